Source: an optimization exercise on an open RTL-to-GDS flow (aim: small area and a short achievable clock period). Production flows keep margins and buffers that such runs may drop. At most, simulation tests tie the RTL to the original design; equivalence was not proved. Order is by start time. A run may have started before the one above it ended, and the first run may already hold edits. Not every run is shown, and edits may drop behaviour that the tests do not exercise. Only the layout flow was run in runs 4, 11 and 12; the RTL was not checked for function there. No driver is modelled on the clock port, so clocking that relies on it looks cheaper here than on a real chip. Power figures rest on the tool's default switching activity, not on a simulated workload.

[flow/design.v]
module Adder(divisor,dividend,carry,difference); 
parameter divisorBITS=8; 
parameter dividendBITS=16;
parameter addBITS=divisorBITS+dividendBITS-1;
input [addBITS-1:0] divisor;
input [addBITS-1:0] dividend;
wire [addBITS-1:0] divisorinv;
output carry;
output [addBITS-1:0] difference;
assign divisorinv=~divisor; 
assign {carry,difference} = dividend+divisorinv+1'b1; 
endmodule 
module Shifter(divisor,shiftby,shiftedvalue);
parameter divisorBITS=8;
parameter dividendBITS=16;
parameter shiftBITS=divisorBITS+dividendBITS-1;
input [shiftBITS-1:0]divisor;
input [31:0]shiftby;
output [shiftBITS-1:0]shiftedvalue;
assign shiftedvalue=divisor<<shiftby; 
endmodule 
module Register(register_divisor_in,register_dividend_in,register_quotient_in,register_divisor_out,register_dividend_out,register_quotient_out,clock);
parameter divisorBITS=8;
parameter dividendBITS=16;
parameter addBITS=divisorBITS+dividendBITS-1;
input [addBITS-1:0]register_dividend_in;
input [addBITS-1:0]register_divisor_in;
input [dividendBITS-1:0]register_quotient_in;
input clock;
output reg [22:0]register_dividend_out;
output reg [22:0]register_divisor_out;
output reg[15:0] register_quotient_out;
always@(posedge clock)     
begin
register_dividend_out<=register_dividend_in; 
register_divisor_out<=register_divisor_in;
register_quotient_out<=register_quotient_in;
end
endmodule
module Stage(divisor,dividend,shiftby,stage_quotient_in,quotient,difference,stage_divisor_out);
parameter divisorBITS=8;
parameter dividendBITS=16;
parameter addBITS=divisorBITS+dividendBITS-1;
input [addBITS-1:0]divisor;
input [addBITS-1:0]dividend;
input [addBITS+divisorBITS:0] shiftby;
input [dividendBITS-1:0]stage_quotient_in;
output [dividendBITS-1:0]quotient;
output [addBITS-1:0]stage_divisor_out;
output signed [addBITS-1:0] difference;
wire [addBITS-1:0] difference1;
wire [addBITS-1:0] shiftedvalue;
wire carry;
Shifter S1 (divisor, shiftby,shiftedvalue); 
Adder A1(shiftedvalue,dividend,carry,difference1);
assign quotient=(carry==1'b1)? ((stage_quotient_in<<1)+1'b1):((stage_quotient_in<<1)+1'b0);
assign difference=(carry==1'b1)?difference1:dividend;	
assign stage_divisor_out=divisor; 
endmodule
module Divider(divisor,dividend,quotient_final,remainder,clock);
parameter divisorBITS=8;
parameter dividendBITS=16;
parameter addBITS=divisorBITS+dividendBITS-1;
input clock;
input [divisorBITS-1:0] divisor;
input [dividendBITS-1:0] dividend;
output [dividendBITS-1:0]quotient_final;
wire [dividendBITS-1:0]quotient[dividendBITS-1:0];
wire [dividendBITS-1:0]quotient_temp[dividendBITS-1:0];
output [addBITS-1:0]remainder;
wire [addBITS-1:0] difference[dividendBITS-1:0];
genvar i;
wire [addBITS-1:0] divisor_int [dividendBITS-1:0];
wire [addBITS-1:0] dividend_int [dividendBITS-1:0];	
wire [addBITS-1:0] stage_divisor_int_out [dividendBITS-1:0];
wire [addBITS-1:0]register_dividend_int_out[dividendBITS-1:0];
wire [addBITS-1:0]register_divisor_int_out[dividendBITS-1:0];
wire [dividendBITS-1:0]register_quotient_int_out[dividendBITS-1:0];
wire [dividendBITS-1:0]stage_quotient_int_in[dividendBITS-1:0];
wire [dividendBITS-1:0]register_quotient_int_in[dividendBITS-1:0];
assign divisor_int[dividendBITS-1]=divisor;
assign dividend_int[dividendBITS-1]=dividend;
assign stage_quotient_int_in[dividendBITS-1] = 'b0;
Stage S1 (divisor_int[dividendBITS-1],dividend_int[dividendBITS-1],dividendBITS-1,stage_quotient_int_in[dividendBITS-1],quotient[dividendBITS-1],difference[dividendBITS-1],stage_divisor_int_out[dividendBITS-1]);  
Register R (stage_divisor_int_out[dividendBITS-1],difference[dividendBITS-1],quotient[dividendBITS-1],register_divisor_int_out[dividendBITS-1],register_dividend_int_out[dividendBITS-1],register_quotient_int_out[dividendBITS-1],clock); 
generate
for (i=dividendBITS-2;i>=0; i=i-1)
begin
Stage S (register_divisor_int_out[i+1],register_dividend_int_out[i+1],i,register_quotient_int_out[i+1],quotient[i],difference[i],stage_divisor_int_out[i]);  
Register R (stage_divisor_int_out[i],difference[i],quotient[i],register_divisor_int_out[i],register_dividend_int_out[i],register_quotient_int_out[i],clock);  
end
endgenerate 
assign quotient_final=register_quotient_int_out[0];  
assign remainder=register_dividend_int_out[0];  
endmodule
[flow/run.sh]
#!/bin/bash
# synth_recipe.tcl (not shown) runs the flow's synth.tcl, then flattens the netlist and writes it again
# the make line also repeats each setting of config.mk as NAME=value (left out here)
make -C /OpenROAD-flow-scripts/flow DESIGN_CONFIG=/design/flow/config.mk WORK_HOME=/design/flow/orfs CLKGATE_MAP_FILE= SYNTH_SCRIPT=/design/flow/synth_recipe.tcl finish
[flow/config.mk]
export PLATFORM = sky130hd
export DESIGN_NAME = Divider
export DESIGN_NICKNAME = Divider
export VERILOG_FILES = /design/flow/design.v
export SDC_FILE = /design/flow/constraint.sdc
export NUM_CORES = 4
export LEC_CHECK = 0
export CAP_MARGIN = 20
export CORE_MARGIN = 2
export CORE_UTILIZATION = 40
export SLEW_MARGIN = 20
[flow/constraint.sdc]
create_clock -name core_clock -period 3.0 [get_ports {clock}]
set_input_delay 0.6000 -clock core_clock [delete_from_list [all_inputs] [get_ports {clock}]]
set_output_delay 0.6000 -clock core_clock [all_outputs]
set_load 0.01 [all_outputs]
==> results of run 1 <==
-- worst max-delay path: cells and delay by family (launching register included) --
family,cells,cell delay (ns)
xor gates and xnor gates,1,0.12
adders and majority gates,2,0.58
AOI/OAI and AO/OA,3,1.02
and+or+nand+nor,2,0.44
buffers and inverters,2,0.11
DFF,1,0.30
-- sequential cells by signal, summed over array words and instances (netlist names) --
signal	cells
R.register_dividend_out	23
genblk1.R.register_quotient_out	135
genblk1.R.register_dividend_out	345
R.register_quotient_out	1
R.register_divisor_out	8
genblk1.R.register_divisor_out	112
-- metrics by stage --
step           area, µm²  cells
2_1_floorplan      22000   2032
4_1_cts            25700   2902
6_report           25700   2902
5_1_grt            25700   2902
3_5_place_dp       23500   2783
3_3_place_gp       23500   2783
-- cell usage in the layout (no fill, tap or decap), types with 24 or more instances in the layout --
cell	n
clkdlybuf4s50_1	63
o21ai_0	102
nor2_1	135
nor3_1	63
nor2b_1	37
a21oi_1	89
ha_1	122
xnor2_1	80
nand2b_1	34
o21a_1	37
clkbuf_16	69
inv_1	163
nand2_1	103
nand3_1	24
mux2_2	46
dfxtp_1	624
a21o_1	24
xor2_1	75
-- cell usage after synthesis, drive strengths merged, types with 10 or more instances --
library cell    n
xnor2          80
a21o           24
nand3b         11
o31ai          14
inv           164
nor3           66
nand2         103
nor2b          37
o21a           37
a21oi          89
nor2          135
buf            10
fa             15
ha            122
nand2b         34
clkbuf         11
mux2           46
dfxtp         624
o21ai         103
nor4           25
xor2           75
a211oi         16
nand3          24
or3            24
or4            12
o31a           12
-- kinds of logic after synthesis --
kind of cell / synth area share, %
other cells: 0.0171
xor+xnor: 6.19
mux: 2.77
compound gates: 10.5
buf+inv: 3.26
simple gates: 12.1
fa+ha+maj: 8.32
flops: 56.9
-- final cells by class --
cell class / instances / area (µm²) / share of cell area [%]
clock buffers: 96 / 1940 / 7.55
clock inverters: 23 / 297 / 1.15
inverters: 164 / 616 / 2.40
multi-input cells: 1223 / 8750 / 34.0
flip-flops and latches: 624 / 12500 / 48.6
well taps: 696 / 871 / 3.39
repair buffers: 76 / 728 / 2.83
-- how the worst max path moves through the flow --
stage | from | end | slack [ns] | depth (start not counted)
CTS | genblk1[9].R.register_dividend_out[8] | genblk1[8].R.register_dividend_out[22] | 0.28 | 10
global placement | genblk1[12].R.register_dividend_out[11] | genblk1[11].R.register_dividend_out[13] | 0.43 | 10
detailed placement | genblk1[9].R.register_dividend_out[8] | genblk1[8].R.register_dividend_out[22] | 0.37 | 10
finish | genblk1[9].R.register_dividend_out[8] | genblk1[8].R.register_dividend_out[22] | 0.29 | 10
global route | genblk1[12].R.register_dividend_out[11] | genblk1[11].R.register_dividend_out[13] | 0.1 | 10
floorplan | genblk1[9].R.register_dividend_out[8] | genblk1[8].R.register_dividend_out[22] | 0.61 | 10
-- layer usage --
layer | vias to the layer above | wire, µm | part of all wire, %
met5 | - | 0 | 0
met4 | 0 | 1390 | 3.8
met3 | 103 | 1310 | 3.6
met2 | 222 | 18600 | 50
met1 | 6457 | 15500 | 42
li1 | 7183 | - | -
-- report_power, final --
part | internal [mW] | switching (mW) | leakage [nW] | total [mW]
sequential | 10.4 | 1.30 | 5.23 | 11.7
combinational | 3.84 | 3.87 | 4.69 | 7.71
clock | 5.03 | 3.21 | 1.10 | 8.24
==> results.toml, run 1 <==
[yosys]
syn_area_per_cell_um2 = 10.8
synth.area.top_cells = "dfxtp_1, ha_1, xnor2_1"
ys.warnings.count = 2
yosysTopAreaCell = "dfxtp_1"
synth_area_um2 = 21900
yosys_register_bits = 624
synth_top_area_share_pct = 56.9
synthArstFlopShare_pct = 0
yosysSeqAreaShare_pct = 56.9
synth_ff_type = "dfxtp_1"
synth_cell_type_count = 75
syn_inst = 2030
synth_edf_count = 0

[critical_path]
worst_path_most_repeated_cell = "inv_1"
crit-reg2reg-launch = "genblk1[9].R.register_dividend_out[8]"
worstSetupStartpointType = "flip-flop"
r2r_slack_ns = 0.29
critPathMaxStageDelay_ns = 0.42
critPathRequiredTime_ns = 3.46
endpoint_kind = "flip-flop"
reg2reg_depth = 10
r2r_end = "genblk1[8].R.register_dividend_out[22]"
critPathMaxFanout = 4
worst-setup-path-type = "reg2reg"
cp.arrival_ns = 3.17
path_cells = "inv_1 > ha_1 > inv_1 > fa_1 > a211oi_1 > nor2_1 > o41a_1 > a221o_1 > nor4_1 > xor2_1"
crit_slowest_cell = "a221o_1"

[clock_network]
cts_hold_buf = 0
numCtsBuffers = 68
root_buffer = "clkbuf_16"
cts_resized = 0
cts_buffer_depth = 3
clk_latency_ns = 0.59
h-tree-depth = 3
cts_sinks = 624
post-cts-setup-buffers = 0
clk_pin_slew_ns = 0.06
cts_tree = "yes"

[pwr]
peakVddDrop_uv = 627
powerDensity_nw_per_um2 = 1080
p_total_mw = 27.6
p_leak_nw = 11.0

[finish]
antenna_cells = 0
area_growth_pct = 17.1
final_util_pct = 47.5
nNetsFinal = 2319
fill_cells = 4896
drive_gt1_share_pct = 8.70

[sta]
setup_slack_ns = 0.292
max_freq_mhz = 369
setup_tns_ns = 0
finalHoldWorstSlack_ns = 0.318
setup_viol = 0
min_period_over_period_pct = 90.3
period_needed_ns = 2.71
worst_pin_slew_ns = 0.633
finalHoldViolCount = 0
fin_skew_ns = 0.0120
rsz0062_at_grt = "false"
slew_viol_final = 0
slew_headroom_pct = 57.4

[route]
firstDrtPassIters = 5
antenna_left = 0
drt_iter0_drc = 625
vias_per_cell = 4.81
vias = 13965
routed_wirelength_mm = 36.8
wire_per_inst_um = 12.7
drc = 0

[die]
die_w_um = 238
ios = 64
num_rows = 85
chipHeight_um = 238
initial_core_util_pct = 40.6
core-area_um2 = 54000
dieArea_um2 = 56800

[placed_design]
pre_cts_ws_ns = 0.370
gp_congestion = 0.850
io_buffers = 63
post-dp-hpwl_mm = 26.8

[global_routing]
grt_first_pass_wirelength_mm = 62.8
grt_util_met1_pct = 14.3
met3_usage_pct = 3.16
grt_pass1_vias = 14039
grt_use_met2_pct = 24.0
grt-busiest-layer = "met2"
track_usage_pct = 13.2
grt_max_degree = 18
gr-total-overflow = 0
antenna_found_initial = 0

[worst_hold_path]
worstHoldStart = "genblk1[1].R.register_quotient_out[11]"
hold_path.class = "reg2reg"
min_to = "genblk1[0].R.register_quotient_out[12]"
min_path_cells = 0

[outcome]
status = "finished clean"

[flow_run]
cap_violations = 0
==> run 2: changes to the inputs <==
==> flow/design.v (replaced) <==
module Register(s_in, r_in, d_in, s_out, r_out, d_out, clock);
parameter W = 8;
input  [15:0] s_in;
input  [7:0]  r_in;
input  [7:0]  d_in;
input         clock;
output reg [15:0] s_out;
output     [7:0]  r_out;
output reg [7:0]  d_out;
reg [W-1:0] r_q;
always @(posedge clock) begin
  s_out <= s_in;
  r_q   <= r_in[W-1:0];
  d_out <= d_in;
end
generate
  if (W < 8) begin : pad
    assign r_out = {{(8 - W){1'b0}}, r_q};
  end else begin : full
    assign r_out = r_q;
  end
endgenerate
endmodule
module Stage(s_in, r_in, d, s_out, r_out);
parameter J = 9;
input  [15:0] s_in;
input  [7:0]  r_in;
input  [7:0]  d;
output [15:0] s_out;
output [7:0]  r_out;
localparam WI = (J - 1 < 8) ? J - 1 : 8;
localparam WO = (J < 8) ? J : 8;
wire [8:0] rin_w = (WI == 0) ? 9'd0 : {1'b0, r_in} & ((9'd1 << WI) - 9'd1);
wire [8:0] t     = {rin_w[7:0], s_in[15]};
wire [9:0] diff  = {1'b0, t} - {2'b0, d};
wire       q     = ~diff[9];
wire [8:0] rn    = q ? diff[8:0] : t;
wire       z     = (d == 8'd0);
wire       qrec  = (J <= 8 && z) ? s_in[15] : q;
assign s_out = {s_in[14:0], qrec};
assign r_out = rn[7:0] & ((9'd1 << WO) - 9'd1);
endmodule
module Divider(divisor,dividend,quotient_final,remainder,clock);
input clock;
input [7:0] divisor;
input [15:0] dividend;
output [15:0] quotient_final;
output [22:0] remainder;
wire [15:0] s  [1:15];
wire [7:0]  r  [1:15];
wire [7:0]  d  [1:15];
wire [15:0] sn [1:15];
wire [7:0]  rn [1:15];
reg [15:0] s1;
reg [7:0]  d1;
always @(posedge clock) begin
  s1 <= dividend;
  d1 <= divisor;
end
assign s[1] = s1;
assign r[1] = 8'd0;
assign d[1] = d1;
wire [15:0] sa;
wire [7:0]  ra;
Stage #(.J(1)) S1 (s[1], r[1], d[1], sa, ra);
Stage #(.J(2)) S2 (sa, ra, d[1], sn[1], rn[1]);
Register #(.W(2)) R2 (sn[1], rn[1], d[1], s[2], r[2], d[2], clock);
genvar k;
generate
  for (k = 2; k <= 14; k = k + 1) begin : st
    Stage #(.J(k + 1)) S (s[k], r[k], d[k], sn[k], rn[k]);
    Register #(.W((k + 1 < 8) ? k + 1 : 8)) R (sn[k], rn[k], d[k], s[k+1], r[k+1], d[k+1], clock);
  end
endgenerate
Stage #(.J(16)) S16 (s[15], r[15], d[15], sn[15], rn[15]);
wire z15 = (d[15] == 8'd0);
reg [15:0] qf;
reg [15:0] rf;
always @(posedge clock) begin
  qf <= sn[15] | {16{z15}};
  rf <= {sn[15][15:8] & {8{z15}}, rn[15]};
end
assign quotient_final = qf;
assign remainder = {7'd0, rf};
endmodule
==> run 2 against run 1 <==
  * Highest routed layer unchanged
  * Final cell count shrank 33%
  * Worst hold slack gained 0.0031 ns
  * Die area shrank 29%
  * Routed wire length shrank 36%
  * Maximum frequency grew 13%
  * Sequential share of layout area grew 3.9 points
  * Sequential power shrank 32%
  * Critical path type unchanged
  * Critical path depth shrank 2
  * Still clean
  * Power shrank 31%
  * Flip-flop and latch count shrank 141
  * First-iteration DRC count shrank 50%
  * Largest power group unchanged
  * Setup slack gained 0.31 ns
==> results.toml, run 2 <==
[placed_design]
io_buffers = 56
post-dp-hpwl_mm = 16.8
gp_congestion = 0.803
pre_cts_ws_ns = 0.600

[clock_network]
numCtsBuffers = 48
clk_pin_slew_ns = 0.06
post-cts-setup-buffers = 0
clk_latency_ns = 0.59
h-tree-depth = 2
cts_hold_buf = 0
cts_sinks = 483
cts_resized = 0
cts_tree = "yes"
cts_buffer_depth = 3
root_buffer = "clkbuf_16"

[route]
drc = 0
drt_iter0_drc = 315
vias_per_cell = 4.62
routed_wirelength_mm = 23.4
vias = 9042
antenna_left = 0
wire_per_inst_um = 12.0
firstDrtPassIters = 4

[finish]
fill_cells = 3550
final_common_cell = "dfxtp_1"
area_growth_pct = 18.1
drive_gt1_share_pct = 10.6
antenna_cells = 0
reg.largest.list = "st.R.s_out: 208 flops, st.R.d_out: 104 flops, st.R.r_q: 89 flops"
final_cell_mix = "dfxtp_1, inv_1, ha_1"
nNetsFinal = 1542
largest-register = "st.R.s_out"
largest_register_ffs = 208
final_util_pct = 47.7

[yosys]
yosys.cell_count.top_type = "dfxtp_1"
synth.area.top_cells = "dfxtp_1, ha_1, mux2_2"
synthMuxAreaShare_pct = 5.37
yosys-top-cells-count = "dfxtp_1, inv_1, ha_1, nor2_1, o21ai_0"
synth-compound-area-share_pct = 10.5
synthAdderAreaFrac_pct = 9.80
syn_inst = 1305
synth_simple_gate_area_share_pct = 7.12
synth_top_area_share_pct = 62.1
syn_area_per_cell_um2 = 11.9
synth_top_family_by_area = "compound AO/OA/AOI/OAI gates"
synthArstFlopShare_pct = 0
yosysSeqAreaShare_pct = 62.1
synth_edf_count = 0
synth_ff_type = "dfxtp_1"
yosysTopAreaCell = "dfxtp_1"
synth_cell_type_count = 48
synth_area_um2 = 15600
yosys_register_bits = 483
ys.warnings.count = 8
synth_xor_area_share_pct = 1.18

[global_routing]
gr-total-overflow = 0
grt_max_degree = 25
grt_pass1_vias = 9133
antenna_found_initial = 0
grt_first_pass_wirelength_mm = 40.7
track_usage_pct = 12.0

[pwr]
p_leak_nw = 8.05
powerDensity_nw_per_um2 = 1030
peakVddDrop_uv = 538

[sta]
period_needed_ns = 2.39
slew_viol_final = 0
setup_tns_ns = 0
setup_viol = 0
setup_slack_ns = 0.607
rsz0062_at_grt = "false"
worst_pin_slew_ns = 0.802
slew_headroom_pct = 46.4
max_freq_mhz = 418
finalHoldViolCount = 0
min_period_over_period_pct = 79.8
fin_skew_ns = 0.0183

[die]
chipHeight_um = 201
die_w_um = 201
num_rows = 72
dieArea_um2 = 40500
core-area_um2 = 38600
initial_core_util_pct = 40.4
ios = 64

[critical_path]
critPathMaxStageDelay_ns = 0.42
endpoint_kind = "flip-flop"
critPathMaxFanout = 7
crit_family = "compound AO/OA/AOI/OAI gates"
path_cells = "ha_1 > inv_1 > fa_1 > a211oi_1 > o21ai_0 > a31oi_1 > or2_2 > mux2_2"
crit_slowest_cell = "fa_1"
worst-setup-path-type = "reg2reg"
worstSetupStartpointType = "flip-flop"
crit_buf_inv = 1
r2r_slack_ns = 0.61
cp.arrival_ns = 2.86
critPathRequiredTime_ns = 3.47

[worst_hold_path]
hold_path.class = "reg2reg"

[flow_run]
cap_violations = 0

[outcome]
status = "finished clean"
==> run 2: cell count changes after synthesis, sizes merged, moves of 21 or more <==
cell / change
or3: -22
a21oi: -51
nor2: -72
nor3: -27
nand2: -60
o21ai: -34
dfxtp: -141
ha: -24
nand2b: -21
xnor2: -64
xor2: -70
inv: -24
==> run 2: worst reg2reg max path: stages, from the launching register on <==
cell and delay (ns):
dfxtp_1 0.39, ha_1 0.20, inv_1 0.06, fa_1 0.42, a211oi_1 0.26, o21ai_0 0.16
a31oi_1 0.21, or2_2 0.23, mux2_2 0.35
==> run 2: report_power, final <==
part | switching (mW) | internal, mW
combinational | 2.44 | 2.54
sequential | 0.445 | 7.49
clock | 2.44 | 3.69
==> run 2: worst paths after layout <==
kind,startpoint,end,depth (start not counted)
worst max register to register,st[5].R.d_out[0],st[6].R.r_q[3],8
worst min register to register,st[2].R.s_out[13],st[3].R.s_out[14],0
worst min-delay path,st[2].R.s_out[13],st[3].R.s_out[14],0
worst max-delay path,st[5].R.d_out[0],st[6].R.r_q[3],8
==> run 2: stage by stage <==
step	cells	area [µm²]	power [mW]	hold slack (ns)
after detailed placement	1872	16700	13.1	0.312
after global placement	1872	16700	12.9	0.310
final	1958	18400	19.0	0.321
after global routing	1958	18400	20.3	0.328
after floorplan	1311	15600	11.9	0.310
after CTS	1958	18400	19.3	0.321
==> run 2: final cells by class <==
type                    count  area (µm²)  area share, %
repair buffers             56         561           3.05
multi-input cells         675        5330           29.0
flip-flops and latches    483        9670           52.6
clock buffers              64        1380           7.52
clock inverters            22         284           1.54
well taps                 518         648           3.52
inverters                 140         526           2.86
==> run 2: metal layers <==
layer	track usage, %	wire (µm)
met1	12.5	9320
met2	22.3	12300
met3	2.92	910
met4	6.25	895
met5	0	0
==> run 3: changes to the inputs <==
--- a/flow/config.mk
+++ b/flow/config.mk
@@ -8,4 +8,6 @@
 export CAP_MARGIN = 20
 export CORE_MARGIN = 2
 export CORE_UTILIZATION = 40
+export CTS_BUF_LIST = sky130_fd_sc_hd__clkbuf_4 sky130_fd_sc_hd__clkbuf_8
+export SETUP_SLACK_MARGIN = 1.2
 export SLEW_MARGIN = 20
==> run 3 against run 2 <==
  * Still clean
  * Worst hold slack got worse by 0.0064 ns
  * Final cell count increased by 7.2%
  * Flip-flop and latch count is the same
  * Synthesized area unchanged
  * Largest power group unchanged
==> results.toml, run 3 <==
[pwr]
clockPowerShare_pct = 26.3
pg_seq_mw = 8.08
peakVddDrop_uv = 538
p_sw_mw = 6.00
p_comb_mw = 7.01
powerDensity_nw_per_um2 = 1010
intPower_mw = 14.5
p_leak_nw = 8.98
seqPwrFrac_pct = 39.4
combPwrFrac_pct = 34.2
power-top-group = "registers"
swShare_pct = 29.3
pg_clk_mw = 5.40

[clock_network]
numCtsBuffers = 79
cts_sinks = 483
clk_latency_ns = 0.61
cts_tree = "yes"
cts_hold_buf = 0
clk_pin_slew_ns = 0.06
cts_buffer_depth = 3
h-tree-depth = 3
root_buffer = "clkbuf_8"

[yosys]
syn_inst = 1305
ys.warnings.count = 8
yosysSeqAreaShare_pct = 62.1
synth_ff_type = "dfxtp_1"
yosys_register_bits = 483
synth_area_um2 = 15600
synth_top_area_share_pct = 62.1
synth_cell_type_count = 48
synth_edf_count = 0
synth.area.top_cells = "dfxtp_1, ha_1, mux2_2"
yosysTopAreaCell = "dfxtp_1"
yosys-top-cells-count = "dfxtp_1, inv_1, ha_1, nor2_1, o21ai_0"
synthArstFlopShare_pct = 0
yosys.cell_count.top_type = "dfxtp_1"
syn_area_per_cell_um2 = 11.9

[global_routing]
grt_use_met2_pct = 24.2
met3_usage_pct = 3.69
gr-total-overflow = 0
grt_util_met1_pct = 14.3
grt_first_pass_wirelength_mm = 45.1
grt_max_degree = 25
grt_pass1_vias = 9845
grt-busiest-layer = "met2"
track_usage_pct = 13.4
antenna_found_initial = 0

[sta]
max_freq_mhz = 485
slew_viol_final = 0
min_period_over_period_pct = 68.7
period_needed_ns = 2.06
worst_pin_slew_ns = 0.608
fin_skew_ns = 0.0231
finalHoldWorstSlack_ns = 0.315
slew_headroom_pct = 59.1
setup_viol = 0
rsz0062_at_grt = "true"
finalHoldViolCount = 0
setup_tns_ns = 0

[die]
initial_core_util_pct = 40.4
ios = 64
num_rows = 72
die_w_um = 201
dieArea_um2 = 40500
core-area_um2 = 38600
chipHeight_um = 201

[route]
drc = 0
routed_wirelength_mm = 27.0
wl_met3_mm = 1.05
wl_met2_mm = 13.9
m1WireLength_mm = 11.2
firstDrtPassIters = 4
antenna_left = 0
vias = 9644
wire_per_inst_um = 12.9
drt_iter0_drc = 294
highest-signal-layer = "met4"
vias_per_cell = 4.59

[placed_design]
post-dp-hpwl_mm = 17.1
placed_cell_area_um2 = 17100
io_buffers = 56
gp_congestion = 0.777

[critical_path]
worst-setup-path-type = "reg2reg"
worstSetupStartpointType = "flip-flop"
crit_buf_inv = 2
critPathMaxStageDelay_ns = 0.34
endpoint_kind = "flip-flop"
critPathMaxFanout = 8
critPathRequiredTime_ns = 3.50
crit_family = "adder cells"
path_cells = "inv_2 > ha_4 > fa_2 > nand2b_4 > a21o_1 > a211oi_4 > buf_12 > mux2_4"
crit_slowest_cell = "fa_2"
cp.arrival_ns = 2.56

[outcome]
status = "finished clean"

[finish]
largest_register_ffs = 208
nNetsFinal = 1671
reg.largest.list = "st.R.s_out: 208 flops, st.R.d_out: 104 flops, st.R.r_q: 89 flops"
final_cell_mix = "dfxtp_1, inv_1, clkbuf_8"
drive_gt1_share_pct = 33.5
fill_cells = 3343
antenna_cells = 0
area_growth_pct = 30.1
largest-register = "st.R.s_out"
final_area_um2 = 20300
final_common_cell = "dfxtp_1"

[worst_hold_path]
hold_path.class = "reg2reg"

[flow_run]
cap_violations = 0
## run 3: cell counts after synthesis
Identical to the previous run, type by type.
## run 3: kinds of logic (layout without fill, tap and decap cells)
logic type	count (synthesis)	after routing	share of synthesized area [%]
other cells	1	7	0.0241
mux	77	77	5.37
flops	483	483	62.1
fa+ha+maj	113	113	9.80
simple gates	229	229	7.12
compound gates	228	230	10.5
xor+xnor	21	21	1.18
buf+inv	153	421	3.90
## run 3: per-stage QoR
step                      total power [mW]  setup WS (ns)  std cells  util (%)
after global routing                  21.8          0.865       2099      52.6
final                                 20.5          0.939       2099      52.6
after global placement                13.3          0.739       1872      44.3
after floorplan                       12.3          0.880       1311         -
after detailed placement              13.5          0.659       1872      44.3
after CTS                             20.4          0.950       2073      51.8
## run 3: final timing paths
path | depth (start not counted) | slack (ns) | start | to
max | 8 | 0.94 | st[6].R.s_out[15] | st[7].R.r_q[2]
min | 0 | 0.31 | st[3].R.s_out[7] | st[4].R.s_out[8]
min reg2reg | 0 | 0.31 | st[3].R.s_out[7] | st[4].R.s_out[8]
max reg2reg | 8 | 0.94 | st[6].R.s_out[15] | st[7].R.r_q[2]
## run 3: final cells by class
class                      count  area [µm²]  area share [%]
timing repair buffer         152        1300            6.43
multi-input combinational    677        6540            32.3
clock buffer                 115        1400            6.92
tap                          518         648            3.20
clock inverter                14         114           0.562
sequential                   483        9740            48.0
inverter                     140         526            2.59
## run 3: worst register-to-register path, delay by kind of cell (launching register included)
kind | cells | cell delay [ns]
flip-flops | 1 | 0.33
AO/OA/AOI/OAI | 2 | 0.46
buffers and inverters | 2 | 0.22
AND/OR/NAND/NOR | 1 | 0.15
adder cells (fa/ha/maj) | 2 | 0.49
multiplexers | 1 | 0.29
## run 3: repair_timing
item | in CTS | in global routing
buffers inserted | 71 | 25
gates resized for setup | 269 | 83
cloned | 1 | 1
pin swaps | 83 | 46
hold endpoints to repair | 0 | 0
endpoints found under the setup margin | 134 | 143
==> run 4: changes to the inputs <==
--- a/flow/design.v
+++ b/flow/design.v
@@ -21,24 +21,33 @@
   end
 endgenerate
 endmodule
-module Stage(s_in, r_in, d, s_out, r_out);
+module Stage(s_in, r_in, nd, s_out, r_out);
 parameter J = 9;
 input  [15:0] s_in;
 input  [7:0]  r_in;
-input  [7:0]  d;
+input  [7:0]  nd;
 output [15:0] s_out;
 output [7:0]  r_out;
 localparam WI = (J - 1 < 8) ? J - 1 : 8;
 localparam WO = (J < 8) ? J : 8;
-wire [8:0] rin_w = (WI == 0) ? 9'd0 : {1'b0, r_in} & ((9'd1 << WI) - 9'd1);
-wire [8:0] t     = {rin_w[7:0], s_in[15]};
-wire [9:0] diff  = {1'b0, t} - {2'b0, d};
-wire       q     = ~diff[9];
-wire [8:0] rn    = q ? diff[8:0] : t;
-wire       z     = (d == 8'd0);
-wire       qrec  = (J <= 8 && z) ? s_in[15] : q;
+wire [7:0] rin_w = r_in & ((9'd1 << WI) - 9'd1);
+wire [8:0] t     = {rin_w, s_in[15]};
+wire [8:0] c;
+wire [7:0] diff;
+assign c[0] = 1'b1;
+genvar i;
+generate
+  for (i = 0; i < 8; i = i + 1) begin : b
+    assign c[i+1] = (t[i] & nd[i]) | ((t[i] | nd[i]) & c[i]);
+    assign diff[i] = t[i] ^ nd[i] ^ c[i];
+  end
+endgenerate
+wire       q    = t[8] | c[8];
+wire [7:0] rn   = q ? diff : t[7:0];
+wire       z    = (nd == 8'hFF);
+wire       qrec = (J <= 8 && z) ? s_in[15] : q;
 assign s_out = {s_in[14:0], qrec};
-assign r_out = rn[7:0] & ((9'd1 << WO) - 9'd1);
+assign r_out = rn & ((9'd1 << WO) - 9'd1);
 endmodule
 module Divider(divisor,dividend,quotient_final,remainder,clock);
 input clock;
@@ -55,7 +64,7 @@
 reg [7:0]  d1;
 always @(posedge clock) begin
   s1 <= dividend;
-  d1 <= divisor;
+  d1 <= ~divisor;
 end
 assign s[1] = s1;
 assign r[1] = 8'd0;
@@ -73,7 +82,7 @@
   end
 endgenerate
 Stage #(.J(16)) S16 (s[15], r[15], d[15], sn[15], rn[15]);
-wire z15 = (d[15] == 8'd0);
+wire z15 = (d[15] == 8'hFF);
 reg [15:0] qf;
 reg [15:0] rf;
 always @(posedge clock) begin
==> run 4 against run 3 <==
  * Now fails the layout checks on setup timing
  * Critical path depth up 6
  * Clock-buffer cell count down 4
  * Final area down 12%
  * Critical path type unchanged
  * Die area down 12%
  * Largest power group unchanged
==> results.toml, run 4 <==
[critical_path]
endpoint_kind = "flip-flop"
crit_buf_inv = 4
r2r_slack_ns = -0.58
worstSetupStartpointType = "flip-flop"
worst-setup-path-type = "reg2reg"
critPathMaxFanout = 9
critPathMaxStageDelay_ns = 0.37
path_cells = "inv_2 > ha_4 > inv_2 > fa_2 > fa_2 > fa_2 > fa_2 > fa_2 > fa_2 > inv_2 > fa_2 > nor2b_4 > buf_12 > mux2_2"
crit_slowest_cell = "fa_2"
cp.arrival_ns = 4.04
crit_family = "adder cells"
critPathRequiredTime_ns = 3.46
worst_path_most_repeated_cell = "fa_2"

[placed_design]
dp_cells = 1492
io_buffers = 56
gp_congestion = 0.757
post-dp-hpwl_mm = 12.2
pre_cts_ws_ns = -0.664
placed_cell_area_um2 = 15400

[pwr]
swShare_pct = 25.7
powerDensity_nw_per_um2 = 983
peakVddDrop_uv = 473
p_comb_mw = 3.65
clockPowerShare_pct = 33.1
pg_seq_mw = 8.09
intPower_mw = 13.0
combPwrFrac_pct = 20.8
p_sw_mw = 4.51
power-top-group = "registers"
p_total_mw = 17.5
p_leak_nw = 7.61
seqPwrFrac_pct = 46.1
pg_clk_mw = 5.80

[route]
vias_per_cell = 4.06
routed_wirelength_mm = 19.0
drt_iter0_drc = 205
wire_per_inst_um = 11.4
drc = 0
vias = 6759
antenna_left = 0
firstDrtPassIters = 4

[yosys]
synth_ff_type = "dfxtp_1"
yosys_register_bits = 483
yosys-top-cells-count = "dfxtp_1, inv_1, nand2_1, fa_1, mux2_2"
synthArstFlopShare_pct = 0
ys.warnings.count = 8
synth.area.top_cells = "dfxtp_1, fa_1, mux2_2"
synth_cell_type_count = 42
synth_area_um2 = 13700
yosysTopAreaCell = "dfxtp_1"
yosys.cell_count.top_type = "dfxtp_1"
yosysSeqAreaShare_pct = 70.7
syn_inst = 974
syn_area_per_cell_um2 = 14.0
synth_edf_count = 0
synth_top_area_share_pct = 70.7

[die]
dieArea_um2 = 35700
die_w_um = 189
initial_core_util_pct = 40.7
ios = 64
num_rows = 67
chipHeight_um = 189
core-area_um2 = 33600

[finish]
area_growth_pct = 30.4
final_area_um2 = 17800
final_cell_mix = "dfxtp_1, clkbuf_8, fa_2"
drive_gt1_share_pct = 42.4
fill_cells = 2799
layout.cells.non_filler = 1666
largest-register = "st.R.s_out"
nNetsFinal = 1290
reg.largest.list = "st.R.s_out: 208 flops, st.R.d_out: 104 flops, st.R.r_q: 89 flops"
final_util_pct = 53.1
largest_register_ffs = 208
antenna_cells = 0
final_common_cell = "dfxtp_1"

[sta]
period_needed_ns = 3.58
fin_skew_ns = 0.0184
min_period_over_period_pct = 119
slew_viol_final = 0
rsz0062_at_grt = "true"
finalHoldViolCount = 0
setup_tns_ns = -32.02
setup_slack_ns = -0.576
setup_viol = 82
finalHoldWorstSlack_ns = 0.317
max_freq_mhz = 280

[clock_network]
cts_buffer_depth = 3
clk_latency_ns = 0.58
root_buffer = "clkbuf_8"
clk_pin_slew_ns = 0.06
cts_sinks = 483
cts_tree = "yes"
h-tree-depth = 3
numCtsBuffers = 75

[outcome]
failed_checks = "setup timing"
status = "finished with violations"

[global_routing]
antenna_found_initial = 0
grt_pass1_vias = 7036
grt_first_pass_wirelength_mm = 31.9
gr-total-overflow = 0
track_usage_pct = 11.2
grt_max_degree = 24

[flow_run]
cap_violations = 0

[worst_hold_path]
hold_path.class = "reg2reg"
[run 4: cell types whose count changed in the layout (fill, tap and decap cells not counted), moves of 36 or more]
cell / before / now
inv_1: 109 / 47
ha_1: 53 / 2
o21ai_0: 44 / 3
fa_2: 13 / 81
buf_4: 76 / 40
nor2_1: 62 / 8
[run 4: timing repair]
action / in CTS / in global routing
endpoints found under the setup margin: 143 / 125
pin swaps: 20 / 22
gates resized for setup: 175 / 68
hold buffers: 0 / 0
cloned: 1 / 0
setup buffers: 26 / 17
[run 4: worst paths after layout]
kind / endpoint / depth (start not counted) / start
setup / recovery: st[12].R.r_q[1] / 14 / st[11].R.s_out[15]
hold / removal: st[6].R.s_out[11] / 0 / st[5].R.s_out[10]
setup reg to reg: st[12].R.r_q[1] / 14 / st[11].R.s_out[15]
hold reg to reg: st[6].R.s_out[11] / 0 / st[5].R.s_out[10]
[run 4: layout make-up]
class | count | area [µm²] | share of cell area [%]
timing repair buffer | 125 | 1170 | 6.58
multi-input combinational | 368 | 4300 | 24.1
clock buffer | 111 | 1410 | 7.90
clock inverter | 19 | 235 | 1.32
tap | 448 | 561 | 3.14
inverter | 111 | 444 | 2.49
sequential | 483 | 9710 | 54.4
timing repair inverter | 1 | 6.26 | 0.0351
[run 4: kinds of logic after synthesis]
group	Yosys count	synth area share (%)
AOI/OAI and AO/OA	41	1.66
and+or+nand+nor	170	5.96
other	1	0.0274
muxes	49	4.05
adders and majority gates	100	13.7
DFF	483	70.7
buffers and inverters	129	3.87
xor gates and xnor gates	1	0.0640
[run 4: layer usage]
metal / vias up / routed length (µm) / share of wire [%] / track usage (%)
met3: 47 / 921 / 4.9 / 3.63
met5: - / 0 / 0 / 0
met4: 0 / 538 / 2.8 / 6.31
met1: 3206 / 7470 / 39 / 11.5
met2: 116 / 10000 / 53 / 19.9
li1: 3390 / - / - / -
==> run 5: changes to the inputs <==
--- a/flow/design.v
+++ b/flow/design.v
@@ -32,16 +32,23 @@
 localparam WO = (J < 8) ? J : 8;
 wire [7:0] rin_w = r_in & ((9'd1 << WI) - 9'd1);
 wire [8:0] t     = {rin_w, s_in[15]};
-wire [8:0] c;
-wire [7:0] diff;
-assign c[0] = 1'b1;
-genvar i;
-generate
-  for (i = 0; i < 8; i = i + 1) begin : b
-    assign c[i+1] = (t[i] & nd[i]) | ((t[i] | nd[i]) & c[i]);
-    assign diff[i] = t[i] ^ nd[i] ^ c[i];
-  end
-endgenerate
+wire [7:0] g0, p0;
+assign g0[0] = t[0] | nd[0];
+assign p0[0] = 1'b0;
+assign g0[7:1] = t[7:1] & nd[7:1];
+assign p0[7:1] = t[7:1] | nd[7:1];
+wire [7:0] g1 = {g0[7] | p0[7] & g0[6], g0[6], g0[5] | p0[5] & g0[4], g0[4],
+                 g0[3] | p0[3] & g0[2], g0[2], g0[1] | p0[1] & g0[0], g0[0]};
+wire [7:0] p1 = {p0[7] & p0[6], p0[6], p0[5] & p0[4], p0[4],
+                 p0[3] & p0[2], p0[2], p0[1] & p0[0], p0[0]};
+wire [7:0] g2 = {g1[7] | p1[7] & g1[5], g1[6] | p1[6] & g1[5], g1[5], g1[4],
+                 g1[3] | p1[3] & g1[1], g1[2] | p1[2] & g1[1], g1[1], g1[0]};
+wire [7:0] p2 = {p1[7] & p1[5], p1[6] & p1[5], p1[5], p1[4],
+                 p1[3] & p1[1], p1[2] & p1[1], p1[1], p1[0]};
+wire [7:0] g3 = {g2[7:4] | p2[7:4] & {4{g2[3]}}, g2[3:0]};
+wire [8:0] c  = {g3, 1'b1};
+wire [7:0] x    = nd ^ c[7:0];
+wire [7:0] diff = t[7:0] ^ x;
 wire       q    = t[8] | c[8];
 wire [7:0] rn   = q ? diff : t[7:0];
 wire       z    = (nd == 8'hFF);
--- a/flow/config.mk
+++ b/flow/config.mk
@@ -8,6 +8,8 @@
 export CAP_MARGIN = 20
 export CORE_MARGIN = 2
 export CORE_UTILIZATION = 40
-export CTS_BUF_LIST = sky130_fd_sc_hd__clkbuf_4 sky130_fd_sc_hd__clkbuf_8
-export SETUP_SLACK_MARGIN = 1.2
+export CTS_BUF_LIST = sky130_fd_sc_hd__clkbuf_8 sky130_fd_sc_hd__clkbuf_16
+export CTS_CLUSTER_DIAMETER = 80
+export CTS_CLUSTER_SIZE = 20
+export SETUP_SLACK_MARGIN = 1.4
 export SLEW_MARGIN = 20
==> run 5 against run 4 <==
  * Now clean on timing, DRC and antenna
  * Global-route usage is 0.11 points lower
  * Synthesized area is 5.1% higher
  * Clock power is 37% lower
  * Final area is 0.53% higher
  * Combinational power is 28% higher
  * Clock-buffer cell count is 81 lower
  * Synthesized cell count is 15% higher
  * Flip-flop and latch count stayed put
  * Critical path depth is 5 lower
  * First-iteration DRC count is 21% higher
  * Critical endpoint is now st[13].R.r_q[2]
  * Largest power group unchanged
==> results.toml, run 5 <==
[finish]
reg.largest.list = "st.R.s_out: 208 flops, st.R.d_out: 104 flops, st.R.r_q: 89 flops"
final_area_um2 = 17900
drive_gt1_share_pct = 35.0
final_cell_mix = "dfxtp_1, buf_6, buf_4"
largest-register = "st.R.s_out"
final_util_pct = 50.5
nNetsFinal = 1355
largest_register_ffs = 208
area_growth_pct = 24.7
final_common_cell = "dfxtp_1"
antenna_cells = 0
layout.cells.non_filler = 1740
fill_cells = 3001

[critical_path]
worst-setup-path-type = "reg2reg"
crit_slowest_cell = "a211o_4"
crit_path_start = "st[12].R.d_out[0]"
critPathMaxFanout = 6
crit-reg2reg-launch = "st[12].R.d_out[0]"
cp.arrival_ns = 2.96
endpoint_kind = "flip-flop"
path_cells = "inv_2 > ha_4 > inv_2 > fa_2 > maj3_2 > maj3_2 > a2bb2oi_4 > a211o_4 > mux2_4"
worstSetupStartpointType = "flip-flop"
critPathMaxStageDelay_ns = 0.39
critPathRequiredTime_ns = 3.43

[yosys]
yosysSeqAreaShare_pct = 67.3
yosys_register_bits = 483
yosysTopAreaCell = "dfxtp_1"
synth_cell_type_count = 59
synth_edf_count = 0
synth_ff_type = "dfxtp_1"
syn_inst = 1118
synth_top_area_share_pct = 67.3
yosys.cell_count.top_type = "dfxtp_1"
synthArstFlopShare_pct = 0
ys.warnings.count = 8
yosys-top-cells-count = "dfxtp_1, inv_1, nor2_1, nand2_1, fa_1"
syn_area_per_cell_um2 = 12.9
synth_area_um2 = 14400
synth.area.top_cells = "dfxtp_1, fa_1, mux2_2"

[pwr]
powerDensity_nw_per_um2 = 927
p_total_mw = 16.6
p_leak_nw = 7.40
peakVddDrop_uv = 686

[clock_network]
cts_buffer_depth = 3
cts_tree = "yes"
cts_hold_buf = 0
clk_latency_ns = 0.55
cts_sinks = 483
h-tree-depth = 1
clk_pin_slew_ns = 0.08
root_buffer = "clkbuf_16"
numCtsBuffers = 28

[die]
die_w_um = 194
dieArea_um2 = 37500
num_rows = 69
chipHeight_um = 194
core-area_um2 = 35500
initial_core_util_pct = 40.5
ios = 64

[placed_design]
dp_cells = 1623
gp_congestion = 0.749
io_buffers = 56
placed_cell_area_um2 = 15900
post-dp-hpwl_mm = 13.7
pre_cts_ws_ns = 0.377

[route]
drc = 0
firstDrtPassIters = 4
vias_per_cell = 4.46
vias = 7756
m1WireLength_mm = 8.81
wl_met2_mm = 10.7
wire_per_inst_um = 12.0
wl_met3_um = 706
routed_wirelength_mm = 20.8
drt_iter0_drc = 248
antenna_left = 0
highest-signal-layer = "met4"

[sta]
setup_tns_ns = 0
finalHoldViolCount = 0
slew_viol_final = 0
setup_slack_ns = 0.473
setup_viol = 0
rsz0062_at_grt = "true"
fin_skew_ns = 0.0163
finalHoldWorstSlack_ns = 0.322
period_needed_ns = 2.53
max_freq_mhz = 396
min_period_over_period_pct = 84.2

[flow_run]
cap_violations = 0

[global_routing]
gr-total-overflow = 0
track_usage_pct = 11.0
antenna_found_initial = 0
grt_pass1_vias = 7730
grt_first_pass_wirelength_mm = 35.3
grt_max_degree = 24

[worst_hold_path]
hold_path.class = "reg2reg"
worstHoldStart = "s1[6]"

[outcome]
status = "finished clean"
[run 5: cell types whose count changed after synthesis, sizes merged, moves of 20 or more]
cell   change
inv       -27
nand2     -43
nor2      +38
a21oi     +27
xor2      +31
o21ai     +20
fa        -45
maj3      +34
xnor2     +24
[run 5: cells by family after synthesis]
family | synth area share [%]
DFF | 67.3
and+or+nand+nor | 6.28
AOI/OAI and AO/OA | 6.64
buffers and inverters | 2.94
adders and majority gates | 9.17
xor gates and xnor gates | 3.41
muxes | 4.27
other | 0.0261
[run 5: worst paths after layout]
check / depth (start not counted) / end / slack, ns
worst max register to register: 9 / st[13].R.r_q[2] / 0.47
worst min register to register: 0 / R2.s_out[8] / 0.32
worst min-delay path: 0 / R2.s_out[8] / 0.32
worst max-delay path: 9 / st[13].R.r_q[2] / 0.47
[run 5: repair_timing]
action / in CTS / in global routing
buffers inserted: 59 / 25
resized for setup: 235 / 93
pin swaps: 55 / 68
endpoints found under the setup margin: 143 / 143
[run 5: report_power, final]
part	internal, mW	total [mW]	switching, mW
Sequential	7.51	8.32	0.809
Combinational	2.75	4.66	1.90
Clock	1.75	3.65	1.90
Total	12.0	16.6	4.62
[run 5: critical path, delay by kind of cell (launching register included)]
family / cells / cell delay, ns
flops: 1 / 0.35
fa+ha+maj: 4 / 1.13
compound gates: 2 / 0.55
mux: 1 / 0.31
buf+inv: 2 / 0.09
[run 5: per-layer routing]
metal	GRT usage (%)	up-vias
met4	3.62	0
met2	20.1	92
met1	13.0	3658
li1	-	3966
met3	2.13	40
met5	0	-
[run 5: cell type report]
cell class | count | area (µm²) | share of cell area (%)
tap | 461 | 577 | 3.22
sequential | 483 | 9720 | 54.2
clock inverter | 3 | 21.3 | 0.119
inverter | 84 | 323 | 1.80
multi-input combinational | 538 | 5280 | 29.5
timing repair buffer | 141 | 1270 | 7.10
clock buffer | 30 | 739 | 4.12
==> run 6: changes to the inputs <==
--- a/flow/config.mk
+++ b/flow/config.mk
@@ -8,8 +8,8 @@
 export CAP_MARGIN = 20
 export CORE_MARGIN = 2
 export CORE_UTILIZATION = 40
-export CTS_BUF_LIST = sky130_fd_sc_hd__clkbuf_8 sky130_fd_sc_hd__clkbuf_16
-export CTS_CLUSTER_DIAMETER = 80
-export CTS_CLUSTER_SIZE = 20
+export CTS_BUF_LIST = sky130_fd_sc_hd__clkbuf_16
+export CTS_CLUSTER_DIAMETER = 100
+export CTS_CLUSTER_SIZE = 30
 export SETUP_SLACK_MARGIN = 1.4
 export SLEW_MARGIN = 20
==> run 6 against run 5 <==
  * Non-clock buffer count is 3 lower
  * Clock-buffer cell count is 10 lower
  * Flip-flop and latch count stayed put
  * Combinational power is 2% lower
  * Critical path type unchanged
  * Largest power group unchanged
==> results.toml, run 6 <==
[global_routing]
grt_util_met1_pct = 12.9
grt_first_pass_wirelength_mm = 35.2
grt_use_met2_pct = 20.2
grt-busiest-layer = "met2"
track_usage_pct = 11.0
grt_pass1_vias = 7697
gr-total-overflow = 0
met3_usage_pct = 1.99
antenna_found_initial = 0
grt_max_degree = 31

[finish]
largest-register = "st.R.s_out"
antenna_cells = 0
largest_register_ffs = 208
area_growth_pct = 22.9
reg.largest.list = "st.R.s_out: 208 flops, st.R.d_out: 104 flops, st.R.r_q: 89 flops"
final_common_cell = "dfxtp_1"
drive_gt1_share_pct = 34.3
final_cell_mix = "dfxtp_1, buf_4, nand2_1, nor2_1, buf_6"
nNetsFinal = 1344

[die]
dieArea_um2 = 37500
chipHeight_um = 194
initial_core_util_pct = 40.5
num_rows = 69
ios = 64
core-area_um2 = 35500
die_w_um = 194

[critical_path]
crit_slowest_cell = "a211o_4"
worst-setup-path-type = "reg2reg"
critPathRequiredTime_ns = 3.43
endpoint_kind = "flip-flop"
path_cells = "inv_2 > ha_4 > inv_2 > fa_2 > maj3_2 > maj3_2 > a2bb2oi_4 > a211o_4 > mux2_4"
cp.arrival_ns = 2.93
worstSetupStartpointType = "flip-flop"
crit_buf_inv = 2
critPathMaxStageDelay_ns = 0.38
critPathMaxFanout = 7
crit_family = "adder cells"

[pwr]
swShare_pct = 28.2
combPwrFrac_pct = 28.6
p_leak_nw = 7.27
powerDensity_nw_per_um2 = 901
power-top-group = "registers"
clockPowerShare_pct = 19.2
seqPwrFrac_pct = 52.2
pg_clk_mw = 3.06
intPower_mw = 11.4
peakVddDrop_uv = 630
p_total_mw = 15.9
p_comb_mw = 4.56
pg_seq_mw = 8.32
p_sw_mw = 4.50

[yosys]
yosysTopAreaCell = "dfxtp_1"
synth_area_um2 = 14400
synth.area.top_cells = "dfxtp_1, fa_1, mux2_2"
synthArstFlopShare_pct = 0
yosys.cell_count.top_type = "dfxtp_1"
yosys-top-cells-count = "dfxtp_1, inv_1, nor2_1, nand2_1, fa_1"
syn_area_per_cell_um2 = 12.9
synth_top_area_share_pct = 67.3
synth_ff_type = "dfxtp_1"
yosys_register_bits = 483
synth_cell_type_count = 59
ys.warnings.count = 8
synth_edf_count = 0
syn_inst = 1118
yosysSeqAreaShare_pct = 67.3

[route]
wire_per_inst_um = 11.9
routed_wirelength_mm = 20.5
m1WireLength_mm = 8.73
antenna_left = 0
vias_per_cell = 4.43
wl_met2_mm = 10.6
drt_iter0_drc = 248
drc = 0
wl_met3_um = 716
highest-signal-layer = "met4"
firstDrtPassIters = 4
vias = 7650

[sta]
fin_skew_ns = 0.0199
slew_viol_final = 0
setup_tns_ns = 0
rsz0062_at_grt = "true"
finalHoldViolCount = 0
setup_viol = 0
min_period_over_period_pct = 83.2
period_needed_ns = 2.50
max_freq_mhz = 401

[clock_network]
clk_latency_ns = 0.54
clk_pin_slew_ns = 0.11
cts_tree = "yes"
cts_sinks = 483
h-tree-depth = 1
numCtsBuffers = 20
root_buffer = "clkbuf_16"
cts_buffer_depth = 3

[outcome]
status = "finished clean"

[worst_hold_path]
hold_path.class = "reg2reg"

[flow_run]
cap_violations = 0

[placed_design]
gp_congestion = 0.749
io_buffers = 56
post-dp-hpwl_mm = 13.7
-- run 6: cell counts after synthesis --
Identical to the previous run, type by type.
-- run 6: timing repair --
action | in CTS | in global routing
setup endpoints to repair | 144 | 142
pin swaps | 44 | 51
setup buffers | 60 | 21
resized for setup | 235 | 88
hold buffers | 0 | 0
cloned | 0 | 0
-- run 6: worst paths after layout --
path / cells after the start / slack, ns / startpoint / endpoint
worst max-delay path: 9 / 0.50 / st[12].R.s_out[15] / st[13].R.r_q[2]
worst min-delay path: 0 / 0.32 / st[3].R.s_out[7] / st[4].R.s_out[8]
worst max register to register: 9 / 0.50 / st[12].R.s_out[15] / st[13].R.r_q[2]
worst min register to register: 0 / 0.32 / st[3].R.s_out[7] / st[4].R.s_out[8]
-- run 6: per-stage QoR --
stage | cells | utilization (%) | instance area (µm²) | hold WS [ns] | setup slack [ns]
finish | 1728 | 49.8 | 17700 | 0.321 | 0.504
global placement | 1623 | 44.7 | 15900 | 0.310 | 0.436
detailed placement | 1623 | 44.7 | 15900 | 0.312 | 0.377
CTS | 1707 | 48.4 | 17200 | 0.327 | 0.484
global route | 1728 | 49.8 | 17700 | 0.328 | 0.429
floorplan | 1124 | - | 14800 | 0.310 | 0.570
-- run 6: final cells by class --
type | instances | area [µm²]
Fill cell | 3024 | 17800
Sequential cell | 483 | 9720
Multi-Input combinational cell | 538 | 5260
Timing Repair Buffer | 138 | 1240
Tap cell | 461 | 577
Clock buffer | 20 | 500
Inverter | 84 | 323
Clock inverter | 4 | 50.0
-- run 6: logic make-up (layout without fill, tap and decap cells) --
kind of cell	after synthesis	after routing	share of synthesized area (%)
AOI/OAI and AO/OA	143	143	6.64
and+or+nand+nor	188	188	6.28
DFF	483	483	67.3
xor gates and xnor gates	56	56	3.41
muxes	56	56	4.27
buffers and inverters	103	246	2.94
adders and majority gates	88	88	9.17
other	1	7	0.0261
==> run 7: changes to the inputs <==
==> flow/design.v (replaced) <==
module Register(s_in, r_in, d_in, s_out, r_out, d_out, clock);
parameter W = 8;
input  [15:0] s_in;
input  [7:0]  r_in;
input  [7:0]  d_in;
input         clock;
output reg [15:0] s_out;
output     [7:0]  r_out;
output reg [7:0]  d_out;
reg [W-1:0] r_q;
always @(posedge clock) begin
  s_out <= s_in;
  r_q   <= r_in[W-1:0];
  d_out <= d_in;
end
generate
  if (W < 8) begin : pad
    assign r_out = {{(8 - W){1'b0}}, r_q};
  end else begin : full
    assign r_out = r_q;
  end
endgenerate
endmodule
module Stage(s_in, r_in, d, s_out, r_out);
parameter J = 9;
input  [15:0] s_in;
input  [7:0]  r_in;
input  [7:0]  d;
output [15:0] s_out;
output [7:0]  r_out;
localparam WI = (J - 1 < 8) ? J - 1 : 8;
localparam WO = (J < 8) ? J : 8;
wire [8:0] rin_w = (WI == 0) ? 9'd0 : {1'b0, r_in} & ((9'd1 << WI) - 9'd1);
wire [8:0] t     = {rin_w[7:0], s_in[15]};
wire [9:0] diff  = {1'b0, t} - {2'b0, d};
wire       q     = ~diff[9];
wire [8:0] rn    = q ? diff[8:0] : t;
wire       z     = (d == 8'd0);
wire       qrec  = (J <= 8 && z) ? s_in[15] : q;
assign s_out = {s_in[14:0], qrec};
assign r_out = rn[7:0] & ((9'd1 << WO) - 9'd1);
endmodule
module Divider(divisor,dividend,quotient_final,remainder,clock);
input clock;
input [7:0] divisor;
input [15:0] dividend;
output [15:0] quotient_final;
output [22:0] remainder;
wire [15:0] s  [1:15];
wire [7:0]  r  [1:15];
wire [7:0]  d  [1:15];
wire [15:0] sn [1:15];
wire [7:0]  rn [1:15];
reg [15:0] s1;
reg [7:0]  d1;
always @(posedge clock) begin
  s1 <= dividend;
  d1 <= divisor;
end
assign s[1] = s1;
assign r[1] = 8'd0;
assign d[1] = d1;
wire [15:0] sa;
wire [7:0]  ra;
Stage #(.J(1)) S1 (s[1], r[1], d[1], sa, ra);
Stage #(.J(2)) S2 (sa, ra, d[1], sn[1], rn[1]);
Register #(.W(2)) R2 (sn[1], rn[1], d[1], s[2], r[2], d[2], clock);
genvar k;
generate
  for (k = 2; k <= 14; k = k + 1) begin : st
    Stage #(.J(k + 1)) S (s[k], r[k], d[k], sn[k], rn[k]);
    Register #(.W((k + 1 < 8) ? k + 1 : 8)) R (sn[k], rn[k], d[k], s[k+1], r[k+1], d[k+1], clock);
  end
endgenerate
Stage #(.J(16)) S16 (s[15], r[15], d[15], sn[15], rn[15]);
wire z15 = (d[15] == 8'd0);
reg [15:0] qf;
reg [15:0] rf;
always @(posedge clock) begin
  qf <= sn[15] | {16{z15}};
  rf <= {sn[15][15:8] & {8{z15}}, rn[15]};
end
assign quotient_final = qf;
assign remainder = {7'd0, rf};
endmodule
==> flow/flow/run.sh (new file) <==
#!/bin/bash
# The standard ORFS layout, with Yosys's full-adder extraction turned off
# (ADDER_MAP_FILE empty) so that ABC maps the divider steps' carry logic
# itself instead of chaining sky130 fa/ha cells.
set -euo pipefail
bash standard.sh ADDER_MAP_FILE= finish > flow_make.log 2>&1
==> flow/standard.sh (new file) <==
#!/bin/bash
# synth_recipe.tcl (not shown) runs the flow's synth.tcl, then flattens the netlist and writes it again
# the make line also repeats each setting of config.mk as NAME=value (left out here)
make -C /OpenROAD-flow-scripts/flow DESIGN_CONFIG=/design/flow/config.mk WORK_HOME=/design/flow/orfs CLKGATE_MAP_FILE= SYNTH_SCRIPT=/design/flow/synth_recipe.tcl "${@:-finish}"
removed: flow/run.sh
==> run 7 against run 6 <==
  * Final cell count up 6.5%
  * Clock skew grew 0.014 ns
  * Worst hold slack about the same
  * Sequential share of layout area fell by 1.6 points
  * Non-clock buffer count grew 6
  * Largest cell class unchanged
  * Highest routed layer unchanged
==> results.toml, run 7 <==
[outcome]
status = "finished clean"

[finish]
ff_latch_area_um2 = 9780
nNetsFinal = 1405
area_growth_pct = 25.7
fill_cells = 3113
nNonClkBuffers = 144
largest_register_ffs = 208
nMultiInputCombCells = 663
antenna_cells = 0
multi_input_area_um2 = 5910
largestClassByArea = "flip-flops and latches"
clock_buffers = 20
seq_cells = 483
largest-register = "st.R.s_out"
final_common_cell = "dfxtp_1"
non_clock_buffer_area_share_pct = 6.68
seq_share_pct = 53.5
drive_gt1_share_pct = 32.9
final_cell_mix = "dfxtp_1, xnor2_1, buf_4"
n_all_inverters = 68
final_area_um2 = 18300
reg.largest.list = "st.R.s_out: 208 flops, st.R.d_out: 104 flops, st.R.r_q: 89 flops"
multi_input_area_share_pct = 32.3
clk_share_pct = 2.99

[sta]
min_period_over_period_pct = 65.0
rsz0062_at_grt = "true"
finalHoldViolCount = 0
slew_viol_final = 0
slew_headroom_pct = 49.0
period_needed_ns = 1.95
setup_tns_ns = 0
max_freq_mhz = 513
worst_pin_slew_ns = 0.758
fin_skew_ns = 0.0339
finalHoldWorstSlack_ns = 0.320
setup_viol = 0

[placed_design]
placed_cell_area_um2 = 16000
gp_congestion = 0.764
io_buffers = 56
post-dp-hpwl_mm = 13.8

[global_routing]
grt_util_met1_pct = 12.1
gr-total-overflow = 0
grt_first_pass_wirelength_mm = 35.2
grt-busiest-layer = "met2"
antenna_found_initial = 0
met3_usage_pct = 1.72
grt_use_met2_pct = 21.4
grt_pass1_vias = 7936
track_usage_pct = 10.9
grt_max_degree = 31

[die]
dieArea_um2 = 37900
chipHeight_um = 195
well_tap_count = 461
ios = 64
die_w_um = 195
num_rows = 69
core-area_um2 = 35700
initial_core_util_pct = 40.8

[clock_network]
clk_latency_ns = 0.54
root_buffer = "clkbuf_16"
numCtsBuffers = 20
h-tree-depth = 1
cts_tree = "yes"
cts_sinks = 483
clk_pin_slew_ns = 0.11
cts_hold_buf = 0
cts_buffer_depth = 3

[yosys]
syn_area_per_cell_um2 = 11.9
synth_top_area_share_pct = 66.5
yosys-top-cells-count = "dfxtp_1, xnor2_1, nand2b_1, inv_1, nor2_1"
yosysSeqAreaShare_pct = 66.5
synth_ff_type = "dfxtp_1"
synth.area.top_cells = "dfxtp_1, xnor2_1, xor2_1"
ys.warnings.count = 8
yosysTopAreaCell = "dfxtp_1"
synth_area_um2 = 14500
synthArstFlopShare_pct = 0
synth_cell_type_count = 57
yosys.cell_count.top_type = "dfxtp_1"
yosys_register_bits = 483
synth_edf_count = 0
syn_inst = 1221

[pwr]
peakVddDrop_uv = 442
p_total_mw = 16.4
powerDensity_nw_per_um2 = 898
p_leak_nw = 7.53

[route]
routed_wirelength_mm = 21.4
vias_per_cell = 4.36
drt_iter0_drc = 213
wire_per_inst_um = 11.6
antenna_left = 0
drc = 0
vias = 8030
firstDrtPassIters = 4

[critical_path]
critPathRequiredTime_ns = 3.44
cp.arrival_ns = 2.39
worstSetupStartpointType = "flip-flop"
endpoint_kind = "flip-flop"
critPathMaxFanout = 3
worst-setup-path-type = "reg2reg"

[flow_run]
cap_violations = 0

[worst_hold_path]
hold_path.class = "reg2reg"
-- run 7: through the flow --
stage,setup WS (ns),util [%],std cells
after floorplan,1.12,-,1227
after global routing,0.986,51.3,1841
after detailed placement,0.890,44.8,1733
final,1.05,51.3,1841
after global placement,0.933,44.8,1733
after CTS,0.994,48.7,1807
-- run 7: final timing paths --
kind | slack [ns] | depth (start not counted) | to | startpoint
setup / recovery | 1.05 | 8 | st[12].R.r_q[7] | st[11].R.d_out[1]
hold / removal | 0.32 | 0 | st[7].R.s_out[1] | st[6].R.s_out[0]
setup reg to reg | 1.05 | 8 | st[12].R.r_q[7] | st[11].R.d_out[1]
hold reg to reg | 0.32 | 0 | st[7].R.s_out[1] | st[6].R.s_out[0]
-- run 7: logic make-up after synthesis --
kind of cell    Yosys count  synth area share (%)
fa+ha+maj                51                  3.62
flops                   483                  66.5
simple gates            299                  11.0
buf+inv                  81                  2.27
compound gates          129                  5.94
xor+xnor                176                  10.6
other cells               1                0.0258
mux                       1                0.0774
-- run 7: report_power, final --
part           internal [mW]  total [mW]  switching [mW]
logic                   2.79        5.17            2.37
registers               7.52        8.18           0.652
clock network           1.24        3.09            1.85
total                   11.6        16.4            4.87
-- run 7: worst max-delay path, cell delays in order, from the launching register on --
cell and delay (ns):
dfxtp_2 0.34, or2b_1 0.27, o21ai_4 0.20, nor4_4 0.07
o2111a_2 0.29, buf_6 0.13, nor2_4 0.07, xor2_1 0.18
mux2_4 0.31
-- run 7: routing by layer --
layer  part of all wire [%]  wire, µm
met5                      0         0
met4                    1.6       338
met3                    3.1       665
met2                     55     11700
met1                     41      8700
-- run 7: repair_timing --
action / CTS / global route
pin swaps: 74 / 106
gates resized for setup: 287 / 151
endpoints found under the setup margin: 146 / 139
buffers inserted: 52 / 34
==> run 8: changes to the inputs <==
--- a/flow/design.v
+++ b/flow/design.v
@@ -21,24 +21,40 @@
   end
 endgenerate
 endmodule
-module Stage(s_in, r_in, d, s_out, r_out);
+module Stage(s_in, r_in, nd, s_out, r_out);
 parameter J = 9;
 input  [15:0] s_in;
 input  [7:0]  r_in;
-input  [7:0]  d;
+input  [7:0]  nd;
 output [15:0] s_out;
 output [7:0]  r_out;
 localparam WI = (J - 1 < 8) ? J - 1 : 8;
 localparam WO = (J < 8) ? J : 8;
-wire [8:0] rin_w = (WI == 0) ? 9'd0 : {1'b0, r_in} & ((9'd1 << WI) - 9'd1);
-wire [8:0] t     = {rin_w[7:0], s_in[15]};
-wire [9:0] diff  = {1'b0, t} - {2'b0, d};
-wire       q     = ~diff[9];
-wire [8:0] rn    = q ? diff[8:0] : t;
-wire       z     = (d == 8'd0);
-wire       qrec  = (J <= 8 && z) ? s_in[15] : q;
+wire [7:0] rin_w = r_in & ((9'd1 << WI) - 9'd1);
+wire [8:0] t     = {rin_w, s_in[15]};
+wire [7:0] g0, p0;
+assign g0[0] = t[0] | nd[0];
+assign p0[0] = 1'b0;
+assign g0[7:1] = t[7:1] & nd[7:1];
+assign p0[7:1] = t[7:1] | nd[7:1];
+wire [7:0] g1 = {g0[7] | p0[7] & g0[6], g0[6], g0[5] | p0[5] & g0[4], g0[4],
+                 g0[3] | p0[3] & g0[2], g0[2], g0[1] | p0[1] & g0[0], g0[0]};
+wire [7:0] p1 = {p0[7] & p0[6], p0[6], p0[5] & p0[4], p0[4],
+                 p0[3] & p0[2], p0[2], p0[1] & p0[0], p0[0]};
+wire [7:0] g2 = {g1[7] | p1[7] & g1[5], g1[6] | p1[6] & g1[5], g1[5], g1[4],
+                 g1[3] | p1[3] & g1[1], g1[2] | p1[2] & g1[1], g1[1], g1[0]};
+wire [7:0] p2 = {p1[7] & p1[5], p1[6] & p1[5], p1[5], p1[4],
+                 p1[3] & p1[1], p1[2] & p1[1], p1[1], p1[0]};
+wire [7:0] g3 = {g2[7:4] | p2[7:4] & {4{g2[3]}}, g2[3:0]};
+wire [8:0] c  = {g3, 1'b1};
+wire [7:0] x    = nd ^ c[7:0];
+wire [7:0] diff = t[7:0] ^ x;
+wire       q    = t[8] | c[8];
+wire [7:0] rn   = q ? diff : t[7:0];
+wire       z    = (nd == 8'hFF);
+wire       qrec = (J <= 8 && z) ? s_in[15] : q;
 assign s_out = {s_in[14:0], qrec};
-assign r_out = rn[7:0] & ((9'd1 << WO) - 9'd1);
+assign r_out = rn & ((9'd1 << WO) - 9'd1);
 endmodule
 module Divider(divisor,dividend,quotient_final,remainder,clock);
 input clock;
@@ -55,7 +71,7 @@
 reg [7:0]  d1;
 always @(posedge clock) begin
   s1 <= dividend;
-  d1 <= divisor;
+  d1 <= ~divisor;
 end
 assign s[1] = s1;
 assign r[1] = 8'd0;
@@ -73,7 +89,7 @@
   end
 endgenerate
 Stage #(.J(16)) S16 (s[15], r[15], d[15], sn[15], rn[15]);
-wire z15 = (d[15] == 8'd0);
+wire z15 = (d[15] == 8'hFF);
 reg [15:0] qf;
 reg [15:0] rf;
 always @(posedge clock) begin
==> run 8 against run 7 <==
  * Combinational power is 16% lower
  * Non-clock buffer count rose by 12
  * First-iteration DRC count fell by 13%
  * Clock power about the same
  * Synthesized area fell by 3.7%
  * Flip-flop and latch count stayed put
  * Critical path depth is the same
  * Power decreased by 3.6%
  * Clock skew decreased by 0.0058 ns
  * Sequential power increased by 2.6%
  * Largest cell class unchanged
  * Largest power group unchanged
==> results.toml, run 8 <==
[outcome]
status = "finished clean"

[yosys]
syn_area_per_cell_um2 = 12.5
syn_inst = 1119
synth_edf_count = 0
synth_cell_type_count = 57
synth_top_area_share_pct = 69.0
synth_ff_type = "dfxtp_1"
yosys_register_bits = 483
synth.area.top_cells = "dfxtp_1, xnor2_1, xor2_1"
synth_area_um2 = 14000
yosysTopAreaCell = "dfxtp_1"
yosys-top-cells-count = "dfxtp_1, nand2_1, xnor2_1, xor2_1, nor2_1"
synthArstFlopShare_pct = 0
yosysSeqAreaShare_pct = 69.0
yosys.cell_count.top_type = "dfxtp_1"
ys.warnings.count = 8

[sta]
max_freq_mhz = 500
fin_skew_ns = 0.0281
setup_tns_ns = 0
worst_pin_slew_ns = 0.807
setup_viol = 0
rsz0062_at_grt = "true"
slew_viol_final = 0
min_period_over_period_pct = 66.6
period_needed_ns = 2.00
slew_headroom_pct = 44.8
finalHoldViolCount = 0

[worst_hold_path]
min_path_cells = 0
min_to = "st[4].R.s_out[12]"
worstHoldStart = "st[3].R.s_out[11]"
hold_path.class = "reg2reg"

[global_routing]
antenna_found_initial = 1
grt_max_degree = 32
grt_first_pass_wirelength_mm = 33.9
grt_pass1_vias = 7539
gr-total-overflow = 0
track_usage_pct = 11.1

[pwr]
peakVddDrop_uv = 493
p_total_mw = 15.8
p_leak_nw = 6.92
powerDensity_nw_per_um2 = 906

[route]
drc = 0
wire_per_inst_um = 11.6
routed_wirelength_mm = 20.3
antenna_left = 0
vias_per_cell = 4.46
firstDrtPassIters = 4
drt_iter0_drc = 185
vias = 7805

[finish]
nNetsFinal = 1318
drive_gt1_share_pct = 32.9
largest-register = "st.R.s_out"
largest_register_ffs = 208
final_common_cell = "dfxtp_1"
fill_cells = 3078
antenna_cells = 0
final_cell_mix = "dfxtp_1, buf_4, xnor2_1"
area_growth_pct = 24.7
reg.largest.list = "st.R.s_out: 208 flops, st.R.d_out: 104 flops, st.R.r_q: 89 flops"

[placed_design]
post-dp-hpwl_mm = 13.3
gp_congestion = 0.720
io_buffers = 56

[critical_path]
r2r_slack_ns = 1.00
critPathMaxStageDelay_ns = 0.41
critPathMaxFanout = 6
critPathRequiredTime_ns = 3.46
path_cells = "o21ai_4 > a211o_4 > a21oi_4 > a31oi_4 > o211ai_4 > buf_4 > nand3_2 > xnor2_1"
endpoint_kind = "flip-flop"
cp.arrival_ns = 2.46
cp_num_cells = 8
crit_buf_inv = 1
endpoint = "st[7].R.r_q[4]"
crit_slowest_cell = "dfxtp_4"
crit-reg2reg-launch = "st[6].R.d_out[1]"
crit_family = "compound AO/OA/AOI/OAI gates"
reg2reg_depth = 8
worstSetupStartpointType = "flip-flop"
r2r_end = "st[7].R.r_q[4]"
worst-setup-path-type = "reg2reg"
crit_path_start = "st[6].R.d_out[1]"

[clock_network]
cts_sinks = 483
root_buffer = "clkbuf_16"
cts_buffer_depth = 3
numCtsBuffers = 20
clk_latency_ns = 0.54
clk_pin_slew_ns = 0.11
cts_tree = "yes"
h-tree-depth = 1

[die]
initial_core_util_pct = 40.5
die_w_um = 191
dieArea_um2 = 36500
chipHeight_um = 191
num_rows = 68
core-area_um2 = 34500
ios = 64

[flow_run]
cap_violations = 0
## run 8: cell count changes after synthesis, moves of 11 or more
cell and delta:
nand2_1 +47, inv_1 -53, maj3_1 -22, and3_1 -13, xor2_1 +18, a21oi_1 -11
nor2b_1 -38, nand2b_1 -57, or2_2 +23, xnor2_1 -37
## run 8: cell type report
type / count / area (µm²) / area share, %
repair buffers: 156 / 1340 / 7.67
multi-input cells: 617 / 5060 / 29.0
inverters: 15 / 56.3 / 0.322
clock inverters: 5 / 57.6 / 0.329
well taps: 455 / 569 / 3.26
flip-flops and latches: 483 / 9890 / 56.6
clock buffers: 20 / 500 / 2.87
## run 8: cells by family after synthesis
logic type	synth area share, %
DFF	69.0
and+or+nand+nor	9.29
xor gates and xnor gates	9.82
AOI/OAI and AO/OA	8.41
adders and majority gates	2.27
buffers and inverters	0.866
muxes	0.286
other	0.0268
## run 8: timing repair
item | CTS | global route
setup endpoints to repair | 134 | 136
hold buffers | 0 | 0
pin swaps | 94 | 85
buffers inserted | 58 | 41
gates resized for setup | 285 | 109
## run 8: metal layers
metal  global-route usage, %  part of all wire (%)  vias up  wire length, µm
li1                        -                     -     4049                -
met1                    11.1                    38     3646             7650
met2                    23.1                    57       80            11700
met3                    1.67                   2.6       30              527
met4                    3.08                   2.3        0              460
met5                       0                     0        -                0
## run 8: power by group
part / internal, mW / total [mW] / switching, mW
registers: 7.55 / 8.39 / 0.842
logic: 2.51 / 4.36 / 1.86
clock network: 1.24 / 3.08 / 1.84
## run 8: through the flow
step | worst slack, ns | hold slack, ns | cell area, µm² | cells | utilization [%]
global placement | 0.990 | 0.310 | 15300 | 1627 | 44.4
detailed placement | 0.968 | 0.312 | 15300 | 1627 | 44.4
floorplan | 1.23 | 0.310 | 14300 | 1125 | -
CTS | 1.05 | 0.293 | 16800 | 1710 | 48.5
global route | 0.909 | 0.291 | 17500 | 1751 | 50.6
finish | 1.00 | 0.296 | 17500 | 1751 | 50.6
==> run 9: changes to the inputs <==
==> flow/flow/run.sh (replaced) <==
#!/bin/bash
# The standard ORFS layout with two changes to synthesis: Yosys's full-adder
# extraction is off (ADDER_MAP_FILE empty), and ABC maps for delay with the
# script in flow/abc_speed.script (map -D) instead of ORFS's default. ORFS's
# scripts are copied here so that only that one ABC script differs.
set -euo pipefail
rm -rf scripts_local
cp -r "$FLOW_HOME/scripts" scripts_local
cp flow/abc_speed.script scripts_local/abc_speed.script
bash standard.sh ADDER_MAP_FILE= SCRIPTS_DIR="$PWD/scripts_local" finish > flow_make.log 2>&1
==> flow/flow/abc_speed.script (new file) <==
strash
dch
map -D 700
topo
stime -c
buffer -c
upsize -c
dnsize -c
==> run 9 against run 8 <==
  * Still clean on timing, DRC and antenna
  * Clock skew decreased by 0.0076 ns
  * First-iteration DRC count grew to 3.0 times the previous value
  * Worst hold slack better by 0.012 ns
  * Sequential power shrank 3.3%
  * Critical endpoint is now quotient_final[10]
==> results.toml, run 9 <==
[route]
antenna_left = 0
vias_per_cell = 4.62
drt_iter0_drc = 558
vias = 10504
firstDrtPassIters = 5
routed_wirelength_mm = 26.2
wire_per_inst_um = 11.5
drc = 0

[finish]
layout.cells.non_filler = 2276
antenna_cells = 0
area_growth_pct = 11.9
final_common_cell = "dfxtp_1"
largest-register = "st.R.s_out"
fill_cells = 3640
drive_gt1_share_pct = 14.1
nNetsFinal = 1782
reg.largest.list = "st.R.s_out: 208 flops, st.R.d_out: 104 flops, st.R.r_q: 89 flops"
final_cell_mix = "dfxtp_1, nand2_1, inv_1"
largest_register_ffs = 208
multi_input_area_um2 = 5470
final_util_pct = 45.5
final_area_um2 = 17600
ff_latch_area_um2 = 9700

[yosys]
yosys-top-cells-count = "dfxtp_1, nand2_1, inv_1, nor2_1, nand3_1"
synth_cell_type_count = 55
synth_ff_type = "dfxtp_1"
synth_area_um2 = 15800
synth.area.top_cells = "dfxtp_1, nand2_1, inv_1"
syn_area_per_cell_um2 = 9.40
yosysTopAreaCell = "dfxtp_1"
yosysSeqAreaShare_pct = 61.3
synthArstFlopShare_pct = 0
synth_edf_count = 0
yosys.cell_count.top_type = "dfxtp_1"
syn_inst = 1677
synth_top_area_share_pct = 61.3
yosys_register_bits = 483
ys.warnings.count = 8

[die]
dieArea_um2 = 41000
num_rows = 72
core-area_um2 = 38700
chipHeight_um = 203
die_w_um = 203
ios = 64
initial_core_util_pct = 40.7

[critical_path]
cp.arrival_ns = 0.99
crit_family = "flip-flops"
critPathRequiredTime_ns = 2.40
worstSetupStartpointType = "flip-flop"
critPathMaxFanout = 1
endpoint_kind = "primary output"
path_cells = "buf_6"
worst-setup-path-type = "reg2out"
critPathMaxStageDelay_ns = 0.34
crit_buf_inv = 1
crit_slowest_cell = "dfxtp_2"

[sta]
setup_slack_ns = 1.41
setup_viol = 0
min_period_over_period_pct = 53.1
setup_tns_ns = 0
rsz0062_at_grt = "true"
max_freq_mhz = 628
finalHoldViolCount = 0
finalHoldWorstSlack_ns = 0.308
slew_viol_final = 0
period_needed_ns = 1.59
fin_skew_ns = 0.0205

[global_routing]
grt_pass1_vias = 9469
grt_max_degree = 31
track_usage_pct = 12.1
antenna_found_initial = 1
gr-total-overflow = 0
grt_first_pass_wirelength_mm = 42.6

[clock_network]
cts_sinks = 483
h-tree-depth = 1
clk_pin_slew_ns = 0.11
cts_hold_buf = 0
numCtsBuffers = 20
root_buffer = "clkbuf_16"
clk_latency_ns = 0.54
cts_buffer_depth = 3
cts_tree = "yes"

[pwr]
seqPwrFrac_pct = 50.3
clockPowerShare_pct = 19.2
combPwrFrac_pct = 30.5
intPower_mw = 10.6
powerDensity_nw_per_um2 = 913
pg_seq_mw = 8.11
pg_clk_mw = 3.09
p_comb_mw = 4.91
swShare_pct = 34.0
p_sw_mw = 5.47
p_total_mw = 16.1
power-top-group = "registers"
p_leak_nw = 7.99
peakVddDrop_uv = 528

[worst_hold_path]
hold_path.class = "reg2reg"

[outcome]
status = "finished clean"

[placed_design]
pre_cts_ws_ns = 1.26
dp_cells = 2233
gp_congestion = 0.884
post-dp-hpwl_mm = 18.1
placed_cell_area_um2 = 16800
io_buffers = 56

[flow_run]
cap_violations = 0
==> run 9: final cells by class <==
| type | instances | share of cell area, % |
|---|---|---|
| clock buffer | 20 | 2.84 |
| multi-input combinational | 987 | 31.0 |
| tap | 518 | 3.67 |
| sequential | 483 | 55.0 |
| clock inverter | 3 | 0.255 |
| timing repair buffer | 71 | 3.16 |
| inverter | 194 | 4.13 |
==> run 9: cell families (layout without fill, tap and decap cells) <==
group	after synthesis	in the layout	share of synthesized area, %
AND/OR/NAND/NOR	674	678	19.9
flip-flops	483	483	61.3
AO/OA/AOI/OAI	276	277	11.4
buffers and inverters	218	288	5.97
XOR/XNOR	25	25	1.39
other	1	7	0.0238
==> run 9: path summary, 6_finish.rpt <==
check                    start                 end  slack (ns)  depth (start not counted)
min reg2reg  st[5].R.s_out[14]   st[6].R.s_out[15]        0.31                          0
max reg2reg   st[9].R.d_out[6]   st[10].R.s_out[0]        1.42                          6
max                     qf[10]  quotient_final[10]        1.41                          1
min          st[5].R.s_out[14]   st[6].R.s_out[15]        0.31                          0
==> run 9: timing repair <==
| item | in CTS | in global routing |
|---|---|---|
| resized for setup | 133 | 83 |
| setup endpoints to repair | 45 | 126 |
| cloned | 0 | 5 |
| buffers inserted | 0 | 15 |
| pin swaps | 0 | 12 |
==> run 9: per-layer routing <==
layer | global-route usage, % | part of all wire (%) | routed length (µm) | up-vias
li1 | - | - | - | 5602
met4 | 3.55 | 3.2 | 834 | 2
met5 | 0 | 0.050 | 13 | -
met3 | 1.88 | 3.8 | 997 | 63
met2 | 21.8 | 49 | 12700 | 181
met1 | 14.9 | 44 | 11600 | 4656
==> run 10: changes to the inputs <==
==> flow/flow/abc_speed.script (replaced) <==
strash
dch
map -D 900
topo
stime -c
buffer -c
upsize -c
dnsize -c
==> run 10 against run 9 <==
  * Combinational power decreased by 1%
  * Die area shrank 5.7%
  * Maximum frequency up 0.40%
  * Clock skew grew 0.0058 ns
  * Final cell count fell by 8.7%
  * First-iteration DRC count down 17%
  * Flip-flop and latch count stayed put
  * Via count fell by 11%
  * Non-clock buffer count up 32
  * Clock-buffer cell count unchanged
  * Global-route usage decreased by 0.31 points
  * Synthesized cell count decreased by 11%
  * Largest cell class unchanged
  * Largest power group unchanged
==> results.toml, run 10 <==
[finish]
n_all_inverters = 161
nMultiInputCombCells = 839
multi_input_area_share_pct = 29.4
area_growth_pct = 17.8
final_common_cell = "dfxtp_1"
ff_latch_area_um2 = 9760
multi_input_area_um2 = 5150
largest_register_ffs = 208
seq_share_pct = 55.8
non_clock_buffer_area_share_pct = 4.84
clk_share_pct = 3.13
fill_cells = 3287
reg.largest.list = "st.R.s_out: 208 flops, st.R.d_out: 104 flops, st.R.r_q: 89 flops"
nNetsFinal = 1633
clock_buffers = 20
largestClassByArea = "flip-flops and latches"
seq_cells = 483
final_cell_mix = "dfxtp_1, nand2_1, inv_1"
antenna_cells = 0
largest-register = "st.R.s_out"
drive_gt1_share_pct = 22.5

[route]
routed_wirelength_mm = 23.8
drc = 0
antenna_left = 0
firstDrtPassIters = 5
vias_per_cell = 4.50
wire_per_inst_um = 11.4
drt_iter0_drc = 462

[die]
core-area_um2 = 36600
dieArea_um2 = 38700
ios = 64
well_tap_count = 468
initial_core_util_pct = 40.6

[outcome]
status = "finished clean"

[worst_hold_path]
hold_path.class = "reg2reg"
min_to = "st[11].R.s_out[13]"
worstHoldStart = "st[10].R.s_out[12]"
min_path_cells = 0

[yosys]
synth_xor_area_share_pct = 3.54
synth_ff_type = "dfxtp_1"
ys.warnings.count = 8
yosysSeqAreaShare_pct = 65.1
yosysTopAreaCell = "dfxtp_1"
synthAdderAreaFrac_pct = 0
syn_inst = 1485
synth_area_um2 = 14900
synth_top_area_share_pct = 65.1
synth_cell_type_count = 61
synth_simple_gate_area_share_pct = 15.4
yosys.cell_count.top_type = "dfxtp_1"
synth_edf_count = 0
synth-compound-area-share_pct = 10.8
yosys-top-cells-count = "dfxtp_1, nand2_1, nor2_1, inv_1, o21ai_0"
synth.area.top_cells = "dfxtp_1, nand2_1, nor2_1"

[global_routing]
grt-busiest-layer = "met2"
grt_first_pass_wirelength_mm = 38.6
grt_util_met1_pct = 14.3
grt_pass1_vias = 8658
grt_use_met2_pct = 21.4
gr-total-overflow = 0
antenna_found_initial = 0
track_usage_pct = 11.8
grt_max_degree = 31

[sta]
period_needed_ns = 1.59
fin_skew_ns = 0.0264
setup_tns_ns = 0
max_freq_mhz = 630
setup_slack_ns = 1.41
slew_viol_final = 0
rsz0062_at_grt = "true"
setup_viol = 0

[pwr]
clockPowerShare_pct = 19.3
powerDensity_nw_per_um2 = 918
p_sw_mw = 5.21
p_leak_nw = 7.72
seqPwrFrac_pct = 50.5
combPwrFrac_pct = 30.2
swShare_pct = 32.5

[critical_path]
endpoint_kind = "primary output"
crit-reg2reg-launch = "st[5].R.d_out[1]"
crit_family = "flip-flops"
worstSetupStartpointType = "flip-flop"
critPathMaxFanout = 1
crit_buf_inv = 1
critPathRequiredTime_ns = 2.40
r2r_slack_ns = 1.45
crit_slowest_cell = "dfxtp_2"
reg2reg_depth = 9
critPathMaxStageDelay_ns = 0.33
cp.arrival_ns = 0.99
r2r_end = "st[6].R.r_q[0]"
path_cells = "buf_6"
worst-setup-path-type = "reg2out"

[placed_design]
gp_congestion = 0.796
post-dp-hpwl_mm = 15.4
pre_cts_ws_ns = 1.11
io_buffers = 56

[clock_network]
cts_tree = "yes"
cts_buffer_depth = 3
clk_latency_ns = 0.55
cts_sinks = 483
numCtsBuffers = 20
-- run 10: changes by cell type in the layout (fill, tap and decap cells not counted), moves of 26 or more --
cell     previous run  this run
nand2_1           297       239
dfxtp_1           460       425
nand4_1            52        11
xor2_1              3        37
dfxtp_2            23        49
inv_1             190       151
nand3_1            67        19
-- run 10: cells by family after synthesis --
group,count (synthesis)
AND/OR/NAND/NOR,531
flip-flops,483
buffers and inverters,178
XOR/XNOR,60
AO/OA/AOI/OAI,231
other,1
multiplexers,1
-- run 10: worst max path at each step --
stage | to | slack [ns] | cells after the start
after floorplan | st[10].R.r_q[3] | 1.53 | 9
after global placement | st[6].R.r_q[0] | 1.15 | 8
after detailed placement | st[8].R.r_q[7] | 1.11 | 8
after CTS | quotient_final[14] | 1.36 | 1
after global routing | st[11].R.r_q[5] | 1.34 | 7
final | quotient_final[4] | 1.41 | 1
-- run 10: metal layers --
metal / share of wire [%] / vias up / wire length (µm)
li1: - / 4946 / -
met1: 44 / 4226 / 10400
met2: 49 / 140 / 11700
met3: 4.1 / 48 / 963
met4: 2.8 / 0 / 655
met5: 0 / - / 0
-- run 10: metrics by stage --
step	power (mW)	std cells	hold WS, ns	util (%)	area, µm²
global route	17.2	2078	0.332	47.8	17500
finish	16.1	2078	0.322	47.8	17500
global placement	12.0	1998	0.310	43.4	15900
floorplan	11.2	1491	0.310	-	14900
detailed placement	12.1	1998	0.312	43.4	15900
CTS	15.5	2039	0.330	45.4	16600
-- run 10: power groups by stage --
stage               registers [mW]  logic, mW  clock network, mW
floorplan                     8.06       3.18                  0
global placement              8.15       3.81                  0
detailed placement            8.16       3.93                  0
CTS                           8.03       4.24               3.26
global route                  8.24       5.42               3.50
finish                        8.11       4.86               3.10
-- run 10: what timing repair did --
item                                    in CTS  in global routing
buffers inserted                            13                 34
hold buffers                                 0                  0
pin swaps                                   11                 60
resized for setup                          189                200
endpoints found under the setup margin     114                130
cloned                                       4                  5
==> run 11: changes to the inputs <==
--- a/flow/design.v
+++ b/flow/design.v
@@ -32,28 +32,19 @@
 localparam WO = (J < 8) ? J : 8;
 wire [7:0] rin_w = r_in & ((9'd1 << WI) - 9'd1);
 wire [8:0] t     = {rin_w, s_in[15]};
-wire [7:0] g0, p0;
-assign g0[0] = t[0] | nd[0];
-assign p0[0] = 1'b0;
-assign g0[7:1] = t[7:1] & nd[7:1];
-assign p0[7:1] = t[7:1] | nd[7:1];
-wire [7:0] g1 = {g0[7] | p0[7] & g0[6], g0[6], g0[5] | p0[5] & g0[4], g0[4],
-                 g0[3] | p0[3] & g0[2], g0[2], g0[1] | p0[1] & g0[0], g0[0]};
-wire [7:0] p1 = {p0[7] & p0[6], p0[6], p0[5] & p0[4], p0[4],
-                 p0[3] & p0[2], p0[2], p0[1] & p0[0], p0[0]};
-wire [7:0] g2 = {g1[7] | p1[7] & g1[5], g1[6] | p1[6] & g1[5], g1[5], g1[4],
-                 g1[3] | p1[3] & g1[1], g1[2] | p1[2] & g1[1], g1[1], g1[0]};
-wire [7:0] p2 = {p1[7] & p1[5], p1[6] & p1[5], p1[5], p1[4],
-                 p1[3] & p1[1], p1[2] & p1[1], p1[1], p1[0]};
-wire [7:0] g3 = {g2[7:4] | p2[7:4] & {4{g2[3]}}, g2[3:0]};
-wire [8:0] c  = {g3, 1'b1};
-wire [7:0] x    = nd ^ c[7:0];
-wire [7:0] diff = t[7:0] ^ x;
-wire       q    = t[8] | c[8];
-wire [7:0] rn   = q ? diff : t[7:0];
-wire       z    = (nd == 8'hFF);
-wire       qrec = (J <= 8 && z) ? s_in[15] : q;
-assign s_out = {s_in[14:0], qrec};
+wire [8:0] c;
+wire [7:0] sum;
+assign c[0] = 1'b0;
+genvar i;
+generate
+  for (i = 0; i < 8; i = i + 1) begin : b
+    assign c[i+1] = (t[i] & nd[i]) | ((t[i] | nd[i]) & c[i]);
+    assign sum[i] = t[i] ^ nd[i] ^ c[i];
+  end
+endgenerate
+wire       q     = t[8] | c[8];
+wire [7:0] rn    = q ? sum : t[7:0];
+assign s_out = {s_in[14:0], q};
 assign r_out = rn & ((9'd1 << WO) - 9'd1);
 endmodule
 module Divider(divisor,dividend,quotient_final,remainder,clock);
@@ -71,7 +62,7 @@
 reg [7:0]  d1;
 always @(posedge clock) begin
   s1 <= dividend;
-  d1 <= ~divisor;
+  d1 <= 8'd0 - divisor;
 end
 assign s[1] = s1;
 assign r[1] = 8'd0;
@@ -89,12 +80,12 @@
   end
 endgenerate
 Stage #(.J(16)) S16 (s[15], r[15], d[15], sn[15], rn[15]);
-wire z15 = (d[15] == 8'hFF);
+wire z15 = (d[15] == 8'd0);
 reg [15:0] qf;
 reg [15:0] rf;
 always @(posedge clock) begin
   qf <= sn[15] | {16{z15}};
-  rf <= {sn[15][15:8] & {8{z15}}, rn[15]};
+  rf <= {sn[15][7:0] & {8{z15}}, rn[15]};
 end
 assign quotient_final = qf;
 assign remainder = {7'd0, rf};
--- a/flow/config.mk
+++ b/flow/config.mk
@@ -7,7 +7,7 @@
 export LEC_CHECK = 0
 export CAP_MARGIN = 20
 export CORE_MARGIN = 2
-export CORE_UTILIZATION = 40
+export CORE_UTILIZATION = 60
 export CTS_BUF_LIST = sky130_fd_sc_hd__clkbuf_16
 export CTS_CLUSTER_DIAMETER = 100
 export CTS_CLUSTER_SIZE = 30
==> run 11 against run 10 <==
  * Synthesized cell count shrank 3.7%
  * Largest cell class unchanged
  * Sequential power grew 1%
  * Largest power group unchanged
  * Die area decreased by 33%
  * Register-to-register slack got worse by 0.17 ns
  * Setup slack lost 0.13 ns
  * Power increased by 6.8%
  * Final cell count is 8.0% lower
==> results.toml, run 11 <==
[worst_hold_path]
worstHoldStart = "s1[9]"
min_to = "R2.s_out[11]"
min_path_cells = 0
hold_path.class = "reg2reg"

[die]
num_rows = 57
die_w_um = 161
initial_core_util_pct = 61.0
dieArea_um2 = 25900
core-area_um2 = 24200
chipHeight_um = 161

[finish]
area_growth_pct = 19.8
final_common_cell = "dfxtp_1"
reg.largest.list = "st.R.s_out: 208 flops, st.R.d_out: 104 flops, st.R.r_q: 89 flops"
nNetsFinal = 1612
final_cell_mix = "dfxtp_1, nand2_1, inv_1"
final_util_pct = 73.1
layout.cells.non_filler = 1912
largest_register_ffs = 208
antenna_cells = 0
largest-register = "st.R.s_out"

[critical_path]
crit-reg2reg-launch = "st[10].R.d_out[1]"
r2r_slack_ns = 1.28
critPathRequiredTime_ns = 3.42
path_cells = "o211ai_1 > nand3_2 > nand3_2 > nand3_2 > nand3_2 > nand3_2 > a31oi_4 > clkbuf_16 > o21ai_1"
crit_slowest_cell = "dfxtp_2"
worst-setup-path-type = "reg2reg"
endpoint_kind = "flip-flop"
cp.arrival_ns = 2.13
critPathMaxStageDelay_ns = 0.34
reg2reg_depth = 9
r2r_end = "st[11].R.r_q[1]"
worstSetupStartpointType = "flip-flop"
critPathMaxFanout = 7

[yosys]
yosys_register_bits = 483
synthMuxAreaShare_pct = 0
synth_ff_type = "dfxtp_1"
synth-compound-area-share_pct = 7.70
synth_top_area_share_pct = 65.4
synth_top_family_by_area = "simple AND/OR/NAND/NOR gates"
synth_edf_count = 0
yosys.cell_count.top_type = "dfxtp_1"
syn_inst = 1430
yosys-top-cells-count = "dfxtp_1, nand2_1, inv_1, nor2_1, nand3_1"
synth.area.top_cells = "dfxtp_1, nand2_1, inv_1"
synth_cell_type_count = 43
synth_simple_gate_area_share_pct = 18.6
synth_xor_area_share_pct = 4.50
ys.warnings.count = 8
synthArstFlopShare_pct = 0
yosysSeqAreaShare_pct = 65.4
synth_area_um2 = 14800
yosysTopAreaCell = "dfxtp_1"

[sta]
fin_skew_ns = 0.0230
min_period_over_period_pct = 57.2
slew_headroom_pct = 61.3
period_needed_ns = 1.72
worst_pin_slew_ns = 0.579
setup_tns_ns = 0
finalHoldViolCount = 0
setup_slack_ns = 1.28
setup_viol = 0
slew_viol_final = 0
max_freq_mhz = 583

[outcome]
status = "finished clean"

[route]
firstDrtPassIters = 4
vias = 9222
antenna_left = 0
drt_iter0_drc = 429
routed_wirelength_mm = 22.4
wire_per_inst_um = 11.7
vias_per_cell = 4.82

[clock_network]
numCtsBuffers = 20
cts_tree = "yes"
h-tree-depth = 1
clk_latency_ns = 0.54
cts_hold_buf = 0
clk_pin_slew_ns = 0.11
root_buffer = "clkbuf_16"
cts_buffer_depth = 3

[placed_design]
gp_congestion = 0.803
dp_cells = 1795
io_buffers = 56
pre_cts_ws_ns = 0.716
post-dp-hpwl_mm = 14.3

[global_routing]
gr-total-overflow = 0
grt_first_pass_wirelength_mm = 36.3
track_usage_pct = 16.3
grt_pass1_vias = 8582
grt_max_degree = 31
antenna_found_initial = 0

[pwr]
swShare_pct = 31.8
p_comb_mw = 5.91
pg_seq_mw = 8.21
peakVddDrop_uv = 569
pg_clk_mw = 3.03
intPower_mw = 11.7
p_leak_nw = 8.05
seqPwrFrac_pct = 47.9
clockPowerShare_pct = 17.7
powerDensity_nw_per_um2 = 968
combPwrFrac_pct = 34.5

[flow_run]
cap_violations = 0
run 11: changes by cell type in the layout (fill, tap and decap cells not counted), sizes merged, moves of 26 or more:
cell	previous run	this run
nand3	29	110
nand2	265	317
inv	163	106
or2	14	50
a21oi	47	21
nor2	187	79
o21ai	128	83
buf	79	121
run 11: how the worst max path moves through the flow:
stage,from,end,slack [ns],cells past startpoint
3_3_place_gp,divisor[0],d1[7],0.79,8
6_report,st[10].R.d_out[1],st[11].R.r_q[1],1.28,9
3_5_place_dp,divisor[0],d1[7],0.72,8
4_1_cts,qf[8],quotient_final[8],1.29,1
5_1_grt,st[7].R.d_out[1],st[8].R.r_q[5],1.18,11
2_1_floorplan,divisor[0],d1[7],1.30,7
run 11: metal layers:
metal	up-vias	part of all wire, %	GRT usage [%]
met5	-	0	0
met4	0	2.4	4.87
met3	40	2.7	2.11
met2	103	51	30.2
met1	4174	44	19.9
li1	4905	-	-
run 11: area by class of cell:
class	count	area (µm²)	share of cell area, %
Inverter	105	399	2.25
Timing Repair Buffer	149	1400	7.88
Multi-Input combinational cell	828	5230	29.5
Clock buffer	20	500	2.83
Sequential cell	483	9730	54.9
Clock inverter	3	48.8	0.275
Tap cell	324	405	2.29
run 11: timing repair:
item,CTS,global route
cloned,4,4
setup endpoints to repair,137,150
gates resized for setup,199,190
pin swaps,51,67
hold endpoints to repair,0,0
setup buffers,59,27
run 11: worst max-delay path: cells and delay by family (launching register included):
| family | cells | cell delay [ns] |
|---|---|---|
| flip-flops | 1 | 0.34 |
| AO/OA/AOI/OAI | 3 | 0.56 |
| buffers and inverters | 1 | 0.21 |
| AND/OR/NAND/NOR | 5 | 0.50 |
run 11: stage by stage:
step	power, mW	instance area (µm²)	hold WS, ns
floorplan	11.5	14800	0.310
global placement	12.2	15600	0.310
detailed placement	12.3	15600	0.312
CTS	16.3	16800	0.316
global route	18.2	17700	0.312
finish	17.2	17700	0.313
==> run 12: changes to the inputs <==
--- a/flow/config.mk
+++ b/flow/config.mk
@@ -7,7 +7,7 @@
 export LEC_CHECK = 0
 export CAP_MARGIN = 20
 export CORE_MARGIN = 2
-export CORE_UTILIZATION = 60
+export CORE_UTILIZATION = 40
 export CTS_BUF_LIST = sky130_fd_sc_hd__clkbuf_16
 export CTS_CLUSTER_DIAMETER = 100
 export CTS_CLUSTER_SIZE = 30
==> run 12 against run 11 <==
  * Clock-buffer cell count grew 1
  * Via count is essentially flat
  * Register-to-register slack lost 0.03 ns
  * Sequential share of layout area shrank 0.58 points
  * Combinational power is essentially flat
  * Largest power group unchanged
  * Synthesized cell count is the same
  * Maximum frequency shrank 1.7%
  * Global-route usage shrank 5.8 points
  * Final cell count grew 7.4%
  * Still clean on timing, DRC and antenna
  * Die area grew 49%
  * Sequential power shrank 0.6%
==> results.toml, run 12 <==
[critical_path]
crit_family = "compound AO/OA/AOI/OAI gates"
cp_num_cells = 9
critPathMaxFanout = 6
critPathRequiredTime_ns = 3.44
r2r_end = "st[13].R.r_q[4]"
worst-setup-path-type = "reg2reg"
r2r_slack_ns = 1.26
crit_slowest_cell = "dfxtp_2"
worst_path_most_repeated_cell = "nand3_4"
endpoint = "st[13].R.r_q[4]"
cp.arrival_ns = 2.19
crit_path_start = "st[12].R.d_out[1]"
critPathMaxStageDelay_ns = 0.33
reg2reg_depth = 9
path_cells = "o211ai_1 > nand3_2 > nand3_2 > nand3_4 > nand3_4 > nand3_4 > a31oi_4 > clkbuf_16 > o21ai_1"

[placed_design]
post-dp-hpwl_mm = 13.9
gp_congestion = 0.778
io_buffers = 56

[pwr]
power-top-group = "registers"
p_comb_mw = 5.89
powerDensity_nw_per_um2 = 959
pg_clk_mw = 3.14
seqPwrFrac_pct = 47.5
peakVddDrop_uv = 487
p_sw_mw = 5.49

[die]
num_rows = 70
chipHeight_um = 196
die_w_um = 196

[sta]
finalHoldViolCount = 0
slew_headroom_pct = 64.8
finalHoldWorstSlack_ns = 0.310
max_freq_mhz = 573
setup_tns_ns = 0
min_period_over_period_pct = 58.2
worst_pin_slew_ns = 0.527
slew_viol_final = 0
setup_slack_ns = 1.26

[yosys]
synthArstFlopShare_pct = 0
synth_area_um2 = 14800
synth_cell_type_count = 43
synth.area.top_cells = "dfxtp_1, nand2_1, inv_1"
yosys-top-cells-count = "dfxtp_1, nand2_1, inv_1, nor2_1, nand3_1"
syn_inst = 1430
synth_top_area_share_pct = 65.4
synth_ff_type = "dfxtp_1"
yosys_register_bits = 483

[global_routing]
grt_pass1_vias = 8529
gr-total-overflow = 0
grt_first_pass_wirelength_mm = 35.1
antenna_found_initial = 0
grt_max_degree = 31

[clock_network]
cts_sinks = 483
h-tree-depth = 1
numCtsBuffers = 20
clk_latency_ns = 0.54
cts_tree = "yes"
cts_buffer_depth = 3

[finish]
drive_gt1_share_pct = 25.3
largest_register_ffs = 208
final_cell_mix = "dfxtp_1, nand2_1, inv_1"
antenna_cells = 0
final_common_cell = "dfxtp_1"
nNetsFinal = 1608
layout.cells.non_filler = 2053

[worst_hold_path]
hold_path.class = "reg2reg"

[route]
vias_per_cell = 4.49
drt_iter0_drc = 281
firstDrtPassIters = 6
drc = 0
routed_wirelength_mm = 22.2

[outcome]
status = "finished clean"
==> run 12: worst min path at each step <==
stage          depth (start not counted)  slack (ns)                  to                from
2_1_floorplan                          0        0.31        R2.s_out[10]               s1[8]
3_3_place_gp                           0        0.31  st[11].R.s_out[12]  st[10].R.s_out[11]
3_5_place_dp                           0        0.31        R2.s_out[10]               s1[8]
4_1_cts                                0        0.31   st[4].R.s_out[12]   st[3].R.s_out[11]
5_1_grt                                0        0.31   st[4].R.s_out[12]   st[3].R.s_out[11]
6_report                               0        0.31   st[4].R.s_out[12]   st[3].R.s_out[11]
==> run 12: metal layers <==
layer | routed length (µm) | GRT usage, %
met1 | 9040 | 11.0
met2 | 11800 | 20.9
met3 | 849 | 2.08
met4 | 533 | 3.45
met5 | 0 | 0
==> run 12: through the flow <==
| stage | area (µm²) | utilization (%) |
|---|---|---|
| 2_1_floorplan | 14800 | - |
| 3_3_place_gp | 15800 | 43.2 |
| 3_5_place_dp | 15800 | 43.2 |
| 4_1_cts | 16900 | 46.1 |
| 5_1_grt | 17900 | 49.0 |
| 6_report | 17900 | 49.0 |
==> run 12: layout make-up <==
type | instances | area [µm²]
fill | 3260 | 18600
sequential | 483 | 9740
multi-input combinational | 828 | 5220
timing repair buffer | 145 | 1410
tap | 468 | 586
clock buffer | 21 | 526
inverter | 105 | 397
clock inverter | 3 | 41.3
==> run 12: logic make-up (layout without fill, tap and decap cells) <==
group | count (synthesis) | after routing | synth area share, %
AND/OR/NAND/NOR | 586 | 587 | 18.6
flip-flops | 483 | 483 | 65.4
AO/OA/AOI/OAI | 158 | 158 | 7.70
buffers and inverters | 126 | 274 | 3.82
XOR/XNOR | 76 | 76 | 4.50
other | 1 | 7 | 0.0254
==> run 12: what timing repair did <==
item,4_1_cts,5_1_grt
endpoints found under the hold margin,0,0
endpoints found under the setup margin,155,142
buffers inserted,41,39
hold buffers,0,0
pin swaps,40,73
gates resized for setup,199,182
cloned,1,9
==> run 13: changes to the inputs <==
--- a/flow/design.v
+++ b/flow/design.v
@@ -32,19 +32,28 @@
 localparam WO = (J < 8) ? J : 8;
 wire [7:0] rin_w = r_in & ((9'd1 << WI) - 9'd1);
 wire [8:0] t     = {rin_w, s_in[15]};
-wire [8:0] c;
-wire [7:0] sum;
-assign c[0] = 1'b0;
-genvar i;
-generate
-  for (i = 0; i < 8; i = i + 1) begin : b
-    assign c[i+1] = (t[i] & nd[i]) | ((t[i] | nd[i]) & c[i]);
-    assign sum[i] = t[i] ^ nd[i] ^ c[i];
-  end
-endgenerate
-wire       q     = t[8] | c[8];
-wire [7:0] rn    = q ? sum : t[7:0];
-assign s_out = {s_in[14:0], q};
+wire [7:0] g0, p0;
+assign g0[0] = t[0] | nd[0];
+assign p0[0] = 1'b0;
+assign g0[7:1] = t[7:1] & nd[7:1];
+assign p0[7:1] = t[7:1] | nd[7:1];
+wire [7:0] g1 = {g0[7] | p0[7] & g0[6], g0[6], g0[5] | p0[5] & g0[4], g0[4],
+                 g0[3] | p0[3] & g0[2], g0[2], g0[1] | p0[1] & g0[0], g0[0]};
+wire [7:0] p1 = {p0[7] & p0[6], p0[6], p0[5] & p0[4], p0[4],
+                 p0[3] & p0[2], p0[2], p0[1] & p0[0], p0[0]};
+wire [7:0] g2 = {g1[7] | p1[7] & g1[5], g1[6] | p1[6] & g1[5], g1[5], g1[4],
+                 g1[3] | p1[3] & g1[1], g1[2] | p1[2] & g1[1], g1[1], g1[0]};
+wire [7:0] p2 = {p1[7] & p1[5], p1[6] & p1[5], p1[5], p1[4],
+                 p1[3] & p1[1], p1[2] & p1[1], p1[1], p1[0]};
+wire [7:0] g3 = {g2[7:4] | p2[7:4] & {4{g2[3]}}, g2[3:0]};
+wire [8:0] c  = {g3, 1'b1};
+wire [7:0] x    = nd ^ c[7:0];
+wire [7:0] diff = t[7:0] ^ x;
+wire       q    = t[8] | c[8];
+wire [7:0] rn   = q ? diff : t[7:0];
+wire       z    = (nd == 8'hFF);
+wire       qrec = (J <= 8 && z) ? s_in[15] : q;
+assign s_out = {s_in[14:0], qrec};
 assign r_out = rn & ((9'd1 << WO) - 9'd1);
 endmodule
 module Divider(divisor,dividend,quotient_final,remainder,clock);
@@ -62,7 +71,7 @@
 reg [7:0]  d1;
 always @(posedge clock) begin
   s1 <= dividend;
-  d1 <= 8'd0 - divisor;
+  d1 <= ~divisor;
 end
 assign s[1] = s1;
 assign r[1] = 8'd0;
@@ -80,12 +89,12 @@
   end
 endgenerate
 Stage #(.J(16)) S16 (s[15], r[15], d[15], sn[15], rn[15]);
-wire z15 = (d[15] == 8'd0);
+wire z15 = (d[15] == 8'hFF);
 reg [15:0] qf;
 reg [15:0] rf;
 always @(posedge clock) begin
   qf <= sn[15] | {16{z15}};
-  rf <= {sn[15][7:0] & {8{z15}}, rn[15]};
+  rf <= {sn[15][15:8] & {8{z15}}, rn[15]};
 end
 assign quotient_final = qf;
 assign remainder = {7'd0, rf};
==> flow/flow/run.sh (replaced) <==
#!/bin/bash
# The standard ORFS layout with these changes:
# - synthesis: Yosys's full-adder extraction is off (ADDER_MAP_FILE empty),
#   and ABC maps for delay with flow/abc_speed.script (map -D) instead of
#   ORFS's default script;
# - clock tree: right after TritonCTS builds the tree, its root buffer (which
#   only drives the two first-level buffers) is removed, so the clock port
#   drives those two buffers itself (flow/rmroot.tcl).
# ORFS's scripts are copied here and only those two points differ.
set -euo pipefail
rm -rf scripts_local
cp -r "$FLOW_HOME/scripts" scripts_local
cp flow/abc_speed.script scripts_local/abc_speed.script
cp flow/rmroot.tcl scripts_local/rmroot.tcl
python3 - <<'PY'
p = "scripts_local/cts.tcl"
s = open(p).read()
anchor = "log_cmd clock_tree_synthesis {*}$cts_args\n"
assert anchor in s
s = s.replace(anchor, anchor + "source $::env(SCRIPTS_DIR)/rmroot.tcl\nremove_clock_root\n")
open(p, "w").write(s)
PY
bash standard.sh ADDER_MAP_FILE= SCRIPTS_DIR="$PWD/scripts_local" finish > flow_make.log 2>&1
==> flow/flow/abc_speed.script (replaced) <==
strash
dch
map -D 850
topo
stime -c
buffer -c
upsize -c
dnsize -c
==> flow/flow/rmroot.tcl (new file) <==
# remove the CTS root buffer: connect the clock port net straight to its loads
proc remove_clock_root {} {
  set block [ord::get_db_block]
  set cnet [$block findNet clock]
  set roots {}
  foreach it [$cnet getITerms] {
    set inst [$it getInst]
    if {[[$it getMTerm] getIoType] eq "INPUT"} { lappend roots $inst }
  }
  puts "clock port loads: [llength $roots]"
  foreach inst $roots {
    set onet ""
    foreach it [$inst getITerms] {
      if {[[$it getMTerm] getIoType] eq "OUTPUT"} { set onet [$it getNet] }
    }
    set sinks {}
    foreach it [$onet getITerms] {
      if {[[$it getMTerm] getIoType] eq "INPUT"} { lappend sinks $it }
    }
    puts "root [$inst getName] drives [llength $sinks]"
    foreach it $sinks { $it disconnect; $it connect $cnet }
    odb::dbInst_destroy $inst
    odb::dbNet_destroy $onet
  }
}
--- a/flow/config.mk
+++ b/flow/config.mk
@@ -11,5 +11,5 @@
 export CTS_BUF_LIST = sky130_fd_sc_hd__clkbuf_16
 export CTS_CLUSTER_DIAMETER = 100
 export CTS_CLUSTER_SIZE = 30
-export SETUP_SLACK_MARGIN = 1.4
+export SETUP_SLACK_MARGIN = 1.5
 export SLEW_MARGIN = 20
==> run 13 against run 12 <==
  * Via count rose by 7.5%
  * Synthesized cell count rose by 6.4%
  * Final cell count rose by 3.9%
  * Sequential power rose by 0.7%
  * Non-clock buffer count fell by 30
  * Utilization rose by 0.83 points
  * Synthesized area fell by 0.31%
  * Power fell by 2.6%
  * Critical path depth did not move
  * Setup slack improved by 0.19 ns
  * Worst hold slack got worse by 0.0075 ns
  * Routed wire length rose by 15%
  * Largest cell class unchanged
  * Largest power group unchanged
==> results.toml, run 13 <==
[finish]
nNetsFinal = 1688
area_growth_pct = 23.3
fill_cells = 3238
reg.largest.list = "st.R.s_out: 208 flops, st.R.d_out: 104 flops, st.R.r_q: 89 flops"
antenna_cells = 0
drive_gt1_share_pct = 25.7
final_cell_mix = "dfxtp_1, nand2_1, inv_1"
multi_input_area_um2 = 5630

[route]
routed_wirelength_mm = 25.5
vias_per_cell = 4.65
highest-signal-layer = "met5"
drt_iter0_drc = 349
antenna_left = 0
wire_per_inst_um = 11.9
vias = 9910
m1WireLength_mm = 10.2

[sta]
setup_viol = 0
finalHoldViolCount = 0
rsz0062_at_grt = "true"
slew_viol_final = 0
setup_tns_ns = 0

[yosys]
synth_cell_type_count = 54
synthArstFlopShare_pct = 0
syn_inst = 1522
synth_edf_count = 0
syn_area_per_cell_um2 = 9.68
synth_area_um2 = 14700
yosys_register_bits = 483
synth.area.top_cells = "dfxtp_1, nand2_1, nor2_1"
yosysTopAreaCell = "dfxtp_1"
ys.warnings.count = 8

[die]
die_w_um = 196
dieArea_um2 = 38400
core-area_um2 = 36400
num_rows = 70
chipHeight_um = 196

[critical_path]
r2r_end = "rf[3]"
reg2reg_depth = 9
crit_family = "simple AND/OR/NAND/NOR gates"
crit_buf_inv = 1
endpoint = "rf[3]"
critPathRequiredTime_ns = 3.34
path_cells = "nand2_2 > a21oi_2 > nand2_2 > a21oi_4 > nand3_2 > nand3b_4 > buf_6 > nand2_1 > o21ai_1"
worst-setup-path-type = "reg2reg"
crit_slowest_cell = "dfxtp_4"
r2r_slack_ns = 1.45
worst_path_most_repeated_cell = "nand2_2"
worstSetupStartpointType = "flip-flop"
critPathMaxFanout = 7

[global_routing]
gr-total-overflow = 0
met3_usage_pct = 2.41
grt_util_met1_pct = 13.3
antenna_found_initial = 2
grt_first_pass_wirelength_mm = 40.8
track_usage_pct = 12.6
grt-busiest-layer = "met2"
grt_use_met2_pct = 24.3

[placed_design]
gp_congestion = 0.779
post-dp-hpwl_mm = 15.7
io_buffers = 56

[worst_hold_path]
min_to = "st[4].R.s_out[12]"
worstHoldStart = "st[3].R.s_out[11]"
min_path_cells = 0

[pwr]
p_leak_nw = 7.95

[clock_network]
cts_tree = "yes"
numCtsBuffers = 20
clk_pin_slew_ns = 0.11
cts_hold_buf = 0
cts_sinks = 483

[flow_run]
cap_violations = 0

[outcome]
status = "finished clean"
run 13: cell types whose count changed after synthesis, sizes merged, moves of 7 or more:
cell     delta
buf         -7
o21ai      +31
o2bb2ai     -9
inv        +63
o211ai     -15
a21oi      +38
nor2       +93
nand3      -56
o21bai     +10
or2        -39
nand3b     +15
xnor2       +8
xor2       -26
nand2      -31
run 13: layout make-up:
class / instances / share of cell area (%)
well taps: 468 / 3.22
flip-flops and latches: 483 / 54.1
clock inverters: 4 / 0.393
multi-input cells: 875 / 31.0
clock buffers: 19 / 2.62
repair buffers: 115 / 5.16
inverters: 168 / 3.51
repair inverters: 1 / 0.0344
run 13: timing repair:
item,CTS,global route
gates resized for setup,286,267
pin swaps,39,84
setup buffers,28,31
cloned,11,2
setup endpoints to repair,157,147
endpoints found under the hold margin,0,0
run 13: stage by stage:
step | area, µm² | std cells | util, % | power [mW] | setup WS (ns)
2_1_floorplan | 14800 | 1528 | - | 11.0 | 1.55
3_3_place_gp | 15800 | 2038 | 43.4 | 11.8 | 1.17
3_5_place_dp | 15800 | 2038 | 43.4 | 12.0 | 1.08
4_1_cts | 17100 | 2100 | 47.0 | 16.0 | 1.34
5_1_grt | 18200 | 2133 | 49.9 | 17.9 | 1.37
6_report | 18200 | 2133 | 49.9 | 16.7 | 1.45
run 13: worst register-to-register path, stage by stage (launching register included):
cell and delay [ns]:
dfxtp_4 0.38, nand2_2 0.05, a21oi_2 0.17, nand2_2 0.10, a21oi_4 0.23, nand3_2 0.13
nand3b_4 0.19, buf_6 0.13, nand2_1 0.04, o21ai_1 0.07
run 13: cell families after synthesis:
group	share of synthesized area [%]
AND/OR/NAND/NOR	16.9
flip-flops	65.6
AO/OA/AOI/OAI	9.02
buffers and inverters	4.97
XOR/XNOR	3.45
other	0.0254
run 13: power breakdown:
part           switching (mW)  internal [mW]
clock network            1.86           1.27
registers               0.685           7.54
logic                    3.04           2.35
total                    5.59           11.2
==> run 14: changes to the inputs <==
==> flow/flow/abc_speed.script (replaced) <==
strash
dch
map -D 900
topo
stime -c
buffer -c
upsize -c
dnsize -c
==> run 14 against run 13 <==
  * Utilization is 0.61 points higher
  * Worst hold slack better by 0.021 ns
  * Synthesized area is 0.79% higher
  * Final area is 1.7% higher
  * Sequential power hardly changed
  * Non-clock buffer count is 34 higher
  * Maximum frequency is 0.67% higher
  * Clock power is 3% lower
  * Critical endpoint is now st[8].R.r_q[0]
==> results.toml, run 14 <==
[sta]
finalHoldViolCount = 0
max_freq_mhz = 648
slew_viol_final = 0
period_needed_ns = 1.54
fin_skew_ns = 0.0285
setup_tns_ns = 0
setup_viol = 0
min_period_over_period_pct = 51.4
rsz0062_at_grt = "true"

[clock_network]
clk_pin_slew_ns = 0.11
cts_tree = "yes"
numCtsBuffers = 20
cts_hold_buf = 0
cts_sinks = 483
clk_latency_ns = 0.43

[placed_design]
placed_cell_area_um2 = 15900
gp_congestion = 0.796
io_buffers = 56
post-dp-hpwl_mm = 15.4

[yosys]
ys.warnings.count = 8
synth_area_um2 = 14900
yosys_register_bits = 483
yosys.cell_count.top_type = "dfxtp_1"
synth.area.top_cells = "dfxtp_1, nand2_1, nor2_1"
yosys-top-cells-count = "dfxtp_1, nand2_1, nor2_1, inv_1, o21ai_0"
syn_area_per_cell_um2 = 10.0
yosysSeqAreaShare_pct = 65.1
yosysTopAreaCell = "dfxtp_1"
synthArstFlopShare_pct = 0
synth_ff_type = "dfxtp_1"
syn_inst = 1485
synth_cell_type_count = 61
synth_top_area_share_pct = 65.1
synth_edf_count = 0

[critical_path]
cp.arrival_ns = 1.85
critPathMaxFanout = 6
crit-reg2reg-launch = "st[7].R.d_out[6]"
r2r_end = "st[8].R.r_q[0]"
cp_num_cells = 8
crit_slowest_cell = "dfxtp_2"
path_cells = "nor2_4 > a21oi_2 > a221oi_4 > o21ai_4 > nor2_4 > inv_4 > nand2_2 > nand2_2"
worst-setup-path-type = "reg2reg"
endpoint = "st[8].R.r_q[0]"
crit_path_start = "st[7].R.d_out[6]"
worstSetupStartpointType = "flip-flop"
crit_family = "compound AO/OA/AOI/OAI gates"
endpoint_kind = "flip-flop"
r2r_slack_ns = 1.46
crit_buf_inv = 1
critPathMaxStageDelay_ns = 0.36
critPathRequiredTime_ns = 3.30
reg2reg_depth = 8

[outcome]
status = "finished clean"

[flow_run]
cap_violations = 0

[finish]
final_area_um2 = 18500
multi_input_area_um2 = 5710
final_cell_mix = "dfxtp_1, nand2_1, inv_1"
ff_latch_area_um2 = 9830
area_growth_pct = 24.4
largest-register = "st.R.s_out"
fill_cells = 3176
drive_gt1_share_pct = 32.8
antenna_cells = 0
nNetsFinal = 1679
largest_register_ffs = 208
reg.largest.list = "st.R.s_out: 208 flops, st.R.d_out: 104 flops, st.R.r_q: 89 flops"
final_common_cell = "dfxtp_1"

[die]
chipHeight_um = 197
ios = 64
initial_core_util_pct = 40.6
num_rows = 70
dieArea_um2 = 38700
die_w_um = 197
core-area_um2 = 36600

[route]
drt_iter0_drc = 403
vias_per_cell = 4.54
drc = 0
wire_per_inst_um = 11.8
firstDrtPassIters = 6
routed_wirelength_mm = 25.1
vias = 9641
antenna_left = 0

[pwr]
p_leak_nw = 8.09
peakVddDrop_uv = 443
p_sw_mw = 5.64
swShare_pct = 33.4
seqPwrFrac_pct = 48.6
p_total_mw = 16.9
powerDensity_nw_per_um2 = 915
combPwrFrac_pct = 33.5
clockPowerShare_pct = 17.9
intPower_mw = 11.3

[global_routing]
grt_first_pass_wirelength_mm = 39.9
antenna_found_initial = 0
track_usage_pct = 12.2
grt_pass1_vias = 8974
gr-total-overflow = 0
grt_max_degree = 31

[worst_hold_path]
min_path_cells = 0
worstHoldStart = "st[10].R.s_out[12]"
min_to = "st[11].R.s_out[13]"
hold_path.class = "reg2reg"
## run 14: power groups by stage
stage	Clock, mW	Combinational [mW]	Sequential [mW]
floorplan	0	3.18	8.06
global placement	0	3.81	8.15
detailed placement	0	3.93	8.16
CTS	3.18	4.66	8.06
global route	3.41	6.23	8.36
finish	3.03	5.66	8.23
## run 14: what timing repair did
action                     CTS  global route
setup endpoints to repair  153           136
pin swaps                   51           118
buffers inserted            48            44
gates cloned                 7             4
resized for setup          300           312
## run 14: kinds of logic (layout without fill, tap and decap cells)
| family | count (synthesis) | count (layout) | share of synthesized area, % |
|---|---|---|---|
| buffers and inverters | 178 | 333 | 5.08 |
| and+or+nand+nor | 531 | 541 | 15.4 |
| AOI/OAI and AO/OA | 231 | 231 | 10.8 |
| xor gates and xnor gates | 60 | 60 | 3.54 |
| muxes | 1 | 1 | 0.0758 |
| DFF | 483 | 483 | 65.1 |
| other | 1 | 7 | 0.0252 |
## run 14: through the flow
stage | util (%) | hold WS (ns) | std cells | worst slack (ns)
6_report | 50.5 | 0.324 | 2124 | 1.46
5_1_grt | 50.5 | 0.332 | 2124 | 1.36
4_1_cts | 47.0 | 0.330 | 2076 | 1.45
3_5_place_dp | 43.4 | 0.312 | 1998 | 1.11
3_3_place_gp | 43.4 | 0.310 | 1998 | 1.15
2_1_floorplan | - | 0.310 | 1491 | 1.53
## run 14: cell type report
cell class	count	share of cell area (%)
timing repair buffer	149	6.58
clock inverter	4	0.257
tap	468	3.17
multi-input combinational	840	30.9
clock buffer	19	2.57
sequential	483	53.2
inverter	161	3.32
## run 14: routing by layer
layer | vias up | global-route usage [%] | share of wire [%] | routed length (µm)
met4 | 0 | 4.20 | 3.3 | 821
met3 | 56 | 1.87 | 3.8 | 961
met2 | 140 | 22.5 | 50 | 12500
met5 | - | 0 | 0 | 0
li1 | 5043 | - | - | -
met1 | 4402 | 14.5 | 43 | 10800
==> run 15: changes to the inputs <==
--- a/flow/design.v
+++ b/flow/design.v
@@ -32,11 +32,8 @@
 localparam WO = (J < 8) ? J : 8;
 wire [7:0] rin_w = r_in & ((9'd1 << WI) - 9'd1);
 wire [8:0] t     = {rin_w, s_in[15]};
-wire [7:0] g0, p0;
-assign g0[0] = t[0] | nd[0];
-assign p0[0] = 1'b0;
-assign g0[7:1] = t[7:1] & nd[7:1];
-assign p0[7:1] = t[7:1] | nd[7:1];
+wire [7:0] g0 = t[7:0] & nd;
+wire [7:0] p0 = t[7:0] | nd;
 wire [7:0] g1 = {g0[7] | p0[7] & g0[6], g0[6], g0[5] | p0[5] & g0[4], g0[4],
                  g0[3] | p0[3] & g0[2], g0[2], g0[1] | p0[1] & g0[0], g0[0]};
 wire [7:0] p1 = {p0[7] & p0[6], p0[6], p0[5] & p0[4], p0[4],
@@ -46,14 +43,12 @@
 wire [7:0] p2 = {p1[7] & p1[5], p1[6] & p1[5], p1[5], p1[4],
                  p1[3] & p1[1], p1[2] & p1[1], p1[1], p1[0]};
 wire [7:0] g3 = {g2[7:4] | p2[7:4] & {4{g2[3]}}, g2[3:0]};
-wire [8:0] c  = {g3, 1'b1};
+wire [8:0] c  = {g3, 1'b0};
 wire [7:0] x    = nd ^ c[7:0];
-wire [7:0] diff = t[7:0] ^ x;
+wire [7:0] sum  = t[7:0] ^ x;
 wire       q    = t[8] | c[8];
-wire [7:0] rn   = q ? diff : t[7:0];
-wire       z    = (nd == 8'hFF);
-wire       qrec = (J <= 8 && z) ? s_in[15] : q;
-assign s_out = {s_in[14:0], qrec};
+wire [7:0] rn   = q ? sum : t[7:0];
+assign s_out = {s_in[14:0], q};
 assign r_out = rn & ((9'd1 << WO) - 9'd1);
 endmodule
 module Divider(divisor,dividend,quotient_final,remainder,clock);
@@ -71,7 +66,7 @@
 reg [7:0]  d1;
 always @(posedge clock) begin
   s1 <= dividend;
-  d1 <= ~divisor;
+  d1 <= 8'd0 - divisor;
 end
 assign s[1] = s1;
 assign r[1] = 8'd0;
@@ -89,12 +84,12 @@
   end
 endgenerate
 Stage #(.J(16)) S16 (s[15], r[15], d[15], sn[15], rn[15]);
-wire z15 = (d[15] == 8'hFF);
+wire z15 = (d[15] == 8'd0);
 reg [15:0] qf;
 reg [15:0] rf;
 always @(posedge clock) begin
   qf <= sn[15] | {16{z15}};
-  rf <= {sn[15][15:8] & {8{z15}}, rn[15]};
+  rf <= {sn[15][7:0] & {8{z15}}, rn[15]};
 end
 assign quotient_final = qf;
 assign remainder = {7'd0, rf};
==> flow/flow/run.sh (replaced) <==
#!/bin/bash
# The standard ORFS layout with these changes:
# - the divider steps 3..16 go to synthesis as sky130 gate netlists, which
#   flow/gen_stage.py writes from design.v (it replaces the Stage module; the
#   registers and everything else stay as in the RTL);
# - synthesis: Yosys's full-adder extraction is off (ADDER_MAP_FILE empty),
#   and ABC maps the remaining logic for delay with flow/abc_speed.script;
# - clock tree: right after TritonCTS, its root buffer (which only drives the
#   two first-level buffers) is removed and each first-level buffer is split
#   in two, so the clock port drives four buffers (flow/rmroot.tcl).
# ORFS's scripts are copied here and only those points differ.
set -euo pipefail
rm -rf scripts_local
cp -r "$FLOW_HOME/scripts" scripts_local
cp flow/abc_speed.script scripts_local/abc_speed.script
cp flow/rmroot.tcl scripts_local/rmroot.tcl
python3 - <<'PY'
p = "scripts_local/cts.tcl"
s = open(p).read()
anchor = "log_cmd clock_tree_synthesis {*}$cts_args\n"
assert anchor in s
s = s.replace(anchor, anchor + "source $::env(SCRIPTS_DIR)/rmroot.tcl\nremove_clock_root\nsplit_clock_level1 4\n")
open(p, "w").write(s)
PY
python3 flow/gen_stage.py design.v > mapped.v 2> gen_stage.log
bash standard.sh ADDER_MAP_FILE= SCRIPTS_DIR="$PWD/scripts_local" VERILOG_FILES="$PWD/mapped.v" finish > flow_make.log 2>&1
==> flow/flow/gen_stage.py (new file) <==
#!/usr/bin/env python3
"""Write a gate-level version of the Stage module (sky130hd cells) for the
layout flow. Reads the design (design.v, all modules of the RTL), replaces its
Stage module with one whose steps J >= 3 are sky130 cell netlists, and prints
the result. Steps 1 and 2 keep the RTL's own description.

Each netlist computes what rtl/Stage.v computes: t = {r_in, s_in[15]} (the
r_in bits above J-1 are zero for J <= 8), q = t[8] | carry(t[7:0] + nd),
r_out = q ? t[7:0] + nd : t[7:0], s_out = {s_in[14:0], q}, where the carries
come from a Sklansky prefix tree, q from one AOI gate, and each remainder bit
as t ^ (q & (nd ^ c)).
"""
import re
import sys


class Net:
    def __init__(self, b):
        self.b = b
        self.cells = []
        self.wires = []
        self.n = 0
        self.memo = {}

    def wire(self):
        self.n += 1
        w = f"n{self.n}"
        self.wires.append(w)
        return w

    def cell(self, typ, out, **pins):
        self.n += 1
        name = f"g{self.n}"
        conns = ", ".join(f".{p}({v})" for p, v in list(pins.items()) + [out])
        self.cells.append(f"sky130_fd_sc_hd__{typ} {name} ({conns});")

    def gate(self, typ, outpin, **pins):
        w = self.wire()
        self.cell(typ, (outpin, w), **pins)
        return w


class Step:
    """Signals are keyed by name; avail[name] maps polarity (True = true
    value) to a net."""

    def __init__(self, J):
        self.J = J
        self.m = min(J, 8)
        self.N = Net(J)
        self.avail = {}

    def t(self, i):
        return "s_in[15]" if i == 0 else f"r_in[{i - 1}]"

    def nd(self, i):
        return f"nd[{i}]"

    def get(self, key, pol):
        a = self.avail.setdefault(key, {})
        if pol in a:
            return a[pol]
        if key[0] in "gp" and len(key) == 2:
            # bit generate / propagate straight from the flops
            kind, i = key
            if kind == "g":
                a[pol] = self.N.gate("and2_1" if pol else "nand2_1", "X" if pol else "Y",
                                     A=self.t(i), B=self.nd(i))
            else:
                a[pol] = self.N.gate("or2_1" if pol else "nor2_1", "X" if pol else "Y",
                                     A=self.t(i), B=self.nd(i))
            return a[pol]
        self.build(key)
        if pol in a:
            return a[pol]
        a[pol] = self.N.gate("inv_1", "Y", A=a[not pol])
        return a[pol]

    def has(self, key):
        return key in self.avail and self.avail[key]

    @staticmethod
    def split(i, j):
        h = (i ^ j).bit_length() - 1
        return (i >> h) << h

    def G(self, i, j):
        return ("G", i, j) if i != j else ("g", i)

    def P(self, i, j):
        return ("P", i, j) if i != j else ("p", i)

    def pref_pol(self, key):
        """The polarity a signal is (or will be) built in."""
        if len(key) == 2:
            return None
        if not self.has(key):
            self.build(key)
        a = self.avail[key]
        return next(iter(a))

    def build(self, key):
        kind, i, j = key
        mid = self.split(i, j)
        hi_g, hi_p, lo_g = self.G(i, mid), self.P(i, mid), self.G(mid - 1, j)
        if kind == "G":
            lp = self.pref_pol(lo_g)
            if lp is None:
                lp = False
            if lp is False:
                # inverted inputs: G = !((Ph' | Gl') & Gh')
                out = self.N.gate("o21ai_1", "Y", A1=self.get(hi_p, False),
                                  A2=self.get(lo_g, False), B1=self.get(hi_g, False))
                self.avail.setdefault(key, {})[True] = out
            else:
                out = self.N.gate("a21oi_1", "Y", A1=self.get(hi_p, True),
                                  A2=self.get(lo_g, True), B1=self.get(hi_g, True))
                self.avail.setdefault(key, {})[False] = out
        else:
            lo_p = self.P(mid - 1, j)
            lp = self.pref_pol(lo_p)
            hp = self.pref_pol(hi_p)
            pol = lp if lp is not None else (hp if hp is not None else False)
            if pol is False:
                out = self.N.gate("nor2_1", "Y", A=self.get(hi_p, False), B=self.get(lo_p, False))
                self.avail.setdefault(key, {})[True] = out
            else:
                out = self.N.gate("nand2_1", "Y", A=self.get(hi_p, True), B=self.get(lo_p, True))
                self.avail.setdefault(key, {})[False] = out

    def carry(self, i):
        """Carry into bit i of t[7:0] + nd (carry in 0), as a key."""
        return self.G(i - 1, 0)

    def emit(self):
        J, m, N = self.J, self.m, self.N
        # q
        if J >= 9:
            mid = self.split(7, 0)
            t8n = N.gate("inv_1", "Y", A="r_in[7]")
            q = N.gate("o211ai_2", "Y", A1=self.get(self.P(7, mid), False),
                       A2=self.get(self.G(mid - 1, 0), False),
                       B1=self.get(self.G(7, mid), False), C1=t8n)
        elif m == 8:
            q = self.get(self.G(7, 0), True)
        else:
            ups = [self.nd(i) for i in range(m, 8)]
            if len(ups) == 1:
                upn = N.gate("inv_1", "Y", A=ups[0])
            elif len(ups) <= 4:
                typ = {2: "nand2_1", 3: "nand3_1", 4: "nand4_1"}[len(ups)]
                upn = N.gate(typ, "Y", **dict(zip("ABCD", ups)))
            else:
                a = N.gate("and3_1", "X", A=ups[0], B=ups[1], C=ups[2])
                rest = [a] + ups[3:]
                typ = {2: "nand2_1", 3: "nand3_1", 4: "nand4_1"}[len(rest)]
                upn = N.gate(typ, "Y", **dict(zip("ABCD", rest)))
            q = N.gate("nor2_2", "Y", A=upn, B=self.get(self.G(m - 1, 0), False))
        lines = []
        # remainder bits: t ^ (q & (nd ^ c))
        for i in range(m):
            if i == 0:
                y = self.nd(0)
            else:
                c = self.carry(i)
                cp = self.pref_pol(c)
                if cp is None:
                    cp = False
                cn = self.get(c, cp)
                y = N.gate("xor2_1" if cp else "xnor2_1", "X" if cp else "Y", A=self.nd(i), B=cn)
            nn = N.gate("nand2_1", "Y", A=q, B=y)
            N.cell("xnor2_1", ("Y", f"r_out[{i}]"), A=self.t(i), B=nn)
        for i in range(m, 8):
            lines.append(f"assign r_out[{i}] = 1'b0;")
        lines.append(f"assign s_out = {{s_in[14:0], {q}}};")
        body = [f"wire {w};" for w in N.wires] + N.cells + lines
        return body


def stage_module(rtl_stage):
    out = ["module Stage(s_in, r_in, nd, s_out, r_out);",
           "parameter J = 9;",
           "input  [15:0] s_in;", "input  [7:0]  r_in;", "input  [7:0]  nd;",
           "output [15:0] s_out;", "output [7:0]  r_out;",
           "generate"]
    first = True
    for J in range(3, 17):
        out.append(f"{'if' if first else 'end else if'} (J == {J}) begin : j{J}")
        first = False
        out += ["  " + l for l in Step(J).emit()]
    out.append("end else begin : rtl")
    out.append(f"  Stage_rtl #(.J(J)) u (s_in, r_in, nd, s_out, r_out);")
    out.append("end")
    out.append("endgenerate")
    out.append("endmodule")
    rtl = re.sub(r"\bmodule\s+Stage\b", "module Stage_rtl", rtl_stage, count=1)
    return rtl + "\n" + "\n".join(out) + "\n"


def main():
    src = open(sys.argv[1]).read()
    m = re.search(r"\bmodule\s+Stage\b.*?\bendmodule\b", src, re.S)
    assert m, "no Stage module"
    rest = src[:m.start()] + src[m.end():]
    sys.stdout.write(rest + "\n" + stage_module(m.group(0)))


if __name__ == "__main__":
    main()
--- a/flow/flow/rmroot.tcl
+++ b/flow/flow/rmroot.tcl
@@ -23,3 +23,55 @@
     odb::dbNet_destroy $onet
   }
 }
+
+# split each buffer the clock port drives into two, each driving the half of
+# its loads on one side, while the port drives at most max_loads pins
+proc split_clock_level1 {max_loads} {
+  set block [ord::get_db_block]
+  set cnet [$block findNet clock]
+  set bufs {}
+  foreach it [$cnet getITerms] { lappend bufs [$it getInst] }
+  set n [llength $bufs]
+  foreach inst $bufs {
+    if {$n >= $max_loads} { break }
+    set master [$inst getMaster]
+    set onet ""; set ain ""; set xout ""
+    foreach it [$inst getITerms] {
+      set io [[$it getMTerm] getIoType]
+      if {$io eq "OUTPUT"} { set onet [$it getNet]; set xout [$it getMTerm] }
+      if {$io eq "INPUT"} { set ain [$it getMTerm] }
+    }
+    set sinks {}
+    foreach it [$onet getITerms] {
+      if {[[$it getMTerm] getIoType] eq "INPUT"} {
+        set bb [[$it getInst] getBBox]
+        lappend sinks [list $it [expr {([$bb xMin]+[$bb xMax])/2}] [expr {([$bb yMin]+[$bb yMax])/2}]]
+      }
+    }
+    if {[llength $sinks] < 2} { continue }
+    set xs [lmap s $sinks {lindex $s 1}]; set ys [lmap s $sinks {lindex $s 2}]
+    set dx [expr {[tcl::mathfunc::max {*}$xs] - [tcl::mathfunc::min {*}$xs]}]
+    set dy [expr {[tcl::mathfunc::max {*}$ys] - [tcl::mathfunc::min {*}$ys]}]
+    set k [expr {$dx >= $dy ? 1 : 2}]
+    set sorted [lsort -integer -index $k $sinks]
+    set h [expr {[llength $sorted] / 2}]
+    set g1 [lrange $sorted 0 [expr {$h-1}]]
+    set g2 [lrange $sorted $h end]
+    set name "[$inst getName]_split"
+    set ni [odb::dbInst_create $block $master $name]
+    set nn [odb::dbNet_create $block "${name}_net"]
+    $nn setSigType CLOCK
+    [$ni findITerm [$ain getName]] connect $cnet
+    [$ni findITerm [$xout getName]] connect $nn
+    foreach s $g2 { set it [lindex $s 0]; $it disconnect; $it connect $nn }
+    foreach {grp ii} [list $g1 $inst $g2 $ni] {
+      set cx 0; set cy 0
+      foreach s $grp { set cx [expr {$cx + [lindex $s 1]}]; set cy [expr {$cy + [lindex $s 2]}] }
+      set cx [expr {$cx / [llength $grp]}]; set cy [expr {$cy / [llength $grp]}]
+      $ii setLocation $cx $cy
+      $ii setPlacementStatus PLACED
+    }
+    incr n
+    puts "split [$inst getName]: [llength $g1] + [llength $g2]"
+  }
+}
--- a/flow/config.mk
+++ b/flow/config.mk
@@ -11,5 +11,5 @@
 export CTS_BUF_LIST = sky130_fd_sc_hd__clkbuf_16
 export CTS_CLUSTER_DIAMETER = 100
 export CTS_CLUSTER_SIZE = 30
-export SETUP_SLACK_MARGIN = 1.5
+export SETUP_SLACK_MARGIN = 1.65
 export SLEW_MARGIN = 20
==> run 15 against run 14 <==
  * Still clean on timing, DRC and antenna
  * Synthesized area fell by 4.3%
  * Sequential power up 3.2%
  * Via count down 11%
  * First-iteration DRC count shrank 46%
  * Utilization rose by 1.9 points
==> results.toml, run 15 <==
[finish]
final_common_cell = "dfxtp_1"
largest-register = "st.R.s_out"
nNetsFinal = 1539
drive_gt1_share_pct = 39.9
area_growth_pct = 30.1
final_area_um2 = 18500
final_util_pct = 52.4
reg.largest.list = "st.R.s_out: 208 flops, st.R.d_out: 104 flops, st.R.r_q: 89 flops"
layout.cells.non_filler = 1976
fill_cells = 2976
largest_register_ffs = 208
antenna_cells = 0
final_cell_mix = "dfxtp_1, nand2_1, dfxtp_2"

[critical_path]
r2r_slack_ns = 1.50
crit_path_start = "st[7].R.d_out[1]"
worstSetupStartpointType = "flip-flop"
crit-reg2reg-launch = "st[7].R.d_out[1]"
cp.arrival_ns = 1.73
critPathRequiredTime_ns = 3.22
critPathMaxFanout = 6
endpoint = "st[8].R.r_q[0]"
r2r_end = "st[8].R.r_q[0]"
endpoint_kind = "flip-flop"
reg2reg_depth = 7
worst-setup-path-type = "reg2reg"

[yosys]
synthArstFlopShare_pct = 0
synth_top_area_share_pct = 68.0
yosys.cell_count.top_type = "dfxtp_1"
ys.warnings.count = 8
syn_inst = 1318
synth_ff_type = "dfxtp_1"
synth_edf_count = 0
yosys_register_bits = 483
syn_area_per_cell_um2 = 10.8
synth_cell_type_count = 27
yosys-top-cells-count = "dfxtp_1, nand2_1, nor2_1, xnor2_1, o21ai_1"
synth.area.top_cells = "dfxtp_1, xnor2_1, nand2_1"
yosysTopAreaCell = "dfxtp_1"
synth_area_um2 = 14200
yosysSeqAreaShare_pct = 68.0

[die]
ios = 64
chipHeight_um = 193
dieArea_um2 = 37100
initial_core_util_pct = 40.3
num_rows = 69
core-area_um2 = 35300
die_w_um = 193

[worst_hold_path]
worstHoldStart = "st[6].R.s_out[1]"
min_path_cells = 0
hold_path.class = "reg2reg"
min_to = "st[7].R.s_out[2]"

[pwr]
seqPwrFrac_pct = 49.2
combPwrFrac_pct = 32.5
clockPowerShare_pct = 18.4
p_comb_mw = 5.61
pg_clk_mw = 3.17
p_leak_nw = 7.59
pg_seq_mw = 8.49
intPower_mw = 11.8
p_total_mw = 17.3
p_sw_mw = 5.47
powerDensity_nw_per_um2 = 934
power-top-group = "registers"
peakVddDrop_uv = 544
swShare_pct = 31.7

[route]
firstDrtPassIters = 6
drt_iter0_drc = 216
antenna_left = 0
vias = 8591
drc = 0
routed_wirelength_mm = 21.7
wire_per_inst_um = 11.0
vias_per_cell = 4.35

[clock_network]
cts_hold_buf = 0
clk_latency_ns = 0.35
cts_sinks = 483
cts_tree = "yes"
numCtsBuffers = 20
clk_pin_slew_ns = 0.11

[sta]
period_needed_ns = 1.50
finalHoldWorstSlack_ns = 0.311
fin_skew_ns = 0.0246
finalHoldViolCount = 0
setup_slack_ns = 1.50
setup_tns_ns = 0
max_freq_mhz = 665
min_period_over_period_pct = 50.2
setup_viol = 0
rsz0062_at_grt = "true"
slew_viol_final = 0

[placed_design]
placed_cell_area_um2 = 15500
gp_congestion = 0.751
pre_cts_ws_ns = 0.812
dp_cells = 1832
post-dp-hpwl_mm = 11.9
io_buffers = 56

[global_routing]
grt_pass1_vias = 8198
antenna_found_initial = 0
grt_max_degree = 31
gr-total-overflow = 0
grt_first_pass_wirelength_mm = 34.2
track_usage_pct = 11.2

[flow_run]
cap_violations = 0

[outcome]
status = "finished clean"
[run 15: cell count changes in the layout (fill, tap and decap cells not counted), moves of 30 or more]
| cell | before | now |
|---|---|---|
| dfxtp_1 | 389 | 301 |
| o21ai_0 | 30 | 0 |
| dfxtp_2 | 76 | 143 |
| inv_1 | 142 | 51 |
| xnor2_1 | 22 | 128 |
| nor2_1 | 128 | 76 |
| nand2_1 | 206 | 168 |
[run 15: worst max-delay path, stage by stage (launching register included)]
cell and delay [ns]:
dfxtp_2 0.38, nor2_4 0.05, o21ai_4 0.18, a21oi_4 0.11
buf_6 0.13, o211ai_4 0.29, nand2_1 0.11, xnor2_1 0.14
[run 15: cell type report, without the clock buffers]
class / instances / area (µm²) / area share [%]
sequential: 483 / 9990 / 54.0
multi-input combinational: 789 / 5740 / 31.0
timing repair buffer: 166 / 1410 / 7.61
tap: 461 / 577 / 3.12
inverter: 53 / 199 / 1.08
buffer: 2 / 50.0 / 0.271
clock inverter: 2 / 32.5 / 0.176
[run 15: metal layers]
metal | track usage, % | share of wire, %
met1 | 10.1 | 36
met2 | 24.1 | 57
met3 | 2.42 | 3.2
met5 | 0 | 0
met4 | 3.67 | 2.8
[run 15: kinds of logic (layout without fill, tap and decap cells)]
| logic type | Yosys count | after routing | share of synthesized area (%) |
|---|---|---|---|
| AOI/OAI and AO/OA | 147 | 156 | 5.65 |
| xor gates and xnor gates | 187 | 187 | 11.5 |
| buffers and inverters | 62 | 243 | 1.82 |
| DFF | 483 | 483 | 68.0 |
| muxes | 1 | 1 | 0.106 |
| other | 1 | 7 | 0.0264 |
| and+or+nand+nor | 437 | 438 | 12.8 |
[run 15: timing repair]
action / 4_1_cts / 5_1_grt
resized for setup: 453 / 213
setup buffers: 69 / 41
pin swaps: 97 / 132
cloned: 10 / 0
endpoints found under the hold margin: 0 / 0
endpoints found under the setup margin: 167 / 153
==> run 16: changes to the inputs <==
--- a/flow/config.mk
+++ b/flow/config.mk
@@ -11,5 +11,5 @@
 export CTS_BUF_LIST = sky130_fd_sc_hd__clkbuf_16
 export CTS_CLUSTER_DIAMETER = 100
 export CTS_CLUSTER_SIZE = 30
-export SETUP_SLACK_MARGIN = 1.65
+export SETUP_SLACK_MARGIN = 1.5
 export SLEW_MARGIN = 20
==> run 16 against run 15 <==
  * Still clean
  * Final cell count is 3.2% lower
  * Clock skew is 0.0041 ns higher
  * Routed wire length is 9.3% lower
  * Clock power is 2% higher
  * Sequential share of layout area is 3.2 points higher
  * Synthesized cell count stayed put
  * Sequential power is 2% lower
  * Register-to-register slack better by 0.02 ns
  * Final area is 7.2% lower
  * Global-route usage is 0.84 points lower
  * Largest cell class unchanged
==> results.toml, run 16 <==
[outcome]
status = "finished clean"

[worst_hold_path]
min_path_cells = 0
worstHoldStart = "st[3].R.s_out[3]"
hold_path.class = "reg2reg"
min_to = "st[4].R.s_out[4]"

[route]
wire_per_inst_um = 10.3
drc = 0
vias = 8278
drt_iter0_drc = 225
antenna_left = 0
routed_wirelength_mm = 19.6
firstDrtPassIters = 4
vias_per_cell = 4.33

[clock_network]
clk_pin_slew_ns = 0.11
clk_latency_ns = 0.35
cts_hold_buf = 0
cts_sinks = 483
numCtsBuffers = 20
cts_tree = "yes"

[placed_design]
gp_congestion = 0.743
post-dp-hpwl_mm = 12.0
io_buffers = 56
dp_cells = 1832
pre_cts_ws_ns = 0.798

[sta]
period_needed_ns = 1.48
setup_slack_ns = 1.52
rsz0062_at_grt = "true"
finalHoldViolCount = 0
setup_viol = 0
max_freq_mhz = 675
min_period_over_period_pct = 49.4
slew_viol_final = 0
setup_tns_ns = 0
fin_skew_ns = 0.0287

[yosys]
yosysTopAreaCell = "dfxtp_1"
synth_top_area_share_pct = 68.0
yosys_register_bits = 483
yosys.cell_count.top_type = "dfxtp_1"
synth_cell_type_count = 27
synth_edf_count = 0
syn_area_per_cell_um2 = 10.8
synthArstFlopShare_pct = 0
synth_ff_type = "dfxtp_1"
synth_area_um2 = 14200
synth.area.top_cells = "dfxtp_1, xnor2_1, nand2_1"
ys.warnings.count = 8
yosys-top-cells-count = "dfxtp_1, nand2_1, nor2_1, xnor2_1, o21ai_1"
syn_inst = 1318
yosysSeqAreaShare_pct = 68.0

[global_routing]
gr-total-overflow = 0
antenna_found_initial = 0
grt_first_pass_wirelength_mm = 31.6
grt_pass1_vias = 7538
track_usage_pct = 10.4
grt_max_degree = 31

[critical_path]
cp.arrival_ns = 1.72
crit_path_start = "st[14].R.d_out[1]"
critPathRequiredTime_ns = 3.24
worstSetupStartpointType = "flip-flop"
worst-setup-path-type = "reg2reg"
r2r_slack_ns = 1.52
crit-reg2reg-launch = "st[14].R.d_out[1]"
critPathMaxFanout = 6
reg2reg_depth = 7
r2r_end = "rf[4]"
endpoint_kind = "flip-flop"
endpoint = "rf[4]"

[pwr]
p_total_mw = 16.3
peakVddDrop_uv = 582
powerDensity_nw_per_um2 = 951
p_leak_nw = 7.05

[die]
dieArea_um2 = 37100
chipHeight_um = 193
ios = 64
die_w_um = 193
initial_core_util_pct = 40.3
num_rows = 69
core-area_um2 = 35300

[finish]
drive_gt1_share_pct = 26.7
nNetsFinal = 1474
largest-register = "st.R.s_out"
largest_register_ffs = 208
layout.cells.non_filler = 1912
final_common_cell = "dfxtp_1"
area_growth_pct = 20.8
reg.largest.list = "st.R.s_out: 208 flops, st.R.d_out: 104 flops, st.R.r_q: 89 flops"
antenna_cells = 0
final_cell_mix = "dfxtp_1, nand2_1, xnor2_1"

[flow_run]
cap_violations = 0
## run 16: per-stage QoR
step                instance area, µm²  util, %  hold WS, ns
floorplan                        14300        -        0.310
global placement                 15300     43.4        0.310
detailed placement               15300     43.4        0.312
CTS                              16600     47.1        0.309
global route                     17200     48.6        0.318
finish                           17200     48.6        0.314
## run 16: kinds of logic (layout without fill, tap and decap cells)
kind of cell | after synthesis | after routing | synth area share, %
other cells | 1 | 7 | 0.0264
flops | 483 | 483 | 68.0
xor+xnor | 187 | 187 | 11.5
simple gates | 437 | 438 | 12.8
compound gates | 147 | 154 | 5.65
mux | 1 | 1 | 0.106
buf+inv | 62 | 181 | 1.82
## run 16: what timing repair did
| item | in CTS | in global routing |
|---|---|---|
| cloned | 7 | 1 |
| gates resized for setup | 187 | 263 |
| pin swaps | 30 | 65 |
| endpoints found under the setup margin | 160 | 134 |
| buffers inserted | 28 | 19 |
## run 16: area by class of cell, without the clock buffers
cell class | count | area [µm²]
clock inverters | 3 | 57.6
inverters | 53 | 199
fillers | 3154 | 18100
well taps | 461 | 577
multi-input cells | 787 | 5180
plain buffers | 2 | 50.0
repair buffers | 103 | 777
flip-flops and latches | 483 | 9830
## run 16: power breakdown
part / leakage (nW) / switching [mW] / internal (mW) / total, mW
Clock: 0.299 / 1.80 / 1.44 / 3.24
Sequential: 4.04 / 0.723 / 7.61 / 8.33
Combinational: 2.71 / 2.47 / 2.29 / 4.76
Total: 7.05 / 4.99 / 11.3 / 16.3
## run 16: worst max-delay path: stages, from the launching register on
cell and delay [ns]:
dfxtp_4 0.39, nor2_4 0.13, o21ai_4 0.08, a21oi_4 0.32
buf_6 0.15, xnor2_2 0.10, nand2_1 0.08, xnor2_1 0.13
## run 16: per-layer routing
layer	track usage (%)	part of all wire [%]	vias up
met2	21.5	57	84
met4	3.58	2.4	0
met3	2.45	3.7	31
met5	0	0	-
li1	-	-	4373
met1	9.73	37	3790
==> run 17: changes to the inputs <==
--- a/flow/flow/gen_stage.py
+++ b/flow/flow/gen_stage.py
@@ -11,7 +11,11 @@
 as t ^ (q & (nd ^ c)).
 """
 import re
+import os
 import sys
+
+MUXFROM = int(os.environ.get('GEN_MUXFROM', '4'))
+QDUP = int(os.environ.get('GEN_QDUP', '6'))
 
 
 class Net:
@@ -134,16 +138,24 @@
 
     def emit(self):
         J, m, N = self.J, self.m, self.N
-        # q
+        # q, in two copies for the wide steps: one for the low remainder bits
+        # and the shift register, one for the high remainder bits
+        def make_q():
+            if J >= 9:
+                mid = self.split(7, 0)
+                return N.gate("o211ai_2", "Y", A1=self.get(self.P(7, mid), False),
+                              A2=self.get(self.G(mid - 1, 0), False),
+                              B1=self.get(self.G(7, mid), False), C1=t8n)
+            if m == 8:
+                mid = self.split(7, 0)
+                return N.gate("o21ai_2", "Y", A1=self.get(self.P(7, mid), False),
+                              A2=self.get(self.G(mid - 1, 0), False),
+                              B1=self.get(self.G(7, mid), False))
+            return N.gate("nor2_2", "Y", A=upn, B=self.get(self.G(m - 1, 0), False))
+        t8n = upn = None
         if J >= 9:
-            mid = self.split(7, 0)
             t8n = N.gate("inv_1", "Y", A="r_in[7]")
-            q = N.gate("o211ai_2", "Y", A1=self.get(self.P(7, mid), False),
-                       A2=self.get(self.G(mid - 1, 0), False),
-                       B1=self.get(self.G(7, mid), False), C1=t8n)
-        elif m == 8:
-            q = self.get(self.G(7, 0), True)
-        else:
+        elif m < 8:
             ups = [self.nd(i) for i in range(m, 8)]
             if len(ups) == 1:
                 upn = N.gate("inv_1", "Y", A=ups[0])
@@ -155,21 +167,30 @@
                 rest = [a] + ups[3:]
                 typ = {2: "nand2_1", 3: "nand3_1", 4: "nand4_1"}[len(rest)]
                 upn = N.gate(typ, "Y", **dict(zip("ABCD", rest)))
-            q = N.gate("nor2_2", "Y", A=upn, B=self.get(self.G(m - 1, 0), False))
+        q = make_q()
+        qhi = make_q() if m >= QDUP else q
         lines = []
-        # remainder bits: t ^ (q & (nd ^ c))
+        # remainder bits: t ^ (q & (nd ^ c)) where the carry comes early,
+        # q ? t ^ nd ^ c : t where it comes late
         for i in range(m):
+            qq = q if i < 4 else qhi
             if i == 0:
-                y = self.nd(0)
-            else:
-                c = self.carry(i)
-                cp = self.pref_pol(c)
-                if cp is None:
-                    cp = False
-                cn = self.get(c, cp)
+                nn = N.gate("nand2_1", "Y", A=qq, B=self.nd(0))
+                N.cell("xnor2_1", ("Y", f"r_out[{i}]"), A=self.t(i), B=nn)
+                continue
+            c = self.carry(i)
+            cp = self.pref_pol(c)
+            if cp is None:
+                cp = False
+            cn = self.get(c, cp)
+            if i >= MUXFROM:
+                x = N.gate("xor2_1", "X", A=self.t(i), B=self.nd(i))
+                sm = N.gate("xor2_1" if cp else "xnor2_1", "X" if cp else "Y", A=x, B=cn)
+                N.cell("mux2_1", ("X", f"r_out[{i}]"), A0=self.t(i), A1=sm, S=qq)
+            else:
                 y = N.gate("xor2_1" if cp else "xnor2_1", "X" if cp else "Y", A=self.nd(i), B=cn)
-            nn = N.gate("nand2_1", "Y", A=q, B=y)
-            N.cell("xnor2_1", ("Y", f"r_out[{i}]"), A=self.t(i), B=nn)
+                nn = N.gate("nand2_1", "Y", A=qq, B=y)
+                N.cell("xnor2_1", ("Y", f"r_out[{i}]"), A=self.t(i), B=nn)
         for i in range(m, 8):
             lines.append(f"assign r_out[{i}] = 1'b0;")
         lines.append(f"assign s_out = {{s_in[14:0], {q}}};")
==> run 17 against run 16 <==
  * Worst hold slack improved by 0.0041 ns
  * Setup slack lost 0.10 ns
  * Combinational power increased by 25%
  * Flip-flop and latch count unchanged
  * Critical endpoint is now st[9].R.r_q[7]
  * Highest routed layer unchanged
==> results.toml, run 17 <==
[yosys]
synth_simple_gate_area_share_pct = 11.5
syn_area_per_cell_um2 = 11.0
yosys.cell_count.top_type = "dfxtp_1"
synth_top_family_by_area = "simple AND/OR/NAND/NOR gates"
synthAdderAreaFrac_pct = 0
yosysSeqAreaShare_pct = 66.0
synth_cell_type_count = 29
yosysTopAreaCell = "dfxtp_1"
synthMuxAreaShare_pct = 3.33
synth_top_area_share_pct = 66.0
synth_edf_count = 0
syn_inst = 1329
synth-compound-area-share_pct = 6.25
yosys_register_bits = 483
synthArstFlopShare_pct = 0
synth_xor_area_share_pct = 11.2
synth_ff_type = "dfxtp_1"
yosys-top-cells-count = "dfxtp_1, nand2_1, nor2_1, xnor2_1, xor2_1"
ys.warnings.count = 8
synth_area_um2 = 14700
synth.area.top_cells = "dfxtp_1, xnor2_1, xor2_1"

[clock_network]
cts_resized = 359
clk_latency_ns = 0.35
clk_pin_slew_ns = 0.11
post-cts-setup-buffers = 41
cts_sinks = 483
cts_hold_buf = 0
numCtsBuffers = 20
cts_tree = "yes"

[global_routing]
grt_first_pass_wirelength_mm = 33.7
track_usage_pct = 10.5
gr-total-overflow = 0
antenna_found_initial = 0
grt_max_degree = 31
grt_pass1_vias = 8049

[die]
num_rows = 70
dieArea_um2 = 38200
ios = 64
core-area_um2 = 36300
initial_core_util_pct = 40.3
chipHeight_um = 195
die_w_um = 195

[finish]
final_cell_mix = "dfxtp_1, nand2_1, dfxtp_2"
final_common_cell = "dfxtp_1"
reg.largest.list = "st.R.s_out: 208 flops, st.R.d_out: 104 flops, st.R.r_q: 89 flops"
area_growth_pct = 25.3
largest_register_ffs = 208
antenna_cells = 0
final_util_pct = 50.5
drive_gt1_share_pct = 38.4
nNetsFinal = 1501
final_area_um2 = 18400
largest-register = "st.R.s_out"

[critical_path]
critPathMaxFanout = 6
worstSetupStartpointType = "flip-flop"
critPathMaxStageDelay_ns = 0.38
path_cells = "nor2_4 > o21ai_4 > a21oi_4 > o21ai_2 > xor2_1 > mux2_4"
r2r_slack_ns = 1.42
crit_family = "compound AO/OA/AOI/OAI gates"
crit_buf_inv = 0
worst-setup-path-type = "reg2reg"
endpoint_kind = "flip-flop"
critPathRequiredTime_ns = 3.24
crit_slowest_cell = "dfxtp_4"
cp.arrival_ns = 1.82

[placed_design]
io_buffers = 56
pre_cts_ws_ns = 0.814
post-dp-hpwl_mm = 13.1
gp_congestion = 0.752
placed_cell_area_um2 = 15800

[sta]
setup_slack_ns = 1.42
finalHoldWorstSlack_ns = 0.318
slew_viol_final = 0
period_needed_ns = 1.58
min_period_over_period_pct = 52.7
fin_skew_ns = 0.0183
finalHoldViolCount = 0
setup_viol = 0
rsz0062_at_grt = "true"
max_freq_mhz = 632
setup_tns_ns = 0

[route]
vias_per_cell = 4.40
drc = 0
antenna_left = 0
drt_iter0_drc = 194
firstDrtPassIters = 4
vias = 8572
routed_wirelength_mm = 21.0
wire_per_inst_um = 10.8

[pwr]
peakVddDrop_uv = 337
powerDensity_nw_per_um2 = 960
p_leak_nw = 7.57

[worst_hold_path]
hold_path.class = "reg2reg"

[flow_run]
cap_violations = 0

[outcome]
status = "finished clean"
## run 17: cell count changes after synthesis
cell	delta
mux2_1	+42
nand2_1	-42
xnor2_1	-42
xor2_1	+42
o211ai_2	+8
nor2_2	+2
o21ai_2	+2
o21ai_1	-1
## run 17: cell type report, without the clock buffers
| cell class | count | area, µm² |
|---|---|---|
| Clock inverter | 4 | 51.3 |
| Sequential cell | 483 | 9980 |
| Fill cell | 3173 | 18000 |
| Inverter | 53 | 199 |
| Multi-Input combinational cell | 791 | 6050 |
| Timing Repair Buffer | 126 | 961 |
| Tap cell | 468 | 586 |
| Buffer | 2 | 50.0 |
## run 17: worst reg2reg max path, cell delays in order (launching register included)
cell and delay, ns:
dfxtp_4 0.38, nor2_4 0.13, o21ai_4 0.09, a21oi_4 0.34, o21ai_2 0.13, xor2_1 0.15, mux2_4 0.25
## run 17: routing by layer
layer  part of all wire (%)  up-vias  GRT usage, %
li1                       -     4489             -
met1                     35     3959          9.59
met2                     58       81          21.9
met3                    3.4       43          2.40
met4                    3.7        0          4.18
met5                      0        -             0
## run 17: final timing paths
kind                                         from           endpoint  cells past startpoint
worst max-delay path               st[8].R.r_q[0]     st[9].R.r_q[7]                      6
worst min-delay path            st[4].R.s_out[14]  st[5].R.s_out[15]                      0
worst max register to register     st[8].R.r_q[0]     st[9].R.r_q[7]                      6
worst min register to register  st[4].R.s_out[14]  st[5].R.s_out[15]                      0
## run 17: per-stage QoR
| step | instances | power, mW |
|---|---|---|
| floorplan | 1335 | 11.6 |
| global placement | 1850 | 12.4 |
| detailed placement | 1850 | 12.5 |
| CTS | 1916 | 16.9 |
| global route | 1946 | 18.7 |
| finish | 1946 | 17.6 |
## run 17: power breakdown
part | switching, mW | leakage, nW | internal (mW) | total [mW]
registers | 0.851 | 4.06 | 7.69 | 8.54
clock network | 1.85 | 0.279 | 1.31 | 3.16
logic | 2.77 | 3.23 | 3.16 | 5.93
==> run 18: changes to the inputs <==
--- a/flow/flow/gen_stage.py
+++ b/flow/flow/gen_stage.py
@@ -14,7 +14,7 @@
 import os
 import sys
 
-MUXFROM = int(os.environ.get('GEN_MUXFROM', '4'))
+MUXFROM = int(os.environ.get('GEN_MUXFROM', '8'))
 QDUP = int(os.environ.get('GEN_QDUP', '6'))
 
 
==> run 18 against run 17 <==
  * Final area decreased by 6.2%
  * Die area shrank 2.1%
  * Register-to-register slack better by 0.11 ns
  * Flip-flop and latch count unchanged
  * Sequential share of layout area up 2.8 points
  * Routed wire length decreased by 7.0%
  * Maximum frequency grew 7.1%
  * Clock power about the same
  * Sequential power down 2%
  * Critical path type unchanged
  * Largest cell class unchanged
  * Highest routed layer unchanged
==> results.toml, run 18 <==
[yosys]
synth_cell_type_count = 28
syn_area_per_cell_um2 = 10.8
synth_area_um2 = 14300
ys.warnings.count = 8
synth_edf_count = 0
yosys-top-cells-count = "dfxtp_1, nand2_1, nor2_1, xnor2_1, o21ai_1"
synthArstFlopShare_pct = 0
synth_ff_type = "dfxtp_1"
yosysTopAreaCell = "dfxtp_1"
syn_inst = 1329
yosys.cell_count.top_type = "dfxtp_1"
yosysSeqAreaShare_pct = 67.4
synth.area.top_cells = "dfxtp_1, xnor2_1, nand2_1"
synth_top_area_share_pct = 67.4
yosys_register_bits = 483

[critical_path]
r2r_slack_ns = 1.52
worstSetupStartpointType = "flip-flop"
r2r_end = "rf[0]"
crit_slowest_cell = "dfxtp_4"
crit-reg2reg-launch = "st[14].R.d_out[0]"
critPathMaxFanout = 6
path_cells = "nand2_4 > o21ai_4 > a21oi_4 > o211ai_4 > nand2_2 > xnor2_2"
endpoint_kind = "flip-flop"
crit_family = "compound AO/OA/AOI/OAI gates"
reg2reg_depth = 6
worst-setup-path-type = "reg2reg"
crit_buf_inv = 0
critPathRequiredTime_ns = 3.24
critPathMaxStageDelay_ns = 0.40
cp.arrival_ns = 1.72

[die]
die_w_um = 193
chipHeight_um = 193
num_rows = 69
core-area_um2 = 35400
dieArea_um2 = 37400
ios = 64
initial_core_util_pct = 40.5

[route]
antenna_left = 0
routed_wirelength_mm = 19.5
m1WireLength_mm = 7.06
wl_met3_um = 740
highest-signal-layer = "met4"
wire_per_inst_um = 10.2
firstDrtPassIters = 4
vias = 8249
vias_per_cell = 4.32
wl_met2_mm = 11.2
drt_iter0_drc = 186
drc = 0

[pwr]
peakVddDrop_uv = 658
p_leak_nw = 7.04
powerDensity_nw_per_um2 = 943
p_total_mw = 16.2

[flow_run]
cap_violations = 0

[worst_hold_path]
worstHoldStart = "st[4].R.s_out[7]"
min_path_cells = 0
min_to = "st[5].R.s_out[8]"
hold_path.class = "reg2reg"

[placed_design]
post-dp-hpwl_mm = 12.4
io_buffers = 56
gp_congestion = 0.758

[finish]
ff_latch_area_um2 = 9840
antenna_cells = 0
largest-register = "st.R.s_out"
reg.largest.list = "st.R.s_out: 208 flops, st.R.d_out: 104 flops, st.R.r_q: 89 flops"
nNetsFinal = 1473
drive_gt1_share_pct = 27.2
largest_register_ffs = 208
multi_input_area_um2 = 5300
fill_cells = 3174
final_cell_mix = "dfxtp_1, nand2_1, xnor2_1"
area_growth_pct = 20.1
final_common_cell = "dfxtp_1"

[sta]
setup_viol = 0
setup_tns_ns = 0
finalHoldViolCount = 0
fin_skew_ns = 0.0249
max_freq_mhz = 677
worst_pin_slew_ns = 0.530
rsz0062_at_grt = "true"
period_needed_ns = 1.48
slew_viol_final = 0
min_period_over_period_pct = 49.2
slew_headroom_pct = 64.4

[clock_network]
cts_sinks = 483
cts_tree = "yes"
clk_latency_ns = 0.34
post-cts-setup-buffers = 6
cts_hold_buf = 0
numCtsBuffers = 20
clk_pin_slew_ns = 0.11
cts_resized = 196

[outcome]
status = "finished clean"

[global_routing]
antenna_found_initial = 0
grt_max_degree = 31
grt_pass1_vias = 7478
grt_first_pass_wirelength_mm = 31.4
gr-total-overflow = 0
track_usage_pct = 9.93
-- run 18: cell types whose count changed in the layout (fill, tap and decap cells not counted), sizes merged, moves of 12 or more --
cell and change:
clkbuf -12, mux2 -42, xor2 -42, buf -15, nand2 +42, xnor2 +42
-- run 18: routing by layer --
metal  up-vias  GRT usage (%)
met3        44           2.60
met2        81           20.6
met5         -              0
met1      3749           9.07
li1       4375              -
met4         0           3.45
-- run 18: power breakdown --
part,total (mW),internal [mW],leakage (nW),switching [mW]
Sequential,8.35,7.60,4.05,0.744
Combinational,4.74,2.25,2.70,2.49
Clock,3.16,1.36,0.291,1.80
-- run 18: how the worst max path moves through the flow --
stage                           start           endpoint  slack [ns]  cells past startpoint
CTS                             qf[7]  quotient_final[7]        1.46                      1
global placement           divisor[0]              d1[7]        0.82                      8
finish              st[14].R.d_out[0]              rf[0]        1.52                      6
global route        st[14].R.d_out[0]              rf[0]        1.42                      6
detailed placement         divisor[0]              d1[7]        0.80                      8
floorplan                  divisor[0]              d1[7]        1.34                      7
-- run 18: cell type report, without the clock buffers --
class,instances,area share (%)
multi-input combinational,791,30.8
buffer,2,0.291
inverter,53,1.16
clock inverter,3,0.211
tap,461,3.35
timing repair buffer,98,4.13
sequential,483,57.2
-- run 18: logic make-up after synthesis --
family / count (synthesis) / synth area share [%]
DFF: 483 / 67.4
and+or+nand+nor: 439 / 12.8
xor gates and xnor gates: 187 / 11.4
AOI/OAI and AO/OA: 156 / 6.39
buffers and inverters: 62 / 1.81
muxes: 1 / 0.105
other: 1 / 0.0262
-- run 18: metrics by stage --
stage                     cell area, µm²  instances  util, %  setup slack, ns  hold WS, ns
final                              17200       1911     48.6             1.52        0.317
after floorplan                    14400       1335        -             1.34        0.310
after global placement             15500       1843     43.7            0.816        0.310
after CTS                          16400       1875     46.3             1.46        0.320
after detailed placement           15500       1843     43.7            0.802        0.312
after global routing               17200       1911     48.6             1.42        0.322
==> run 19: changes to the inputs <==
--- a/flow/flow/gen_stage.py
+++ b/flow/flow/gen_stage.py
@@ -11,11 +11,7 @@
 as t ^ (q & (nd ^ c)).
 """
 import re
-import os
 import sys
-
-MUXFROM = int(os.environ.get('GEN_MUXFROM', '8'))
-QDUP = int(os.environ.get('GEN_QDUP', '6'))
 
 
 class Net:
@@ -53,6 +49,7 @@
         self.m = min(J, 8)
         self.N = Net(J)
         self.avail = {}
+        self.level = {}
 
     def t(self, i):
         return "s_in[15]" if i == 0 else f"r_in[{i - 1}]"
@@ -85,8 +82,20 @@
 
     @staticmethod
     def split(i, j):
-        h = (i ^ j).bit_length() - 1
-        return (i >> h) << h
+        """Kogge-Stone: a prefix G(i,0) splits at i-s+1 (s the largest power
+        of two <= i); a group of 2^k bits splits in halves."""
+        if j == 0:
+            s = 1 << (i.bit_length() - 1)
+            return i - s + 1
+        w = i - j + 1
+        return i - w // 2 + 1
+
+    def lvl(self, key):
+        if len(key) == 2:
+            return 0
+        if key not in self.level:
+            self.build(key)
+        return self.level[key]
 
     def G(self, i, j):
         return ("G", i, j) if i != j else ("g", i)
@@ -108,7 +117,10 @@
         mid = self.split(i, j)
         hi_g, hi_p, lo_g = self.G(i, mid), self.P(i, mid), self.G(mid - 1, j)
         if kind == "G":
-            lp = self.pref_pol(lo_g)
+            lh, ll = self.lvl(hi_g), self.lvl(lo_g)
+            self.level[key] = 1 + max(lh, ll, self.lvl(hi_p))
+            deep = hi_g if lh > ll else lo_g
+            lp = self.pref_pol(deep)
             if lp is None:
                 lp = False
             if lp is False:
@@ -122,6 +134,7 @@
                 self.avail.setdefault(key, {})[False] = out
         else:
             lo_p = self.P(mid - 1, j)
+            self.level[key] = 1 + max(self.lvl(hi_p), self.lvl(lo_p))
             lp = self.pref_pol(lo_p)
             hp = self.pref_pol(hi_p)
             pol = lp if lp is not None else (hp if hp is not None else False)
@@ -138,24 +151,16 @@
 
     def emit(self):
         J, m, N = self.J, self.m, self.N
-        # q, in two copies for the wide steps: one for the low remainder bits
-        # and the shift register, one for the high remainder bits
-        def make_q():
-            if J >= 9:
-                mid = self.split(7, 0)
-                return N.gate("o211ai_2", "Y", A1=self.get(self.P(7, mid), False),
-                              A2=self.get(self.G(mid - 1, 0), False),
-                              B1=self.get(self.G(7, mid), False), C1=t8n)
-            if m == 8:
-                mid = self.split(7, 0)
-                return N.gate("o21ai_2", "Y", A1=self.get(self.P(7, mid), False),
-                              A2=self.get(self.G(mid - 1, 0), False),
-                              B1=self.get(self.G(7, mid), False))
-            return N.gate("nor2_2", "Y", A=upn, B=self.get(self.G(m - 1, 0), False))
-        t8n = upn = None
+        # q
         if J >= 9:
+            mid = self.split(7, 0)
             t8n = N.gate("inv_1", "Y", A="r_in[7]")
-        elif m < 8:
+            q = N.gate("o211ai_2", "Y", A1=self.get(self.P(7, mid), False),
+                       A2=self.get(self.G(mid - 1, 0), False),
+                       B1=self.get(self.G(7, mid), False), C1=t8n)
+        elif m == 8:
+            q = self.get(self.G(7, 0), True)
+        else:
             ups = [self.nd(i) for i in range(m, 8)]
             if len(ups) == 1:
                 upn = N.gate("inv_1", "Y", A=ups[0])
@@ -167,30 +172,21 @@
                 rest = [a] + ups[3:]
                 typ = {2: "nand2_1", 3: "nand3_1", 4: "nand4_1"}[len(rest)]
                 upn = N.gate(typ, "Y", **dict(zip("ABCD", rest)))
-        q = make_q()
-        qhi = make_q() if m >= QDUP else q
+            q = N.gate("nor2_2", "Y", A=upn, B=self.get(self.G(m - 1, 0), False))
         lines = []
-        # remainder bits: t ^ (q & (nd ^ c)) where the carry comes early,
-        # q ? t ^ nd ^ c : t where it comes late
+        # remainder bits: t ^ (q & (nd ^ c))
         for i in range(m):
-            qq = q if i < 4 else qhi
             if i == 0:
-                nn = N.gate("nand2_1", "Y", A=qq, B=self.nd(0))
-                N.cell("xnor2_1", ("Y", f"r_out[{i}]"), A=self.t(i), B=nn)
-                continue
-            c = self.carry(i)
-            cp = self.pref_pol(c)
-            if cp is None:
-                cp = False
-            cn = self.get(c, cp)
-            if i >= MUXFROM:
-                x = N.gate("xor2_1", "X", A=self.t(i), B=self.nd(i))
-                sm = N.gate("xor2_1" if cp else "xnor2_1", "X" if cp else "Y", A=x, B=cn)
-                N.cell("mux2_1", ("X", f"r_out[{i}]"), A0=self.t(i), A1=sm, S=qq)
-            else:
+                y = self.nd(0)
+            else:
+                c = self.carry(i)
+                cp = self.pref_pol(c)
+                if cp is None:
+                    cp = False
+                cn = self.get(c, cp)
                 y = N.gate("xor2_1" if cp else "xnor2_1", "X" if cp else "Y", A=self.nd(i), B=cn)
-                nn = N.gate("nand2_1", "Y", A=qq, B=y)
-                N.cell("xnor2_1", ("Y", f"r_out[{i}]"), A=self.t(i), B=nn)
+            nn = N.gate("nand2_1", "Y", A=q, B=y)
+            N.cell("xnor2_1", ("Y", f"r_out[{i}]"), A=self.t(i), B=nn)
         for i in range(m, 8):
             lines.append(f"assign r_out[{i}] = 1'b0;")
         lines.append(f"assign s_out = {{s_in[14:0], {q}}};")
==> run 19 against run 18 <==
  * Die area is 0.79% higher
  * Critical path type unchanged
  * Final cell count is 3.5% higher
  * Still clean on timing, DRC and antenna
  * Synthesized cell count is 4.2% higher
==> results.toml, run 19 <==
[die]
num_rows = 69
core-area_um2 = 35600
die_w_um = 194
chipHeight_um = 194
ios = 64
dieArea_um2 = 37700
initial_core_util_pct = 40.6

[critical_path]
crit_buf_inv = 1
r2r_slack_ns = 1.51
endpoint = "st[6].R.r_q[1]"
crit_family = "simple AND/OR/NAND/NOR gates"
critPathMaxStageDelay_ns = 0.38
worst-setup-path-type = "reg2reg"
crit_slowest_cell = "dfxtp_4"
reg2reg_depth = 8
critPathRequiredTime_ns = 3.21
worstSetupStartpointType = "flip-flop"
r2r_end = "st[6].R.r_q[1]"
path_cells = "nand2_4 > o21ai_4 > a21oi_2 > o21ai_2 > inv_2 > nor2_4 > nand2_1 > xnor2_1"
endpoint_kind = "flip-flop"
cp.arrival_ns = 1.71
cp_num_cells = 8
critPathMaxFanout = 8
crit_path_start = "st[5].R.r_q[0]"
crit-reg2reg-launch = "st[5].R.r_q[0]"

[finish]
final_common_cell = "dfxtp_1"
final_area_um2 = 17400
nNetsFinal = 1541
layout.cells.non_filler = 1978
largest-register = "st.R.s_out"
reg.largest.list = "st.R.s_out: 208 flops, st.R.d_out: 104 flops, st.R.r_q: 89 flops"
final_util_pct = 48.9
drive_gt1_share_pct = 28.9
area_growth_pct = 20.2
antenna_cells = 0
multi_input_area_um2 = 5350
fill_cells = 3217
ff_latch_area_um2 = 9870
final_cell_mix = "dfxtp_1, nand2_1, xnor2_1"
largest_register_ffs = 208

[route]
wl_met2_mm = 11.8
highest-signal-layer = "met4"
vias = 8887
routed_wirelength_mm = 23.2
antenna_left = 0
drc = 0
m1WireLength_mm = 9.72
drt_iter0_drc = 344
wl_met3_um = 967
firstDrtPassIters = 5
wire_per_inst_um = 11.7
vias_per_cell = 4.49

[global_routing]
gr-total-overflow = 0
grt_pass1_vias = 8255
grt_first_pass_wirelength_mm = 37.0
antenna_found_initial = 0
grt_use_met2_pct = 21.4
grt-busiest-layer = "met2"
track_usage_pct = 11.7
grt_util_met1_pct = 13.4
met3_usage_pct = 2.59
grt_max_degree = 31

[yosys]
synth_top_area_share_pct = 66.9
yosysTopAreaCell = "dfxtp_1"
synthArstFlopShare_pct = 0
ys.warnings.count = 8
yosys.cell_count.top_type = "dfxtp_1"
syn_inst = 1385
synth_ff_type = "dfxtp_1"
synth_area_um2 = 14500
yosys-top-cells-count = "dfxtp_1, nand2_1, nor2_1, xnor2_1, o21ai_1"
synth.area.top_cells = "dfxtp_1, xnor2_1, nand2_1"
synth_cell_type_count = 27
syn_area_per_cell_um2 = 10.4
yosys_register_bits = 483
yosysSeqAreaShare_pct = 66.9
synth_edf_count = 0

[outcome]
status = "finished clean"

[flow_run]
cap_violations = 0

[clock_network]
numCtsBuffers = 20
clk_latency_ns = 0.37
cts_tree = "yes"
clk_pin_slew_ns = 0.10
cts_sinks = 483

[sta]
min_period_over_period_pct = 49.7
setup_tns_ns = 0
max_freq_mhz = 670
rsz0062_at_grt = "true"
slew_viol_final = 0
fin_skew_ns = 0.0601
setup_viol = 0
period_needed_ns = 1.49
finalHoldViolCount = 0
setup_slack_ns = 1.51
finalHoldWorstSlack_ns = 0.282

[placed_design]
placed_cell_area_um2 = 15600
post-dp-hpwl_mm = 15.0
io_buffers = 56
pre_cts_ws_ns = 0.787
gp_congestion = 0.894
dp_cells = 1899

[pwr]
p_leak_nw = 7.12
powerDensity_nw_per_um2 = 940
peakVddDrop_uv = 536
p_total_mw = 16.3

[worst_hold_path]
hold_path.class = "reg2reg"
==> run 19: power by group <==
part	leakage (nW)	switching, mW	internal, mW
sequential	4.05	0.743	7.60
clock	0.283	1.84	1.32
combinational	2.78	2.58	2.25
total	7.12	5.16	11.2
==> run 19: kinds of logic (layout without fill, tap and decap cells) <==
| logic type | count (synthesis) | count (layout) | synth area share [%] |
|---|---|---|---|
| XOR/XNOR | 187 | 187 | 11.3 |
| AO/OA/AOI/OAI | 206 | 208 | 7.60 |
| AND/OR/NAND/NOR | 456 | 457 | 12.5 |
| buffers and inverters | 51 | 174 | 1.51 |
| other | 1 | 7 | 0.0259 |
| multiplexers | 1 | 1 | 0.104 |
| flip-flops | 483 | 483 | 66.9 |
==> run 19: worst min-delay path by stage <==
| stage | start | endpoint | slack (ns) | cells past startpoint |
|---|---|---|---|---|
| 4_1_cts | R2.s_out[3] | st[2].R.s_out[4] | 0.29 | 0 |
| 2_1_floorplan | s1[8] | R2.s_out[10] | 0.31 | 0 |
| 3_3_place_gp | st[3].R.s_out[0] | st[4].R.s_out[1] | 0.31 | 0 |
| 5_1_grt | st[9].R.s_out[14] | st[10].R.s_out[15] | 0.29 | 0 |
| 3_5_place_dp | s1[11] | R2.s_out[13] | 0.31 | 0 |
| 6_report | R2.s_out[3] | st[2].R.s_out[4] | 0.28 | 0 |
==> run 19: repair_timing <==
| action | in CTS | in global routing |
|---|---|---|
| hold buffers | 0 | 0 |
| resized for setup | 200 | 299 |
| buffers inserted | 24 | 27 |
| cloned | 3 | 1 |
| pin swaps | 19 | 58 |
| setup endpoints to repair | 151 | 109 |
==> run 19: layout make-up, without the clock buffers <==
cell class,count,share of cell area (%)
plain buffers,2,0.288
multi-input cells,860,30.8
clock inverters,3,0.367
inverters,42,0.907
flip-flops and latches,483,56.8
repair buffers,108,4.75
well taps,461,3.32
==> run 20: changes to the inputs <==
--- a/flow/flow/gen_stage.py
+++ b/flow/flow/gen_stage.py
@@ -49,7 +49,6 @@
         self.m = min(J, 8)
         self.N = Net(J)
         self.avail = {}
-        self.level = {}
 
     def t(self, i):
         return "s_in[15]" if i == 0 else f"r_in[{i - 1}]"
@@ -82,20 +81,8 @@
 
     @staticmethod
     def split(i, j):
-        """Kogge-Stone: a prefix G(i,0) splits at i-s+1 (s the largest power
-        of two <= i); a group of 2^k bits splits in halves."""
-        if j == 0:
-            s = 1 << (i.bit_length() - 1)
-            return i - s + 1
-        w = i - j + 1
-        return i - w // 2 + 1
-
-    def lvl(self, key):
-        if len(key) == 2:
-            return 0
-        if key not in self.level:
-            self.build(key)
-        return self.level[key]
+        h = (i ^ j).bit_length() - 1
+        return (i >> h) << h
 
     def G(self, i, j):
         return ("G", i, j) if i != j else ("g", i)
@@ -117,10 +104,7 @@
         mid = self.split(i, j)
         hi_g, hi_p, lo_g = self.G(i, mid), self.P(i, mid), self.G(mid - 1, j)
         if kind == "G":
-            lh, ll = self.lvl(hi_g), self.lvl(lo_g)
-            self.level[key] = 1 + max(lh, ll, self.lvl(hi_p))
-            deep = hi_g if lh > ll else lo_g
-            lp = self.pref_pol(deep)
+            lp = self.pref_pol(lo_g)
             if lp is None:
                 lp = False
             if lp is False:
@@ -134,7 +118,6 @@
                 self.avail.setdefault(key, {})[False] = out
         else:
             lo_p = self.P(mid - 1, j)
-            self.level[key] = 1 + max(self.lvl(hi_p), self.lvl(lo_p))
             lp = self.pref_pol(lo_p)
             hp = self.pref_pol(hi_p)
             pol = lp if lp is not None else (hp if hp is not None else False)
--- a/flow/config.mk
+++ b/flow/config.mk
@@ -11,5 +11,5 @@
 export CTS_BUF_LIST = sky130_fd_sc_hd__clkbuf_16
 export CTS_CLUSTER_DIAMETER = 100
 export CTS_CLUSTER_SIZE = 30
-export SETUP_SLACK_MARGIN = 1.5
+export SETUP_SLACK_MARGIN = 1.58
 export SLEW_MARGIN = 20
==> run 20 against run 19 <==
  * Worst hold slack improved by 0.035 ns
  * Critical path depth down 1
  * Routed wire length down 8.6%
  * First-iteration DRC count down 33%
  * Largest cell class unchanged
  * Setup slack got worse by 0.038 ns
  * Power rose by 5.1%
  * Flip-flop and latch count is the same
  * Final area grew 4.7%
  * Global-route usage shrank 0.74 points
==> results.toml, run 20 <==
[finish]
antenna_cells = 0
nNetsFinal = 1516
largest-register = "st.R.s_out"
final_common_cell = "dfxtp_1"
drive_gt1_share_pct = 38.3
reg.largest.list = "st.R.s_out: 208 flops, st.R.d_out: 104 flops, st.R.r_q: 89 flops"
final_util_pct = 51.5
ff_latch_area_um2 = 9980
fill_cells = 2998
largest_register_ffs = 208
final_cell_mix = "dfxtp_1, nand2_1, dfxtp_2"
multi_input_area_um2 = 5630
area_growth_pct = 27.9

[critical_path]
worst-setup-path-type = "reg2reg"
critPathMaxStageDelay_ns = 0.35
endpoint_kind = "flip-flop"
r2r_slack_ns = 1.47
path_cells = "nor2_2 > o21ai_2 > a21oi_4 > o21ai_2 > xor2_1 > nand2_2 > xnor2_2"
cp.arrival_ns = 1.75
crit-reg2reg-launch = "st[7].R.d_out[1]"
critPathRequiredTime_ns = 3.22
worst_path_most_repeated_cell = "o21ai_2"
reg2reg_depth = 7
critPathMaxFanout = 5
r2r_end = "st[8].R.r_q[6]"

[yosys]
yosys-top-cells-count = "dfxtp_1, nand2_1, nor2_1, xnor2_1, o21ai_1"
ys.warnings.count = 8
syn_inst = 1318
yosys.cell_count.top_type = "dfxtp_1"
synth_ff_type = "dfxtp_1"
synth-compound-area-share_pct = 5.65
synth_edf_count = 0
synth_top_area_share_pct = 68.0
synthMuxAreaShare_pct = 0.106
synth_area_um2 = 14200
synthAdderAreaFrac_pct = 0
syn_area_per_cell_um2 = 10.8
synthArstFlopShare_pct = 0
synth_cell_type_count = 27
synth.area.top_cells = "dfxtp_1, xnor2_1, nand2_1"
synth_simple_gate_area_share_pct = 12.8
synth_xor_area_share_pct = 11.5
yosysSeqAreaShare_pct = 68.0
synth_top_family_by_area = "simple AND/OR/NAND/NOR gates"
yosys_register_bits = 483

[worst_hold_path]
min_to = "st[3].R.s_out[10]"
worstHoldStart = "st[2].R.s_out[9]"
min_path_cells = 0
hold_path.class = "reg2reg"

[sta]
finalHoldViolCount = 0
setup_viol = 0
slew_headroom_pct = 63.3
setup_tns_ns = 0
fin_skew_ns = 0.0333
setup_slack_ns = 1.47
rsz0062_at_grt = "true"
period_needed_ns = 1.53
worst_pin_slew_ns = 0.547
min_period_over_period_pct = 51.0

[pwr]
p_total_mw = 17.2
seqPwrFrac_pct = 49.3
p_sw_mw = 5.37
peakVddDrop_uv = 806
combPwrFrac_pct = 31.8
intPower_mw = 11.8
powerDensity_nw_per_um2 = 944
swShare_pct = 31.3
clockPowerShare_pct = 18.9
p_leak_nw = 7.44

[flow_run]
cap_violations = 0

[route]
drc = 0
routed_wirelength_mm = 21.2
vias_per_cell = 4.35
antenna_left = 0
vias = 8499
firstDrtPassIters = 4
drt_iter0_drc = 230
wire_per_inst_um = 10.8

[global_routing]
grt_first_pass_wirelength_mm = 33.1
grt_pass1_vias = 7695
antenna_found_initial = 0
grt_max_degree = 31
gr-total-overflow = 0

[clock_network]
cts_tree = "yes"
cts_sinks = 483
clk_latency_ns = 0.35
clk_pin_slew_ns = 0.11
numCtsBuffers = 20
post-cts-setup-buffers = 57
cts_resized = 368
cts_hold_buf = 0

[outcome]
status = "finished clean"

[placed_design]
pre_cts_ws_ns = 0.811
post-dp-hpwl_mm = 11.8
io_buffers = 56
gp_congestion = 0.743

[die]
initial_core_util_pct = 40.3
dieArea_um2 = 37100
die_w_um = 193
ios = 64
num_rows = 69
core-area_um2 = 35300
==> run 20: cell types whose count changed after synthesis, sizes merged <==
| cell | change |
|---|---|
| o21ai | -36 |
| nor2 | -28 |
| nand2 | -25 |
| or2 | +24 |
| a21oi | -23 |
| inv | +11 |
| and2 | +10 |
==> run 20: power by group through the flow <==
stage                     clock network [mW]  logic [mW]  registers, mW
after floorplan                            0        2.98           8.29
after global placement                     0        3.62           8.34
after detailed placement                   0        3.72           8.37
after CTS                               3.40        4.67           8.29
after global routing                    3.62        5.99           8.62
final                                   3.25        5.46           8.47
==> run 20: stage by stage <==
step	hold WS (ns)	cell area, µm²	instances
floorplan	0.310	14300	1324
CTS	0.323	17100	1920
finish	0.317	18200	1955
detailed placement	0.312	15400	1832
global route	0.324	18200	1955
global placement	0.310	15400	1832
==> run 20: worst max path at each step <==
stage | from | end
3_5_place_dp | divisor[0] | d1[7]
2_1_floorplan | divisor[0] | d1[7]
5_1_grt | st[7].R.d_out[1] | st[8].R.r_q[6]
3_3_place_gp | divisor[0] | d1[7]
6_report | st[7].R.d_out[1] | st[8].R.r_q[6]
4_1_cts | qf[10] | quotient_final[10]
==> run 20: layer usage <==
| layer | share of wire [%] | GRT usage [%] | vias up |
|---|---|---|---|
| li1 | - | - | 4467 |
| met1 | 35 | 9.87 | 3894 |
| met2 | 58 | 22.7 | 92 |
| met3 | 3.8 | 2.82 | 46 |
| met4 | 3.4 | 4.11 | 0 |
| met5 | 0 | 0 | - |
==> run 20: layout make-up, without the clock buffers <==
cell class | instances | share of cell area (%)
well taps | 461 | 3.17
clock inverters | 4 | 0.316
repair buffers | 147 | 6.55
inverters | 53 | 1.09
multi-input cells | 785 | 31.0
plain buffers | 2 | 0.275
flip-flops and latches | 483 | 54.9
==> run 20: critical path: cells and delay by family (launching register included) <==
family	cells	cell delay, ns
and+or+nand+nor	2	0.23
AOI/OAI and AO/OA	3	0.49
xor gates and xnor gates	2	0.34
DFF	1	0.35
==> run 21: changes to the inputs <==
--- a/flow/config.mk
+++ b/flow/config.mk
@@ -11,5 +11,5 @@
 export CTS_BUF_LIST = sky130_fd_sc_hd__clkbuf_16
 export CTS_CLUSTER_DIAMETER = 100
 export CTS_CLUSTER_SIZE = 30
-export SETUP_SLACK_MARGIN = 1.58
+export SETUP_SLACK_MARGIN = 1.55
 export SLEW_MARGIN = 20
==> run 21 against run 20 <==
  * Utilization fell by 1.5 points
  * Clock skew is 0.0042 ns lower
  * Power down 3.3%
  * Die area unchanged
  * Synthesized area is the same
  * Setup slack improved by 0.051 ns
  * Sequential share of layout area up 1.3 points
==> results.toml, run 21 <==
[yosys]
synth.area.top_cells = "dfxtp_1, xnor2_1, nand2_1"
synth_area_um2 = 14200
synth_edf_count = 0
yosys_register_bits = 483
synthArstFlopShare_pct = 0
yosysSeqAreaShare_pct = 68.0
syn_area_per_cell_um2 = 10.8
ys.warnings.count = 8
yosysTopAreaCell = "dfxtp_1"
yosys-top-cells-count = "dfxtp_1, nand2_1, nor2_1, xnor2_1, o21ai_1"
synth_cell_type_count = 27
synth_ff_type = "dfxtp_1"
syn_inst = 1318
yosys.cell_count.top_type = "dfxtp_1"
synth_top_area_share_pct = 68.0

[sta]
finalHoldViolCount = 0
finalHoldWorstSlack_ns = 0.310
setup_slack_ns = 1.52
rsz0062_at_grt = "true"
period_needed_ns = 1.48
setup_viol = 0
min_period_over_period_pct = 49.3
setup_tns_ns = 0
max_freq_mhz = 676
slew_viol_final = 0
fin_skew_ns = 0.0291

[route]
wl_met3_um = 732
vias = 8375
wire_per_inst_um = 10.3
firstDrtPassIters = 6
drt_iter0_drc = 226
antenna_left = 0
m1WireLength_mm = 7.24
vias_per_cell = 4.33
routed_wirelength_mm = 19.9
highest-signal-layer = "met4"
wl_met2_mm = 11.4
drc = 0

[finish]
largest-register = "st.R.s_out"
ff_latch_area_um2 = 9910
final_util_pct = 50.0
antenna_cells = 0
final_cell_mix = "dfxtp_1, nand2_1, dfxtp_2"
area_growth_pct = 24.1
reg.largest.list = "st.R.s_out: 208 flops, st.R.d_out: 104 flops, st.R.r_q: 89 flops"
layout.cells.non_filler = 1936
largest_register_ffs = 208
nNetsFinal = 1498
final_area_um2 = 17600
fill_cells = 3093
multi_input_area_um2 = 5350
drive_gt1_share_pct = 33.4
final_common_cell = "dfxtp_1"

[critical_path]
worst-setup-path-type = "reg2reg"
endpoint_kind = "flip-flop"
critPathRequiredTime_ns = 3.25
crit_path_start = "st[12].R.d_out[1]"
crit-reg2reg-launch = "st[12].R.d_out[1]"
critPathMaxFanout = 6
worstSetupStartpointType = "flip-flop"
cp.arrival_ns = 1.73

[placed_design]
pre_cts_ws_ns = 0.798
dp_cells = 1832
io_buffers = 56
placed_cell_area_um2 = 15300
gp_congestion = 0.743
post-dp-hpwl_mm = 12.0

[clock_network]
cts_sinks = 483
cts_hold_buf = 0
cts_tree = "yes"
clk_latency_ns = 0.35
clk_pin_slew_ns = 0.11
numCtsBuffers = 20

[die]
initial_core_util_pct = 40.3
dieArea_um2 = 37100
ios = 64
chipHeight_um = 193
core-area_um2 = 35300
die_w_um = 193
num_rows = 69

[flow_run]
cap_violations = 0

[global_routing]
grt_max_degree = 31
grt_pass1_vias = 7614
antenna_found_initial = 0
grt_first_pass_wirelength_mm = 32.0
gr-total-overflow = 0
track_usage_pct = 10.5

[worst_hold_path]
hold_path.class = "reg2reg"
worstHoldStart = "st[7].R.s_out[14]"

[pwr]
p_leak_nw = 7.24
peakVddDrop_uv = 546
powerDensity_nw_per_um2 = 942
p_total_mw = 16.6

[outcome]
status = "finished clean"
run 21: cell counts after synthesis:
Identical to the previous run, type by type.
run 21: timing repair:
action,4_1_cts,5_1_grt
pin swaps,51,95
cloned,5,0
buffers inserted,47,27
gates resized for setup,281,289
setup endpoints to repair,160,112
run 21: cell families after synthesis:
family,count (synthesis),share of synthesized area (%)
flops,483,68.0
simple gates,437,12.8
xor+xnor,187,11.5
compound gates,147,5.65
buf+inv,62,1.82
mux,1,0.106
other cells,1,0.0264
run 21: path summary, 6_finish.rpt:
| check | end | slack (ns) | cells past startpoint |
|---|---|---|---|
| max | st[13].R.r_q[4] | 1.52 | 7 |
| min | st[8].R.s_out[15] | 0.31 | 0 |
| max reg2reg | st[13].R.r_q[4] | 1.52 | 7 |
| min reg2reg | st[8].R.s_out[15] | 0.31 | 0 |
run 21: final cells by class, without the clock buffers:
type	count	share of cell area [%]
Buffer	2	0.284
Clock inverter	3	0.326
Inverter	53	1.13
Multi-Input combinational cell	784	30.3
Sequential cell	483	56.1
Tap cell	461	3.27
Timing Repair Buffer	130	5.70
run 21: worst max-delay path, stage by stage (launching register included):
cell and delay, ns:
dfxtp_2 0.36, nor2_4 0.13, o21ai_4 0.08, a21oi_4 0.31, buf_4 0.18, xnor2_1 0.11
nand2_1 0.08, xnor2_1 0.14
run 21: power by group:
part	total [mW]	switching, mW	internal [mW]
Sequential	8.41	0.769	7.64
Clock	3.24	1.80	1.44
Combinational	4.97	2.49	2.48
Total	16.6	5.06	11.6
run 21: layer usage:
metal  global-route usage (%)  vias up
li1                         -     4423
met1                     9.78     3841
met2                     21.8       78
met3                     2.53       33
met4                     3.70        0
met5                        0        -
==> run 22: changes to the inputs <==
--- a/flow/flow/gen_stage.py
+++ b/flow/flow/gen_stage.py
@@ -11,7 +11,10 @@
 as t ^ (q & (nd ^ c)).
 """
 import re
+import os
 import sys
+
+MAXFAN = int(os.environ.get('GEN_MAXFAN', '3'))
 
 
 class Net:
@@ -31,8 +34,37 @@
     def cell(self, typ, out, **pins):
         self.n += 1
         name = f"g{self.n}"
-        conns = ", ".join(f".{p}({v})" for p, v in list(pins.items()) + [out])
-        self.cells.append(f"sky130_fd_sc_hd__{typ} {name} ({conns});")
+        self.cells.append([typ, name, dict(pins), out])
+
+    def clone_loaded(self, maxfan):
+        """Give each gate output with more than maxfan loads a copy of its
+        gate, and move half of the loads to the copy."""
+        done = False
+        while not done:
+            done = True
+            loads = {}
+            for c in self.cells:
+                for pin, net in c[2].items():
+                    loads.setdefault(net, []).append((c, pin))
+            for c in list(self.cells):
+                typ, name, pins, (opin, onet) = c
+                ld = loads.get(onet, [])
+                if len(ld) <= maxfan or typ.startswith("inv"):
+                    continue
+                w = self.wire()
+                self.n += 1
+                self.cells.append([typ, f"g{self.n}", dict(pins), (opin, w)])
+                for cc, pin in ld[len(ld) // 2:]:
+                    cc[2][pin] = w
+                done = False
+                break
+
+    def text(self):
+        out = []
+        for typ, name, pins, o in self.cells:
+            conns = ", ".join(f".{p}({v})" for p, v in list(pins.items()) + [o])
+            out.append(f"sky130_fd_sc_hd__{typ} {name} ({conns});")
+        return out
 
     def gate(self, typ, outpin, **pins):
         w = self.wire()
@@ -173,7 +205,8 @@
         for i in range(m, 8):
             lines.append(f"assign r_out[{i}] = 1'b0;")
         lines.append(f"assign s_out = {{s_in[14:0], {q}}};")
-        body = [f"wire {w};" for w in N.wires] + N.cells + lines
+        N.clone_loaded(MAXFAN)
+        body = [f"wire {w};" for w in N.wires] + N.text() + lines
         return body
 
 
==> run 22 against run 21 <==
  * Register-to-register slack improved by 0.02 ns
  * Combinational power increased by 11%
  * Global-route usage increased by 0.68 points
  * Sequential power increased by 0.7%
  * Critical path type unchanged
==> results.toml, run 22 <==
[critical_path]
endpoint_kind = "flip-flop"
reg2reg_depth = 8
endpoint = "st[5].R.r_q[1]"
r2r_end = "st[5].R.r_q[1]"
crit_path_start = "st[4].R.d_out[1]"
crit-reg2reg-launch = "st[4].R.d_out[1]"
worstSetupStartpointType = "flip-flop"
worst-setup-path-type = "reg2reg"
r2r_slack_ns = 1.54
critPathMaxFanout = 4
critPathRequiredTime_ns = 3.24
cp.arrival_ns = 1.70

[placed_design]
io_buffers = 56
post-dp-hpwl_mm = 15.1
gp_congestion = 0.809
placed_cell_area_um2 = 16000

[clock_network]
cts_hold_buf = 0
cts_sinks = 483
numCtsBuffers = 20
clk_pin_slew_ns = 0.11
clk_latency_ns = 0.34
cts_tree = "yes"

[die]
dieArea_um2 = 38700
num_rows = 70
ios = 64
core-area_um2 = 36600
chipHeight_um = 197
initial_core_util_pct = 40.6
die_w_um = 197

[sta]
fin_skew_ns = 0.0179
slew_viol_final = 0
finalHoldViolCount = 0
min_period_over_period_pct = 48.8
max_freq_mhz = 683
rsz0062_at_grt = "true"
period_needed_ns = 1.46
setup_viol = 0
setup_tns_ns = 0

[finish]
multi_input_area_um2 = 6050
largest-register = "st.R.s_out"
drive_gt1_share_pct = 33.8
nNetsFinal = 1579
area_growth_pct = 22.8
final_common_cell = "dfxtp_1"
reg.largest.list = "st.R.s_out: 208 flops, st.R.d_out: 104 flops, st.R.r_q: 89 flops"
antenna_cells = 0
fill_cells = 3201
largest_register_ffs = 208
final_area_um2 = 18200
final_cell_mix = "dfxtp_1, nand2_1, xnor2_1"
ff_latch_area_um2 = 9960

[worst_hold_path]
worstHoldStart = "st[5].R.s_out[14]"
hold_path.class = "reg2reg"
min_to = "st[6].R.s_out[15]"
min_path_cells = 0

[yosys]
yosys-top-cells-count = "dfxtp_1, nand2_1, nor2_1, xnor2_1, o21ai_1"
yosysSeqAreaShare_pct = 65.1
yosys.cell_count.top_type = "dfxtp_1"
syn_inst = 1416
synth_cell_type_count = 27
ys.warnings.count = 8
synth-compound-area-share_pct = 8.81
yosys_register_bits = 483
synth_edf_count = 0
synth.area.top_cells = "dfxtp_1, xnor2_1, nand2_1"
syn_area_per_cell_um2 = 10.5
synthArstFlopShare_pct = 0
yosysTopAreaCell = "dfxtp_1"
synth_top_area_share_pct = 65.1
synth_ff_type = "dfxtp_1"
synth_top_family_by_area = "simple AND/OR/NAND/NOR gates"
synth_simple_gate_area_share_pct = 13.2
synthMuxAreaShare_pct = 0.101
synth_xor_area_share_pct = 11.0
synthAdderAreaFrac_pct = 0
synth_area_um2 = 14900

[route]
drc = 0
vias = 8943
antenna_left = 0
drt_iter0_drc = 302
vias_per_cell = 4.42
firstDrtPassIters = 6
routed_wirelength_mm = 23.2
wire_per_inst_um = 11.5

[pwr]
peakVddDrop_uv = 400
p_leak_nw = 7.39
powerDensity_nw_per_um2 = 938

[global_routing]
grt_max_degree = 31
grt_pass1_vias = 8087
antenna_found_initial = 0
gr-total-overflow = 0
track_usage_pct = 11.2
grt_first_pass_wirelength_mm = 36.0

[flow_run]
cap_violations = 0

[outcome]
status = "finished clean"
-- run 22: logic make-up after synthesis --
group | count (synthesis)
flip-flops | 483
AND/OR/NAND/NOR | 470
AO/OA/AOI/OAI | 212
XOR/XNOR | 187
buffers and inverters | 62
multiplexers | 1
other | 1
-- run 22: repair_timing --
item / 4_1_cts / 5_1_grt
setup buffers: 22 / 39
setup endpoints to repair: 144 / 126
gates resized for setup: 249 / 352
gates cloned: 0 / 1
pin swaps: 28 / 101
-- run 22: cell type report, without the clock buffers --
type	count	share of cell area, %
flip-flops and latches	483	54.6
multi-input cells	878	33.2
plain buffers	2	0.274
clock inverters	3	0.261
well taps	468	3.21
repair buffers	117	4.75
inverters	53	1.09
-- run 22: layer usage --
metal | vias up | global-route usage, % | routed length (µm)
met4 | 0 | 3.90 | 539
met2 | 103 | 19.9 | 11700
met3 | 42 | 2.53 | 803
met1 | 4044 | 13.3 | 10100
li1 | 4754 | - | -
met5 | - | 0 | 0
-- run 22: critical path, cell delays in order (launching register included) --
cell and delay (ns):
dfxtp_4 0.38, nor2_2 0.05, o21ai_2 0.19, a21oi_2 0.11, o21ai_2 0.15, inv_2 0.07, nor2_4 0.19, nand2_2 0.09
xnor2_2 0.13
-- run 22: metrics by stage --
step / instances / util [%] / hold WS, ns / setup WS, ns / power, mW
floorplan: 1422 / - / 0.310 / 1.34 / 11.9
global placement: 1937 / 43.6 / 0.310 / 0.811 / 12.8
detailed placement: 1937 / 43.6 / 0.312 / 0.805 / 12.9
CTS: 1983 / 46.1 / 0.329 / 1.48 / 16.3
global route: 2023 / 49.8 / 0.323 / 1.44 / 18.3
finish: 2023 / 49.8 / 0.323 / 1.54 / 17.1
-- run 22: power by group --
part | leakage (nW) | switching (mW) | internal [mW] | total, mW
logic | 3.05 | 2.97 | 2.54 | 5.50
registers | 4.06 | 0.824 | 7.65 | 8.47
clock network | 0.282 | 1.83 | 1.31 | 3.14
total | 7.39 | 5.62 | 11.5 | 17.1
==> run 23: changes to the inputs <==
--- a/flow/flow/gen_stage.py
+++ b/flow/flow/gen_stage.py
@@ -14,7 +14,7 @@
 import os
 import sys
 
-MAXFAN = int(os.environ.get('GEN_MAXFAN', '3'))
+MAXFAN = int(os.environ.get('GEN_MAXFAN', '4'))
 
 
 class Net:
==> run 23 against run 22 <==
  * Sequential power is 0.6% lower
  * Largest power group unchanged
  * Sequential share of layout area is 1.1 points higher
  * Clock power is 2% higher
  * Maximum frequency is 0.75% higher
  * Still clean
  * Combinational power is 5.1% lower
==> results.toml, run 23 <==
[outcome]
status = "finished clean"

[sta]
finalHoldWorstSlack_ns = 0.305
max_freq_mhz = 688
min_period_over_period_pct = 48.4
rsz0062_at_grt = "true"
fin_skew_ns = 0.0475
setup_slack_ns = 1.55
setup_viol = 0
slew_viol_final = 0
period_needed_ns = 1.45
setup_tns_ns = 0
finalHoldViolCount = 0

[yosys]
synth_edf_count = 0
yosys-top-cells-count = "dfxtp_1, nand2_1, nor2_1, xnor2_1, o21ai_1"
synth.area.top_cells = "dfxtp_1, xnor2_1, nand2_1"
yosys.cell_count.top_type = "dfxtp_1"
yosysSeqAreaShare_pct = 67.2
synth_cell_type_count = 27
yosys_register_bits = 483
synth_top_area_share_pct = 67.2
synthArstFlopShare_pct = 0
ys.warnings.count = 8
synth_area_um2 = 14400
synth_ff_type = "dfxtp_1"
yosysTopAreaCell = "dfxtp_1"
syn_area_per_cell_um2 = 10.7
syn_inst = 1339

[critical_path]
crit_buf_inv = 0
critPathMaxStageDelay_ns = 0.36
critPathRequiredTime_ns = 3.21
crit_family = "compound AO/OA/AOI/OAI gates"
worstSetupStartpointType = "flip-flop"
endpoint_kind = "flip-flop"
cp.arrival_ns = 1.66
path_cells = "nand4_4 > o31ai_4 > nand2_1 > a21oi_2 > nor3_4 > mux2_4"
crit_slowest_cell = "dfxtp_2"
worst-setup-path-type = "reg2reg"
critPathMaxFanout = 3

[placed_design]
pre_cts_ws_ns = 0.804
post-dp-hpwl_mm = 12.9
placed_cell_area_um2 = 15500
io_buffers = 56
dp_cells = 1853
gp_congestion = 0.819

[route]
firstDrtPassIters = 4
drt_iter0_drc = 177
m1WireLength_mm = 7.56
wl_met2_mm = 11.8
highest-signal-layer = "met4"
drc = 0
antenna_left = 0
vias = 8434
routed_wirelength_mm = 21.0
wl_met3_um = 703
vias_per_cell = 4.35
wire_per_inst_um = 10.8

[die]
core-area_um2 = 35500
dieArea_um2 = 37500
chipHeight_um = 194
initial_core_util_pct = 40.5
num_rows = 69
ios = 64
die_w_um = 194

[global_routing]
grt_pass1_vias = 7711
track_usage_pct = 10.4
grt_first_pass_wirelength_mm = 32.8
gr-total-overflow = 0
grt_max_degree = 31
antenna_found_initial = 0

[clock_network]
cts_tree = "yes"
clk_latency_ns = 0.36
cts_hold_buf = 0
clk_pin_slew_ns = 0.11
post-cts-setup-buffers = 37
numCtsBuffers = 20
cts_sinks = 483
cts_resized = 299

[pwr]
p_total_mw = 16.9
powerDensity_nw_per_um2 = 943
p_leak_nw = 7.25
peakVddDrop_uv = 674

[finish]
final_common_cell = "dfxtp_1"
antenna_cells = 0
area_growth_pct = 24.3
layout.cells.non_filler = 1940
reg.largest.list = "st.R.s_out: 208 flops, st.R.d_out: 104 flops, st.R.r_q: 89 flops"
drive_gt1_share_pct = 33.5
final_cell_mix = "dfxtp_1, nand2_1, xnor2_1"
nNetsFinal = 1503
final_util_pct = 50.4
final_area_um2 = 17900
largest-register = "st.R.s_out"
largest_register_ffs = 208

[flow_run]
cap_violations = 0

[worst_hold_path]
hold_path.class = "reg2reg"
[run 23: cell types whose count changed after synthesis]
| cell | delta |
|---|---|
| o21ai_1 | -12 |
| o211ai_2 | -16 |
| a21oi_1 | -19 |
| nand2_1 | -9 |
| nor2_1 | -19 |
| nor2_2 | -2 |
[run 23: final timing paths]
check / end / cells after the start / slack, ns / start
max: R2.r_q[0] / 6 / 1.55 / d1[7]
min: st[2].R.s_out[15] / 0 / 0.30 / R2.s_out[14]
max reg2reg: R2.r_q[0] / 6 / 1.55 / d1[7]
min reg2reg: st[2].R.s_out[15] / 0 / 0.30 / R2.s_out[14]
[run 23: final cells by class, without the clock buffers]
| class | instances | area [µm²] |
|---|---|---|
| Timing Repair Buffer | 118 | 883 |
| Sequential cell | 483 | 9950 |
| Buffer | 2 | 50.0 |
| Multi-Input combinational cell | 801 | 5680 |
| Clock inverter | 2 | 31.3 |
| Inverter | 53 | 199 |
| Fill cell | 3025 | 17600 |
| Tap cell | 461 | 577 |
[run 23: cells by family after synthesis]
logic type,count (synthesis),share of synthesized area (%)
AOI/OAI and AO/OA,165,6.63
xor gates and xnor gates,187,11.4
buffers and inverters,62,1.80
DFF,483,67.2
muxes,1,0.104
other,1,0.0261
and+or+nand+nor,440,12.8
[run 23: power by group]
group / switching (mW) / total [mW] / leakage (nW) / internal, mW
Sequential: 0.769 / 8.42 / 4.05 / 7.66
Clock: 1.85 / 3.21 / 0.287 / 1.36
Combinational: 2.75 / 5.22 / 2.91 / 2.47
Total: 5.37 / 16.9 / 7.25 / 11.5
[run 23: metal layers]
| layer | GRT usage [%] | vias to the layer above |
|---|---|---|
| met5 | 0 | - |
| met4 | 6.16 | 0 |
| met3 | 2.16 | 55 |
| met2 | 20.7 | 97 |
| met1 | 9.68 | 3815 |
| li1 | - | 4467 |
==> run 24: changes to the inputs <==
--- a/flow/flow/run.sh
+++ b/flow/flow/run.sh
@@ -23,4 +23,4 @@
 open(p, "w").write(s)
 PY
 python3 flow/gen_stage.py design.v > mapped.v 2> gen_stage.log
-bash standard.sh ADDER_MAP_FILE= SCRIPTS_DIR="$PWD/scripts_local" VERILOG_FILES="$PWD/mapped.v" finish > flow_make.log 2>&1
+bash standard.sh ADDER_MAP_FILE= RECOVER_POWER=100 BUFFER_PORTS_ARGS="-buffer_cell sky130_fd_sc_hd__buf_1" SCRIPTS_DIR="$PWD/scripts_local" VERILOG_FILES="$PWD/mapped.v" finish > flow_make.log 2>&1
--- a/flow/flow/gen_stage.py
+++ b/flow/flow/gen_stage.py
@@ -11,10 +11,7 @@
 as t ^ (q & (nd ^ c)).
 """
 import re
-import os
 import sys
-
-MAXFAN = int(os.environ.get('GEN_MAXFAN', '4'))
 
 
 class Net:
@@ -34,37 +31,8 @@
     def cell(self, typ, out, **pins):
         self.n += 1
         name = f"g{self.n}"
-        self.cells.append([typ, name, dict(pins), out])
-
-    def clone_loaded(self, maxfan):
-        """Give each gate output with more than maxfan loads a copy of its
-        gate, and move half of the loads to the copy."""
-        done = False
-        while not done:
-            done = True
-            loads = {}
-            for c in self.cells:
-                for pin, net in c[2].items():
-                    loads.setdefault(net, []).append((c, pin))
-            for c in list(self.cells):
-                typ, name, pins, (opin, onet) = c
-                ld = loads.get(onet, [])
-                if len(ld) <= maxfan or typ.startswith("inv"):
-                    continue
-                w = self.wire()
-                self.n += 1
-                self.cells.append([typ, f"g{self.n}", dict(pins), (opin, w)])
-                for cc, pin in ld[len(ld) // 2:]:
-                    cc[2][pin] = w
-                done = False
-                break
-
-    def text(self):
-        out = []
-        for typ, name, pins, o in self.cells:
-            conns = ", ".join(f".{p}({v})" for p, v in list(pins.items()) + [o])
-            out.append(f"sky130_fd_sc_hd__{typ} {name} ({conns});")
-        return out
+        conns = ", ".join(f".{p}({v})" for p, v in list(pins.items()) + [out])
+        self.cells.append(f"sky130_fd_sc_hd__{typ} {name} ({conns});")
 
     def gate(self, typ, outpin, **pins):
         w = self.wire()
@@ -205,8 +173,7 @@
         for i in range(m, 8):
             lines.append(f"assign r_out[{i}] = 1'b0;")
         lines.append(f"assign s_out = {{s_in[14:0], {q}}};")
-        N.clone_loaded(MAXFAN)
-        body = [f"wire {w};" for w in N.wires] + N.text() + lines
+        body = [f"wire {w};" for w in N.wires] + N.cells + lines
         return body
 
 
--- a/flow/config.mk
+++ b/flow/config.mk
@@ -11,5 +11,5 @@
 export CTS_BUF_LIST = sky130_fd_sc_hd__clkbuf_16
 export CTS_CLUSTER_DIAMETER = 100
 export CTS_CLUSTER_SIZE = 30
-export SETUP_SLACK_MARGIN = 1.55
+export SETUP_SLACK_MARGIN = 1.5
 export SLEW_MARGIN = 20
==> run 24 against run 23 <==
  * Combinational power shrank about 20%
  * Sequential share of layout area is 3.6 points higher
  * Final cell count down 1.1%
  * Clock power decreased by 2%
  * Final area down 8.2%
  * Clock skew down 0.0087 ns
  * Still clean on timing, DRC and antenna
  * Setup slack got worse by 0.64 ns
  * First-iteration DRC count rose by 34%
  * Synthesized cell count decreased by 1.6%
  * Power decreased by 7.1%
  * Maximum frequency fell by 31%
==> results.toml, run 24 <==
[yosys]
synth_top_area_share_pct = 68.0
synth_area_um2 = 14200
yosysSeqAreaShare_pct = 68.0
yosys-top-cells-count = "dfxtp_1, nand2_1, nor2_1, xnor2_1, o21ai_1"
syn_inst = 1318
synth.area.top_cells = "dfxtp_1, xnor2_1, nand2_1"
synth_edf_count = 0
synth_ff_type = "dfxtp_1"
ys.warnings.count = 8
yosys.cell_count.top_type = "dfxtp_1"
synth_cell_type_count = 27
yosysTopAreaCell = "dfxtp_1"
syn_area_per_cell_um2 = 10.8
synthArstFlopShare_pct = 0
yosys_register_bits = 483

[finish]
fill_cells = 3268
reg.largest.list = "st.R.s_out: 208 flops, st.R.d_out: 104 flops, st.R.r_q: 89 flops"
final_util_pct = 46.5
nNetsFinal = 1480
final_area_um2 = 16400
antenna_cells = 0
final_common_cell = "dfxtp_1"
drive_gt1_share_pct = 15.2
area_growth_pct = 15.5
largest-register = "st.R.s_out"
layout.cells.non_filler = 1918
largest_register_ffs = 208
final_cell_mix = "dfxtp_1, nand2_1, xnor2_1"

[pwr]
p_sw_mw = 4.68
pg_clk_mw = 3.15
swShare_pct = 29.9
p_total_mw = 15.7
p_leak_nw = 6.75
intPower_mw = 11.0
pg_seq_mw = 8.31
powerDensity_nw_per_um2 = 954
seqPwrFrac_pct = 53.1
power-top-group = "registers"
combPwrFrac_pct = 26.8
p_comb_mw = 4.20
clockPowerShare_pct = 20.1
peakVddDrop_uv = 601

[worst_hold_path]
min_to = "st[13].R.s_out[8]"
hold_path.class = "reg2reg"
min_path_cells = 0
worstHoldStart = "st[12].R.s_out[7]"

[route]
routed_wirelength_mm = 19.5
firstDrtPassIters = 4
drc = 0
drt_iter0_drc = 237
antenna_left = 0
vias_per_cell = 4.28
vias = 8203
wire_per_inst_um = 10.2

[sta]
slew_viol_final = 0
slew_headroom_pct = 21.3
setup_slack_ns = 0.909
finalHoldViolCount = 0
period_needed_ns = 2.09
setup_tns_ns = 0
max_freq_mhz = 478
worst_pin_slew_ns = 1.17
setup_viol = 0
rsz0062_at_grt = "true"
fin_skew_ns = 0.0388
finalHoldWorstSlack_ns = 0.319
min_period_over_period_pct = 69.7

[critical_path]
r2r_slack_ns = 0.91
crit-reg2reg-launch = "st[10].R.d_out[0]"
crit_path_start = "st[10].R.d_out[0]"
cp.arrival_ns = 2.34
critPathRequiredTime_ns = 3.24
reg2reg_depth = 6
critPathMaxFanout = 6
worst-setup-path-type = "reg2reg"
endpoint_kind = "flip-flop"
worstSetupStartpointType = "flip-flop"
r2r_end = "st[11].R.r_q[0]"

[flow_run]
cap_violations = 0

[placed_design]
pre_cts_ws_ns = 1.17
gp_congestion = 0.744
io_buffers = 56
placed_cell_area_um2 = 15000
dp_cells = 1832
post-dp-hpwl_mm = 11.6

[die]
dieArea_um2 = 37100
ios = 64
die_w_um = 193
num_rows = 69
core-area_um2 = 35300
initial_core_util_pct = 40.3
chipHeight_um = 193

[clock_network]
cts_hold_buf = 0
clk_pin_slew_ns = 0.10
numCtsBuffers = 20
clk_latency_ns = 0.35
cts_sinks = 483
cts_tree = "yes"

[global_routing]
grt_max_degree = 31
track_usage_pct = 10.4
antenna_found_initial = 0
grt_pass1_vias = 7514
grt_first_pass_wirelength_mm = 31.7
gr-total-overflow = 0

[outcome]
status = "finished clean"
## run 24: cell count changes after synthesis, sizes merged
| cell | change |
|---|---|
| a21oi | -9 |
| nor2 | -3 |
| o211ai | -8 |
| o21ai | -1 |
## run 24: routing by layer
layer / wire length (µm) / global-route usage (%)
met5: 0 / 0
met3: 576 / 1.82
met1: 7240 / 9.73
met2: 11200 / 21.7
met4: 568 / 4.26
## run 24: how the worst max path moves through the flow
| stage | end | slack (ns) |
|---|---|---|
| after global routing | st[11].R.r_q[0] | 0.75 |
| final | st[11].R.r_q[0] | 0.91 |
| after global placement | d1[7] | 1.18 |
| after CTS | rf[6] | 1.44 |
| after detailed placement | d1[7] | 1.17 |
| after floorplan | d1[7] | 1.34 |
## run 24: worst max-delay path: stages, from the launching register on
cell and delay, ns:
dfxtp_1 0.37, nand2_2 0.07, o21ai_0 0.36, a21oi_1 0.31
o211ai_1 0.58, nand2_1 0.15, xnor2_1 0.15
## run 24: final cells by class, without the clock buffers
class	instances	area, µm²	share of cell area [%]
flip-flops and latches	483	9730	59.3
multi-input cells	785	4710	28.7
repair buffers	111	604	3.68
well taps	461	577	3.51
inverters	53	199	1.21
plain buffers	2	50.0	0.305
clock inverters	3	35.0	0.213
## run 24: logic make-up after synthesis
family | share of synthesized area (%)
AO/OA/AOI/OAI | 5.65
flip-flops | 68.0
AND/OR/NAND/NOR | 12.8
buffers and inverters | 1.82
XOR/XNOR | 11.5
other | 0.0264
multiplexers | 0.106
## run 24: what timing repair did
| item | 4_1_cts | 5_1_grt |
|---|---|---|
| gates resized for setup | 90 | 207 |
| setup buffers | 25 | 29 |
| pin swaps | 29 | 57 |
| cloned | 5 | 2 |
| setup endpoints to repair | 125 | 110 |
==> run 25: changes to the inputs <==
--- a/flow/flow/run.sh
+++ b/flow/flow/run.sh
@@ -23,4 +23,4 @@
 open(p, "w").write(s)
 PY
 python3 flow/gen_stage.py design.v > mapped.v 2> gen_stage.log
-bash standard.sh ADDER_MAP_FILE= RECOVER_POWER=100 BUFFER_PORTS_ARGS="-buffer_cell sky130_fd_sc_hd__buf_1" SCRIPTS_DIR="$PWD/scripts_local" VERILOG_FILES="$PWD/mapped.v" finish > flow_make.log 2>&1
+bash standard.sh ADDER_MAP_FILE= SCRIPTS_DIR="$PWD/scripts_local" VERILOG_FILES="$PWD/mapped.v" finish > flow_make.log 2>&1
--- a/flow/config.mk
+++ b/flow/config.mk
@@ -11,5 +11,5 @@
 export CTS_BUF_LIST = sky130_fd_sc_hd__clkbuf_16
 export CTS_CLUSTER_DIAMETER = 100
 export CTS_CLUSTER_SIZE = 30
-export SETUP_SLACK_MARGIN = 1.5
+export SETUP_SLACK_MARGIN = 1.45
 export SLEW_MARGIN = 20
==> run 25 against run 24 <==
  * Still clean
  * Register-to-register slack improved by 0.60 ns
  * Largest power group unchanged
  * Critical path depth fell by 5
  * Highest routed layer unchanged
  * Largest cell class unchanged
  * Routed wire length up 0.76%
  * Critical path type is now reg2out
  * Maximum frequency grew 39%
  * Clock power is essentially flat
  * Via count fell by 0.32%
  * Setup slack improved by 0.59 ns
  * Synthesized cell count unchanged
  * Worst hold slack worse by 0.0023 ns
==> results.toml, run 25 <==
[critical_path]
crit_slowest_cell = "dfxtp_1"
critPathMaxStageDelay_ns = 0.31
worst-setup-path-type = "reg2out"
critPathRequiredTime_ns = 2.40
r2r_slack_ns = 1.51
cp_num_cells = 1
crit_family = "flip-flops"
endpoint_kind = "primary output"
path_cells = "dlygate4sd2_1"
critPathMaxFanout = 1
r2r_end = "st[10].R.r_q[5]"
reg2reg_depth = 7
cp.arrival_ns = 0.90
crit-reg2reg-launch = "st[9].R.r_q[2]"
crit_buf_inv = 1
worstSetupStartpointType = "flip-flop"

[yosys]
synth_area_um2 = 14200
synth_ff_type = "dfxtp_1"
synth_cell_type_count = 27
synth_top_area_share_pct = 68.0
yosysTopAreaCell = "dfxtp_1"
yosysSeqAreaShare_pct = 68.0
synthArstFlopShare_pct = 0
synth_edf_count = 0
yosys.cell_count.top_type = "dfxtp_1"
yosys-top-cells-count = "dfxtp_1, nand2_1, nor2_1, xnor2_1, o21ai_1"
syn_area_per_cell_um2 = 10.8
syn_inst = 1318
yosys_register_bits = 483
ys.warnings.count = 8
synth.area.top_cells = "dfxtp_1, xnor2_1, nand2_1"

[finish]
fill_cells = 3160
antenna_cells = 0
largest-register = "st.R.s_out"
largest_register_ffs = 208
final_area_um2 = 17100
final_common_cell = "dfxtp_1"
reg.largest.list = "st.R.s_out: 208 flops, st.R.d_out: 104 flops, st.R.r_q: 89 flops"
drive_gt1_share_pct = 19.6
nNetsFinal = 1467
final_cell_mix = "dfxtp_1, nand2_1, xnor2_1"
final_util_pct = 48.4
area_growth_pct = 20.1

[route]
vias = 8177
vias_per_cell = 4.29
antenna_left = 0
wire_per_inst_um = 10.3
routed_wirelength_mm = 19.7
firstDrtPassIters = 4
drt_iter0_drc = 188
drc = 0

[global_routing]
gr-total-overflow = 0
antenna_found_initial = 0
track_usage_pct = 10.6
grt_use_met2_pct = 22.2
grt_max_degree = 31
grt_pass1_vias = 7547
met3_usage_pct = 2.05
grt_util_met1_pct = 9.58
grt_first_pass_wirelength_mm = 32.2
grt-busiest-layer = "met2"

[die]
num_rows = 69
die_w_um = 193
ios = 64
core-area_um2 = 35300
dieArea_um2 = 37100
initial_core_util_pct = 40.3
chipHeight_um = 193

[placed_design]
post-dp-hpwl_mm = 12.1
placed_cell_area_um2 = 15300
gp_congestion = 0.752
io_buffers = 56

[sta]
period_needed_ns = 1.50
setup_viol = 0
finalHoldViolCount = 0
slew_viol_final = 0
max_freq_mhz = 665
finalHoldWorstSlack_ns = 0.317
worst_pin_slew_ns = 0.546
min_period_over_period_pct = 50.1
rsz0062_at_grt = "true"
slew_headroom_pct = 63.3
fin_skew_ns = 0.0351
setup_tns_ns = 0

[clock_network]
numCtsBuffers = 20
clk_latency_ns = 0.34
clk_pin_slew_ns = 0.11
cts_hold_buf = 0
cts_sinks = 483
cts_tree = "yes"

[pwr]
power-top-group = "registers"
p_sw_mw = 4.96
swShare_pct = 30.7
combPwrFrac_pct = 29.3
powerDensity_nw_per_um2 = 947
p_leak_nw = 7.01
seqPwrFrac_pct = 51.3
pg_clk_mw = 3.14
peakVddDrop_uv = 652
intPower_mw = 11.2
p_comb_mw = 4.73
clockPowerShare_pct = 19.4
p_total_mw = 16.2
pg_seq_mw = 8.30

[flow_run]
cap_violations = 0

[worst_hold_path]
min_to = "st[8].R.s_out[3]"
worstHoldStart = "st[7].R.s_out[2]"
min_path_cells = 0
hold_path.class = "reg2reg"

[outcome]
status = "finished clean"
==> run 25: cell count changes in the layout (fill, tap and decap cells not counted), moves of 18 or more <==
cell	previous run	this run
buf_1	56	0
dfxtp_1	438	416
o21ai_0	25	0
dfxtp_2	42	64
clkdlybuf4s15_1	0	18
clkdlybuf4s50_1	0	21
==> run 25: cell type report, without the clock buffers <==
type	instances	area, µm²	share of cell area, %
tap	461	577	3.38
clock inverter	3	33.8	0.198
buffer	2	50.0	0.293
inverter	53	199	1.17
timing repair buffer	98	846	4.95
multi-input combinational	785	5110	29.9
sequential	483	9760	57.2
==> run 25: kinds of logic after synthesis <==
logic type	share of synthesized area [%]
and+or+nand+nor	12.8
other	0.0264
DFF	68.0
AOI/OAI and AO/OA	5.65
buffers and inverters	1.82
muxes	0.106
xor gates and xnor gates	11.5
==> run 25: repair_timing <==
| action | 4_1_cts | 5_1_grt |
|---|---|---|
| resized for setup | 112 | 198 |
| pin swaps | 23 | 49 |
| setup buffers | 16 | 26 |
| endpoints found under the setup margin | 159 | 126 |
| gates cloned | 5 | 1 |
==> run 25: routing by layer <==
layer,up-vias,part of all wire (%)
met5,-,0
met4,0,3.5
met3,42,3.6
met2,84,57
met1,3700,36
li1,4351,-
==> run 25: worst max-delay path by stage <==
stage	from	end
2_1_floorplan	divisor[0]	d1[7]
3_3_place_gp	divisor[0]	d1[7]
3_5_place_dp	divisor[0]	d1[7]
4_1_cts	st[11].R.d_out[1]	st[12].R.r_q[7]
5_1_grt	st[5].R.d_out[0]	st[6].R.r_q[5]
6_report	qf[7]	quotient_final[7]
==> run 25: through the flow <==
| stage | worst slack (ns) | std cells |
|---|---|---|
| floorplan | 1.34 | 1324 |
| global placement | 0.813 | 1832 |
| detailed placement | 0.797 | 1832 |
| CTS | 1.44 | 1878 |
| global route | 1.41 | 1905 |
| finish | 1.50 | 1905 |
==> run 26: changes to the inputs <==
--- a/flow/flow/run.sh
+++ b/flow/flow/run.sh
@@ -7,7 +7,9 @@
 #   and ABC maps the remaining logic for delay with flow/abc_speed.script;
 # - clock tree: right after TritonCTS, its root buffer (which only drives the
 #   two first-level buffers) is removed and each first-level buffer is split
-#   in two, so the clock port drives four buffers (flow/rmroot.tcl).
+#   in two, so the clock port drives four buffers (flow/rmroot.tcl);
+# - after global routing, non-critical gates are downsized (RECOVER_POWER)
+#   and the setup repair runs once more right after.
 # ORFS's scripts are copied here and only those points differ.
 set -euo pipefail
 rm -rf scripts_local
@@ -22,5 +24,13 @@
 s = s.replace(anchor, anchor + "source $::env(SCRIPTS_DIR)/rmroot.tcl\nremove_clock_root\nsplit_clock_level1 4\n")
 open(p, "w").write(s)
 PY
+python3 - <<'PY'
+p = "scripts_local/global_route.tcl"
+s = open(p).read()
+anchor = "  recover_power_helper\n"
+assert anchor in s
+s = s.replace(anchor, anchor + "  if { $::env(RECOVER_POWER) != 0 } { repair_timing_helper }\n")
+open(p, "w").write(s)
+PY
 python3 flow/gen_stage.py design.v > mapped.v 2> gen_stage.log
-bash standard.sh ADDER_MAP_FILE= SCRIPTS_DIR="$PWD/scripts_local" VERILOG_FILES="$PWD/mapped.v" finish > flow_make.log 2>&1
+bash standard.sh ADDER_MAP_FILE= RECOVER_POWER=100 SCRIPTS_DIR="$PWD/scripts_local" VERILOG_FILES="$PWD/mapped.v" finish > flow_make.log 2>&1
--- a/flow/config.mk
+++ b/flow/config.mk
@@ -11,5 +11,5 @@
 export CTS_BUF_LIST = sky130_fd_sc_hd__clkbuf_16
 export CTS_CLUSTER_DIAMETER = 100
 export CTS_CLUSTER_SIZE = 30
-export SETUP_SLACK_MARGIN = 1.45
+export SETUP_SLACK_MARGIN = 1.5
 export SLEW_MARGIN = 20
==> run 26 against run 25 <==
  * The flow now stops in 5_1_grt
  * Synthesized cell count unchanged
  * Synthesized area did not move
==> results.toml, run 26 <==
[yosys]
synth_simple_gate_area_share_pct = 12.8
synthMuxAreaShare_pct = 0.106
synthArstFlopShare_pct = 0
yosys.cell_count.top_type = "dfxtp_1"
synth.area.top_cells = "dfxtp_1, xnor2_1, nand2_1"
synth_edf_count = 0
yosys-top-cells-count = "dfxtp_1, nand2_1, nor2_1, xnor2_1, o21ai_1"
syn_inst = 1318
ys.warnings.count = 8
synth_cell_type_count = 27
yosysSeqAreaShare_pct = 68.0
syn_area_per_cell_um2 = 10.8
synthAdderAreaFrac_pct = 0
synth_top_family_by_area = "simple AND/OR/NAND/NOR gates"
yosysTopAreaCell = "dfxtp_1"
synth-compound-area-share_pct = 5.65
synth_xor_area_share_pct = 11.5
synth_area_um2 = 14200
yosys_register_bits = 483
synth_ff_type = "dfxtp_1"
synth_top_area_share_pct = 68.0

[placed_design]
post-dp-hpwl_mm = 12.0
placed_cell_area_um2 = 15300
gp_congestion = 0.743
dp_cells = 1832
io_buffers = 56

[clock_network]
numCtsBuffers = 20
cts_sinks = 483

[sta]
worstEndpointGrtRepair = "st[5].R.r_q[2]$_DFF_P_/D"
worst_endpoint_kind = "sequential cell input"

[global_routing]
grt_max_degree = 31
antenna_found_initial = 0

[outcome]
tool.error = "[ERROR DPL-0033] detailed placement checks failed during check placement."
status = "stopped before the end"
failing_step = "5_1_grt"

[die]
ios = 64
num_rows = 69
chipHeight_um = 193
initial_core_util_pct = 40.3
die_w_um = 193
## run 26: cell counts after synthesis
Identical to the previous run, type by type.
## run 26: cells by family after synthesis
family / after synthesis
buf+inv: 62
flops: 483
mux: 1
simple gates: 437
xor+xnor: 187
other cells: 1
compound gates: 147
## run 26: power by group through the flow
stage               sequential, mW  clock, mW  combinational (mW)
global placement              8.34          0                3.58
CTS                           8.23       3.41                4.35
floorplan                     8.29          0                2.93
detailed placement            8.38          0                3.69
## run 26: how the worst min path moves through the flow
stage,start,to,slack (ns)
after floorplan,s1[8],R2.s_out[10],0.31
after global placement,st[6].R.s_out[7],st[7].R.s_out[8],0.31
after detailed placement,s1[0],R2.s_out[2],0.31
after CTS,st[5].R.s_out[0],st[6].R.s_out[1],0.31
## run 26: what timing repair did
action                                  4_1_cts
setup buffers                                28
endpoints found under the setup margin      160
gates cloned                                  7
pin swaps                                    30
hold buffers                                  0
gates resized for setup                     187
## run 26: through the flow
step / power (mW) / worst slack (ns)
after CTS: 16.0 / 1.44
after detailed placement: 12.1 / 0.798
after floorplan: 11.2 / 1.34
after global placement: 11.9 / 0.811
==> run 27: changes to the inputs <==
==> flow/flow/run.sh (replaced) <==
#!/bin/bash
# The standard ORFS layout with these changes:
# - the divider steps 3..16 go to synthesis as sky130 gate netlists, which
#   flow/gen_stage.py writes from design.v (it replaces the Stage module; the
#   registers and everything else stay as in the RTL);
# - synthesis: Yosys's full-adder extraction is off (ADDER_MAP_FILE empty),
#   and ABC maps the remaining logic for delay with flow/abc_speed.script;
# - clock tree: right after TritonCTS, its root buffer (which only drives the
#   two first-level buffers) is removed and each first-level buffer is split
#   in two, so the clock port drives four buffers (flow/rmroot.tcl).
# ORFS's scripts are copied here and only those points differ.
set -euo pipefail
rm -rf scripts_local
cp -r "$FLOW_HOME/scripts" scripts_local
cp flow/abc_speed.script scripts_local/abc_speed.script
cp flow/rmroot.tcl scripts_local/rmroot.tcl
python3 - <<'PY'
p = "scripts_local/cts.tcl"
s = open(p).read()
anchor = "log_cmd clock_tree_synthesis {*}$cts_args\n"
assert anchor in s
s = s.replace(anchor, anchor + "source $::env(SCRIPTS_DIR)/rmroot.tcl\nremove_clock_root\nsplit_clock_level1 4\n")
open(p, "w").write(s)
PY
python3 flow/gen_stage.py design.v > mapped.v 2> gen_stage.log
bash standard.sh ADDER_MAP_FILE= BUFFER_PORTS_ARGS="-buffer_cell sky130_fd_sc_hd__buf_1" SCRIPTS_DIR="$PWD/scripts_local" VERILOG_FILES="$PWD/mapped.v" finish > flow_make.log 2>&1
==> run 27 against run 26 <==
  * Now clean on timing, DRC and antenna
  * Synthesized area unchanged
  * Synthesized cell count unchanged
==> results.toml, run 27 <==
[yosys]
synthArstFlopShare_pct = 0
synth_ff_type = "dfxtp_1"
synth_simple_gate_area_share_pct = 12.8
yosysSeqAreaShare_pct = 68.0
synth_area_um2 = 14200
syn_inst = 1318
synthAdderAreaFrac_pct = 0
synth_edf_count = 0
synthMuxAreaShare_pct = 0.106
syn_area_per_cell_um2 = 10.8
synth_top_area_share_pct = 68.0
ys.warnings.count = 8
synth_xor_area_share_pct = 11.5
synth_top_family_by_area = "simple AND/OR/NAND/NOR gates"
yosys_register_bits = 483
synth_cell_type_count = 27
synth.area.top_cells = "dfxtp_1, xnor2_1, nand2_1"
synth-compound-area-share_pct = 5.65
yosys-top-cells-count = "dfxtp_1, nand2_1, nor2_1, xnor2_1, o21ai_1"
yosys.cell_count.top_type = "dfxtp_1"
yosysTopAreaCell = "dfxtp_1"

[sta]
finalHoldWorstSlack_ns = 0.319
period_needed_ns = 1.48
setup_tns_ns = 0
setup_viol = 0
rsz0062_at_grt = "true"
fin_skew_ns = 0.0376
slew_viol_final = 0
finalHoldViolCount = 0
min_period_over_period_pct = 49.4
max_freq_mhz = 675

[route]
routed_wirelength_mm = 19.5
firstDrtPassIters = 4
drc = 0
drt_iter0_drc = 226
antenna_left = 0
vias = 8194
vias_per_cell = 4.27
wire_per_inst_um = 10.2

[placed_design]
dp_cells = 1832
post-dp-hpwl_mm = 11.6
io_buffers = 56
gp_congestion = 0.744
placed_cell_area_um2 = 15000

[clock_network]
numCtsBuffers = 20
clk_pin_slew_ns = 0.11
cts_tree = "yes"
cts_hold_buf = 0
clk_latency_ns = 0.35
cts_sinks = 483

[worst_hold_path]
hold_path.class = "reg2reg"
min_path_cells = 0

[die]
chipHeight_um = 193
core-area_um2 = 35300
initial_core_util_pct = 40.3
num_rows = 69
dieArea_um2 = 37100
die_w_um = 193
ios = 64

[finish]
drive_gt1_share_pct = 23.5
multi_input_area_um2 = 5150
fill_cells = 3147
largest_register_ffs = 208
final_area_um2 = 17000
area_growth_pct = 19.5
layout.cells.non_filler = 1918
ff_latch_area_um2 = 9810
largest-register = "st.R.s_out"
final_cell_mix = "dfxtp_1, nand2_1, xnor2_1"
final_common_cell = "dfxtp_1"
reg.largest.list = "st.R.s_out: 208 flops, st.R.d_out: 104 flops, st.R.r_q: 89 flops"
nNetsFinal = 1480
antenna_cells = 0

[critical_path]
critPathMaxStageDelay_ns = 0.37
crit_family = "compound AO/OA/AOI/OAI gates"
worstSetupStartpointType = "flip-flop"
endpoint_kind = "flip-flop"
path_cells = "nor2_4 > o21ai_4 > a21oi_4 > o21ai_2 > xor2_1 > nand2_1 > xnor2_1"
worst-setup-path-type = "reg2reg"
reg2reg_depth = 7
crit_slowest_cell = "dfxtp_4"
cp.arrival_ns = 1.72
critPathRequiredTime_ns = 3.24
cp_num_cells = 7
critPathMaxFanout = 6
crit_buf_inv = 0

[global_routing]
track_usage_pct = 10.4
grt_max_degree = 31
gr-total-overflow = 0
grt_first_pass_wirelength_mm = 31.7
antenna_found_initial = 0
grt_pass1_vias = 7514

[pwr]
p_leak_nw = 6.89
peakVddDrop_uv = 644
powerDensity_nw_per_um2 = 954
p_total_mw = 16.2

[outcome]
status = "finished clean"

[flow_run]
cap_violations = 0
## run 27: cell counts after synthesis
No cell type changed its count.
## run 27: area by class of cell, without the clock buffers
class                   count  share of cell area [%]
plain buffers               2                   0.295
flip-flops and latches    483                    57.8
clock inverters             3                   0.206
inverters                  53                    1.17
repair buffers            111                    3.90
multi-input cells         785                    30.3
well taps                 461                    3.39
## run 27: per-stage QoR
stage | utilization, % | setup slack (ns)
finish | 48.1 | 1.52
global route | 48.1 | 1.42
CTS | 46.0 | 1.44
detailed placement | 42.4 | 1.17
global placement | 42.4 | 1.18
floorplan | - | 1.34
## run 27: final timing paths
check | startpoint | endpoint | slack, ns
min | st[12].R.s_out[7] | st[13].R.s_out[8] | 0.32
max reg2reg | st[10].R.d_out[1] | st[11].R.r_q[7] | 1.52
min reg2reg | st[12].R.s_out[7] | st[13].R.s_out[8] | 0.32
max | st[10].R.d_out[1] | st[11].R.r_q[7] | 1.52
## run 27: kinds of logic (layout without fill, tap and decap cells)
kind of cell / Yosys count / in the layout
AO/OA/AOI/OAI: 147 / 152
other: 1 / 7
AND/OR/NAND/NOR: 437 / 438
multiplexers: 1 / 1
flip-flops: 483 / 483
XOR/XNOR: 187 / 187
buffers and inverters: 62 / 189
## run 27: timing repair
action                     4_1_cts  5_1_grt
setup endpoints to repair      125      110
resized for setup               90      207
pin swaps                       29       57
hold endpoints to repair         0        0
cloned                           5        2
setup buffers                   25       29
## run 27: per-layer routing
metal	part of all wire (%)	track usage, %	wire length, µm	up-vias
met1	37	9.73	7210	3694
li1	-	-	-	4377
met2	57	21.7	11200	90
met4	2.8	4.26	543	0
met3	2.9	1.82	573	33
met5	0	0	0	-
## run 27: power by group
part           total [mW]  switching [mW]  internal [mW]  leakage, nW
logic                4.73            2.45           2.28         2.57
registers            8.33           0.729           7.60         4.04
clock network        3.15            1.79           1.36        0.281
total                16.2            4.97           11.2         6.89
==> run 28: changes to the inputs <==
--- a/flow/flow/run.sh
+++ b/flow/flow/run.sh
@@ -7,7 +7,9 @@
 #   and ABC maps the remaining logic for delay with flow/abc_speed.script;
 # - clock tree: right after TritonCTS, its root buffer (which only drives the
 #   two first-level buffers) is removed and each first-level buffer is split
-#   in two, so the clock port drives four buffers (flow/rmroot.tcl).
+#   in two, so the clock port drives four buffers (flow/rmroot.tcl);
+# - after global routing, non-critical gates are downsized (RECOVER_POWER)
+#   and the setup repair runs once more right after.
 # ORFS's scripts are copied here and only those points differ.
 set -euo pipefail
 rm -rf scripts_local
@@ -22,5 +24,13 @@
 s = s.replace(anchor, anchor + "source $::env(SCRIPTS_DIR)/rmroot.tcl\nremove_clock_root\nsplit_clock_level1 4\n")
 open(p, "w").write(s)
 PY
+python3 - <<'PY'
+p = "scripts_local/global_route.tcl"
+s = open(p).read()
+anchor = "  recover_power_helper\n"
+assert anchor in s
+s = s.replace(anchor, anchor + "  if { $::env(RECOVER_POWER) != 0 } { repair_timing_helper; detailed_placement }\n")
+open(p, "w").write(s)
+PY
 python3 flow/gen_stage.py design.v > mapped.v 2> gen_stage.log
-bash standard.sh ADDER_MAP_FILE= BUFFER_PORTS_ARGS="-buffer_cell sky130_fd_sc_hd__buf_1" SCRIPTS_DIR="$PWD/scripts_local" VERILOG_FILES="$PWD/mapped.v" finish > flow_make.log 2>&1
+bash standard.sh ADDER_MAP_FILE= RECOVER_POWER=100 BUFFER_PORTS_ARGS="-buffer_cell sky130_fd_sc_hd__buf_1" SCRIPTS_DIR="$PWD/scripts_local" VERILOG_FILES="$PWD/mapped.v" finish > flow_make.log 2>&1
==> run 28 against run 27 <==
  * Combinational power grew 3%
  * Maximum frequency fell by 5.4%
  * Utilization increased by 0.66 points
  * Via count is 1.7% higher
  * First-iteration DRC count down 0.88%
  * Largest cell class unchanged
  * Largest power group unchanged
==> results.toml, run 28 <==
[outcome]
status = "finished clean"

[yosys]
yosys.cell_count.top_type = "dfxtp_1"
synthArstFlopShare_pct = 0
yosysSeqAreaShare_pct = 68.0
synth_cell_type_count = 27
synth_edf_count = 0
synth_area_um2 = 14200
synth_top_area_share_pct = 68.0
syn_area_per_cell_um2 = 10.8
syn_inst = 1318
synth.area.top_cells = "dfxtp_1, xnor2_1, nand2_1"
yosys_register_bits = 483
ys.warnings.count = 8
yosysTopAreaCell = "dfxtp_1"
synth_ff_type = "dfxtp_1"
yosys-top-cells-count = "dfxtp_1, nand2_1, nor2_1, xnor2_1, o21ai_1"

[global_routing]
grt_max_degree = 31
track_usage_pct = 10.4
grt_pass1_vias = 7514
gr-total-overflow = 0
antenna_found_initial = 0
grt_first_pass_wirelength_mm = 31.7

[critical_path]
cp.arrival_ns = 1.78
endpoint_kind = "flip-flop"
critPathRequiredTime_ns = 3.21
critPathMaxStageDelay_ns = 0.34
crit_buf_inv = 0
worstSetupStartpointType = "flip-flop"
crit_slowest_cell = "dfxtp_2"
critPathMaxFanout = 3
crit_family = "compound AO/OA/AOI/OAI gates"
path_cells = "nand4_1 > o31ai_4 > nand2_1 > a21oi_2 > nor3_2 > mux2_4"
worst-setup-path-type = "reg2reg"

[die]
core-area_um2 = 35300
initial_core_util_pct = 40.3
ios = 64
die_w_um = 193
num_rows = 69
dieArea_um2 = 37100
chipHeight_um = 193

[clock_network]
cts_hold_buf = 0
cts_sinks = 483
numCtsBuffers = 20
clk_latency_ns = 0.35
cts_tree = "yes"
clk_pin_slew_ns = 0.11

[pwr]
powerDensity_nw_per_um2 = 952
pg_clk_mw = 3.15
p_comb_mw = 4.88
clockPowerShare_pct = 19.2
p_sw_mw = 5.00
swShare_pct = 30.5
p_leak_nw = 7.04
pg_seq_mw = 8.37
intPower_mw = 11.4
combPwrFrac_pct = 29.7
power-top-group = "registers"
peakVddDrop_uv = 624
p_total_mw = 16.4
seqPwrFrac_pct = 51.0

[finish]
reg.largest.list = "st.R.s_out: 208 flops, st.R.d_out: 104 flops, st.R.r_q: 89 flops"
final_cell_mix = "dfxtp_1, nand2_1, xnor2_1"
final_common_cell = "dfxtp_1"
antenna_cells = 0
nNetsFinal = 1502
largest_register_ffs = 208
largest-register = "st.R.s_out"
layout.cells.non_filler = 1940
area_growth_pct = 21.2
drive_gt1_share_pct = 26.6

[sta]
setup_slack_ns = 1.43
fin_skew_ns = 0.0383
slew_headroom_pct = 64.1
min_period_over_period_pct = 52.2
rsz0062_at_grt = "true"
period_needed_ns = 1.57
finalHoldViolCount = 0
setup_viol = 0
worst_pin_slew_ns = 0.534
setup_tns_ns = 0
max_freq_mhz = 638
slew_viol_final = 0

[route]
vias = 8335
antenna_left = 0
firstDrtPassIters = 4
drc = 0
drt_iter0_drc = 224
wire_per_inst_um = 10.4
vias_per_cell = 4.30
routed_wirelength_mm = 20.2

[worst_hold_path]
hold_path.class = "reg2reg"

[placed_design]
pre_cts_ws_ns = 1.17
post-dp-hpwl_mm = 11.6
dp_cells = 1832
io_buffers = 56
gp_congestion = 0.744

[flow_run]
cap_violations = 0
[run 28: changes by cell type in the layout (fill, tap and decap cells not counted), sizes merged]
cell | before | now
buf | 111 | 131
clkbuf | 22 | 24
[run 28: what timing repair did]
item	4_1_cts	5_1_grt
setup endpoints to repair	125	110
cloned	5	2
gates resized for setup	90	455
pin swaps	29	112
buffers inserted	25	51
[run 28: per-layer routing]
metal / track usage, % / up-vias / wire length [µm]
li1: - / 4424 / -
met1: 9.73 / 3785 / 7430
met2: 21.7 / 93 / 11600
met3: 1.82 / 33 / 601
met4: 4.26 / 0 / 539
met5: 0 / - / 0
[run 28: logic make-up after synthesis]
| kind of cell | Yosys count | synth area share (%) |
|---|---|---|
| compound gates | 147 | 5.65 |
| mux | 1 | 0.106 |
| simple gates | 437 | 12.8 |
| flops | 483 | 68.0 |
| other cells | 1 | 0.0264 |
| xor+xnor | 187 | 11.5 |
| buf+inv | 62 | 1.82 |
[run 28: metrics by stage]
stage               instance area (µm²)  hold slack, ns  utilization, %
floorplan                         14300           0.310               -
global placement                  15000           0.310            42.4
detailed placement                15000           0.312            42.4
CTS                               16200           0.319            46.0
global route                      17200           0.313            48.8
finish                            17200           0.316            48.8
[run 28: area by class of cell, without the clock buffers]
| cell class | instances | area, µm² |
|---|---|---|
| Clock inverter | 3 | 35.0 |
| Multi-Input combinational cell | 785 | 5210 |
| Sequential cell | 483 | 9840 |
| Inverter | 53 | 199 |
| Fill cell | 3138 | 18100 |
| Tap cell | 461 | 577 |
| Buffer | 2 | 50.0 |
| Timing Repair Buffer | 133 | 821 |
[run 28: path summary, 6_finish.rpt]
kind                            to  cells past startpoint             start  slack [ns]
hold / removal    st[4].R.d_out[5]                      0  st[3].R.d_out[5]        0.32
hold reg to reg   st[4].R.d_out[5]                      0  st[3].R.d_out[5]        0.32
setup reg to reg         R2.r_q[0]                      6             d1[6]        1.43
setup / recovery         R2.r_q[0]                      6             d1[6]        1.43
==> run 29: changes to the inputs <==
--- a/flow/design.v
+++ b/flow/design.v
@@ -66,11 +66,11 @@
 reg [7:0]  d1;
 always @(posedge clock) begin
   s1 <= dividend;
-  d1 <= 8'd0 - divisor;
+  d1 <= divisor;
 end
 assign s[1] = s1;
 assign r[1] = 8'd0;
-assign d[1] = d1;
+assign d[1] = 8'd0 - d1;
 wire [15:0] sa;
 wire [7:0]  ra;
 Stage #(.J(1)) S1 (s[1], r[1], d[1], sa, ra);
==> flow/flow/run.sh (replaced) <==
#!/bin/bash
# The standard ORFS layout with these changes:
# - the divider steps 3..16 go to synthesis as sky130 gate netlists, which
#   flow/gen_stage.py writes from design.v (it replaces the Stage module; the
#   registers and everything else stay as in the RTL);
# - synthesis: Yosys's full-adder extraction is off (ADDER_MAP_FILE empty),
#   and ABC maps the remaining logic for delay with flow/abc_speed.script;
# - clock tree: right after TritonCTS, its root buffer (which only drives the
#   two first-level buffers) is removed and each first-level buffer is split
#   in two, so the clock port drives four buffers (flow/rmroot.tcl).
# ORFS's scripts are copied here and only those points differ.
set -euo pipefail
rm -rf scripts_local
cp -r "$FLOW_HOME/scripts" scripts_local
cp flow/abc_speed.script scripts_local/abc_speed.script
cp flow/rmroot.tcl scripts_local/rmroot.tcl
python3 - <<'PY'
p = "scripts_local/cts.tcl"
s = open(p).read()
anchor = "log_cmd clock_tree_synthesis {*}$cts_args\n"
assert anchor in s
s = s.replace(anchor, anchor + "source $::env(SCRIPTS_DIR)/rmroot.tcl\nremove_clock_root\nsplit_clock_level1 4\n")
open(p, "w").write(s)
PY
python3 flow/gen_stage.py design.v > mapped.v 2> gen_stage.log
bash standard.sh ADDER_MAP_FILE= BUFFER_PORTS_ARGS="-buffer_cell sky130_fd_sc_hd__buf_1" SCRIPTS_DIR="$PWD/scripts_local" VERILOG_FILES="$PWD/mapped.v" finish > flow_make.log 2>&1
--- a/flow/flow/gen_stage.py
+++ b/flow/flow/gen_stage.py
@@ -11,7 +11,10 @@
 as t ^ (q & (nd ^ c)).
 """
 import re
+import os
 import sys
+
+MAXFAN = int(os.environ.get('GEN_MAXFAN', '4'))
 
 
 class Net:
@@ -31,8 +34,37 @@
     def cell(self, typ, out, **pins):
         self.n += 1
         name = f"g{self.n}"
-        conns = ", ".join(f".{p}({v})" for p, v in list(pins.items()) + [out])
-        self.cells.append(f"sky130_fd_sc_hd__{typ} {name} ({conns});")
+        self.cells.append([typ, name, dict(pins), out])
+
+    def clone_loaded(self, maxfan):
+        """Give each gate output with more than maxfan loads a copy of its
+        gate, and move half of the loads to the copy."""
+        done = False
+        while not done:
+            done = True
+            loads = {}
+            for c in self.cells:
+                for pin, net in c[2].items():
+                    loads.setdefault(net, []).append((c, pin))
+            for c in list(self.cells):
+                typ, name, pins, (opin, onet) = c
+                ld = loads.get(onet, [])
+                if len(ld) <= maxfan or typ.startswith("inv"):
+                    continue
+                w = self.wire()
+                self.n += 1
+                self.cells.append([typ, f"g{self.n}", dict(pins), (opin, w)])
+                for cc, pin in ld[len(ld) // 2:]:
+                    cc[2][pin] = w
+                done = False
+                break
+
+    def text(self):
+        out = []
+        for typ, name, pins, o in self.cells:
+            conns = ", ".join(f".{p}({v})" for p, v in list(pins.items()) + [o])
+            out.append(f"sky130_fd_sc_hd__{typ} {name} ({conns});")
+        return out
 
     def gate(self, typ, outpin, **pins):
         w = self.wire()
@@ -173,7 +205,8 @@
         for i in range(m, 8):
             lines.append(f"assign r_out[{i}] = 1'b0;")
         lines.append(f"assign s_out = {{s_in[14:0], {q}}};")
-        body = [f"wire {w};" for w in N.wires] + N.cells + lines
+        N.clone_loaded(MAXFAN)
+        body = [f"wire {w};" for w in N.wires] + N.text() + lines
         return body
 
 
--- a/flow/config.mk
+++ b/flow/config.mk
@@ -11,5 +11,5 @@
 export CTS_BUF_LIST = sky130_fd_sc_hd__clkbuf_16
 export CTS_CLUSTER_DIAMETER = 100
 export CTS_CLUSTER_SIZE = 30
-export SETUP_SLACK_MARGIN = 1.5
+export SETUP_SLACK_MARGIN = 1.55
 export SLEW_MARGIN = 20
==> run 29 against run 28 <==
  * Sequential power is 0.5% higher
  * Still clean
  * Critical path depth is 1 higher
  * Highest routed layer unchanged
  * Routed wire length is 4.3% higher
  * Maximum frequency is 8.2% higher
==> results.toml, run 29 <==
[outcome]
status = "finished clean"

[worst_hold_path]
min_path_cells = 0
worstHoldStart = "st[5].R.s_out[13]"
min_to = "st[6].R.s_out[14]"
hold_path.class = "reg2reg"

[sta]
setup_tns_ns = 0
slew_viol_final = 0
setup_viol = 0
finalHoldViolCount = 0
rsz0062_at_grt = "true"
setup_slack_ns = 1.55
fin_skew_ns = 0.0315
finalHoldWorstSlack_ns = 0.319
period_needed_ns = 1.45
min_period_over_period_pct = 48.2
max_freq_mhz = 691

[finish]
reg.largest.list = "st.R.s_out: 208 flops, st.R.d_out: 104 flops, st.R.r_q: 89 flops"
final_area_um2 = 17500
largest_register_ffs = 208
largest-register = "st.R.s_out"
multi_input_area_um2 = 5550
final_util_pct = 49.3
nNetsFinal = 1500
antenna_cells = 0
drive_gt1_share_pct = 29.7
area_growth_pct = 21.4
fill_cells = 3109
final_cell_mix = "dfxtp_1, nand2_1, xnor2_1"
final_common_cell = "dfxtp_1"
ff_latch_area_um2 = 9920
layout.cells.non_filler = 1939

[route]
vias_per_cell = 4.39
routed_wirelength_mm = 21.1
m1WireLength_mm = 7.75
firstDrtPassIters = 4
highest-signal-layer = "met4"
antenna_left = 0
wl_met3_um = 748
drc = 0
wire_per_inst_um = 10.9
vias = 8518
wl_met2_mm = 11.7
drt_iter0_drc = 249

[placed_design]
post-dp-hpwl_mm = 13.3
io_buffers = 56
pre_cts_ws_ns = 1.23
placed_cell_area_um2 = 15200
dp_cells = 1859
gp_congestion = 0.817

[pwr]
pg_clk_mw = 3.25
pg_seq_mw = 8.41
clockPowerShare_pct = 19.6
intPower_mw = 11.4
powerDensity_nw_per_um2 = 947
peakVddDrop_uv = 612
p_comb_mw = 4.90
p_sw_mw = 5.21
p_leak_nw = 7.03
combPwrFrac_pct = 29.6
p_total_mw = 16.6
power-top-group = "registers"
seqPwrFrac_pct = 50.8
swShare_pct = 31.5

[critical_path]
endpoint_kind = "flip-flop"
crit_slowest_cell = "dfxtp_2"
critPathRequiredTime_ns = 3.23
reg2reg_depth = 7
crit-reg2reg-launch = "st[8].R.d_out[0]"
worstSetupStartpointType = "flip-flop"
cp.arrival_ns = 1.68
worst-setup-path-type = "reg2reg"
crit_family = "compound AO/OA/AOI/OAI gates"
r2r_end = "st[9].R.r_q[7]"
critPathMaxFanout = 3
path_cells = "nand2_4 > o21ai_4 > a21oi_4 > o21ai_2 > xor2_1 > nand2_1 > xnor2_1"
crit_buf_inv = 0
critPathMaxStageDelay_ns = 0.38
r2r_slack_ns = 1.55

[yosys]
yosysTopAreaCell = "dfxtp_1"
yosys-top-cells-count = "dfxtp_1, nand2_1, nor2_1, xnor2_1, o21ai_1"
synthArstFlopShare_pct = 0
synth_cell_type_count = 26
synth_top_area_share_pct = 67.1
yosysSeqAreaShare_pct = 67.1
synth_area_um2 = 14400
syn_area_per_cell_um2 = 10.7
yosys.cell_count.top_type = "dfxtp_1"
ys.warnings.count = 8
yosys_register_bits = 483
synth_ff_type = "dfxtp_1"
synth_edf_count = 0
synth.area.top_cells = "dfxtp_1, xnor2_1, nand2_1"
syn_inst = 1345

[clock_network]
cts_tree = "yes"
cts_sinks = 483
clk_pin_slew_ns = 0.11
clk_latency_ns = 0.35
cts_hold_buf = 0
numCtsBuffers = 20

[die]
initial_core_util_pct = 40.6
core-area_um2 = 35500
ios = 64
die_w_um = 194
num_rows = 69
dieArea_um2 = 37500
chipHeight_um = 194

[flow_run]
cap_violations = 0

[global_routing]
antenna_found_initial = 0
grt_pass1_vias = 7742
gr-total-overflow = 0
track_usage_pct = 10.5
grt_first_pass_wirelength_mm = 33.0
grt_max_degree = 31
-- run 29: cell count changes after synthesis, moves of 2 or more --
| cell | previous run | this run |
|---|---|---|
| o211ai_2 | 8 | 16 |
| a21oi_1 | 47 | 57 |
| xor2_1 | 51 | 47 |
| nor2_2 | 7 | 9 |
| nor2_1 | 136 | 141 |
| inv_1 | 53 | 56 |
| nand2_2 | 1 | 3 |
-- run 29: final cells by class, without the clock buffers --
type	instances	area share [%]
sequential	483	56.7
multi-input combinational	804	31.7
timing repair buffer	109	3.60
buffer	2	0.286
inverter	56	1.20
tap	461	3.30
clock inverter	4	0.329
-- run 29: repair_timing --
| action | in CTS | in global routing |
|---|---|---|
| pin swaps | 46 | 76 |
| resized for setup | 142 | 294 |
| setup endpoints to repair | 123 | 116 |
| setup buffers | 32 | 21 |
| gates cloned | 1 | 0 |
| hold endpoints to repair | 0 | 0 |
-- run 29: kinds of logic after synthesis --
logic type	count (synthesis)	share of synthesized area (%)
DFF	483	67.1
and+or+nand+nor	444	12.9
buffers and inverters	65	1.88
AOI/OAI and AO/OA	168	6.84
xor gates and xnor gates	184	11.2
other	1	0.0260
-- run 29: per-layer routing --
layer | up-vias | GRT usage (%)
li1 | 4468 | -
met3 | 50 | 2.56
met1 | 3890 | 10.1
met2 | 110 | 20.7
met4 | 0 | 5.20
met5 | - | 0
-- run 29: worst max-delay path by stage --
stage | startpoint | end | depth (start not counted)
floorplan | st[5].R.d_out[1] | st[6].R.r_q[3] | 8
global placement | st[5].R.d_out[0] | st[6].R.r_q[0] | 8
detailed placement | st[9].R.d_out[1] | st[10].R.r_q[2] | 6
CTS | st[9].R.r_q[4] | st[10].R.r_q[0] | 7
global route | st[8].R.d_out[3] | st[9].R.r_q[2] | 6
finish | st[8].R.d_out[0] | st[9].R.r_q[7] | 7
==> run 30: changes to the inputs <==
--- a/flow/flow/gen_stage.py
+++ b/flow/flow/gen_stage.py
@@ -15,6 +15,7 @@
 import sys
 
 MAXFAN = int(os.environ.get('GEN_MAXFAN', '4'))
+MUXFROM = int(os.environ.get('GEN_MUXFROM', '5'))
 
 
 class Net:
@@ -189,7 +190,8 @@
                 upn = N.gate(typ, "Y", **dict(zip("ABCD", rest)))
             q = N.gate("nor2_2", "Y", A=upn, B=self.get(self.G(m - 1, 0), False))
         lines = []
-        # remainder bits: t ^ (q & (nd ^ c))
+        # remainder bits: t ^ (q & (nd ^ c)), or q ? t ^ nd ^ c : t for the
+        # bits whose carry comes last
         for i in range(m):
             if i == 0:
                 y = self.nd(0)
@@ -199,6 +201,12 @@
                 if cp is None:
                     cp = False
                 cn = self.get(c, cp)
+                if i >= MUXFROM:
+                    # late carry: q ? t ^ nd ^ c : t
+                    x = N.gate("xor2_1", "X", A=self.t(i), B=self.nd(i))
+                    sm = N.gate("xor2_1" if cp else "xnor2_1", "X" if cp else "Y", A=x, B=cn)
+                    N.cell("mux2_1", ("X", f"r_out[{i}]"), A0=self.t(i), A1=sm, S=q)
+                    continue
                 y = N.gate("xor2_1" if cp else "xnor2_1", "X" if cp else "Y", A=self.nd(i), B=cn)
             nn = N.gate("nand2_1", "Y", A=q, B=y)
             N.cell("xnor2_1", ("Y", f"r_out[{i}]"), A=self.t(i), B=nn)
==> run 30 against run 29 <==
  * Clock power decreased by 2%
  * Maximum frequency decreased by 4.3%
  * Sequential power increased by 0.7%
  * Utilization grew 1.4 points
  * Via count is 3.0% higher
  * Register-to-register slack worse by 0.06 ns
  * Largest power group unchanged
  * Highest routed layer unchanged
==> results.toml, run 30 <==
[pwr]
powerDensity_nw_per_um2 = 956
p_total_mw = 17.6
peakVddDrop_uv = 414
p_leak_nw = 7.57

[yosys]
synth_simple_gate_area_share_pct = 12.0
syn_inst = 1345
yosys-top-cells-count = "dfxtp_1, nand2_1, nor2_1, xnor2_1, o21ai_1"
synth_top_family_by_area = "simple AND/OR/NAND/NOR gates"
synth_xor_area_share_pct = 11.0
yosys.cell_count.top_type = "dfxtp_1"
synth_edf_count = 0
synth_top_area_share_pct = 66.1
synth_ff_type = "dfxtp_1"
synth_area_um2 = 14600
synthAdderAreaFrac_pct = 0
synth_cell_type_count = 27
yosysSeqAreaShare_pct = 66.1
ys.warnings.count = 8
synthArstFlopShare_pct = 0
synth-compound-area-share_pct = 6.74
synthMuxAreaShare_pct = 2.31
syn_area_per_cell_um2 = 10.9
yosys_register_bits = 483
synth.area.top_cells = "dfxtp_1, xnor2_1, nand2_1"
yosysTopAreaCell = "dfxtp_1"

[route]
wl_met2_mm = 12.2
firstDrtPassIters = 6
drc = 0
wl_met3_um = 629
antenna_left = 0
highest-signal-layer = "met4"
routed_wirelength_mm = 21.9
vias = 8777
drt_iter0_drc = 243
vias_per_cell = 4.40
wire_per_inst_um = 10.9
m1WireLength_mm = 8.23

[critical_path]
critPathMaxFanout = 4
crit_slowest_cell = "dfxtp_4"
endpoint_kind = "flip-flop"
critPathRequiredTime_ns = 3.25
crit_family = "flip-flops"
cp.arrival_ns = 1.76
crit_buf_inv = 1
worstSetupStartpointType = "flip-flop"
critPathMaxStageDelay_ns = 0.39
worst-setup-path-type = "reg2reg"
path_cells = "nor2_4 > o21ai_4 > buf_6 > a21oi_4 > o21ai_2 > xor2_1 > mux2_4"

[finish]
final_util_pct = 50.7
reg.largest.list = "st.R.s_out: 208 flops, st.R.d_out: 104 flops, st.R.r_q: 89 flops"
antenna_cells = 0
multi_input_area_um2 = 6010
ff_latch_area_um2 = 9950
final_area_um2 = 18400
drive_gt1_share_pct = 36.2
area_growth_pct = 26.0
final_cell_mix = "dfxtp_1, nand2_1, dfxtp_2"
largest_register_ffs = 208
final_common_cell = "dfxtp_1"
fill_cells = 3111
layout.cells.non_filler = 1997
nNetsFinal = 1553
largest-register = "st.R.s_out"

[global_routing]
grt_pass1_vias = 8241
gr-total-overflow = 0
antenna_found_initial = 0
grt_first_pass_wirelength_mm = 35.2
grt_max_degree = 31
track_usage_pct = 11.1

[die]
die_w_um = 195
dieArea_um2 = 38100
core-area_um2 = 36300
num_rows = 70
initial_core_util_pct = 40.3
ios = 64
chipHeight_um = 195

[clock_network]
clk_pin_slew_ns = 0.11
cts_sinks = 483
numCtsBuffers = 20
cts_tree = "yes"
clk_latency_ns = 0.34
cts_hold_buf = 0

[sta]
finalHoldWorstSlack_ns = 0.317
finalHoldViolCount = 0
slew_viol_final = 0
period_needed_ns = 1.51
max_freq_mhz = 662
setup_slack_ns = 1.49
fin_skew_ns = 0.0245
min_period_over_period_pct = 50.4
setup_tns_ns = 0
rsz0062_at_grt = "true"
setup_viol = 0

[worst_hold_path]
hold_path.class = "reg2reg"

[placed_design]
dp_cells = 1866
placed_cell_area_um2 = 15400
pre_cts_ws_ns = 1.28
gp_congestion = 0.808
post-dp-hpwl_mm = 13.6
io_buffers = 56

[flow_run]
cap_violations = 0

[outcome]
status = "finished clean"
[run 30: cell types whose count changed after synthesis]
cell,previous run,this run
xor2_1,47,77
nand2_1,232,202
xnor2_1,137,107
mux2_1,0,30
[run 30: kinds of logic (layout without fill, tap and decap cells)]
kind of cell	count (synthesis)	in the layout
flip-flops	483	483
multiplexers	30	30
AND/OR/NAND/NOR	414	415
XOR/XNOR	184	184
AO/OA/AOI/OAI	168	168
other	1	7
buffers and inverters	65	242
[run 30: worst register-to-register path, stage by stage, from the launching register on]
cell	delay, ns
dfxtp_4	0.39
nor2_4	0.13
o21ai_4	0.08
buf_6	0.13
a21oi_4	0.21
o21ai_2	0.09
xor2_1	0.14
mux2_4	0.25
[run 30: timing repair]
item | in CTS | in global routing
setup endpoints to repair | 121 | 131
gates resized for setup | 313 | 194
pin swaps | 61 | 97
gates cloned | 1 | 0
endpoints found under the hold margin | 0 | 0
buffers inserted | 68 | 38
[run 30: report_power, final]
part	total, mW	internal [mW]	switching [mW]
logic	5.98	3.12	2.86
registers	8.47	7.66	0.815
clock network	3.17	1.36	1.82
[run 30: cell type report, without the clock buffers]
type	instances	share of cell area (%)
Buffer	2	0.272
Clock inverter	2	0.177
Inverter	56	1.14
Multi-Input combinational cell	804	32.6
Sequential cell	483	54.0
Tap cell	468	3.18
Timing Repair Buffer	162	5.91
[run 30: final timing paths]
kind	from	to	slack (ns)	cells after the start
worst max-delay path	st[14].R.d_out[1]	rf[6]	1.49	7
worst min-delay path	st[2].R.s_out[14]	st[3].R.s_out[15]	0.32	0
worst max register to register	st[14].R.d_out[1]	rf[6]	1.49	7
worst min register to register	st[2].R.s_out[14]	st[3].R.s_out[15]	0.32	0
[run 30: metal layers]
| metal | GRT usage [%] | up-vias |
|---|---|---|
| li1 | - | 4600 |
| met2 | 22.5 | 100 |
| met5 | 0 | - |
| met3 | 2.00 | 55 |
| met4 | 6.16 | 0 |
| met1 | 10.4 | 4022 |
==> run 31: changes to the inputs <==
--- a/flow/flow/gen_stage.py
+++ b/flow/flow/gen_stage.py
@@ -15,7 +15,6 @@
 import sys
 
 MAXFAN = int(os.environ.get('GEN_MAXFAN', '4'))
-MUXFROM = int(os.environ.get('GEN_MUXFROM', '5'))
 
 
 class Net:
@@ -190,8 +189,7 @@
                 upn = N.gate(typ, "Y", **dict(zip("ABCD", rest)))
             q = N.gate("nor2_2", "Y", A=upn, B=self.get(self.G(m - 1, 0), False))
         lines = []
-        # remainder bits: t ^ (q & (nd ^ c)), or q ? t ^ nd ^ c : t for the
-        # bits whose carry comes last
+        # remainder bits: t ^ (q & (nd ^ c))
         for i in range(m):
             if i == 0:
                 y = self.nd(0)
@@ -201,12 +199,6 @@
                 if cp is None:
                     cp = False
                 cn = self.get(c, cp)
-                if i >= MUXFROM:
-                    # late carry: q ? t ^ nd ^ c : t
-                    x = N.gate("xor2_1", "X", A=self.t(i), B=self.nd(i))
-                    sm = N.gate("xor2_1" if cp else "xnor2_1", "X" if cp else "Y", A=x, B=cn)
-                    N.cell("mux2_1", ("X", f"r_out[{i}]"), A0=self.t(i), A1=sm, S=q)
-                    continue
                 y = N.gate("xor2_1" if cp else "xnor2_1", "X" if cp else "Y", A=self.nd(i), B=cn)
             nn = N.gate("nand2_1", "Y", A=q, B=y)
             N.cell("xnor2_1", ("Y", f"r_out[{i}]"), A=self.t(i), B=nn)
--- a/flow/config.mk
+++ b/flow/config.mk
@@ -11,5 +11,5 @@
 export CTS_BUF_LIST = sky130_fd_sc_hd__clkbuf_16
 export CTS_CLUSTER_DIAMETER = 100
 export CTS_CLUSTER_SIZE = 30
-export SETUP_SLACK_MARGIN = 1.55
+export SETUP_SLACK_MARGIN = 1.5
 export SLEW_MARGIN = 20
==> run 31 against run 30 <==
  * Still clean
  * Power decreased by 7.9%
  * Clock power increased by 3%
  * Critical path depth unchanged
  * Register-to-register slack improved by 0.02 ns
  * Combinational power decreased by 22%
==> results.toml, run 31 <==
[sta]
finalHoldWorstSlack_ns = 0.320
setup_tns_ns = 0
slew_viol_final = 0
rsz0062_at_grt = "true"
finalHoldViolCount = 0
setup_slack_ns = 1.51
period_needed_ns = 1.49
min_period_over_period_pct = 49.6
max_freq_mhz = 673
fin_skew_ns = 0.0311
setup_viol = 0

[die]
chipHeight_um = 194
ios = 64
num_rows = 69
dieArea_um2 = 37500
core-area_um2 = 35500
die_w_um = 194
initial_core_util_pct = 40.6

[placed_design]
io_buffers = 56
placed_cell_area_um2 = 15200
post-dp-hpwl_mm = 13.3
gp_congestion = 0.817
dp_cells = 1859
pre_cts_ws_ns = 1.23

[worst_hold_path]
hold_path.class = "reg2reg"

[route]
vias = 8380
drc = 0
vias_per_cell = 4.38
drt_iter0_drc = 219
antenna_left = 0
firstDrtPassIters = 4
routed_wirelength_mm = 20.3
wire_per_inst_um = 10.6

[finish]
reg.largest.list = "st.R.s_out: 208 flops, st.R.d_out: 104 flops, st.R.r_q: 89 flops"
largest_register_ffs = 208
ff_latch_area_um2 = 9830
multi_input_area_um2 = 5360
fill_cells = 3161
drive_gt1_share_pct = 22.3
largest-register = "st.R.s_out"
final_common_cell = "dfxtp_1"
final_cell_mix = "dfxtp_1, nand2_1, xnor2_1"
final_util_pct = 47.9
area_growth_pct = 18.0
layout.cells.non_filler = 1914
nNetsFinal = 1475
final_area_um2 = 17000
antenna_cells = 0

[critical_path]
critPathRequiredTime_ns = 3.23
critPathMaxFanout = 4
worst-setup-path-type = "reg2reg"
critPathMaxStageDelay_ns = 0.38
worstSetupStartpointType = "flip-flop"
crit_slowest_cell = "dfxtp_2"
cp.arrival_ns = 1.72
endpoint_kind = "flip-flop"
path_cells = "nand2_4 > o21ai_4 > a21oi_4 > o21ai_2 > xor2_1 > nand2_1 > xnor2_1"

[yosys]
synth_ff_type = "dfxtp_1"
syn_area_per_cell_um2 = 10.7
synth_cell_type_count = 26
ys.warnings.count = 8
synth_area_um2 = 14400
synthArstFlopShare_pct = 0
synth.area.top_cells = "dfxtp_1, xnor2_1, nand2_1"
yosysSeqAreaShare_pct = 67.1
yosys.cell_count.top_type = "dfxtp_1"
yosys_register_bits = 483
syn_inst = 1345
synth_edf_count = 0
synth_top_area_share_pct = 67.1
yosys-top-cells-count = "dfxtp_1, nand2_1, nor2_1, xnor2_1, o21ai_1"
yosysTopAreaCell = "dfxtp_1"

[pwr]
peakVddDrop_uv = 537
powerDensity_nw_per_um2 = 955
p_total_mw = 16.2
p_leak_nw = 6.83

[outcome]
status = "finished clean"

[global_routing]
grt_first_pass_wirelength_mm = 32.5
track_usage_pct = 10.3
grt_max_degree = 31
grt_pass1_vias = 7641
gr-total-overflow = 0
antenna_found_initial = 0

[clock_network]
cts_sinks = 483
clk_latency_ns = 0.35
cts_tree = "yes"
numCtsBuffers = 20
clk_pin_slew_ns = 0.11

[flow_run]
cap_violations = 0
run 31: repair_timing:
| action | 4_1_cts | 5_1_grt |
|---|---|---|
| pin swaps | 25 | 56 |
| hold buffers | 0 | 0 |
| endpoints found under the setup margin | 119 | 101 |
| setup buffers | 14 | 14 |
| resized for setup | 65 | 249 |
| gates cloned | 1 | 0 |
run 31: layout make-up, without the clock buffers:
type,count,share of cell area [%]
flip-flops and latches,483,57.8
multi-input cells,804,31.5
well taps,461,3.39
repair buffers,84,2.47
inverters,56,1.24
clock inverters,4,0.338
plain buffers,2,0.294
run 31: where the power goes:
part           switching (mW)  internal, mW
Sequential              0.747          7.59
Combinational            2.50          2.15
Clock                    1.81          1.44
Total                    5.06          11.2
run 31: path summary, 6_finish.rpt:
check | from | to | slack [ns] | depth (start not counted)
setup / recovery | st[6].R.s_out[15] | st[7].R.r_q[7] | 1.51 | 7
hold / removal | st[5].R.s_out[13] | st[6].R.s_out[14] | 0.32 | 0
setup reg to reg | st[6].R.s_out[15] | st[7].R.r_q[7] | 1.51 | 7
hold reg to reg | st[5].R.s_out[13] | st[6].R.s_out[14] | 0.32 | 0
run 31: per-layer routing:
layer	part of all wire [%]	vias to the layer above	global-route usage, %
met4	4.5	0	5.34
met2	54	102	20.2
met5	0	-	0
met3	3.6	55	2.54
li1	-	4419	-
met1	37	3804	9.95
run 31: cell families after synthesis:
group,share of synthesized area [%]
AO/OA/AOI/OAI,6.84
XOR/XNOR,11.2
buffers and inverters,1.88
flip-flops,67.1
other,0.0260
AND/OR/NAND/NOR,12.9
run 31: critical path, delay by kind of cell (launching register included):
kind / cells / cell delay, ns
AOI/OAI and AO/OA: 3 / 0.52
xor gates and xnor gates: 2 / 0.32
DFF: 1 / 0.38
and+or+nand+nor: 2 / 0.16
==> run 32: changes to the inputs <==
--- a/flow/config.mk
+++ b/flow/config.mk
@@ -7,7 +7,7 @@
 export LEC_CHECK = 0
 export CAP_MARGIN = 20
 export CORE_MARGIN = 2
-export CORE_UTILIZATION = 40
+export CORE_UTILIZATION = 55
 export CTS_BUF_LIST = sky130_fd_sc_hd__clkbuf_16
 export CTS_CLUSTER_DIAMETER = 100
 export CTS_CLUSTER_SIZE = 30
==> run 32 against run 31 <==
  * Synthesized cell count did not move
  * Sequential share of layout area increased by 1.6 points
  * First-iteration DRC count up 15%
  * Final area down 3.1%
  * Critical endpoint is now st[6].R.r_q[2]
  * Largest power group unchanged
==> results.toml, run 32 <==
[route]
wire_per_inst_um = 11.4
highest-signal-layer = "met4"
firstDrtPassIters = 5
wl_met3_um = 713
drc = 0
wl_met2_mm = 10.5
m1WireLength_mm = 8.63
vias_per_cell = 4.63
antenna_left = 0
routed_wirelength_mm = 20.4
vias = 8262
drt_iter0_drc = 251

[finish]
largest_register_ffs = 208
antenna_cells = 0
drive_gt1_share_pct = 20.1
layout.cells.non_filler = 1783
reg.largest.list = "st.R.s_out: 208 flops, st.R.d_out: 104 flops, st.R.r_q: 89 flops"
final_common_cell = "dfxtp_1"
area_growth_pct = 14.3
final_area_um2 = 16500
final_util_pct = 63.6
largest-register = "st.R.s_out"
final_cell_mix = "dfxtp_1, nand2_1, xnor2_1"
nNetsFinal = 1473

[worst_hold_path]
min_path_cells = 0
min_to = "st[2].R.s_out[14]"
hold_path.class = "reg2reg"
worstHoldStart = "R2.s_out[13]"

[clock_network]
clk_pin_slew_ns = 0.10
clk_latency_ns = 0.34
cts_tree = "yes"
cts_hold_buf = 0
numCtsBuffers = 20
cts_sinks = 483

[yosys]
synth_edf_count = 0
synth.area.top_cells = "dfxtp_1, xnor2_1, nand2_1"
synth_ff_type = "dfxtp_1"
synthAdderAreaFrac_pct = 0
synthArstFlopShare_pct = 0
yosysSeqAreaShare_pct = 67.1
synth_area_um2 = 14400
synth_top_family_by_area = "simple AND/OR/NAND/NOR gates"
synth_cell_type_count = 26
synth-compound-area-share_pct = 6.84
yosys_register_bits = 483
syn_inst = 1345
synth_top_area_share_pct = 67.1
syn_area_per_cell_um2 = 10.7
synthMuxAreaShare_pct = 0
yosysTopAreaCell = "dfxtp_1"
synth_simple_gate_area_share_pct = 12.9
synth_xor_area_share_pct = 11.2
yosys.cell_count.top_type = "dfxtp_1"
ys.warnings.count = 8
yosys-top-cells-count = "dfxtp_1, nand2_1, nor2_1, xnor2_1, o21ai_1"

[global_routing]
track_usage_pct = 14.4
antenna_found_initial = 0
grt_first_pass_wirelength_mm = 33.1
grt_max_degree = 31
grt_pass1_vias = 7714
gr-total-overflow = 0

[placed_design]
placed_cell_area_um2 = 15000
io_buffers = 56
post-dp-hpwl_mm = 14.0
pre_cts_ws_ns = 1.04
gp_congestion = 0.742
dp_cells = 1733

[critical_path]
worstSetupStartpointType = "flip-flop"
crit-reg2reg-launch = "st[5].R.d_out[0]"
reg2reg_depth = 8
worst-setup-path-type = "reg2reg"
cp.arrival_ns = 1.74
endpoint_kind = "flip-flop"
r2r_slack_ns = 1.49
critPathRequiredTime_ns = 3.24
critPathMaxFanout = 4
r2r_end = "st[6].R.r_q[2]"

[pwr]
seqPwrFrac_pct = 53.2
p_sw_mw = 4.81
powerDensity_nw_per_um2 = 951
pg_seq_mw = 8.32
pg_clk_mw = 3.07
power-top-group = "registers"
swShare_pct = 30.7
p_comb_mw = 4.26
intPower_mw = 10.9
p_total_mw = 15.7
clockPowerShare_pct = 19.6
combPwrFrac_pct = 27.2
peakVddDrop_uv = 677
p_leak_nw = 6.75

[die]
die_w_um = 166
initial_core_util_pct = 55.6
num_rows = 59
core-area_um2 = 25900
dieArea_um2 = 27500
ios = 64
chipHeight_um = 166

[sta]
fin_skew_ns = 0.0284
rsz0062_at_grt = "true"
setup_viol = 0
period_needed_ns = 1.51
slew_viol_final = 0
min_period_over_period_pct = 50.3
finalHoldViolCount = 0
setup_tns_ns = 0
finalHoldWorstSlack_ns = 0.302
max_freq_mhz = 663
setup_slack_ns = 1.49

[outcome]
status = "finished clean"

[flow_run]
cap_violations = 0
run 32: cell types whose count changed in the layout (fill, tap and decap cells not counted), moves of 10 or more:
cell,change
dfxtp_1,+26
nor2_4,-12
o21ai_1,+10
nor2_2,+11
dfxtp_2,-18
a21oi_4,-13
a21oi_2,+15
run 32: logic make-up (layout without fill, tap and decap cells):
kind of cell              Yosys count  in the layout
AOI/OAI and AO/OA                 168            168
and+or+nand+nor                   444            444
DFF                               483            483
xor gates and xnor gates          184            184
buffers and inverters              65            162
other                               1              7
run 32: area by class of cell, without the clock buffers:
cell class,count,area [µm²]
Inverter,56,210
Multi-Input combinational cell,803,5070
Fill cell,2076,9440
Buffer,2,50.0
Tap cell,335,419
Timing Repair Buffer,83,417
Clock inverter,2,46.3
Sequential cell,483,9780
run 32: worst max-delay path: stages, from the launching register on:
cell and delay (ns):
dfxtp_2 0.38, nand2_4 0.07, o21ai_4 0.22, a21oi_4 0.10, o21ai_2 0.15, inv_2 0.08
nor2_4 0.19, nand2_1 0.09, xnor2_1 0.12
run 32: worst max-delay path by stage:
stage                           from        endpoint  slack, ns  depth (start not counted)
global placement    st[4].R.d_out[0]  st[5].R.r_q[0]       1.01                          8
global route        st[5].R.d_out[0]  st[6].R.r_q[2]       1.43                          8
CTS                 st[4].R.d_out[0]  st[5].R.r_q[0]       1.47                          8
finish              st[5].R.d_out[0]  st[6].R.r_q[2]       1.49                          8
floorplan           st[5].R.d_out[1]  st[6].R.r_q[3]       1.62                          8
detailed placement  st[4].R.d_out[0]  st[5].R.r_q[0]       1.04                          8
run 32: metal layers:
metal,vias to the layer above,global-route usage [%]
met4,0,5.18
met3,31,2.53
met1,3725,15.6
met5,-,0
li1,4393,-
met2,113,27.7
run 32: repair_timing:
item,in CTS,in global routing
buffers inserted,13,14
pin swaps,17,44
resized for setup,41,199
gates cloned,0,0
endpoints found under the setup margin,117,106
endpoints found under the hold margin,0,0
==> run 33: changes to the inputs <==
--- a/flow/config.mk
+++ b/flow/config.mk
@@ -7,9 +7,10 @@
 export LEC_CHECK = 0
 export CAP_MARGIN = 20
 export CORE_MARGIN = 2
-export CORE_UTILIZATION = 55
+export CORE_UTILIZATION = 65
 export CTS_BUF_LIST = sky130_fd_sc_hd__clkbuf_16
 export CTS_CLUSTER_DIAMETER = 100
 export CTS_CLUSTER_SIZE = 30
+export PLACE_DENSITY = 0.8
 export SETUP_SLACK_MARGIN = 1.5
 export SLEW_MARGIN = 20
==> run 33 against run 32 <==
  * Still clean
  * Global-route usage rose by 2.9 points
  * Setup slack worse by 0.038 ns
  * Die area is 15% lower
  * Combinational power is 13% higher
  * Critical path depth decreased by 2
  * Final cell count is 2.9% lower
  * Sequential share of layout area decreased by 0.63 points
  * First-iteration DRC count rose by 54%
  * Synthesized area unchanged
  * Critical path type unchanged
  * Largest power group unchanged
==> results.toml, run 33 <==
[finish]
nNetsFinal = 1477
largest_register_ffs = 208
largest-register = "st.R.s_out"
final_area_um2 = 16700
final_common_cell = "dfxtp_1"
antenna_cells = 0
drive_gt1_share_pct = 23.6
final_cell_mix = "dfxtp_1, nand2_1, xnor2_1"
area_growth_pct = 16.2
layout.cells.non_filler = 1732
reg.largest.list = "st.R.s_out: 208 flops, st.R.d_out: 104 flops, st.R.r_q: 89 flops"

[yosys]
syn_inst = 1345
ys.warnings.count = 8
syn_area_per_cell_um2 = 10.7
yosysSeqAreaShare_pct = 67.1
synth.area.top_cells = "dfxtp_1, xnor2_1, nand2_1"
synthArstFlopShare_pct = 0
synth_xor_area_share_pct = 11.2
yosys.cell_count.top_type = "dfxtp_1"
synth_top_area_share_pct = 67.1
synth_top_family_by_area = "simple AND/OR/NAND/NOR gates"
synth_simple_gate_area_share_pct = 12.9
yosysTopAreaCell = "dfxtp_1"
synth_ff_type = "dfxtp_1"
synthMuxAreaShare_pct = 0
synthAdderAreaFrac_pct = 0
synth_edf_count = 0
yosys-top-cells-count = "dfxtp_1, nand2_1, nor2_1, xnor2_1, o21ai_1"
synth_cell_type_count = 26
synth_area_um2 = 14400
yosys_register_bits = 483
synth-compound-area-share_pct = 6.84

[route]
routed_wirelength_mm = 22.8
drt_iter0_drc = 386
wire_per_inst_um = 13.2
drc = 0
firstDrtPassIters = 4
antenna_left = 0
vias = 8627
vias_per_cell = 4.98

[clock_network]
numCtsBuffers = 20
cts_hold_buf = 0
clk_pin_slew_ns = 0.11
cts_tree = "yes"
cts_sinks = 483
clk_latency_ns = 0.34

[die]
num_rows = 54
chipHeight_um = 153
dieArea_um2 = 23400
initial_core_util_pct = 66.2
die_w_um = 153
core-area_um2 = 21800
ios = 64

[pwr]
p_total_mw = 16.3
p_leak_nw = 6.81
peakVddDrop_uv = 645
powerDensity_nw_per_um2 = 975

[worst_hold_path]
hold_path.class = "reg2reg"

[sta]
min_period_over_period_pct = 51.5
setup_tns_ns = 0
setup_slack_ns = 1.45
setup_viol = 0
slew_headroom_pct = 65.8
finalHoldViolCount = 0
slew_viol_final = 0
worst_pin_slew_ns = 0.509
period_needed_ns = 1.55
rsz0062_at_grt = "true"
max_freq_mhz = 647
fin_skew_ns = 0.0344

[global_routing]
track_usage_pct = 17.3
grt_util_met1_pct = 16.1
grt_use_met2_pct = 36.0
grt_pass1_vias = 8106
antenna_found_initial = 0
grt_max_degree = 31
grt_first_pass_wirelength_mm = 33.7
grt-busiest-layer = "met2"
met3_usage_pct = 2.72
gr-total-overflow = 0

[critical_path]
critPathRequiredTime_ns = 3.25
critPathMaxFanout = 5
endpoint_kind = "flip-flop"
worstSetupStartpointType = "flip-flop"
cp.arrival_ns = 1.80
r2r_slack_ns = 1.45
worst-setup-path-type = "reg2reg"

[placed_design]
pre_cts_ws_ns = 1.21
placed_cell_area_um2 = 14900
dp_cells = 1678
io_buffers = 56
post-dp-hpwl_mm = 13.8
gp_congestion = 0.837

[outcome]
status = "finished clean"

[flow_run]
cap_violations = 0
## run 33: cell counts after synthesis
Identical to the previous run, type by type.
## run 33: where the power goes
| part | leakage [nW] | switching, mW | internal (mW) | total (mW) |
|---|---|---|---|---|
| logic | 2.49 | 2.70 | 2.13 | 4.83 |
| clock network | 0.283 | 1.76 | 1.35 | 3.11 |
| registers | 4.04 | 0.779 | 7.60 | 8.38 |
## run 33: final cells by class, without the clock buffers
cell class,instances,area [µm²]
tap,280,350
sequential,483,9840
timing repair buffer,86,435
fill,1317,5010
multi-input combinational,804,5330
buffer,2,50.0
clock inverter,1,30.0
inverter,56,210
## run 33: final timing paths
check,startpoint,to,cells after the start
hold / removal,st[10].R.s_out[2],st[11].R.s_out[3],0
setup / recovery,st[14].R.d_out[3],rf[0],6
setup reg to reg,st[14].R.d_out[3],rf[0],6
hold reg to reg,st[10].R.s_out[2],st[11].R.s_out[3],0
## run 33: through the flow
step                hold WS (ns)  util, %
finish                     0.304     77.0
global route               0.320     77.0
CTS                        0.322     72.9
detailed placement         0.312     68.6
global placement           0.310     68.6
floorplan                  0.310        -
## run 33: cell families after synthesis
kind of cell           after synthesis
AO/OA/AOI/OAI                      168
XOR/XNOR                           184
buffers and inverters               65
flip-flops                         483
other                                1
AND/OR/NAND/NOR                    444
## run 33: critical path, stage by stage, from the launching register on
cell and delay [ns]:
dfxtp_2 0.41, nor2_2 0.08, nor2_2 0.23, a21oi_4 0.13, o211ai_4 0.26, nand2_1 0.13
xnor2_1 0.21
## run 33: what timing repair did
item | 4_1_cts | 5_1_grt
pin swaps | 28 | 49
setup buffers | 16 | 14
resized for setup | 64 | 256
cloned | 0 | 1
endpoints found under the setup margin | 121 | 121
## run 33: per-layer routing
layer / vias to the layer above / routed length, µm
met3: 61 / 734
met5: - / 0
met1: 3988 / 8120
met2: 163 / 13100
li1: 4415 / -
met4: 0 / 845
==> run 34: changes to the inputs <==
--- a/flow/config.mk
+++ b/flow/config.mk
@@ -7,10 +7,10 @@
 export LEC_CHECK = 0
 export CAP_MARGIN = 20
 export CORE_MARGIN = 2
-export CORE_UTILIZATION = 65
+export CORE_UTILIZATION = 55
 export CTS_BUF_LIST = sky130_fd_sc_hd__clkbuf_16
 export CTS_CLUSTER_DIAMETER = 100
 export CTS_CLUSTER_SIZE = 30
-export PLACE_DENSITY = 0.8
+export PLACE_DENSITY = 0.85
 export SETUP_SLACK_MARGIN = 1.5
 export SLEW_MARGIN = 20
==> run 34 against run 33 <==
  * Utilization shrank 13 points
  * Combinational power decreased by 3%
  * Global-route usage fell by 3.1 points
  * Critical path type unchanged
  * Largest power group unchanged
==> results.toml, run 34 <==
[die]
initial_core_util_pct = 55.6
dieArea_um2 = 27500
core-area_um2 = 25900
num_rows = 59
ios = 64
chipHeight_um = 166
die_w_um = 166

[placed_design]
post-dp-hpwl_mm = 13.8
io_buffers = 56
pre_cts_ws_ns = 1.23
gp_congestion = 0.845
placed_cell_area_um2 = 15000
dp_cells = 1733

[sta]
setup_viol = 0
setup_tns_ns = 0
min_period_over_period_pct = 49.5
slew_viol_final = 0
fin_skew_ns = 0.0296
setup_slack_ns = 1.51
finalHoldViolCount = 0
finalHoldWorstSlack_ns = 0.320
period_needed_ns = 1.49
max_freq_mhz = 673
rsz0062_at_grt = "true"

[pwr]
combPwrFrac_pct = 29.1
peakVddDrop_uv = 722
swShare_pct = 31.7
clockPowerShare_pct = 19.2
p_sw_mw = 5.11
seqPwrFrac_pct = 51.8
p_total_mw = 16.1
p_leak_nw = 6.76
intPower_mw = 11.0
powerDensity_nw_per_um2 = 967

[yosys]
synth_ff_type = "dfxtp_1"
synth_top_area_share_pct = 67.1
syn_inst = 1345
syn_area_per_cell_um2 = 10.7
synth_cell_type_count = 26
synth-compound-area-share_pct = 6.84
synth.area.top_cells = "dfxtp_1, xnor2_1, nand2_1"
yosysSeqAreaShare_pct = 67.1
yosysTopAreaCell = "dfxtp_1"
synth_area_um2 = 14400
synthAdderAreaFrac_pct = 0
synth_top_family_by_area = "simple AND/OR/NAND/NOR gates"
synthMuxAreaShare_pct = 0
yosys.cell_count.top_type = "dfxtp_1"
yosys-top-cells-count = "dfxtp_1, nand2_1, nor2_1, xnor2_1, o21ai_1"
synth_simple_gate_area_share_pct = 12.9
synth_xor_area_share_pct = 11.2
yosys_register_bits = 483
synth_edf_count = 0
synthArstFlopShare_pct = 0
ys.warnings.count = 8

[finish]
antenna_cells = 0
final_common_cell = "dfxtp_1"
largest_register_ffs = 208
nNetsFinal = 1468
final_cell_mix = "dfxtp_1, nand2_1, xnor2_1"
largest-register = "st.R.s_out"
reg.largest.list = "st.R.s_out: 208 flops, st.R.d_out: 104 flops, st.R.r_q: 89 flops"
final_area_um2 = 16700
area_growth_pct = 15.8
drive_gt1_share_pct = 22.0
layout.cells.non_filler = 1778
final_util_pct = 64.4

[worst_hold_path]
worstHoldStart = "st[6].R.s_out[11]"
min_path_cells = 0
hold_path.class = "reg2reg"
min_to = "st[7].R.s_out[12]"

[global_routing]
grt_max_degree = 31
antenna_found_initial = 0
grt_pass1_vias = 8141
track_usage_pct = 14.1
grt_first_pass_wirelength_mm = 33.0
gr-total-overflow = 0

[route]
wl_met2_mm = 12.4
drt_iter0_drc = 318
routed_wirelength_mm = 21.6
highest-signal-layer = "met4"
firstDrtPassIters = 5
antenna_left = 0
wire_per_inst_um = 12.1
wl_met3_um = 625
vias_per_cell = 4.82
drc = 0
m1WireLength_mm = 7.61
vias = 8575

[critical_path]
r2r_end = "st[14].R.r_q[7]"
critPathMaxFanout = 5
crit_family = "compound AO/OA/AOI/OAI gates"
path_cells = "nand2_1 > o21ai_2 > a21oi_2 > o21ai_1 > xor2_1 > nand2_1 > xnor2_1"
r2r_slack_ns = 1.51
crit-reg2reg-launch = "st[13].R.r_q[1]"
crit_slowest_cell = "dfxtp_1"
worst_path_most_repeated_cell = "nand2_1"
worst-setup-path-type = "reg2reg"
cp.arrival_ns = 1.73
critPathMaxStageDelay_ns = 0.43
endpoint_kind = "flip-flop"
crit_buf_inv = 0
reg2reg_depth = 7
worstSetupStartpointType = "flip-flop"
critPathRequiredTime_ns = 3.25
cp_num_cells = 7

[flow_run]
cap_violations = 0

[clock_network]
clk_latency_ns = 0.32
cts_tree = "yes"
clk_pin_slew_ns = 0.11
cts_sinks = 483
cts_hold_buf = 0
numCtsBuffers = 20

[outcome]
status = "finished clean"
run 34: cell counts after synthesis:
Identical to the previous run, type by type.
run 34: power by group through the flow:
stage	clock, mW	sequential (mW)	combinational (mW)
finish	3.09	8.35	4.69
global route	3.43	8.48	5.16
detailed placement	0	8.38	3.77
floorplan	0	8.27	3.09
global placement	0	8.32	3.56
CTS	3.19	8.23	3.99
run 34: kinds of logic (layout without fill, tap and decap cells):
family | after synthesis | in the layout
buf+inv | 65 | 157
simple gates | 444 | 444
xor+xnor | 184 | 184
compound gates | 168 | 168
other cells | 1 | 7
flops | 483 | 483
run 34: metal layers:
metal / vias to the layer above / GRT usage, %
li1: 4397 / -
met1: 3950 / 12.4
met2: 153 / 29.8
met3: 75 / 2.19
met4: 0 / 7.71
met5: - / 0
run 34: cell type report, without the clock buffers:
| type | count | area (µm²) |
|---|---|---|
| Buffer | 2 | 50.0 |
| Clock inverter | 1 | 30.0 |
| Fill cell | 1843 | 9230 |
| Inverter | 56 | 210 |
| Multi-Input combinational cell | 803 | 5270 |
| Sequential cell | 483 | 9830 |
| Tap cell | 335 | 419 |
| Timing Repair Buffer | 78 | 375 |
run 34: how the worst max path moves through the flow:
| stage | start | to |
|---|---|---|
| after floorplan | st[5].R.d_out[1] | st[6].R.r_q[3] |
| after global placement | st[6].R.d_out[0] | st[7].R.r_q[0] |
| after detailed placement | st[6].R.s_out[15] | st[7].R.r_q[0] |
| after CTS | st[9].R.d_out[0] | st[10].R.r_q[0] |
| after global routing | st[13].R.r_q[1] | st[14].R.r_q[7] |
| final | st[13].R.r_q[1] | st[14].R.r_q[7] |
run 34: timing repair:
| item | in CTS | in global routing |
|---|---|---|
| buffers inserted | 12 | 10 |
| pin swaps | 26 | 49 |
| gates resized for setup | 57 | 247 |
| setup endpoints to repair | 116 | 117 |
==> run 35: changes to the inputs <==
--- a/flow/config.mk
+++ b/flow/config.mk
@@ -11,6 +11,6 @@
 export CTS_BUF_LIST = sky130_fd_sc_hd__clkbuf_16
 export CTS_CLUSTER_DIAMETER = 100
 export CTS_CLUSTER_SIZE = 30
-export PLACE_DENSITY = 0.85
+export PLACE_DENSITY = 0.7
 export SETUP_SLACK_MARGIN = 1.5
 export SLEW_MARGIN = 20
==> run 35 against run 34 <==
  * Final area shrank 0.38%
  * Sequential share of layout area barely moved
  * Highest routed layer unchanged
  * Sequential power barely moved
  * Via count is 2.8% lower
  * Power decreased by 1.3%
  * Flip-flop and latch count unchanged
  * Routed wire length down 5.2%
==> results.toml, run 35 <==
[critical_path]
path_cells = "nand2_2 > o21ai_4 > a21oi_4 > o21ai_1 > xor2_1 > nand2_1 > xnor2_1"
cp.arrival_ns = 1.70
worst-setup-path-type = "reg2reg"
critPathRequiredTime_ns = 3.25
critPathMaxStageDelay_ns = 0.36
crit_family = "compound AO/OA/AOI/OAI gates"
crit_slowest_cell = "dfxtp_2"
worstSetupStartpointType = "flip-flop"
critPathMaxFanout = 4
crit_buf_inv = 0
endpoint_kind = "flip-flop"

[pwr]
powerDensity_nw_per_um2 = 958
p_leak_nw = 6.76
p_total_mw = 15.9
peakVddDrop_uv = 706

[placed_design]
io_buffers = 56
pre_cts_ws_ns = 1.25
gp_congestion = 0.814
post-dp-hpwl_mm = 13.7

[yosys]
synth_area_um2 = 14400
synthMuxAreaShare_pct = 0
synth_simple_gate_area_share_pct = 12.9
yosys.cell_count.top_type = "dfxtp_1"
synthArstFlopShare_pct = 0
yosys-top-cells-count = "dfxtp_1, nand2_1, nor2_1, xnor2_1, o21ai_1"
synth_xor_area_share_pct = 11.2
yosysTopAreaCell = "dfxtp_1"
synth-compound-area-share_pct = 6.84
yosys_register_bits = 483
synth_ff_type = "dfxtp_1"
synth.area.top_cells = "dfxtp_1, xnor2_1, nand2_1"
synth_cell_type_count = 26
syn_inst = 1345
syn_area_per_cell_um2 = 10.7
yosysSeqAreaShare_pct = 67.1
synth_edf_count = 0
ys.warnings.count = 8
synth_top_family_by_area = "simple AND/OR/NAND/NOR gates"
synthAdderAreaFrac_pct = 0
synth_top_area_share_pct = 67.1

[finish]
reg.largest.list = "st.R.s_out: 208 flops, st.R.d_out: 104 flops, st.R.r_q: 89 flops"
area_growth_pct = 15.4
final_common_cell = "dfxtp_1"
drive_gt1_share_pct = 20.8
largest_register_ffs = 208
largest-register = "st.R.s_out"
nNetsFinal = 1470
antenna_cells = 0
final_cell_mix = "dfxtp_1, nand2_1, xnor2_1"

[route]
firstDrtPassIters = 4
vias = 8334
drt_iter0_drc = 299
drc = 0
vias_per_cell = 4.68
routed_wirelength_mm = 20.4
antenna_left = 0
wire_per_inst_um = 11.5

[clock_network]
clk_latency_ns = 0.34
cts_tree = "yes"
cts_sinks = 483
numCtsBuffers = 20
clk_pin_slew_ns = 0.11

[die]
initial_core_util_pct = 55.6
chipHeight_um = 166
core-area_um2 = 25900
die_w_um = 166
num_rows = 59
dieArea_um2 = 27500
ios = 64

[sta]
setup_tns_ns = 0
rsz0062_at_grt = "true"
max_freq_mhz = 686
setup_slack_ns = 1.54
setup_viol = 0
finalHoldWorstSlack_ns = 0.314
fin_skew_ns = 0.0301
worst_pin_slew_ns = 0.505
period_needed_ns = 1.46
slew_headroom_pct = 66.0
finalHoldViolCount = 0
slew_viol_final = 0
min_period_over_period_pct = 48.6

[global_routing]
gr-total-overflow = 0
grt_pass1_vias = 7992
antenna_found_initial = 0
grt_first_pass_wirelength_mm = 34.0
track_usage_pct = 14.6
grt_max_degree = 31

[flow_run]
cap_violations = 0

[worst_hold_path]
hold_path.class = "reg2reg"

[outcome]
status = "finished clean"
==> run 35: path summary, 6_finish.rpt <==
check | startpoint | end | slack, ns | depth (start not counted)
max reg2reg | st[12].R.s_out[15] | st[13].R.r_q[5] | 1.54 | 7
max | st[12].R.s_out[15] | st[13].R.r_q[5] | 1.54 | 7
min | s1[10] | R2.s_out[12] | 0.31 | 0
min reg2reg | s1[10] | R2.s_out[12] | 0.31 | 0
==> run 35: power breakdown <==
group | total, mW | switching [mW] | internal, mW
registers | 8.32 | 0.746 | 7.57
clock network | 3.10 | 1.75 | 1.35
logic | 4.50 | 2.44 | 2.06
total | 15.9 | 4.94 | 11.0
==> run 35: metrics by stage <==
| step | cell area, µm² | cells | utilization, % |
|---|---|---|---|
| after CTS | 15800 | 1770 | 61.2 |
| final | 16600 | 1780 | 64.1 |
| after floorplan | 14400 | 1351 | - |
| after global placement | 15000 | 1733 | 57.9 |
| after global routing | 16600 | 1780 | 64.1 |
| after detailed placement | 15000 | 1733 | 57.9 |
==> run 35: layout make-up, without the clock buffers <==
| cell class | instances | area, µm² |
|---|---|---|
| flip-flops and latches | 483 | 9800 |
| fillers | 1952 | 9290 |
| multi-input cells | 804 | 5230 |
| well taps | 335 | 419 |
| repair buffers | 79 | 383 |
| inverters | 56 | 210 |
| plain buffers | 2 | 50.0 |
| clock inverters | 1 | 30.0 |
==> run 35: what timing repair did <==
item                       4_1_cts  5_1_grt
gates cloned                     1        0
pin swaps                       18       47
buffers inserted                13       10
setup endpoints to repair      120      112
hold buffers                     0        0
gates resized for setup         46      226
==> run 35: metal layers <==
metal | routed length (µm) | global-route usage (%) | part of all wire, %
met5 | 0 | 0 | 0
met3 | 669 | 2.36 | 3.3
met1 | 7940 | 15.2 | 39
met4 | 736 | 7.45 | 3.6
met2 | 11100 | 28.3 | 54
==> run 36: changes to the inputs <==
--- a/flow/flow/gen_stage.py
+++ b/flow/flow/gen_stage.py
@@ -15,6 +15,7 @@
 import sys
 
 MAXFAN = int(os.environ.get('GEN_MAXFAN', '4'))
+CSEL = int(os.environ.get('GEN_CSEL', '5'))
 
 
 class Net:
@@ -160,6 +161,24 @@
                 out = self.N.gate("nand2_1", "Y", A=self.get(hi_p, True), B=self.get(lo_p, True))
                 self.avail.setdefault(key, {})[False] = out
 
+    def gp(self, i):
+        """G(i..4) | P(i..4), the carry out of bits i..4 with a carry in."""
+        if i == 4:
+            return ("p", 4)
+        key = ("GP", i, 4)
+        if key not in self.avail:
+            hi_g, hi_p, lo = self.G(i, 5), self.P(i, 5), ("p", 4)
+            hp = self.pref_pol(hi_g)
+            if hp is None or hp is False:
+                out = self.N.gate("o21ai_1", "Y", A1=self.get(hi_p, False),
+                                  A2=self.get(lo, False), B1=self.get(hi_g, False))
+                self.avail.setdefault(key, {})[True] = out
+            else:
+                out = self.N.gate("a21oi_1", "Y", A1=self.get(hi_p, True),
+                                  A2=self.get(lo, True), B1=self.get(hi_g, True))
+                self.avail.setdefault(key, {})[False] = out
+        return key
+
     def carry(self, i):
         """Carry into bit i of t[7:0] + nd (carry in 0), as a key."""
         return self.G(i - 1, 0)
@@ -194,6 +213,27 @@
             if i == 0:
                 y = self.nd(0)
             else:
+                if m == 8 and i >= CSEL:
+                    # carry select on c4: y = c4 ? nd ^ (G|P)(i-1..4) : nd ^ G(i-1..4)
+                    g = self.G(i - 1, 4)
+                    gp = self.gp(i - 1)
+                    gpol = self.pref_pol(g)
+                    gpol = False if gpol is None else gpol
+                    y0 = N.gate("xor2_1" if gpol else "xnor2_1", "X" if gpol else "Y",
+                                A=self.nd(i), B=self.get(g, gpol))
+                    ppol = self.pref_pol(gp)
+                    ppol = True if ppol is None else ppol
+                    y1 = N.gate("xor2_1" if ppol else "xnor2_1", "X" if ppol else "Y",
+                                A=self.nd(i), B=self.get(gp, ppol))
+                    c4 = self.G(3, 0)
+                    c4p = self.pref_pol(c4)
+                    if c4p:
+                        y = N.gate("mux2_1", "X", A0=y0, A1=y1, S=self.get(c4, True))
+                    else:
+                        y = N.gate("mux2_1", "X", A0=y1, A1=y0, S=self.get(c4, False))
+                    nn = N.gate("nand2_1", "Y", A=q, B=y)
+                    N.cell("xnor2_1", ("Y", f"r_out[{i}]"), A=self.t(i), B=nn)
+                    continue
                 c = self.carry(i)
                 cp = self.pref_pol(c)
                 if cp is None:
--- a/flow/config.mk
+++ b/flow/config.mk
@@ -12,5 +12,5 @@
 export CTS_CLUSTER_DIAMETER = 100
 export CTS_CLUSTER_SIZE = 30
 export PLACE_DENSITY = 0.7
-export SETUP_SLACK_MARGIN = 1.5
+export SETUP_SLACK_MARGIN = 1.55
 export SLEW_MARGIN = 20
==> run 36 against run 35 <==
  * Still clean
  * Maximum frequency decreased by 2.1%
  * Via count increased by 8.7%
  * Register-to-register slack got worse by 0.03 ns
  * Die area grew 3.1%
  * First-iteration DRC count rose by 23%
  * Clock skew is essentially flat
  * Clock power is essentially flat
  * Critical path depth stayed put
==> results.toml, run 36 <==
[yosys]
synth_area_um2 = 14900
synth_edf_count = 0
synth.area.top_cells = "dfxtp_1, xnor2_1, nand2_1"
syn_inst = 1372
syn_area_per_cell_um2 = 10.8
synthArstFlopShare_pct = 0
synth_cell_type_count = 27
yosys-top-cells-count = "dfxtp_1, nand2_1, xnor2_1, nor2_1, o21ai_1"
yosys.cell_count.top_type = "dfxtp_1"
yosys_register_bits = 483
synth_top_area_share_pct = 65.1
synth_ff_type = "dfxtp_1"
yosysTopAreaCell = "dfxtp_1"
yosysSeqAreaShare_pct = 65.1
ys.warnings.count = 8

[sta]
slew_viol_final = 0
setup_viol = 0
max_freq_mhz = 672
min_period_over_period_pct = 49.6
finalHoldViolCount = 0
fin_skew_ns = 0.0300
period_needed_ns = 1.49
finalHoldWorstSlack_ns = 0.323
rsz0062_at_grt = "true"
setup_tns_ns = 0

[finish]
area_growth_pct = 27.0
final_cell_mix = "dfxtp_1, nand2_1, xnor2_1"
final_area_um2 = 18900
largest-register = "st.R.s_out"
layout.cells.non_filler = 1877
largest_register_ffs = 208
reg.largest.list = "st.R.s_out: 208 flops, st.R.d_out: 104 flops, st.R.r_q: 89 flops"
nNetsFinal = 1561
drive_gt1_share_pct = 38.5
fill_cells = 1773
antenna_cells = 0
final_common_cell = "dfxtp_1"

[critical_path]
critPathMaxStageDelay_ns = 0.38
crit_buf_inv = 1
worst-setup-path-type = "reg2reg"
worstSetupStartpointType = "flip-flop"
critPathMaxFanout = 4
critPathRequiredTime_ns = 3.23
endpoint_kind = "flip-flop"
cp.arrival_ns = 1.72
path_cells = "nand2_1 > o21ai_4 > buf_4 > a21oi_1 > xnor2_1 > nand2_1 > xnor2_1"
crit_family = "flip-flops"
crit_slowest_cell = "dfxtp_4"

[die]
chipHeight_um = 168
die_w_um = 168
core-area_um2 = 26700
num_rows = 60
initial_core_util_pct = 55.6
dieArea_um2 = 28300
ios = 64

[placed_design]
placed_cell_area_um2 = 15500
io_buffers = 56
dp_cells = 1766
gp_congestion = 0.801
post-dp-hpwl_mm = 14.8

[clock_network]
clk_pin_slew_ns = 0.11
numCtsBuffers = 20
cts_hold_buf = 0
cts_tree = "yes"
clk_latency_ns = 0.34
cts_sinks = 483

[worst_hold_path]
hold_path.class = "reg2reg"

[pwr]
seqPwrFrac_pct = 47.1
p_comb_mw = 6.60
p_sw_mw = 6.07
power-top-group = "registers"
pg_seq_mw = 8.63
p_leak_nw = 7.50
intPower_mw = 12.3
clockPowerShare_pct = 16.9
pg_clk_mw = 3.10
combPwrFrac_pct = 36.0
peakVddDrop_uv = 615
powerDensity_nw_per_um2 = 972
swShare_pct = 33.1

[route]
antenna_left = 0
firstDrtPassIters = 6
vias_per_cell = 4.83
wire_per_inst_um = 13.7
drt_iter0_drc = 368
routed_wirelength_mm = 25.6
vias = 9059
drc = 0

[global_routing]
gr-total-overflow = 0
grt_first_pass_wirelength_mm = 37.3
grt_max_degree = 31
track_usage_pct = 15.9
antenna_found_initial = 0
grt_pass1_vias = 8429

[flow_run]
cap_violations = 0

[outcome]
status = "finished clean"
-- run 36: cell count changes after synthesis --
cell,previous run,this run
a21oi_1,57,66
inv_1,56,38
mux2_1,0,27
nand2_1,232,223
o21ai_1,92,74
or2_1,24,33
xnor2_1,137,164
-- run 36: final timing paths --
path,start,endpoint,slack [ns],cells past startpoint
worst max-delay path,st[9].R.d_out[1],st[10].R.r_q[3],1.51,7
worst min-delay path,st[2].R.s_out[12],st[3].R.s_out[13],0.32,0
worst max register to register,st[9].R.d_out[1],st[10].R.r_q[3],1.51,7
worst min register to register,st[2].R.s_out[12],st[3].R.s_out[13],0.32,0
-- run 36: repair_timing --
action,CTS,global route
buffers inserted,36,51
pin swaps,44,152
resized for setup,213,443
setup endpoints to repair,125,137
cloned,0,1
-- run 36: per-stage QoR --
stage | utilization (%) | power (mW) | worst slack [ns]
6_report | 70.6 | 18.3 | 1.51
5_1_grt | 70.6 | 19.3 | 1.43
4_1_cts | 63.5 | 16.4 | 1.51
2_1_floorplan | - | 11.7 | 1.55
3_5_place_dp | 57.8 | 12.5 | 1.28
3_3_place_gp | 57.8 | 12.4 | 1.26
-- run 36: final cells by class, without the clock buffers --
class	instances	area (µm²)	area share, %
plain buffers	2	50.0	0.265
clock inverters	2	46.3	0.245
inverters	38	143	0.756
multi-input cells	849	6760	35.8
flip-flops and latches	483	10000	53.2
well taps	341	427	2.26
repair buffers	143	931	4.94
-- run 36: metal layers --
layer	GRT usage, %	vias up	share of wire [%]
li1	-	4659	-
met1	16.7	4162	39
met2	30.2	165	54
met3	3.34	73	3.1
met4	7.72	0	3.9
met5	0	-	0
-- run 36: cell families after synthesis --
logic type	Yosys count	share of synthesized area (%)
xor+xnor	211	12.4
compound gates	159	6.33
simple gates	444	12.7
mux	27	2.05
flops	483	65.1
other cells	1	0.0252
buf+inv	47	1.36
==> run 37: changes to the inputs <==
--- a/flow/flow/gen_stage.py
+++ b/flow/flow/gen_stage.py
@@ -14,8 +14,7 @@
 import os
 import sys
 
-MAXFAN = int(os.environ.get('GEN_MAXFAN', '4'))
-CSEL = int(os.environ.get('GEN_CSEL', '5'))
+MAXFAN = int(os.environ.get('GEN_MAXFAN', '100'))
 
 
 class Net:
@@ -161,24 +160,6 @@
                 out = self.N.gate("nand2_1", "Y", A=self.get(hi_p, True), B=self.get(lo_p, True))
                 self.avail.setdefault(key, {})[False] = out
 
-    def gp(self, i):
-        """G(i..4) | P(i..4), the carry out of bits i..4 with a carry in."""
-        if i == 4:
-            return ("p", 4)
-        key = ("GP", i, 4)
-        if key not in self.avail:
-            hi_g, hi_p, lo = self.G(i, 5), self.P(i, 5), ("p", 4)
-            hp = self.pref_pol(hi_g)
-            if hp is None or hp is False:
-                out = self.N.gate("o21ai_1", "Y", A1=self.get(hi_p, False),
-                                  A2=self.get(lo, False), B1=self.get(hi_g, False))
-                self.avail.setdefault(key, {})[True] = out
-            else:
-                out = self.N.gate("a21oi_1", "Y", A1=self.get(hi_p, True),
-                                  A2=self.get(lo, True), B1=self.get(hi_g, True))
-                self.avail.setdefault(key, {})[False] = out
-        return key
-
     def carry(self, i):
         """Carry into bit i of t[7:0] + nd (carry in 0), as a key."""
         return self.G(i - 1, 0)
@@ -213,27 +194,6 @@
             if i == 0:
                 y = self.nd(0)
             else:
-                if m == 8 and i >= CSEL:
-                    # carry select on c4: y = c4 ? nd ^ (G|P)(i-1..4) : nd ^ G(i-1..4)
-                    g = self.G(i - 1, 4)
-                    gp = self.gp(i - 1)
-                    gpol = self.pref_pol(g)
-                    gpol = False if gpol is None else gpol
-                    y0 = N.gate("xor2_1" if gpol else "xnor2_1", "X" if gpol else "Y",
-                                A=self.nd(i), B=self.get(g, gpol))
-                    ppol = self.pref_pol(gp)
-                    ppol = True if ppol is None else ppol
-                    y1 = N.gate("xor2_1" if ppol else "xnor2_1", "X" if ppol else "Y",
-                                A=self.nd(i), B=self.get(gp, ppol))
-                    c4 = self.G(3, 0)
-                    c4p = self.pref_pol(c4)
-                    if c4p:
-                        y = N.gate("mux2_1", "X", A0=y0, A1=y1, S=self.get(c4, True))
-                    else:
-                        y = N.gate("mux2_1", "X", A0=y1, A1=y0, S=self.get(c4, False))
-                    nn = N.gate("nand2_1", "Y", A=q, B=y)
-                    N.cell("xnor2_1", ("Y", f"r_out[{i}]"), A=self.t(i), B=nn)
-                    continue
                 c = self.carry(i)
                 cp = self.pref_pol(c)
                 if cp is None:
--- a/flow/config.mk
+++ b/flow/config.mk
@@ -12,5 +12,5 @@
 export CTS_CLUSTER_DIAMETER = 100
 export CTS_CLUSTER_SIZE = 30
 export PLACE_DENSITY = 0.7
-export SETUP_SLACK_MARGIN = 1.55
+export SETUP_SLACK_MARGIN = 1.5
 export SLEW_MARGIN = 20
==> run 37 against run 36 <==
  * Critical path type unchanged
  * Utilization down 3.2 points
  * Highest routed layer unchanged
  * Worst hold slack better by 0.0033 ns
  * Die area is 4.1% lower
  * Clock skew is 0.011 ns higher
  * Combinational power fell by 26%
  * Routed wire length down 20%
  * Critical path depth up 1
  * Power fell by 11%
  * Final area fell by 9.5%
  * Flip-flop and latch count unchanged
  * Setup slack got worse by 0.00072 ns
==> results.toml, run 37 <==
[outcome]
status = "finished clean"

[yosys]
yosys_register_bits = 483
synth_area_um2 = 14200
synth_top_area_share_pct = 67.9
synthMuxAreaShare_pct = 0
yosys-top-cells-count = "dfxtp_1, nand2_1, nor2_1, xnor2_1, o21ai_1"
syn_inst = 1324
synth_top_family_by_area = "simple AND/OR/NAND/NOR gates"
synth_simple_gate_area_share_pct = 13.0
synthArstFlopShare_pct = 0
synth-compound-area-share_pct = 5.87
synth.area.top_cells = "dfxtp_1, xnor2_1, nand2_1"
yosysSeqAreaShare_pct = 67.9
ys.warnings.count = 8
synthAdderAreaFrac_pct = 0
synth_ff_type = "dfxtp_1"
syn_area_per_cell_um2 = 10.8
synth_cell_type_count = 26
synth_xor_area_share_pct = 11.3
yosysTopAreaCell = "dfxtp_1"
yosys.cell_count.top_type = "dfxtp_1"
synth_edf_count = 0

[finish]
nNetsFinal = 1501
ff_latch_area_um2 = 9840
seq_cells = 483
final_common_cell = "dfxtp_1"
antenna_cells = 1
n_all_inverters = 56
reg.largest.list = "st.R.s_out: 208 flops, st.R.d_out: 104 flops, st.R.r_q: 89 flops"
multi_input_area_um2 = 5270
drive_gt1_share_pct = 26.4
fill_cells = 1855
seq_share_pct = 57.7
multi_input_area_share_pct = 30.9
area_growth_pct = 19.8
final_cell_mix = "dfxtp_1, nand2_1, xnor2_1"
largest-register = "st.R.s_out"
layout.cells.non_filler = 1807
nMultiInputCombCells = 790
largest_register_ffs = 208
largestClassByArea = "flip-flops and latches"

[flow_run]
cap_violations = 0

[clock_network]
cts_tree = "yes"
numCtsBuffers = 20
clk_pin_slew_ns = 0.11
cts_sinks = 483
clk_latency_ns = 0.34

[critical_path]
worst_path_most_repeated_cell = "o21ai_2"
critPathMaxStageDelay_ns = 0.37
path_cells = "nor2_2 > o21ai_2 > a21oi_2 > buf_4 > o21ai_2 > xor2_1 > nand2_2 > xnor2_2"
critPathMaxFanout = 3
cp.arrival_ns = 1.71
worstSetupStartpointType = "flip-flop"
critPathRequiredTime_ns = 3.22
endpoint_kind = "flip-flop"
reg2reg_depth = 8
worst-setup-path-type = "reg2reg"
r2r_slack_ns = 1.51
crit_slowest_cell = "dfxtp_2"

[die]
die_w_um = 165
num_rows = 58
chipHeight_um = 165
core-area_um2 = 25300
initial_core_util_pct = 56.2
well_tap_count = 330
dieArea_um2 = 27200
ios = 64

[global_routing]
grt_pass1_vias = 7904
track_usage_pct = 14.8
antenna_found_initial = 0
grt_max_degree = 31
grt_first_pass_wirelength_mm = 32.8
gr-total-overflow = 0

[placed_design]
gp_congestion = 0.778
dp_cells = 1707
post-dp-hpwl_mm = 12.2
io_buffers = 56

[pwr]
peakVddDrop_uv = 634
p_leak_nw = 6.99
powerDensity_nw_per_um2 = 958

[worst_hold_path]
hold_path.class = "reg2reg"
min_path_cells = 0

[sta]
worst_pin_slew_ns = 0.515
slew_viol_final = 0
min_period_over_period_pct = 49.6
rsz0062_at_grt = "true"
fin_skew_ns = 0.0407
finalHoldViolCount = 0
setup_tns_ns = 0
setup_viol = 0
max_freq_mhz = 671
period_needed_ns = 1.49
slew_headroom_pct = 65.4

[route]
drt_iter0_drc = 272
vias = 8432
drc = 0
firstDrtPassIters = 4
vias_per_cell = 4.67
wire_per_inst_um = 11.4
routed_wirelength_mm = 20.6
antenna_left = 0
## run 37: timing repair
| action | 4_1_cts | 5_1_grt |
|---|---|---|
| pin swaps | 40 | 84 |
| cloned | 8 | 0 |
| buffers inserted | 31 | 37 |
| resized for setup | 98 | 241 |
| endpoints found under the setup margin | 127 | 102 |
| hold buffers | 0 | 0 |
## run 37: worst max-delay path: cells and delay by family, from the launching register on
family | cells | cell delay [ns]
AND/OR/NAND/NOR | 2 | 0.14
flip-flops | 1 | 0.37
XOR/XNOR | 2 | 0.34
AO/OA/AOI/OAI | 3 | 0.39
buffers and inverters | 1 | 0.14
## run 37: routing by layer
metal / vias to the layer above / global-route usage (%) / wire length (µm)
met5: - / 0 / 0
met4: 0 / 6.40 / 788
met3: 52 / 3.19 / 671
met2: 113 / 30.9 / 11700
met1: 3832 / 13.3 / 7430
li1: 4435 / - / -
## run 37: where the power goes
group	switching (mW)	total (mW)	internal, mW
clock	1.76	3.10	1.35
sequential	0.760	8.35	7.59
combinational	2.54	4.89	2.35
## run 37: metrics by stage
stage          utilization, %  area [µm²]  hold slack [ns]  setup slack [ns]  total power, mW
2_1_floorplan               -       14300            0.310              1.55             11.2
3_3_place_gp             58.5       14800            0.310              1.21             11.7
3_5_place_dp             58.5       14800            0.312              1.19             11.9
4_1_cts                  63.8       16200            0.330              1.48             15.7
5_1_grt                  67.3       17100            0.323              1.39             17.4
6_report                 67.4       17100            0.326              1.51             16.3
## run 37: path summary, 6_finish.rpt
check	endpoint	from
hold / removal	st[12].R.s_out[13]	st[11].R.s_out[12]
setup / recovery	st[5].R.r_q[5]	st[4].R.r_q[0]
setup reg to reg	st[5].R.r_q[5]	st[4].R.r_q[0]
hold reg to reg	st[12].R.s_out[13]	st[11].R.s_out[12]
==> run 38: changes to the inputs <==
--- a/flow/flow/gen_stage.py
+++ b/flow/flow/gen_stage.py
@@ -14,7 +14,7 @@
 import os
 import sys
 
-MAXFAN = int(os.environ.get('GEN_MAXFAN', '100'))
+MAXFAN = int(os.environ.get('GEN_MAXFAN', '4'))
 
 
 class Net:
--- a/flow/config.mk
+++ b/flow/config.mk
@@ -12,5 +12,5 @@
 export CTS_CLUSTER_DIAMETER = 100
 export CTS_CLUSTER_SIZE = 30
 export PLACE_DENSITY = 0.7
-export SETUP_SLACK_MARGIN = 1.5
+export SETUP_SLACK_MARGIN = 1.45
 export SLEW_MARGIN = 20
==> run 38 against run 37 <==
  * Via count shrank 1.5%
  * Maximum frequency grew 0.84%
  * Clock power is essentially flat
  * Worst hold slack lost 0.0087 ns
  * Utilization shrank 4.7 points
  * Highest routed layer unchanged
  * Clock skew shrank 0.012 ns
  * Combinational power shrank 15%
  * Sequential power shrank 1%
  * Final area shrank 4.8%
==> results.toml, run 38 <==
[yosys]
syn_inst = 1345
yosys-top-cells-count = "dfxtp_1, nand2_1, nor2_1, xnor2_1, o21ai_1"
synth_ff_type = "dfxtp_1"
yosysTopAreaCell = "dfxtp_1"
yosys.cell_count.top_type = "dfxtp_1"
yosys_register_bits = 483
synth_cell_type_count = 26
synth_top_area_share_pct = 67.1
synthArstFlopShare_pct = 0
ys.warnings.count = 8
synth.area.top_cells = "dfxtp_1, xnor2_1, nand2_1"
yosysSeqAreaShare_pct = 67.1
synth_edf_count = 0
syn_area_per_cell_um2 = 10.7
synth_area_um2 = 14400

[critical_path]
critPathMaxStageDelay_ns = 0.44
critPathMaxFanout = 5
path_cells = "nor2_1 > nor2_1 > nand2_1 > o211ai_4 > nand2_1 > xnor2_1"
worst-setup-path-type = "reg2reg"
crit_slowest_cell = "dfxtp_1"
r2r_slack_ns = 1.52
worstSetupStartpointType = "flip-flop"
crit_family = "simple AND/OR/NAND/NOR gates"
critPathRequiredTime_ns = 3.24
endpoint_kind = "flip-flop"
reg2reg_depth = 6
r2r_end = "rf[0]"
crit-reg2reg-launch = "st[14].R.d_out[7]"
cp.arrival_ns = 1.71
crit_buf_inv = 0

[sta]
finalHoldViolCount = 0
setup_viol = 0
period_needed_ns = 1.48
finalHoldWorstSlack_ns = 0.317
setup_slack_ns = 1.52
rsz0062_at_grt = "true"
max_freq_mhz = 677
slew_viol_final = 0
setup_tns_ns = 0
fin_skew_ns = 0.0287
min_period_over_period_pct = 49.2
worst_pin_slew_ns = 0.539
slew_headroom_pct = 63.8

[finish]
final_area_um2 = 16200
fill_cells = 2024
largest_register_ffs = 208
final_cell_mix = "dfxtp_1, nand2_1, xnor2_1"
layout.cells.non_filler = 1773
drive_gt1_share_pct = 14.9
antenna_cells = 0
area_growth_pct = 12.7
final_util_pct = 62.7
final_common_cell = "dfxtp_1"
reg.largest.list = "st.R.s_out: 208 flops, st.R.d_out: 104 flops, st.R.r_q: 89 flops"
nNetsFinal = 1463
largest-register = "st.R.s_out"

[placed_design]
io_buffers = 56
gp_congestion = 0.814
dp_cells = 1733
pre_cts_ws_ns = 1.25
post-dp-hpwl_mm = 13.7
placed_cell_area_um2 = 15000

[worst_hold_path]
min_path_cells = 0
hold_path.class = "reg2reg"
min_to = "R2.s_out[15]"
worstHoldStart = "s1[13]"

[outcome]
status = "finished clean"

[pwr]
powerDensity_nw_per_um2 = 955
peakVddDrop_uv = 701
p_leak_nw = 6.69
p_total_mw = 15.5

[route]
routed_wirelength_mm = 19.9
antenna_left = 0
m1WireLength_mm = 7.85
vias = 8305
wl_met2_mm = 10.6
firstDrtPassIters = 4
highest-signal-layer = "met4"
wl_met3_um = 661
drt_iter0_drc = 277
drc = 0
wire_per_inst_um = 11.2
vias_per_cell = 4.68

[clock_network]
cts_tree = "yes"
numCtsBuffers = 20
cts_hold_buf = 0
cts_sinks = 483
clk_pin_slew_ns = 0.10
clk_latency_ns = 0.34

[global_routing]
track_usage_pct = 14.3
antenna_found_initial = 0
grt_pass1_vias = 7886
grt_util_met1_pct = 14.9
met3_usage_pct = 2.41
grt_first_pass_wirelength_mm = 33.3
grt_max_degree = 31
gr-total-overflow = 0
grt-busiest-layer = "met2"
grt_use_met2_pct = 27.5

[die]
num_rows = 59
ios = 64
die_w_um = 166
chipHeight_um = 166
initial_core_util_pct = 55.6
core-area_um2 = 25900
dieArea_um2 = 27500

[flow_run]
cap_violations = 0
## run 38: cell count changes in the layout (fill, tap and decap cells not counted), moves of 14 or more
cell      before  now
buf_4         62   16
nand2_2       32   15
nand2_1      202  221
dfxtp_2      111   46
o211ai_2       1   15
nor2_4        19    5
dfxtp_1      364  437
nor2_1        91  121
## run 38: power breakdown
group / internal, mW / switching (mW)
combinational: 1.91 / 2.24
sequential: 7.55 / 0.719
clock: 1.35 / 1.74
## run 38: area by class of cell, without the clock buffers
| class | instances | area [µm²] | area share (%) |
|---|---|---|---|
| inverters | 56 | 210 | 1.29 |
| clock inverters | 1 | 30.0 | 0.185 |
| well taps | 335 | 419 | 2.58 |
| plain buffers | 2 | 50.0 | 0.308 |
| multi-input cells | 804 | 4970 | 30.6 |
| flip-flops and latches | 483 | 9730 | 59.9 |
| repair buffers | 72 | 330 | 2.03 |
## run 38: how the worst max path moves through the flow
stage	start	endpoint	slack (ns)	cells past startpoint
after floorplan	st[5].R.d_out[1]	st[6].R.r_q[3]	1.62	8
after global placement	st[4].R.d_out[0]	st[5].R.r_q[0]	1.28	8
after detailed placement	st[4].R.d_out[1]	st[5].R.r_q[2]	1.25	8
after CTS	st[14].R.d_out[1]	rf[10]	1.44	3
after global routing	st[14].R.d_out[3]	rf[6]	1.42	7
final	st[14].R.d_out[7]	rf[0]	1.52	6
## run 38: kinds of logic (layout without fill, tap and decap cells)
kind of cell | Yosys count | in the layout | share of synthesized area (%)
DFF | 483 | 483 | 67.1
AOI/OAI and AO/OA | 168 | 168 | 6.84
buffers and inverters | 65 | 151 | 1.88
xor gates and xnor gates | 184 | 184 | 11.2
and+or+nand+nor | 444 | 445 | 12.9
other | 1 | 7 | 0.0260
## run 38: timing repair
item | in CTS | in global routing
pin swaps | 6 | 33
endpoints found under the setup margin | 100 | 101
cloned | 1 | 0
setup buffers | 2 | 14
hold endpoints to repair | 0 | 0
resized for setup | 28 | 136
==> run 39: changes to the inputs <==
--- a/flow/config.mk
+++ b/flow/config.mk
@@ -7,10 +7,10 @@
 export LEC_CHECK = 0
 export CAP_MARGIN = 20
 export CORE_MARGIN = 2
-export CORE_UTILIZATION = 55
+export CORE_UTILIZATION = 50
 export CTS_BUF_LIST = sky130_fd_sc_hd__clkbuf_16
 export CTS_CLUSTER_DIAMETER = 100
 export CTS_CLUSTER_SIZE = 30
 export PLACE_DENSITY = 0.7
-export SETUP_SLACK_MARGIN = 1.45
+export SETUP_SLACK_MARGIN = 1.5
 export SLEW_MARGIN = 20
==> run 39 against run 38 <==
  * Still clean on timing, DRC and antenna
  * Clock power about the same
  * Setup slack better by 0.0070 ns
  * First-iteration DRC count is 3.6% higher
  * Worst hold slack got worse by 0.0054 ns
  * Largest power group unchanged
==> results.toml, run 39 <==
[outcome]
status = "finished clean"

[pwr]
swShare_pct = 31.2
peakVddDrop_uv = 587
seqPwrFrac_pct = 51.6
p_leak_nw = 6.80
powerDensity_nw_per_um2 = 958
p_sw_mw = 5.03
combPwrFrac_pct = 29.1
intPower_mw = 11.1
clockPowerShare_pct = 19.3

[route]
drc = 0
drt_iter0_drc = 287
firstDrtPassIters = 4
vias_per_cell = 4.56
wire_per_inst_um = 11.0
routed_wirelength_mm = 20.2
vias = 8375
antenna_left = 0

[placed_design]
io_buffers = 56
placed_cell_area_um2 = 15100
post-dp-hpwl_mm = 13.1
gp_congestion = 0.828

[clock_network]
cts_tree = "yes"
numCtsBuffers = 20
cts_hold_buf = 0
clk_pin_slew_ns = 0.11
cts_sinks = 483
cts_resized = 60
clk_latency_ns = 0.35
post-cts-setup-buffers = 15

[critical_path]
crit_slowest_cell = "dfxtp_2"
worst_path_most_repeated_cell = "nand2_1"
crit_buf_inv = 0
worst-setup-path-type = "reg2reg"
crit_family = "compound AO/OA/AOI/OAI gates"
path_cells = "nand2_1 > o21ai_4 > a21oi_4 > o21ai_1 > xor2_1 > nand2_1 > xnor2_1"
worstSetupStartpointType = "flip-flop"
critPathMaxStageDelay_ns = 0.35
reg2reg_depth = 7
critPathRequiredTime_ns = 3.22
cp.arrival_ns = 1.69
critPathMaxFanout = 3
endpoint_kind = "flip-flop"
cp_num_cells = 7

[finish]
nNetsFinal = 1477
drive_gt1_share_pct = 22.3
final_cell_mix = "dfxtp_1, nand2_1, xnor2_1"
largest_register_ffs = 208
seq_cells = 483
fill_cells = 2318
antenna_cells = 0
largestClassByArea = "flip-flops and latches"
final_area_um2 = 16800
multi_input_area_um2 = 5300
reg.largest.list = "st.R.s_out: 208 flops, st.R.d_out: 104 flops, st.R.r_q: 89 flops"
multi_input_area_share_pct = 31.5
largest-register = "st.R.s_out"
nMultiInputCombCells = 804
seq_share_pct = 58.4
area_growth_pct = 16.9
n_all_inverters = 56
ff_latch_area_um2 = 9820
final_common_cell = "dfxtp_1"

[sta]
rsz0062_at_grt = "true"
setup_viol = 0
finalHoldViolCount = 0
max_freq_mhz = 680
min_period_over_period_pct = 49.0
fin_skew_ns = 0.0294
slew_viol_final = 0
worst_pin_slew_ns = 0.543
setup_tns_ns = 0
slew_headroom_pct = 63.5
period_needed_ns = 1.47

[die]
die_w_um = 174
num_rows = 62
core-area_um2 = 28500
dieArea_um2 = 30200
initial_core_util_pct = 50.5
chipHeight_um = 174
well_tap_count = 384
ios = 64

[yosys]
yosys.cell_count.top_type = "dfxtp_1"
synth_ff_type = "dfxtp_1"
synth_edf_count = 0
synth_top_area_share_pct = 67.1
yosysSeqAreaShare_pct = 67.1
syn_inst = 1345
synth_cell_type_count = 26
synth.area.top_cells = "dfxtp_1, xnor2_1, nand2_1"
ys.warnings.count = 8
yosysTopAreaCell = "dfxtp_1"
yosys_register_bits = 483
synthArstFlopShare_pct = 0
yosys-top-cells-count = "dfxtp_1, nand2_1, nor2_1, xnor2_1, o21ai_1"
synth_area_um2 = 14400
syn_area_per_cell_um2 = 10.7

[worst_hold_path]
min_path_cells = 0
hold_path.class = "reg2reg"

[global_routing]
grt_pass1_vias = 7782
grt_max_degree = 31
gr-total-overflow = 0
track_usage_pct = 12.7
grt_first_pass_wirelength_mm = 32.3
antenna_found_initial = 0

[flow_run]
cap_violations = 0
## run 39: cell counts after synthesis
Identical to the previous run, type by type.
## run 39: kinds of logic (layout without fill, tap and decap cells)
family,count (synthesis),after routing,synth area share [%]
buffers and inverters,65,166,1.88
other,1,7,0.0260
AND/OR/NAND/NOR,444,445,12.9
XOR/XNOR,184,184,11.2
flip-flops,483,483,67.1
AO/OA/AOI/OAI,168,168,6.84
## run 39: per-stage QoR
step                      instances  hold slack (ns)  power [mW]  worst slack, ns  util [%]
after floorplan                1351            0.310        11.4             1.62         -
after global placement         1782            0.310        12.0             1.24      52.7
after detailed placement       1782            0.312        12.1             1.24      52.7
after CTS                      1822            0.315        15.5             1.50      56.0
after global routing           1837            0.323        17.1             1.44      59.0
final                          1837            0.312        16.1             1.53      59.0
## run 39: worst paths after layout
| check | slack (ns) | startpoint | to |
|---|---|---|---|
| worst max-delay path | 1.53 | st[7].R.d_out[0] | st[8].R.r_q[5] |
| worst min-delay path | 0.31 | s1[11] | R2.s_out[13] |
| worst max register to register | 1.53 | st[7].R.d_out[0] | st[8].R.r_q[5] |
| worst min register to register | 0.31 | s1[11] | R2.s_out[13] |
## run 39: metal layers
layer | global-route usage (%) | up-vias | part of all wire, %
met5 | 0 | - | 0
met4 | 6.65 | 0 | 3.8
met3 | 2.11 | 52 | 2.9
met2 | 26.0 | 107 | 55
met1 | 11.7 | 3803 | 38
li1 | - | 4413 | -
## run 39: power by group through the flow
| stage | Combinational (mW) | Clock (mW) | Sequential (mW) |
|---|---|---|---|
| final | 4.69 | 3.11 | 8.33 |
| after floorplan | 3.09 | 0 | 8.27 |
| after detailed placement | 3.74 | 0 | 8.37 |
| after global routing | 5.17 | 3.49 | 8.47 |
| after global placement | 3.62 | 0 | 8.33 |
| after CTS | 4.00 | 3.24 | 8.22 |
==> run 40: changes to the inputs <==
--- a/flow/config.mk
+++ b/flow/config.mk
@@ -7,7 +7,7 @@
 export LEC_CHECK = 0
 export CAP_MARGIN = 20
 export CORE_MARGIN = 2
-export CORE_UTILIZATION = 50
+export CORE_UTILIZATION = 60
 export CTS_BUF_LIST = sky130_fd_sc_hd__clkbuf_16
 export CTS_CLUSTER_DIAMETER = 100
 export CTS_CLUSTER_SIZE = 30
==> run 40 against run 39 <==
  * Largest cell class unchanged
  * Via count decreased by 0.53%
  * Maximum frequency decreased by 0.42%
  * Flip-flop and latch count unchanged
  * Utilization increased by 12 points
  * Register-to-register slack about the same
  * Clock power about the same
  * Critical path depth unchanged
  * Final cell count decreased by 3.5%
==> results.toml, run 40 <==
[sta]
max_freq_mhz = 678
rsz0062_at_grt = "true"
finalHoldWorstSlack_ns = 0.312
fin_skew_ns = 0.0290
period_needed_ns = 1.48
setup_tns_ns = 0
slew_viol_final = 0
finalHoldViolCount = 0
min_period_over_period_pct = 49.2
setup_viol = 0

[route]
drc = 0
routed_wirelength_mm = 20.5
drt_iter0_drc = 308
antenna_left = 0
vias = 8331
wire_per_inst_um = 11.5
vias_per_cell = 4.70
firstDrtPassIters = 4

[critical_path]
critPathMaxFanout = 4
r2r_slack_ns = 1.52
r2r_end = "st[8].R.r_q[5]"
path_cells = "nand2_2 > o21ai_4 > a21oi_4 > o21ai_2 > xor2_1 > nand2_1 > xnor2_2"
cp_num_cells = 7
reg2reg_depth = 7
crit_buf_inv = 0
worstSetupStartpointType = "flip-flop"
cp.arrival_ns = 1.71
endpoint_kind = "flip-flop"
crit_slowest_cell = "dfxtp_2"
crit_path_start = "st[7].R.s_out[15]"
endpoint = "st[8].R.r_q[5]"
critPathMaxStageDelay_ns = 0.36
crit-reg2reg-launch = "st[7].R.s_out[15]"
critPathRequiredTime_ns = 3.23
worst-setup-path-type = "reg2reg"
crit_family = "compound AO/OA/AOI/OAI gates"

[flow_run]
cap_violations = 0

[finish]
largest_register_ffs = 208
fill_cells = 1707
reg.largest.list = "st.R.s_out: 208 flops, st.R.d_out: 104 flops, st.R.r_q: 89 flops"
area_growth_pct = 15.8
final_common_cell = "dfxtp_1"
nNetsFinal = 1479
antenna_cells = 0
final_cell_mix = "dfxtp_1, nand2_1, xnor2_1"
largest-register = "st.R.s_out"
final_util_pct = 70.8
drive_gt1_share_pct = 21.2

[clock_network]
cts_hold_buf = 0
clk_pin_slew_ns = 0.11
clk_latency_ns = 0.35
numCtsBuffers = 20
cts_sinks = 483
cts_tree = "yes"

[yosys]
synth_simple_gate_area_share_pct = 12.9
synthArstFlopShare_pct = 0
synth_cell_type_count = 26
synth_edf_count = 0
yosys.cell_count.top_type = "dfxtp_1"
ys.warnings.count = 8
yosysSeqAreaShare_pct = 67.1
synth.area.top_cells = "dfxtp_1, xnor2_1, nand2_1"
yosysTopAreaCell = "dfxtp_1"
yosys_register_bits = 483
synth_xor_area_share_pct = 11.2
yosys-top-cells-count = "dfxtp_1, nand2_1, nor2_1, xnor2_1, o21ai_1"
synthMuxAreaShare_pct = 0
synthAdderAreaFrac_pct = 0
synth_area_um2 = 14400
synth_top_family_by_area = "simple AND/OR/NAND/NOR gates"
synth_top_area_share_pct = 67.1
syn_area_per_cell_um2 = 10.7
syn_inst = 1345
synth-compound-area-share_pct = 6.84
synth_ff_type = "dfxtp_1"

[worst_hold_path]
hold_path.class = "reg2reg"

[pwr]
p_leak_nw = 6.82
powerDensity_nw_per_um2 = 959
peakVddDrop_uv = 556
p_total_mw = 16.0

[placed_design]
io_buffers = 56
post-dp-hpwl_mm = 13.7
gp_congestion = 0.797

[outcome]
status = "finished clean"

[die]
dieArea_um2 = 25300
die_w_um = 159
num_rows = 56
core-area_um2 = 23500
initial_core_util_pct = 61.2
ios = 64
chipHeight_um = 159

[global_routing]
track_usage_pct = 15.7
grt_max_degree = 31
grt_first_pass_wirelength_mm = 33.1
gr-total-overflow = 0
grt_pass1_vias = 7853
antenna_found_initial = 0
run 40: cell type report, without the clock buffers:
type | count | area [µm²] | share of cell area, %
flip-flops and latches | 483 | 9810 | 58.8
multi-input cells | 803 | 5220 | 31.3
repair buffers | 89 | 458 | 2.75
well taps | 319 | 399 | 2.39
inverters | 56 | 210 | 1.26
plain buffers | 2 | 50.0 | 0.300
clock inverters | 1 | 30.0 | 0.180
run 40: stage by stage:
step                      worst slack [ns]  area (µm²)  instances
after floorplan                       1.62       14400       1351
after global placement                1.16       15000       1717
after detailed placement              1.16       15000       1717
after CTS                             1.50       15900       1755
after global routing                  1.42       16700       1773
final                                 1.52       16700       1773
run 40: how the worst min path moves through the flow:
stage                                  from           endpoint  slack, ns  cells after the start
after floorplan                       s1[8]       R2.s_out[10]       0.31                      0
after global placement    st[7].R.s_out[10]  st[8].R.s_out[11]       0.31                      0
after detailed placement              s1[7]        R2.s_out[9]       0.31                      0
after CTS                 st[6].R.s_out[14]  st[7].R.s_out[15]       0.32                      0
after global routing      st[6].R.s_out[14]  st[7].R.s_out[15]       0.32                      0
final                     st[6].R.s_out[14]  st[7].R.s_out[15]       0.31                      0
run 40: cell families after synthesis:
logic type,count (synthesis)
other,1
xor gates and xnor gates,184
buffers and inverters,65
and+or+nand+nor,444
DFF,483
AOI/OAI and AO/OA,168
run 40: timing repair:
| item | 4_1_cts | 5_1_grt |
|---|---|---|
| pin swaps | 22 | 43 |
| gates resized for setup | 57 | 218 |
| buffers inserted | 15 | 18 |
| endpoints found under the setup margin | 118 | 108 |
run 40: report_power, final:
part	total [mW]	switching (mW)	internal [mW]
Clock	3.11	1.76	1.35
Sequential	8.32	0.737	7.58
Combinational	4.57	2.45	2.12
run 40: layer usage:
layer  vias up  part of all wire (%)  global-route usage (%)
met5         -                     0                       0
met4         0                   3.4                    4.96
li1       4417                     -                       -
met3        49                   3.9                    3.44
met1      3734                    40                    16.0
met2       131                    52                    31.6
==> run 41: changes to the inputs <==
--- a/flow/config.mk
+++ b/flow/config.mk
@@ -7,10 +7,10 @@
 export LEC_CHECK = 0
 export CAP_MARGIN = 20
 export CORE_MARGIN = 2
-export CORE_UTILIZATION = 60
+export CORE_UTILIZATION = 55
 export CTS_BUF_LIST = sky130_fd_sc_hd__clkbuf_16
 export CTS_CLUSTER_DIAMETER = 100
 export CTS_CLUSTER_SIZE = 30
 export PLACE_DENSITY = 0.7
-export SETUP_SLACK_MARGIN = 1.5
+export SETUP_SLACK_MARGIN = 1.4
 export SLEW_MARGIN = 20
==> run 41 against run 40 <==
  * Synthesized area unchanged
  * Sequential power decreased by 1%
  * Maximum frequency decreased by 3.4%
  * Flip-flop and latch count unchanged
  * Via count decreased by 1.6%
  * Largest cell class unchanged
==> results.toml, run 41 <==
[outcome]
status = "finished clean"

[route]
routed_wirelength_mm = 19.5
vias_per_cell = 4.64
firstDrtPassIters = 4
wire_per_inst_um = 11.0
m1WireLength_mm = 7.80
highest-signal-layer = "met4"
drt_iter0_drc = 280
drc = 0
wl_met3_um = 661
antenna_left = 0
wl_met2_mm = 10.2
vias = 8199

[yosys]
synthMuxAreaShare_pct = 0
synth_edf_count = 0
synth_top_area_share_pct = 67.1
syn_area_per_cell_um2 = 10.7
synth-compound-area-share_pct = 6.84
synth_xor_area_share_pct = 11.2
synth.area.top_cells = "dfxtp_1, xnor2_1, nand2_1"
yosysTopAreaCell = "dfxtp_1"
synth_cell_type_count = 26
syn_inst = 1345
yosysSeqAreaShare_pct = 67.1
synthAdderAreaFrac_pct = 0
yosys-top-cells-count = "dfxtp_1, nand2_1, nor2_1, xnor2_1, o21ai_1"
ys.warnings.count = 8
synth_top_family_by_area = "simple AND/OR/NAND/NOR gates"
synth_ff_type = "dfxtp_1"
yosys.cell_count.top_type = "dfxtp_1"
synth_area_um2 = 14400
yosys_register_bits = 483
synth_simple_gate_area_share_pct = 12.9
synthArstFlopShare_pct = 0

[die]
num_rows = 59
ios = 64
initial_core_util_pct = 55.6
die_w_um = 166
dieArea_um2 = 27500
core-area_um2 = 25900
chipHeight_um = 166

[critical_path]
worst-setup-path-type = "reg2reg"
crit_family = "simple AND/OR/NAND/NOR gates"
critPathRequiredTime_ns = 3.26
worstSetupStartpointType = "flip-flop"
worst_path_most_repeated_cell = "nand2_1"
endpoint_kind = "flip-flop"
critPathMaxFanout = 12
cp.arrival_ns = 1.79
crit_slowest_cell = "nor4_2"
critPathMaxStageDelay_ns = 0.55
crit_buf_inv = 0
path_cells = "nor4_2 > nand2_1 > nand2_1"

[finish]
largest_register_ffs = 208
final_cell_mix = "dfxtp_1, nand2_1, nor2_1"
area_growth_pct = 10.7
antenna_cells = 0
final_common_cell = "dfxtp_1"
nNetsFinal = 1456
largest-register = "st.R.s_out"
reg.largest.list = "st.R.s_out: 208 flops, st.R.d_out: 104 flops, st.R.r_q: 89 flops"
drive_gt1_share_pct = 9.15
fill_cells = 2069

[pwr]
peakVddDrop_uv = 712
clockPowerShare_pct = 20.2
p_total_mw = 15.3
p_leak_nw = 6.61
intPower_mw = 10.7
combPwrFrac_pct = 26.0
swShare_pct = 30.0
seqPwrFrac_pct = 53.8
powerDensity_nw_per_um2 = 960
p_sw_mw = 4.59

[clock_network]
numCtsBuffers = 20
post-cts-setup-buffers = 0
clk_latency_ns = 0.34
clk_pin_slew_ns = 0.11
cts_hold_buf = 0
cts_sinks = 483
cts_tree = "yes"
cts_resized = 15

[flow_run]
cap_violations = 0

[sta]
fin_skew_ns = 0.0305
setup_tns_ns = 0
rsz0062_at_grt = "true"
slew_headroom_pct = 63.0
slew_viol_final = 0
max_freq_mhz = 654
worst_pin_slew_ns = 0.550
finalHoldWorstSlack_ns = 0.317
period_needed_ns = 1.53
finalHoldViolCount = 0
min_period_over_period_pct = 50.9
setup_viol = 0

[placed_design]
io_buffers = 56
post-dp-hpwl_mm = 13.7
gp_congestion = 0.814

[global_routing]
grt_pass1_vias = 7839
antenna_found_initial = 0
grt_max_degree = 31
track_usage_pct = 14.1
gr-total-overflow = 0
grt_first_pass_wirelength_mm = 32.8

[worst_hold_path]
hold_path.class = "reg2reg"
## run 41: cells by family after synthesis
family                    after synthesis
and+or+nand+nor                       444
DFF                                   483
buffers and inverters                  65
other                                   1
AOI/OAI and AO/OA                     168
xor gates and xnor gates              184
## run 41: power groups by stage
stage / Sequential, mW / Combinational [mW] / Clock (mW)
3_5_place_dp: 8.39 / 3.74 / 0
3_3_place_gp: 8.37 / 3.62 / 0
5_1_grt: 8.39 / 4.47 / 3.47
2_1_floorplan: 8.27 / 3.09 / 0
4_1_cts: 8.24 / 3.79 / 3.23
6_report: 8.23 / 3.98 / 3.09
## run 41: routing by layer
layer | global-route usage (%) | vias up
met5 | 0 | -
met1 | 14.7 | 3662
met4 | 7.49 | 0
met3 | 2.41 | 47
met2 | 26.9 | 130
li1 | - | 4360
## run 41: final timing paths
kind | start | end | slack, ns | cells after the start
setup reg to reg | st[14].R.d_out[1] | qf[11] | 1.47 | 3
hold / removal | s1[10] | R2.s_out[12] | 0.32 | 0
hold reg to reg | s1[10] | R2.s_out[12] | 0.32 | 0
setup / recovery | st[14].R.d_out[1] | qf[11] | 1.47 | 3
## run 41: final cells by class, without the clock buffers
cell class	count	area, µm²	area share (%)
sequential	483	9690	60.8
multi-input combinational	804	4760	29.9
tap	335	419	2.63
timing repair buffer	65	278	1.74
inverter	56	210	1.32
buffer	2	50.0	0.314
clock inverter	1	30.0	0.188
## run 41: stage by stage
step | setup WS, ns | utilization, % | cells | instance area, µm²
floorplan | 1.62 | - | 1351 | 14400
global placement | 1.28 | 57.9 | 1733 | 15000
finish | 1.47 | 61.5 | 1766 | 15900
detailed placement | 1.25 | 57.9 | 1733 | 15000
global route | 1.33 | 61.5 | 1766 | 15900
CTS | 1.40 | 60.3 | 1756 | 15600
==> run 42: changes to the inputs <==
--- a/flow/config.mk
+++ b/flow/config.mk
@@ -12,5 +12,5 @@
 export CTS_CLUSTER_DIAMETER = 100
 export CTS_CLUSTER_SIZE = 30
 export PLACE_DENSITY = 0.7
-export SETUP_SLACK_MARGIN = 1.4
+export SETUP_SLACK_MARGIN = 1.3
 export SLEW_MARGIN = 20
==> run 42 against run 41 <==
  * Critical endpoint is now rf[0]
  * First-iteration DRC count decreased by 5.0%
  * Worst hold slack about the same
  * Largest cell class unchanged
  * Maximum frequency is 1.8% lower
  * Clock power barely moved
  * Sequential share of layout area increased by 0.99 points
==> results.toml, run 42 <==
[placed_design]
post-dp-hpwl_mm = 13.7
gp_congestion = 0.814
pre_cts_ws_ns = 1.25
io_buffers = 56
placed_cell_area_um2 = 15000

[finish]
final_area_um2 = 15700
final_cell_mix = "dfxtp_1, nand2_1, nor2_1"
largest_register_ffs = 208
drive_gt1_share_pct = 5.34
largest-register = "st.R.s_out"
antenna_cells = 0
area_growth_pct = 8.71
final_common_cell = "dfxtp_1"
nNetsFinal = 1448
reg.largest.list = "st.R.s_out: 208 flops, st.R.d_out: 104 flops, st.R.r_q: 89 flops"

[yosys]
syn_area_per_cell_um2 = 10.7
yosys.cell_count.top_type = "dfxtp_1"
synth_top_area_share_pct = 67.1
yosysSeqAreaShare_pct = 67.1
yosys_register_bits = 483
yosysTopAreaCell = "dfxtp_1"
synth_cell_type_count = 26
synthArstFlopShare_pct = 0
ys.warnings.count = 8
synth.area.top_cells = "dfxtp_1, xnor2_1, nand2_1"
synth_edf_count = 0
yosys-top-cells-count = "dfxtp_1, nand2_1, nor2_1, xnor2_1, o21ai_1"
syn_inst = 1345
synth_ff_type = "dfxtp_1"
synth_area_um2 = 14400

[route]
vias_per_cell = 4.65
drt_iter0_drc = 266
drc = 0
routed_wirelength_mm = 18.9
wire_per_inst_um = 10.7
firstDrtPassIters = 4
vias = 8170
antenna_left = 0

[die]
initial_core_util_pct = 55.6
die_w_um = 166
core-area_um2 = 25900
chipHeight_um = 166
dieArea_um2 = 27500
ios = 64
num_rows = 59

[clock_network]
clk_pin_slew_ns = 0.10
numCtsBuffers = 20
clk_latency_ns = 0.35
cts_sinks = 483
cts_tree = "yes"

[critical_path]
critPathRequiredTime_ns = 3.24
crit-reg2reg-launch = "st[14].R.d_out[1]"
worstSetupStartpointType = "flip-flop"
critPathMaxFanout = 5
cp.arrival_ns = 1.79
worst-setup-path-type = "reg2reg"
r2r_slack_ns = 1.44
endpoint_kind = "flip-flop"
crit_path_start = "st[14].R.d_out[1]"

[global_routing]
gr-total-overflow = 0
grt_first_pass_wirelength_mm = 32.8
grt_pass1_vias = 7837
track_usage_pct = 14.1
grt_max_degree = 31
antenna_found_initial = 0

[sta]
setup_slack_ns = 1.44
finalHoldViolCount = 0
fin_skew_ns = 0.0284
rsz0062_at_grt = "true"
max_freq_mhz = 643
min_period_over_period_pct = 51.9
period_needed_ns = 1.56
setup_viol = 0
slew_viol_final = 0
finalHoldWorstSlack_ns = 0.317
setup_tns_ns = 0

[pwr]
powerDensity_nw_per_um2 = 962
p_total_mw = 15.1
p_leak_nw = 6.54
peakVddDrop_uv = 710

[flow_run]
cap_violations = 0

[outcome]
status = "finished clean"

[worst_hold_path]
hold_path.class = "reg2reg"
worstHoldStart = "s1[13]"
run 42: kinds of logic (layout without fill, tap and decap cells):
group	Yosys count	count (layout)	synth area share (%)
flops	483	483	67.1
simple gates	444	444	12.9
xor+xnor	184	184	11.2
buf+inv	65	137	1.88
other cells	1	7	0.0260
compound gates	168	168	6.84
run 42: path summary, 6_finish.rpt:
path | end | depth (start not counted)
max | rf[0] | 6
min | R2.s_out[15] | 0
max reg2reg | rf[0] | 6
min reg2reg | R2.s_out[15] | 0
run 42: worst max-delay path, cell delays in order (launching register included):
cell	delay (ns)
dfxtp_1	0.40
nor2_1	0.08
o21ai_2	0.22
a21oi_1	0.18
o211ai_2	0.33
nand2_1	0.12
xnor2_1	0.14
run 42: per-layer routing:
| metal | part of all wire (%) | global-route usage (%) | up-vias |
|---|---|---|---|
| met3 | 3.6 | 2.41 | 54 |
| met2 | 52 | 26.7 | 140 |
| met5 | 0 | 0 | - |
| met1 | 40 | 14.7 | 3626 |
| met4 | 4.6 | 7.71 | 0 |
| li1 | - | - | 4350 |
run 42: where the power goes:
group	internal (mW)	switching, mW
Sequential	7.53	0.690
Combinational	1.73	2.02
Clock	1.35	1.74
run 42: stage by stage:
step / std cells / utilization (%)
floorplan: 1351 / -
CTS: 1756 / 60.2
detailed placement: 1733 / 57.9
global placement: 1733 / 57.9
finish: 1758 / 60.4
global route: 1758 / 60.4
run 42: layout make-up, without the clock buffers:
type	instances	area (µm²)
Tap cell	335	419
Inverter	56	210
Buffer	2	50.0
Clock inverter	1	30.0
Multi-Input combinational cell	803	4550
Sequential cell	483	9670
Timing Repair Buffer	58	225
Fill cell	2105	10300
run 42: repair_timing:
action	in CTS	in global routing
hold buffers	0	0
pin swaps	0	1
endpoints found under the hold margin	0	0
setup buffers	0	2
setup endpoints to repair	5	76
cloned	0	0
gates resized for setup	3	17
==> run 43: changes to the inputs <==
--- a/flow/config.mk
+++ b/flow/config.mk
@@ -12,5 +12,5 @@
 export CTS_CLUSTER_DIAMETER = 100
 export CTS_CLUSTER_SIZE = 30
 export PLACE_DENSITY = 0.7
-export SETUP_SLACK_MARGIN = 1.3
+export SETUP_SLACK_MARGIN = 0.0
 export SLEW_MARGIN = 20
==> run 43 against run 42 <==
  * Combinational power hardly changed
  * Utilization is 0.32 points lower
  * Synthesized cell count unchanged
  * Register-to-register slack worse by 0.18 ns
  * Final area shrank 0.53%
  * Synthesized area did not move
  * Sequential power barely moved
  * Via count shrank 0.20%
  * Critical endpoint is now st[5].R.r_q[0]
==> results.toml, run 43 <==
[critical_path]
worst_path_most_repeated_cell = "o21ai_1"
path_cells = "nor2_1 > o21ai_1 > a21oi_1 > o21ai_1 > inv_1 > nor2_2 > nand2_1 > xnor2_1"
critPathRequiredTime_ns = 3.24
cp.arrival_ns = 1.97
worst-setup-path-type = "reg2reg"
critPathMaxFanout = 4
endpoint_kind = "flip-flop"
worstSetupStartpointType = "flip-flop"
crit_slowest_cell = "dfxtp_1"
critPathMaxStageDelay_ns = 0.45

[sta]
rsz0062_at_grt = "false"
setup_slack_ns = 1.27
period_needed_ns = 1.73
slew_viol_final = 0
setup_tns_ns = 0
setup_viol = 0
finalHoldViolCount = 0
finalHoldWorstSlack_ns = 0.317
max_freq_mhz = 577
min_period_over_period_pct = 57.8
worst_pin_slew_ns = 0.713
fin_skew_ns = 0.0300
slew_headroom_pct = 52.4

[clock_network]
cts_resized = 0
numCtsBuffers = 20
clk_pin_slew_ns = 0.10
clk_latency_ns = 0.34
cts_hold_buf = 0
cts_sinks = 483
cts_tree = "yes"
post-cts-setup-buffers = 0

[yosys]
synth.area.top_cells = "dfxtp_1, xnor2_1, nand2_1"
syn_inst = 1345
yosys_register_bits = 483
synth_top_area_share_pct = 67.1
synthArstFlopShare_pct = 0
yosysTopAreaCell = "dfxtp_1"
syn_area_per_cell_um2 = 10.7
yosysSeqAreaShare_pct = 67.1
synth_edf_count = 0
yosys.cell_count.top_type = "dfxtp_1"
synth_cell_type_count = 26
yosys-top-cells-count = "dfxtp_1, nand2_1, nor2_1, xnor2_1, o21ai_1"
synth_area_um2 = 14400
synth_ff_type = "dfxtp_1"
ys.warnings.count = 8

[global_routing]
grt_max_degree = 31
grt_first_pass_wirelength_mm = 32.8
gr-total-overflow = 0
antenna_found_initial = 0
grt_pass1_vias = 7841
track_usage_pct = 14.1

[die]
dieArea_um2 = 27500
ios = 64
num_rows = 59
die_w_um = 166
chipHeight_um = 166
core-area_um2 = 25900
initial_core_util_pct = 55.6

[finish]
final_cell_mix = "dfxtp_1, nand2_1, nor2_1"
largest_register_ffs = 208
final_common_cell = "dfxtp_1"
largest-register = "st.R.s_out"
area_growth_pct = 8.14
final_area_um2 = 15600
layout.cells.non_filler = 1756
reg.largest.list = "st.R.s_out: 208 flops, st.R.d_out: 104 flops, st.R.r_q: 89 flops"
final_util_pct = 60.1
drive_gt1_share_pct = 3.87
antenna_cells = 0
nNetsFinal = 1446

[route]
wire_per_inst_um = 10.7
vias_per_cell = 4.64
firstDrtPassIters = 4
drt_iter0_drc = 275
vias = 8154
antenna_left = 0
drc = 0
routed_wirelength_mm = 18.8

[placed_design]
gp_congestion = 0.814
dp_cells = 1733
post-dp-hpwl_mm = 13.7
pre_cts_ws_ns = 1.25
io_buffers = 56
placed_cell_area_um2 = 15000

[outcome]
status = "finished clean"

[pwr]
intPower_mw = 10.6
clockPowerShare_pct = 20.5
p_sw_mw = 4.43
combPwrFrac_pct = 24.8
powerDensity_nw_per_um2 = 965
swShare_pct = 29.5
peakVddDrop_uv = 711
p_leak_nw = 6.51
p_total_mw = 15.0
seqPwrFrac_pct = 54.7

[flow_run]
cap_violations = 0

[worst_hold_path]
hold_path.class = "reg2reg"
run 43: changes by cell type in the layout (fill, tap and decap cells not counted):
cell / change
a21oi_1: +1
nor2_2: +1
o21ai_1: +14
dfxtp_2: -3
o21ai_2: -14
dfxtp_1: +3
buf_4: -2
a21oi_2: -1
nand2_2: -1
nor2_4: -1
nand2_1: +1
run 43: layout make-up, without the clock buffers:
cell class	count	area [µm²]
Clock inverter	1	30.0
Sequential cell	483	9670
Multi-Input combinational cell	803	4490
Tap cell	335	419
Inverter	56	210
Fill cell	2114	10300
Timing Repair Buffer	56	210
Buffer	2	50.0
run 43: logic make-up (layout without fill, tap and decap cells):
family                    after synthesis  in the layout  synth area share, %
DFF                                   483            483                 67.1
and+or+nand+nor                       444            444                 12.9
xor gates and xnor gates              184            184                 11.2
AOI/OAI and AO/OA                     168            168                 6.84
buffers and inverters                  65            135                 1.88
other                                   1              7               0.0260
run 43: critical path: cells and delay by family (launching register included):
kind	cells	cell delay, ns
compound gates	3	0.57
flops	1	0.45
simple gates	3	0.41
xor+xnor	1	0.14
buf+inv	1	0.08
run 43: power by group through the flow:
stage	registers [mW]	clock network [mW]	logic (mW)
2_1_floorplan	8.27	0	3.09
3_3_place_gp	8.37	0	3.62
3_5_place_dp	8.39	0	3.74
4_1_cts	8.24	3.23	3.76
5_1_grt	8.38	3.47	4.20
6_report	8.22	3.09	3.72
run 43: layer usage:
metal	up-vias	part of all wire [%]	global-route usage, %
met5	-	0	0
met4	0	4.6	7.71
met3	54	3.5	2.41
met2	138	51	26.7
met1	3614	41	14.7
li1	4348	-	-
run 43: worst paths after layout:
kind	slack, ns	endpoint	from	cells past startpoint
worst min-delay path	0.32	R2.s_out[15]	s1[13]	0
worst max register to register	1.27	st[5].R.r_q[0]	st[4].R.d_out[1]	8
worst max-delay path	1.27	st[5].R.r_q[0]	st[4].R.d_out[1]	8
worst min register to register	0.32	R2.s_out[15]	s1[13]	0
==> run 44: changes to the inputs <==
--- a/flow/config.mk
+++ b/flow/config.mk
@@ -12,5 +12,5 @@
 export CTS_CLUSTER_DIAMETER = 100
 export CTS_CLUSTER_SIZE = 30
 export PLACE_DENSITY = 0.7
-export SETUP_SLACK_MARGIN = 0.0
+export SETUP_SLACK_MARGIN = 1.0
 export SLEW_MARGIN = 20
==> run 44 against run 43 <==
  * Still clean
  * Via count unchanged
  * Synthesized area unchanged
  * First-iteration DRC count unchanged
  * Synthesized cell count unchanged
  * Critical path depth unchanged
  * Routed wire length unchanged
  * Critical endpoint unchanged
==> results.toml, run 44 <==
[placed_design]
gp_congestion = 0.814
placed_cell_area_um2 = 15000
dp_cells = 1733
io_buffers = 56
pre_cts_ws_ns = 1.25
post-dp-hpwl_mm = 13.7

[route]
antenna_left = 0
drc = 0
wire_per_inst_um = 10.7
firstDrtPassIters = 4
routed_wirelength_mm = 18.8
vias = 8154
drt_iter0_drc = 275
vias_per_cell = 4.64

[sta]
min_period_over_period_pct = 57.8
worst_pin_slew_ns = 0.713
finalHoldViolCount = 0
setup_slack_ns = 1.27
setup_tns_ns = 0
slew_viol_final = 0
rsz0062_at_grt = "false"
finalHoldWorstSlack_ns = 0.317
slew_headroom_pct = 52.4
setup_viol = 0
max_freq_mhz = 577
period_needed_ns = 1.73
fin_skew_ns = 0.0300

[clock_network]
cts_hold_buf = 0
cts_tree = "yes"
cts_resized = 0
clk_pin_slew_ns = 0.10
clk_latency_ns = 0.34
numCtsBuffers = 20
post-cts-setup-buffers = 0
cts_sinks = 483

[die]
dieArea_um2 = 27500
num_rows = 59
ios = 64
die_w_um = 166
chipHeight_um = 166
core-area_um2 = 25900
initial_core_util_pct = 55.6

[flow_run]
cap_violations = 0

[yosys]
syn_inst = 1345
yosys-top-cells-count = "dfxtp_1, nand2_1, nor2_1, xnor2_1, o21ai_1"
synthArstFlopShare_pct = 0
synth.area.top_cells = "dfxtp_1, xnor2_1, nand2_1"
synth_ff_type = "dfxtp_1"
yosysTopAreaCell = "dfxtp_1"
synth_top_area_share_pct = 67.1
yosysSeqAreaShare_pct = 67.1
yosys_register_bits = 483
synth_edf_count = 0
yosys.cell_count.top_type = "dfxtp_1"
synth_cell_type_count = 26
ys.warnings.count = 8
syn_area_per_cell_um2 = 10.7
synth_area_um2 = 14400

[global_routing]
antenna_found_initial = 0
gr-total-overflow = 0
grt_first_pass_wirelength_mm = 32.8
grt_max_degree = 31
track_usage_pct = 14.1
grt_pass1_vias = 7841

[outcome]
status = "finished clean"

[pwr]
p_leak_nw = 6.51
p_total_mw = 15.0
peakVddDrop_uv = 711
powerDensity_nw_per_um2 = 965

[critical_path]
endpoint_kind = "flip-flop"
worstSetupStartpointType = "flip-flop"
worst-setup-path-type = "reg2reg"
critPathRequiredTime_ns = 3.24
critPathMaxFanout = 4
cp.arrival_ns = 1.97

[finish]
nNetsFinal = 1446
largest_register_ffs = 208
final_cell_mix = "dfxtp_1, nand2_1, nor2_1"
final_common_cell = "dfxtp_1"
reg.largest.list = "st.R.s_out: 208 flops, st.R.d_out: 104 flops, st.R.r_q: 89 flops"
largest-register = "st.R.s_out"
area_growth_pct = 8.14
final_util_pct = 60.1
fill_cells = 2114
final_area_um2 = 15600
layout.cells.non_filler = 1756
antenna_cells = 0
drive_gt1_share_pct = 3.87

[worst_hold_path]
hold_path.class = "reg2reg"
-- run 44: cell counts in the layout (fill, tap and decap cells not counted) --
Identical to the previous run, type by type.
-- run 44: kinds of logic (layout without fill, tap and decap cells) --
group	Yosys count	after routing	share of synthesized area, %
flops	483	483	67.1
xor+xnor	184	184	11.2
compound gates	168	168	6.84
simple gates	444	444	12.9
other cells	1	7	0.0260
buf+inv	65	135	1.88
-- run 44: metal layers --
| layer | track usage [%] | up-vias | part of all wire [%] |
|---|---|---|---|
| li1 | - | 4348 | - |
| met1 | 14.7 | 3614 | 41 |
| met3 | 2.41 | 54 | 3.5 |
| met5 | 0 | - | 0 |
| met2 | 26.7 | 138 | 51 |
| met4 | 7.71 | 0 | 4.6 |
-- run 44: area by class of cell, without the clock buffers --
class | instances | area [µm²] | area share, %
sequential | 483 | 9670 | 62.1
multi-input combinational | 803 | 4490 | 28.8
tap | 335 | 419 | 2.69
timing repair buffer | 56 | 210 | 1.35
inverter | 56 | 210 | 1.35
buffer | 2 | 50.0 | 0.321
clock inverter | 1 | 30.0 | 0.193
-- run 44: report_power, final --
| group | internal, mW | switching [mW] | total [mW] |
|---|---|---|---|
| logic | 1.72 | 2.00 | 3.72 |
| registers | 7.53 | 0.691 | 8.22 |
| clock network | 1.35 | 1.74 | 3.09 |
-- run 44: final timing paths --
check | to | slack [ns] | cells after the start | from
worst min-delay path | R2.s_out[15] | 0.32 | 0 | s1[13]
worst min register to register | R2.s_out[15] | 0.32 | 0 | s1[13]
worst max register to register | st[5].R.r_q[0] | 1.27 | 8 | st[4].R.d_out[1]
worst max-delay path | st[5].R.r_q[0] | 1.27 | 8 | st[4].R.d_out[1]
-- run 44: critical path, stage by stage, from the launching register on --
cell     delay [ns]
dfxtp_1        0.45
nor2_1         0.06
o21ai_1        0.26
a21oi_1        0.17
o21ai_1        0.14
inv_1          0.08
nor2_2         0.24
nand2_1        0.11
xnor2_1        0.14
==> run 45: changes to the inputs <==
--- a/flow/config.mk
+++ b/flow/config.mk
@@ -12,5 +12,5 @@
 export CTS_CLUSTER_DIAMETER = 100
 export CTS_CLUSTER_SIZE = 30
 export PLACE_DENSITY = 0.7
-export SETUP_SLACK_MARGIN = 1.0
+export SETUP_SLACK_MARGIN = 1.35
 export SLEW_MARGIN = 20
==> run 45 against run 44 <==
  * Sequential share of layout area decreased by 0.63 points
  * Final area increased by 1.1%
  * Combinational power increased by 3%
  * Clock skew decreased by 0.0014 ns
  * Synthesized area unchanged
  * Via count increased by 0.17%
  * Maximum frequency increased by 11%
  * Register-to-register slack improved by 0.17 ns
  * Global-route usage about the same
==> results.toml, run 45 <==
[global_routing]
grt_max_degree = 31
track_usage_pct = 14.1
grt_first_pass_wirelength_mm = 32.8
antenna_found_initial = 0
gr-total-overflow = 0
grt_pass1_vias = 7837

[finish]
largest_register_ffs = 208
ff_latch_area_um2 = 9680
area_growth_pct = 9.32
nNetsFinal = 1450
final_area_um2 = 15700
reg.largest.list = "st.R.s_out: 208 flops, st.R.d_out: 104 flops, st.R.r_q: 89 flops"
drive_gt1_share_pct = 6.25
largest-register = "st.R.s_out"
layout.cells.non_filler = 1760
antenna_cells = 0
final_cell_mix = "dfxtp_1, nand2_1, nor2_1"
multi_input_area_um2 = 4620
final_common_cell = "dfxtp_1"
fill_cells = 2095
final_util_pct = 60.8

[route]
antenna_left = 0
m1WireLength_mm = 7.65
wl_met2_mm = 9.87
wire_per_inst_um = 10.8
vias = 8168
wl_met3_um = 675
vias_per_cell = 4.64
routed_wirelength_mm = 19.1
highest-signal-layer = "met4"
drc = 0
drt_iter0_drc = 275
firstDrtPassIters = 4

[placed_design]
dp_cells = 1733
gp_congestion = 0.814
io_buffers = 56
placed_cell_area_um2 = 15000
pre_cts_ws_ns = 1.25
post-dp-hpwl_mm = 13.7

[die]
initial_core_util_pct = 55.6
chipHeight_um = 166
ios = 64
num_rows = 59
die_w_um = 166
dieArea_um2 = 27500
core-area_um2 = 25900

[clock_network]
clk_latency_ns = 0.35
cts_tree = "yes"
cts_sinks = 483
clk_pin_slew_ns = 0.10
numCtsBuffers = 20
cts_hold_buf = 0

[critical_path]
critPathMaxFanout = 4
endpoint_kind = "flip-flop"
critPathRequiredTime_ns = 3.24
critPathMaxStageDelay_ns = 0.37
worst_path_most_repeated_cell = "nand2_1"
path_cells = "nand2_1 > o21ai_2 > a21oi_1 > o21ai_1 > xor2_1 > nand2_1 > xnor2_1"
cp.arrival_ns = 1.80
crit_slowest_cell = "dfxtp_1"
crit_family = "compound AO/OA/AOI/OAI gates"
worst-setup-path-type = "reg2reg"
worstSetupStartpointType = "flip-flop"
crit_buf_inv = 0

[pwr]
p_total_mw = 15.1
intPower_mw = 10.6
clockPowerShare_pct = 20.4
peakVddDrop_uv = 712
powerDensity_nw_per_um2 = 961
seqPwrFrac_pct = 54.3
combPwrFrac_pct = 25.3
p_leak_nw = 6.56
p_sw_mw = 4.50
swShare_pct = 29.7

[yosys]
yosys-top-cells-count = "dfxtp_1, nand2_1, nor2_1, xnor2_1, o21ai_1"
synth_cell_type_count = 26
yosys.cell_count.top_type = "dfxtp_1"
synth_edf_count = 0
syn_inst = 1345
yosysSeqAreaShare_pct = 67.1
synth_area_um2 = 14400
yosysTopAreaCell = "dfxtp_1"
syn_area_per_cell_um2 = 10.7
synth_top_area_share_pct = 67.1
synthArstFlopShare_pct = 0
synth.area.top_cells = "dfxtp_1, xnor2_1, nand2_1"
synth_ff_type = "dfxtp_1"
ys.warnings.count = 8
yosys_register_bits = 483

[sta]
slew_viol_final = 0
period_needed_ns = 1.56
setup_viol = 0
finalHoldViolCount = 0
fin_skew_ns = 0.0286
finalHoldWorstSlack_ns = 0.317
rsz0062_at_grt = "true"
max_freq_mhz = 641
min_period_over_period_pct = 52.0
setup_tns_ns = 0
setup_slack_ns = 1.44

[outcome]
status = "finished clean"

[worst_hold_path]
hold_path.class = "reg2reg"

[flow_run]
cap_violations = 0
## run 45: kinds of logic after synthesis
family / count (synthesis) / share of synthesized area, %
and+or+nand+nor: 444 / 12.9
DFF: 483 / 67.1
AOI/OAI and AO/OA: 168 / 6.84
buffers and inverters: 65 / 1.88
other: 1 / 0.0260
xor gates and xnor gates: 184 / 11.2
## run 45: path summary, 6_finish.rpt
check | startpoint | end | slack (ns) | cells past startpoint
hold / removal | s1[13] | R2.s_out[15] | 0.32 | 0
setup reg to reg | st[6].R.d_out[0] | st[7].R.r_q[5] | 1.44 | 7
setup / recovery | st[6].R.d_out[0] | st[7].R.r_q[5] | 1.44 | 7
hold reg to reg | s1[13] | R2.s_out[15] | 0.32 | 0
## run 45: cell type report, without the clock buffers
class,count,share of cell area (%)
repair buffers,60,1.53
inverters,56,1.33
flip-flops and latches,483,61.4
multi-input cells,803,29.4
clock inverters,1,0.191
well taps,335,2.66
plain buffers,2,0.318
## run 45: worst reg2reg max path: stages (launching register included)
cell	delay (ns)
dfxtp_1	0.37
nand2_1	0.10
o21ai_2	0.20
a21oi_1	0.16
o21ai_1	0.17
xor2_1	0.17
nand2_1	0.08
xnor2_1	0.20
## run 45: what timing repair did
action / in CTS / in global routing
setup buffers: 0 / 4
resized for setup: 9 / 27
setup endpoints to repair: 35 / 77
pin swaps: 1 / 7
## run 45: routing by layer
| layer | global-route usage, % | vias up |
|---|---|---|
| met4 | 7.49 | 0 |
| met5 | 0 | - |
| met2 | 26.9 | 141 |
| met1 | 14.7 | 3623 |
| met3 | 2.41 | 54 |
| li1 | - | 4350 |
## run 45: power groups by stage
stage                     logic, mW  clock network (mW)  registers [mW]
after floorplan                3.09                   0            8.27
after global placement         3.62                   0            8.37
after detailed placement       3.74                   0            8.39
after CTS                      3.78                3.23            8.24
after global routing           4.32                3.47            8.38
final                          3.83                3.09            8.22
==> run 46: changes to the inputs <==
--- a/flow/config.mk
+++ b/flow/config.mk
@@ -11,6 +11,6 @@
 export CTS_BUF_LIST = sky130_fd_sc_hd__clkbuf_16
 export CTS_CLUSTER_DIAMETER = 100
 export CTS_CLUSTER_SIZE = 30
-export PLACE_DENSITY = 0.7
-export SETUP_SLACK_MARGIN = 1.35
+export PLACE_DENSITY = 0.75
+export SETUP_SLACK_MARGIN = 1.45
 export SLEW_MARGIN = 20
==> run 46 against run 45 <==
  * Final cell count up 0.97%
  * Die area stayed put
  * Flip-flop and latch count did not move
  * Via count up 2.1%
  * Critical endpoint is now st[12].R.r_q[7]
==> results.toml, run 46 <==
[outcome]
status = "finished clean"

[die]
core-area_um2 = 25900
chipHeight_um = 166
die_w_um = 166
initial_core_util_pct = 55.6
ios = 64
num_rows = 59
dieArea_um2 = 27500

[yosys]
yosys.cell_count.top_type = "dfxtp_1"
synth_area_um2 = 14400
ys.warnings.count = 8
yosysSeqAreaShare_pct = 67.1
synth_ff_type = "dfxtp_1"
syn_inst = 1345
synth_edf_count = 0
synth_top_area_share_pct = 67.1
synth.area.top_cells = "dfxtp_1, xnor2_1, nand2_1"
syn_area_per_cell_um2 = 10.7
synth_cell_type_count = 26
yosys_register_bits = 483
yosysTopAreaCell = "dfxtp_1"
yosys-top-cells-count = "dfxtp_1, nand2_1, nor2_1, xnor2_1, o21ai_1"
synthArstFlopShare_pct = 0

[critical_path]
crit_slowest_cell = "dfxtp_1"
path_cells = "nor2_1 > nor2_2 > a21oi_4 > o21ai_1 > xor2_1 > nand2_1 > xnor2_1"
critPathMaxStageDelay_ns = 0.40
critPathMaxFanout = 4
r2r_slack_ns = 1.46
worstSetupStartpointType = "flip-flop"
endpoint_kind = "flip-flop"
critPathRequiredTime_ns = 3.24
worst-setup-path-type = "reg2reg"
cp.arrival_ns = 1.78
reg2reg_depth = 7

[route]
firstDrtPassIters = 4
drt_iter0_drc = 293
vias = 8338
drc = 0
wire_per_inst_um = 11.3
routed_wirelength_mm = 20.1
antenna_left = 0
vias_per_cell = 4.69

[finish]
largest-register = "st.R.s_out"
antenna_cells = 0
reg.largest.list = "st.R.s_out: 208 flops, st.R.d_out: 104 flops, st.R.r_q: 89 flops"
area_growth_pct = 13.7
layout.cells.non_filler = 1777
final_common_cell = "dfxtp_1"
final_area_um2 = 16400
largest_register_ffs = 208
drive_gt1_share_pct = 14.7
fill_cells = 1968
nNetsFinal = 1466
final_util_pct = 63.2
final_cell_mix = "dfxtp_1, nand2_1, xnor2_1"

[pwr]
p_total_mw = 15.8
clockPowerShare_pct = 19.6
combPwrFrac_pct = 28.3
powerDensity_nw_per_um2 = 967
intPower_mw = 10.9
swShare_pct = 31.1
p_leak_nw = 6.72
seqPwrFrac_pct = 52.0
peakVddDrop_uv = 782
p_sw_mw = 4.92

[placed_design]
io_buffers = 56
placed_cell_area_um2 = 15000
pre_cts_ws_ns = 1.20
gp_congestion = 0.824
dp_cells = 1733
post-dp-hpwl_mm = 13.4

[sta]
setup_viol = 0
period_needed_ns = 1.54
setup_tns_ns = 0
rsz0062_at_grt = "true"
finalHoldWorstSlack_ns = 0.310
min_period_over_period_pct = 51.4
setup_slack_ns = 1.46
finalHoldViolCount = 0
fin_skew_ns = 0.0252
slew_viol_final = 0
max_freq_mhz = 648

[global_routing]
grt_pass1_vias = 7816
track_usage_pct = 13.6
grt_max_degree = 31
grt_first_pass_wirelength_mm = 31.7
gr-total-overflow = 0
antenna_found_initial = 0

[clock_network]
cts_sinks = 483
clk_pin_slew_ns = 0.10
numCtsBuffers = 20
cts_tree = "yes"
clk_latency_ns = 0.33

[flow_run]
cap_violations = 0

[worst_hold_path]
hold_path.class = "reg2reg"
min_path_cells = 0
run 46: repair_timing:
item / in CTS / in global routing
pin swaps: 7 / 37
hold buffers: 0 / 0
gates cloned: 0 / 1
setup buffers: 4 / 15
gates resized for setup: 26 / 145
endpoints found under the setup margin: 110 / 118
run 46: per-layer routing:
| metal | vias to the layer above | global-route usage (%) | routed length [µm] |
|---|---|---|---|
| li1 | 4398 | - | - |
| met1 | 3768 | 12.4 | 7590 |
| met2 | 123 | 28.4 | 11300 |
| met3 | 49 | 2.29 | 608 |
| met4 | 0 | 6.81 | 630 |
| met5 | - | 0 | 0 |
run 46: worst paths after layout:
| check | endpoint | startpoint |
|---|---|---|
| worst max-delay path | st[12].R.r_q[7] | st[11].R.d_out[3] |
| worst min-delay path | st[2].R.s_out[1] | R2.s_out[0] |
| worst max register to register | st[12].R.r_q[7] | st[11].R.d_out[3] |
| worst min register to register | st[2].R.s_out[1] | R2.s_out[0] |
run 46: layout make-up, without the clock buffers:
class	instances	area, µm²	area share, %
sequential	483	9720	59.4
multi-input combinational	804	5080	31.1
tap	335	419	2.56
timing repair buffer	75	353	2.15
inverter	56	210	1.28
buffer	2	50.0	0.306
clock inverter	2	35.0	0.214
run 46: cells by family after synthesis:
logic type,share of synthesized area [%]
other cells,0.0260
flops,67.1
compound gates,6.84
simple gates,12.9
buf+inv,1.88
xor+xnor,11.2
run 46: worst max-delay path, delay by kind of cell, from the launching register on:
family / cells / cell delay, ns
compound gates: 2 / 0.31
flops: 1 / 0.40
simple gates: 3 / 0.42
xor+xnor: 2 / 0.31
run 46: power groups by stage:
stage                     clock network [mW]  registers (mW)  logic (mW)
after global placement                     0            8.33        3.61
after CTS                               3.22            8.22        3.88
final                                   3.11            8.24        4.48
after global routing                    3.45            8.38        4.93
after floorplan                            0            8.27        3.09
after detailed placement                   0            8.37        3.76
==> run 47: changes to the inputs <==
--- a/flow/config.mk
+++ b/flow/config.mk
@@ -7,10 +7,10 @@
 export LEC_CHECK = 0
 export CAP_MARGIN = 20
 export CORE_MARGIN = 2
-export CORE_UTILIZATION = 55
+export CORE_UTILIZATION = 50
 export CTS_BUF_LIST = sky130_fd_sc_hd__clkbuf_16
 export CTS_CLUSTER_DIAMETER = 100
 export CTS_CLUSTER_SIZE = 30
-export PLACE_DENSITY = 0.75
+export PLACE_DENSITY = 0.7
 export SETUP_SLACK_MARGIN = 1.45
 export SLEW_MARGIN = 20
==> run 47 against run 46 <==
  * Still clean
  * Sequential share of layout area about the same
  * Utilization is 5.8 points lower
  * Sequential power hardly changed
  * Routed wire length decreased by 2.4%
  * Worst hold slack better by 0.0031 ns
  * Die area grew 9.8%
  * Largest cell class unchanged
  * Largest power group unchanged
==> results.toml, run 47 <==
[yosys]
synth_edf_count = 0
yosys.cell_count.top_type = "dfxtp_1"
yosys-top-cells-count = "dfxtp_1, nand2_1, nor2_1, xnor2_1, o21ai_1"
syn_area_per_cell_um2 = 10.7
synth_area_um2 = 14400
synth_ff_type = "dfxtp_1"
synthArstFlopShare_pct = 0
synth_cell_type_count = 26
yosysSeqAreaShare_pct = 67.1
synth.area.top_cells = "dfxtp_1, xnor2_1, nand2_1"
yosysTopAreaCell = "dfxtp_1"
ys.warnings.count = 8
syn_inst = 1345
yosys_register_bits = 483
synth_top_area_share_pct = 67.1

[route]
vias = 8306
wire_per_inst_um = 10.7
highest-signal-layer = "met4"
vias_per_cell = 4.54
antenna_left = 0
firstDrtPassIters = 4
wl_met2_mm = 10.8
drt_iter0_drc = 272
drc = 0
m1WireLength_mm = 7.50
routed_wirelength_mm = 19.6
wl_met3_um = 604

[sta]
finalHoldViolCount = 0
period_needed_ns = 1.49
slew_viol_final = 0
setup_slack_ns = 1.51
setup_tns_ns = 0
fin_skew_ns = 0.0279
rsz0062_at_grt = "true"
min_period_over_period_pct = 49.5
max_freq_mhz = 673
setup_viol = 0

[pwr]
powerDensity_nw_per_um2 = 958
clockPowerShare_pct = 19.8
swShare_pct = 30.5
intPower_mw = 10.9
seqPwrFrac_pct = 52.6
p_leak_nw = 6.71
combPwrFrac_pct = 27.6
p_sw_mw = 4.79
peakVddDrop_uv = 581

[flow_run]
cap_violations = 0

[finish]
largest_register_ffs = 208
nNetsFinal = 1471
area_growth_pct = 13.7
largest-register = "st.R.s_out"
antenna_cells = 0
final_common_cell = "dfxtp_1"
drive_gt1_share_pct = 15.3
reg.largest.list = "st.R.s_out: 208 flops, st.R.d_out: 104 flops, st.R.r_q: 89 flops"
final_cell_mix = "dfxtp_1, nand2_1, xnor2_1"

[worst_hold_path]
hold_path.class = "reg2reg"
min_to = "R2.s_out[13]"
worstHoldStart = "s1[11]"
min_path_cells = 0

[die]
ios = 64
dieArea_um2 = 30200
initial_core_util_pct = 50.5
die_w_um = 174
core-area_um2 = 28500
chipHeight_um = 174
num_rows = 62

[global_routing]
met3_usage_pct = 2.11
grt_use_met2_pct = 25.2
grt_util_met1_pct = 11.4
grt_first_pass_wirelength_mm = 31.5
antenna_found_initial = 0
gr-total-overflow = 0
grt_max_degree = 31
grt-busiest-layer = "met2"
track_usage_pct = 12.4
grt_pass1_vias = 7643

[placed_design]
pre_cts_ws_ns = 1.24
post-dp-hpwl_mm = 13.1
gp_congestion = 0.828
io_buffers = 56

[critical_path]
worstSetupStartpointType = "flip-flop"
reg2reg_depth = 7
endpoint = "st[13].R.r_q[7]"
endpoint_kind = "flip-flop"
r2r_end = "st[13].R.r_q[7]"
crit_path_start = "st[12].R.r_q[0]"
worst-setup-path-type = "reg2reg"
r2r_slack_ns = 1.51
cp.arrival_ns = 1.70
critPathRequiredTime_ns = 3.22
critPathMaxFanout = 4
crit-reg2reg-launch = "st[12].R.r_q[0]"

[outcome]
status = "finished clean"

[clock_network]
cts_tree = "yes"
cts_sinks = 483
numCtsBuffers = 20
clk_pin_slew_ns = 0.10
cts_hold_buf = 0
clk_latency_ns = 0.34
run 47: cell count changes in the layout (fill, tap and decap cells not counted), moves of 4 or more:
cell	change
a21oi_4	-4
dfxtp_2	+5
o211ai_2	+6
o211ai_4	-6
dfxtp_1	-5
a21oi_2	+4
buf_4	+5
run 47: through the flow:
stage	total power, mW	instances	area (µm²)	utilization, %	hold slack [ns]
6_report	15.7	1831	16400	57.4	0.313
5_1_grt	16.7	1831	16400	57.4	0.323
4_1_cts	15.3	1814	15800	55.4	0.315
3_5_place_dp	12.1	1782	15100	52.7	0.312
3_3_place_gp	12.0	1782	15100	52.7	0.310
2_1_floorplan	11.4	1351	14400	-	0.310
run 47: layout make-up, without the clock buffers:
| type | instances | area (µm²) |
|---|---|---|
| plain buffers | 2 | 50.0 |
| multi-input cells | 804 | 4980 |
| clock inverters | 2 | 33.8 |
| repair buffers | 80 | 390 |
| fillers | 2386 | 12200 |
| inverters | 56 | 210 |
| well taps | 384 | 480 |
| flip-flops and latches | 483 | 9730 |
run 47: cells by family after synthesis:
logic type,count (synthesis),synth area share [%]
flops,483,67.1
other cells,1,0.0260
compound gates,168,6.84
buf+inv,65,1.88
xor+xnor,184,11.2
simple gates,444,12.9
run 47: worst max-delay path, stage by stage, from the launching register on:
cell and delay, ns:
dfxtp_1 0.34, nor2_1 0.22, o21ai_4 0.11, a21oi_2 0.24, o21ai_2 0.10, xor2_1 0.14, nand2_1 0.08, xnor2_1 0.13
run 47: power by group through the flow:
stage	Combinational (mW)	Sequential [mW]	Clock, mW
2_1_floorplan	3.09	8.27	0
3_3_place_gp	3.62	8.33	0
3_5_place_dp	3.74	8.37	0
4_1_cts	3.89	8.21	3.24
5_1_grt	4.80	8.39	3.48
6_report	4.32	8.24	3.11
run 47: what timing repair did:
item	CTS	global route
gates cloned	0	1
buffers inserted	8	16
gates resized for setup	26	140
endpoints found under the hold margin	0	0
setup endpoints to repair	107	119
pin swaps	10	32
==> run 48: changes to the inputs <==
--- a/flow/config.mk
+++ b/flow/config.mk
@@ -7,10 +7,10 @@
 export LEC_CHECK = 0
 export CAP_MARGIN = 20
 export CORE_MARGIN = 2
-export CORE_UTILIZATION = 50
+export CORE_UTILIZATION = 60
 export CTS_BUF_LIST = sky130_fd_sc_hd__clkbuf_16
 export CTS_CLUSTER_DIAMETER = 100
 export CTS_CLUSTER_SIZE = 30
 export PLACE_DENSITY = 0.7
-export SETUP_SLACK_MARGIN = 1.45
+export SETUP_SLACK_MARGIN = 1.3
 export SLEW_MARGIN = 20
==> run 48 against run 47 <==
  * Still clean
  * Combinational power decreased by 13%
  * Synthesized cell count stayed put
  * Setup slack worse by 0.085 ns
  * Utilization grew 9.1 points
  * Clock skew increased by 0.0021 ns
  * Via count decreased by 2.5%
  * Power shrank 3.8%
  * Critical path depth is the same
  * Global-route usage up 2.9 points
  * Final area is 4.4% lower
  * Largest power group unchanged
==> results.toml, run 48 <==
[outcome]
status = "finished clean"

[yosys]
synth_top_area_share_pct = 67.1
synthArstFlopShare_pct = 0
synth_area_um2 = 14400
yosysTopAreaCell = "dfxtp_1"
yosys_register_bits = 483
synth_edf_count = 0
yosys.cell_count.top_type = "dfxtp_1"
yosysSeqAreaShare_pct = 67.1
yosys-top-cells-count = "dfxtp_1, nand2_1, nor2_1, xnor2_1, o21ai_1"
ys.warnings.count = 8
synth_cell_type_count = 26
synth_ff_type = "dfxtp_1"
synth.area.top_cells = "dfxtp_1, xnor2_1, nand2_1"
syn_inst = 1345
syn_area_per_cell_um2 = 10.7

[critical_path]
critPathMaxFanout = 4
endpoint_kind = "flip-flop"
cp.arrival_ns = 1.79
crit_path_start = "st[8].R.d_out[0]"
crit-reg2reg-launch = "st[8].R.d_out[0]"
critPathRequiredTime_ns = 3.22
worst-setup-path-type = "reg2reg"
reg2reg_depth = 7
worstSetupStartpointType = "flip-flop"

[worst_hold_path]
min_path_cells = 0
hold_path.class = "reg2reg"
worstHoldStart = "st[6].R.s_out[14]"

[clock_network]
cts_sinks = 483
clk_pin_slew_ns = 0.10
cts_tree = "yes"
clk_latency_ns = 0.32
numCtsBuffers = 20

[pwr]
p_sw_mw = 4.46
peakVddDrop_uv = 587
pg_seq_mw = 8.23
swShare_pct = 29.6
p_comb_mw = 3.76
p_leak_nw = 6.54
combPwrFrac_pct = 24.9
clockPowerShare_pct = 20.5
intPower_mw = 10.6
power-top-group = "registers"
p_total_mw = 15.1
pg_clk_mw = 3.09
seqPwrFrac_pct = 54.6
powerDensity_nw_per_um2 = 963

[finish]
multi_input_area_um2 = 4570
ff_latch_area_um2 = 9670
seq_cells = 483
largest-register = "st.R.s_out"
largest_register_ffs = 208
multi_input_area_share_pct = 29.2
nNetsFinal = 1447
antenna_cells = 0
largestClassByArea = "flip-flops and latches"
drive_gt1_share_pct = 5.41
seq_share_pct = 61.8
n_all_inverters = 56
reg.largest.list = "st.R.s_out: 208 flops, st.R.d_out: 104 flops, st.R.r_q: 89 flops"
final_cell_mix = "dfxtp_1, nand2_1, nor2_1"
area_growth_pct = 8.68
final_area_um2 = 15700
fill_cells = 1865
layout.cells.non_filler = 1741
final_common_cell = "dfxtp_1"
nMultiInputCombCells = 803

[route]
firstDrtPassIters = 4
vias_per_cell = 4.65
antenna_left = 0
routed_wirelength_mm = 19.0
drt_iter0_drc = 325
drc = 0
wire_per_inst_um = 10.9
vias = 8100

[die]
ios = 64
die_w_um = 159
core-area_um2 = 23500
dieArea_um2 = 25300
initial_core_util_pct = 61.2
well_tap_count = 319
num_rows = 56
chipHeight_um = 159

[global_routing]
grt_first_pass_wirelength_mm = 32.3
grt_pass1_vias = 7691
antenna_found_initial = 0
grt_max_degree = 31
gr-total-overflow = 0
track_usage_pct = 15.3

[placed_design]
gp_congestion = 0.797
io_buffers = 56
dp_cells = 1717
post-dp-hpwl_mm = 13.7
placed_cell_area_um2 = 15000

[sta]
setup_tns_ns = 0
finalHoldViolCount = 0
period_needed_ns = 1.57
rsz0062_at_grt = "false"
min_period_over_period_pct = 52.4
slew_viol_final = 0
setup_viol = 0
fin_skew_ns = 0.0300
max_freq_mhz = 637

[flow_run]
cap_violations = 0
==> run 48: path summary, 6_finish.rpt <==
check / slack [ns] / endpoint
worst max-delay path: 1.43 / st[9].R.r_q[5]
worst min-delay path: 0.32 / st[7].R.s_out[15]
worst max register to register: 1.43 / st[9].R.r_q[5]
worst min register to register: 0.32 / st[7].R.s_out[15]
==> run 48: cell families after synthesis <==
logic type	after synthesis	share of synthesized area (%)
compound gates	168	6.84
other cells	1	0.0260
flops	483	67.1
buf+inv	65	1.88
simple gates	444	12.9
xor+xnor	184	11.2
==> run 48: what timing repair did <==
item | in CTS | in global routing
pin swaps | 0 | 2
gates resized for setup | 3 | 22
endpoints found under the setup margin | 8 | 82
endpoints found under the hold margin | 0 | 0
hold buffers | 0 | 0
setup buffers | 0 | 1
==> run 48: stage by stage <==
step / hold slack, ns / setup WS [ns] / util (%)
after floorplan: 0.310 / 1.62 / -
after CTS: 0.322 / 1.30 / 66.1
after global routing: 0.331 / 1.30 / 66.5
after detailed placement: 0.312 / 1.16 / 63.6
after global placement: 0.310 / 1.16 / 63.6
final: 0.320 / 1.43 / 66.5
==> run 48: per-layer routing <==
metal	share of wire, %	routed length [µm]	track usage (%)	up-vias
met2	52	9820	30.4	119
met1	42	7900	15.7	3583
met3	4.1	777	3.52	39
met4	2.7	520	5.04	0
li1	-	-	-	4359
met5	0	0	0	-
==> run 48: critical path, cell delays in order, from the launching register on <==
cell and delay (ns):
dfxtp_1 0.36, nand2_1 0.11, o21ai_2 0.24, a21oi_1 0.18, o21ai_1 0.17, xor2_1 0.16, nand2_1 0.08, xnor2_1 0.14
==> run 49: changes to the inputs <==
--- a/flow/config.mk
+++ b/flow/config.mk
@@ -7,10 +7,10 @@
 export LEC_CHECK = 0
 export CAP_MARGIN = 20
 export CORE_MARGIN = 2
-export CORE_UTILIZATION = 60
+export CORE_UTILIZATION = 55
 export CTS_BUF_LIST = sky130_fd_sc_hd__clkbuf_16
 export CTS_CLUSTER_DIAMETER = 100
 export CTS_CLUSTER_SIZE = 30
-export PLACE_DENSITY = 0.7
-export SETUP_SLACK_MARGIN = 1.3
+export PLACE_DENSITY = 0.65
+export SETUP_SLACK_MARGIN = 1.4
 export SLEW_MARGIN = 20
==> run 49 against run 48 <==
  * Register-to-register slack improved by 0.03 ns
  * Largest power group unchanged
  * Setup slack better by 0.028 ns
  * Clock power about the same
  * Routed wire length grew 3.3%
  * Worst hold slack worse by 0.0044 ns
  * Critical path type unchanged
==> results.toml, run 49 <==
[yosys]
synthArstFlopShare_pct = 0
yosysTopAreaCell = "dfxtp_1"
synth_ff_type = "dfxtp_1"
ys.warnings.count = 8
yosysSeqAreaShare_pct = 67.1
yosys-top-cells-count = "dfxtp_1, nand2_1, nor2_1, xnor2_1, o21ai_1"
synth-compound-area-share_pct = 6.84
synthAdderAreaFrac_pct = 0
syn_inst = 1345
synth_top_area_share_pct = 67.1
synth_top_family_by_area = "simple AND/OR/NAND/NOR gates"
yosys.cell_count.top_type = "dfxtp_1"
synth.area.top_cells = "dfxtp_1, xnor2_1, nand2_1"
synthMuxAreaShare_pct = 0
synth_edf_count = 0
synth_xor_area_share_pct = 11.2
syn_area_per_cell_um2 = 10.7
synth_simple_gate_area_share_pct = 12.9
synth_area_um2 = 14400
yosys_register_bits = 483
synth_cell_type_count = 26

[sta]
finalHoldWorstSlack_ns = 0.315
rsz0062_at_grt = "true"
finalHoldViolCount = 0
min_period_over_period_pct = 51.5
fin_skew_ns = 0.0314
setup_viol = 0
max_freq_mhz = 648
setup_tns_ns = 0
period_needed_ns = 1.54
setup_slack_ns = 1.46
slew_viol_final = 0

[critical_path]
r2r_end = "st[9].R.r_q[6]"
endpoint_kind = "flip-flop"
crit_buf_inv = 0
crit-reg2reg-launch = "st[8].R.r_q[0]"
crit_family = "compound AO/OA/AOI/OAI gates"
worstSetupStartpointType = "flip-flop"
critPathMaxFanout = 4
crit_slowest_cell = "dfxtp_1"
worst-setup-path-type = "reg2reg"
r2r_slack_ns = 1.46
reg2reg_depth = 7
cp.arrival_ns = 1.76
critPathRequiredTime_ns = 3.22
path_cells = "nor2_1 > o21ai_4 > a21oi_1 > o21ai_1 > xor2_1 > nand2_1 > xnor2_1"
critPathMaxStageDelay_ns = 0.35

[route]
firstDrtPassIters = 4
drt_iter0_drc = 393
vias_per_cell = 4.61
routed_wirelength_mm = 19.6
antenna_left = 0
drc = 0
vias = 8183
wire_per_inst_um = 11.1

[clock_network]
numCtsBuffers = 20
clk_latency_ns = 0.33
cts_tree = "yes"
clk_pin_slew_ns = 0.11
cts_hold_buf = 0
cts_sinks = 483

[pwr]
p_total_mw = 15.4
p_leak_nw = 6.68
peakVddDrop_uv = 769
powerDensity_nw_per_um2 = 958

[worst_hold_path]
min_to = "st[7].R.s_out[14]"
worstHoldStart = "st[6].R.s_out[13]"
hold_path.class = "reg2reg"
min_path_cells = 0

[die]
num_rows = 59
initial_core_util_pct = 55.6
dieArea_um2 = 27500
chipHeight_um = 166
core-area_um2 = 25900
ios = 64
die_w_um = 166

[finish]
drive_gt1_share_pct = 10.3
largest_register_ffs = 208
largest-register = "st.R.s_out"
reg.largest.list = "st.R.s_out: 208 flops, st.R.d_out: 104 flops, st.R.r_q: 89 flops"
multi_input_area_um2 = 4830
nNetsFinal = 1465
layout.cells.non_filler = 1775
final_cell_mix = "dfxtp_1, nand2_1, nor2_1"
final_area_um2 = 16100
ff_latch_area_um2 = 9690
final_util_pct = 62.1
antenna_cells = 0
area_growth_pct = 11.6
final_common_cell = "dfxtp_1"
fill_cells = 2139

[global_routing]
grt_max_degree = 31
antenna_found_initial = 0
gr-total-overflow = 0
grt_first_pass_wirelength_mm = 32.9
track_usage_pct = 14.3
grt_pass1_vias = 7492

[outcome]
status = "finished clean"

[placed_design]
io_buffers = 56
gp_congestion = 0.770
dp_cells = 1733
post-dp-hpwl_mm = 13.7
pre_cts_ws_ns = 1.13
placed_cell_area_um2 = 15000

[flow_run]
cap_violations = 0
==> run 49: kinds of logic after synthesis <==
| logic type | after synthesis |
|---|---|
| other | 1 |
| and+or+nand+nor | 444 |
| xor gates and xnor gates | 184 |
| AOI/OAI and AO/OA | 168 |
| DFF | 483 |
| buffers and inverters | 65 |
==> run 49: where the power goes <==
part,internal [mW],switching (mW),total (mW),leakage (nW)
clock network,1.35,1.75,3.10,0.283
registers,7.54,0.710,8.25,4.04
logic,1.89,2.16,4.05,2.36
total,10.8,4.62,15.4,6.68
==> run 49: layer usage <==
layer  up-vias  track usage [%]  wire length [µm]
met2       106             26.5              9940
met1      3658             16.3              8500
met5         -                0                 0
met3        36             3.05               713
li1       4383                -                 -
met4         0             4.46               490
==> run 49: worst max-delay path by stage <==
| stage | from | to | cells past startpoint |
|---|---|---|---|
| after floorplan | st[5].R.d_out[1] | st[6].R.r_q[3] | 8 |
| after global placement | st[4].R.d_out[0] | st[5].R.r_q[1] | 8 |
| after detailed placement | st[4].R.d_out[0] | st[5].R.r_q[0] | 8 |
| after CTS | st[4].R.d_out[0] | st[5].R.r_q[0] | 8 |
| after global routing | st[3].R.s_out[15] | st[4].R.r_q[1] | 8 |
| final | st[8].R.r_q[0] | st[9].R.r_q[6] | 7 |
==> run 49: cell type report, without the clock buffers <==
| class | count | share of cell area [%] |
|---|---|---|
| multi-input cells | 803 | 30.0 |
| well taps | 335 | 2.61 |
| clock inverters | 1 | 0.187 |
| repair buffers | 75 | 2.19 |
| plain buffers | 2 | 0.311 |
| flip-flops and latches | 483 | 60.3 |
| inverters | 56 | 1.31 |
==> run 49: repair_timing <==
action                     4_1_cts  5_1_grt
pin swaps                        3       21
setup buffers                    3       16
resized for setup               18       76
hold endpoints to repair         0        0
setup endpoints to repair       57       87
==> run 50: changes to the inputs <==
--- a/flow/config.mk
+++ b/flow/config.mk
@@ -7,10 +7,10 @@
 export LEC_CHECK = 0
 export CAP_MARGIN = 20
 export CORE_MARGIN = 2
-export CORE_UTILIZATION = 55
+export CORE_UTILIZATION = 60
 export CTS_BUF_LIST = sky130_fd_sc_hd__clkbuf_16
 export CTS_CLUSTER_DIAMETER = 100
 export CTS_CLUSTER_SIZE = 30
-export PLACE_DENSITY = 0.65
-export SETUP_SLACK_MARGIN = 1.4
+export PLACE_DENSITY = 0.75
+export SETUP_SLACK_MARGIN = 1.45
 export SLEW_MARGIN = 20
==> run 50 against run 49 <==
  * Still clean on timing, DRC and antenna
  * Flip-flop and latch count is the same
  * Final cell count decreased by 1.1%
  * Register-to-register slack improved by 0.07 ns
  * Sequential share of layout area decreased by 0.34 points
  * Synthesized area unchanged
  * Maximum frequency up 4.8%
  * Global-route usage grew 1.1 points
  * Utilization up 6.9 points
  * Setup slack gained 0.071 ns
  * Critical path type unchanged
  * Highest routed layer unchanged
==> results.toml, run 50 <==
[outcome]
status = "finished clean"

[sta]
setup_tns_ns = 0
finalHoldWorstSlack_ns = 0.316
max_freq_mhz = 679
setup_slack_ns = 1.53
finalHoldViolCount = 0
slew_viol_final = 0
min_period_over_period_pct = 49.1
setup_viol = 0
fin_skew_ns = 0.0312
rsz0062_at_grt = "true"
period_needed_ns = 1.47

[worst_hold_path]
worstHoldStart = "st[11].R.s_out[4]"
hold_path.class = "reg2reg"
min_path_cells = 0
min_to = "st[12].R.s_out[5]"

[finish]
area_growth_pct = 12.6
multi_input_area_um2 = 4980
antenna_cells = 0
layout.cells.non_filler = 1756
nNetsFinal = 1462
final_common_cell = "dfxtp_1"
largest_register_ffs = 208
drive_gt1_share_pct = 14.9
ff_latch_area_um2 = 9730
final_util_pct = 68.9
final_area_um2 = 16200
final_cell_mix = "dfxtp_1, nand2_1, xnor2_1"
largest-register = "st.R.s_out"
reg.largest.list = "st.R.s_out: 208 flops, st.R.d_out: 104 flops, st.R.r_q: 89 flops"
fill_cells = 1718

[yosys]
synth_edf_count = 0
yosys_register_bits = 483
yosys-top-cells-count = "dfxtp_1, nand2_1, nor2_1, xnor2_1, o21ai_1"
syn_area_per_cell_um2 = 10.7
synthArstFlopShare_pct = 0
yosysSeqAreaShare_pct = 67.1
synth_cell_type_count = 26
synth_top_area_share_pct = 67.1
synth_area_um2 = 14400
yosysTopAreaCell = "dfxtp_1"
yosys.cell_count.top_type = "dfxtp_1"
syn_inst = 1345
synth_ff_type = "dfxtp_1"
ys.warnings.count = 8
synth.area.top_cells = "dfxtp_1, xnor2_1, nand2_1"

[pwr]
p_total_mw = 15.6
powerDensity_nw_per_um2 = 961
p_leak_nw = 6.68
peakVddDrop_uv = 782

[critical_path]
worst_path_most_repeated_cell = "nand2_1"
r2r_slack_ns = 1.53
reg2reg_depth = 7
critPathMaxFanout = 4
crit-reg2reg-launch = "st[13].R.d_out[0]"
path_cells = "nand2_1 > o21ai_4 > a21oi_2 > o21ai_1 > xor2_1 > nand2_1 > xnor2_1"
crit_slowest_cell = "dfxtp_1"
worst-setup-path-type = "reg2reg"
r2r_end = "st[14].R.r_q[6]"
crit_family = "compound AO/OA/AOI/OAI gates"
critPathMaxStageDelay_ns = 0.36
cp.arrival_ns = 1.72
crit_buf_inv = 0
worstSetupStartpointType = "flip-flop"
critPathRequiredTime_ns = 3.24
endpoint_kind = "flip-flop"

[die]
core-area_um2 = 23500
num_rows = 56
die_w_um = 159
dieArea_um2 = 25300
ios = 64
chipHeight_um = 159
initial_core_util_pct = 61.2

[global_routing]
grt_first_pass_wirelength_mm = 32.6
gr-total-overflow = 0
antenna_found_initial = 0
grt_pass1_vias = 7884
grt_max_degree = 31
track_usage_pct = 15.3

[clock_network]
clk_pin_slew_ns = 0.11
cts_hold_buf = 0
clk_latency_ns = 0.32
cts_resized = 27
cts_tree = "yes"
post-cts-setup-buffers = 4
numCtsBuffers = 20
cts_sinks = 483

[route]
m1WireLength_mm = 7.92
drt_iter0_drc = 386
antenna_left = 0
highest-signal-layer = "met4"
firstDrtPassIters = 4
wl_met2_mm = 10.9
drc = 0
wl_met3_um = 609
wire_per_inst_um = 11.5
routed_wirelength_mm = 20.1
vias_per_cell = 4.69
vias = 8227

[placed_design]
placed_cell_area_um2 = 15000
io_buffers = 56
dp_cells = 1717
pre_cts_ws_ns = 1.21
post-dp-hpwl_mm = 13.6
gp_congestion = 0.854

[flow_run]
cap_violations = 0
-- run 50: cell counts after synthesis --
Identical to the previous run, type by type.
-- run 50: worst max path at each step --
stage	cells past startpoint	start	end	slack, ns
after floorplan	8	st[5].R.d_out[1]	st[6].R.r_q[3]	1.62
after global placement	8	st[4].R.d_out[0]	st[5].R.r_q[0]	1.28
after detailed placement	8	st[4].R.d_out[1]	st[5].R.r_q[2]	1.21
after CTS	8	st[4].R.d_out[0]	st[5].R.r_q[0]	1.45
after global routing	7	st[8].R.r_q[2]	st[9].R.r_q[5]	1.40
final	7	st[13].R.d_out[0]	st[14].R.r_q[6]	1.53
-- run 50: worst reg2reg max path, stage by stage, from the launching register on --
cell and delay, ns:
dfxtp_1 0.36, nand2_1 0.13, o21ai_4 0.24, a21oi_2 0.11
o21ai_1 0.18, xor2_1 0.16, nand2_1 0.08, xnor2_1 0.13
-- run 50: per-layer routing --
layer	GRT usage (%)	vias up
met5	0	-
met1	15.2	3684
met2	30.9	122
li1	-	4380
met3	2.40	41
met4	7.23	0
-- run 50: cells by family after synthesis --
| family | after synthesis | synth area share [%] |
|---|---|---|
| DFF | 483 | 67.1 |
| and+or+nand+nor | 444 | 12.9 |
| xor gates and xnor gates | 184 | 11.2 |
| AOI/OAI and AO/OA | 168 | 6.84 |
| buffers and inverters | 65 | 1.88 |
| other | 1 | 0.0260 |
-- run 50: report_power, final --
group	total [mW]	switching (mW)	internal, mW
clock	3.08	1.74	1.35
combinational	4.26	2.32	1.94
sequential	8.25	0.704	7.55
total	15.6	4.76	10.8
-- run 50: area by class of cell, without the clock buffers --
| class | instances | area share, % |
|---|---|---|
| well taps | 319 | 2.46 |
| clock inverters | 1 | 0.185 |
| inverters | 56 | 1.30 |
| flip-flops and latches | 483 | 59.9 |
| multi-input cells | 803 | 30.7 |
| repair buffers | 72 | 2.04 |
| plain buffers | 2 | 0.308 |
==> run 51: changes to the inputs <==
--- a/flow/flow/gen_stage.py
+++ b/flow/flow/gen_stage.py
@@ -176,18 +176,43 @@
         elif m == 8:
             q = self.get(self.G(7, 0), True)
         else:
+            # q = Pup & G(m-1..0) with Pup = &nd[7:m], as one a32oi gate
+            # giving ~q: ~q = !(Pup & Ph & Gl | Pup & Gh)
             ups = [self.nd(i) for i in range(m, 8)]
             if len(ups) == 1:
-                upn = N.gate("inv_1", "Y", A=ups[0])
+                up = ups[0]
             elif len(ups) <= 4:
-                typ = {2: "nand2_1", 3: "nand3_1", 4: "nand4_1"}[len(ups)]
-                upn = N.gate(typ, "Y", **dict(zip("ABCD", ups)))
+                typ = {2: "and2_1", 3: "and3_1", 4: "and4_1"}[len(ups)]
+                up = N.gate(typ, "X", **dict(zip("ABCD", ups)))
             else:
                 a = N.gate("and3_1", "X", A=ups[0], B=ups[1], C=ups[2])
                 rest = [a] + ups[3:]
-                typ = {2: "nand2_1", 3: "nand3_1", 4: "nand4_1"}[len(rest)]
-                upn = N.gate(typ, "Y", **dict(zip("ABCD", rest)))
-            q = N.gate("nor2_2", "Y", A=upn, B=self.get(self.G(m - 1, 0), False))
+                typ = {2: "and2_1", 3: "and3_1"}[len(rest)]
+                up = N.gate(typ, "X", **dict(zip("ABCD", rest)))
+            mid = self.split(m - 1, 0)
+            qn = N.gate("a32oi_1", "Y", A1=up, A2=self.get(self.P(m - 1, mid), True),
+                        A3=self.get(self.G(mid - 1, 0), True), B1=up,
+                        B2=self.get(self.G(m - 1, mid), True))
+            q = N.gate("inv_1", "Y", A=qn)
+            lines = []
+            # remainder bits: t ^ (q & y), with q & y = nor(~q, ~y)
+            for i in range(m):
+                if i == 0:
+                    nn = N.gate("and2b_1", "X", A_N=qn, B=self.nd(0))
+                else:
+                    c = self.carry(i)
+                    cp = self.pref_pol(c)
+                    if cp is None:
+                        cp = False
+                    cn = self.get(c, cp)
+                    yn = N.gate("xnor2_1" if cp else "xor2_1", "Y" if cp else "X", A=self.nd(i), B=cn)
+                    nn = N.gate("nor2_1", "Y", A=qn, B=yn)
+                N.cell("xor2_1", ("X", f"r_out[{i}]"), A=self.t(i), B=nn)
+            for i in range(m, 8):
+                lines.append(f"assign r_out[{i}] = 1'b0;")
+            lines.append(f"assign s_out = {{s_in[14:0], {q}}};")
+            N.clone_loaded(MAXFAN)
+            return [f"wire {w};" for w in N.wires] + N.text() + lines
         lines = []
         # remainder bits: t ^ (q & (nd ^ c))
         for i in range(m):
==> run 51 against run 50 <==
  * Final area grew 1.7%
  * Largest cell class unchanged
  * Sequential share of layout area decreased by 0.91 points
  * Via count is 1.8% higher
  * Utilization grew 1.2 points
  * Die area increased by 0.34%
  * Sequential power grew 0.7%
  * Clock skew fell by 0.0021 ns
  * Synthesized cell count did not move
  * Setup slack worse by 0.096 ns
  * Combinational power up 5.6%
  * Register-to-register slack got worse by 0.096 ns
==> results.toml, run 51 <==
[sta]
period_needed_ns = 1.57
slew_viol_final = 0
setup_viol = 0
min_period_over_period_pct = 52.3
setup_tns_ns = 0
rsz0062_at_grt = "true"
max_freq_mhz = 638
finalHoldViolCount = 0

[critical_path]
cp.arrival_ns = 1.82
critPathRequiredTime_ns = 3.25
worstSetupStartpointType = "flip-flop"
crit_buf_inv = 1
critPathMaxFanout = 3
reg2reg_depth = 7
crit_slowest_cell = "dfxtp_2"
crit_path_start = "st[5].R.r_q[0]"
path_cells = "nor2_4 > o21ai_4 > a21oi_2 > inv_2 > a32oi_2 > and2b_1 > xor2_1"
worst-setup-path-type = "reg2reg"
r2r_slack_ns = 1.43
critPathMaxStageDelay_ns = 0.36
crit_family = "compound AO/OA/AOI/OAI gates"
crit-reg2reg-launch = "st[5].R.r_q[0]"
endpoint_kind = "flip-flop"

[pwr]
p_leak_nw = 6.91
combPwrFrac_pct = 28.3
power-top-group = "registers"
pg_clk_mw = 3.08
swShare_pct = 31.1
intPower_mw = 10.9
seqPwrFrac_pct = 52.3
powerDensity_nw_per_um2 = 963
p_sw_mw = 4.94
pg_seq_mw = 8.31
p_comb_mw = 4.50
peakVddDrop_uv = 555

[finish]
fill_cells = 1666
final_common_cell = "dfxtp_1"
final_cell_mix = "dfxtp_1, nand2_1, nor2_1"
nNetsFinal = 1475
reg.largest.list = "st.R.s_out: 208 flops, st.R.d_out: 104 flops, st.R.r_q: 89 flops"
antenna_cells = 0
drive_gt1_share_pct = 16.3
final_area_um2 = 16500
largest-register = "st.R.s_out"
area_growth_pct = 14.2
largest_register_ffs = 208

[global_routing]
gr-total-overflow = 0
grt_use_met2_pct = 32.6
grt_util_met1_pct = 14.5
met3_usage_pct = 3.13
antenna_found_initial = 0
grt_pass1_vias = 7835
track_usage_pct = 15.4
grt_first_pass_wirelength_mm = 32.7
grt_max_degree = 31
grt-busiest-layer = "met2"

[yosys]
synth_edf_count = 0
syn_inst = 1345
syn_area_per_cell_um2 = 10.7
yosys.cell_count.top_type = "dfxtp_1"
synthArstFlopShare_pct = 0
synth_area_um2 = 14500
ys.warnings.count = 8
synth_top_area_share_pct = 66.9
yosys-top-cells-count = "dfxtp_1, nand2_1, nor2_1, xnor2_1, o21ai_1"
synth_cell_type_count = 28
yosys_register_bits = 483
yosysTopAreaCell = "dfxtp_1"

[route]
m1WireLength_mm = 7.98
wl_met3_um = 652
highest-signal-layer = "met4"
drt_iter0_drc = 385
firstDrtPassIters = 4
routed_wirelength_mm = 20.5
vias = 8379
antenna_left = 0
vias_per_cell = 4.74
wire_per_inst_um = 11.6
drc = 0

[clock_network]
post-cts-setup-buffers = 16
clk_latency_ns = 0.34
cts_tree = "yes"
cts_sinks = 483
cts_hold_buf = 0
cts_resized = 41
clk_pin_slew_ns = 0.11
numCtsBuffers = 20

[die]
dieArea_um2 = 25300
initial_core_util_pct = 61.4
die_w_um = 159
chipHeight_um = 159
ios = 64
num_rows = 56
core-area_um2 = 23500

[worst_hold_path]
min_path_cells = 0
worstHoldStart = "st[10].R.s_out[14]"
min_to = "st[11].R.s_out[15]"

[flow_run]
cap_violations = 0

[outcome]
status = "finished clean"

[placed_design]
post-dp-hpwl_mm = 13.7
placed_cell_area_um2 = 15000
io_buffers = 56
## run 51: cell types whose count changed after synthesis, moves of 2 or more
cell	previous run	this run
and2_1	25	27
xnor2_1	137	108
xor2_1	47	76
nor2_1	141	160
inv_1	56	60
a32oi_1	0	9
and2b_1	0	5
o21ai_1	92	89
nand3_1	3	1
a21oi_1	57	55
nor2_2	9	1
and3_1	1	3
nand2_1	232	205
## run 51: through the flow
| step | cells | setup WS (ns) | power (mW) | hold slack [ns] | util [%] |
|---|---|---|---|---|---|
| global placement | 1717 | 1.14 | 12.1 | 0.309 | 63.8 |
| global route | 1769 | 1.38 | 16.8 | 0.326 | 70.1 |
| floorplan | 1351 | 1.45 | 11.5 | 0.310 | - |
| CTS | 1756 | 1.40 | 15.5 | 0.318 | 67.6 |
| finish | 1769 | 1.43 | 15.9 | 0.325 | 70.1 |
| detailed placement | 1717 | 1.09 | 12.2 | 0.312 | 63.8 |
## run 51: worst max-delay path by stage
stage | to | cells past startpoint | slack [ns]
after floorplan | st[6].R.r_q[0] | 7 | 1.45
after global placement | st[4].R.r_q[0] | 7 | 1.14
after detailed placement | st[4].R.r_q[0] | 7 | 1.09
after CTS | st[4].R.r_q[0] | 7 | 1.40
after global routing | st[5].R.r_q[0] | 7 | 1.38
final | st[6].R.r_q[0] | 7 | 1.43
## run 51: cell families (layout without fill, tap and decap cells)
family          count (synthesis)  after routing  synth area share, %
simple gates                  436            436                 12.8
xor+xnor                      184            184                 11.1
compound gates                172            172                 7.19
buf+inv                        69            168                 1.97
other cells                     1              7               0.0259
flops                         483            483                 66.9
## run 51: area by class of cell, without the clock buffers
type / count / area, µm² / area share [%]
Inverter: 60 / 225 / 1.36
Multi-Input combinational cell: 799 / 5140 / 31.1
Timing Repair Buffer: 85 / 428 / 2.59
Buffer: 2 / 50.0 / 0.303
Sequential cell: 483 / 9740 / 59.0
Tap cell: 319 / 399 / 2.42
Clock inverter: 2 / 46.3 / 0.281
==> run 52: changes to the inputs <==
==> flow/flow/gen_stage.py: back to that of run 23 <==
--- a/flow/config.mk
+++ b/flow/config.mk
@@ -14,3 +14,4 @@
 export PLACE_DENSITY = 0.75
 export SETUP_SLACK_MARGIN = 1.45
 export SLEW_MARGIN = 20
+export TNS_END_PERCENT = 0
==> run 52 against run 51 <==
  * Highest routed layer unchanged
  * Critical path depth shrank 1
  * Worst hold slack lost 0.0091 ns
  * Maximum frequency grew 2.9%
  * Sequential power shrank 0.8%
  * Flip-flop and latch count is the same
  * Still clean
==> results.toml, run 52 <==
[global_routing]
grt_max_degree = 31
gr-total-overflow = 0
met3_usage_pct = 2.40
antenna_found_initial = 0
track_usage_pct = 15.2
grt_pass1_vias = 7815
grt_first_pass_wirelength_mm = 32.2
grt_use_met2_pct = 30.4
grt-busiest-layer = "met2"
grt_util_met1_pct = 15.0

[critical_path]
critPathRequiredTime_ns = 3.24
crit-reg2reg-launch = "st[11].R.d_out[0]"
critPathMaxFanout = 5
cp.arrival_ns = 1.77
worst-setup-path-type = "reg2reg"
r2r_end = "st[12].R.r_q[1]"
crit_path_start = "st[11].R.d_out[0]"
endpoint_kind = "flip-flop"
r2r_slack_ns = 1.48
worstSetupStartpointType = "flip-flop"
reg2reg_depth = 6

[die]
ios = 64
num_rows = 56
chipHeight_um = 159
die_w_um = 159
initial_core_util_pct = 61.2
dieArea_um2 = 25300
core-area_um2 = 23500

[route]
routed_wirelength_mm = 19.8
vias_per_cell = 4.67
wl_met2_mm = 10.6
antenna_left = 0
drt_iter0_drc = 381
vias = 8191
wire_per_inst_um = 11.3
m1WireLength_mm = 7.89
drc = 0
wl_met3_um = 593
firstDrtPassIters = 4
highest-signal-layer = "met4"

[sta]
period_needed_ns = 1.52
rsz0062_at_grt = "true"
fin_skew_ns = 0.0305
slew_viol_final = 0
finalHoldWorstSlack_ns = 0.316
setup_tns_ns = 0
finalHoldViolCount = 0
setup_slack_ns = 1.48
setup_viol = 0
max_freq_mhz = 656
min_period_over_period_pct = 50.8

[yosys]
synth_edf_count = 0
yosysTopAreaCell = "dfxtp_1"
synth_ff_type = "dfxtp_1"
synth_cell_type_count = 26
yosys_register_bits = 483
yosys.cell_count.top_type = "dfxtp_1"
synthArstFlopShare_pct = 0
synth.area.top_cells = "dfxtp_1, xnor2_1, nand2_1"
synth_top_area_share_pct = 67.1
synth_area_um2 = 14400
syn_area_per_cell_um2 = 10.7
ys.warnings.count = 8
yosysSeqAreaShare_pct = 67.1
yosys-top-cells-count = "dfxtp_1, nand2_1, nor2_1, xnor2_1, o21ai_1"
syn_inst = 1345

[finish]
multi_input_area_um2 = 4930
largest-register = "st.R.s_out"
fill_cells = 1738
nNetsFinal = 1460
antenna_cells = 0
layout.cells.non_filler = 1754
reg.largest.list = "st.R.s_out: 208 flops, st.R.d_out: 104 flops, st.R.r_q: 89 flops"
ff_latch_area_um2 = 9720
final_common_cell = "dfxtp_1"
area_growth_pct = 12.1
final_util_pct = 68.6
final_area_um2 = 16100
largest_register_ffs = 208
drive_gt1_share_pct = 13.0
final_cell_mix = "dfxtp_1, nand2_1, nor2_1, xnor2_1, o21ai_1"

[outcome]
status = "finished clean"

[pwr]
pg_clk_mw = 3.09
pg_seq_mw = 8.24
intPower_mw = 10.8
p_total_mw = 15.6
combPwrFrac_pct = 27.3
power-top-group = "registers"
seqPwrFrac_pct = 52.9
clockPowerShare_pct = 19.8
peakVddDrop_uv = 783
swShare_pct = 30.6
p_comb_mw = 4.26
powerDensity_nw_per_um2 = 965
p_sw_mw = 4.76
p_leak_nw = 6.67

[placed_design]
dp_cells = 1717
placed_cell_area_um2 = 15000
io_buffers = 56
pre_cts_ws_ns = 1.21
post-dp-hpwl_mm = 13.6
gp_congestion = 0.854

[worst_hold_path]
min_path_cells = 0
hold_path.class = "reg2reg"
worstHoldStart = "st[11].R.s_out[4]"
min_to = "st[12].R.s_out[5]"

[clock_network]
cts_hold_buf = 0
cts_tree = "yes"
numCtsBuffers = 20
clk_latency_ns = 0.32
cts_sinks = 483
clk_pin_slew_ns = 0.10

[flow_run]
cap_violations = 0
-- run 52: cell count changes in the layout (fill, tap and decap cells not counted), moves of 5 or more --
cell / before / now
a32oi_2: 6 / 0
and2b_1: 5 / 0
buf_4: 29 / 14
dfxtp_1: 432 / 445
dfxtp_2: 48 / 38
nand2_1: 194 / 220
nor2_2: 23 / 11
o21ai_1: 59 / 66
o21ai_4: 13 / 8
xnor2_1: 107 / 133
xor2_1: 76 / 47
-- run 52: worst max-delay path, cell delays in order (launching register included) --
cell and delay [ns]:
dfxtp_1 0.36, nand2_1 0.12, o21ai_4 0.23, a21oi_2 0.12, o211ai_2 0.31, nand2_1 0.14
xnor2_1 0.14
-- run 52: cell families (layout without fill, tap and decap cells) --
| family | after synthesis | count (layout) | synth area share [%] |
|---|---|---|---|
| XOR/XNOR | 184 | 184 | 11.2 |
| flip-flops | 483 | 483 | 67.1 |
| AO/OA/AOI/OAI | 168 | 168 | 6.84 |
| buffers and inverters | 65 | 149 | 1.88 |
| AND/OR/NAND/NOR | 444 | 444 | 12.9 |
| other | 1 | 7 | 0.0260 |
-- run 52: worst max path at each step --
stage | end | slack [ns]
2_1_floorplan | st[6].R.r_q[3] | 1.62
3_3_place_gp | st[5].R.r_q[0] | 1.28
6_report | st[12].R.r_q[1] | 1.48
4_1_cts | st[7].R.r_q[6] | 1.34
5_1_grt | st[12].R.r_q[1] | 1.38
3_5_place_dp | st[5].R.r_q[2] | 1.21
-- run 52: area by class of cell, without the clock buffers --
| class | instances | area share, % |
|---|---|---|
| clock inverters | 1 | 0.186 |
| well taps | 319 | 2.47 |
| inverters | 56 | 1.30 |
| multi-input cells | 803 | 30.5 |
| flip-flops and latches | 483 | 60.2 |
| plain buffers | 2 | 0.310 |
| repair buffers | 70 | 1.95 |
-- run 52: what timing repair did --
action                     in CTS  in global routing
gates resized for setup         6                134
setup endpoints to repair     103                123
pin swaps                       3                 37
buffers inserted                1                 13
==> run 53: changes to the inputs <==
--- a/flow/config.mk
+++ b/flow/config.mk
@@ -14,4 +14,4 @@
 export PLACE_DENSITY = 0.75
 export SETUP_SLACK_MARGIN = 1.45
 export SLEW_MARGIN = 20
-export TNS_END_PERCENT = 0
+export TNS_END_PERCENT = 20
==> run 53 against run 52 <==
  * Still clean
  * Setup slack improved by 0.0064 ns
  * Final area shrank 0.86%
  * Power down 0.96%
==> results.toml, run 53 <==
[outcome]
status = "finished clean"

[finish]
final_util_pct = 68.0
final_cell_mix = "dfxtp_1, nand2_1, xnor2_1"
largest-register = "st.R.s_out"
ff_latch_area_um2 = 9700
reg.largest.list = "st.R.s_out: 208 flops, st.R.d_out: 104 flops, st.R.r_q: 89 flops"
antenna_cells = 0
multi_input_area_um2 = 4820
final_common_cell = "dfxtp_1"
nNetsFinal = 1458
layout.cells.non_filler = 1752
final_area_um2 = 16000
drive_gt1_share_pct = 10.5
fill_cells = 1759
largest_register_ffs = 208
area_growth_pct = 11.1

[route]
vias_per_cell = 4.66
vias = 8173
wl_met3_um = 600
highest-signal-layer = "met4"
m1WireLength_mm = 7.86
wl_met2_mm = 10.7
drt_iter0_drc = 327
firstDrtPassIters = 4
routed_wirelength_mm = 19.8
wire_per_inst_um = 11.3
drc = 0
antenna_left = 0

[placed_design]
gp_congestion = 0.854
pre_cts_ws_ns = 1.21
post-dp-hpwl_mm = 13.6
placed_cell_area_um2 = 15000
dp_cells = 1717
io_buffers = 56

[global_routing]
grt_max_degree = 31
antenna_found_initial = 0
track_usage_pct = 15.3
grt_first_pass_wirelength_mm = 32.4
grt_pass1_vias = 7857
gr-total-overflow = 0

[flow_run]
cap_violations = 0

[clock_network]
cts_tree = "yes"
clk_pin_slew_ns = 0.11
cts_hold_buf = 0
cts_sinks = 483
numCtsBuffers = 20
clk_latency_ns = 0.32

[yosys]
synth_ff_type = "dfxtp_1"
synth_area_um2 = 14400
synth_top_area_share_pct = 67.1
yosys_register_bits = 483
yosysSeqAreaShare_pct = 67.1
synth_edf_count = 0
ys.warnings.count = 8
yosys.cell_count.top_type = "dfxtp_1"
synthArstFlopShare_pct = 0
yosysTopAreaCell = "dfxtp_1"
yosys-top-cells-count = "dfxtp_1, nand2_1, nor2_1, xnor2_1, o21ai_1"
synth.area.top_cells = "dfxtp_1, xnor2_1, nand2_1"
syn_area_per_cell_um2 = 10.7
synth_cell_type_count = 26
syn_inst = 1345

[sta]
fin_skew_ns = 0.0311
min_period_over_period_pct = 50.6
max_freq_mhz = 659
period_needed_ns = 1.52
finalHoldWorstSlack_ns = 0.317
rsz0062_at_grt = "true"
setup_viol = 0
setup_tns_ns = 0
finalHoldViolCount = 0
slew_viol_final = 0
setup_slack_ns = 1.48

[pwr]
peakVddDrop_uv = 783
swShare_pct = 30.3
clockPowerShare_pct = 20.0
powerDensity_nw_per_um2 = 964
p_total_mw = 15.4
p_sw_mw = 4.67
intPower_mw = 10.8
combPwrFrac_pct = 26.7
p_leak_nw = 6.63
seqPwrFrac_pct = 53.3

[critical_path]
reg2reg_depth = 6
worst_path_most_repeated_cell = "nand2_1"
crit-reg2reg-launch = "st[13].R.d_out[2]"
r2r_slack_ns = 1.48
path_cells = "nand2_1 > o21ai_1 > a21oi_2 > o211ai_4 > nand2_1 > xnor2_1"
crit_family = "compound AO/OA/AOI/OAI gates"
worst-setup-path-type = "reg2reg"
crit_slowest_cell = "dfxtp_1"
worstSetupStartpointType = "flip-flop"
crit_buf_inv = 0
r2r_end = "st[14].R.r_q[0]"
critPathRequiredTime_ns = 3.23
cp.arrival_ns = 1.75
critPathMaxFanout = 6
critPathMaxStageDelay_ns = 0.42
endpoint_kind = "flip-flop"

[worst_hold_path]
min_to = "st[12].R.s_out[5]"
hold_path.class = "reg2reg"
min_path_cells = 0
worstHoldStart = "st[11].R.s_out[4]"

[die]
initial_core_util_pct = 61.2
ios = 64
num_rows = 56
core-area_um2 = 23500
die_w_um = 159
dieArea_um2 = 25300
chipHeight_um = 159
run 53: cell types whose count changed in the layout (fill, tap and decap cells not counted), sizes merged:
| cell | previous run | this run |
|---|---|---|
| buf | 70 | 68 |
run 53: area by class of cell, without the clock buffers:
cell class	instances	area share (%)
Buffer	2	0.313
Sequential cell	483	60.6
Inverter	56	1.31
Timing Repair Buffer	68	1.88
Clock inverter	1	0.188
Tap cell	319	2.49
Multi-Input combinational cell	803	30.1
run 53: routing by layer:
metal | vias up | GRT usage, %
met4 | 0 | 7.23
met5 | - | 0
met2 | 113 | 30.8
met1 | 3648 | 15.1
met3 | 43 | 2.40
li1 | 4369 | -
run 53: repair_timing:
action,CTS,global route
cloned,0,0
setup endpoints to repair,103,122
hold endpoints to repair,0,0
pin swaps,8,25
buffers inserted,4,8
gates resized for setup,17,84
run 53: worst max-delay path by stage:
stage / start / slack, ns / cells after the start / to
after floorplan: st[5].R.d_out[1] / 1.62 / 8 / st[6].R.r_q[3]
after global placement: st[4].R.d_out[0] / 1.28 / 8 / st[5].R.r_q[0]
after detailed placement: st[4].R.d_out[1] / 1.21 / 8 / st[5].R.r_q[2]
after CTS: st[2].R.d_out[1] / 1.36 / 6 / st[3].R.r_q[2]
after global routing: st[12].R.d_out[3] / 1.35 / 6 / st[13].R.r_q[0]
final: st[13].R.d_out[2] / 1.48 / 6 / st[14].R.r_q[0]
run 53: logic make-up after synthesis:
kind of cell              synth area share, %
xor gates and xnor gates                 11.2
and+or+nand+nor                          12.9
buffers and inverters                    1.88
AOI/OAI and AO/OA                        6.84
other                                  0.0260
DFF                                      67.1
run 53: power by group through the flow:
stage	combinational (mW)	clock (mW)	sequential, mW
floorplan	3.09	0	8.27
global placement	3.62	0	8.35
detailed placement	3.76	0	8.38
CTS	3.85	3.19	8.23
global route	4.60	3.41	8.38
finish	4.12	3.08	8.23
==> run 54: changes to the inputs <==
--- a/flow/config.mk
+++ b/flow/config.mk
@@ -11,7 +11,7 @@
 export CTS_BUF_LIST = sky130_fd_sc_hd__clkbuf_16
 export CTS_CLUSTER_DIAMETER = 100
 export CTS_CLUSTER_SIZE = 30
+export GPL_ROUTABILITY_DRIVEN = 0
 export PLACE_DENSITY = 0.75
 export SETUP_SLACK_MARGIN = 1.45
 export SLEW_MARGIN = 20
-export TNS_END_PERCENT = 20
==> run 54 against run 53 <==
  * Sequential power barely moved
  * Largest cell class unchanged
  * Flip-flop and latch count is the same
  * Clock skew about the same
  * Worst hold slack worse by 0.00059 ns
  * Critical path depth rose by 1
  * Power rose by 1.0%
  * Via count is 0.66% higher
  * Register-to-register slack improved by 0.05 ns
  * Critical endpoint is now st[14].R.r_q[6]
==> results.toml, run 54 <==
[global_routing]
grt_first_pass_wirelength_mm = 32.6
met3_usage_pct = 2.40
grt-busiest-layer = "met2"
grt_pass1_vias = 7884
gr-total-overflow = 0
track_usage_pct = 15.3
grt_max_degree = 31
grt_use_met2_pct = 30.9
grt_util_met1_pct = 15.2
antenna_found_initial = 0

[sta]
min_period_over_period_pct = 49.1
max_freq_mhz = 679
slew_viol_final = 0
fin_skew_ns = 0.0312
setup_viol = 0
period_needed_ns = 1.47
rsz0062_at_grt = "true"
setup_tns_ns = 0
finalHoldViolCount = 0

[route]
wl_met3_um = 609
firstDrtPassIters = 4
m1WireLength_mm = 7.92
routed_wirelength_mm = 20.1
drc = 0
vias_per_cell = 4.69
drt_iter0_drc = 386
wire_per_inst_um = 11.5
wl_met2_mm = 10.9
antenna_left = 0
vias = 8227
highest-signal-layer = "met4"

[yosys]
synth.area.top_cells = "dfxtp_1, xnor2_1, nand2_1"
yosys.cell_count.top_type = "dfxtp_1"
yosysSeqAreaShare_pct = 67.1
yosys-top-cells-count = "dfxtp_1, nand2_1, nor2_1, xnor2_1, o21ai_1"
synth_cell_type_count = 26
syn_inst = 1345
synth_top_area_share_pct = 67.1
synthArstFlopShare_pct = 0
syn_area_per_cell_um2 = 10.7
synth_edf_count = 0
yosys_register_bits = 483
yosysTopAreaCell = "dfxtp_1"
synth_ff_type = "dfxtp_1"
ys.warnings.count = 8
synth_area_um2 = 14400

[die]
chipHeight_um = 159
core-area_um2 = 23500
ios = 64
dieArea_um2 = 25300
initial_core_util_pct = 61.2
num_rows = 56
die_w_um = 159

[clock_network]
clk_latency_ns = 0.32
numCtsBuffers = 20
cts_sinks = 483
cts_tree = "yes"
clk_pin_slew_ns = 0.11
cts_hold_buf = 0

[critical_path]
critPathMaxFanout = 4
crit_path_start = "st[13].R.d_out[0]"
cp.arrival_ns = 1.72
worstSetupStartpointType = "flip-flop"
r2r_slack_ns = 1.53
critPathRequiredTime_ns = 3.24
crit-reg2reg-launch = "st[13].R.d_out[0]"
endpoint_kind = "flip-flop"
worst-setup-path-type = "reg2reg"

[pwr]
swShare_pct = 30.5
combPwrFrac_pct = 27.3
clockPowerShare_pct = 19.8
p_leak_nw = 6.68
p_total_mw = 15.6
powerDensity_nw_per_um2 = 961
peakVddDrop_uv = 782
p_sw_mw = 4.76
seqPwrFrac_pct = 52.9
intPower_mw = 10.8

[finish]
multi_input_area_um2 = 4980
largest-register = "st.R.s_out"
final_common_cell = "dfxtp_1"
nNetsFinal = 1462
antenna_cells = 0
fill_cells = 1718
largest_register_ffs = 208
drive_gt1_share_pct = 14.9
layout.cells.non_filler = 1756
final_cell_mix = "dfxtp_1, nand2_1, xnor2_1"
reg.largest.list = "st.R.s_out: 208 flops, st.R.d_out: 104 flops, st.R.r_q: 89 flops"
final_util_pct = 68.9
area_growth_pct = 12.6
ff_latch_area_um2 = 9730

[placed_design]
post-dp-hpwl_mm = 13.6
io_buffers = 56
dp_cells = 1717

[worst_hold_path]
hold_path.class = "reg2reg"
worstHoldStart = "st[11].R.s_out[4]"

[outcome]
status = "finished clean"

[flow_run]
cap_violations = 0
## run 54: cell counts after synthesis
No cell type changed its count.
## run 54: repair_timing
action | CTS | global route
pin swaps | 9 | 38
gates resized for setup | 27 | 140
endpoints found under the setup margin | 103 | 101
setup buffers | 4 | 12
## run 54: power groups by stage
stage	Sequential [mW]	Combinational [mW]	Clock [mW]
floorplan	8.27	3.09	0
finish	8.25	4.26	3.08
global placement	8.35	3.62	0
detailed placement	8.38	3.76	0
CTS	8.23	3.87	3.19
global route	8.40	4.74	3.41
## run 54: path summary, 6_finish.rpt
check,to,cells past startpoint
min,st[12].R.s_out[5],0
min reg2reg,st[12].R.s_out[5],0
max,st[14].R.r_q[6],7
max reg2reg,st[14].R.r_q[6],7
## run 54: cell type report, without the clock buffers
type	instances	area share (%)
Timing Repair Buffer	72	2.04
Clock inverter	1	0.185
Multi-Input combinational cell	803	30.7
Buffer	2	0.308
Inverter	56	1.30
Tap cell	319	2.46
Sequential cell	483	59.9
## run 54: cells by family (layout without fill, tap and decap cells)
logic type | Yosys count | count (layout) | synth area share [%]
flops | 483 | 483 | 67.1
simple gates | 444 | 444 | 12.9
xor+xnor | 184 | 184 | 11.2
compound gates | 168 | 168 | 6.84
buf+inv | 65 | 151 | 1.88
other cells | 1 | 7 | 0.0260
## run 54: through the flow
step | cell area [µm²] | worst slack [ns] | hold WS [ns]
floorplan | 14400 | 1.62 | 0.310
global placement | 15000 | 1.28 | 0.309
detailed placement | 15000 | 1.21 | 0.312
CTS | 15700 | 1.45 | 0.315
global route | 16200 | 1.40 | 0.325
finish | 16200 | 1.53 | 0.316
## run 54: critical path, cell delays in order, from the launching register on
cell,delay [ns]
dfxtp_1,0.36
nand2_1,0.13
o21ai_4,0.24
a21oi_2,0.11
o21ai_1,0.18
xor2_1,0.15
nand2_1,0.08
xnor2_1,0.13
==> run 55: changes to the inputs <==
--- a/flow/config.mk
+++ b/flow/config.mk
@@ -9,9 +9,8 @@
 export CORE_MARGIN = 2
 export CORE_UTILIZATION = 60
 export CTS_BUF_LIST = sky130_fd_sc_hd__clkbuf_16
-export CTS_CLUSTER_DIAMETER = 100
+export CTS_CLUSTER_DIAMETER = 60
 export CTS_CLUSTER_SIZE = 30
-export GPL_ROUTABILITY_DRIVEN = 0
 export PLACE_DENSITY = 0.75
 export SETUP_SLACK_MARGIN = 1.45
 export SLEW_MARGIN = 20
==> run 55 against run 54 <==
  * Critical path depth stayed put
  * Still clean on timing, DRC and antenna
  * Highest routed layer unchanged
  * First-iteration DRC count increased by 7.0%
  * Synthesized cell count did not move
  * Register-to-register slack lost 0.03 ns
  * Critical endpoint is now st[12].R.r_q[7]
  * Combinational power is 1% higher
  * Largest cell class unchanged
  * Utilization increased by 1.8 points
  * Final cell count increased by 1.5%
  * Flip-flop and latch count unchanged
  * Setup slack got worse by 0.027 ns
  * Critical path type unchanged
  * Final area grew 2.6%
==> results.toml, run 55 <==
[die]
num_rows = 56
initial_core_util_pct = 61.2
ios = 64
dieArea_um2 = 25300
chipHeight_um = 159
die_w_um = 159
core-area_um2 = 23500

[sta]
finalHoldViolCount = 0
setup_viol = 0
period_needed_ns = 1.50
max_freq_mhz = 667
min_period_over_period_pct = 50.0
setup_slack_ns = 1.50
slew_viol_final = 0
rsz0062_at_grt = "true"
finalHoldWorstSlack_ns = 0.313
fin_skew_ns = 0.0244
setup_tns_ns = 0

[pwr]
intPower_mw = 11.5
p_sw_mw = 5.16
swShare_pct = 31.0
peakVddDrop_uv = 565
seqPwrFrac_pct = 49.6
p_leak_nw = 6.90
powerDensity_nw_per_um2 = 1000
clockPowerShare_pct = 24.5
combPwrFrac_pct = 25.9
p_total_mw = 16.7

[finish]
final_common_cell = "dfxtp_1"
final_area_um2 = 16700
layout.cells.non_filler = 1783
drive_gt1_share_pct = 16.5
final_cell_mix = "dfxtp_1, nand2_1, xnor2_1"
antenna_cells = 0
largest-register = "st.R.s_out"
reg.largest.list = "st.R.s_out: 208 flops, st.R.d_out: 104 flops, st.R.r_q: 89 flops"
largest_register_ffs = 208
area_growth_pct = 15.6
nNetsFinal = 1472
final_util_pct = 70.7

[worst_hold_path]
worstHoldStart = "st[11].R.s_out[4]"
hold_path.class = "reg2reg"

[yosys]
synth_top_area_share_pct = 67.1
syn_area_per_cell_um2 = 10.7
yosysSeqAreaShare_pct = 67.1
yosysTopAreaCell = "dfxtp_1"
yosys.cell_count.top_type = "dfxtp_1"
ys.warnings.count = 8
synth_area_um2 = 14400
synthArstFlopShare_pct = 0
synth_edf_count = 0
syn_inst = 1345
synth_cell_type_count = 26
synth.area.top_cells = "dfxtp_1, xnor2_1, nand2_1"
synth_ff_type = "dfxtp_1"
yosys-top-cells-count = "dfxtp_1, nand2_1, nor2_1, xnor2_1, o21ai_1"
yosys_register_bits = 483

[clock_network]
numCtsBuffers = 25
cts_sinks = 483
clk_pin_slew_ns = 0.10
clk_latency_ns = 0.35
cts_tree = "yes"
cts_hold_buf = 0

[critical_path]
worst-setup-path-type = "reg2reg"
crit-reg2reg-launch = "st[11].R.d_out[1]"
crit_buf_inv = 0
critPathMaxStageDelay_ns = 0.40
critPathRequiredTime_ns = 3.24
crit_path_start = "st[11].R.d_out[1]"
endpoint_kind = "flip-flop"
crit_family = "compound AO/OA/AOI/OAI gates"
crit_slowest_cell = "dfxtp_1"
critPathMaxFanout = 4
cp.arrival_ns = 1.74
worstSetupStartpointType = "flip-flop"
path_cells = "nor2_2 > o21ai_4 > a21oi_2 > o21ai_2 > xor2_1 > nand2_1 > xnor2_1"

[route]
drt_iter0_drc = 413
firstDrtPassIters = 6
antenna_left = 0
wire_per_inst_um = 11.4
vias = 8354
routed_wirelength_mm = 20.4
drc = 0
vias_per_cell = 4.69

[global_routing]
antenna_found_initial = 0
grt_pass1_vias = 7739
grt_first_pass_wirelength_mm = 32.7
track_usage_pct = 15.5
gr-total-overflow = 0
grt_max_degree = 31

[flow_run]
cap_violations = 0

[outcome]
status = "finished clean"

[placed_design]
io_buffers = 56
gp_congestion = 0.854
dp_cells = 1717
pre_cts_ws_ns = 1.21
placed_cell_area_um2 = 15000
post-dp-hpwl_mm = 13.6
[run 55: final timing paths]
kind	to	slack, ns	cells past startpoint
setup / recovery	st[12].R.r_q[7]	1.50	7
hold / removal	st[12].R.s_out[5]	0.31	0
setup reg to reg	st[12].R.r_q[7]	1.50	7
hold reg to reg	st[12].R.s_out[5]	0.31	0
[run 55: worst register-to-register path, delay by kind of cell, from the launching register on]
family	cells	cell delay (ns)
AOI/OAI and AO/OA	3	0.52
DFF	1	0.40
xor gates and xnor gates	2	0.31
and+or+nand+nor	2	0.16
[run 55: layout make-up, without the clock buffers]
type	count	area, µm²
Buffer	2	50.0
Multi-Input combinational cell	803	5010
Tap cell	319	399
Clock inverter	19	290
Timing Repair Buffer	77	368
Sequential cell	483	9730
Inverter	56	210
Fill cell	1683	6890
[run 55: power by group through the flow]
| stage | Combinational, mW | Clock [mW] | Sequential (mW) |
|---|---|---|---|
| 3_5_place_dp | 3.76 | 0 | 8.38 |
| 2_1_floorplan | 3.09 | 0 | 8.27 |
| 4_1_cts | 3.90 | 4.21 | 8.23 |
| 6_report | 4.32 | 4.08 | 8.26 |
| 3_3_place_gp | 3.62 | 0 | 8.35 |
| 5_1_grt | 4.79 | 4.45 | 8.40 |
[run 55: metal layers]
metal,wire (µm),track usage [%],vias up,share of wire [%]
li1,-,-,4427,-
met1,8050,15.6,3742,40
met2,10900,30.6,127,53
met3,718,3.59,58,3.5
met4,707,6.12,0,3.5
met5,0,0,-,0
[run 55: cell families after synthesis]
family / count (synthesis) / share of synthesized area [%]
compound gates: 168 / 6.84
buf+inv: 65 / 1.88
flops: 483 / 67.1
other cells: 1 / 0.0260
simple gates: 444 / 12.9
xor+xnor: 184 / 11.2
[run 55: what timing repair did]
action | 4_1_cts | 5_1_grt
pin swaps | 10 | 42
buffers inserted | 7 | 14
gates cloned | 0 | 0
gates resized for setup | 27 | 145
setup endpoints to repair | 105 | 101
==> run 56: changes to the inputs <==
--- a/flow/config.mk
+++ b/flow/config.mk
@@ -6,10 +6,11 @@
 export NUM_CORES = 4
 export LEC_CHECK = 0
 export CAP_MARGIN = 20
+export CORE_ASPECT_RATIO = 0.5
 export CORE_MARGIN = 2
 export CORE_UTILIZATION = 60
 export CTS_BUF_LIST = sky130_fd_sc_hd__clkbuf_16
-export CTS_CLUSTER_DIAMETER = 60
+export CTS_CLUSTER_DIAMETER = 100
 export CTS_CLUSTER_SIZE = 30
 export PLACE_DENSITY = 0.75
 export SETUP_SLACK_MARGIN = 1.45
==> run 56 against run 55 <==
  * Still clean
  * Power is 6.7% lower
  * Clock skew is 0.026 ns higher
  * Routed wire length is 2.1% lower
  * Maximum frequency is 0.98% higher
  * Critical path depth stayed put
  * Final area is 2.8% lower
  * Critical path type unchanged
  * Largest power group unchanged
==> results.toml, run 56 <==
[outcome]
status = "finished clean"

[placed_design]
post-dp-hpwl_mm = 13.5
pre_cts_ws_ns = 1.24
placed_cell_area_um2 = 15000
io_buffers = 56
gp_congestion = 0.802

[clock_network]
cts_sinks = 483
clk_latency_ns = 0.34
numCtsBuffers = 20
cts_tree = "yes"
clk_pin_slew_ns = 0.11

[yosys]
synthArstFlopShare_pct = 0
yosys_register_bits = 483
synth_top_area_share_pct = 67.1
synthMuxAreaShare_pct = 0
ys.warnings.count = 8
yosys.cell_count.top_type = "dfxtp_1"
synth-compound-area-share_pct = 6.84
yosysTopAreaCell = "dfxtp_1"
synth_ff_type = "dfxtp_1"
yosysSeqAreaShare_pct = 67.1
synth_simple_gate_area_share_pct = 12.9
synth_area_um2 = 14400
synth_cell_type_count = 26
synth_edf_count = 0
yosys-top-cells-count = "dfxtp_1, nand2_1, nor2_1, xnor2_1, o21ai_1"
synth_top_family_by_area = "simple AND/OR/NAND/NOR gates"
synth.area.top_cells = "dfxtp_1, xnor2_1, nand2_1"
syn_inst = 1345
synthAdderAreaFrac_pct = 0

[finish]
nNetsFinal = 1461
antenna_cells = 0
drive_gt1_share_pct = 15.0
largest-register = "st.R.s_out"
final_cell_mix = "dfxtp_1, nand2_1, xnor2_1"
final_common_cell = "dfxtp_1"
fill_cells = 1700
largest_register_ffs = 208
area_growth_pct = 12.4
reg.largest.list = "st.R.s_out: 208 flops, st.R.d_out: 104 flops, st.R.r_q: 89 flops"
final_area_um2 = 16200

[route]
wl_met3_um = 684
routed_wirelength_mm = 20.0
antenna_left = 0
highest-signal-layer = "met4"
vias = 8425
m1WireLength_mm = 7.83
vias_per_cell = 4.81
drc = 0
wl_met2_mm = 10.8
firstDrtPassIters = 4

[sta]
slew_headroom_pct = 63.1
rsz0062_at_grt = "true"
finalHoldWorstSlack_ns = 0.287
fin_skew_ns = 0.0505
max_freq_mhz = 673
worst_pin_slew_ns = 0.549
slew_viol_final = 0
setup_viol = 0
setup_slack_ns = 1.51
min_period_over_period_pct = 49.5
finalHoldViolCount = 0
setup_tns_ns = 0
period_needed_ns = 1.49

[global_routing]
antenna_found_initial = 0
met3_usage_pct = 2.89
grt_use_met2_pct = 29.9
grt_first_pass_wirelength_mm = 31.1
track_usage_pct = 14.8
gr-total-overflow = 0
grt-busiest-layer = "met2"
grt_util_met1_pct = 14.5
grt_max_degree = 31

[die]
core-area_um2 = 23800
dieArea_um2 = 25300
die_w_um = 223
chipHeight_um = 114
ios = 64
initial_core_util_pct = 60.6
num_rows = 40

[flow_run]
cap_violations = 0

[worst_hold_path]
hold_path.class = "reg2reg"
min_path_cells = 0
min_to = "st[3].R.s_out[3]"
worstHoldStart = "st[2].R.s_out[2]"

[critical_path]
critPathMaxFanout = 4
worst-setup-path-type = "reg2reg"
path_cells = "nand2_1 > o21ai_4 > a21oi_2 > o21ai_2 > xor2_1 > nand2_1 > xnor2_1"
cp.arrival_ns = 1.72
reg2reg_depth = 7
critPathMaxStageDelay_ns = 0.36
endpoint_kind = "flip-flop"
critPathRequiredTime_ns = 3.23
worstSetupStartpointType = "flip-flop"
crit_slowest_cell = "dfxtp_1"
r2r_slack_ns = 1.51
crit-reg2reg-launch = "st[12].R.d_out[0]"
worst_path_most_repeated_cell = "nand2_1"

[pwr]
powerDensity_nw_per_um2 = 961
p_total_mw = 15.6
p_leak_nw = 6.66
peakVddDrop_uv = 419
run 56: cell families (layout without fill, tap and decap cells):
group,Yosys count,count (layout)
buffers and inverters,65,149
XOR/XNOR,184,184
other,1,7
flip-flops,483,483
AND/OR/NAND/NOR,444,445
AO/OA/AOI/OAI,168,168
run 56: critical path: cells and delay by family (launching register included):
kind | cells | cell delay, ns
and+or+nand+nor | 2 | 0.20
AOI/OAI and AO/OA | 3 | 0.52
DFF | 1 | 0.36
xor gates and xnor gates | 2 | 0.29
run 56: cell type report, without the clock buffers:
cell class | instances | area, µm² | share of cell area, %
Inverter | 56 | 210 | 1.30
Sequential cell | 483 | 9750 | 60.2
Tap cell | 315 | 394 | 2.43
Clock inverter | 1 | 30.0 | 0.185
Timing Repair Buffer | 70 | 315 | 1.95
Multi-Input combinational cell | 804 | 4940 | 30.5
Buffer | 2 | 50.0 | 0.309
run 56: through the flow:
step | utilization (%) | instances
floorplan | - | 1351
global placement | 63.0 | 1713
detailed placement | 63.0 | 1713
CTS | 65.9 | 1738
global route | 68.1 | 1751
finish | 68.1 | 1751
run 56: report_power, final:
group | internal (mW) | total, mW | switching, mW
clock | 1.35 | 3.09 | 1.74
sequential | 7.55 | 8.28 | 0.728
combinational | 1.91 | 4.19 | 2.28
total | 10.8 | 15.6 | 4.75
run 56: what timing repair did:
item / in CTS / in global routing
endpoints found under the setup margin: 104 / 113
hold buffers: 0 / 0
setup buffers: 2 / 12
gates resized for setup: 24 / 147
cloned: 0 / 1
pin swaps: 5 / 41
run 56: worst max path at each step:
stage | start | to | slack, ns
after CTS | st[8].R.d_out[0] | st[9].R.r_q[7] | 1.45
after global placement | st[14].R.d_out[0] | rf[0] | 1.38
after detailed placement | st[14].R.d_out[1] | rf[1] | 1.24
after global routing | st[12].R.d_out[0] | st[13].R.r_q[7] | 1.40
after floorplan | st[5].R.d_out[1] | st[6].R.r_q[3] | 1.62
final | st[12].R.d_out[0] | st[13].R.r_q[7] | 1.51
==> run 57: changes to the inputs <==
--- a/flow/config.mk
+++ b/flow/config.mk
@@ -6,7 +6,7 @@
 export NUM_CORES = 4
 export LEC_CHECK = 0
 export CAP_MARGIN = 20
-export CORE_ASPECT_RATIO = 0.5
+export CORE_ASPECT_RATIO = 2.0
 export CORE_MARGIN = 2
 export CORE_UTILIZATION = 60
 export CTS_BUF_LIST = sky130_fd_sc_hd__clkbuf_16
==> run 57 against run 56 <==
  * Synthesized area did not move
  * Die area is the same
  * Synthesized cell count stayed put
  * Critical path depth up 1
  * Power rose by 3.5%
  * Setup slack got worse by 0.070 ns
  * Register-to-register slack got worse by 0.07 ns
  * Global-route usage is 2.5 points higher
  * Critical path type unchanged
  * Critical endpoint is now st[11].R.r_q[3]
==> results.toml, run 57 <==
[pwr]
swShare_pct = 31.8
powerDensity_nw_per_um2 = 978
clockPowerShare_pct = 19.3
seqPwrFrac_pct = 51.4
p_total_mw = 16.1
combPwrFrac_pct = 29.3
peakVddDrop_uv = 767
intPower_mw = 11.0
p_sw_mw = 5.12
p_leak_nw = 6.76

[placed_design]
placed_cell_area_um2 = 14900
dp_cells = 1685
io_buffers = 56
pre_cts_ws_ns = 1.14
gp_congestion = 0.813
post-dp-hpwl_mm = 16.1

[yosys]
yosys.cell_count.top_type = "dfxtp_1"
yosys-top-cells-count = "dfxtp_1, nand2_1, nor2_1, xnor2_1, o21ai_1"
synth_simple_gate_area_share_pct = 12.9
synth_area_um2 = 14400
synth_ff_type = "dfxtp_1"
syn_area_per_cell_um2 = 10.7
yosys_register_bits = 483
synth_xor_area_share_pct = 11.2
synth.area.top_cells = "dfxtp_1, xnor2_1, nand2_1"
yosysSeqAreaShare_pct = 67.1
synthMuxAreaShare_pct = 0
synth_edf_count = 0
ys.warnings.count = 8
synth_top_family_by_area = "simple AND/OR/NAND/NOR gates"
syn_inst = 1345
synth_top_area_share_pct = 67.1
synth_cell_type_count = 26
synth-compound-area-share_pct = 6.84
synthAdderAreaFrac_pct = 0
synthArstFlopShare_pct = 0
yosysTopAreaCell = "dfxtp_1"

[sta]
fin_skew_ns = 0.0356
rsz0062_at_grt = "true"
period_needed_ns = 1.56
slew_viol_final = 0
setup_tns_ns = 0
finalHoldWorstSlack_ns = 0.304
worst_pin_slew_ns = 0.577
max_freq_mhz = 643
finalHoldViolCount = 0
setup_slack_ns = 1.44
slew_headroom_pct = 61.2
setup_viol = 0
min_period_over_period_pct = 51.8

[critical_path]
cp.arrival_ns = 1.81
crit_family = "flip-flops"
worst-setup-path-type = "reg2reg"
crit_buf_inv = 2
path_cells = "nor2_2 > o21ai_4 > buf_4 > buf_4 > a21oi_1 > xnor2_1 > nand2_1 > xnor2_1"
critPathMaxStageDelay_ns = 0.35
worstSetupStartpointType = "flip-flop"
critPathRequiredTime_ns = 3.25
endpoint_kind = "flip-flop"
critPathMaxFanout = 3
crit_slowest_cell = "dfxtp_2"

[die]
chipHeight_um = 223
ios = 64
die_w_um = 114
num_rows = 80
core-area_um2 = 23700
dieArea_um2 = 25300
initial_core_util_pct = 60.7

[global_routing]
gr-total-overflow = 0
grt_max_degree = 31
track_usage_pct = 17.3
grt_pass1_vias = 8364
antenna_found_initial = 0
grt_first_pass_wirelength_mm = 35.2

[route]
vias = 8553
wire_per_inst_um = 13.1
drc = 0
drt_iter0_drc = 272
routed_wirelength_mm = 22.7
firstDrtPassIters = 4
antenna_left = 0
vias_per_cell = 4.94

[finish]
largest-register = "st.R.s_out"
drive_gt1_share_pct = 17.9
layout.cells.non_filler = 1733
area_growth_pct = 14.3
fill_cells = 1778
antenna_cells = 0
final_common_cell = "dfxtp_1"
final_area_um2 = 16500
reg.largest.list = "st.R.s_out: 208 flops, st.R.d_out: 104 flops, st.R.r_q: 89 flops"
nNetsFinal = 1471
final_util_pct = 69.4
largest_register_ffs = 208
final_cell_mix = "dfxtp_1, nand2_1, xnor2_1"

[outcome]
status = "finished clean"

[clock_network]
clk_latency_ns = 0.33
numCtsBuffers = 20
clk_pin_slew_ns = 0.11
cts_sinks = 483
cts_hold_buf = 0
cts_tree = "yes"

[flow_run]
cap_violations = 0

[worst_hold_path]
hold_path.class = "reg2reg"
==> run 57: timing repair <==
action | 4_1_cts | 5_1_grt
resized for setup | 62 | 164
pin swaps | 27 | 32
endpoints found under the setup margin | 120 | 98
buffers inserted | 14 | 11
==> run 57: power by group through the flow <==
stage	registers, mW	logic (mW)	clock network, mW
floorplan	8.27	3.09	0
global placement	8.34	3.76	0
detailed placement	8.39	3.90	0
CTS	8.24	4.20	3.20
global route	8.42	5.16	3.42
finish	8.28	4.73	3.10
==> run 57: path summary, 6_finish.rpt <==
| check | from | to | slack [ns] | depth (start not counted) |
|---|---|---|---|---|
| max | st[10].R.r_q[0] | st[11].R.r_q[3] | 1.44 | 8 |
| min | st[6].R.s_out[0] | st[7].R.s_out[1] | 0.30 | 0 |
| max reg2reg | st[10].R.r_q[0] | st[11].R.r_q[3] | 1.44 | 8 |
| min reg2reg | st[6].R.s_out[0] | st[7].R.s_out[1] | 0.30 | 0 |
==> run 57: cells by family (layout without fill, tap and decap cells) <==
family                 Yosys count  after routing
AO/OA/AOI/OAI                  168            168
XOR/XNOR                       184            184
buffers and inverters           65            160
flip-flops                     483            483
other                            1              7
AND/OR/NAND/NOR                444            444
==> run 57: per-layer routing <==
layer	wire length (µm)	global-route usage [%]	part of all wire [%]	vias to the layer above
li1	-	-	-	4386
met3	539	2.47	2.4	61
met1	6660	12.4	29	3986
met4	1140	8.14	5.0	0
met5	0	0	0	-
met2	14400	39.3	63	120
==> run 57: cell type report, without the clock buffers <==
type | instances | area, µm² | area share [%]
Clock inverter | 1 | 30.0 | 0.182
Sequential cell | 483 | 9760 | 59.3
Tap cell | 287 | 359 | 2.18
Buffer | 2 | 50.0 | 0.304
Inverter | 56 | 210 | 1.28
Timing Repair Buffer | 81 | 402 | 2.44
Multi-Input combinational cell | 803 | 5160 | 31.3
==> run 58: changes to the inputs <==
--- a/flow/flow/gen_stage.py
+++ b/flow/flow/gen_stage.py
@@ -14,7 +14,7 @@
 import os
 import sys
 
-MAXFAN = int(os.environ.get('GEN_MAXFAN', '4'))
+MAXFAN = int(os.environ.get('GEN_MAXFAN', '3'))
 
 
 class Net:
--- a/flow/config.mk
+++ b/flow/config.mk
@@ -6,7 +6,6 @@
 export NUM_CORES = 4
 export LEC_CHECK = 0
 export CAP_MARGIN = 20
-export CORE_ASPECT_RATIO = 2.0
 export CORE_MARGIN = 2
 export CORE_UTILIZATION = 60
 export CTS_BUF_LIST = sky130_fd_sc_hd__clkbuf_16
==> run 58 against run 57 <==
  * Register-to-register slack improved by 0.06 ns
  * First-iteration DRC count increased by 110%
  * Final area about the same
  * Setup slack improved by 0.058 ns
  * Critical endpoint is now rf[0]
==> results.toml, run 58 <==
[route]
routed_wirelength_mm = 21.4
vias_per_cell = 4.82
firstDrtPassIters = 5
drc = 0
antenna_left = 0
vias = 8843
drt_iter0_drc = 572
wire_per_inst_um = 11.7

[sta]
setup_slack_ns = 1.50
min_period_over_period_pct = 49.9
setup_viol = 0
finalHoldViolCount = 0
period_needed_ns = 1.50
max_freq_mhz = 668
rsz0062_at_grt = "true"
fin_skew_ns = 0.0255
setup_tns_ns = 0
slew_viol_final = 0
finalHoldWorstSlack_ns = 0.328

[yosys]
synth_edf_count = 0
yosys.cell_count.top_type = "dfxtp_1"
synth-compound-area-share_pct = 9.02
synth_xor_area_share_pct = 10.8
synth_area_um2 = 14900
syn_inst = 1422
synth_cell_type_count = 26
synth_top_family_by_area = "simple AND/OR/NAND/NOR gates"
yosysTopAreaCell = "dfxtp_1"
synthAdderAreaFrac_pct = 0
synthMuxAreaShare_pct = 0
yosys_register_bits = 483
syn_area_per_cell_um2 = 10.5
ys.warnings.count = 8
synth_top_area_share_pct = 65.0
synth_simple_gate_area_share_pct = 13.3
synth_ff_type = "dfxtp_1"
yosysSeqAreaShare_pct = 65.0
synth.area.top_cells = "dfxtp_1, xnor2_1, nand2_1"
yosys-top-cells-count = "dfxtp_1, nand2_1, nor2_1, xnor2_1, o21ai_1"
synthArstFlopShare_pct = 0

[placed_design]
placed_cell_area_um2 = 15500
post-dp-hpwl_mm = 15.0
io_buffers = 56
gp_congestion = 0.832
pre_cts_ws_ns = 1.30
dp_cells = 1799

[finish]
ff_latch_area_um2 = 9730
final_util_pct = 67.8
final_common_cell = "dfxtp_1"
final_cell_mix = "dfxtp_1, nand2_1, nor2_1"
nNetsFinal = 1534
antenna_cells = 0
reg.largest.list = "st.R.s_out: 208 flops, st.R.d_out: 104 flops, st.R.r_q: 89 flops"
final_area_um2 = 16500
largest_register_ffs = 208
area_growth_pct = 10.8
multi_input_area_um2 = 5280
fill_cells = 1813
layout.cells.non_filler = 1833
drive_gt1_share_pct = 13.7
largest-register = "st.R.s_out"

[critical_path]
cp.arrival_ns = 1.72
endpoint_kind = "flip-flop"
endpoint = "rf[0]"
crit-reg2reg-launch = "st[14].R.d_out[1]"
r2r_end = "rf[0]"
worstSetupStartpointType = "flip-flop"
crit_path_start = "st[14].R.d_out[1]"
r2r_slack_ns = 1.50
critPathRequiredTime_ns = 3.22
reg2reg_depth = 6
worst-setup-path-type = "reg2reg"
critPathMaxFanout = 4

[global_routing]
grt_max_degree = 31
antenna_found_initial = 0
track_usage_pct = 16.4
grt_first_pass_wirelength_mm = 35.3
grt_pass1_vias = 8060
gr-total-overflow = 0

[clock_network]
numCtsBuffers = 20
cts_tree = "yes"
cts_sinks = 483
cts_hold_buf = 0
clk_pin_slew_ns = 0.10
clk_latency_ns = 0.33

[pwr]
peakVddDrop_uv = 615
powerDensity_nw_per_um2 = 969
p_total_mw = 16.0
p_leak_nw = 6.78

[die]
dieArea_um2 = 26100
initial_core_util_pct = 61.2
num_rows = 57
core-area_um2 = 24300
chipHeight_um = 161
ios = 64
die_w_um = 161

[flow_run]
cap_violations = 0

[worst_hold_path]
min_path_cells = 0
hold_path.class = "reg2reg"
worstHoldStart = "st[3].R.s_out[13]"

[outcome]
status = "finished clean"
-- run 58: cell count changes after synthesis --
cell / before / now
nand2_1: 232 / 241
o21ai_1: 92 / 104
nor2_2: 9 / 11
a21oi_1: 57 / 76
nor2_1: 141 / 160
o211ai_2: 16 / 32
-- run 58: critical path, stage by stage, from the launching register on --
cell      delay (ns)
dfxtp_1         0.42
nand2_1         0.16
o21ai_4         0.11
a21oi_1         0.14
o211ai_2        0.28
nand2_1         0.13
xnor2_1         0.14
-- run 58: layer usage --
layer	GRT usage, %	up-vias	share of wire (%)
li1	-	4677	-
met1	20.8	3958	47
met2	28.1	171	47
met3	2.72	37	4.2
met4	6.09	0	2.3
met5	0	-	0
-- run 58: cells by family after synthesis --
logic type | Yosys count
DFF | 483
and+or+nand+nor | 474
AOI/OAI and AO/OA | 215
xor gates and xnor gates | 184
buffers and inverters | 65
other | 1
-- run 58: report_power, final --
| part | internal [mW] | switching, mW |
|---|---|---|
| Clock | 1.30 | 1.74 |
| Combinational | 2.04 | 2.57 |
| Sequential | 7.55 | 0.766 |
-- run 58: worst min path at each step --
stage / end / slack, ns
2_1_floorplan: R2.s_out[10] / 0.31
3_3_place_gp: st[6].R.s_out[7] / 0.31
3_5_place_dp: R2.s_out[13] / 0.31
4_1_cts: s1[6] / 0.33
5_1_grt: s1[7] / 0.32
6_report: st[4].R.s_out[14] / 0.33
-- run 58: final cells by class, without the clock buffers --
class,instances,share of cell area [%]
flip-flops and latches,483,59.0
clock inverters,2,0.281
plain buffers,2,0.304
inverters,56,1.28
well taps,324,2.46
repair buffers,67,1.78
multi-input cells,880,32.0
-- run 58: what timing repair did --
action	in CTS	in global routing
endpoints found under the setup margin	45	87
pin swaps	2	19
gates resized for setup	10	122
setup buffers	2	9
==> run 59: changes to the inputs <==
--- a/flow/flow/gen_stage.py
+++ b/flow/flow/gen_stage.py
@@ -14,7 +14,7 @@
 import os
 import sys
 
-MAXFAN = int(os.environ.get('GEN_MAXFAN', '3'))
+MAXFAN = int(os.environ.get('GEN_MAXFAN', '5'))
 
 
 class Net:
==> run 59 against run 58 <==
  * Critical path depth increased by 1
  * Synthesized cell count fell by 5.5%
  * Die area down 3.1%
  * Power decreased by 0.82%
  * First-iteration DRC count is 32% lower
  * Routed wire length decreased by 2.6%
  * Final area is 0.94% lower
  * Flip-flop and latch count is the same
  * Largest cell class unchanged
==> results.toml, run 59 <==
[placed_design]
post-dp-hpwl_mm = 13.7
gp_congestion = 0.792
pre_cts_ws_ns = 1.27
placed_cell_area_um2 = 15000
dp_cells = 1716
io_buffers = 56

[finish]
largest_register_ffs = 208
final_common_cell = "dfxtp_1"
largest-register = "st.R.s_out"
final_area_um2 = 16300
area_growth_pct = 13.4
antenna_cells = 0
reg.largest.list = "st.R.s_out: 208 flops, st.R.d_out: 104 flops, st.R.r_q: 89 flops"
final_cell_mix = "dfxtp_1, nand2_1, xnor2_1"
final_util_pct = 69.4
nNetsFinal = 1472
layout.cells.non_filler = 1766
drive_gt1_share_pct = 15.4

[flow_run]
cap_violations = 0

[yosys]
yosys-top-cells-count = "dfxtp_1, nand2_1, nor2_1, xnor2_1, o21ai_1"
synthArstFlopShare_pct = 0
syn_area_per_cell_um2 = 10.7
yosys.cell_count.top_type = "dfxtp_1"
synth_area_um2 = 14400
yosysTopAreaCell = "dfxtp_1"
ys.warnings.count = 8
syn_inst = 1344
yosysSeqAreaShare_pct = 67.2
synth.area.top_cells = "dfxtp_1, xnor2_1, nand2_1"
synth_edf_count = 0
synth_ff_type = "dfxtp_1"
synth_cell_type_count = 26
synth_top_area_share_pct = 67.2
yosys_register_bits = 483

[sta]
slew_headroom_pct = 63.3
slew_viol_final = 0
period_needed_ns = 1.54
rsz0062_at_grt = "true"
finalHoldWorstSlack_ns = 0.326
setup_slack_ns = 1.46
setup_tns_ns = 0
max_freq_mhz = 651
min_period_over_period_pct = 51.2
fin_skew_ns = 0.0301
worst_pin_slew_ns = 0.546
finalHoldViolCount = 0
setup_viol = 0

[die]
initial_core_util_pct = 61.2
num_rows = 56
core-area_um2 = 23500
ios = 64
chipHeight_um = 159
die_w_um = 159
dieArea_um2 = 25300

[critical_path]
worstSetupStartpointType = "flip-flop"
critPathMaxFanout = 3
critPathRequiredTime_ns = 3.23
crit-reg2reg-launch = "st[12].R.r_q[2]"
worst-setup-path-type = "reg2reg"
endpoint_kind = "flip-flop"
r2r_end = "st[13].R.r_q[5]"
cp.arrival_ns = 1.77
r2r_slack_ns = 1.46
reg2reg_depth = 7

[pwr]
p_comb_mw = 4.50
p_sw_mw = 4.92
pg_seq_mw = 8.27
peakVddDrop_uv = 648
combPwrFrac_pct = 28.4
seqPwrFrac_pct = 52.2
power-top-group = "registers"
intPower_mw = 10.9
p_leak_nw = 6.72
p_total_mw = 15.8
pg_clk_mw = 3.07
clockPowerShare_pct = 19.4
swShare_pct = 31.1
powerDensity_nw_per_um2 = 970

[outcome]
status = "finished clean"

[clock_network]
clk_pin_slew_ns = 0.11
cts_hold_buf = 0
numCtsBuffers = 20
cts_sinks = 483
clk_latency_ns = 0.34
cts_tree = "yes"

[worst_hold_path]
min_path_cells = 0
worstHoldStart = "st[10].R.s_out[4]"
min_to = "st[11].R.s_out[5]"
hold_path.class = "reg2reg"

[route]
antenna_left = 0
wire_per_inst_um = 11.8
vias = 8361
vias_per_cell = 4.73
drc = 0
drt_iter0_drc = 388
firstDrtPassIters = 4
routed_wirelength_mm = 20.9

[global_routing]
grt_pass1_vias = 7753
gr-total-overflow = 0
antenna_found_initial = 0
grt_first_pass_wirelength_mm = 32.9
track_usage_pct = 15.5
grt_max_degree = 31
==> run 59: layout make-up, without the clock buffers <==
type | count | area, µm²
inverter | 56 | 210
multi-input combinational | 803 | 5010
clock inverter | 2 | 46.3
sequential | 483 | 9730
tap | 319 | 399
timing repair buffer | 82 | 405
buffer | 2 | 50.0
fill | 1715 | 7220
==> run 59: how the worst max path moves through the flow <==
stage | depth (start not counted) | slack, ns | from | end
2_1_floorplan | 7 | 1.59 | st[14].R.d_out[1] | rf[5]
3_3_place_gp | 6 | 1.27 | st[7].R.d_out[1] | st[8].R.r_q[0]
3_5_place_dp | 6 | 1.27 | st[7].R.d_out[1] | st[8].R.r_q[3]
4_1_cts | 6 | 1.45 | st[9].R.d_out[0] | st[10].R.r_q[2]
5_1_grt | 8 | 1.38 | st[11].R.r_q[0] | st[12].R.r_q[3]
6_report | 7 | 1.46 | st[12].R.r_q[2] | st[13].R.r_q[5]
==> run 59: worst max-delay path, stage by stage (launching register included) <==
cell     delay, ns
dfxtp_1       0.35
nor2_1        0.23
nor2_2        0.11
a21oi_2       0.28
o21ai_1       0.11
xor2_1        0.14
nand2_1       0.08
xnor2_1       0.13
==> run 59: repair_timing <==
| action | 4_1_cts | 5_1_grt |
|---|---|---|
| setup buffers | 14 | 12 |
| resized for setup | 20 | 152 |
| cloned | 0 | 1 |
| setup endpoints to repair | 107 | 114 |
| pin swaps | 14 | 24 |
==> run 59: logic make-up (layout without fill, tap and decap cells) <==
family	Yosys count	after routing	synth area share, %
AOI/OAI and AO/OA	168	168	6.85
xor gates and xnor gates	184	184	11.2
buffers and inverters	65	161	1.88
DFF	483	483	67.2
other	1	7	0.0260
and+or+nand+nor	443	444	12.9
==> run 59: per-layer routing <==
layer  part of all wire (%)  vias up  GRT usage, %
met5                      0        -             0
met4                    3.5        0          6.07
met3                    3.5       53          3.21
met2                     53      136          30.8
met1                     40     3769          15.7
li1                       -     4403             -
==> run 60: changes to the inputs <==
--- a/flow/flow/gen_stage.py
+++ b/flow/flow/gen_stage.py
@@ -14,7 +14,7 @@
 import os
 import sys
 
-MAXFAN = int(os.environ.get('GEN_MAXFAN', '5'))
+MAXFAN = int(os.environ.get('GEN_MAXFAN', '4'))
 
 
 class Net:
--- a/flow/config.mk
+++ b/flow/config.mk
@@ -12,5 +12,5 @@
 export CTS_CLUSTER_DIAMETER = 100
 export CTS_CLUSTER_SIZE = 30
 export PLACE_DENSITY = 0.75
-export SETUP_SLACK_MARGIN = 1.45
+export SETUP_SLACK_MARGIN = 1.48
 export SLEW_MARGIN = 20
==> run 60 against run 59 <==
  * Still clean
  * Final cell count rose by 0.23%
  * Clock skew rose by 0.0012 ns
  * Via count fell by 1.1%
  * Critical path depth fell by 1
  * First-iteration DRC count rose by 2.6%
  * Combinational power fell by 1%
==> results.toml, run 60 <==
[pwr]
p_leak_nw = 6.78
pg_clk_mw = 3.09
peakVddDrop_uv = 782
p_comb_mw = 4.45
seqPwrFrac_pct = 52.3
p_total_mw = 15.8
clockPowerShare_pct = 19.5
combPwrFrac_pct = 28.1
p_sw_mw = 4.88
swShare_pct = 30.8
power-top-group = "registers"
pg_seq_mw = 8.28
intPower_mw = 10.9
powerDensity_nw_per_um2 = 959

[route]
vias_per_cell = 4.67
drc = 0
firstDrtPassIters = 4
drt_iter0_drc = 398
routed_wirelength_mm = 20.4
vias = 8270
wire_per_inst_um = 11.5

[clock_network]
cts_resized = 38
clk_pin_slew_ns = 0.10
post-cts-setup-buffers = 10
cts_sinks = 483
clk_latency_ns = 0.32
cts_tree = "yes"
numCtsBuffers = 20

[critical_path]
critPathRequiredTime_ns = 3.23
reg2reg_depth = 6
crit_buf_inv = 0
critPathMaxFanout = 5
cp.arrival_ns = 1.71
crit_slowest_cell = "dfxtp_1"
path_cells = "nor2_1 > nor2_2 > nand2_1 > o211ai_2 > nand2_1 > xnor2_1"
crit_family = "simple AND/OR/NAND/NOR gates"
critPathMaxStageDelay_ns = 0.41
worst_path_most_repeated_cell = "nand2_1"
endpoint_kind = "flip-flop"
r2r_slack_ns = 1.52
r2r_end = "st[10].R.r_q[1]"
worst-setup-path-type = "reg2reg"

[sta]
max_freq_mhz = 677
min_period_over_period_pct = 49.2
rsz0062_at_grt = "true"
setup_slack_ns = 1.52
finalHoldViolCount = 0
setup_tns_ns = 0
finalHoldWorstSlack_ns = 0.315
slew_viol_final = 0

[yosys]
syn_area_per_cell_um2 = 10.7
synthMuxAreaShare_pct = 0
yosysTopAreaCell = "dfxtp_1"
synth_xor_area_share_pct = 11.2
synthAdderAreaFrac_pct = 0
synth_top_area_share_pct = 67.1
synth_edf_count = 0
synthArstFlopShare_pct = 0
synth_simple_gate_area_share_pct = 12.9
yosys-top-cells-count = "dfxtp_1, nand2_1, nor2_1, xnor2_1, o21ai_1"
synth.area.top_cells = "dfxtp_1, xnor2_1, nand2_1"
syn_inst = 1345
synth_top_family_by_area = "simple AND/OR/NAND/NOR gates"
synth_area_um2 = 14400
yosys.cell_count.top_type = "dfxtp_1"
synth-compound-area-share_pct = 6.84
yosys_register_bits = 483
synth_ff_type = "dfxtp_1"
ys.warnings.count = 8

[outcome]
status = "finished clean"

[placed_design]
io_buffers = 56
pre_cts_ws_ns = 1.21
gp_congestion = 0.854

[finish]
final_common_cell = "dfxtp_1"
area_growth_pct = 14.5
largest_register_ffs = 208
multi_input_area_um2 = 5110
nNetsFinal = 1476
final_util_pct = 70.1
antenna_cells = 0
final_cell_mix = "dfxtp_1, nand2_1, xnor2_1"
ff_latch_area_um2 = 9760
fill_cells = 1677
largest-register = "st.R.s_out"
drive_gt1_share_pct = 18.8

[global_routing]
gr-total-overflow = 0
grt_pass1_vias = 7914
grt_max_degree = 31
grt_first_pass_wirelength_mm = 32.8
track_usage_pct = 15.5

[worst_hold_path]
worstHoldStart = "st[11].R.s_out[4]"
hold_path.class = "reg2reg"
min_path_cells = 0
min_to = "st[12].R.s_out[5]"

[die]
initial_core_util_pct = 61.2
dieArea_um2 = 25300
chipHeight_um = 159
die_w_um = 159
ios = 64
num_rows = 56
core-area_um2 = 23500

[flow_run]
cap_violations = 0
-- run 60: changes by cell type after synthesis --
cell	previous run	this run
nor2_2	8	9
-- run 60: worst max path at each step --
stage,from,endpoint,cells past startpoint
after detailed placement,st[4].R.d_out[1],st[5].R.r_q[2],8
after floorplan,st[5].R.d_out[1],st[6].R.r_q[3],8
after global routing,st[9].R.d_out[7],st[10].R.r_q[1],6
final,st[9].R.d_out[7],st[10].R.r_q[1],6
after CTS,st[13].R.d_out[3],st[14].R.r_q[0],6
after global placement,st[4].R.d_out[0],st[5].R.r_q[0],8
-- run 60: logic make-up (layout without fill, tap and decap cells) --
group | Yosys count | count (layout)
other | 1 | 7
AOI/OAI and AO/OA | 168 | 168
DFF | 483 | 483
xor gates and xnor gates | 184 | 184
and+or+nand+nor | 444 | 444
buffers and inverters | 65 | 165
-- run 60: metal layers --
| metal | track usage [%] | vias up | part of all wire [%] |
|---|---|---|---|
| li1 | - | 4401 | - |
| met3 | 2.40 | 44 | 3.1 |
| met2 | 31.2 | 116 | 54 |
| met5 | 0 | - | 0 |
| met1 | 15.3 | 3709 | 39 |
| met4 | 7.23 | 0 | 3.4 |
-- run 60: stage by stage --
step	instances	instance area (µm²)
after floorplan	1351	14400
after global placement	1717	15000
after detailed placement	1717	15000
after CTS	1750	15800
after global routing	1770	16500
final	1770	16500
-- run 60: worst register-to-register path: cells and delay by family, from the launching register on --
kind	cells	cell delay, ns
AND/OR/NAND/NOR	4	0.52
flip-flops	1	0.41
AO/OA/AOI/OAI	1	0.32
XOR/XNOR	1	0.14
-- run 60: area by class of cell, without the clock buffers --
| type | instances | area share (%) |
|---|---|---|
| Inverter | 56 | 1.27 |
| Timing Repair Buffer | 86 | 2.64 |
| Clock inverter | 1 | 0.182 |
| Tap cell | 319 | 2.42 |
| Multi-Input combinational cell | 803 | 31.0 |
| Sequential cell | 483 | 59.2 |
| Buffer | 2 | 0.303 |
==> run 61: changes to the inputs <==
--- a/flow/config.mk
+++ b/flow/config.mk
@@ -12,5 +12,5 @@
 export CTS_CLUSTER_DIAMETER = 100
 export CTS_CLUSTER_SIZE = 30
 export PLACE_DENSITY = 0.75
-export SETUP_SLACK_MARGIN = 1.48
+export SETUP_SLACK_MARGIN = 1.42
 export SLEW_MARGIN = 20
==> run 61 against run 60 <==
  * Global-route usage fell by 0.16 points
  * Die area did not move
  * First-iteration DRC count decreased by 12%
  * Still clean
  * Flip-flop and latch count unchanged
  * Largest cell class unchanged
  * Critical path type unchanged
  * Synthesized cell count unchanged
  * Critical endpoint is now st[14].R.r_q[0]
==> results.toml, run 61 <==
[global_routing]
grt_max_degree = 31
antenna_found_initial = 0
grt_pass1_vias = 7866
track_usage_pct = 15.3
grt_first_pass_wirelength_mm = 32.4
gr-total-overflow = 0

[outcome]
status = "finished clean"

[yosys]
syn_inst = 1345
yosys_register_bits = 483
synthArstFlopShare_pct = 0
yosys.cell_count.top_type = "dfxtp_1"
synth_edf_count = 0
syn_area_per_cell_um2 = 10.7
yosysTopAreaCell = "dfxtp_1"
synth_ff_type = "dfxtp_1"
ys.warnings.count = 8
synth_cell_type_count = 26
yosysSeqAreaShare_pct = 67.1
yosys-top-cells-count = "dfxtp_1, nand2_1, nor2_1, xnor2_1, o21ai_1"
synth_area_um2 = 14400
synth.area.top_cells = "dfxtp_1, xnor2_1, nand2_1"
synth_top_area_share_pct = 67.1

[die]
dieArea_um2 = 25300
ios = 64
chipHeight_um = 159
initial_core_util_pct = 61.2
die_w_um = 159
num_rows = 56
core-area_um2 = 23500

[sta]
min_period_over_period_pct = 50.3
finalHoldWorstSlack_ns = 0.313
setup_viol = 0
setup_slack_ns = 1.49
fin_skew_ns = 0.0308
period_needed_ns = 1.51
setup_tns_ns = 0
max_freq_mhz = 662
slew_viol_final = 0
rsz0062_at_grt = "true"
finalHoldViolCount = 0

[finish]
final_cell_mix = "dfxtp_1, nand2_1, xnor2_1"
final_util_pct = 68.0
drive_gt1_share_pct = 10.9
final_area_um2 = 16000
final_common_cell = "dfxtp_1"
reg.largest.list = "st.R.s_out: 208 flops, st.R.d_out: 104 flops, st.R.r_q: 89 flops"
fill_cells = 1760
nNetsFinal = 1461
layout.cells.non_filler = 1755
largest-register = "st.R.s_out"
area_growth_pct = 11.2
antenna_cells = 0
largest_register_ffs = 208

[clock_network]
cts_tree = "yes"
clk_pin_slew_ns = 0.11
cts_sinks = 483
numCtsBuffers = 20
clk_latency_ns = 0.32

[critical_path]
r2r_end = "st[14].R.r_q[0]"
worstSetupStartpointType = "flip-flop"
crit_family = "compound AO/OA/AOI/OAI gates"
crit_slowest_cell = "dfxtp_1"
crit-reg2reg-launch = "st[13].R.d_out[2]"
worst-setup-path-type = "reg2reg"
worst_path_most_repeated_cell = "nand2_1"
cp.arrival_ns = 1.75
critPathRequiredTime_ns = 3.24
crit_buf_inv = 0
r2r_slack_ns = 1.49
reg2reg_depth = 6
path_cells = "nand2_1 > o21ai_1 > a21oi_2 > o211ai_4 > nand2_1 > xnor2_1"
critPathMaxFanout = 6
endpoint_kind = "flip-flop"
critPathMaxStageDelay_ns = 0.42

[worst_hold_path]
min_path_cells = 0
worstHoldStart = "st[11].R.s_out[4]"
min_to = "st[12].R.s_out[5]"
hold_path.class = "reg2reg"

[route]
antenna_left = 0
drt_iter0_drc = 352
wl_met2_mm = 10.8
vias = 8203
wire_per_inst_um = 11.3
wl_met3_um = 576
routed_wirelength_mm = 19.8
m1WireLength_mm = 7.80
vias_per_cell = 4.67
firstDrtPassIters = 4
drc = 0
highest-signal-layer = "met4"

[pwr]
peakVddDrop_uv = 783
powerDensity_nw_per_um2 = 964
p_leak_nw = 6.64
p_total_mw = 15.4

[placed_design]
pre_cts_ws_ns = 1.21
io_buffers = 56
dp_cells = 1717
post-dp-hpwl_mm = 13.6
gp_congestion = 0.854
placed_cell_area_um2 = 15000

[flow_run]
cap_violations = 0
run 61: cell counts after synthesis:
No cell type changed its count.
run 61: cells by family (layout without fill, tap and decap cells):
group,after synthesis,in the layout,synth area share (%)
buffers and inverters,65,150,1.88
AOI/OAI and AO/OA,168,168,6.84
other,1,7,0.0260
DFF,483,483,67.1
xor gates and xnor gates,184,184,11.2
and+or+nand+nor,444,444,12.9
run 61: cell type report, without the clock buffers:
type	count	area (µm²)	area share, %
buffer	2	50.0	0.313
clock inverter	1	30.0	0.188
inverter	56	210	1.31
multi-input combinational	803	4800	30.0
sequential	483	9700	60.6
tap	319	399	2.49
timing repair buffer	71	323	2.02
run 61: timing repair:
item	in CTS	in global routing
buffers inserted	3	12
hold buffers	0	0
gates resized for setup	19	82
endpoints found under the setup margin	88	94
pin swaps	5	29
endpoints found under the hold margin	0	0
gates cloned	0	0
run 61: worst max path at each step:
stage	from	endpoint	slack, ns	cells after the start
floorplan	st[5].R.d_out[1]	st[6].R.r_q[3]	1.62	8
CTS	st[7].R.d_out[1]	st[8].R.r_q[7]	1.42	7
detailed placement	st[4].R.d_out[1]	st[5].R.r_q[2]	1.21	8
finish	st[13].R.d_out[2]	st[14].R.r_q[0]	1.49	6
global route	st[2].R.d_out[1]	st[3].R.r_q[2]	1.36	6
global placement	st[4].R.d_out[0]	st[5].R.r_q[0]	1.28	8
run 61: where the power goes:
part	switching, mW	internal (mW)
registers	0.694	7.54
clock network	1.74	1.35
logic	2.23	1.88
total	4.66	10.8
run 61: routing by layer:
metal,global-route usage [%],vias up
li1,-,4378
met1,15.1,3672
met2,30.8,112
met3,2.40,41
met4,7.40,0
met5,0,-
run 61: worst reg2reg max path, stage by stage, from the launching register on:
cell	delay, ns
dfxtp_1	0.42
nand2_1	0.08
o21ai_1	0.26
a21oi_2	0.13
o211ai_4	0.28
nand2_1	0.10
xnor2_1	0.13
==> run 62: changes to the inputs <==
--- a/flow/config.mk
+++ b/flow/config.mk
@@ -7,10 +7,10 @@
 export LEC_CHECK = 0
 export CAP_MARGIN = 20
 export CORE_MARGIN = 2
-export CORE_UTILIZATION = 60
+export CORE_UTILIZATION = 65
 export CTS_BUF_LIST = sky130_fd_sc_hd__clkbuf_16
 export CTS_CLUSTER_DIAMETER = 100
 export CTS_CLUSTER_SIZE = 30
 export PLACE_DENSITY = 0.75
-export SETUP_SLACK_MARGIN = 1.42
+export SETUP_SLACK_MARGIN = 1.45
 export SLEW_MARGIN = 20
==> run 62 against run 61 <==
  * Still clean on timing, DRC and antenna
  * Final cell count shrank 2.2%
  * First-iteration DRC count shrank 34%
  * Routed wire length grew 1.1%
  * Die area shrank 7.5%
  * Global-route usage grew 1.0 points
  * Synthesized area is the same
  * Register-to-register slack is essentially flat
  * Utilization grew 6.5 points
  * Maximum frequency shrank 0.36%
  * Critical path depth grew 1
  * Setup slack lost 0.0055 ns
  * Largest power group unchanged
==> results.toml, run 62 <==
[die]
dieArea_um2 = 23400
chipHeight_um = 153
initial_core_util_pct = 66.2
ios = 64
die_w_um = 153
num_rows = 54
core-area_um2 = 21800

[route]
vias_per_cell = 4.82
routed_wirelength_mm = 20.0
vias = 8279
antenna_left = 0
drt_iter0_drc = 234
wire_per_inst_um = 11.7
drc = 0
firstDrtPassIters = 4

[sta]
finalHoldViolCount = 0
finalHoldWorstSlack_ns = 0.316
setup_tns_ns = 0
setup_viol = 0
fin_skew_ns = 0.0274
rsz0062_at_grt = "true"
min_period_over_period_pct = 50.5
slew_viol_final = 0
period_needed_ns = 1.52
max_freq_mhz = 660

[critical_path]
critPathMaxFanout = 4
worst-setup-path-type = "reg2reg"
critPathMaxStageDelay_ns = 0.36
crit_buf_inv = 0
worstSetupStartpointType = "flip-flop"
path_cells = "nor2_1 > o21ai_2 > a21oi_2 > o21ai_1 > xor2_1 > nand2_1 > xnor2_1"
cp.arrival_ns = 1.76
crit_family = "compound AO/OA/AOI/OAI gates"
crit_path_start = "st[12].R.d_out[3]"
crit-reg2reg-launch = "st[12].R.d_out[3]"
crit_slowest_cell = "dfxtp_1"
critPathRequiredTime_ns = 3.24
endpoint_kind = "flip-flop"

[pwr]
p_comb_mw = 4.33
pg_seq_mw = 8.27
p_leak_nw = 6.69
powerDensity_nw_per_um2 = 966
peakVddDrop_uv = 518
combPwrFrac_pct = 27.7
seqPwrFrac_pct = 52.8
pg_clk_mw = 3.07
swShare_pct = 30.6
intPower_mw = 10.9
p_sw_mw = 4.80
clockPowerShare_pct = 19.6
power-top-group = "registers"

[yosys]
synth_edf_count = 0
synth_ff_type = "dfxtp_1"
ys.warnings.count = 8
synthArstFlopShare_pct = 0
synth_top_area_share_pct = 67.1
yosysTopAreaCell = "dfxtp_1"
syn_area_per_cell_um2 = 10.7
yosys.cell_count.top_type = "dfxtp_1"
yosysSeqAreaShare_pct = 67.1
yosys_register_bits = 483
yosys-top-cells-count = "dfxtp_1, nand2_1, nor2_1, xnor2_1, o21ai_1"
syn_inst = 1345
synth.area.top_cells = "dfxtp_1, xnor2_1, nand2_1"
synth_cell_type_count = 26
synth_area_um2 = 14400

[clock_network]
clk_pin_slew_ns = 0.11
numCtsBuffers = 20
clk_latency_ns = 0.32
cts_hold_buf = 0
cts_tree = "yes"
cts_sinks = 483

[global_routing]
antenna_found_initial = 0
grt_pass1_vias = 7629
track_usage_pct = 16.3
grt_max_degree = 31
gr-total-overflow = 0
grt_first_pass_wirelength_mm = 31.8

[finish]
largest-register = "st.R.s_out"
largest_register_ffs = 208
final_cell_mix = "dfxtp_1, nand2_1, xnor2_1"
multi_input_area_um2 = 5010
antenna_cells = 0
final_common_cell = "dfxtp_1"
ff_latch_area_um2 = 9730
area_growth_pct = 12.6
fill_cells = 1443
nNetsFinal = 1462
drive_gt1_share_pct = 14.7
reg.largest.list = "st.R.s_out: 208 flops, st.R.d_out: 104 flops, st.R.r_q: 89 flops"

[worst_hold_path]
hold_path.class = "reg2reg"
worstHoldStart = "st[7].R.s_out[12]"

[outcome]
status = "finished clean"

[placed_design]
io_buffers = 56
post-dp-hpwl_mm = 13.8
gp_congestion = 0.799

[flow_run]
cap_violations = 0
==> run 62: through the flow <==
step                std cells  util, %  power, mW  setup WS (ns)  instance area [µm²]
finish                   1717     74.5       15.7           1.48                16200
global route             1717     74.5       16.6           1.36                16200
CTS                      1702     71.8       15.2           1.44                15600
detailed placement       1678     68.6       12.1           1.27                14900
global placement         1678     68.6       12.0           1.25                14900
floorplan                1351        -       11.4           1.62                14400
==> run 62: cells by family (layout without fill, tap and decap cells) <==
logic type,count (synthesis),after routing,synth area share [%]
XOR/XNOR,184,184,11.2
flip-flops,483,483,67.1
AO/OA/AOI/OAI,168,168,6.84
other,1,7,0.0260
buffers and inverters,65,151,1.88
AND/OR/NAND/NOR,444,444,12.9
==> run 62: worst paths after layout <==
path,end,slack [ns],cells after the start
max,st[13].R.r_q[5],1.48,7
min,st[8].R.s_out[13],0.32,0
max reg2reg,st[13].R.r_q[5],1.48,7
min reg2reg,st[8].R.s_out[13],0.32,0
==> run 62: layer usage <==
layer | GRT usage, % | up-vias | share of wire, %
met2 | 32.6 | 127 | 54
met3 | 3.23 | 47 | 3.1
met4 | 6.39 | 0 | 3.0
met1 | 16.4 | 3728 | 40
met5 | 0 | - | 0
li1 | - | 4377 | -
==> run 62: cell type report, without the clock buffers <==
class | instances | share of cell area, %
Clock inverter | 1 | 0.185
Sequential cell | 483 | 60.0
Tap cell | 280 | 2.16
Multi-Input combinational cell | 803 | 30.9
Buffer | 2 | 0.309
Timing Repair Buffer | 72 | 2.04
Inverter | 56 | 1.30
==> run 62: repair_timing <==
item / 4_1_cts / 5_1_grt
endpoints found under the hold margin: 0 / 0
pin swaps: 5 / 37
resized for setup: 25 / 145
buffers inserted: 1 / 15
setup endpoints to repair: 107 / 95
==> run 63: changes to the inputs <==
--- a/flow/config.mk
+++ b/flow/config.mk
@@ -7,10 +7,10 @@
 export LEC_CHECK = 0
 export CAP_MARGIN = 20
 export CORE_MARGIN = 2
-export CORE_UTILIZATION = 65
+export CORE_UTILIZATION = 60
 export CTS_BUF_LIST = sky130_fd_sc_hd__clkbuf_16
-export CTS_CLUSTER_DIAMETER = 100
-export CTS_CLUSTER_SIZE = 30
+export CTS_CLUSTER_DIAMETER = 80
+export CTS_CLUSTER_SIZE = 25
 export PLACE_DENSITY = 0.75
 export SETUP_SLACK_MARGIN = 1.45
 export SLEW_MARGIN = 20
==> run 63 against run 62 <==
  * Highest routed layer unchanged
  * Sequential power hardly changed
  * Critical endpoint is now st[4].R.r_q[1]
  * Via count down 0.27%
  * Synthesized area unchanged
  * Critical path type unchanged
  * Final cell count up 2.6%
==> results.toml, run 63 <==
[die]
ios = 64
die_w_um = 159
chipHeight_um = 159
dieArea_um2 = 25300
initial_core_util_pct = 61.2
num_rows = 56
core-area_um2 = 23500

[worst_hold_path]
hold_path.class = "reg2reg"

[yosys]
yosys-top-cells-count = "dfxtp_1, nand2_1, nor2_1, xnor2_1, o21ai_1"
yosys.cell_count.top_type = "dfxtp_1"
synth_top_area_share_pct = 67.1
syn_area_per_cell_um2 = 10.7
ys.warnings.count = 8
syn_inst = 1345
synth_edf_count = 0
yosysTopAreaCell = "dfxtp_1"
synth_cell_type_count = 26
yosysSeqAreaShare_pct = 67.1
yosys_register_bits = 483
synth_ff_type = "dfxtp_1"
synth.area.top_cells = "dfxtp_1, xnor2_1, nand2_1"
synth_area_um2 = 14400
synthArstFlopShare_pct = 0

[critical_path]
worst-setup-path-type = "reg2reg"
path_cells = "nand2_1 > o21ai_2 > a21oi_2 > o21ai_1 > inv_2 > nor2_4 > nand2_1 > xnor2_1"
worst_path_most_repeated_cell = "nand2_1"
critPathRequiredTime_ns = 3.23
critPathMaxStageDelay_ns = 0.34
crit_slowest_cell = "dfxtp_2"
crit_buf_inv = 1
crit_family = "compound AO/OA/AOI/OAI gates"
critPathMaxFanout = 3
endpoint_kind = "flip-flop"
cp.arrival_ns = 1.74
worstSetupStartpointType = "flip-flop"

[finish]
nNetsFinal = 1467
fill_cells = 1727
layout.cells.non_filler = 1761
final_cell_mix = "dfxtp_1, nand2_1, xnor2_1"
largest-register = "st.R.s_out"
area_growth_pct = 12.9
multi_input_area_um2 = 4970
largest_register_ffs = 208
final_area_um2 = 16300
final_util_pct = 69.1
drive_gt1_share_pct = 14.3
reg.largest.list = "st.R.s_out: 208 flops, st.R.d_out: 104 flops, st.R.r_q: 89 flops"
ff_latch_area_um2 = 9710
antenna_cells = 0
final_common_cell = "dfxtp_1"

[global_routing]
grt_max_degree = 26
grt_first_pass_wirelength_mm = 32.6
antenna_found_initial = 0
grt_pass1_vias = 7838
gr-total-overflow = 0
track_usage_pct = 15.3

[route]
highest-signal-layer = "met4"
m1WireLength_mm = 8.03
drc = 0
wl_met3_um = 645
drt_iter0_drc = 364
wl_met2_mm = 10.7
vias = 8257
antenna_left = 0
routed_wirelength_mm = 20.0
wire_per_inst_um = 11.3
firstDrtPassIters = 6
vias_per_cell = 4.69

[sta]
max_freq_mhz = 664
setup_viol = 0
fin_skew_ns = 0.0157
setup_slack_ns = 1.49
setup_tns_ns = 0
finalHoldWorstSlack_ns = 0.323
rsz0062_at_grt = "false"
min_period_over_period_pct = 50.2
finalHoldViolCount = 0
period_needed_ns = 1.51
slew_viol_final = 0

[clock_network]
cts_tree = "yes"
clk_pin_slew_ns = 0.10
cts_sinks = 483
cts_hold_buf = 0
clk_latency_ns = 0.33
numCtsBuffers = 23

[placed_design]
io_buffers = 56
pre_cts_ws_ns = 1.21
gp_congestion = 0.854
placed_cell_area_um2 = 15000
dp_cells = 1717
post-dp-hpwl_mm = 13.6

[pwr]
p_total_mw = 15.8
powerDensity_nw_per_um2 = 971
p_leak_nw = 6.71
peakVddDrop_uv = 656

[flow_run]
cap_violations = 0

[outcome]
status = "finished clean"
[run 63: cell counts after synthesis]
Identical to the previous run, type by type.
[run 63: cell type report, without the clock buffers]
class | count | area share [%]
flip-flops and latches | 483 | 59.7
multi-input cells | 803 | 30.6
well taps | 319 | 2.45
repair buffers | 74 | 2.12
inverters | 56 | 1.29
plain buffers | 2 | 0.308
clock inverters | 2 | 0.131
[run 63: what timing repair did]
action | in CTS | in global routing
endpoints found under the setup margin | 100 | 99
buffers inserted | 5 | 13
resized for setup | 25 | 129
pin swaps | 11 | 35
gates cloned | 0 | 0
[run 63: power breakdown]
group	internal, mW	switching (mW)	leakage, nW
combinational	1.96	2.36	2.36
clock	1.46	1.76	0.307
sequential	7.54	0.704	4.04
[run 63: logic make-up after synthesis]
group / after synthesis / synth area share [%]
AOI/OAI and AO/OA: 168 / 6.84
DFF: 483 / 67.1
xor gates and xnor gates: 184 / 11.2
other: 1 / 0.0260
and+or+nand+nor: 444 / 12.9
buffers and inverters: 65 / 1.88
[run 63: routing by layer]
metal	vias to the layer above	global-route usage, %
li1	4395	-
met1	3686	15.1
met2	130	31.0
met3	46	3.36
met4	0	5.58
met5	-	0
[run 63: worst register-to-register path, stage by stage, from the launching register on]
cell and delay, ns:
dfxtp_2 0.34, nand2_1 0.09, o21ai_2 0.21, a21oi_2 0.10, o21ai_1 0.19, inv_2 0.09, nor2_4 0.18, nand2_1 0.10
xnor2_1 0.13
[run 63: path summary, 6_finish.rpt]
| path | from | to | slack, ns | depth (start not counted) |
|---|---|---|---|---|
| max | st[3].R.s_out[15] | st[4].R.r_q[1] | 1.49 | 8 |
| min | st[6].R.s_out[14] | st[7].R.s_out[15] | 0.32 | 0 |
| max reg2reg | st[3].R.s_out[15] | st[4].R.r_q[1] | 1.49 | 8 |
| min reg2reg | st[6].R.s_out[14] | st[7].R.s_out[15] | 0.32 | 0 |
==> run 64: changes to the inputs <==
--- a/flow/flow/gen_stage.py
+++ b/flow/flow/gen_stage.py
@@ -92,6 +92,14 @@
         a = self.avail.setdefault(key, {})
         if pol in a:
             return a[pol]
+        if key == ("p_hi",) or (key[0] == "p" and len(key) == 2 and key[1] >= self.m):
+            # above the remainder's bits t is 0: the propagate is nd itself
+            i = key[1]
+            a[True] = self.nd(i)
+            if pol in a:
+                return a[pol]
+            a[False] = self.N.gate("inv_1", "Y", A=self.nd(i))
+            return a[False]
         if key[0] in "gp" and len(key) == 2:
             # bit generate / propagate straight from the flops
             kind, i = key
@@ -122,9 +130,19 @@
     def P(self, i, j):
         return ("P", i, j) if i != j else ("p", i)
 
+    def zero(self, key):
+        """Generate terms made only of bits above the remainder's are 0."""
+        if key[0] == "g":
+            return key[1] >= self.m
+        if key[0] == "G":
+            return key[2] >= self.m
+        return False
+
     def pref_pol(self, key):
         """The polarity a signal is (or will be) built in."""
         if len(key) == 2:
+            if key[0] == "p" and key[1] >= self.m:
+                return True
             return None
         if not self.has(key):
             self.build(key)
@@ -135,6 +153,15 @@
         kind, i, j = key
         mid = self.split(i, j)
         hi_g, hi_p, lo_g = self.G(i, mid), self.P(i, mid), self.G(mid - 1, j)
+        if kind == "G" and self.zero(hi_g):
+            lp = self.pref_pol(lo_g)
+            if lp is None or lp is False:
+                out = self.N.gate("nor2_1", "Y", A=self.get(hi_p, False), B=self.get(lo_g, False))
+                self.avail.setdefault(key, {})[True] = out
+            else:
+                out = self.N.gate("nand2_1", "Y", A=self.get(hi_p, True), B=self.get(lo_g, True))
+                self.avail.setdefault(key, {})[False] = out
+            return
         if kind == "G":
             lp = self.pref_pol(lo_g)
             if lp is None:
@@ -173,21 +200,10 @@
             q = N.gate("o211ai_2", "Y", A1=self.get(self.P(7, mid), False),
                        A2=self.get(self.G(mid - 1, 0), False),
                        B1=self.get(self.G(7, mid), False), C1=t8n)
-        elif m == 8:
+        else:
+            # J <= 8: the bits above t's are 0, so q = carry out of the
+            # 8-bit prefix
             q = self.get(self.G(7, 0), True)
-        else:
-            ups = [self.nd(i) for i in range(m, 8)]
-            if len(ups) == 1:
-                upn = N.gate("inv_1", "Y", A=ups[0])
-            elif len(ups) <= 4:
-                typ = {2: "nand2_1", 3: "nand3_1", 4: "nand4_1"}[len(ups)]
-                upn = N.gate(typ, "Y", **dict(zip("ABCD", ups)))
-            else:
-                a = N.gate("and3_1", "X", A=ups[0], B=ups[1], C=ups[2])
-                rest = [a] + ups[3:]
-                typ = {2: "nand2_1", 3: "nand3_1", 4: "nand4_1"}[len(rest)]
-                upn = N.gate(typ, "Y", **dict(zip("ABCD", rest)))
-            q = N.gate("nor2_2", "Y", A=upn, B=self.get(self.G(m - 1, 0), False))
         lines = []
         # remainder bits: t ^ (q & (nd ^ c))
         for i in range(m):
--- a/flow/config.mk
+++ b/flow/config.mk
@@ -9,8 +9,8 @@
 export CORE_MARGIN = 2
 export CORE_UTILIZATION = 60
 export CTS_BUF_LIST = sky130_fd_sc_hd__clkbuf_16
-export CTS_CLUSTER_DIAMETER = 80
-export CTS_CLUSTER_SIZE = 25
+export CTS_CLUSTER_DIAMETER = 100
+export CTS_CLUSTER_SIZE = 30
 export PLACE_DENSITY = 0.75
 export SETUP_SLACK_MARGIN = 1.45
 export SLEW_MARGIN = 20
==> run 64 against run 63 <==
  * Still clean on timing, DRC and antenna
  * Final cell count increased by 0.80%
  * Utilization is 0.059 points higher
  * Combinational power increased by 2%
  * Routed wire length grew 3.7%
  * First-iteration DRC count is 2.7% higher
  * Critical path depth down 5
  * Global-route usage up 0.11 points
  * Via count up 1.9%
==> results.toml, run 64 <==
[global_routing]
grt_pass1_vias = 7656
grt_max_degree = 31
grt_first_pass_wirelength_mm = 32.7
track_usage_pct = 15.4
gr-total-overflow = 0
antenna_found_initial = 0

[yosys]
synth_simple_gate_area_share_pct = 12.9
yosys.cell_count.top_type = "dfxtp_1"
yosys-top-cells-count = "dfxtp_1, nand2_1, nor2_1, xnor2_1, o21ai_1"
synthArstFlopShare_pct = 0
synth.area.top_cells = "dfxtp_1, xnor2_1, nand2_1"
synth_top_area_share_pct = 67.0
yosys_register_bits = 483
synth-compound-area-share_pct = 6.97
synthMuxAreaShare_pct = 0
synth_ff_type = "dfxtp_1"
yosysTopAreaCell = "dfxtp_1"
synth_edf_count = 0
synth_area_um2 = 14400
synthAdderAreaFrac_pct = 0
synth_cell_type_count = 24
syn_inst = 1361
yosysSeqAreaShare_pct = 67.0
syn_area_per_cell_um2 = 10.6
synth_top_family_by_area = "simple AND/OR/NAND/NOR gates"
ys.warnings.count = 8
synth_xor_area_share_pct = 11.2

[critical_path]
r2r_slack_ns = 1.45
cp.arrival_ns = 1.81
endpoint_kind = "flip-flop"
worstSetupStartpointType = "flip-flop"
crit_slowest_cell = "nor4_2"
critPathRequiredTime_ns = 3.26
worst-setup-path-type = "reg2reg"
critPathMaxFanout = 12
crit_family = "simple AND/OR/NAND/NOR gates"
critPathMaxStageDelay_ns = 0.62
path_cells = "nor4_2 > nand2_2 > nor2_1"
crit_buf_inv = 0

[clock_network]
clk_latency_ns = 0.33
clk_pin_slew_ns = 0.11
numCtsBuffers = 20
cts_tree = "yes"
cts_sinks = 483
cts_hold_buf = 0

[die]
chipHeight_um = 159
num_rows = 56
ios = 64
dieArea_um2 = 25300
initial_core_util_pct = 61.3
die_w_um = 159
core-area_um2 = 23500

[pwr]
p_leak_nw = 6.73
powerDensity_nw_per_um2 = 973
peakVddDrop_uv = 683

[sta]
finalHoldViolCount = 0
setup_slack_ns = 1.45
slew_viol_final = 0
slew_headroom_pct = 55.9
worst_pin_slew_ns = 0.656
setup_tns_ns = 0
period_needed_ns = 1.55
setup_viol = 0
rsz0062_at_grt = "true"
fin_skew_ns = 0.0332
min_period_over_period_pct = 51.6
max_freq_mhz = 646

[finish]
largest-register = "st.R.s_out"
final_util_pct = 69.1
fill_cells = 1706
nNetsFinal = 1481
layout.cells.non_filler = 1775
final_cell_mix = "dfxtp_1, nand2_1, xnor2_1"
drive_gt1_share_pct = 14.2
multi_input_area_um2 = 4990
final_common_cell = "dfxtp_1"
largest_register_ffs = 208
ff_latch_area_um2 = 9730
reg.largest.list = "st.R.s_out: 208 flops, st.R.d_out: 104 flops, st.R.r_q: 89 flops"
area_growth_pct = 12.7
final_area_um2 = 16300
antenna_cells = 0

[placed_design]
placed_cell_area_um2 = 15000
dp_cells = 1733
gp_congestion = 0.820
post-dp-hpwl_mm = 13.7
pre_cts_ws_ns = 1.31
io_buffers = 56

[outcome]
status = "finished clean"

[route]
vias_per_cell = 4.74
drc = 0
firstDrtPassIters = 4
drt_iter0_drc = 374
vias = 8411
routed_wirelength_mm = 20.7
wire_per_inst_um = 11.7
antenna_left = 0

[worst_hold_path]
hold_path.class = "reg2reg"

[flow_run]
cap_violations = 0
==> run 64: layout make-up, without the clock buffers <==
class                   count  area share [%]
multi-input cells         816            30.7
plain buffers               2           0.308
repair buffers             74            2.12
well taps                 319            2.45
clock inverters             1           0.185
flip-flops and latches    483            59.8
inverters                  60            1.38
==> run 64: kinds of logic (layout without fill, tap and decap cells) <==
group,count (synthesis),after routing
AOI/OAI and AO/OA,172,172
xor gates and xnor gates,184,184
buffers and inverters,69,157
DFF,483,483
other,1,7
and+or+nand+nor,452,453
==> run 64: per-layer routing <==
metal | wire (µm) | global-route usage, % | vias up | share of wire [%]
met5 | 0 | 0 | - | 0
met4 | 748 | 7.15 | 0 | 3.6
met3 | 656 | 2.66 | 47 | 3.2
met2 | 11300 | 30.8 | 138 | 54
met1 | 8050 | 15.4 | 3791 | 39
li1 | - | - | 4435 | -
==> run 64: power by group <==
group | internal, mW | switching (mW)
Sequential | 7.59 | 0.738
Clock | 1.35 | 1.77
Combinational | 2.00 | 2.40
==> run 64: path summary, 6_finish.rpt <==
kind	start	to	depth (start not counted)
max	st[14].R.d_out[1]	rf[15]	3
min reg2reg	st[11].R.s_out[2]	st[12].R.s_out[3]	0
max reg2reg	st[14].R.d_out[1]	rf[15]	3
min	st[11].R.s_out[2]	st[12].R.s_out[3]	0
==> run 64: stage by stage <==
step | hold WS, ns | total power [mW]
after floorplan | 0.310 | 11.5
after global placement | 0.309 | 12.1
after detailed placement | 0.312 | 12.3
after CTS | 0.315 | 15.5
after global routing | 0.318 | 16.8
final | 0.307 | 15.8
==> run 64: timing repair <==
action | 4_1_cts | 5_1_grt
gates cloned | 0 | 1
hold endpoints to repair | 0 | 0
pin swaps | 9 | 31
gates resized for setup | 28 | 137
setup buffers | 6 | 12
setup endpoints to repair | 112 | 120

re-timing with driven ports:
Ports are ideal in the flow. The routed layouts listed here were re-timed in OpenROAD. Step 1 (the two cells are an assumption about what drives the block):
set clk [get_ports {clock}]
set_driving_cell -lib_cell sky130_fd_sc_hd__clkbuf_16 $clk
set_driving_cell -lib_cell sky130_fd_sc_hd__buf_2 [delete_from_list [all_inputs] $clk]
Step 2 also shifts input and output timing later by t, the mid clock arrival at the registers, as if the neighbouring blocks saw the same clock. a / b / c = ideal / step 1 / step 2; a / b = the first two.
run | shift t [ns] | setup slack, ns | worst hold slack (ns) | worst register clock-pin slew, ns
run 1 | 0.642 | 0.292 / 0.292 / 0.292 | 0.318 / 0.318 / 0.318 | 0.06 / 0.06
run 2 | 0.629 | 0.607 / 0.607 / 0.607 | 0.321 / 0.321 / 0.321 | 0.06 / 0.06
run 3 | 0.651 | 0.939 / 0.939 / 0.939 | 0.315 / 0.315 / 0.315 | 0.06 / 0.06
run 4 | 0.618 | -0.576 / -0.576 / -0.576 | 0.317 / 0.317 / 0.317 | 0.07 / 0.07
run 5 | 0.591 | 0.473 / 0.473 / 0.473 | 0.322 / 0.322 / 0.322 | 0.08 / 0.08
run 6 | 0.577 | 0.504 / 0.504 / 0.504 | 0.321 / 0.321 / 0.321 | 0.11 / 0.11
run 7 | 0.574 | 1.049 / 1.049 / 1.049 | 0.320 / 0.320 / 0.320 | 0.11 / 0.11
run 8 | 0.583 | 1.001 / 1.001 / 1.001 | 0.296 / 0.296 / 0.296 | 0.12 / 0.12
run 9 | 0.586 | 1.407 / 1.356 / 1.420 | 0.308 / 0.308 / 0.308 | 0.11 / 0.11
run 10 | 0.587 | 1.413 / 1.363 / 1.454 | 0.322 / 0.322 / 0.322 | 0.11 / 0.11
run 11 | 0.570 | 1.284 / 1.284 / 0.938 | 0.313 / 0.313 / 0.313 | 0.11 / 0.11
run 12 | 0.583 | 1.255 / 1.255 / 0.973 | 0.310 / 0.310 / 0.310 | 0.11 / 0.11
run 13 | 0.470 | 1.447 / 1.447 / 1.447 | 0.303 / 0.303 / 0.303 | 0.11 / 0.11
run 14 | 0.478 | 1.457 / 1.457 / 1.457 | 0.324 / 0.324 / 0.324 | 0.11 / 0.11
run 15 | 0.433 | 1.495 / 1.495 / 1.231 | 0.311 / 0.311 / 0.311 | 0.11 / 0.11
run 16 | 0.431 | 1.519 / 1.502 / 1.172 | 0.314 / 0.314 / 0.314 | 0.12 / 0.12
run 17 | 0.442 | 1.418 / 1.418 / 1.219 | 0.318 / 0.301 / 0.318 | 0.11 / 0.11
run 18 | 0.430 | 1.524 / 1.500 / 1.206 | 0.317 / 0.317 / 0.317 | 0.11 / 0.11
run 19 | 0.436 | 1.508 / 1.493 / 1.173 | 0.282 / 0.282 / 0.282 | 0.11 / 0.11
run 20 | 0.430 | 1.470 / 1.470 / 1.229 | 0.317 / 0.317 / 0.317 | 0.11 / 0.11
run 21 | 0.430 | 1.520 / 1.511 / 1.180 | 0.310 / 0.311 / 0.311 | 0.11 / 0.11
run 22 | 0.445 | 1.536 / 1.497 / 1.197 | 0.323 / 0.319 / 0.323 | 0.11 / 0.11
run 23 | 0.436 | 1.547 / 1.499 / 1.222 | 0.305 / 0.305 / 0.305 | 0.11 / 0.11
run 24 | 0.431 | 0.909 / 0.909 / 0.909 | 0.319 / 0.260 / 0.319 | 0.11 / 0.11
run 25 | 0.431 | 1.497 / 1.393 / 1.199 | 0.317 / 0.317 / 0.317 | 0.11 / 0.11
run 27 | 0.431 | 1.518 / 1.474 / 1.246 | 0.319 / 0.260 / 0.319 | 0.11 / 0.11
run 28 | 0.431 | 1.434 / 1.433 / 1.248 | 0.316 / 0.260 / 0.316 | 0.11 / 0.11
run 29 | 0.436 | 1.553 / 1.488 / 1.553 | 0.319 / 0.254 / 0.319 | 0.11 / 0.11
run 30 | 0.438 | 1.488 / 1.486 / 1.488 | 0.317 / 0.249 / 0.317 | 0.11 / 0.11
run 31 | 0.435 | 1.513 / 1.484 / 1.513 | 0.320 / 0.257 / 0.320 | 0.11 / 0.11
run 32 | 0.425 | 1.492 / 1.472 / 1.492 | 0.302 / 0.268 / 0.302 | 0.11 / 0.11
run 33 | 0.416 | 1.454 / 1.454 / 1.454 | 0.304 / 0.271 / 0.304 | 0.11 / 0.11
run 34 | 0.419 | 1.514 / 1.487 / 1.514 | 0.320 / 0.279 / 0.320 | 0.11 / 0.11
run 35 | 0.420 | 1.543 / 1.486 / 1.543 | 0.314 / 0.269 / 0.314 | 0.11 / 0.11
run 36 | 0.432 | 1.512 / 1.493 / 1.512 | 0.323 / 0.251 / 0.323 | 0.11 / 0.11
run 37 | 0.420 | 1.511 / 1.495 / 1.511 | 0.326 / 0.267 / 0.326 | 0.11 / 0.11
run 38 | 0.418 | 1.523 / 1.488 / 1.523 | 0.317 / 0.271 / 0.317 | 0.11 / 0.11
run 39 | 0.419 | 1.530 / 1.502 / 1.530 | 0.312 / 0.267 / 0.312 | 0.11 / 0.11
run 40 | 0.420 | 1.524 / 1.484 / 1.524 | 0.312 / 0.273 / 0.312 | 0.11 / 0.11
run 41 | 0.418 | 1.472 / 1.472 / 1.472 | 0.317 / 0.271 / 0.317 | 0.11 / 0.11
run 42 | 0.417 | 1.444 / 1.444 / 1.444 | 0.317 / 0.271 / 0.317 | 0.11 / 0.11
run 43 | 0.417 | 1.266 / 1.266 / 1.266 | 0.317 / 0.271 / 0.317 | 0.11 / 0.11
run 44 | 0.417 | 1.266 / 1.266 / 1.266 | 0.317 / 0.271 / 0.317 | 0.11 / 0.11
run 45 | 0.418 | 1.439 / 1.439 / 1.439 | 0.317 / 0.271 / 0.317 | 0.11 / 0.11
run 46 | 0.421 | 1.457 / 1.457 / 1.457 | 0.310 / 0.275 / 0.310 | 0.11 / 0.11
run 47 | 0.417 | 1.514 / 1.502 / 1.514 | 0.313 / 0.267 / 0.313 | 0.11 / 0.11
run 48 | 0.419 | 1.429 / 1.429 / 1.429 | 0.320 / 0.275 / 0.320 | 0.11 / 0.11
run 49 | 0.416 | 1.456 / 1.456 / 1.456 | 0.315 / 0.274 / 0.315 | 0.11 / 0.11
run 50 | 0.418 | 1.527 / 1.491 / 1.527 | 0.316 / 0.269 / 0.316 | 0.11 / 0.11
run 51 | 0.426 | 1.432 / 1.432 / 1.432 | 0.325 / 0.263 / 0.325 | 0.11 / 0.11
run 52 | 0.418 | 1.475 / 1.475 / 1.475 | 0.316 / 0.270 / 0.316 | 0.11 / 0.11
run 53 | 0.417 | 1.482 / 1.482 / 1.482 | 0.317 / 0.270 / 0.317 | 0.11 / 0.11
run 54 | 0.418 | 1.527 / 1.491 / 1.527 | 0.316 / 0.269 / 0.316 | 0.11 / 0.11
run 55 | 0.434 | 1.500 / 1.488 / 1.500 | 0.313 / 0.268 / 0.313 | 0.10 / 0.10
run 56 | 0.417 | 1.515 / 1.474 / 1.515 | 0.287 / 0.262 / 0.286 | 0.11 / 0.11
run 57 | 0.416 | 1.445 / 1.445 / 1.445 | 0.304 / 0.277 / 0.304 | 0.12 / 0.12
run 58 | 0.425 | 1.503 / 1.489 / 1.503 | 0.328 / 0.259 / 0.328 | 0.11 / 0.11
run 59 | 0.425 | 1.464 / 1.464 / 1.464 | 0.326 / 0.265 / 0.326 | 0.11 / 0.11
run 60 | 0.420 | 1.524 / 1.489 / 1.524 | 0.315 / 0.265 / 0.315 | 0.11 / 0.11
run 61 | 0.413 | 1.490 / 1.490 / 1.490 | 0.313 / 0.275 / 0.313 | 0.11 / 0.11
run 62 | 0.413 | 1.484 / 1.484 / 1.484 | 0.316 / 0.285 / 0.316 | 0.11 / 0.11
run 63 | 0.419 | 1.493 / 1.493 / 1.493 | 0.323 / 0.285 / 0.323 | 0.10 / 0.10
run 64 | 0.420 | 1.453 / 1.453 / 1.453 | 0.307 / 0.266 / 0.307 | 0.11 / 0.11
For run 16, which loses most, drivers alone change the setup slack by -0.017 ns; drivers and shift together by -0.347 ns.
